What follows belongs to an exercise in optimizing a design on an open flow for small area, a short achievable clock period and few clock cycles; a production flow would make more cautious choices.
Where RTL was checked, it was by simulation tests only, not by an equivalence proof against the original.
Runs are listed by start time; runs that overlapped did not see each other's results, and the first one shown may already differ from the original design.
The series may have gaps, and a smaller design here may also do less where the tests do not look.
Function not checked in runs 3 to 6: the RTL went through the layout flow alone.
No activity file was given, so power comes from the tool's default toggle rates.

==> flow/design.v <==
module ycbcr(
    input   [ 7: 0] R,
    input   [ 7: 0] G,
    input   [ 7: 0] B,
    output  [ 7: 0] Y,
    output  [ 7: 0] Cb,
    output  [ 7: 0] Cr
);
wire    [10: 0] Y_;
wire    [10: 0] Cb_;
wire    [10: 0] Cr_;
assign Y_   = {2'b0, R, 1'b0} + {1'b0, G, 2'b0} + {3'b0, G};
assign Y    = Y_[10: 3] + {7'b0, Y_[2]};
assign Cb_  = {1'b1, 10'b0} - {3'b0, R} - {2'b0, G, 1'b0} + {1'b0, B, 2'b0};
assign Cb   = Cb_[10: 3] + {7'b0, Cb_[2]};
assign Cr_  = {1'b1, 10'b0} + {1'b0, R, 2'b0} - {2'b0, G, 1'b0} - {3'b0, G} - {3'b0, B};
assign Cr   = Cr_[10: 3] + {7'b0, Cr_[2]};
endmodule
module sort3_8 (
    input  [7:0] a, b, c,
    output [7:0] lo, md, hi
);
wire ab = (a >= b);
wire ac = (a >= c);
wire bc = (b >= c);
assign hi = (ab & ac)   ? a : (bc  ? b : c);
assign lo = (~ab & ~ac) ? a : (~bc ? b : c);
assign md = ab ? (bc ? b : (ac ? c : a)) : (ac ? a : (bc ? c : b));
endmodule
module max3_8 (input [7:0] a, b, c, output [7:0] y);
wire ab = (a >= b);
wire ac = (a >= c);
wire bc = (b >= c);
assign y = (ab & ac) ? a : (bc ? b : c);
endmodule
module min3_8 (input [7:0] a, b, c, output [7:0] y);
wire ab = (a >= b);
wire ac = (a >= c);
wire bc = (b >= c);
assign y = (~ab & ~ac) ? a : (~bc ? b : c);
endmodule
module med3_8 (input [7:0] a, b, c, output [7:0] y);
wire ab = (a >= b);
wire ac = (a >= c);
wire bc = (b >= c);
assign y = ab ? (bc ? b : (ac ? c : a)) : (ac ? a : (bc ? c : b));
endmodule
module median_ch (
    input        clk,
    input  [7:0] top, mid, bot,      
    input        lz, rz,             
    output reg [7:0] med             
);
wire [7:0] l0, m0, h0;
sort3_8 u_sort (.a(top), .b(mid), .c(bot), .lo(l0), .md(m0), .hi(h0));
reg [7:0] l1, m1, h1;    
reg [7:0] l2, m2, h2;    
reg [7:0] l3, m3, h3;    
always @(posedge clk) begin
    {l1, m1, h1} <= {l0, m0, h0};
    {l2, m2, h2} <= {l1, m1, h1};
    {l3, m3, h3} <= {l2, m2, h2};
end
wire [7:0] la = lz ? 8'd0 : l3, ma = lz ? 8'd0 : m3, ha = lz ? 8'd0 : h3;
wire [7:0] lc = rz ? 8'd0 : l1, mc = rz ? 8'd0 : m1, hc = rz ? 8'd0 : h1;
wire [7:0] mx, md, mn;
max3_8 u_mx (.a(la), .b(l2), .c(lc), .y(mx));
med3_8 u_md (.a(ma), .b(m2), .c(mc), .y(md));
min3_8 u_mn (.a(ha), .b(h2), .c(hc), .y(mn));
reg [7:0] s_mx, s_md, s_mn;
always @(posedge clk) {s_mx, s_md, s_mn} <= {mx, md, mn};
wire [7:0] fin;
med3_8 u_fin (.a(s_mx), .b(s_md), .c(s_mn), .y(fin));
always @(posedge clk) med <= fin;
endmodule
module ipdc (                        
	input         i_clk,
	input         i_rst_n,
	input         i_op_valid,
	input  [ 2:0] i_op_mode,
	input         i_in_valid,
	input  [23:0] i_in_data,
	output        o_in_ready,
	output        o_out_valid,
	output [23:0] o_out_data
);
reg  [1535:0] ring;
wire [  23:0] rp [0:63];
genvar gi;
generate
    for (gi = 0; gi < 64; gi = gi + 1) begin : g_rp
        assign rp[gi] = ring[24*gi +: 24];
    end
endgenerate
reg  [23:0] in_q;            
reg         ld_ins;          
reg         ld_first;        
reg         med_ins;         
wire [23:0] med_res;
wire [23:0] ring_in = med_ins ? med_res : (ld_ins ? in_q : rp[0]);
always @(posedge i_clk) begin
    ring <= {ring_in, ring[1535:24]};
    in_q <= i_in_data;
end
reg [5:0] B;
always @(posedge i_clk or negedge i_rst_n) begin
    if (!i_rst_n)               B <= 6'd0;
    else if (ld_ins & ld_first) B <= 6'd63;
    else                        B <= B - 6'd1;
end
wire op_load = i_op_valid & (i_op_mode == 3'd0);
wire op_disp = i_op_valid & (i_op_mode != 3'd0) & ~i_op_mode[2] | i_op_valid & (i_op_mode == 3'd4);
wire op_med  = i_op_valid & (i_op_mode == 3'd5);
wire op_cs   = i_op_valid & (i_op_mode[2:1] == 2'b11);
reg in_ready_r;
always @(posedge i_clk or negedge i_rst_n) begin
    if (!i_rst_n) in_ready_r <= 1'b0;
    else          in_ready_r <= op_load;
end
assign o_in_ready = in_ready_r;
reg [5:0] icnt;
always @(posedge i_clk or negedge i_rst_n) begin
    if (!i_rst_n) begin
        icnt     <= 6'd0;
        ld_ins   <= 1'b0;
        ld_first <= 1'b0;
    end
    else begin
        if (i_in_valid) icnt <= icnt + 6'd1;
        ld_ins   <= i_in_valid;
        ld_first <= i_in_valid & (icnt == 6'd0);
    end
end
wire ld_done = i_in_valid & (icnt == 6'd63);
reg       med_pend;
reg [5:0] ins_cnt;
wire      med_go = (med_pend | op_med) & (B == 6'd1);
always @(posedge i_clk or negedge i_rst_n) begin
    if (!i_rst_n) begin
        med_pend <= 1'b0;
        med_ins  <= 1'b0;
        ins_cnt  <= 6'd0;
    end
    else begin
        if (med_go) begin
            med_ins  <= 1'b1;
            ins_cnt  <= 6'd0;
            med_pend <= 1'b0;
        end
        else begin
            if (op_med) med_pend <= 1'b1;
            if (med_ins) begin
                ins_cnt <= ins_cnt + 6'd1;
                if (ins_cnt == 6'd63) med_ins <= 1'b0;
            end
        end
    end
end
wire med_done = med_ins & (ins_cnt == 6'd61);
wire [5:0] m_next = 6'd9 - B;
wire [5:0] n_now  = 6'd7 - B;
reg mtop, mbot, lz, rz;
reg [7:0] dly_lz;
always @(posedge i_clk) begin
    mtop <= (m_next[5:3] == 3'd0);
    mbot <= (m_next[5:3] == 3'd7);
    lz   <= (n_now[2:0] == 3'd0);
    rz   <= (n_now[2:0] == 3'd7);
end
wire [23:0] tap_t = rp[0]  & {24{~mtop}};
wire [23:0] tap_m = rp[8];
wire [23:0] tap_b = rp[16] & {24{~mbot}};
wire [23:0] med3c;
generate
    for (gi = 0; gi < 3; gi = gi + 1) begin : g_med
        median_ch u_ch (
            .clk (i_clk),
            .top (tap_t[8*gi +: 8]),
            .mid (tap_m[8*gi +: 8]),
            .bot (tap_b[8*gi +: 8]),
            .lz  (lz),
            .rz  (rz),
            .med (med3c[8*gi +: 8])
        );
    end
endgenerate
reg [23:0] md4, md5, md6, md7;
always @(posedge i_clk) begin
    md4 <= med3c;
    md5 <= md4;
    md6 <= md5;
    md7 <= md6;
end
assign med_res = md7;
reg [2:0] ox, oy;
reg       ymode;
wire [2:0] ox1 = (ox < 3'd4) ? ox + 3'd1 : ox;
wire [2:0] oy2 = (oy < 3'd4) ? oy + 3'd1 : oy;
wire [5:0] Bn  = B - 6'd1;
wire [5:0] q1 = Bn + {oy, ox1};
wire [5:0] q2 = Bn + {oy2, ox};
wire [5:0] q3 = Bn;
wire [5:0] q4 = Bn + 6'd18;
function [15:0] onehot16(input [3:0] k);
    begin
        onehot16    = 16'd0;
        onehot16[k] = 1'b1;
    end
endfunction
reg [5:0]  q_is;
always @(*) begin
    case (i_op_mode)
        3'd1:    q_is = q1;
        3'd2:    q_is = q2;
        3'd3:    q_is = q3;
        default: q_is = q4;
    endcase
end
reg        dw;           
reg [5:0]  qw;           
reg        run;          
reg [3:0]  cnt;
reg [15:0] ksel;         
wire [5:0] qn = qw - 6'd1;
always @(posedge i_clk or negedge i_rst_n) begin
    if (!i_rst_n) begin
        ox    <= 3'd0;
        oy    <= 3'd0;
        ymode <= 1'b0;
        dw    <= 1'b0;
        qw    <= 6'd0;
        run   <= 1'b0;
        cnt   <= 4'd0;
        ksel  <= 16'd0;
    end
    else begin
        if (op_cs) ymode <= ~i_op_mode[0];
        if (op_disp) begin
            case (i_op_mode)
                3'd1:    begin ox <= ox1;  end
                3'd2:    begin oy <= oy2;  end
                3'd3:    begin ox <= 3'd0; oy <= 3'd0; end
                default: begin ox <= 3'd2; oy <= 3'd2; end
            endcase
            if (q_is[1:0] == 2'd2) begin
                run  <= 1'b1;
                cnt  <= 4'd0;
                ksel <= onehot16(q_is[5:2]);
            end
            else begin
                dw <= 1'b1;
                qw <= q_is;
            end
        end
        else if (dw) begin
            qw <= qn;
            if (qn[1:0] == 2'd2) begin
                dw   <= 1'b0;
                run  <= 1'b1;
                cnt  <= 4'd0;
                ksel <= onehot16(qn[5:2]);
            end
        end
        if (run) begin
            cnt <= cnt + 4'd1;
            if (cnt[1:0] == 2'd3) ksel <= {ksel[14:0], ksel[15]};
            if (cnt == 4'd15) run <= 1'b0;
        end
    end
end
reg [23:0] pix;
integer k;
always @(*) begin
    pix = 24'd0;
    for (k = 0; k < 16; k = k + 1)
        pix = pix | (rp[4*k + 2'd2] & {24{ksel[k]}});
end
reg [23:0] px_r;
reg        pv;
always @(posedge i_clk) px_r <= pix;
wire [7:0] Y, Cb, Cr;
ycbcr u_ycbcr (px_r[7:0], px_r[15:8], px_r[23:16], Y, Cb, Cr);
reg [23:0] od;
reg        ov;
always @(posedge i_clk) od <= ymode ? {Cr, Cb, Y} : pix;
always @(posedge i_clk or negedge i_rst_n) begin
    if (!i_rst_n) begin
        pv <= 1'b0;
        ov <= 1'b0;
    end
    else begin
        pv <= run;
        ov <= (ymode ? pv : run) | ld_done | med_done | op_cs;
    end
end
assign o_out_valid = ov;
assign o_out_data  = od;
endmodule
==> flow/run.sh <==
#!/bin/bash
# synth_recipe.tcl (not shown) runs the flow's synth.tcl, then flattens the netlist and writes it again
# the make line also repeats each setting of config.mk as NAME=value (left out here)
make -C /OpenROAD-flow-scripts/flow DESIGN_CONFIG=/design/flow/config.mk WORK_HOME=/design/flow/orfs CLKGATE_MAP_FILE= SYNTH_SCRIPT=/design/flow/synth_recipe.tcl finish
==> flow/config.mk <==
export PLATFORM = sky130hd
export DESIGN_NAME = ipdc
export DESIGN_NICKNAME = ipdc
export VERILOG_FILES = /design/flow/design.v
export SDC_FILE = /design/flow/constraint.sdc
export NUM_CORES = 4
export LEC_CHECK = 0
export CAP_MARGIN = 20
export CORE_MARGIN = 2
export CORE_UTILIZATION = 40
export SLEW_MARGIN = 20
==> flow/constraint.sdc <==
create_clock -name core_clock -period 10.0 [get_ports {i_clk}]
set_input_delay 2.0000 -clock core_clock [delete_from_list [all_inputs] [get_ports {i_clk}]]
set_output_delay 2.0000 -clock core_clock [all_outputs]
set_load 0.01 [all_outputs]
==> flow_results.org, run 1 <==
** STA
- After layout, the worst path uses 58.0% of the clock period.
- RSZ-0062 raised after global routing :: no
- The max-slew violation count is 0.
- Derived from the worst setup path, the maximum achievable clock frequency is about 170 MHz.
- Max-Slew Margin vs Limit :: 29.0%
- Clock period minus worst slack :: 5.80 ns
- Post-route setup TNS :: 0 ns
- At the pin with the least slew margin, the transition time is 1.06 ns.
- Final Hold Violating Endpoints :: 0
- Layout Skew :: 0.0575 ns
- Setup violations remaining at the end of the flow were counted as 0.

** CTS
- Clock sinks :: 2080
- The clock passes through at most 3 buffers.
- Root Buffer :: sky130_fd_sc_hd__clkbuf_16
- At the later pin of the worst-skew pair, clock insertion delay measures 0.80 ns.
- In this run the number of H-tree levels came out at 4.
- After clock tree synthesis, the clock-pin slew on the worst setup and hold paths is 0.06 ns.
- In this run, post-CTS repair resized a total of 0 instances.
- TritonCTS built the clock tree.
- Buffers inserted to repair hold after CTS numbered 0.
- The number of setup buffers added after CTS is 0.
- Cts bufs inserted :: 192

** Worst setup path
- The cell family contributing the most delay on the critical path is compound AO/OA/AOI/OAI gates.
- The largest single stage delay on the critical path is 0.67 ns.
- In this run the worst setup path terminates at ksel[12].
- Type of the worst setup path :: in -> reg
- Worst-case register-to-register setup slack :: 5.78 ns
- The endpoint identified for the worst register-to-register timing path is g_med[1].u_ch.s_md[0].
- R2R Path Start :: lz
- CP startpoint kind :: input port
- The number of buffers and inverters on the critical path is 2.
- Highest net fanout along the worst path :: 16
- STA classifies the critical path endpoint as a flip-flop.
- In this run the number of cells on the critical path is 15.
- For the worst setup path, the data required time is 10.70 ns.
- Ordered list of cells on the worst path :: clkdlybuf4s50_1 -> nand2b_1 -> nor2_1 -> nor2_1 -> xor2_1 -> ha_1 -> fa_1 -> maj3_1 -> o31ai_1 -> nor3_1 -> a31oi_1 -> buf_4 -> a221o_1 -> o21ai_0 -> o31ai_1
- Data arrives at the worst endpoint at 6.50 ns.
- Measured in cells, the most critical reg-to-reg path has a length of 12.
- Slowest-stage cell, CP :: sky130_fd_sc_hd__clkdlybuf4s50_1
- The most critical setup path has its startpoint at i_op_mode[2].

** Die
- Floorplan die area :: 157000 um^2
- Die span in x :: 397 um
- Effective utilization at floorplan :: 40.1%
- In this run the vertical extent of the chip is 397 um.
- The floorplan step defined a core boundary enclosing 154000 um^2.
- Number of top-level pins :: 57
- Cell row count :: 144

** Yosys
- Yosys warning count :: 2
- After synthesis the netlist holds a flip-flop and latch count of roughly 2100.
- Most used DFF post-synth :: sky130_fd_sc_hd__dfxtp_1
- Synthesis instantiated 82 different standard cells from the library.
- After synthesis, the cell types taking the most area are sky130_fd_sc_hd__dfxtp_1, sky130_fd_sc_hd__ha_1, sky130_fd_sc_hd__dfrtp_1.
- Gate count after technology mapping :: 4803
- Top cell type by total area after synthesis :: sky130_fd_sc_hd__dfxtp_1
- Synth Area per Inst :: 12.8 um^2
- Post-synth top area share :: 65.5%
- The synthesized netlist occupies a cell area of 61700 um^2.
- Post-synth EDFFs :: 0
- After synthesis, flip-flops and latches occupy 68.0% of the total area.
- In the synthesized netlist the async set-or-reset flop fraction comes to 2.88%.
- Syn nets :: ~5300

** Run
- # Max-Cap Violations :: 0

** GRT
- Wire length of the first global-routing pass :: 202 mm
- Largest net degree at the start of global routing :: 61
- Via count of the first global-routing pass :: 34500
- The initial antenna violation count is 3.
- Across every metal layer, demand over resource in global routing totals 16.5%.
- Congestion Overflow GR :: 0

** Drt
- Final routed DRC violation total :: 0
- First-iteration detailed-routing DRC count :: just over 2000
- The count of nets left with antenna violations once routing finished came out at 0.
- Via count :: 34100
- In the routed layout, each cell is associated on average with a via count of 4.76.
- Routed WL per cell :: 18.1 um
- The pre-antenna-repair detailed-routing pass consisted of 6 iterations.
- Post-detailed-routing wire length :: 130 mm

** Finish
- Final net count :: 5446
- Number of inserted filler cells in the final layout :: between 10000 and 15000
- Post-route cell area :: between 70000 and 80000 um^2
- Growth of design area from synthesis to finish :: 15.5%
- Non-filler cells in the finished layout :: 7165
- Max FFs per register :: approximately 1500
- Fraction of final layout cells with drive strength greater than 1 :: under 10%
- For this run, the share of the core covered by cells in the final layout is between 40% and 50%.
- Largest register by flop count :: ring

** Place
- Routability congestion estimate from global placement :: ~0.84
- # port buffers :: between 50 and 60
- Inst Count DP :: 6812
- Once placement finished, the instance area stood at between 60000 and 70000 um^2.
- Summed over all nets, the half-perimeter wirelength after detailed placement is just under 90 mm.

** Power and ir drop
- The analysis attributes to cell leakage a power of 0.0299 uW.
- Power density over the cells :: ~330 nW/um^2
- IR analysis of the VDD net gives a maximum drop of 0.336 mV.
- Final Power :: 23400 uW

** Worst hold path
- The min-delay analysis places its worst path in the category reg -> reg.

** Outcome
- Outcome :: no timing/DRC/antenna violations
[how the worst min path moves through the flow]
stage                               from    endpoint  slack, ns  depth (start not counted)
floorplan           g_med[0].u_ch.med[0]      md4[0]       0.31                          0
global placement               ring[756]   ring[732]       0.31                          0
detailed placement            ring[1439]  ring[1415]       0.31                          0
CTS                            ring[866]   ring[842]       0.30                          0
global route        g_med[1].u_ch.med[6]     md4[14]       0.31                          0
finish                         ring[866]   ring[842]       0.31                          0
[report_power, final]
part	total (uW)	switching, uW	internal (uW)	leakage, uW
clock network	7480	3160	4320	0.00327
registers	9510	495	9010	0.0174
logic	6430	3860	2570	0.00923
total	23400	7510	15900	0.0299
[cell usage after synthesis (all sizes together) (18+ instances only)]
cell	instances
nor2	193
a21o	73
fa	29
nand2	152
nor3	18
a2111oi	23
o21ai	176
xor2	29
nand3	45
mux2	57
a22oi	18
dfrtp	60
a221oi	143
a22o	93
o21a	23
a211oi	30
mux2i	93
inv	283
a222oi	24
nor2b	90
clkbuf	107
a21oi	165
nand4	31
ha	424
dfxtp	2020
nand2b	191
xnor2	34
[placed cells by master, fill, tap and decap left out, types with 18 or more instances in the layout]
master,instances
sky130_fd_sc_hd__a21oi_1,164
sky130_fd_sc_hd__a22oi_1,18
sky130_fd_sc_hd__mux2_2,57
sky130_fd_sc_hd__a211oi_1,30
sky130_fd_sc_hd__ha_1,424
sky130_fd_sc_hd__nand4_1,31
sky130_fd_sc_hd__nor2_1,193
sky130_fd_sc_hd__clkdlybuf4s50_1,55
sky130_fd_sc_hd__a2111oi_0,22
sky130_fd_sc_hd__clkbuf_8,45
sky130_fd_sc_hd__nor2b_1,90
sky130_fd_sc_hd__o21ai_0,165
sky130_fd_sc_hd__clkbuf_16,193
sky130_fd_sc_hd__a221oi_1,143
sky130_fd_sc_hd__clkbuf_1,28
sky130_fd_sc_hd__a222oi_1,24
sky130_fd_sc_hd__xor2_1,28
sky130_fd_sc_hd__nor3_1,18
sky130_fd_sc_hd__nand2b_1,191
sky130_fd_sc_hd__a22o_1,93
sky130_fd_sc_hd__a21o_1,73
sky130_fd_sc_hd__nand3_1,44
sky130_fd_sc_hd__clkinv_2,32
sky130_fd_sc_hd__dfxtp_1,2018
sky130_fd_sc_hd__xnor2_1,32
sky130_fd_sc_hd__nand2_1,152
sky130_fd_sc_hd__fa_1,29
sky130_fd_sc_hd__mux2i_1,93
sky130_fd_sc_hd__dfrtp_1,58
sky130_fd_sc_hd__inv_1,283
sky130_fd_sc_hd__buf_4,29
sky130_fd_sc_hd__o21a_1,23
[cell families (layout without fill, tap and decap cells)]
family	count (synthesis)	after routing	share of synthesized area (%)
muxes	150	150	2.55
other	0	1	0
buffers and inverters	404	721	2.49
xor gates and xnor gates	63	63	0.931
AOI/OAI and AO/OA	870	870	9.96
and+or+nand+nor	782	782	6.54
adders and majority gates	454	454	9.56
DFF	2080	2080	68.0
[cell type report]
cell class	instances	area (um^2)	share of cell area, %
clock buffers	266	5550	7.79
diodes	1	2.50	0.00351
repair buffers	85	773	1.08
clock inverters	86	1120	1.57
multi-input cells	2319	18300	25.6
flip-flops and latches	2080	41900	58.9
inverters	284	1070	1.50
well taps	2044	2560	3.59
[routing by layer]
metal	part of all wire [%]	vias up	track usage, %
met5	0	-	0
li1	-	16900	-
met4	1.8	0	4.42
met3	3.9	184	2.86
met2	43	616	24.8
met1	52	16300	24.3
[through the flow]
stage | setup slack, ns | hold slack (ns)
6_report | 4.20 | 0.307
5_1_grt | 3.88 | 0.311
4_1_cts | 4.30 | 0.304
3_5_place_dp | 3.45 | 0.312
3_3_place_gp | 3.52 | 0.310
2_1_floorplan | 5.09 | 0.310
Testbench counts, summed over its fixed seeds: cycles 15,536.
==> run 2, diff against run 1 <==
--- a/flow/design.v
+++ b/flow/design.v
@@ -1,18 +1,18 @@
-module ycbcr(
-    input   [ 7: 0] R,
-    input   [ 7: 0] G,
-    input   [ 7: 0] B,
-    output  [ 7: 0] Y,
-    output  [ 7: 0] Cb,
-    output  [ 7: 0] Cr
-);
-wire    [10: 0] Y_;
-wire    [10: 0] Cb_;
-wire    [10: 0] Cr_;
-assign Y_   = {2'b0, R, 1'b0} + {1'b0, G, 2'b0} + {3'b0, G};
-assign Y    = Y_[10: 3] + {7'b0, Y_[2]};
-assign Cb_  = {1'b1, 10'b0} - {3'b0, R} - {2'b0, G, 1'b0} + {1'b0, B, 2'b0};
-assign Cb   = Cb_[10: 3] + {7'b0, Cb_[2]};
-assign Cr_  = {1'b1, 10'b0} + {1'b0, R, 2'b0} - {2'b0, G, 1'b0} - {3'b0, G} - {3'b0, B};
-assign Cr   = Cr_[10: 3] + {7'b0, Cr_[2]};
+module ge8 (input [7:0] a, b, output y);
+wire [7:0] g1 = a & ~b;
+wire [7:0] e1 = a | ~b;
+wire [3:0] g2, e2;
+wire [1:0] g4, e4;
+genvar i;
+generate
+    for (i = 0; i < 4; i = i + 1) begin : l2
+        assign g2[i] = g1[2*i+1] | e1[2*i+1] & g1[2*i];
+        assign e2[i] = g1[2*i+1] | e1[2*i+1] & e1[2*i];
+    end
+    for (i = 0; i < 2; i = i + 1) begin : l4
+        assign g4[i] = g2[2*i+1] | e2[2*i+1] & g2[2*i];
+        assign e4[i] = g2[2*i+1] | e2[2*i+1] & e2[2*i];
+    end
+endgenerate
+assign y = g4[1] | e4[1] & e4[0];
 endmodule
@@ -22,5 +22,6 @@
 );
-wire ab = (a >= b);
-wire ac = (a >= c);
-wire bc = (b >= c);
+wire ab, ac, bc;
+ge8 u_ab (.a(a), .b(b), .y(ab));
+ge8 u_ac (.a(a), .b(c), .y(ac));
+ge8 u_bc (.a(b), .b(c), .y(bc));
 assign hi = (ab & ac)   ? a : (bc  ? b : c);
@@ -30,5 +31,6 @@
 module max3_8 (input [7:0] a, b, c, output [7:0] y);
-wire ab = (a >= b);
-wire ac = (a >= c);
-wire bc = (b >= c);
+wire ab, ac, bc;
+ge8 u_ab (.a(a), .b(b), .y(ab));
+ge8 u_ac (.a(a), .b(c), .y(ac));
+ge8 u_bc (.a(b), .b(c), .y(bc));
 assign y = (ab & ac) ? a : (bc ? b : c);
@@ -36,5 +38,6 @@
 module min3_8 (input [7:0] a, b, c, output [7:0] y);
-wire ab = (a >= b);
-wire ac = (a >= c);
-wire bc = (b >= c);
+wire ab, ac, bc;
+ge8 u_ab (.a(a), .b(b), .y(ab));
+ge8 u_ac (.a(a), .b(c), .y(ac));
+ge8 u_bc (.a(b), .b(c), .y(bc));
 assign y = (~ab & ~ac) ? a : (~bc ? b : c);
@@ -42,5 +45,6 @@
 module med3_8 (input [7:0] a, b, c, output [7:0] y);
-wire ab = (a >= b);
-wire ac = (a >= c);
-wire bc = (b >= c);
+wire ab, ac, bc;
+ge8 u_ab (.a(a), .b(b), .y(ab));
+ge8 u_ac (.a(a), .b(c), .y(ac));
+ge8 u_bc (.a(b), .b(c), .y(bc));
 assign y = ab ? (bc ? b : (ac ? c : a)) : (ac ? a : (bc ? c : b));
@@ -121,2 +125,3 @@
 reg [5:0] icnt;
+reg       icnt0, icnt63;     
 always @(posedge i_clk or negedge i_rst_n) begin
@@ -124,2 +129,4 @@
         icnt     <= 6'd0;
+        icnt0    <= 1'b1;
+        icnt63   <= 1'b0;
         ld_ins   <= 1'b0;
@@ -128,11 +135,20 @@
     else begin
-        if (i_in_valid) icnt <= icnt + 6'd1;
+        if (i_in_valid) begin
+            icnt   <= icnt + 6'd1;
+            icnt0  <= (icnt == 6'd63);
+            icnt63 <= (icnt == 6'd62);
+        end
         ld_ins   <= i_in_valid;
-        ld_first <= i_in_valid & (icnt == 6'd0);
+        ld_first <= i_in_valid & icnt0;
     end
 end
-wire ld_done = i_in_valid & (icnt == 6'd63);
+wire ld_done = i_in_valid & icnt63;
 reg       med_pend;
 reg [5:0] ins_cnt;
-wire      med_go = (med_pend | op_med) & (B == 6'd1);
+reg       b_is1;             
+always @(posedge i_clk or negedge i_rst_n) begin
+    if (!i_rst_n) b_is1 <= 1'b0;
+    else          b_is1 <= (B == 6'd2) & ~(ld_ins & ld_first);
+end
+wire      med_go = (med_pend | op_med) & b_is1;
 always @(posedge i_clk or negedge i_rst_n) begin
@@ -162,3 +178,2 @@
 reg mtop, mbot, lz, rz;
-reg [7:0] dly_lz;
 always @(posedge i_clk) begin
@@ -198,28 +213,34 @@
 wire [2:0] oy2 = (oy < 3'd4) ? oy + 3'd1 : oy;
-wire [5:0] Bn  = B - 6'd1;
-wire [5:0] q1 = Bn + {oy, ox1};
-wire [5:0] q2 = Bn + {oy2, ox};
-wire [5:0] q3 = Bn;
-wire [5:0] q4 = Bn + 6'd18;
-function [15:0] onehot16(input [3:0] k);
-    begin
-        onehot16    = 16'd0;
-        onehot16[k] = 1'b1;
+reg [5:0] cq1, cq2, cq3, cq4;
+always @(posedge i_clk) begin
+    cq1 <= B - 6'd2 + {oy, ox1};
+    cq2 <= B - 6'd2 + {oy2, ox};
+    cq3 <= B - 6'd2;
+    cq4 <= B + 6'd16;
+end
+reg       dreq;
+reg [1:0] dsel;
+always @(posedge i_clk or negedge i_rst_n) begin
+    if (!i_rst_n) begin
+        dreq <= 1'b0;
+        dsel <= 2'd0;
+    end
+    else begin
+        dreq <= op_disp;
+        dsel <= i_op_mode[1:0];
     end
-endfunction
-reg [5:0]  q_is;
+end
+reg [5:0] q_is;
 always @(*) begin
-    case (i_op_mode)
-        3'd1:    q_is = q1;
-        3'd2:    q_is = q2;
-        3'd3:    q_is = q3;
-        default: q_is = q4;
+    case (dsel)
+        2'd1:    q_is = cq1;
+        2'd2:    q_is = cq2;
+        2'd3:    q_is = cq3;
+        default: q_is = cq4;
     endcase
 end
-reg        dw;           
-reg [5:0]  qw;           
-reg        run;          
+reg        dact;
+reg [5:0]  dq;
 reg [3:0]  cnt;
-reg [15:0] ksel;         
-wire [5:0] qn = qw - 6'd1;
+wire       run = dact & (dq[1:0] == 2'd2);
 always @(posedge i_clk or negedge i_rst_n) begin
@@ -229,7 +250,5 @@
         ymode <= 1'b0;
-        dw    <= 1'b0;
-        qw    <= 6'd0;
-        run   <= 1'b0;
+        dact  <= 1'b0;
+        dq    <= 6'd0;
         cnt   <= 4'd0;
-        ksel  <= 16'd0;
     end
@@ -237,33 +256,23 @@
         if (op_cs) ymode <= ~i_op_mode[0];
-        if (op_disp) begin
-            case (i_op_mode)
-                3'd1:    begin ox <= ox1;  end
-                3'd2:    begin oy <= oy2;  end
-                3'd3:    begin ox <= 3'd0; oy <= 3'd0; end
+        if (dreq) begin
+            case (dsel)
+                2'd1:    begin ox <= ox1;  end
+                2'd2:    begin oy <= oy2;  end
+                2'd3:    begin ox <= 3'd0; oy <= 3'd0; end
                 default: begin ox <= 3'd2; oy <= 3'd2; end
             endcase
-            if (q_is[1:0] == 2'd2) begin
-                run  <= 1'b1;
-                cnt  <= 4'd0;
-                ksel <= onehot16(q_is[5:2]);
+            dact <= 1'b1;
+            dq   <= q_is;
+            cnt  <= 4'd0;
+        end
+        else if (dact) begin
+            if (run) begin
+                cnt <= cnt + 4'd1;
+                if (cnt[1:0] == 2'd3) dq[5:2] <= dq[5:2] + 4'd1;
+                if (cnt == 4'd15)     dact <= 1'b0;
             end
             else begin
-                dw <= 1'b1;
-                qw <= q_is;
+                dq <= dq - 6'd1;
             end
         end
-        else if (dw) begin
-            qw <= qn;
-            if (qn[1:0] == 2'd2) begin
-                dw   <= 1'b0;
-                run  <= 1'b1;
-                cnt  <= 4'd0;
-                ksel <= onehot16(qn[5:2]);
-            end
-        end
-        if (run) begin
-            cnt <= cnt + 4'd1;
-            if (cnt[1:0] == 2'd3) ksel <= {ksel[14:0], ksel[15]};
-            if (cnt == 4'd15) run <= 1'b0;
-        end
     end
@@ -275,20 +284,34 @@
     for (k = 0; k < 16; k = k + 1)
-        pix = pix | (rp[4*k + 2'd2] & {24{ksel[k]}});
+        if (dq[5:2] == k) pix = rp[4*k + 2'd2];
 end
 reg [23:0] px_r;
-reg        pv;
 always @(posedge i_clk) px_r <= pix;
-wire [7:0] Y, Cb, Cr;
-ycbcr u_ycbcr (px_r[7:0], px_r[15:8], px_r[23:16], Y, Cb, Cr);
+wire [7:0] pr = px_r[7:0], pg = px_r[15:8], pb = px_r[23:16];
+reg  [10:0] y_a, cb_a, cr_a;
+reg  [ 7:0] y_g, cb_r;
+reg  [ 8:0] cr_s;
+always @(posedge i_clk) begin
+    y_a  <= {2'b0, pr, 1'b0} + {1'b0, pg, 2'b0} + 11'd4;
+    y_g  <= pg;
+    cb_a <= {1'b0, pb, 2'b0} - {2'b0, pg, 1'b0} + 11'd1028;
+    cb_r <= pr;
+    cr_a <= {1'b0, pr, 2'b0} - {2'b0, pg, 1'b0} + 11'd1028;
+    cr_s <= {1'b0, pg} + {1'b0, pb};
+end
+wire [10:0] y_s  = y_a  + {3'b0, y_g};
+wire [10:0] cb_s = cb_a - {3'b0, cb_r};
+wire [10:0] cr_f = cr_a - {2'b0, cr_s};
 reg [23:0] od;
-reg        ov;
-always @(posedge i_clk) od <= ymode ? {Cr, Cb, Y} : pix;
+reg        ov, pv1, pv2;
+always @(posedge i_clk) od <= ymode ? {cr_f[10:3], cb_s[10:3], y_s[10:3]} : pix;
 always @(posedge i_clk or negedge i_rst_n) begin
     if (!i_rst_n) begin
-        pv <= 1'b0;
-        ov <= 1'b0;
+        pv1 <= 1'b0;
+        pv2 <= 1'b0;
+        ov  <= 1'b0;
     end
     else begin
-        pv <= run;
-        ov <= (ymode ? pv : run) | ld_done | med_done | op_cs;
+        pv1 <= run;
+        pv2 <= pv1;
+        ov  <= (ymode ? pv2 : run) | ld_done | med_done | op_cs;
     end
==> run 2 against run 1 <==
Net effect:
- global-route usage grew 0.83 points
- worst hold slack lost 0.016 ns
- register-to-register slack got worse by 0.096 ns
- synthesized cell count rose by 7.2%
- via count is 8.2% higher
- non-clock buffer count rose by 4
- wire length rose by 6.5%
- flip-flop and latch count grew 65
- combinational power grew 1%
- final cell count up 4.3%
- critical path type is now reg -> reg
- largest cell class unchanged
- largest power group unchanged
==> flow_results.org, run 2 <==
** Worst setup path
- Along the worst path, the maximum fanout reaches 59.
- At the worst endpoint, the arrival time is 4.98 ns.
- Type of the worst setup path :: reg -> reg
- STA classifies the critical path startpoint as a flip-flop.
- Count of buffer and inverter cells on the critical path :: 1
- Largest delay contributor family on the critical path :: compound AO/OA/AOI/OAI gates
- Type of destination of the critical path :: flip-flop
- Traced cell by cell, the critical path runs through buf_4 -> nor2b_1 -> or3_1 -> a221oi_1 -> o21ai_0 -> a31o_2 -> a31oi_2 -> nor2b_1 -> a211oi_1 -> o22a_1.
- Counting stages on the worst path, the most repeated cell is sky130_fd_sc_hd__nor2b_1.
- For this design, the slowest cell found on the critical path is sky130_fd_sc_hd__buf_4.
- Crit-path max cell delay :: roughly 0.64 ns
- Critical path required time :: 10.66 ns

** Place
- Inst Count DP :: 7112
- Routability congestion estimate from global placement :: 0.839
- Input and output buffers added on the ports amount to 56.
- Half-perimeter wire length after detailed placement :: 93.9 mm

** Power and ir drop
- Switching Share :: 31.8%
- Cell leakage power :: 0.0287 uW
- Of the total power, combinational logic draws 26.2%.
- The design draws 24900 uW.
- The worst-case IR drop observed on VDD is 0.198 mV.
- Of the total power, registers draw 42.9%.
- Power spread over the standard cell area amounts to roughly 350 nW/um^2.
- Proportion of power drawn by the clock network :: 30.9%
- Internal power contribution :: between 15000 and 20000 uW
- The analysis attributes to net switching a power of 7940 uW.

** Yosys
- In the post-synthesis netlist, the cell with the most instances is sky130_fd_sc_hd__dfxtp_1.
- Number of storage elements in the synthesis netlist :: 2145
- In the post-synthesis netlist, the biggest area contributors are sky130_fd_sc_hd__dfxtp_1, sky130_fd_sc_hd__o21ai_0, sky130_fd_sc_hd__ha_1.
- Synth unique cells :: 94
- By count the netlist is led by sky130_fd_sc_hd__dfxtp_1, sky130_fd_sc_hd__nand2_1, sky130_fd_sc_hd__o21ai_0.
- Post-synth EDFFs :: 0
- Syn nets :: 5285
- For this run, the number of Yosys warnings is 2.
- Post-synth top area share :: between 60% and 70%
- Summed over all instances, the cell type with the most area after synthesis is sky130_fd_sc_hd__dfxtp_1.
- After synthesis, the mean cell area works out to 12.0 um^2.
- For this run, the leading register cell type out of synthesis is sky130_fd_sc_hd__dfxtp_1.
- Counting flops with an async set or reset pin after synthesis yields a share of 2.33%.
- Sequential elements use 69.6% of the synthesized area.
- In the synthesized netlist, the number of instances is between 5000 and 6000.
- Post-synthesis instance area :: 62000 um^2

** Run
- # Max-Cap Violations :: 0

** STA
- Final Hold Violating Endpoints :: 0
- Period utilisation layout :: 43.2%
- At the pin with the least slew margin, the transition time is 1.03 ns.
- Worst hold slack :: 0.290 ns
- The max-slew violation count came to 0.
- Max-Slew Margin vs Limit :: a little under a third
- Clock period minus worst slack :: approximately 4.3 ns
- Layout Skew :: 0.0523 ns
- Setup violations remaining at the end of the flow were counted as 0.
- Post-route setup TNS :: 0 ns
- RSZ-0062 raised after global routing :: no
- Fmax :: 232 MHz

** Die
- Die boundary height :: 398 um
- Cell row count :: 144
- The floorplan step defined a die boundary enclosing 158000 um^2.
- From left edge to right edge, the die measures 398 um.
- CORE AREA :: 154000 um^2
- Number of top-level pins :: 57
- Effective utilization at floorplan :: 40.3%

** Drt
- Dividing the detail-routed via count by the number of cells gives between 4 and 5.
- For this run, the detailed router's first-pass iteration total came to 6.
- Final routed DRC violation total :: 0
- Post-detailed-routing wire length :: 138 mm
- The detailed router placed between 30000 and 40000 vias in this run.
- Routed WL per cell :: 18.5 um
- After the first detailed-routing iteration, the DRC count stood at 2648.
- Antenna-violating nets left :: 0

** Finish
- Number of inserted diodes :: 0
- Most common library cell in the layout ignoring fill and taps :: sky130_fd_sc_hd__dfxtp_1
- Leaving out fill and tap cells, the most frequent cells in the layout are sky130_fd_sc_hd__dfxtp_1, sky130_fd_sc_hd__nand2_1, sky130_fd_sc_hd__o21ai_0.
- After filler insertion, the fill cell instance count of the layout stands at 13700.
- Counting flops per register, the top entry is ring.
- The finished layout holds 7472 standard cells, fillers aside.
- Cells with a size suffix above 1 make up around a tenth of the layout.
- The area growth from synthesis to layout is 15.5%.
- Measured on the finished design, the core utilization comes to 46.5%.
- Max FFs per register :: about 1500
- After the last flow step, the layout net total stands at ~5400.

** GRT
- All-Layer GR Usage :: 17.3%
- The first global-routing pass estimated 213 mm of wire.
- The initial antenna violation count was 5.
- Via count of the first global-routing pass :: 36200
- Congestion Overflow GR :: 0
- Largest net degree at the start of global routing :: 63

** CTS
- Root Buffer :: sky130_fd_sc_hd__clkbuf_16
- Clock-pin slew on the worst setup and hold paths :: 0.06 ns
- The number of setup buffers added after CTS is 0.
- The H-tree was split into 4 levels.
- TritonCTS built the clock tree.
- Counting the buffers created by CTS gives between 150 and 200.
- The clock passes through at most 3 buffers.
- Hold repair after CTS inserted 0 buffers.
- Clock sinks :: 2145
- Worst-skew pair later-pin latency :: roughly 0.81 ns
- Cts repair resizes :: 0

** Worst hold path
- The tightest min-delay check is of the reg -> reg type.

** Outcome
- The run finished with no timing, DRC or antenna violations.
## run 2: final timing paths
path	from	end	slack, ns	cells past startpoint
max	lz	g_med[1].u_ch.s_md[4]	5.68	10
min	ring[368]	ring[344]	0.29	0
max reg2reg	lz	g_med[1].u_ch.s_md[4]	5.68	10
min reg2reg	ring[368]	ring[344]	0.29	0
max in group asynchronous	i_rst_n	ymode	8.23	2
min in group asynchronous	i_rst_n	icnt[0]	1.30	2
## run 2: logic make-up after synthesis
family,share of synthesized area [%]
mux,2.73
flops,69.6
compound gates,12.7
simple gates,7.25
buf+inv,2.74
fa+ha+maj,3.60
xor+xnor,1.30
## run 2: layout make-up
class / instances / area, um^2 / share of cell area, %
inverters: 274 / 1030 / 1.44
clock inverters: 98 / 1260 / 1.76
well taps: 2044 / 2560 / 3.57
multi-input cells: 2561 / 17200 / 24.0
repair buffers: 89 / 801 / 1.12
flip-flops and latches: 2145 / 43200 / 60.3
clock buffers: 261 / 5590 / 7.81
## run 2: power by group through the flow
stage	sequential (uW)	combinational [uW]	clock, uW
floorplan	10500	4850	0
global placement	10900	6340	0
detailed placement	10900	6480	0
CTS	10700	6530	7870
global route	10800	7240	8230
finish	10700	6520	7710
## run 2: per-layer routing
layer,vias up,global-route usage [%],part of all wire (%)
li1,18100,-,-
met1,17800,24.4,49
met2,768,27.4,45
met3,201,2.77,4.0
met4,2,4.92,2.2
met5,-,0,0.0087
## run 2: per-stage QoR
| step | setup slack (ns) | cell area (um^2) |
|---|---|---|
| after global routing | 5.42 | 71600 |
| after CTS | 5.52 | 71600 |
| after detailed placement | 5.56 | 64800 |
| after global placement | 5.69 | 64800 |
| final | 5.68 | 71600 |
| after floorplan | 6.97 | 62000 |
Testbench counts for the RTL of run 2, summed over its fixed seeds: cycles 16,147.
==> run 3, diff against run 2 <==
--- a/flow/design.v
+++ b/flow/design.v
@@ -61,3 +61,5 @@
 reg [7:0] l2, m2, h2;    
-reg [7:0] l3, m3, h3;    
+reg [7:0] m3;            
+reg [7:0] lp, hp;        
+reg       c32;           
 always @(posedge clk) begin
@@ -65,10 +67,23 @@
     {l2, m2, h2} <= {l1, m1, h1};
-    {l3, m3, h3} <= {l2, m2, h2};
+    m3 <= m2;
 end
-wire [7:0] la = lz ? 8'd0 : l3, ma = lz ? 8'd0 : m3, ha = lz ? 8'd0 : h3;
-wire [7:0] lc = rz ? 8'd0 : l1, mc = rz ? 8'd0 : m1, hc = rz ? 8'd0 : h1;
-wire [7:0] mx, md, mn;
-max3_8 u_mx (.a(la), .b(l2), .c(lc), .y(mx));
-med3_8 u_md (.a(ma), .b(m2), .c(mc), .y(md));
-min3_8 u_mn (.a(ha), .b(h2), .c(hc), .y(mn));
+wire g21l, g21m, g21h, g31m;
+ge8 u_g21l (.a(l2), .b(l1), .y(g21l));
+ge8 u_g21m (.a(m2), .b(m1), .y(g21m));
+ge8 u_g21h (.a(h2), .b(h1), .y(g21h));
+ge8 u_g31m (.a(m3), .b(m1), .y(g31m));
+wire [7:0] l21 = g21l ? l2 : l1;         
+wire [7:0] h21 = g21h ? h1 : h2;         
+wire gpl, gph;
+ge8 u_gpl (.a(lp), .b(l1), .y(gpl));
+ge8 u_gph (.a(hp), .b(h1), .y(gph));
+always @(posedge clk) begin
+    lp  <= l21;
+    hp  <= h21;
+    c32 <= g21m;
+end
+wire [7:0] mx = lz ? l21 : rz ? lp : (gpl ? lp : l1);
+wire [7:0] mn = (lz | rz) ? 8'd0 : (gph ? h1 : hp);
+wire [7:0] md3 = c32 ? (g21m ? m2 : (g31m ? m1 : m3)) : (g31m ? m3 : (g21m ? m1 : m2));
+wire [7:0] md = lz ? (g21m ? m1 : m2) : rz ? (c32 ? m2 : m3) : md3;
 reg [7:0] s_mx, s_md, s_mn;
@@ -177,12 +192,2 @@
 wire [5:0] n_now  = 6'd7 - B;
-reg mtop, mbot, lz, rz;
-always @(posedge i_clk) begin
-    mtop <= (m_next[5:3] == 3'd0);
-    mbot <= (m_next[5:3] == 3'd7);
-    lz   <= (n_now[2:0] == 3'd0);
-    rz   <= (n_now[2:0] == 3'd7);
-end
-wire [23:0] tap_t = rp[0]  & {24{~mtop}};
-wire [23:0] tap_m = rp[8];
-wire [23:0] tap_b = rp[16] & {24{~mbot}};
 wire [23:0] med3c;
@@ -190,7 +195,14 @@
     for (gi = 0; gi < 3; gi = gi + 1) begin : g_med
+        reg mtop, mbot, lz, rz;
+        always @(posedge i_clk) begin
+            mtop <= (m_next[5:3] == 3'd0);
+            mbot <= (m_next[5:3] == 3'd7);
+            lz   <= (n_now[2:0] == 3'd0);
+            rz   <= (n_now[2:0] == 3'd7);
+        end
         median_ch u_ch (
             .clk (i_clk),
-            .top (tap_t[8*gi +: 8]),
-            .mid (tap_m[8*gi +: 8]),
-            .bot (tap_b[8*gi +: 8]),
+            .top (rp[0][8*gi +: 8]  & {8{~mtop}}),
+            .mid (rp[8][8*gi +: 8]),
+            .bot (rp[16][8*gi +: 8] & {8{~mbot}}),
             .lz  (lz),
@@ -220,17 +232,5 @@
 end
-reg       dreq;
-reg [1:0] dsel;
-always @(posedge i_clk or negedge i_rst_n) begin
-    if (!i_rst_n) begin
-        dreq <= 1'b0;
-        dsel <= 2'd0;
-    end
-    else begin
-        dreq <= op_disp;
-        dsel <= i_op_mode[1:0];
-    end
-end
 reg [5:0] q_is;
 always @(*) begin
-    case (dsel)
+    case (i_op_mode[1:0])
         2'd1:    q_is = cq1;
@@ -256,4 +256,4 @@
         if (op_cs) ymode <= ~i_op_mode[0];
-        if (dreq) begin
-            case (dsel)
+        if (op_disp) begin
+            case (i_op_mode[1:0])
                 2'd1:    begin ox <= ox1;  end
==> flow/flow/run.sh (new file) <==
#!/bin/bash
# Standard ORFS layout; timing repair aims for a setup slack of 6.5 ns
# against the 10 ns clock, i.e. for a cycle of about 3.5 ns.
bash standard.sh SETUP_SLACK_MARGIN=6.5 finish > standard.log 2>&1
==> flow/standard.sh (new file) <==
#!/bin/bash
# synth_recipe.tcl (not shown) runs the flow's synth.tcl, then flattens the netlist and writes it again
# the make line also repeats each setting of config.mk as NAME=value (left out here)
make -C /OpenROAD-flow-scripts/flow DESIGN_CONFIG=/design/flow/config.mk WORK_HOME=/design/flow/orfs CLKGATE_MAP_FILE= SYNTH_SCRIPT=/design/flow/synth_recipe.tcl "${@:-finish}"
removed: flow/run.sh
==> run 3 against run 2 <==
Net effect:
- still clean
- combinational power decreased by 22%
- worst setup slack improved by 0.90 ns
- flip-flop and latch count unchanged
- largest power group unchanged
==> flow_results.org, run 3 <==
** GRT
- All-Layer GR Usage :: about 17%
- The initial antenna violation count was 5.
- For this run, global-route usage on met2 was measured as 24.9%.
- Largest net degree at the start of global routing :: 75
- For met1 alone, demand over resource in global routing was about a quarter.
- Via count of the first global-routing pass :: ~35000
- Wire length of the first global-routing pass :: 205 mm
- In this run the most used layer during global routing was met2.
- Met3 global-route usage :: 2.78%
- Congestion Overflow GR :: 0

** STA
- RSZ-0062 raised after global routing :: yes
- Fin. max-slew vios :: 0
- In this run the tightest slew margin relative to its limit is 36.2%.
- Dividing the final minimum period by the clock period gives 34.2%.
- Post-route setup TNS :: 0 ns
- Between clock sinks in the finished design, the worst skew comes to 0.0433 ns.
- Setup violations remaining at the end of the flow were counted as 0.
- Transition time of the tightest slew-check pin :: 0.955 ns
- The final count of hold timing violations came to 0.
- Fmax :: between 200 and 300 MHz
- The worst path in the final design needs a cycle of 3.42 ns, including I/O delays and setup.
- Min setup slack post-route :: 6.58 ns

** Die
- Floorplan die area :: roughly 160000 um^2
- Effective utilization at floorplan :: 40.4%
- Number of top-level pins :: 57
- Cell row count :: 143
- CORE AREA :: 152000 um^2
- In this run the horizontal extent of the chip is 396 um.
- In this run the vertical extent of the chip is around 400 um.

** Place
- OpenSTA, run right after detailed placement, puts the worst setup slack at 5.35 ns.
- Summing all placed instances gives a cell area of 64200 um^2.
- Routability congestion estimate from global placement :: around 0.84
- Input and output buffers added on the ports amount to 56.
- Summed over all nets, the half-perimeter wirelength after detailed placement is 87.4 mm.

** Yosys
- In this run the cell area of the synthesized design comes to 61500 um^2.
- Among all cell types in the netlist, the one instantiated most often is sky130_fd_sc_hd__dfxtp_1.
- Sequential-to-total area share from yosys stat :: 70.2%
- Ranked by instance count, the synthesized netlist is headed by sky130_fd_sc_hd__dfxtp_1, sky130_fd_sc_hd__nand2_1, sky130_fd_sc_hd__o21ai_0.
- In the synthesized netlist the async set-or-reset flop fraction comes to ~2.2%.
- Of all cell types, the one taking the most synthesized area is sky130_fd_sc_hd__dfxtp_1.
- Gate count after technology mapping :: 4999
- The Yosys step of the flow raised 2 warnings.
- Most area-consuming cells after synthesis :: sky130_fd_sc_hd__dfxtp_1, sky130_fd_sc_hd__nand2_1, sky130_fd_sc_hd__o21ai_0
- In the synthesized netlist the dominant register cell turns out to be sky130_fd_sc_hd__dfxtp_1.
- Synth unique cells :: 83
- The share of synthesized area in the top cell type comes to a little under 70%.
- Number of storage elements in the synthesis netlist :: roughly 2100
- Syn nets :: 5135
- Post-synth EDFFs :: 0
- In this run the mean area of a mapped cell was between 10 and 15 um^2.

** Finish
- In the final layout, the multi-input gates occupy ~17000 um^2.
- In the final layout, flip-flops and latches occupy around 43000 um^2.
- Fraction of final layout cells with drive strength greater than 1 :: 11.1%
- The finished cells cover 71600 um^2.
- Growth of design area from synthesis to finish :: 16.4%
- Commonest non-fill, non-tap cells in the layout :: sky130_fd_sc_hd__dfxtp_1, sky130_fd_sc_hd__nand2_1, sky130_fd_sc_hd__o21ai_0
- The layout has roughly 13000 filler cells.
- The net count of the finished layout is 5260.
- More flip-flops sit in one register than any other, and that register is ring.
- The register with the most flip-flops in the layout has 1536 of them.
- The library cell used most frequently in the layout, excluding fill and tap cells, is sky130_fd_sc_hd__dfxtp_1.

** Drt
- Final routed DRC violation total :: 0
- For this run, the detailed router's first-pass iteration total came to 5.
- For this block, the via count after detailed routing is between 30000 and 40000.
- In the final routed layout, each cell accounts on average for 18.0 um.
- Post-detailed-routing wire length :: 132 mm
- The count of nets left with antenna violations once routing finished came out at 0.
- In this run, the number of DRC markers left after iteration 0 of detailed routing was 2421.
- Using the TritonRoute via totals, the vias-per-cell ratio works out to between 4 and 5.

** CTS
- CTS max path bufs :: 3
- Level count of the clock H-tree :: 4
- Clock sinks :: approximately 2100
- TritonCTS built the clock tree.
- Root Buffer :: sky130_fd_sc_hd__clkbuf_16
- CTS Hold Buffers Added :: 0
- After clock tree synthesis, the clock-pin slew on the worst setup and hold paths is around 0.060 ns.
- Counting the buffers created by CTS gives ~200.
- Worst-skew pair later-pin latency :: 0.82 ns

** Power and ir drop
- Power spread over the standard cell area amounts to 329 nW/um^2.
- Cell leakage power :: 0.0288 uW
- Across the VDD grid, the largest voltage drop is 0.158 mV.

** Worst setup path
- The signal on the critical path passes through clkdlybuf4s15_2.
- Along the worst path, the maximum fanout reaches 1.
- Largest delay contributor family on the critical path :: flip-flops
- Data arrival time at the worst-slack endpoint :: between 1 and 1.5 ns
- For the worst setup path, the data required time is 8.00 ns.
- Counting both buffers and inverters, the worst setup path holds a total of 1.
- Slowest-stage cell, CP :: sky130_fd_sc_hd__dfxtp_1
- CP startpoint kind :: flip-flop
- The largest single stage delay on the critical path is ~0.36 ns.
- Type of destination of the critical path :: output port
- The worst setup path is of the reg -> out kind.

** Run
- Max-cap violations in this run came to 0.

** Outcome
- Outcome :: no timing/DRC/antenna violations

** Worst hold path
- Class of the tightest hold or removal check :: reg -> reg
run 3: cell count changes in the layout (fill, tap and decap cells not counted), moves of 23 or more:
cell / change
sky130_fd_sc_hd__a21oi_1: -80
sky130_fd_sc_hd__nor2b_1: -48
sky130_fd_sc_hd__nor2_1: -38
sky130_fd_sc_hd__mux2_2: +37
sky130_fd_sc_hd__o22ai_1: -34
sky130_fd_sc_hd__clkdlybuf4s50_1: -26
sky130_fd_sc_hd__nand2_1: +25
sky130_fd_sc_hd__nand2b_1: +23
run 3: logic make-up (layout without fill, tap and decap cells):
kind of cell,after synthesis,after routing,synth area share [%]
flip-flops,2145,2145,70.2
AO/OA/AOI/OAI,1021,1022,11.4
AND/OR/NAND/NOR,916,916,6.89
buffers and inverters,435,727,2.70
adder cells (fa/ha/maj),202,202,3.82
multiplexers,200,200,3.83
XOR/XNOR,80,80,1.15
other,0,3,0
run 3: per-stage QoR:
step           utilization, %  cells  hold slack (ns)  power (uW)
2_1_floorplan               -   4999            0.310       14100
3_3_place_gp             42.2   6949            0.310       15700
3_5_place_dp             42.2   6950            0.312       15800
4_1_cts                  46.9   7320            0.289       23700
5_1_grt                  47.0   7322            0.290       24800
6_report                 47.0   7325            0.299       23600
run 3: layout make-up:
| class | count | area share, % |
|---|---|---|
| sequential | 2145 | 60.4 |
| clock inverter | 95 | 1.91 |
| clock buffer | 273 | 7.96 |
| tap | 2030 | 3.55 |
| inverter | 270 | 1.43 |
| antenna | 3 | 0.0105 |
| multi-input combinational | 2420 | 23.6 |
| timing repair buffer | 89 | 1.18 |
run 3: worst paths after layout:
check	from	end	slack [ns]	depth (start not counted)
max in group asynchronous	i_rst_n	dq[4]	8.32	1
hold / removal	md5[7]	md6[7]	0.30	0
hold reg to reg	md5[7]	md6[7]	0.30	0
setup reg to reg	dq[2]	od[6]	6.62	11
setup / recovery	od[13]	o_out_data[13]	6.58	1
min in group asynchronous	i_rst_n	icnt[3]	1.20	1
run 3: routing by layer:
metal	part of all wire, %	wire, um
met1	51	67800
met2	43	56200
met3	4.3	5710
met4	1.8	2320
met5	0	0
run 3: power breakdown:
part           switching [uW]  internal, uW
logic                    2930          2140
clock network            3270          4630
registers                 805          9790
total                    7000         16600
run 3: what timing repair did:
action / CTS / global route
setup buffers: 2 / 0
resized for setup: 109 / 28
pin swaps: 0 / 2
endpoints found under the setup margin: 121 / 58
gates cloned: 0 / 2
==> run 4, diff against run 3 <==
==> flow/flow/run.sh (replaced) <==
#!/bin/bash
# Standard ORFS layout; timing repair aims for a setup slack of 7.0 ns
# against the 10 ns clock, i.e. for a cycle of about 3.0 ns.
bash standard.sh SETUP_SLACK_MARGIN=7.0 finish > standard.log 2>&1
==> run 4 against run 3 <==
Net effect:
- still clean
- critical path depth is the same
- clock skew decreased by 0.0044 ns
- total power grew 3.2%
- global-route usage up 0.30 points
- sequential power is essentially flat
- design area rose by 2.3%
- first-iteration DRC count rose by 7.9%
- non-clock buffer count rose by 43
- register-to-register slack better by 0.37 ns
- via count up 0.84%
- area after synthesis unchanged
- largest cell class unchanged
- highest routed layer unchanged
==> flow_results.org, run 4 <==
** Finish
- The library cell used most frequently in the layout, excluding fill and tap cells, is sky130_fd_sc_hd__dfxtp_1.
- After the last flow step, the layout net total stands at 5303.
- Summing all multi-input logic gate instances after layout gives 17700 um^2.
- The finished cells cover between 70000 and 80000 um^2.
- Largest register by flop count :: ring
- Growth of design area from synthesis to finish :: 19.1%
- The register with the most flip-flops in the layout has 1536 of them.
- Commonest non-fill, non-tap cells in the layout :: sky130_fd_sc_hd__dfxtp_1, sky130_fd_sc_hd__nand2_1, sky130_fd_sc_hd__inv_1
- The post-route netlist has 14.8% of its cells at a drive strength greater than 1.
- The layout has 13200 filler cells.
- The sequential cells in the finished layout cover a total of 43300 um^2.

** Die
- Number of top-level pins :: 57
- The core region is between 150000 and 200000 um^2.
- The floorplan has 143 rows.
- Effective utilization at floorplan :: 40.4%
- Die span in x :: a little under 400 um
- The floorplan step set the die height to 396 um.
- Floorplan die area :: 157000 um^2

** Yosys
- Averaged over all synthesized cells, the footprint is 12.3 um^2.
- Summing the sequential cell areas from Yosys gives 70.2% of the chip area.
- Top cell type by total area after synthesis :: sky130_fd_sc_hd__dfxtp_1
- Dominant cell by count in the synthesized netlist :: sky130_fd_sc_hd__dfxtp_1
- Yosys attributes the largest share of cell area to sky130_fd_sc_hd__dfxtp_1, sky130_fd_sc_hd__nand2_1, sky130_fd_sc_hd__o21ai_0.
- Most numerous cell types in the synthesized netlist :: sky130_fd_sc_hd__dfxtp_1, sky130_fd_sc_hd__nand2_1, sky130_fd_sc_hd__o21ai_0
- Syn nets :: 5135
- Most used DFF post-synth :: sky130_fd_sc_hd__dfxtp_1
- Post-synthesis instance area :: roughly 61000 um^2
- During synthesis, Yosys emitted a total of 2 warnings.
- In this run the biggest area consumer among cell types represents 68.3% of the synthesized area.
- In this run, synthesis produced a sequential element count of around 2100.
- Counting flops with a built-in enable in the synthesized netlist gives 0.
- In the synthesized netlist the async set-or-reset flop fraction comes to 2.19%.
- Synthesis produced 4999 cells.
- Synth unique cells :: 83

** Outcome
- Outcome :: no timing/DRC/antenna violations

** Drt
- Via count :: 35900
- Using the TritonRoute via totals, the vias-per-cell ratio works out to 4.87.
- In this run, the number of DRC markers left after iteration 0 of detailed routing was ~2600.
- The final layout contains routed wiring with a total length of approximately 130 mm.
- The pre-antenna-repair detailed-routing pass consisted of 6 iterations.
- In the final routed layout, each cell accounts on average for 18.2 um.
- For this run, design rule violations remaining after detail routing come to 0.
- Antenna-violating nets left :: 0

** Power and ir drop
- Internal power contribution :: 17000 uW
- Logic gate share of total power :: a little under a quarter
- For this design the ratio of total power to cell area is roughly 330 nW/um^2.
- Reg power frac :: 43.7%
- IR analysis of the VDD net gives a maximum drop of 0.176 mV.
- In this run, the clock network consumes between 30% and 40% of the power.
- In this run the power spent charging and discharging nets is 7250 uW.
- Cell leakage power :: 0.0294 uW
- Final Power :: ~24000 uW
- Net switching is between 20% and 30% of the power.

** Worst setup path
- For the worst setup path, the data required time is around 8 ns.
- Cell count along the critical path :: 1
- Length in cells of the worst reg-to-reg path :: 9
- Type of the worst setup path :: reg -> out
- Count of buffer and inverter cells on the critical path :: 1
- Highest net fanout along the worst path :: 1
- On the critical path the largest part of the delay comes from flip-flops.
- The worst setup path is launched from a flip-flop.
- Crit-path max cell delay :: roughly 0.35 ns
- The critical path goes through buf_6.
- Slowest-stage cell, CP :: sky130_fd_sc_hd__dfxtp_4
- STA classifies the critical path endpoint as an output port.
- Data arrival time at the worst-slack endpoint :: 1.31 ns

** STA
- At the pin with the least slew margin, the transition time is 1.03 ns.
- Clock period minus worst slack :: between 3 and 4 ns
- Fin. max-slew vios :: 0
- Summed over all failing endpoints, the final setup total negative slack is 0 ns.
- The worst path uses 33.1% of the clock period.
- Setup repair after global routing could not meet its margin everywhere.
- Fmax :: 302 MHz
- Measured against its own limit, the worst slew margin works out to just over 30%.
- Setup violations remaining at the end of the flow were counted as 0.
- Layout Skew :: ~0.039 ns
- Final Hold Violating Endpoints :: 0

** CTS
- Clock tree synthesis found a total of 2145 sinks.
- The cell sitting at the root of the clock tree is a sky130_fd_sc_hd__clkbuf_16.
- TritonCTS clock tree :: built
- After clock tree synthesis, the clock-pin slew on the worst setup and hold paths is ~0.070 ns.
- The later pin in the worst-skew pair is clocked with a latency of 0.82 ns.
- No sink is reached through more buffers than the 3 on the longest clock path.
- In this run the number of H-tree levels came out at 4.
- Buffers inserted during clock tree synthesis total 198.

** Worst hold path
- The worst hold path passes through 0 cells.
- The tightest min-delay check is of the reg -> reg type.

** Place
- Summed over all nets, the half-perimeter wirelength after detailed placement is 87.0 mm.
- Routability congestion estimate from global placement :: 0.847
- # port buffers :: 56
- Summing all placed instances gives a cell area of 64200 um^2.

** Run
- The tool flagged a number of max-cap violations equal to 0.

** GRT
- The number of global-route vias before repair is 35500.
- Global routing consumed, over all layers together, 17.0% of the routing resources.
- The first global-routing pass estimated 208 mm of wire.
- For this run the aggregate overflow at the end of global routing stands at 0.
- Largest net degree at the start of global routing :: between 50 and 60
- Number of antenna violations at the first check in global routing :: 4
==> run 4: final timing paths <==
path | from | end | slack, ns
worst min register to register | ring[1243] | ring[1219] | 0.29
worst max register to register | g_med[1].u_ch.hp[0] | g_med[1].u_ch.s_mn[0] | 6.99
worst min-delay path | ring[1243] | ring[1219] | 0.29
min in group asynchronous | i_rst_n | icnt[0] | 1.19
max in group asynchronous | i_rst_n | dq[4] | 8.34
worst max-delay path | od[1] | o_out_data[1] | 6.69
==> run 4: power groups by stage <==
stage | clock network [uW] | logic (uW) | registers (uW)
2_1_floorplan | 0 | 3720 | 10400
3_3_place_gp | 0 | 4950 | 10800
3_5_place_dp | 0 | 5030 | 10800
4_1_cts | 8200 | 5460 | 10600
5_1_grt | 8560 | 6230 | 10800
6_report | 8030 | 5650 | 10600
==> run 4: final cells by class <==
cell class	count	area share, %
multi-input combinational	2420	24.2
antenna	1	0.00342
clock buffer	277	7.84
clock inverter	98	2.01
inverter	270	1.41
tap	2030	3.47
sequential	2145	59.1
timing repair buffer	132	1.92
==> run 4: cells by family (layout without fill, tap and decap cells) <==
logic type / after synthesis / count (layout) / share of synthesized area [%]
buf+inv: 435 / 777 / 2.70
fa+ha+maj: 202 / 202 / 3.82
simple gates: 916 / 916 / 6.89
flops: 2145 / 2145 / 70.2
other cells: 0 / 1 / 0
xor+xnor: 80 / 80 / 1.15
mux: 200 / 200 / 3.83
compound gates: 1021 / 1022 / 11.4
==> run 4: metal layers <==
layer | vias up | GRT usage [%] | routed length [um]
met5 | - | 0 | 0
met4 | 0 | 5.31 | 3040
met3 | 223 | 2.90 | 5530
met2 | 790 | 25.6 | 57800
met1 | 17200 | 24.7 | 67800
li1 | 17700 | - | -
==> run 4: through the flow <==
stage	worst slack, ns	utilization, %	std cells	hold slack [ns]
2_1_floorplan	7.00	-	4999	0.310
3_3_place_gp	5.39	42.2	6950	0.310
3_5_place_dp	5.33	42.2	6950	0.312
4_1_cts	6.61	47.5	7354	0.292
5_1_grt	6.62	48.1	7372	0.292
6_report	6.69	48.1	7373	0.293
==> run 4: what timing repair did <==
item                       4_1_cts  5_1_grt
cloned                           6        1
hold buffers                     0        0
buffers inserted                23       17
pin swaps                       47       84
setup endpoints to repair      220      178
gates resized for setup        313      181
==> run 5, diff against run 4 <==
==> flow/flow/run.sh (replaced) <==
#!/bin/bash
# Standard ORFS layout; timing repair aims for a setup slack of 6.75 ns
# against the 10 ns clock, i.e. for a cycle of about 3.25 ns.
bash standard.sh SETUP_SLACK_MARGIN=6.75 finish > standard.log 2>&1
==> run 5 against run 4 <==
Net effect:
- still clean on timing, DRC and antenna
- synthesized cell count is the same
- first-iteration DRC count shrank 5.6%
- sequential power is essentially flat
- utilization shrank 0.76 points
- die area is the same
- via count shrank 0.50%
- critical path type unchanged
- largest cell class unchanged
- largest power group unchanged
==> flow_results.org, run 5 <==
** Worst setup path
- Count of buffer and inverter cells on the critical path :: 1
- For this run, the slowest stage of the critical path takes approximately 0.38 ns.
- The worst setup path is captured at an output port.
- The worst register-to-register path has a depth of 10.
- Worst-case register-to-register setup slack :: slightly below 7 ns
- Ordered list of cells on the worst path :: buf_6
- The critical path is of the reg -> out type.
- The worst setup path is launched from a flip-flop.
- For the worst setup path, the data arrival time is 1.32 ns.
- Broken down by cell family, the worst path's largest delay share belongs to flip-flops.
- At the worst endpoint, the required time is 8.00 ns.
- Highest net fanout along the worst path :: 1
- The slowest stage of the critical path is the sky130_fd_sc_hd__dfxtp_4 cell.
- In this run the number of cells on the critical path is 1.

** Drt
- The first routing iteration left 2465 violations.
- TritonRoute pass-1 iters :: 6
- Antenna-violating nets left :: 0
- Routed WL per cell :: between 15 and 20 um
- The final route contains 35700 vias.
- Using the TritonRoute via totals, the vias-per-cell ratio works out to 4.87.
- Post-detailed-routing wire length :: 133 mm
- Final routed DRC violation total :: 0

** STA
- The max-slew violation count is 0.
- Setup-failing EPs final :: 0
- Post-route setup TNS :: 0 ns
- Transition time of the tightest slew-check pin :: roughly 1.0 ns
- Setup repair after global routing could not meet its margin everywhere.
- On the final layout, the worst hold slack is just under 0.3 ns.
- The final count of hold timing violations came to 0.
- Of the available clock period, the critical path in the final layout requires 33.2%.
- Layout Skew :: 0.0432 ns
- Clock period minus worst slack :: 3.32 ns
- Fmax :: 301 MHz
- In this run the tightest slew margin relative to its limit is between 30% and 40%.

** Yosys
- Synth Area per Inst :: 12.3 um^2
- The mapped netlist covers 61500 um^2.
- Synthesis produced a netlist whose cell count is 4999.
- In the post-synthesis netlist, the cell with the most instances is sky130_fd_sc_hd__dfxtp_1.
- Counting flops with an async set or reset pin after synthesis yields a share of 2.19%.
- Synthesis inferred approximately 2100 register bits.
- Syn nets :: 5135
- sky130_fd_sc_hd__dfxtp_1 takes more of the synthesized area than any other cell.
- In the synthesized netlist, the cells that appear most often are sky130_fd_sc_hd__dfxtp_1, sky130_fd_sc_hd__nand2_1, sky130_fd_sc_hd__o21ai_0.
- The number of different library cells used by synthesis comes to 83.
- Most used DFF post-synth :: sky130_fd_sc_hd__dfxtp_1
- Yosys mapped a number of flops with a built-in enable equal to 0.
- Sequential elements use 70.2% of the synthesized area.
- After synthesis, the cell types taking the most area are sky130_fd_sc_hd__dfxtp_1, sky130_fd_sc_hd__nand2_1, sky130_fd_sc_hd__o21ai_0.
- Yosys printed 2 warnings.
- Post-synth top area share :: 68.3%

** Finish
- Non-filler cells in the finished layout :: roughly 7300
- The multi-input combinational cells in the finished layout cover a total of approximately 17000 um^2.
- With fillers left out, the area of the finished cells amounts to 72000 um^2.
- Leaving out fill and tap cells, the most frequent cells in the layout are sky130_fd_sc_hd__dfxtp_1, sky130_fd_sc_hd__nand2_1, sky130_fd_sc_hd__inv_1.
- The register with the most flip-flops in the layout has 1536 of them.
- More flip-flops sit in one register than any other, and that register is ring.
- For this run, the post-layout net count is 5272.
- The library cell used most frequently in the layout, excluding fill and tap cells, is sky130_fd_sc_hd__dfxtp_1.
- Number of inserted filler cells in the final layout :: 13300
- Fraction of final layout cells with drive strength greater than 1 :: 12.5%
- Flip-flop and latch area :: 43300 um^2
- From synthesis to final layout, the design area changed by 17.2%.

** Outcome
- The run finished with no timing, DRC or antenna violations.

** GRT
- All-Layer GR Usage :: roughly 17%
- After global routing the overflow that remains totals 0.
- Wire length of the first global-routing pass :: a little over 200 mm
- The initial antenna violation count is 5.
- Via count of the first global-routing pass :: 35100
- Largest net degree at the start of global routing :: 75

** Place
- The wire-length estimate of the detail-placed layout is approximately 87 mm.
- In this run the tool buffered the top-level ports with 56 buffer cells.
- Inst Count DP :: 6950
- Routability congestion estimate from global placement :: 0.842
- Placed cell area :: about 64000 um^2

** CTS
- Clock tree synthesis inserted a total of 198 buffers.
- Counting every sink on the clock net gives 2145.
- CTS Hold Buffers Added :: 0
- CTS max path bufs :: 3
- After clock tree synthesis, the clock-pin slew on the worst setup and hold paths is 0.06 ns.
- Worst-skew pair later-pin latency :: around 0.83 ns
- Level count of the clock H-tree :: 4
- TritonCTS built the clock tree.
- The tree is rooted in a sky130_fd_sc_hd__clkbuf_16.

** Run
- # Max-Cap Violations :: 0

** Die
- Number of top-level pins :: 57
- Die boundary height :: around 400 um
- After floorplanning, the core was divided into between 100 and 150 placement rows.
- The die covers 157000 um^2.
- Effective utilization at floorplan :: 40.4%
- Die span in x :: 396 um
- CORE AREA :: 152000 um^2

** Worst hold path
- The worst hold path was traced through 0 stages.
- Class of the tightest hold or removal check :: reg -> reg

** Power and ir drop
- Power density over the cells :: 330 nW/um^2
- Cell leakage power :: 0.0290 uW
- VDD sags by at most 0.157 mV.
## run 5: changes by cell type in the layout (fill, tap and decap cells not counted), sizes merged
cell          before  now
buf              100   68
bufinv            27   23
clkbuf           279  274
clkinv            58   52
clkinvlp          12   13
diode              1    6
dlymetal6s2s       1    2
inv              271  277
nor2b             82   83
## run 5: final timing paths
path                          startpoint                   to
setup / recovery                   od[6]        o_out_data[6]
max in group asynchronous        i_rst_n                dq[2]
hold / removal                 ring[662]            ring[638]
hold reg to reg                ring[662]            ring[638]
setup reg to reg           g_med[0].mbot  g_med[1].u_ch.m1[5]
min in group asynchronous        i_rst_n              icnt[3]
## run 5: power breakdown
group / switching [uW] / internal (uW)
clock network: 3280 / 4630
registers: 815 / 9800
logic: 2990 / 2250
total: 7080 / 16700
## run 5: what timing repair did
action,in CTS,in global routing
gates cloned,4,1
buffers inserted,0,11
gates resized for setup,233,64
pin swaps,2,10
setup endpoints to repair,165,143
## run 5: worst register-to-register path, stage by stage (launching register included)
cell and delay (ns):
sky130_fd_sc_hd__dfxtp_1 0.29, sky130_fd_sc_hd__buf_4 0.25, sky130_fd_sc_hd__or3b_2 0.57, sky130_fd_sc_hd__maj3_1 0.37
sky130_fd_sc_hd__maj3_1 0.36, sky130_fd_sc_hd__o21ai_0 0.24, sky130_fd_sc_hd__a21oi_4 0.17, sky130_fd_sc_hd__nor4_4 0.37
sky130_fd_sc_hd__mux2i_1 0.23, sky130_fd_sc_hd__a21oi_1 0.17, sky130_fd_sc_hd__a221oi_1 0.07
## run 5: logic make-up after synthesis
| group | share of synthesized area (%) |
|---|---|
| adders and majority gates | 3.82 |
| AOI/OAI and AO/OA | 11.4 |
| muxes | 3.83 |
| buffers and inverters | 2.70 |
| DFF | 70.2 |
| and+or+nand+nor | 6.89 |
| xor gates and xnor gates | 1.15 |
## run 5: layout make-up
class / count / share of cell area (%)
Tap cell: 2030 / 3.53
Sequential cell: 2145 / 60.0
Multi-Input combinational cell: 2421 / 23.8
Antenna cell: 6 / 0.0208
Clock inverter: 95 / 1.89
Inverter: 270 / 1.43
Clock buffer: 273 / 7.91
Timing Repair Buffer: 100 / 1.43
## run 5: metal layers
layer | GRT usage, % | vias to the layer above | share of wire, %
met3 | 2.78 | 180 | 4.3
li1 | - | 17600 | -
met5 | 0 | - | 0
met1 | 24.9 | 17200 | 51
met4 | 4.43 | 0 | 1.7
met2 | 25.2 | 777 | 43
## run 5: per-stage QoR
stage          total power (uW)  setup slack (ns)  util (%)
4_1_cts                   23900              6.60      47.1
6_report                  23800              6.68      47.3
3_5_place_dp              15800              5.35      42.2
2_1_floorplan             14100              6.76         -
3_3_place_gp              15700              5.42      42.2
5_1_grt                   25000              6.62      47.3
==> run 6, diff against run 5 <==
==> flow/flow/run.sh (replaced) <==
#!/bin/bash
# Standard ORFS layout; timing repair aims for a setup slack of 7 ns
# against the 10 ns clock, i.e. for a cycle of about 3 ns.
bash standard.sh SETUP_SLACK_MARGIN=7 finish > standard.log 2>&1
--- a/flow/config.mk
+++ b/flow/config.mk
@@ -10,2 +10,3 @@
 export CORE_UTILIZATION = 40
+export CTS_BUF_LIST = sky130_fd_sc_hd__clkbuf_8
 export SLEW_MARGIN = 20
==> run 6 against run 5 <==
Net effect:
- still clean
- non-clock buffer count rose by 34
- first-iteration DRC count rose by 0.73%
- wire length rose by 1.9%
- critical path type unchanged
- critical endpoint is now o_out_data[1]
- highest routed layer unchanged
==> flow_results.org, run 6 <==
** Yosys
- Post-synth EDFFs :: 0
- Of the total synthesized cell area, the portion taken by full adders, half adders and majority gates is 3.82%.
- After synthesis, the mean cell area works out to 12.3 um^2.
- In this run, synthesis produced a sequential element count of about 2100.
- The synthesized netlist contains 83 unique library cells.
- Most numerous cell types in the synthesized netlist :: sky130_fd_sc_hd__dfxtp_1, sky130_fd_sc_hd__nand2_1, sky130_fd_sc_hd__o21ai_0
- During synthesis, Yosys emitted a total of 2 warnings.
- The synthesized design spends more area on one cell type than any other, namely sky130_fd_sc_hd__dfxtp_1.
- Combinational family with the most area after synthesis :: compound AO/OA/AOI/OAI gates
- Simple-gate portion of the synthesized area :: 6.89%
- Syn nets :: ~5100
- Post-synthesis instance area :: 61500 um^2
- Multiplexer share of the synthesized area :: 3.83%
- Gate count after technology mapping :: 4999
- For this run, the leading register cell type out of synthesis is sky130_fd_sc_hd__dfxtp_1.
- Dominant cell by count in the synthesized netlist :: sky130_fd_sc_hd__dfxtp_1
- In the synthesized netlist the async set-or-reset flop fraction comes to 2.19%.
- Most area-consuming cells after synthesis :: sky130_fd_sc_hd__dfxtp_1, sky130_fd_sc_hd__nand2_1, sky130_fd_sc_hd__o21ai_0
- Summing the areas of all compound-gate instances in the mapped netlist gives 11.4% of the synthesized area.
- For this run, the register share of the synthesized area comes to 70.2%.
- The share of synthesized area in the top cell type comes to 68.3%.
- The synthesized netlist devotes 1.15% of its cell area to XOR and XNOR gates.

** Die
- CORE AREA :: 152000 um^2
- The floorplan has 143 rows.
- Measured along the y axis, the die boundary spans approximately 400 um.
- Effective utilization at floorplan :: 40.4%
- Die span in x :: 396 um
- In this run the count of I/O pins placed on the die edge is 57.
- Floorplan die area :: between 150000 and 200000 um^2

** Place
- Once detailed placement completed, the half-perimeter wirelength came to between 80 and 90 mm.
- # port buffers :: 56
- Post-Place Setup Slack :: ~5.3 ns
- Routability congestion estimate from global placement :: 0.847

** Worst setup path
- Setup slack on the worst reg-to-reg path comes out at about 7 ns.
- Ordered list of cells on the worst path :: buf_6
- Count of buffer and inverter cells on the critical path :: 1
- CP startpoint kind :: flip-flop
- STA puts the critical path data required time at approximately 8.0 ns.
- For this design, the slowest cell found on the critical path is sky130_fd_sc_hd__dfxtp_4.
- On the critical path the largest part of the delay comes from flip-flops.
- Crit-path max cell delay :: 0.35 ns
- Highest net fanout along the worst path :: 1
- Type of the worst setup path :: reg -> out
- The worst setup path is captured at an output port.
- Data on the critical path arrives at its endpoint at 1.45 ns.

** STA
- Period utilisation layout :: 34.5%
- Min setup slack post-route :: between 6 and 7 ns
- Counting I/O delays and the setup requirement, the final critical path takes 3.45 ns.
- For this run, the top clock speed supported by timing is about 290 MHz.
- Fin. max-slew vios :: 0
- Setup repair after global routing could not meet its margin everywhere.
- Headroom to the max-slew limit came out at a little under two fifths.
- Post-route setup TNS :: 0 ns
- Setup-failing EPs final :: 0
- The final count of hold timing violations came to 0.
- Layout Skew :: around 0.058 ns
- Transition time of the tightest slew-check pin :: 0.943 ns

** GRT
- Congestion Overflow GR :: 0
- The first global-routing pass estimated 210 mm of wire.
- Global routing consumed, over all layers together, about 17% of the routing resources.
- The number of global-route vias before repair is 36600.
- Largest net degree at the start of global routing :: 57
- Number of antenna violations at the first check in global routing :: 4

** Power and ir drop
- The clock network burns 30.7% of the power.
- Switching Share :: between 30% and 40%
- For this design the static power due to leakage is 0.0297 uW.
- For this design the ratio of total power to cell area is 323 nW/um^2.
- Of the total power, registers draw 45.2%.
- IR analysis of the VDD net gives a maximum drop of 0.153 mV.
- Combinational logic is responsible for about a quarter of the overall power.
- Switching Power :: ~7200 uW
- Internal power contribution :: between 15000 and 20000 uW

** Drt
- The detail route stage leaves a number of antenna-violating nets equal to 0.
- After detailed routing, the average wire length per cell comes to about 18 um.
- After detailed routing, the number of vias per cell comes to around 4.8.
- Final routed DRC violation total :: 0
- Wires add up to about 140 mm.
- First-iteration detailed-routing DRC count :: 2483
- The detailed router placed 36600 vias in this run.
- TritonRoute pass-1 iters :: 8

** Finish
- Counting flops per register, the top entry is ring.
- Max FFs per register :: 1536
- Fraction of final layout cells with drive strength greater than 1 :: 16.8%
- Commonest non-fill, non-tap cells in the layout :: sky130_fd_sc_hd__dfxtp_1, sky130_fd_sc_hd__clkbuf_8, sky130_fd_sc_hd__inv_1
- The library cell used most frequently in the layout, excluding fill and tap cells, is sky130_fd_sc_hd__dfxtp_1.
- After the last flow step, the layout net total stands at roughly 5400.
- Growth of design area from synthesis to finish :: 18.3%
- Number of inserted filler cells in the final layout :: 13400

** CTS
- The clock drives 2145 sinks.
- The tree is rooted in a sky130_fd_sc_hd__clkbuf_8.
- Clock-pin slew was measured on the worst setup and hold paths at 0.06 ns.
- Cts bufs inserted :: between 300 and 400
- Worst-skew pair later-pin latency :: 1.00 ns
- In this run the deepest clock path goes through 4 buffers.
- Level count of the clock H-tree :: 5
- TritonCTS built the clock tree.

** Outcome
- Outcome :: no timing/DRC/antenna violations

** Run
- # Max-Cap Violations :: 0

** Worst hold path
- Class of the tightest hold or removal check :: reg -> reg
## run 6: timing repair
item                       in CTS  in global routing
buffers inserted               22                 19
pin swaps                      55                 91
hold buffers                    0                  0
cloned                          6                  2
resized for setup             331                177
setup endpoints to repair     208                196
## run 6: through the flow
step / utilization, % / hold WS [ns] / area (um^2) / power (uW) / cells
2_1_floorplan: - / 0.310 / 61500 / 14100 / 4999
5_1_grt: 47.8 / 0.278 / 72700 / 24800 / 7570
4_1_cts: 47.2 / 0.285 / 71900 / 23500 / 7548
3_3_place_gp: 42.2 / 0.310 / 64200 / 15700 / 6950
3_5_place_dp: 42.2 / 0.312 / 64200 / 15800 / 6950
6_report: 47.8 / 0.286 / 72700 / 23500 / 7570
## run 6: kinds of logic (layout without fill, tap and decap cells)
kind of cell / Yosys count / count (layout)
DFF: 2145 / 2145
AOI/OAI and AO/OA: 1021 / 1022
and+or+nand+nor: 916 / 916
adders and majority gates: 202 / 202
xor gates and xnor gates: 80 / 80
other: 0 / 1
muxes: 200 / 200
buffers and inverters: 435 / 974
## run 6: final timing paths
check,startpoint,to,cells past startpoint
setup / recovery,od[1],o_out_data[1],1
hold / removal,ring[1196],ring[1172],0
setup reg to reg,g_med[1].u_ch.hp[0],g_med[1].u_ch.s_mn[0],9
hold reg to reg,ring[1196],ring[1172],0
max in group asynchronous,i_rst_n,dq[4],1
min in group asynchronous,i_rst_n,icnt[0],1
## run 6: layout make-up
class / instances / area [um^2] / share of cell area, %
clock buffers: 420 / 5780 / 7.95
flip-flops and latches: 2145 / 43300 / 59.5
repair buffers: 134 / 1430 / 1.97
clock inverters: 150 / 906 / 1.25
well taps: 2030 / 2540 / 3.49
diodes: 1 / 2.50 / 0.00344
inverters: 270 / 1030 / 1.42
multi-input cells: 2420 / 17800 / 24.4
## run 6: metal layers
layer	vias up	track usage, %	part of all wire (%)
met3	240	3.72	5.1
met2	938	25.7	43
met5	-	0	0
met4	0	5.44	2.0
li1	18000	-	-
met1	17400	24.5	50
## run 6: power by group through the flow
stage	sequential, uW	combinational [uW]	clock, uW
after floorplan	10400	3720	0
after global placement	10800	4950	0
after detailed placement	10800	5030	0
after CTS	10600	5460	7410
after global routing	10800	6240	7810
final	10600	5660	7210
==> run 7, diff against run 6 <==
--- a/flow/design.v
+++ b/flow/design.v
@@ -113,11 +113,8 @@
 endgenerate
-reg  [23:0] in_q;            
-reg         ld_ins;          
-reg         ld_first;        
+wire        ld_first;        
 reg         med_ins;         
 wire [23:0] med_res;
-wire [23:0] ring_in = med_ins ? med_res : (ld_ins ? in_q : rp[0]);
+wire [23:0] ring_in = med_ins ? med_res : (i_in_valid ? i_in_data : rp[0]);
 always @(posedge i_clk) begin
     ring <= {ring_in, ring[1535:24]};
-    in_q <= i_in_data;
 end
@@ -126,3 +123,3 @@
     if (!i_rst_n)               B <= 6'd0;
-    else if (ld_ins & ld_first) B <= 6'd63;
+    else if (ld_first)          B <= 6'd63;
     else                        B <= B - 6'd1;
@@ -146,4 +143,2 @@
         icnt63   <= 1'b0;
-        ld_ins   <= 1'b0;
-        ld_first <= 1'b0;
     end
@@ -155,6 +150,5 @@
         end
-        ld_ins   <= i_in_valid;
-        ld_first <= i_in_valid & icnt0;
     end
 end
+assign ld_first = i_in_valid & icnt0;
 wire ld_done = i_in_valid & icnt63;
@@ -165,5 +159,5 @@
     if (!i_rst_n) b_is1 <= 1'b0;
-    else          b_is1 <= (B == 6'd2) & ~(ld_ins & ld_first);
+    else          b_is1 <= (B[2:0] == 3'd2) & ~ld_first;
 end
-wire      med_go = (med_pend | op_med) & b_is1;
+wire      med_go = (med_pend | op_med) & b_is1 & ~med_ins;
 always @(posedge i_clk or negedge i_rst_n) begin
@@ -193,2 +187,11 @@
 wire [23:0] med3c;
+reg  [191:0] sv;             
+wire         sv_cap = med_ins & (ins_cnt[5:3] == 3'd0);
+always @(posedge i_clk) sv <= {sv[167:0], sv_cap ? rp[0] : sv[191:168]};
+reg          sv_sel;         
+always @(posedge i_clk or negedge i_rst_n) begin
+    if (!i_rst_n) sv_sel <= 1'b0;
+    else          sv_sel <= med_ins & (ins_cnt >= 6'd47) & (ins_cnt <= 6'd54);
+end
+wire [23:0] bot_raw = sv_sel ? sv[191:168] : rp[16];
 generate
@@ -206,3 +209,3 @@
             .mid (rp[8][8*gi +: 8]),
-            .bot (rp[16][8*gi +: 8] & {8{~mbot}}),
+            .bot (bot_raw[8*gi +: 8] & {8{~mbot}}),
             .lz  (lz),
==> flow/flow/run.sh (replaced) <==
#!/bin/bash
# Standard ORFS layout; timing repair aims for a setup slack of 6.75 ns
# against the 10 ns clock, i.e. for a cycle of about 3.25 ns.
bash standard.sh SETUP_SLACK_MARGIN=6.75 finish > standard.log 2>&1
--- a/flow/config.mk
+++ b/flow/config.mk
@@ -10,3 +10,2 @@
 export CORE_UTILIZATION = 40
-export CTS_BUF_LIST = sky130_fd_sc_hd__clkbuf_8
 export SLEW_MARGIN = 20
==> run 7 against run 6 <==
Net effect:
- still clean on timing, DRC and antenna
- clock power up 13%
- via count up 1.0%
- synthesized cell count up 3.1%
- register-to-register slack worse by 0.49 ns
==> flow_results.org, run 7 <==
** Yosys
- In this run the cell area of the synthesized design comes to around 65000 um^2.
- Yosys mapped a number of flops with a built-in enable equal to 0.
- The most used flip-flop cell after synthesis is sky130_fd_sc_hd__dfxtp_1.
- Dominant cell by count in the synthesized netlist :: sky130_fd_sc_hd__dfxtp_1
- Syn nets :: ~5300
- Number of storage elements in the synthesis netlist :: 2312
- Gate count after technology mapping :: 5154
- Most area-consuming cells after synthesis :: sky130_fd_sc_hd__dfxtp_1, sky130_fd_sc_hd__mux2i_1, sky130_fd_sc_hd__ha_1
- The Yosys step of the flow raised 2 warnings.
- After synthesis, the largest area contributor takes up 70.0% of total cell area.
- Synth unique cells :: 90
- Averaged over all synthesized cells, the footprint is 12.6 um^2.
- Of all flip-flops after synthesis, the portion carrying an async set or reset was slightly below 2%.
- Top cell type by total area after synthesis :: sky130_fd_sc_hd__dfxtp_1
- For this run, the register share of the synthesized area comes to between 70% and 80%.
- By count the netlist is led by sky130_fd_sc_hd__dfxtp_1, sky130_fd_sc_hd__nand2_1, sky130_fd_sc_hd__inv_1.

** Power and ir drop
- The worst-case IR drop observed on VDD is 0.229 mV.
- Overall power consumption after layout is estimated at 26600 uW.
- For this design the ratio of total power to cell area is 344 nW/um^2.
- Per report_power, the clock group accounts for 30.6% of the total.
- Internal power comes to 18800 uW.
- Of the total power, the share spent switching nets is 29.3%.
- Reg power frac :: 48.1%
- Summed over all nets, the switching power comes to 7810 uW.
- Logic gate share of total power :: 21.3%
- Summed over all cells, the static leakage comes to 0.0310 uW.

** CTS
- The longest clock path from root to sink contains 3 buffers.
- The tree is rooted in a sky130_fd_sc_hd__clkbuf_16.
- Clock sinks :: 2312
- In this run, CTS created clock tree buffers numbering 201.
- After clock tree synthesis, the clock-pin slew on the worst setup and hold paths is 0.06 ns.
- Clock latency on the worst-skew pair, taken at its later pin, is 0.81 ns.
- TritonCTS clock tree :: built
- Level count of the clock H-tree :: 4

** Worst hold path
- In this run the worst hold path is classified as reg -> reg.

** Finish
- The library cell used most frequently in the layout, excluding fill and tap cells, is sky130_fd_sc_hd__dfxtp_1.
- Of the cells placed in the final design, the portion with a size suffix greater than 1 is 16.2%.
- Commonest non-fill, non-tap cells in the layout :: sky130_fd_sc_hd__dfxtp_1, sky130_fd_sc_hd__nand2_1, sky130_fd_sc_hd__inv_1
- Largest register by flop count :: ring
- The finished cells cover 77400 um^2.
- The register with the most flip-flops in the layout has 1536 of them.
- Largest registers :: ring (1536), sv (192)
- Compared with the post-synthesis result, the final layout area differs by 19.4%.
- Final net count :: 5516

** Drt
- The final layout contains routed wiring with a total length of 145 mm.
- Routed WL per cell :: around 19 um
- The first routing iteration left 2446 violations.
- The detailed router placed around 37000 vias in this run.
- After detailed routing, the number of remaining DRC violations is 0.
- Vias/cell :: 4.79
- Once detail routing completed, the nets flagged for antenna violations numbered 0.
- The first detailed-routing pass ran for 7 iterations.

** Place
- At the end of routability-driven placement, the weighted congestion stood at 0.853.
- Placed cell area :: 67800 um^2
- Half-perimeter wire length after detailed placement :: 91.8 mm
- OpenSTA, run right after detailed placement, puts the worst setup slack at between 5 and 6 ns.
- In this run the tool buffered the top-level ports with between 50 and 60 buffer cells.

** STA
- Based on the critical path, the design can be clocked at up to 286 MHz.
- Final hold analysis gives a worst-case slack of 0.307 ns.
- For the pin with the worst max-slew slack, the measured transition is 1.07 ns.
- Max-Slew Margin vs Limit :: 28.8%
- After routing, the total negative slack on setup checks comes to 0 ns.
- The max-slew violation count was 0.
- Setup repair after global routing could not meet its margin everywhere.
- Period utilisation layout :: about a third
- The smallest clock period supported by the final layout is computed as 3.50 ns.
- The final count of hold timing violations is 0.
- The worst path meets setup with 6.50 ns of slack.
- Setup violations remaining at the end of the flow were counted as 0.
- Layout Skew :: 0.0254 ns

** Worst setup path
- Data arrival time at the worst-slack endpoint :: 4.13 ns
- Highest net fanout along the worst path :: 7
- Among all stages on the critical path, the largest delay is contributed by sky130_fd_sc_hd__a222oi_1.
- Type of destination of the critical path :: flip-flop
- Ordered list of cells on the worst path :: nor2b_4 -> maj3_2 -> maj3_2 -> maj3_2 -> maj3_2 -> maj3_2 -> maj3_2 -> maj3_2 -> xor2_4 -> a222oi_1
- Most common cell type on the critical path :: sky130_fd_sc_hd__maj3_2
- The critical path is of the reg -> reg type.
- Critical path required time :: between 10 and 15 ns
- The largest single stage delay on the critical path is between 0.5 and 0.6 ns.
- STA classifies the critical path startpoint as a flip-flop.

** GRT
- Wire length of the first global-routing pass :: ~220 mm
- All-Layer GR Usage :: 17.3%
- The number of global-route vias before repair was 36500.
- Entering global routing, the biggest net connects 77 pins.
- The initial antenna violation count is 4.
- Congestion Overflow GR :: 0

** Die
- Effective utilization at floorplan :: 40.3%
- The floorplan step set the die width to 407 um.
- The die covers 165000 um^2.
- Die boundary height :: 407 um
- Cell row count :: 147
- CORE AREA :: 161000 um^2
- In this run the count of I/O pins placed on the die edge is 57.

** Outcome
- Outcome :: no timing/DRC/antenna violations

** Run
- The tool flagged a number of max-cap violations equal to 0.
[run 7: cell count changes after synthesis, moves of 19 or more]
cell / before / now
sky130_fd_sc_hd__a21oi_1: 170 / 214
sky130_fd_sc_hd__a221oi_1: 70 / 36
sky130_fd_sc_hd__dfxtp_1: 2098 / 2266
sky130_fd_sc_hd__maj3_1: 70 / 118
sky130_fd_sc_hd__mux2i_1: 106 / 140
sky130_fd_sc_hd__nand2_1: 360 / 304
sky130_fd_sc_hd__nand3_1: 50 / 73
sky130_fd_sc_hd__nor2b_1: 82 / 61
sky130_fd_sc_hd__nor3_1: 46 / 66
sky130_fd_sc_hd__o21ai_0: 262 / 225
sky130_fd_sc_hd__o21ai_1: 5 / 24
sky130_fd_sc_hd__o221a_2: 2 / 21
sky130_fd_sc_hd__o22ai_1: 37 / 59
sky130_fd_sc_hd__or2_2: 7 / 28
[run 7: final cells by class]
type | count | area [um^2]
Antenna cell | 4 | 10.0
Clock buffer | 271 | 5750
Clock inverter | 104 | 1390
Fill cell | 14000 | 83400
Inverter | 274 | 1030
Multi-Input combinational cell | 2410 | 18000
Sequential cell | 2312 | 46600
Tap cell | 2160 | 2700
Timing Repair Buffer | 180 | 1930
[run 7: metal layers]
layer,routed length [um],track usage [%]
met1,74100,25.9
met2,62100,25.7
met5,0,0
met3,5830,2.64
met4,2600,4.90
[run 7: final timing paths]
check / startpoint / end / slack [ns] / cells past startpoint
min in group asynchronous: i_rst_n / icnt[4] / 1.29 / 2
worst min-delay path: ring[1145] / ring[1121] / 0.31 / 0
worst max-delay path: g_med[0].u_ch.s_mn[0] / g_med[0].u_ch.med[3] / 6.50 / 10
worst max register to register: g_med[0].u_ch.s_mn[0] / g_med[0].u_ch.med[3] / 6.50 / 10
max in group asynchronous: i_rst_n / sv_sel / 8.26 / 2
worst min register to register: ring[1145] / ring[1121] / 0.31 / 0
[run 7: critical path: cells and delay by family (launching register included)]
kind / cells / cell delay [ns]
xor+xnor: 1 / 0.20
simple gates: 1 / 0.11
compound gates: 1 / 0.56
flops: 1 / 0.32
fa+ha+maj: 7 / 2.12
[run 7: repair_timing]
action / in CTS / in global routing
resized for setup: 302 / 194
pin swaps: 43 / 80
setup buffers: 41 / 43
hold buffers: 0 / 0
endpoints found under the setup margin: 239 / 226
cloned: 10 / 3
[run 7: power groups by stage]
stage	clock, uW	sequential [uW]	combinational [uW]
floorplan	0	12400	3440
global placement	0	12900	4800
finish	8150	12800	5670
detailed placement	0	12900	4850
CTS	8300	12800	5380
global route	8690	13000	6200
[run 7: metrics by stage]
step,std cells,utilization [%]
after floorplan,5154,-
after global placement,7239,42.2
after detailed placement,7239,42.2
after CTS,7665,47.4
after global routing,7711,48.1
final,7715,48.1
[run 7: cells by family (layout without fill, tap and decap cells)]
logic type	after synthesis	count (layout)	synth area share (%)
compound gates	943	944	9.59
xor+xnor	84	84	1.16
fa+ha+maj	244	247	4.26
buf+inv	436	829	2.56
flops	2312	2312	71.7
mux	230	230	4.16
other cells	0	4	0
simple gates	905	905	6.53
Testbench counts for the RTL of run 7, summed over its fixed seeds: cycles 13,492.
==> run 8, diff against run 7 <==
==> flow/flow/run.sh (replaced) <==
#!/bin/bash
# Standard ORFS layout; timing repair aims for a setup slack of 6.75 ns
# against the 10 ns clock, i.e. for a cycle of about 3.25 ns. The clock tree
# is built without dummy loads.
bash standard.sh SETUP_SLACK_MARGIN=6.75 \
  'CTS_ARGS=-sink_clustering_enable -repair_clock_nets -dont_use_dummy_load' \
  finish > standard.log 2>&1
==> run 8 against run 7 <==
Net effect:
- maximum frequency grew 1.0%
- count of clock-buffer cells in the layout shrank 70
- design area shrank 2.6%
- wire length shrank 0.76%
- global-route usage shrank 0.13 points
- final cell count is 2.2% lower
- clock power is about 20% lower
- utilization is 1.3 points lower
- critical endpoint unchanged
==> flow_results.org, run 8 <==
** STA
- RSZ-0062 raised after global routing :: yes
- Setup violations remaining at the end of the flow were counted as 0.
- The max-slew violation count was 0.
- Measured against its own limit, the worst slew margin works out to slightly below 30%.
- For the finished layout, the period the worst path requires is around 3.5 ns.
- Transition time of the tightest slew-check pin :: 1.06 ns
- In the final timing run, aggregate negative setup slack is 0 ns.
- Final Hold Violating Endpoints :: 0
- Fmax :: between 200 and 300 MHz
- Layout Skew :: roughly 0.064 ns
- Of the available clock period, the critical path in the final layout requires 34.6%.
- Min setup slack post-route :: 6.54 ns

** Worst setup path
- In this run the critical register-to-register path is captured at g_med[0].u_ch.med[3].
- Count of buffer and inverter cells on the critical path :: 0
- Most common cell type on the critical path :: sky130_fd_sc_hd__maj3_2
- Grouping stages by cell kind, the critical path spends the most delay in adder cells.
- Ordered list of cells on the worst path :: nor2b_4 -> maj3_2 -> maj3_2 -> maj3_2 -> maj3_2 -> maj3_2 -> maj3_2 -> maj3_2 -> xor2_4 -> a222oi_1
- Worst-case register-to-register setup slack :: approximately 6.5 ns
- The worst setup path is launched from a flip-flop.
- In this run the critical register-to-register path is launched from g_med[0].u_ch.s_mn[0].
- Type of destination of the critical path :: flip-flop
- The critical path is of the reg -> reg type.
- Crit-path max cell delay :: 0.55 ns
- Highest net fanout along the worst path :: 7
- Slowest-stage cell, CP :: sky130_fd_sc_hd__a222oi_1
- Data arrival time at the worst-slack endpoint :: 4.07 ns
- STA puts the critical path data required time at roughly 11 ns.
- Length in cells of the worst reg-to-reg path :: 10

** Finish
- Relative to the synthesized area, the layout overhead comes to 16.2%.
- Counting the fill cells in the layout gives 14200.
- Most common library cell in the layout ignoring fill and taps :: sky130_fd_sc_hd__dfxtp_1
- At the end of the flow, the number of nets in the layout was 5524.
- The finished cells cover between 70000 and 80000 um^2.
- Ranked by flip-flop count, first place goes to ring.
- Cells with a size suffix above 1 make up around 14% of the layout.
- Max FFs per register :: 1536
- Commonest non-fill, non-tap cells in the layout :: sky130_fd_sc_hd__dfxtp_1, sky130_fd_sc_hd__nand2_1, sky130_fd_sc_hd__inv_1
- Largest registers :: ring (1536), sv (192)

** Worst hold path
- For hold timing, the worst endpoint is ring[1141].
- The startpoint identified for the worst hold timing path is ring[1165].
- Cell depth of the worst hold path :: 0
- The min-delay analysis places its worst path in the category reg -> reg.

** CTS
- Level count of the clock H-tree :: 4
- CTS max path bufs :: 3
- TritonCTS clock tree :: built
- Clock sinks :: 2312
- Hold repair after CTS inserted 0 buffers.
- Clock-pin slew on the worst setup and hold paths :: approximately 0.06 ns
- Root Buffer :: sky130_fd_sc_hd__clkbuf_16
- The number of clock buffers added by TritonCTS is 201.
- Worst-skew pair later-pin latency :: 0.80 ns

** Power and ir drop
- For this design the static power due to leakage is about 0.030 uW.
- The share of total power dissipated in the clock network is 26.0%.
- Internal power contribution :: approximately 18000 uW
- Maximum vdd drop :: about 0.23 mV
- Overall power consumption after layout is estimated at 24900 uW.
- Logic gate share of total power :: between 20% and 30%
- Reg power frac :: a little over 50%
- For this design the ratio of total power to cell area is 331 nW/um^2.
- Switching Power :: 7350 uW
- Switching Share :: 29.5%

** Yosys
- Synth unique cells :: 90
- After synthesis, the largest family of logic cells by area is compound AO/OA/AOI/OAI gates.
- Measured against the total synthesized area, the mux share comes to between 4 and 5%.
- In this run the biggest area consumer among cell types represents 70.0% of the synthesized area.
- After synthesis, flip-flops and latches occupy 71.7% of the total area.
- Post-synthesis share of cell area spent on xor and xnor gates :: ~1.2%
- Post-synth EDFFs :: 0
- The cell area that synthesis handed to floorplanning was 64800 um^2.
- Async set-reset flop share out of synthesis :: 1.99%
- The number of nets handed over by synthesis was 5291.
- Yosys warning count :: 2
- The most used flip-flop cell after synthesis is sky130_fd_sc_hd__dfxtp_1.
- Number of storage elements in the synthesis netlist :: 2312
- The synthesized netlist devotes ~6.5% of its cell area to simple gates.
- By area the synthesized netlist is led by sky130_fd_sc_hd__dfxtp_1, sky130_fd_sc_hd__mux2i_1, sky130_fd_sc_hd__ha_1.
- Most numerous cell types in the synthesized netlist :: sky130_fd_sc_hd__dfxtp_1, sky130_fd_sc_hd__nand2_1, sky130_fd_sc_hd__inv_1
- Summing the areas of all fa, ha and maj instances in the mapped netlist gives 4.26% of the synthesized area.
- Synth Area per Inst :: roughly 13 um^2
- Dominant cell by count in the synthesized netlist :: sky130_fd_sc_hd__dfxtp_1
- Compound-gate portion of the synthesized area :: 9.59%
- The cell count after synthesis came out at a little over 5000.
- Top cell type by total area after synthesis :: sky130_fd_sc_hd__dfxtp_1

** GRT
- Global routing usage on met1 :: 25.8%
- The first global-routing pass estimated 218 mm of wire.
- In the global route stage, met2 resource usage came out at about a quarter.
- Largest net degree at the start of global routing :: 77
- All-Layer GR Usage :: 17.1%
- Via count of the first global-routing pass :: 36400
- Congestion Overflow GR :: 0
- In the global route stage, met3 resource usage came out at between 2 and 3%.
- Busiest grt layer :: met1
- The initial antenna violation count came to 5.

** Die
- Cell row count :: around 150
- Number of top-level pins :: 57
- Effective utilization at floorplan :: between 40% and 50%
- Die span in x :: 407 um
- Floorplan die area :: 165000 um^2
- Die boundary height :: 407 um
- The floorplan step defined a core boundary enclosing 161000 um^2.

** Drt
- Once detail routing completed, the nets flagged for antenna violations numbered 0.
- Routed WL per cell :: 19.0 um
- Final routed DRC violation total :: 0
- First-iteration detailed-routing DRC count :: roughly 2700
- Detailed routing inserted a total of 36800 vias.
- After detailed routing, the number of vias per cell comes to a little under 5.
- The pre-antenna-repair detailed-routing pass consisted of 8 iterations.
- Post-detailed-routing wire length :: 144 mm

** Run
- The tool flagged a number of max-cap violations equal to 0.

** Outcome
- Outcome :: no timing/DRC/antenna violations

** Place
- Buffers placed on the I/O ports in this run total 56.
- Post-Place Setup Slack :: approximately 5.6 ns
- Detailed placement ended at an HPWL of just over 90 mm.
- Placed cell area :: ~68000 um^2
- Routability congestion estimate from global placement :: 0.853
==> run 8: layout make-up <==
| class | count | area, um^2 | share of cell area [%] |
|---|---|---|---|
| sequential | 2312 | 46600 | 61.8 |
| multi-input combinational | 2411 | 18000 | 23.9 |
| clock buffer | 201 | 5030 | 6.68 |
| tap | 2160 | 2700 | 3.59 |
| timing repair buffer | 187 | 2010 | 2.67 |
| inverter | 274 | 1030 | 1.37 |
| antenna | 3 | 7.51 | 0.00996 |
==> run 8: repair_timing <==
| action | in CTS | in global routing |
|---|---|---|
| gates cloned | 12 | 2 |
| setup buffers | 53 | 38 |
| gates resized for setup | 345 | 166 |
| endpoints found under the hold margin | 0 | 0 |
| pin swaps | 48 | 72 |
| endpoints found under the setup margin | 240 | 233 |
==> run 8: worst max-delay path by stage <==
stage | startpoint | end | slack, ns | cells past startpoint
floorplan | g_med[1].u_ch.h1[0] | g_med[1].u_ch.s_mn[4] | 6.79 | 11
detailed placement | i_op_mode[1] | ins_cnt[2] | 5.60 | 6
finish | g_med[0].u_ch.s_mn[0] | g_med[0].u_ch.med[3] | 6.54 | 10
global route | g_med[0].u_ch.s_mn[0] | g_med[0].u_ch.med[3] | 6.44 | 10
global placement | i_op_mode[1] | ins_cnt[2] | 5.62 | 6
CTS | g_med[0].u_ch.s_mx[0] | g_med[0].u_ch.med[1] | 6.51 | 10
==> run 8: cell families after synthesis <==
group / after synthesis
DFF: 2312
AOI/OAI and AO/OA: 943
and+or+nand+nor: 905
buffers and inverters: 436
adders and majority gates: 244
muxes: 230
xor gates and xnor gates: 84
==> run 8: power by group through the flow <==
| stage | combinational, uW | sequential [uW] | clock [uW] |
|---|---|---|---|
| 6_report | 5650 | 12800 | 6480 |
| 2_1_floorplan | 3440 | 12400 | 0 |
| 3_3_place_gp | 4800 | 12900 | 0 |
| 4_1_cts | 5330 | 12800 | 6640 |
| 3_5_place_dp | 4850 | 12900 | 0 |
| 5_1_grt | 6170 | 13000 | 7010 |
==> run 8: routing by layer <==
metal / wire length, um / vias up
met5: 0 / -
met4: 2540 / 0
met3: 5960 / 213
met2: 61300 / 783
met1: 73800 / 17900
li1: - / 18000
==> run 8: worst reg2reg max path, delay by kind of cell, from the launching register on <==
family | cells | cell delay, ns
and+or+nand+nor | 1 | 0.11
AOI/OAI and AO/OA | 1 | 0.55
DFF | 1 | 0.32
adders and majority gates | 7 | 2.14
xor gates and xnor gates | 1 | 0.20
==> run 8: metrics by stage <==
stage	util (%)	std cells	hold slack, ns
after floorplan	-	5154	0.310
after global placement	42.2	7239	0.310
after detailed placement	42.2	7239	0.312
after CTS	46.3	7505	0.279
after global routing	46.9	7545	0.282
final	46.9	7548	0.281
==> run 9, diff against run 8 <==
==> flow/flow/run.sh (replaced) <==
#!/bin/bash
# Standard ORFS layout; timing repair aims for a setup slack of 6.75 ns
# against the 10 ns clock, i.e. for a cycle of about 3.25 ns.
bash standard.sh SETUP_SLACK_MARGIN=6.75 finish > standard.log 2>&1
--- a/flow/config.mk
+++ b/flow/config.mk
@@ -10,2 +10,4 @@
 export CORE_UTILIZATION = 40
+export CTS_CLUSTER_DIAMETER = 80
+export CTS_CLUSTER_SIZE = 30
 export SLEW_MARGIN = 20
==> run 9 against run 8 <==
Net effect:
- clock skew decreased by 0.032 ns
- synthesized cell count unchanged
- non-clock buffer count decreased by 8
- clock power decreased by 29%
- via count decreased by 1.8%
- flip-flop and latch count unchanged
- maximum frequency decreased by 2.9%
- combinational power decreased by 2%
- final cell count decreased by 1.2%
==> flow_results.org, run 9 <==
** Yosys
- The cell area that synthesis handed to floorplanning was 64800 um^2.
- The number of different library cells used by synthesis comes to 90.
- By count the netlist is led by sky130_fd_sc_hd__dfxtp_1, sky130_fd_sc_hd__nand2_1, sky130_fd_sc_hd__inv_1.
- Number of storage elements in the synthesis netlist :: 2312
- In this run the biggest area consumer among cell types represents 70.0% of the synthesized area.
- Post-synth EDFFs :: 0
- In the post-synthesis netlist, the biggest area contributors are sky130_fd_sc_hd__dfxtp_1, sky130_fd_sc_hd__mux2i_1, sky130_fd_sc_hd__ha_1.
- In the synthesized netlist, the number of instances is 5154.
- Synth Area per Inst :: 12.6 um^2
- In the post-synthesis netlist, the cell with the most instances is sky130_fd_sc_hd__dfxtp_1.
- Most used DFF post-synth :: sky130_fd_sc_hd__dfxtp_1
- During synthesis, Yosys emitted a total of 2 warnings.
- Async set-reset flop share out of synthesis :: 1.99%
- Summed over all instances, the cell type with the most area after synthesis is sky130_fd_sc_hd__dfxtp_1.
- Sequential-to-total area share from yosys stat :: between 70% and 80%
- The number of nets in the synthesized netlist is 5291.

** STA
- Worst hold slack :: ~0.32 ns
- Layout Skew :: 0.0320 ns
- Fmax :: 280 MHz
- Measured against its own limit, the worst slew margin works out to ~29%.
- The final count of hold timing violations came to 0.
- Setup-failing EPs final :: 0
- Clock period minus worst slack :: 3.57 ns
- RSZ-0062 raised after global routing :: yes
- Fin. max-slew vios :: 0
- After layout, the worst path uses 35.7% of the clock period.
- Transition time of the tightest slew-check pin :: 1.06 ns
- After routing, the total negative slack on setup checks comes to 0 ns.

** CTS
- After clock tree synthesis, the clock-pin slew on the worst setup and hold paths is 0.11 ns.
- Buffers inserted during clock tree synthesis total just over 90.
- TritonCTS clock tree :: built
- The later pin in the worst-skew pair is clocked with a latency of 0.75 ns.
- Counting every sink on the clock net gives 2312.
- In this run the deepest clock path goes through 3 buffers.
- Level count of the clock H-tree :: 3
- Root Buffer :: sky130_fd_sc_hd__clkbuf_16

** Worst setup path
- Type of the worst setup path :: reg -> reg
- R2R Path Start :: sv_sel
- R2r endpoint :: g_med[1].u_ch.m1[0]
- In this run the worst setup path begins at sv_sel.
- Critical path required time :: approximately 11 ns
- Worst-case register-to-register setup slack :: 6.43 ns
- Data arrival time at the worst-slack endpoint :: 4.20 ns
- The number of cells on the worst reg-to-reg path is 14.
- Type of destination of the critical path :: flip-flop
- CP startpoint kind :: flip-flop
- In this run the worst setup path terminates at g_med[1].u_ch.m1[0].
- In this run the worst path has a maximum fanout of 6.

** Finish
- From synthesis to final layout, the design area changed by 12.3%.
- Counting flops per register, the top entry is ring.
- The register with the most flip-flops in the layout has 1536 of them.
- Post-route cell area :: about 73000 um^2
- Fraction of final layout cells with drive strength greater than 1 :: 12.5%
- The largest registers in the layout are ring (1536), sv (192).
- The library cell used most frequently in the layout, excluding fill and tap cells, is sky130_fd_sc_hd__dfxtp_1.
- Cells fill a little under half of the core in the end.
- Commonest non-fill, non-tap cells in the layout :: sky130_fd_sc_hd__dfxtp_1, sky130_fd_sc_hd__nand2_1, sky130_fd_sc_hd__inv_1
- Final net count :: 5406

** Drt
- Summed over all nets, wire length on met3 after detailed routing comes to 5.14 mm.
- The routed design has 141 mm of wire.
- Vias/cell :: 4.85
- Routed WL per cell :: approximately 19 um
- Via count :: 36200
- After detailed routing, the number of remaining DRC violations is 0.
- For this run, the detailed router's first-pass iteration total came to 7.
- In this run, the number of DRC markers left after iteration 0 of detailed routing was 2421.
- The detailed router put a total of 72.9 mm of wire on met1.
- The highest metal layer carrying signal wires in the routed design is met4.
- Metal2 WL :: 60.1 mm
- Antenna-violating nets left :: 0

** Power and ir drop
- In this run the power density over the cells is 314 nW/um^2.
- Across the VDD grid, the largest voltage drop is 0.167 mV.
- After layout, the design draws a total of 22900 uW.
- In this run the static leakage power is 0.0287 uW.

** Die
- The floorplan step set the die height to 407 um.
- Number of top-level pins :: 57
- Cell row count :: 147
- Effective utilization at floorplan :: 40.3%
- CORE AREA :: 161000 um^2
- Measured along the x axis, the die boundary spans between 400 and 500 um.
- The die covers 165000 um^2.

** GRT
- Number of antenna violations at the first check in global routing :: 4
- The number of global-route vias before repair is about 35000.
- The first global-routing pass estimated 213 mm of wire.
- Congestion Overflow GR :: 0
- Largest net degree at the start of global routing :: between 70 and 80
- In the global route stage, overall resource usage came out at 16.7%.

** Place
- The HPWL after detailed placement is around 92 mm.
- Routability congestion estimate from global placement :: 0.853
- Placed cell area :: 67800 um^2
- # port buffers :: 56

** Outcome
- Outcome :: no timing/DRC/antenna violations

** Worst hold path
- Class of the tightest hold or removal check :: reg -> reg

** Run
- Max-cap violations in this run came to 0.
## run 9: cell counts after synthesis
No cell type changed its count.
## run 9: cell families after synthesis
kind of cell	count (synthesis)	share of synthesized area, %
AOI/OAI and AO/OA	943	9.59
xor gates and xnor gates	84	1.16
adders and majority gates	244	4.26
buffers and inverters	436	2.56
DFF	2312	71.7
muxes	230	4.16
and+or+nand+nor	905	6.53
## run 9: worst min-delay path by stage
stage	cells after the start	start	endpoint
final	0	md5[14]	md6[14]
after global routing	0	ring[1269]	ring[1245]
after CTS	0	md5[14]	md6[14]
after detailed placement	0	ring[1064]	ring[1040]
after global placement	0	ring[1427]	ring[1403]
after floorplan	0	g_med[0].u_ch.med[0]	md4[0]
## run 9: metrics by stage
| step | std cells | setup slack (ns) |
|---|---|---|
| 6_report | 7458 | 6.43 |
| 3_3_place_gp | 7239 | 5.62 |
| 5_1_grt | 7455 | 6.38 |
| 4_1_cts | 7417 | 6.47 |
| 2_1_floorplan | 5154 | 6.79 |
| 3_5_place_dp | 7239 | 5.60 |
## run 9: timing repair
item | in CTS | in global routing
endpoints found under the setup margin | 240 | 210
resized for setup | 321 | 163
hold buffers | 0 | 0
pin swaps | 44 | 68
cloned | 9 | 1
setup buffers | 49 | 37
## run 9: report_power, final
group | internal (uW) | leakage, uW | total [uW] | switching, uW
clock | 1810 | 0.00133 | 4580 | 2770
combinational | 2390 | 0.00812 | 5550 | 3160
sequential | 11600 | 0.0193 | 12800 | 1150
total | 15800 | 0.0287 | 22900 | 7080
## run 9: worst max-delay path, cell delays in order, from the launching register on
cell                       delay [ns]
sky130_fd_sc_hd__dfrtp_2         0.44
sky130_fd_sc_hd__buf_12          0.15
sky130_fd_sc_hd__buf_12          0.13
sky130_fd_sc_hd__buf_12          0.13
sky130_fd_sc_hd__mux2i_4         0.20
sky130_fd_sc_hd__o21ai_1         0.11
sky130_fd_sc_hd__a221o_1         0.32
sky130_fd_sc_hd__o211ai_1        0.10
sky130_fd_sc_hd__o211ai_1        0.21
sky130_fd_sc_hd__a21o_1          0.20
sky130_fd_sc_hd__maj3_2          0.32
sky130_fd_sc_hd__a221oi_4        0.33
sky130_fd_sc_hd__buf_12          0.17
sky130_fd_sc_hd__mux2_2          0.32
sky130_fd_sc_hd__a221o_1         0.31
## run 9: layout make-up
type,instances,area [um^2]
Antenna cell,3,7.51
Clock buffer,100,2390
Clock inverter,20,334
Fill cell,14500,87900
Inverter,274,1030
Multi-Input combinational cell,2410,17900
Sequential cell,2312,46600
Tap cell,2160,2700
Timing Repair Buffer,179,1910
## run 9: metal layers
layer  vias up  track usage, %
li1      17700               -
met1     17600            25.5
met2       645            25.1
met3       155            2.14
met4         0            3.45
met5         -               0
==> run 10, diff against run 9 <==
--- a/flow/config.mk
+++ b/flow/config.mk
@@ -9,5 +9,4 @@
 export CORE_MARGIN = 2
-export CORE_UTILIZATION = 40
-export CTS_CLUSTER_DIAMETER = 80
-export CTS_CLUSTER_SIZE = 30
+export CORE_UTILIZATION = 60
+export PLACE_DENSITY = 0.72
 export SLEW_MARGIN = 20
==> run 10 against run 9 <==
Net effect:
- critical endpoint is now g_med[0].u_ch.med[4]
- area after synthesis unchanged
- synthesized cell count unchanged
- global-route usage up 8.7 points
- clock power up 76%
- still clean on timing, DRC and antenna
- count of clock-buffer cells in the layout up 188
- first-iteration DRC count up 13%
- final cell count down 6.9%
- largest power group unchanged
==> flow_results.org, run 10 <==
** Outcome
- The flow ran to the end and the layout has no timing, DRC or antenna violations.

** Drt
- Via count :: 37800
- Routed WL per cell :: 20.8 um
- First-iteration detailed-routing DRC count :: 2735
- Antenna-violating nets left :: 0
- Wires add up to 144 mm.
- Dividing the detail-routed via count by the number of cells gives 5.45.
- For this run, design rule violations remaining after detail routing come to 0.
- The first detailed-routing pass took 6 iterations.

** Worst setup path
- On the critical path, the stage with the largest delay is an instance of sky130_fd_sc_hd__a222oi_1.
- Highest net fanout along the worst path :: 4
- At the worst endpoint, the required time is 10.61 ns.
- Most common cell type on the critical path :: sky130_fd_sc_hd__maj3_2
- CP startpoint kind :: flip-flop
- The critical path is of the reg -> reg type.
- On the worst path, the slowest cell contributes a delay of 0.48 ns.
- Data arrival time at the worst-slack endpoint :: slightly above 4 ns
- STA classifies the critical path endpoint as a flip-flop.
- Ordered list of cells on the worst path :: nor2b_4 -> maj3_2 -> maj3_2 -> maj3_2 -> maj3_2 -> maj3_2 -> maj3_2 -> maj3_2 -> xor2_4 -> buf_6 -> a222oi_1

** Yosys
- The cell count after synthesis came out at 5154.
- The synthesized netlist occupies a cell area of 64800 um^2.
- Sequential-to-total area share from yosys stat :: 71.7%
- Synth Area per Inst :: ~13 um^2
- Dominant cell by count in the synthesized netlist :: sky130_fd_sc_hd__dfxtp_1
- In the synthesized netlist the async set-or-reset flop fraction comes to between 1.5 and 2%.
- Yosys warning count :: 2
- The netlist uses 90 different library cells.
- Most numerous cell types in the synthesized netlist :: sky130_fd_sc_hd__dfxtp_1, sky130_fd_sc_hd__nand2_1, sky130_fd_sc_hd__inv_1
- Post-synth top area share :: 70.0%
- Post-synth EDFFs :: 0
- Syn nets :: 5291
- Most used DFF post-synth :: sky130_fd_sc_hd__dfxtp_1
- Most area-consuming cells after synthesis :: sky130_fd_sc_hd__dfxtp_1, sky130_fd_sc_hd__mux2i_1, sky130_fd_sc_hd__ha_1
- Synthesis inferred 2312 register bits.
- Summed over all instances, the cell type with the most area after synthesis is sky130_fd_sc_hd__dfxtp_1.

** CTS
- In this run the clock root is driven by a sky130_fd_sc_hd__clkbuf_16.
- Clock-pin slew on the worst setup and hold paths :: 0.06 ns
- CTS max path bufs :: 3
- Counting the buffers created by CTS gives 198.
- TritonCTS clock tree :: built
- Level count of the clock H-tree :: 4
- Clock tree synthesis found a total of between 2000 and 2500 sinks.
- Worst-skew pair later-pin latency :: 0.79 ns

** GRT
- Via count of the first global-routing pass :: ~37000
- All-Layer GR Usage :: 25.4%
- Congestion Overflow GR :: 0
- Wire length of the first global-routing pass :: around 220 mm
- Number of antenna violations at the first check in global routing :: 5
- Largest net degree at the start of global routing :: 65

** Power and ir drop
- Cell leakage power :: 0.0309 uW
- Power spread over the standard cell area amounts to roughly 350 nW/um^2.
- The completed layout was analyzed and its total power is 26500 uW.
- Maximum vdd drop :: 0.191 mV

** Die
- In this run the core area contains 120 standard-cell rows.
- CORE AREA :: 107000 um^2
- Die boundary height :: 333 um
- The floorplan step set the die width to 333 um.
- Effective utilization at floorplan :: 60.5%
- Floorplan die area :: 111000 um^2
- 57 I/O pins were placed.

** Finish
- After filler insertion, the fill cell instance count of the layout stands at 7028.
- The largest registers in the layout are ring (1536), sv (192).
- Counting flops per register, the top entry is ring.
- The multi-input combinational cells in the finished layout cover a total of 18100 um^2.
- In the final layout, the share of cells above drive strength 1 is 16.1%.
- The area growth from synthesis to layout is 17.8%.
- Across the whole layout, storage elements account for 46600 um^2.
- Leaving out filler cells and counting taps, the final layout contains 6941.
- The net count of the finished layout is between 5000 and 6000.
- Leaving out fill and tap cells, the most frequent cell in the layout is sky130_fd_sc_hd__dfxtp_1.
- The top cell types in the final layout, fill and taps aside, are sky130_fd_sc_hd__dfxtp_1, sky130_fd_sc_hd__nand2_1, sky130_fd_sc_hd__inv_1.
- Max FFs per register :: 1536

** STA
- Post-route setup TNS :: 0 ns
- Layout Skew :: 0.0276 ns
- Worst hold slack :: 0.307 ns
- Max-Slew Margin vs Limit :: 29.0%
- Dividing the final minimum period by the clock period gives 35.4%.
- Counting I/O delays and the setup requirement, the final critical path takes 3.54 ns.
- RSZ-0062 raised after global routing :: yes
- At the pin with the least slew margin, the transition time is ~1.1 ns.
- Final Hold Violating Endpoints :: 0
- Setup violations remaining at the end of the flow were counted as 0.
- Fmax :: ~280 MHz
- Fin. max-slew vios :: 0

** Worst hold path
- The tightest min-delay check is of the reg -> reg type.

** Run
- # Max-Cap Violations :: 0

** Place
- Half-perimeter wire length after detailed placement :: 89.8 mm
- During placement, the flow inserted port buffers numbering 56.
- Inst Count DP :: roughly 6500
- Routability congestion estimate from global placement :: 0.871
## run 10: cells by family (layout without fill, tap and decap cells)
family / Yosys count / count (layout) / share of synthesized area (%)
compound gates: 943 / 944 / 9.59
xor+xnor: 84 / 84 / 1.16
fa+ha+maj: 244 / 247 / 4.26
buf+inv: 436 / 812 / 2.56
flops: 2312 / 2312 / 71.7
mux: 230 / 230 / 4.16
other cells: 0 / 4 / 0
simple gates: 905 / 905 / 6.53
## run 10: final timing paths
path,from,to,slack (ns),cells after the start
worst max-delay path,g_med[0].u_ch.s_mn[0],g_med[0].u_ch.med[4],6.46,11
worst min-delay path,ring[1065],ring[1041],0.31,0
worst max register to register,g_med[0].u_ch.s_mn[0],g_med[0].u_ch.med[4],6.46,11
worst min register to register,ring[1065],ring[1041],0.31,0
max in group asynchronous,i_rst_n,dq[2],8.31,1
min in group asynchronous,i_rst_n,cnt[2],1.24,1
## run 10: layer usage
metal / part of all wire, % / up-vias / GRT usage, %
met5: 0 / - / 0
met3: 5.3 / 278 / 4.19
met2: 46 / 1051 / 40.6
met1: 46 / 18400 / 35.4
met4: 2.7 / 0 / 7.99
li1: - / 18100 / -
## run 10: power by group
group	internal, uW	switching (uW)	total [uW]
combinational	2390	3200	5590
clock	4680	3350	8040
sequential	11600	1200	12800
## run 10: what timing repair did
item,CTS,global route
pin swaps,46,99
gates cloned,5,3
setup endpoints to repair,239,215
resized for setup,332,208
buffers inserted,49,32
hold buffers,0,0
## run 10: area by class of cell
| class | count | share of cell area (%) |
|---|---|---|
| flip-flops and latches | 2312 | 61.0 |
| multi-input cells | 2410 | 23.7 |
| clock buffers | 288 | 7.75 |
| repair buffers | 175 | 2.44 |
| well taps | 1403 | 2.30 |
| clock inverters | 75 | 1.45 |
| inverters | 274 | 1.35 |
| diodes | 4 | 0.0131 |
## run 10: metrics by stage
| step | instance area, um^2 | setup slack, ns | util (%) |
|---|---|---|---|
| 6_report | 76400 | 6.46 | 71.3 |
| 5_1_grt | 76400 | 6.41 | 71.2 |
| 4_1_cts | 75200 | 6.50 | 70.1 |
| 3_5_place_dp | 66800 | 5.78 | 62.4 |
| 3_3_place_gp | 66800 | 5.78 | 62.4 |
| 2_1_floorplan | 64800 | 6.79 | - |
## run 10: worst max-delay path, delay by kind of cell, from the launching register on
kind / cells / cell delay (ns)
buf+inv: 1 / 0.13
fa+ha+maj: 7 / 2.15
simple gates: 1 / 0.12
xor+xnor: 1 / 0.18
flops: 1 / 0.32
compound gates: 1 / 0.48
==> run 11, diff against run 10 <==
--- a/flow/design.v
+++ b/flow/design.v
@@ -235,2 +235,14 @@
 end
+reg       dreq;
+reg [1:0] dsel;
+always @(posedge i_clk or negedge i_rst_n) begin
+    if (!i_rst_n) begin
+        dreq <= 1'b0;
+        dsel <= 2'd0;
+    end
+    else begin
+        dreq <= op_disp;
+        dsel <= i_op_mode[1:0];
+    end
+end
 reg [5:0] q_is;
@@ -259,4 +271,4 @@
         if (op_cs) ymode <= ~i_op_mode[0];
-        if (op_disp) begin
-            case (i_op_mode[1:0])
+        if (dreq) begin
+            case (dsel)
                 2'd1:    begin ox <= ox1;  end
@@ -266,2 +278,4 @@
             endcase
+        end
+        if (op_disp) begin
             dact <= 1'b1;
@@ -287,23 +301,24 @@
     for (k = 0; k < 16; k = k + 1)
-        if (dq[5:2] == k) pix = rp[4*k + 2'd2];
+        pix = pix | (rp[4*k + 2'd2] & {24{dq[5:2] == k}});
 end
-reg [23:0] px_r;
-always @(posedge i_clk) px_r <= pix;
-wire [7:0] pr = px_r[7:0], pg = px_r[15:8], pb = px_r[23:16];
-reg  [10:0] y_a, cb_a, cr_a;
-reg  [ 7:0] y_g, cb_r;
-reg  [ 8:0] cr_s;
+function [21:0] csa11(input [10:0] a, input [10:0] b, input [10:0] c);
+    csa11 = {(a & b | a & c | b & c) << 1, a ^ b ^ c};
+endfunction
+wire [7:0]  pr = pix[7:0], pg = pix[15:8], pb = pix[23:16];
+wire [21:0] y_cs  = csa11({2'b0, pr, 1'b0}, {1'b0, pg, 2'b0}, {3'b0, pg});
+wire [21:0] cb_cs = csa11({1'b0, pb, 2'b0}, ~{2'b0, pg, 1'b0}, ~{3'b0, pr});
+wire [21:0] cr_cs = csa11({1'b0, pr, 2'b0}, ~{2'b0, pg, 1'b0}, ~{3'b0, pg});
+reg  [21:0] y_r, cb_r, cr_r;
+reg  [ 7:0] b_r;
 always @(posedge i_clk) begin
-    y_a  <= {2'b0, pr, 1'b0} + {1'b0, pg, 2'b0} + 11'd4;
-    y_g  <= pg;
-    cb_a <= {1'b0, pb, 2'b0} - {2'b0, pg, 1'b0} + 11'd1028;
-    cb_r <= pr;
-    cr_a <= {1'b0, pr, 2'b0} - {2'b0, pg, 1'b0} + 11'd1028;
-    cr_s <= {1'b0, pg} + {1'b0, pb};
-end
-wire [10:0] y_s  = y_a  + {3'b0, y_g};
-wire [10:0] cb_s = cb_a - {3'b0, cb_r};
-wire [10:0] cr_f = cr_a - {2'b0, cr_s};
+    y_r  <= y_cs;
+    cb_r <= cb_cs;
+    cr_r <= cr_cs;
+    b_r  <= pb;
+end
+wire [10:0] y_s  = y_r[10:0]  + y_r[21:11]  + 11'd4;
+wire [10:0] cb_s = cb_r[10:0] + cb_r[21:11] + 11'd1030;
+wire [10:0] cr_f = cr_r[10:0] + cr_r[21:11] + ~{3'b0, b_r} + 11'd1031;
 reg [23:0] od;
-reg        ov, pv1, pv2;
+reg        ov, pv1;
 always @(posedge i_clk) od <= ymode ? {cr_f[10:3], cb_s[10:3], y_s[10:3]} : pix;
@@ -312,3 +327,2 @@
         pv1 <= 1'b0;
-        pv2 <= 1'b0;
         ov  <= 1'b0;
@@ -317,4 +331,3 @@
         pv1 <= run;
-        pv2 <= pv1;
-        ov  <= (ymode ? pv2 : run) | ld_done | med_done | op_cs;
+        ov  <= (ymode ? pv1 : run) | ld_done | med_done | op_cs;
     end
--- a/flow/config.mk
+++ b/flow/config.mk
@@ -9,4 +9,5 @@
 export CORE_MARGIN = 2
-export CORE_UTILIZATION = 60
-export PLACE_DENSITY = 0.72
+export CORE_UTILIZATION = 40
+export CTS_CLUSTER_DIAMETER = 80
+export CTS_CLUSTER_SIZE = 30
 export SLEW_MARGIN = 20
==> run 11 against run 10 <==
Net effect:
- largest power group unchanged
- clock skew rose by 0.0057 ns
- design area fell by 8.8%
- combinational power is 31% lower
- wire length is 8.7% lower
- maximum frequency is 7.3% higher
- utilization is 27 points lower
- final cell count increased by 2.0%
- still clean on timing, DRC and antenna
==> flow_results.org, run 11 <==
** Worst setup path
- Data arrival time at the worst-slack endpoint :: 1.30 ns
- For the worst flop-to-flop path, the logic depth is 10.
- Ordered list of cells on the worst path :: buf_2
- The largest individual stage delay along the critical path comes from the cell sky130_fd_sc_hd__dfrtp_1.
- The cell family contributing the most delay on the critical path is flip-flops.
- Crit-path max cell delay :: 0.42 ns
- Type of the worst setup path :: reg -> out
- In this run the worst path has a maximum fanout of 1.
- R2r endpoint :: cb_r[2]
- Critical path required time :: ~8 ns
- Counting both buffers and inverters, the worst setup path holds a total of 1.
- The startpoint identified for the worst register-to-register timing path is dq[2].
- Type of destination of the critical path :: output port
- The setup check on the worst reg-to-reg path leaves a slack of 6.85 ns.
- CP startpoint kind :: flip-flop

** Yosys
- Gate count after technology mapping :: just under 5000
- Most numerous cell types in the synthesized netlist :: sky130_fd_sc_hd__dfxtp_1, sky130_fd_sc_hd__inv_1, sky130_fd_sc_hd__nand2_1
- Synth Area per Inst :: 13.0 um^2
- Synthesis produced a netlist with a net count of 5036.
- Post-synth top area share :: 70.9%
- Yosys warning count :: 2
- Dominant cell by count in the synthesized netlist :: sky130_fd_sc_hd__dfxtp_1
- Number of storage elements in the synthesis netlist :: 2298
- Post-synthesis instance area :: 63500 um^2
- Most area-consuming cells after synthesis :: sky130_fd_sc_hd__dfxtp_1, sky130_fd_sc_hd__ha_1, sky130_fd_sc_hd__dfrtp_1
- Synth unique cells :: 99
- Sequential-to-total area share from yosys stat :: 72.8%
- Counting flops with an async set or reset pin after synthesis yields a share of between 2 and 2.5%.
- Post-synth EDFFs :: 0
- Top cell type by total area after synthesis :: sky130_fd_sc_hd__dfxtp_1
- Most used DFF post-synth :: sky130_fd_sc_hd__dfxtp_1

** CTS
- Clock-pin slew on the worst setup and hold paths :: roughly 0.11 ns
- Clock tree synthesis selected as its root buffer the cell sky130_fd_sc_hd__clkbuf_16.
- TritonCTS created 95 clock buffers.
- In this run the deepest clock path goes through 3 buffers.
- For the worst-skew pair, the clock arrives at the later sink with an insertion delay of 0.75 ns.
- TritonCTS built the clock tree.
- Clock sinks :: 2298
- The H-tree was split into 3 levels.
- Buffers inserted to repair hold after CTS numbered 0.

** STA
- Fin. max-slew vios :: 0
- Post-route setup TNS :: 0 ns
- The final count of hold timing violations is 0.
- Layout Skew :: 0.0333 ns
- Derived from the worst setup path, the maximum achievable clock frequency is 303 MHz.
- Setup repair after global routing could not meet its margin everywhere.
- The worst path uses 33.0% of the clock period.
- Clock period minus worst slack :: between 3 and 4 ns
- Transition time of the tightest slew-check pin :: 1.11 ns
- Setup violations remaining at the end of the flow were counted as 0.
- Max-Slew Margin vs Limit :: about a quarter

** Die
- Row generation in the floorplan step produced 146 rows.
- In this run the standard cell core region covers 158000 um^2.
- Number of top-level pins :: 57
- For this configuration, the core starts out at a cell density of 40.2%.
- The die covers 162000 um^2.
- Die boundary height :: 402 um
- Die span in x :: between 400 and 500 um

** Finish
- Growth of design area from synthesis to finish :: 9.77%
- Most common library cell in the layout ignoring fill and taps :: sky130_fd_sc_hd__dfxtp_1
- Fraction of final layout cells with drive strength greater than 1 :: 9.15%
- Largest register by flop count :: ring
- Largest registers :: ring (1536), sv (192)
- The top cell types in the final layout, fill and taps aside, are sky130_fd_sc_hd__dfxtp_1, sky130_fd_sc_hd__inv_1, sky130_fd_sc_hd__nand2_1.
- After the last flow step, the layout net total stands at roughly 5100.
- The register with the most flip-flops in the layout has 1536 of them.

** Power and ir drop
- Proportion of power drawn by the clock network :: a little under a quarter
- Reg power frac :: 58.4%
- Of the total power, the share spent switching nets is 28.8%.
- VDD sags by at most 0.177 mV.
- The share of total power dissipated in combinational logic is 18.9%.
- Cell leakage power :: 0.0277 uW
- Power density over the cells :: roughly 290 nW/um^2
- Summed over all nets, the switching power comes to 5910 uW.
- Internal power comes to roughly 15000 uW.
- Final Power :: 20500 uW

** GRT
- The total overflow left after global routing is 0.
- All-Layer GR Usage :: between 15 and 20%
- The number of global-route vias before repair is 33100.
- The initial antenna violation count was 0.
- The first global-routing pass estimated 198 mm of wire.
- Entering global routing, the biggest net connects 64 pins.

** Worst hold path
- The worst hold path was traced through 0 stages.
- Worst hold endpoint :: sv[31]
- The worst hold path belongs to the class reg -> reg.
- Startpoint of the lowest-slack hold path :: sv[7]

** Place
- At the end of routability-driven placement, the weighted congestion stood at ~0.84.
- Half-perimeter wire length after detailed placement :: 89.2 mm
- # port buffers :: 56

** Drt
- In the routed design, unresolved DRC markers number 0.
- Via count :: 34300
- Post-detailed-routing wire length :: 132 mm
- First-iteration detailed-routing DRC count :: approximately 2700
- Routed WL per cell :: 18.6 um
- Vias/cell :: 4.85
- The first TritonRoute pass finished after 9 iterations.
- The detail route stage leaves a number of antenna-violating nets equal to 0.

** Outcome
- Outcome :: no timing/DRC/antenna violations

** Run
- # Max-Cap Violations :: 0
## run 11: worst max-delay path by stage
| stage | startpoint | to | cells past startpoint |
|---|---|---|---|
| after CTS | ov | o_out_valid | 1 |
| after global routing | ov | o_out_valid | 1 |
| after detailed placement | i_op_mode[0] | ins_cnt[2] | 6 |
| after floorplan | i_op_mode[1] | dq[1] | 8 |
| final | ov | o_out_valid | 1 |
| after global placement | i_op_mode[0] | ins_cnt[2] | 6 |
## run 11: cells by family after synthesis
| kind of cell | Yosys count | synth area share [%] |
|---|---|---|
| AO/OA/AOI/OAI | 862 | 9.67 |
| AND/OR/NAND/NOR | 818 | 6.27 |
| adder cells (fa/ha/maj) | 215 | 4.01 |
| flip-flops | 2298 | 72.8 |
| buffers and inverters | 425 | 2.62 |
| multiplexers | 198 | 3.45 |
| XOR/XNOR | 82 | 1.13 |
## run 11: power groups by stage
stage	Combinational, uW	Clock [uW]	Sequential (uW)
floorplan	2650	0	11800
global placement	3690	0	12200
detailed placement	3760	0	12200
CTS	3820	4800	12000
global route	4310	5120	12200
finish	3880	4650	12000
## run 11: layout make-up
type	instances	area, um^2
Antenna cell	1	2.50
Clock buffer	101	2420
Clock inverter	30	448
Fill cell	14200	88300
Inverter	282	1060
Multi-Input combinational cell	2178	16000
Sequential cell	2298	46300
Tap cell	2072	2590
Timing Repair Buffer	118	945
## run 11: stage by stage
step | std cells | utilization (%) | cell area (um^2) | hold WS, ns | worst slack, ns
2_1_floorplan | 4898 | - | 63500 | 0.310 | 6.80
3_3_place_gp | 6913 | 41.9 | 66300 | 0.310 | 5.97
3_5_place_dp | 6914 | 41.9 | 66300 | 0.312 | 6.03
4_1_cts | 7054 | 43.9 | 69300 | 0.300 | 6.66
5_1_grt | 7079 | 44.1 | 69700 | 0.307 | 6.67
6_report | 7080 | 44.1 | 69700 | 0.301 | 6.70
## run 11: per-layer routing
metal  up-vias  routed length (um)  global-route usage (%)
met5         -                   0                       0
met1     16700               61400                    21.5
met3       176                4440                    1.76
met2       659               61000                    26.1
li1      16800                   -                       -
met4         0                4950                    6.47
## run 11: repair_timing
action,4_1_cts,5_1_grt
endpoints found under the setup margin,116,129
setup buffers,8,23
pin swaps,5,15
gates cloned,1,2
gates resized for setup,157,51
Testbench counts for the RTL of run 11, summed over its fixed seeds: cycles 13,449.
==> run 12, diff against run 11 <==
--- a/flow/config.mk
+++ b/flow/config.mk
@@ -11,3 +11,3 @@
 export CTS_CLUSTER_DIAMETER = 80
-export CTS_CLUSTER_SIZE = 30
+export CTS_CLUSTER_SIZE = 24
 export SLEW_MARGIN = 20
==> run 12 against run 11 <==
Net effect:
- still clean on timing, DRC and antenna
- utilization rose by 0.27 points
- worst setup slack got worse by 0.017 ns
- area after synthesis did not move
==> flow_results.org, run 12 <==
** Yosys
- Post-synth top area share :: 70.9%
- The number of nets handed over by synthesis was a little over 5000.
- Async set-reset flop share out of synthesis :: under 10%
- Most area-consuming cells after synthesis :: sky130_fd_sc_hd__dfxtp_1, sky130_fd_sc_hd__ha_1, sky130_fd_sc_hd__dfrtp_1
- Sequential-to-total area share from yosys stat :: between 70% and 80%
- Number of storage elements in the synthesis netlist :: 2298
- The biggest area contributor in the post-synthesis netlist is sky130_fd_sc_hd__dfxtp_1.
- In the synthesized netlist the dominant register cell turns out to be sky130_fd_sc_hd__dfxtp_1.
- The synthesized netlist contains 99 unique library cells.
- After synthesis, the mean cell area works out to approximately 13 um^2.
- By instance count, the leading cell after synthesis is sky130_fd_sc_hd__dfxtp_1.
- Post-synth EDFFs :: 0
- Most numerous cell types in the synthesized netlist :: sky130_fd_sc_hd__dfxtp_1, sky130_fd_sc_hd__inv_1, sky130_fd_sc_hd__nand2_1
- Post-synthesis instance area :: approximately 63000 um^2
- During synthesis, Yosys emitted a total of 2 warnings.
- Gate count after technology mapping :: 4898

** Drt
- In this run, the number of DRC markers left after iteration 0 of detailed routing was 2694.
- Final routed DRC violation total :: 0
- The final layout contains routed wiring with a total length of between 100 and 150 mm.
- Routed WL per cell :: 18.6 um
- TritonRoute pass-1 iters :: 6
- Antenna-violating nets left :: 0
- Using the TritonRoute via totals, the vias-per-cell ratio works out to 4.85.
- Summing over every cut layer, the via total after detailed routing is 34400.

** GRT
- Via count of the first global-routing pass :: 33300
- The first global-routing pass estimated 199 mm of wire.
- Congestion Overflow GR :: 0
- The initial antenna violation count was 0.
- All-Layer GR Usage :: 15.9%
- Largest net degree at the start of global routing :: 64

** CTS
- CTS built an H-tree with a depth of 3.
- Clock-pin slew on the worst setup and hold paths :: 0.09 ns
- After clock tree synthesis, the flow added hold-fix buffers numbering 0.
- CTS max path bufs :: 3
- Clock sinks :: 2298
- Worst-skew pair later-pin latency :: 0.75 ns
- The cell sitting at the root of the clock tree is a sky130_fd_sc_hd__clkbuf_16.
- Cts bufs inserted :: 112
- TritonCTS clock tree :: built

** Worst setup path
- Largest delay contributor family on the critical path :: flip-flops
- Across all register-to-register paths, the minimum setup slack is approximately 6.8 ns.
- Data on the critical path is required at its endpoint by 8.00 ns.
- The largest single stage delay on the critical path is a little over 0.4 ns.
- Count of buffer and inverter cells on the critical path :: 1
- Type of the worst setup path :: reg -> out
- Ordered list of cells on the worst path :: buf_2
- The largest individual stage delay along the critical path comes from the cell sky130_fd_sc_hd__dfrtp_1.
- Data arrives at the worst endpoint at 1.31 ns.
- The worst setup path is captured at an output port.
- Highest net fanout along the worst path :: 1
- CP startpoint kind :: flip-flop

** Power and ir drop
- Maximum vdd drop :: 0.198 mV
- Power comes to 20800 uW.
- For this design the ratio of total power to cell area is just under 300 nW/um^2.
- Summed over all cells, the static leakage comes to 0.0279 uW.

** STA
- Adding up every negative setup slack in the final design gives 0 ns.
- After layout, the minimum clock period comes to 3.31 ns.
- The final count of hold timing violations is 0.
- Max-Slew Margin vs Limit :: between 20 and 30%
- The max-slew violation count came to 0.
- The worst path uses 33.1% of the clock period.
- Between clock sinks in the finished design, the worst skew comes to 0.0550 ns.
- For this run, the top clock speed supported by timing is 302 MHz.
- Setup repair after global routing could not meet its margin everywhere.
- Setup-failing EPs final :: 0
- At the pin with the least slew margin, the transition time is 1.12 ns.

** Worst hold path
- The path class of the tightest hold or removal check is reg -> reg.

** Finish
- Commonest non-fill, non-tap cells in the layout :: sky130_fd_sc_hd__dfxtp_1, sky130_fd_sc_hd__inv_1, sky130_fd_sc_hd__nand2_1
- Most common library cell in the layout ignoring fill and taps :: sky130_fd_sc_hd__dfxtp_1
- The register with the most flip-flops in the layout has 1536 of them.
- The final layout contains 5129 nets.
- After the flow finishes, the layout carries non-filler instances totaling 7093.
- For this run, the share of the core covered by cells in the final layout is between 40% and 50%.
- Cells with a size suffix above 1 make up under 10% of the layout.
- From synthesis to final layout, the design area changed by 10.4%.
- The filler cells instantiated in the layout total between 10000 and 15000.
- The register with the most flip-flops in the final layout is ring.
- Post-route cell area :: 70100 um^2
- Largest registers :: ring (1536), sv (192)

** Place
- Including well taps, the total number of placed cells is 6914.
- Half-perimeter wire length after detailed placement :: between 80 and 90 mm
- The placed instances occupy a cell area of 66300 um^2.
- Buffers placed on the I/O ports in this run total 56.
- The congestion estimate from routability-driven global placement came to 0.838.

** Run
- # Max-Cap Violations :: 0

** Die
- Effective utilization at floorplan :: 40.2%
- The die covers about 160000 um^2.
- The floorplan has 146 rows.
- Number of top-level pins :: 57
- The floorplan step set the die width to 402 um.
- The floorplan step set the die height to 402 um.
- CORE AREA :: 158000 um^2

** Outcome
- The flow ran to the end and the layout has no timing, DRC or antenna violations.
[run 12: cell types whose count changed in the layout (fill, tap and decap cells not counted), sizes merged]
cell	change
clkbuf	+22
clkinv	-7
inv	-2
bufinv	-1
clkinvlp	+1
[run 12: what timing repair did]
item                       in CTS  in global routing
resized for setup             159                 63
setup endpoints to repair     118                130
pin swaps                       5                 13
cloned                          1                  3
setup buffers                  10                 21
[run 12: final timing paths]
check | start | endpoint | depth (start not counted)
min reg2reg | sv[31] | sv[55] | 0
min | sv[31] | sv[55] | 0
max | ov | o_out_valid | 1
min in group asynchronous | i_rst_n | icnt63 | 2
max reg2reg | sv_sel | g_med[2].u_ch.m1[4] | 10
max in group asynchronous | i_rst_n | sv_sel | 2
[run 12: layout make-up]
type | instances | area (um^2) | share of cell area [%]
sequential | 2298 | 46300 | 66.0
antenna | 1 | 2.50 | 0.00357
clock inverter | 21 | 315 | 0.450
multi-input combinational | 2178 | 16000 | 22.8
tap | 2072 | 2590 | 3.70
clock buffer | 122 | 2900 | 4.14
inverter | 282 | 1060 | 1.51
timing repair buffer | 119 | 1010 | 1.45
[run 12: logic make-up (layout without fill, tap and decap cells)]
group / Yosys count / after routing / share of synthesized area, %
flip-flops: 2298 / 2298 / 72.8
buffers and inverters: 425 / 544 / 2.62
AO/OA/AOI/OAI: 862 / 864 / 9.67
XOR/XNOR: 82 / 82 / 1.13
adder cells (fa/ha/maj): 215 / 216 / 4.01
AND/OR/NAND/NOR: 818 / 818 / 6.27
multiplexers: 198 / 198 / 3.45
other: 0 / 1 / 0
[run 12: power breakdown]
group	total, uW	leakage (uW)	switching [uW]	internal [uW]
Clock	4920	0.00156	2800	2120
Sequential	12000	0.0191	824	11100
Combinational	3900	0.00727	2290	1610
Total	20800	0.0279	5910	14900
[run 12: stage by stage]
stage / hold slack (ns) / worst slack, ns
detailed placement: 0.312 / 6.03
global placement: 0.310 / 5.97
CTS: 0.293 / 6.63
floorplan: 0.310 / 6.80
finish: 0.297 / 6.69
global route: 0.306 / 6.63
[run 12: layer usage]
metal / up-vias / global-route usage [%] / routed length (um)
met2: 664 / 26.3 / 61500
li1: 16900 / - / -
met5: - / 0 / 0
met3: 194 / 1.99 / 4870
met4: 0 / 6.10 / 4540
met1: 16600 / 21.4 / 61300
==> run 13, diff against run 12 <==
--- a/flow/config.mk
+++ b/flow/config.mk
@@ -7,2 +7,3 @@
 export LEC_CHECK = 0
+export ABC_AREA = 1
 export CAP_MARGIN = 20
@@ -11,3 +12,3 @@
 export CTS_CLUSTER_DIAMETER = 80
-export CTS_CLUSTER_SIZE = 24
+export CTS_CLUSTER_SIZE = 30
 export SLEW_MARGIN = 20
==> run 13 against run 12 <==
Net effect:
- still clean on timing, DRC and antenna
- design area increased by 4.1%
- utilization shrank 0.56 points
- global-route usage increased by 1.4 points
- flip-flop and latch count unchanged
- final cell count up 26%
- critical path depth unchanged
- die area rose by 5.4%
- first-iteration DRC count grew 25%
- synthesized cell count grew 36%
- register-to-register slack improved by 0.10 ns
- count of clock-buffer cells in the layout decreased by 17
- critical path type unchanged
- largest power group unchanged
- highest routed layer unchanged
==> flow_results.org, run 13 <==
** Drt
- Detailed routing inserted a total of 42600 vias.
- First-iteration detailed-routing DRC count :: 3355
- The routed design uses 6.08 mm of met3 wire.
- The first detailed-routing pass ran for 8 iterations.
- In the final routing, the length of wire on met1 measures 75.1 mm.
- Final routed DRC violation total :: 0
- Vias/cell :: between 4 and 5
- Antenna-violating nets left :: 0
- In the final routed layout, each cell accounts on average for between 15 and 20 um.
- After detailed routing, the met2 layer carries 66.3 mm of wire.
- Post-detailed-routing wire length :: 151 mm
- Uppermost layer routed :: met4

** Finish
- The register with the most flip-flops in the layout has between 1500 and 2000 of them.
- Most common library cell in the layout ignoring fill and taps :: sky130_fd_sc_hd__dfxtp_1
- Non-filler cells in the finished layout :: roughly 9000
- Counting flops per register, the top entry is ring.
- In the final layout, the registers with the most flip-flops are ring (1536), sv (192).
- Growth of design area from synthesis to finish :: 9.03%
- With fillers left out, the area of the finished cells amounts to 73000 um^2.
- Number of inserted filler cells in the final layout :: 15800
- At the end of the flow, the number of nets in the layout was 6853.
- Commonest non-fill, non-tap cells in the layout :: sky130_fd_sc_hd__dfxtp_1, sky130_fd_sc_hd__nand2_1, sky130_fd_sc_hd__inv_1
- At the end of the flow the core is filled with cells to 43.8%.
- Of the cells placed in the final design, the portion with a size suffix greater than 1 is 5.26%.

** GRT
- Via count of the first global-routing pass :: 40000
- Global routing used between 10% and 20% of the available tracks.
- Wire length of the first global-routing pass :: 230 mm
- Largest net degree at the start of global routing :: 83
- Congestion Overflow GR :: 0
- The initial antenna violation count was 5.

** Worst hold path
- Startpoint of the lowest-slack hold path :: g_med[2].u_ch.med[5]
- The worst hold path terminates at md4[21].
- Class of the tightest hold or removal check :: reg -> reg
- Along the worst hold path, the cell count comes to 0.

** Place
- Half-perimeter wire length after detailed placement :: 104 mm
- In this run the tool buffered the top-level ports with 56 buffer cells.
- Routability congestion estimate from global placement :: 0.845
- Once placement finished, the instance area stood at ~70000 um^2.
- Including well taps, the total number of placed cells is 8806.

** Worst setup path
- Ordered list of cells on the worst path :: buf_2
- Largest delay contributor family on the critical path :: flip-flops
- Length in cells of the worst reg-to-reg path :: 13
- In this run the critical register-to-register path is captured at cb_r[7].
- The worst setup path is launched from a flip-flop.
- In this run the register-to-register setup slack is 6.90 ns.
- R2R Path Start :: dq[2]
- The number of buffers and inverters on the critical path is 1.
- Type of the worst setup path :: reg -> out
- Highest net fanout along the worst path :: 1
- Data on the critical path is required at its endpoint by 8.00 ns.
- The largest single stage delay on the critical path is slightly above 0.4 ns.
- On the critical path, the stage with the largest delay is an instance of sky130_fd_sc_hd__dfrtp_1.
- Type of destination of the critical path :: output port
- Data arrives at the worst endpoint at 1.30 ns.

** STA
- Static timing analysis puts the maximum clock frequency at between 300 and 400 MHz.
- RSZ-0062 raised after global routing :: yes
- Fin. max-slew vios :: 0
- In the finished design, the share of the clock period the worst path needs comes to 33.0%.
- Counting I/O delays and the setup requirement, the final critical path takes 3.30 ns.
- In this run the tightest slew margin relative to its limit is 27.8%.
- For the pin with the worst max-slew slack, the measured transition is 1.08 ns.
- Summed over all failing endpoints, the final setup total negative slack is 0 ns.
- Setup violations remaining at the end of the flow were counted as 0.
- Layout Skew :: 0.0511 ns
- The final count of hold timing violations came to 0.

** Die
- CORE AREA :: 167000 um^2
- The die covers 171000 um^2.
- Once the floorplan was initialized, standard cells occupied 40.2% of the core.
- During I/O placement, the number of pins put on the boundary was 57.
- The die is 413 um wide.
- Cell row count :: 150
- From bottom edge to top edge, the die measures 413 um.

** CTS
- In this run, post-CTS hold repair placed 0 buffers.
- CTS max path bufs :: 3
- Worst-skew pair later-pin latency :: 0.77 ns
- Level count of the clock H-tree :: 3
- Clock sinks :: 2298
- Cts bufs inserted :: 97
- Root Buffer :: sky130_fd_sc_hd__clkbuf_16
- TritonCTS clock tree :: built
- Clock-pin slew on the worst setup and hold paths :: 0.11 ns

** Yosys
- Ranked by total cell area, the synthesized netlist is headed by sky130_fd_sc_hd__dfxtp_1, sky130_fd_sc_hd__nand2_1, sky130_fd_sc_hd__nand3_1.
- The synthesized design contains 0 enable-type register cells.
- Async set-reset flop share out of synthesis :: 2.09%
- The share of the Yosys chip area taken by registers is between 60% and 70%.
- Counting instances in the post-synthesis netlist gives the leading cell types as sky130_fd_sc_hd__dfxtp_1, sky130_fd_sc_hd__nand2_1, sky130_fd_sc_hd__inv_1.
- Synth unique cells :: 65
- For this run, the leading register cell type out of synthesis is sky130_fd_sc_hd__dfxtp_1.
- The number of nets in the synthesized netlist is 6797.
- Post-synth top area share :: 67.3%
- The synthesized netlist occupies a cell area of 67000 um^2.
- Number of storage elements in the synthesis netlist :: 2298
- Top cell type by total area after synthesis :: sky130_fd_sc_hd__dfxtp_1
- Dominant cell by count in the synthesized netlist :: sky130_fd_sc_hd__dfxtp_1
- Dividing the synthesized area by the synthesized cell count gives 10.1 um^2.
- Synthesis produced a netlist whose cell count is 6659.
- Yosys warning count :: 2

** Run
- Across the run, the number of max-cap violations was 0.

** Outcome
- The flow ran to the end and the layout has no timing, DRC or antenna violations.

** Power and ir drop
- Cell leakage power :: 0.0317 uW
- Final Power :: approximately 22000 uW
- Dividing total power by cell area gives a power density of between 300 and 400 nW/um^2.
- Across the VDD grid, the largest voltage drop is 0.201 mV.
run 13: worst max-delay path by stage:
stage	to	startpoint	cells after the start
after CTS	o_out_data[7]	od[7]	1
after floorplan	dq[4]	i_op_mode[1]	10
after global routing	o_out_valid	ov	1
after global placement	icnt[5]	i_in_valid	7
final	o_out_valid	ov	1
after detailed placement	dq[4]	i_op_mode[0]	11
run 13: logic make-up after synthesis:
family	after synthesis	synth area share [%]
compound gates	846	7.27
xor+xnor	50	0.654
fa+ha+maj	107	2.13
buf+inv	729	4.46
flops	2298	69.0
mux	10	0.166
simple gates	2619	16.3
run 13: layer usage:
metal | vias to the layer above | GRT usage, %
li1 | 21400 | -
met3 | 179 | 2.19
met2 | 900 | 27.3
met5 | - | 0
met1 | 20200 | 25.2
met4 | 0 | 3.99
run 13: where the power goes:
| part | switching (uW) | internal [uW] |
|---|---|---|
| logic | 3740 | 1770 |
| registers | 870 | 11000 |
| clock network | 2880 | 1930 |
run 13: final cells by class:
class | count | area (um^2) | area share [%]
antenna | 3 | 7.51 | 0.0103
tap | 2204 | 2760 | 3.78
inverter | 589 | 2250 | 3.08
multi-input combinational | 3632 | 17900 | 24.5
clock buffer | 105 | 2500 | 3.42
clock inverter | 32 | 536 | 0.733
sequential | 2298 | 46300 | 63.4
timing repair buffer | 97 | 841 | 1.15
run 13: through the flow:
stage / setup slack, ns / hold WS, ns
after floorplan: 6.81 / 0.310
after detailed placement: 5.65 / 0.312
after global placement: 5.68 / 0.310
after global routing: 6.64 / 0.300
after CTS: 6.53 / 0.289
final: 6.70 / 0.295
run 13: timing repair:
action                                  in CTS  in global routing
pin swaps                                    6                  4
setup buffers                               12                  2
endpoints found under the setup margin      85                 85
resized for setup                          131                 39
==> run 14, diff against run 13 <==
--- a/flow/design.v
+++ b/flow/design.v
@@ -115,2 +115,3 @@
 reg         med_ins;         
+reg  [ 5:0] ins_cnt;         
 wire [23:0] med_res;
@@ -130,6 +131,14 @@
 wire op_cs   = i_op_valid & (i_op_mode[2:1] == 2'b11);
-reg in_ready_r;
+reg  in_ready_r, ld_pend;
+wire ld_want = op_load | ld_pend;
+wire ld_free = ~med_ins | (ins_cnt == 6'd63);    
 always @(posedge i_clk or negedge i_rst_n) begin
-    if (!i_rst_n) in_ready_r <= 1'b0;
-    else          in_ready_r <= op_load;
+    if (!i_rst_n) begin
+        in_ready_r <= 1'b0;
+        ld_pend    <= 1'b0;
+    end
+    else begin
+        in_ready_r <= ld_want & ld_free;
+        ld_pend    <= ld_want & ~ld_free;
+    end
 end
@@ -155,3 +164,2 @@
 reg       med_pend;
-reg [5:0] ins_cnt;
 reg       b_is1;             
@@ -183,3 +191,3 @@
 end
-wire med_done = med_ins & (ins_cnt == 6'd61);
+wire med_done = med_ins & (ins_cnt == 6'd59);
 wire [5:0] m_next = 6'd9 - B;
--- a/flow/config.mk
+++ b/flow/config.mk
@@ -7,3 +7,2 @@
 export LEC_CHECK = 0
-export ABC_AREA = 1
 export CAP_MARGIN = 20
==> run 14 against run 13 <==
Net effect:
- via count fell by 22%
- register-to-register slack lost 0.49 ns
- critical path type is now reg -> reg
- design area is 2.7% lower
- critical path depth increased by 9
- combinational power fell by 29%
- maximum frequency fell by 8.0%
- area after synthesis is 6.1% lower
==> flow_results.org, run 14 <==
** Power and ir drop
- Cell leakage power :: roughly 0.028 uW
- Logic gate share of total power :: 18.7%
- For this design the ratio of total power to cell area is 294 nW/um^2.
- Per report_power, the clock group accounts for roughly a quarter of the total.
- Switching Power :: about 6000 uW
- Maximum vdd drop :: 0.252 mV
- Reg power frac :: 58.1%
- Of the total power, the share spent switching nets is about 29%.
- Internal power contribution :: 14900 uW

** Drt
- The final route contains 33100 vias.
- In this run, the number of DRC markers left after iteration 0 of detailed routing was approximately 2000.
- In the final routed layout, each cell accounts on average for 18.6 um.
- For this run, design rule violations remaining after detail routing come to 0.
- The detail route stage leaves a number of antenna-violating nets equal to 0.
- Wires add up to between 100 and 150 mm.
- The pre-antenna-repair detailed-routing pass consisted of 9 iterations.
- Dividing the detail-routed via count by the number of cells gives 4.75.

** Outcome
- The flow ran to the end and the layout has no timing, DRC or antenna violations.

** STA
- Timing would allow up to 279 MHz.
- In the finished design, the share of the clock period the worst path needs comes to 35.9%.
- RSZ-0062 raised after global routing :: yes
- Fin. max-slew vios :: 0
- Transition time of the tightest slew-check pin :: roughly 1.1 ns
- Layout Skew :: roughly 0.039 ns
- The final count of hold timing violations was 0.
- Clock period minus worst slack :: 3.59 ns
- Measured against its own limit, the worst slew margin works out to around 25%.
- Post-route setup TNS :: 0 ns
- Setup violations remaining at the end of the flow were counted as 0.

** Yosys
- Most numerous cell types in the synthesized netlist :: sky130_fd_sc_hd__dfxtp_1, sky130_fd_sc_hd__inv_1, sky130_fd_sc_hd__mux2i_1
- Multiplexer share of the synthesized area :: 4.79%
- Dominant cell by count in the synthesized netlist :: sky130_fd_sc_hd__dfxtp_1
- The top cell type by area accounts for between 70 and 80% of the synthesized area.
- Combinational family with the most area after synthesis :: compound AO/OA/AOI/OAI gates
- In this run, synthesis produced a sequential element count of around 2300.
- After Yosys synthesis, XOR and XNOR cells account for under 10% of the synthesized area.
- Counting flops with an async set or reset pin after synthesis yields a share of 2.13%.
- Syn nets :: 4836
- Compound-gate portion of the synthesized area :: 8.35%
- The number of different library cells used by synthesis comes to 79.
- In the synthesized netlist the dominant register cell turns out to be sky130_fd_sc_hd__dfxtp_1.
- The average instance in the mapped netlist occupies approximately 13 um^2.
- Yosys attributes the largest share of cell area to sky130_fd_sc_hd__dfxtp_1, sky130_fd_sc_hd__mux2i_1, sky130_fd_sc_hd__dfrtp_1.
- The synthesized design contains 0 enable-type register cells.
- Post-synthesis adder-cell area fraction :: 4.84%
- Summing the areas of all and, or, nand and nor instances in the mapped netlist gives 4.61% of the synthesized area.
- Post-synthesis instance area :: 62900 um^2
- Of all cell types, the one taking the most synthesized area is sky130_fd_sc_hd__dfxtp_1.
- Yosys printed 2 warnings.
- The share of the Yosys chip area taken by registers is about three quarters.
- Synthesis handed over a netlist of 4699 instances.

** Finish
- Growth of design area from synthesis to finish :: 13.0%
- Summing all multi-input logic gate instances after layout gives 16200 um^2.
- Flip-flop and latch area :: 46300 um^2
- The post-route netlist has ~14% of its cells at a drive strength greater than 1.
- The repair_antennas step left the layout with diodes totalling 0.
- Final net count :: 4995
- The largest registers in the layout are ring (1536), sv (192).
- Non-filler cells in the finished layout :: 6959
- Max FFs per register :: 1536
- Most common library cell in the layout ignoring fill and taps :: sky130_fd_sc_hd__dfxtp_1
- Largest register by flop count :: ring
- In the layout the commonest cells are sky130_fd_sc_hd__dfxtp_1, sky130_fd_sc_hd__inv_1, sky130_fd_sc_hd__mux2i_1.
- Counting the fill cells in the layout gives 13900.

** Place
- The number of placed instances, taps included, is around 6700.
- Routability-driven placement finished with a final weighted congestion of 0.817.
- Half-perimeter wire length after detailed placement :: 83.9 mm
- # port buffers :: 56

** CTS
- Root Buffer :: sky130_fd_sc_hd__clkbuf_16
- CTS Hold Buffers Added :: 0
- TritonCTS built the clock tree.
- Clock-pin slew was measured on the worst setup and hold paths at about 0.11 ns.
- CTS max path bufs :: 3
- Level count of the clock H-tree :: 3
- The later pin in the worst-skew pair is clocked with a latency of about 0.75 ns.
- The number of clock buffers added by TritonCTS is a little under 100.
- Clock sinks :: 2299

** Worst setup path
- Following the worst setup path forward leads to its endpoint at g_med[0].u_ch.med[5].
- Type of destination of the critical path :: flip-flop
- The endpoint identified for the worst register-to-register timing path is g_med[0].u_ch.med[5].
- Crit path from :: g_med[0].u_ch.s_mn[0]
- CP startpoint kind :: flip-flop
- The worst register-to-register path has a setup slack of 6.41 ns.
- Length in cells of the worst reg-to-reg path :: 10
- Critical path required time :: 10.56 ns
- Data arrival time at the worst-slack endpoint :: 4.15 ns
- Type of the worst setup path :: reg -> reg
- Of all nets on the critical path, the largest fanout is 7.
- R2R Path Start :: g_med[0].u_ch.s_mn[0]

** Die
- Effective utilization at floorplan :: between 40% and 50%
- The floorplan step set the die width to 400 um.
- CORE AREA :: 156000 um^2
- Floorplan die area :: 160000 um^2
- 57 I/O pins were placed.
- Cell row count :: about 150
- From bottom edge to top edge, the die measures 400 um.

** GRT
- Largest net degree at the start of global routing :: a little under 60
- Number of antenna violations at the first check in global routing :: 1
- Via count of the first global-routing pass :: 32900
- Congestion Overflow GR :: 0
- Wire length of the first global-routing pass :: slightly below 200 mm
- All-Layer GR Usage :: 15.7%

** Worst hold path
- Class of the tightest hold or removal check :: reg -> reg

** Run
- Max-cap violations in this run came to 0.
run 14: cell types whose count changed after synthesis, moves of 50 or more:
cell and delta:
sky130_fd_sc_hd__nand2_1 -1495, sky130_fd_sc_hd__nand3_1 -434, sky130_fd_sc_hd__inv_1 -282, sky130_fd_sc_hd__mux2i_1 +190, sky130_fd_sc_hd__o21ai_0 -185, sky130_fd_sc_hd__a21oi_1 -152
sky130_fd_sc_hd__nor2_1 -145, sky130_fd_sc_hd__maj3_1 +106, sky130_fd_sc_hd__a22oi_1 +90, sky130_fd_sc_hd__mux2_2 +76, sky130_fd_sc_hd__a221oi_1 +63, sky130_fd_sc_hd__maj3_2 +50
run 14: worst min-delay path by stage:
stage                    startpoint         end  slack (ns)  cells after the start
4_1_cts                   ring[269]   ring[245]        0.31                      0
3_5_place_dp              ring[509]   ring[485]        0.31                      0
6_report                 ring[1293]  ring[1269]        0.31                      0
2_1_floorplan  g_med[0].u_ch.med[0]      md4[0]        0.31                      0
5_1_grt                  ring[1293]  ring[1269]        0.31                      0
3_3_place_gp             ring[1483]  ring[1459]        0.31                      0
run 14: cells by family after synthesis:
family / after synthesis
buffers and inverters: 421
XOR/XNOR: 87
AND/OR/NAND/NOR: 609
AO/OA/AOI/OAI: 738
adder cells (fa/ha/maj): 262
flip-flops: 2299
multiplexers: 283
run 14: layer usage:
layer  routed length (um)  track usage, %  part of all wire (%)
met5                    0               0                     0
met4                 2970            4.55                   2.3
met3                 3990            1.73                   3.1
met2                60000            25.8                    46
met1                62400            22.0                    48
run 14: layout make-up:
| class | instances | share of cell area, % |
|---|---|---|
| multi-input cells | 1982 | 22.8 |
| well taps | 2058 | 3.63 |
| clock buffers | 107 | 3.57 |
| clock inverters | 36 | 0.863 |
| repair inverters | 1 | 0.0106 |
| inverters | 292 | 1.55 |
| flip-flops and latches | 2299 | 65.3 |
| repair buffers | 184 | 2.35 |
run 14: through the flow:
stage | cell area, um^2 | setup slack (ns) | power [uW] | hold slack (ns) | util, %
after detailed placement | 65800 | 5.73 | 16000 | 0.312 | 42.1
final | 71000 | 6.41 | 20900 | 0.311 | 45.5
after global placement | 65800 | 5.80 | 15900 | 0.310 | 42.1
after CTS | 69900 | 6.44 | 21000 | 0.312 | 44.7
after global routing | 71000 | 6.36 | 22100 | 0.314 | 45.5
after floorplan | 62900 | 6.76 | 14500 | 0.310 | -
run 14: power by group through the flow:
stage	registers, uW	logic (uW)	clock network [uW]
global route	12400	4370	5330
detailed placement	12300	3680	0
CTS	12200	3800	4990
floorplan	12000	2540	0
global placement	12300	3640	0
finish	12100	3900	4860
run 14: timing repair:
item | 4_1_cts | 5_1_grt
gates cloned | 5 | 2
resized for setup | 277 | 159
setup buffers | 33 | 59
setup endpoints to repair | 229 | 208
pin swaps | 93 | 90
run 14: critical path, cell delays in order (launching register included):
cell	delay, ns
sky130_fd_sc_hd__dfxtp_4	0.37
sky130_fd_sc_hd__nor2b_4	0.12
sky130_fd_sc_hd__maj3_2	0.29
sky130_fd_sc_hd__maj3_2	0.29
sky130_fd_sc_hd__maj3_2	0.31
sky130_fd_sc_hd__maj3_2	0.30
sky130_fd_sc_hd__maj3_2	0.31
sky130_fd_sc_hd__maj3_2	0.32
sky130_fd_sc_hd__maj3_2	0.40
sky130_fd_sc_hd__xor2_4	0.21
sky130_fd_sc_hd__a222oi_1	0.51
Testbench counts for the RTL of run 14, summed over its fixed seeds: cycles 13,349.
==> run 15, diff against run 14 <==
==> flow/flow/run.sh (replaced) <==
#!/bin/bash
# Standard ORFS layout with two changes:
#  - timing repair aims for a setup slack of 6.85 ns against the 10 ns clock
#    (a cycle of about 3.15 ns), and ports are buffered with buf_6;
#  - after the floorplan, the registers that drive output ports are given
#    their strongest drive (same cell type, larger size), see size_io.tcl.
set -euo pipefail
M=SETUP_SLACK_MARGIN=6.85
B='BUFFER_PORTS_ARGS=-buffer_cell sky130_fd_sc_hd__buf_6'
bash standard.sh "$M" "$B" floorplan > standard_floorplan.log 2>&1
openroad -no_init -exit flow/size_io.tcl > size_io.log 2>&1
bash standard.sh "$M" "$B" finish > standard_finish.log 2>&1
==> flow/flow/size_io.tcl (new file) <==
# Upsize the flip-flops that drive output ports in the floorplanned design.
set odb orfs/results/sky130hd/ipdc/base/2_floorplan.odb
read_liberty $::env(FLOW_HOME)/platforms/sky130hd/lib/sky130_fd_sc_hd__tt_025C_1v80.lib
read_db $odb
foreach inst [get_cells *] {
    set name [get_name $inst]
    if {![regexp {^(ov|in_ready_r|od\[[0-9]+\])\$} $name]} { continue }
    set cell [get_property [get_lib_cells -of_objects $inst] name]
    if {$cell eq "sky130_fd_sc_hd__dfrtp_1"} {
        replace_cell $inst sky130_fd_sc_hd__dfrtp_4
        puts "upsized $name to dfrtp_4"
    } elseif {$cell eq "sky130_fd_sc_hd__dfxtp_1"} {
        replace_cell $inst sky130_fd_sc_hd__dfxtp_4
        puts "upsized $name to dfxtp_4"
    }
}
write_db $odb
==> run 15 against run 14 <==
Net effect:
- still clean
- area after synthesis unchanged
- register-to-register slack improved by 0.07 ns
- critical path depth unchanged
- clock power decreased by 3%
- die area unchanged
- synthesized cell count unchanged
- critical endpoint is now g_med[1].u_ch.med[5]
- largest power group unchanged
- highest routed layer unchanged
==> flow_results.org, run 15 <==
** Yosys
- Most area-consuming cells after synthesis :: sky130_fd_sc_hd__dfxtp_1, sky130_fd_sc_hd__mux2i_1, sky130_fd_sc_hd__dfrtp_1
- Post-synthesis instance area :: 62900 um^2
- In this run, synthesis produced a sequential element count of 2299.
- Syn nets :: 4836
- Post-synth top area share :: 71.6%
- Async set-reset flop share out of synthesis :: 2.13%
- Sequential-to-total area share from yosys stat :: 73.6%
- By count the netlist is led by sky130_fd_sc_hd__dfxtp_1, sky130_fd_sc_hd__inv_1, sky130_fd_sc_hd__mux2i_1.
- The average instance in the mapped netlist occupies ~13 um^2.
- Top cell type by total area after synthesis :: sky130_fd_sc_hd__dfxtp_1
- The netlist uses 79 different library cells.
- Post-synth EDFFs :: 0
- For this run, the leading register cell type out of synthesis is sky130_fd_sc_hd__dfxtp_1.
- For this run, the number of Yosys warnings is 2.
- The most common cell in the synthesized netlist is sky130_fd_sc_hd__dfxtp_1.
- Gate count after technology mapping :: 4699

** GRT
- The initial antenna violation count was 2.
- Congestion Overflow GR :: 0
- Entering global routing, the biggest net connects 59 pins.
- Wire length of the first global-routing pass :: 196 mm
- For this run, the total global-route usage over all layers was measured as 15.8%.
- Via count of the first global-routing pass :: 32500

** Worst setup path
- The critical path in this run is classified as reg -> reg.
- Data on the critical path arrives at its endpoint at 4.12 ns.
- Worst-case register-to-register setup slack :: 6.48 ns
- R2r endpoint :: g_med[1].u_ch.med[5]
- The number of cells on the worst reg-to-reg path is 10.
- Critical path required time :: 10.60 ns
- The cell that appears most often on the critical path is sky130_fd_sc_hd__maj3_2.
- The worst setup path is captured at a flip-flop.
- Crit-path max cell delay :: around 0.48 ns
- The worst setup path is launched from a flip-flop.
- Ordered list of cells on the worst path :: nor2b_4 -> maj3_2 -> maj3_2 -> maj3_2 -> maj3_2 -> maj3_2 -> maj3_2 -> maj3_4 -> xnor2_4 -> a222oi_1
- The slowest stage of the critical path is the sky130_fd_sc_hd__a222oi_1 cell.
- Highest net fanout along the worst path :: 7
- R2R Path Start :: g_med[1].u_ch.s_md[0]

** Power and ir drop
- Cell leakage power :: 0.0285 uW
- The completed layout was analyzed and its total power is ~21000 uW.
- Maximum vdd drop :: 0.169 mV
- For this design the ratio of total power to cell area is 293 nW/um^2.

** Finish
- Leaving out fill and tap cells, the most frequent cell in the layout is sky130_fd_sc_hd__dfxtp_1.
- In the final layout, flip-flops and latches occupy 46400 um^2.
- From synthesis to final layout, the design area changed by 13.5%.
- Largest registers :: ring (1536), sv (192)
- Counting flops per register, the top entry is ring.
- Fraction of final layout cells with drive strength greater than 1 :: 16.1%
- Number of inserted diodes :: 0
- The multi-input combinational cells in the finished layout cover a total of 16500 um^2.
- Max FFs per register :: 1536
- Non-filler cells in the finished layout :: 6946
- Final net count :: 4991
- The top cell types in the final layout, fill and taps aside, are sky130_fd_sc_hd__dfxtp_1, sky130_fd_sc_hd__inv_1, sky130_fd_sc_hd__nand2_1.
- Counting the fill cells in the layout gives 13800.

** Place
- Routability congestion estimate from global placement :: 0.830
- Half-perimeter wire length after detailed placement :: 84.2 mm
- Post-Place Setup Slack :: 5.79 ns
- Counting tap cells, the placed design contains a total of about 6700 instances.
- Buffers placed on the I/O ports in this run total 56.

** CTS
- The H-tree was split into 3 levels.
- CTS Hold Buffers Added :: 0
- The tree is rooted in a sky130_fd_sc_hd__clkbuf_16.
- The clock passes through at most 3 buffers.
- TritonCTS built the clock tree.
- Clock-pin slew on the worst setup and hold paths :: between 0.1 and 0.15 ns
- In this run, CTS created clock tree buffers numbering 95.
- Clock sinks :: 2299
- Worst-skew pair later-pin latency :: 0.73 ns

** Drt
- Antenna-violating nets left :: 0
- Via count :: 33100
- Post-detailed-routing wire length :: about 130 mm
- For this run, design rule violations remaining after detail routing come to 0.
- Routed WL per cell :: 19.0 um
- TritonRoute pass-1 iters :: 7
- For this block, the initial DRC count from the detailed router was about 2200.
- Using the TritonRoute via totals, the vias-per-cell ratio works out to 4.76.

** Outcome
- Outcome :: no timing/DRC/antenna violations

** STA
- Clock period minus worst slack :: roughly 3.5 ns
- Dividing the final minimum period by the clock period gives 35.2%.
- Layout Skew :: 0.0304 ns
- Measured against its own limit, the worst slew margin works out to 21.9%.
- Post-route setup TNS :: 0 ns
- Timing would allow up to 284 MHz.
- Setup violations remaining at the end of the flow were counted as 0.
- RSZ-0062 raised after global routing :: yes
- The max-slew violation count was 0.
- Final Hold Violating Endpoints :: 0
- For the pin with the worst max-slew slack, the measured transition is 1.17 ns.
- On the final layout, the worst hold slack is 0.315 ns.
- Min setup slack post-route :: 6.48 ns

** Worst hold path
- Counting instances, the worst hold path has a depth of 0.
- The worst hold path terminates at sv[125].
- Startpoint of the lowest-slack hold path :: sv[101]
- The worst hold path belongs to the class reg -> reg.

** Die
- Once the floorplan was initialized, standard cells occupied 40.2% of the core.
- The floorplan step set the die width to 400 um.
- The floorplan step defined a die boundary enclosing 160000 um^2.
- CORE AREA :: approximately 160000 um^2
- Number of top-level pins :: 57
- Die boundary height :: 400 um
- Cell row count :: 145

** Run
- # Max-Cap Violations :: 0
-- run 15: cells by family (layout without fill, tap and decap cells) --
family / Yosys count / in the layout / synth area share (%)
and+or+nand+nor: 609 / 610 / 4.61
adders and majority gates: 262 / 268 / 4.84
buffers and inverters: 421 / 602 / 2.54
muxes: 283 / 283 / 4.79
xor gates and xnor gates: 87 / 87 / 1.27
AOI/OAI and AO/OA: 738 / 739 / 8.35
DFF: 2299 / 2299 / 73.6
-- run 15: what timing repair did --
item,4_1_cts,5_1_grt
resized for setup,174,191
gates cloned,5,6
setup buffers,33,57
pin swaps,67,109
endpoints found under the setup margin,245,220
-- run 15: report_power, final --
part	switching, uW	leakage [uW]	internal [uW]
combinational	2290	0.00794	1720
clock	2790	0.00142	1910
sequential	831	0.0192	11300
-- run 15: layout make-up --
class                   instances  area share, %
clock buffers                 105           3.52
clock inverters                26          0.552
inverters                     292           1.55
multi-input cells            1987           23.1
flip-flops and latches       2299           65.1
well taps                    2058           3.61
repair buffers                179           2.57
-- run 15: critical path: cells and delay by family (launching register included) --
family / cells / cell delay [ns]
DFF: 1 / 0.38
and+or+nand+nor: 1 / 0.12
adders and majority gates: 7 / 2.18
xor gates and xnor gates: 1 / 0.21
AOI/OAI and AO/OA: 1 / 0.48
-- run 15: worst max path at each step --
stage | end | from
after floorplan | g_med[0].u_ch.s_mx[2] | g_med[0].u_ch.l2[0]
after global placement | g_med[1].u_ch.m1[0] | sv_sel
after detailed placement | g_med[1].u_ch.m1[3] | sv_sel
after CTS | g_med[1].u_ch.med[5] | g_med[1].u_ch.s_md[0]
after global routing | g_med[1].u_ch.med[0] | g_med[1].u_ch.s_md[0]
final | g_med[1].u_ch.med[5] | g_med[1].u_ch.s_md[0]
-- run 15: layer usage --
layer	GRT usage, %	vias up	part of all wire [%]	wire [um]
met3	2.36	162	3.5	4570
met2	25.8	537	46	60800
li1	-	16200	-	-
met1	21.9	16100	48	63500
met5	0	-	0	0
met4	4.15	0	2.3	3090
-- run 15: metrics by stage --
stage | cell area (um^2) | utilization [%]
6_report | 71300 | 45.7
5_1_grt | 71300 | 45.7
4_1_cts | 70000 | 44.8
3_5_place_dp | 66000 | 42.3
3_3_place_gp | 66000 | 42.3
2_1_floorplan | 63000 | -
==> run 16, diff against run 15 <==
--- a/flow/design.v
+++ b/flow/design.v
@@ -18,78 +18,2 @@
 endmodule
-module sort3_8 (
-    input  [7:0] a, b, c,
-    output [7:0] lo, md, hi
-);
-wire ab, ac, bc;
-ge8 u_ab (.a(a), .b(b), .y(ab));
-ge8 u_ac (.a(a), .b(c), .y(ac));
-ge8 u_bc (.a(b), .b(c), .y(bc));
-assign hi = (ab & ac)   ? a : (bc  ? b : c);
-assign lo = (~ab & ~ac) ? a : (~bc ? b : c);
-assign md = ab ? (bc ? b : (ac ? c : a)) : (ac ? a : (bc ? c : b));
-endmodule
-module max3_8 (input [7:0] a, b, c, output [7:0] y);
-wire ab, ac, bc;
-ge8 u_ab (.a(a), .b(b), .y(ab));
-ge8 u_ac (.a(a), .b(c), .y(ac));
-ge8 u_bc (.a(b), .b(c), .y(bc));
-assign y = (ab & ac) ? a : (bc ? b : c);
-endmodule
-module min3_8 (input [7:0] a, b, c, output [7:0] y);
-wire ab, ac, bc;
-ge8 u_ab (.a(a), .b(b), .y(ab));
-ge8 u_ac (.a(a), .b(c), .y(ac));
-ge8 u_bc (.a(b), .b(c), .y(bc));
-assign y = (~ab & ~ac) ? a : (~bc ? b : c);
-endmodule
-module med3_8 (input [7:0] a, b, c, output [7:0] y);
-wire ab, ac, bc;
-ge8 u_ab (.a(a), .b(b), .y(ab));
-ge8 u_ac (.a(a), .b(c), .y(ac));
-ge8 u_bc (.a(b), .b(c), .y(bc));
-assign y = ab ? (bc ? b : (ac ? c : a)) : (ac ? a : (bc ? c : b));
-endmodule
-module median_ch (
-    input        clk,
-    input  [7:0] top, mid, bot,      
-    input        lz, rz,             
-    output reg [7:0] med             
-);
-wire [7:0] l0, m0, h0;
-sort3_8 u_sort (.a(top), .b(mid), .c(bot), .lo(l0), .md(m0), .hi(h0));
-reg [7:0] l1, m1, h1;    
-reg [7:0] l2, m2, h2;    
-reg [7:0] m3;            
-reg [7:0] lp, hp;        
-reg       c32;           
-always @(posedge clk) begin
-    {l1, m1, h1} <= {l0, m0, h0};
-    {l2, m2, h2} <= {l1, m1, h1};
-    m3 <= m2;
-end
-wire g21l, g21m, g21h, g31m;
-ge8 u_g21l (.a(l2), .b(l1), .y(g21l));
-ge8 u_g21m (.a(m2), .b(m1), .y(g21m));
-ge8 u_g21h (.a(h2), .b(h1), .y(g21h));
-ge8 u_g31m (.a(m3), .b(m1), .y(g31m));
-wire [7:0] l21 = g21l ? l2 : l1;         
-wire [7:0] h21 = g21h ? h1 : h2;         
-wire gpl, gph;
-ge8 u_gpl (.a(lp), .b(l1), .y(gpl));
-ge8 u_gph (.a(hp), .b(h1), .y(gph));
-always @(posedge clk) begin
-    lp  <= l21;
-    hp  <= h21;
-    c32 <= g21m;
-end
-wire [7:0] mx = lz ? l21 : rz ? lp : (gpl ? lp : l1);
-wire [7:0] mn = (lz | rz) ? 8'd0 : (gph ? h1 : hp);
-wire [7:0] md3 = c32 ? (g21m ? m2 : (g31m ? m1 : m3)) : (g31m ? m3 : (g21m ? m1 : m2));
-wire [7:0] md = lz ? (g21m ? m1 : m2) : rz ? (c32 ? m2 : m3) : md3;
-reg [7:0] s_mx, s_md, s_mn;
-always @(posedge clk) {s_mx, s_md, s_mn} <= {mx, md, mn};
-wire [7:0] fin;
-med3_8 u_fin (.a(s_mx), .b(s_md), .c(s_mn), .y(fin));
-always @(posedge clk) med <= fin;
-endmodule
 module ipdc (                        
@@ -204,2 +128,10 @@
 wire [23:0] bot_raw = sv_sel ? sv[191:168] : rp[16];
+function ge8f(input [7:0] a, input [7:0] b);
+    integer j;
+    begin
+        ge8f = 1'b1;
+        for (j = 0; j < 8; j = j + 1)
+            ge8f = (a[j] & ~b[j]) | ((a[j] | ~b[j]) & ge8f);
+    end
+endfunction
 generate
@@ -213,11 +145,45 @@
         end
-        median_ch u_ch (
-            .clk (i_clk),
-            .top (rp[0][8*gi +: 8]  & {8{~mtop}}),
-            .mid (rp[8][8*gi +: 8]),
-            .bot (bot_raw[8*gi +: 8] & {8{~mbot}}),
-            .lz  (lz),
-            .rz  (rz),
-            .med (med3c[8*gi +: 8])
-        );
+        wire [7:0] top = rp[0][8*gi +: 8]   & {8{~mtop}};
+        wire [7:0] mid = rp[8][8*gi +: 8];
+        wire [7:0] bot = bot_raw[8*gi +: 8] & {8{~mbot}};
+        wire ab, ac, bc;
+        ge8 u_ab (.a(top), .b(mid), .y(ab));
+        ge8 u_ac (.a(top), .b(bot), .y(ac));
+        ge8 u_bc (.a(mid), .b(bot), .y(bc));
+        wire [7:0] h0 = (ab & ac)   ? top : (bc  ? mid : bot);
+        wire [7:0] l0 = (~ab & ~ac) ? top : (~bc ? mid : bot);
+        wire [7:0] m0 = ab ? (bc ? mid : (ac ? bot : top)) : (ac ? top : (bc ? bot : mid));
+        reg [7:0] l1, m1, h1;    
+        reg [7:0] l2, m2, h2;    
+        reg [7:0] m3;            
+        reg [7:0] lp, hp;        
+        reg       c32;           
+        always @(posedge i_clk) begin
+            {l1, m1, h1} <= {l0, m0, h0};
+            {l2, m2, h2} <= {l1, m1, h1};
+            m3 <= m2;
+        end
+        wire g21l = ge8f(l2, l1), g21m = ge8f(m2, m1), g21h = ge8f(h2, h1);
+        wire g31m = ge8f(m3, m1), gpl  = ge8f(lp, l1), gph  = ge8f(hp, h1);
+        wire [7:0] l21 = g21l ? l2 : l1;         
+        wire [7:0] h21 = g21h ? h1 : h2;         
+        always @(posedge i_clk) begin
+            lp  <= l21;
+            hp  <= h21;
+            c32 <= g21m;
+        end
+        wire [7:0] mx = lz ? l21 : rz ? lp : (gpl ? lp : l1);
+        wire [7:0] mn = (lz | rz) ? 8'd0 : (gph ? h1 : hp);
+        wire [7:0] md3 = c32 ? (g21m ? m2 : (g31m ? m1 : m3)) : (g31m ? m3 : (g21m ? m1 : m2));
+        wire [7:0] md  = lz ? (g21m ? m1 : m2) : rz ? (c32 ? m2 : m3) : md3;
+        reg [7:0] s_mx, s_md, s_mn;
+        always @(posedge i_clk) {s_mx, s_md, s_mn} <= {mx, md, mn};
+        wire fab, fac, fbc;
+        ge8 u_fab (.a(s_mx), .b(s_md), .y(fab));
+        ge8 u_fac (.a(s_mx), .b(s_mn), .y(fac));
+        ge8 u_fbc (.a(s_md), .b(s_mn), .y(fbc));
+        reg [7:0] med;
+        always @(posedge i_clk)
+            med <= fab ? (fbc ? s_md : (fac ? s_mn : s_mx)) : (fac ? s_mx : (fbc ? s_mn : s_md));
+        assign med3c[8*gi +: 8] = med;
     end
--- a/flow/config.mk
+++ b/flow/config.mk
@@ -13 +13,3 @@
 export SLEW_MARGIN = 20
+export SYNTH_HIERARCHICAL = 1
+export SYNTH_MINIMUM_KEEP_SIZE = 0
==> run 16 against run 15 <==
Net effect:
- largest power group unchanged
- clock power down 1%
- worst setup slack better by 0.17 ns
- highest routed layer unchanged
- maximum frequency up 5.1%
==> flow_results.org, run 16 <==
** CTS
- The clock tree synthesis step divided the H-tree into 3 levels.
- Clock sinks :: 2299
- TritonCTS built the clock tree.
- Root Buffer :: sky130_fd_sc_hd__clkbuf_16
- Clock-pin slew on the worst setup and hold paths :: 0.11 ns
- Counting along the longest clock path gives a buffer depth of 3.
- Clock latency on the worst-skew pair, taken at its later pin, is 0.73 ns.
- Cts bufs inserted :: 94
- CTS Hold Buffers Added :: 0

** STA
- Setup repair after global routing could not meet its margin everywhere.
- Derived from the worst setup path, the maximum achievable clock frequency is 299 MHz.
- The max-slew violation count came to 0.
- Subtracting the final worst setup slack from the clock period gives roughly 3.3 ns.
- Setup-failing EPs final :: 0
- Final Hold Violating Endpoints :: 0
- For the pin with the worst max-slew slack, the measured transition is 0.925 ns.
- After layout, the worst setup slack is between 6 and 7 ns.
- Period utilisation layout :: 33.5%
- Between clock sinks in the finished design, the worst skew comes to 0.0364 ns.
- Max-Slew Margin vs Limit :: 38.2%
- After routing, the total negative slack on setup checks comes to 0 ns.
- Worst hold slack :: 0.311 ns

** Worst setup path
- On the critical path, the stage with the largest delay is an instance of sky130_fd_sc_hd__dfrtp_4.
- Counting both buffers and inverters, the worst setup path holds a total of 1.
- Largest delay contributor family on the critical path :: flip-flops
- Data arrival time at the worst-slack endpoint :: 1.35 ns
- Type of destination of the critical path :: output port
- Ordered list of cells on the worst path :: buf_6
- The worst setup path is launched from a flip-flop.
- For this run, the slowest stage of the critical path takes ~0.49 ns.
- The setup path with the least slack is of type reg -> out.
- Along the worst path, the maximum fanout reaches 1.
- At the worst endpoint, the required time is 8.00 ns.

** GRT
- The first global-routing pass estimated slightly above 200 mm of wire.
- Largest net degree at the start of global routing :: 53
- All-Layer GR Usage :: 16.2%
- The number of global-route vias before repair was roughly 35000.
- After global routing the overflow that remains totals 0.
- Number of antenna violations at the first check in global routing :: 1

** Power and ir drop
- Cell leakage power :: 0.0284 uW
- Maximum vdd drop :: 0.153 mV
- Power density over the cells :: around 300 nW/um^2

** Yosys
- The netlist uses 82 different library cells.
- Post-synth top area share :: between 60% and 70%
- Dominant cell by count in the synthesized netlist :: sky130_fd_sc_hd__dfxtp_1
- After synthesis the cells add up to 64800 um^2.
- Of all flip-flops after synthesis, the portion carrying an async set or reset was 2.13%.
- The share of the Yosys chip area taken by registers is approximately 70%.
- Most numerous cell types in the synthesized netlist :: sky130_fd_sc_hd__dfxtp_1, sky130_fd_sc_hd__inv_1, sky130_fd_sc_hd__a21oi_1
- In the post-synthesis netlist, the biggest area contributors are sky130_fd_sc_hd__dfxtp_1, sky130_fd_sc_hd__mux2i_1, sky130_fd_sc_hd__a21oi_1.
- Top cell type by total area after synthesis :: sky130_fd_sc_hd__dfxtp_1
- In this run, synthesis produced a sequential element count of 2299.
- Syn nets :: 5278
- Synthesis produced a netlist whose cell count is approximately 5000.
- Synth Area per Inst :: 12.6 um^2
- For this run, the leading register cell type out of synthesis is sky130_fd_sc_hd__dfxtp_1.
- Yosys warning count :: 7
- Post-synth EDFFs :: 0

** Finish
- Non-filler cells in the finished layout :: 7406
- From synthesis to final layout, the design area changed by 10.9%.
- After the last flow step, the layout net total stands at 5343.
- Largest register by flop count :: ring
- Final design utilization :: 44.7%
- The top cell types in the final layout, fill and taps aside, are sky130_fd_sc_hd__dfxtp_1, sky130_fd_sc_hd__inv_1, sky130_fd_sc_hd__a21oi_1.
- Of the cells placed in the final design, the portion with a size suffix greater than 1 is 11.4%.
- Max FFs per register :: ~1500
- Flip-flop and latch area :: 46400 um^2
- The library cell used most frequently in the layout, excluding fill and tap cells, is sky130_fd_sc_hd__dfxtp_1.
- In the final layout, the multi-input gates occupy 17300 um^2.
- The largest registers in the layout are ring (1536), sv (192).
- Number of inserted filler cells in the final layout :: 14700

** Run
- # Max-Cap Violations :: 0

** Drt
- Via count :: 35800
- Antenna-violating nets left :: 0
- Dividing the detail-routed via count by the number of cells gives approximately 4.8.
- First-iteration detailed-routing DRC count :: roughly 2500
- For this block, the routed nets add up to 137 mm of wire.
- Final routed DRC violation total :: 0
- After detailed routing, the average wire length per cell comes to 18.5 um.
- The first TritonRoute pass finished after 7 iterations.

** Die
- The total area inside the core boundary comes to 161000 um^2.
- The floorplan step defined a die boundary enclosing 165000 um^2.
- For this configuration, the core starts out at a cell density of 40.3%.
- In this run the vertical extent of the chip is between 400 and 500 um.
- Number of top-level pins :: 57
- Cell row count :: 147
- The die is a little over 400 um wide.

** Place
- # port buffers :: 56
- The HPWL after detailed placement is between 80 and 90 mm.
- The congestion estimate from routability-driven global placement came to between 0.8 and 0.9.
- Inst Count DP :: 7214
- Post-Place Setup Slack :: between 5 and 6 ns

** Outcome
- The run finished with no timing, DRC or antenna violations.

** Worst hold path
- The tightest min-delay check is of the reg -> reg type.
==> run 16: worst paths after layout <==
kind                                 from        endpoint  slack (ns)  cells after the start
setup / recovery               in_ready_r      o_in_ready        6.65                      1
hold / removal                 ring[1065]      ring[1041]        0.31                      0
setup reg to reg           g_med[2].h1[1]  g_med[2].hp[1]        6.85                      9
hold reg to reg                ring[1065]      ring[1041]        0.31                      0
max in group asynchronous         i_rst_n           dq[3]        8.43                      1
min in group asynchronous         i_rst_n         icnt[2]        1.19                      1
==> run 16: timing repair <==
item | 4_1_cts | 5_1_grt
cloned | 1 | 4
endpoints found under the setup margin | 175 | 194
pin swaps | 18 | 41
hold endpoints to repair | 0 | 0
buffers inserted | 18 | 33
resized for setup | 95 | 92
==> run 16: cells by family (layout without fill, tap and decap cells) <==
logic type	Yosys count	in the layout	share of synthesized area [%]
AOI/OAI and AO/OA	964	964	10.1
xor gates and xnor gates	75	75	1.01
adders and majority gates	182	182	3.41
buffers and inverters	504	604	2.92
DFF	2299	2299	71.4
muxes	257	257	4.22
other	0	1	0
and+or+nand+nor	860	864	6.87
==> run 16: per-module statistics from Yosys (local to each module, per instance) <==
module  times used  flops+latches  cell area [um^2]  cells
ge8             18              0               148     24
ipdc             1           2299             62100   4709
==> run 16: per-layer routing <==
metal | part of all wire (%) | vias up | global-route usage [%]
li1 | - | 17700 | -
met1 | 49 | 17400 | 23.0
met2 | 45 | 586 | 25.9
met3 | 3.8 | 188 | 2.46
met4 | 2.4 | 0 | 4.06
met5 | 0 | - | 0
==> run 16: per-stage QoR <==
step	power [uW]	cell area [um^2]
floorplan	15300	64800
global placement	16900	67800
detailed placement	17000	67800
CTS	21700	71200
global route	22800	71800
finish	21600	71800
==> run 16: cell type report <==
cell class                      instances  share of cell area [%]
Inverter                              328                    1.71
Clock buffer                          109                    3.40
Tap cell                             2160                    3.76
Multi-Input combinational cell       2342                    24.0
Sequential cell                      2299                    64.6
Antenna cell                            1                 0.00348
Timing Repair Buffer                  141                    1.95
Clock inverter                         26                   0.561
==> run 16: power by group <==
| group | leakage, uW | total, uW | internal, uW | switching [uW] |
|---|---|---|---|---|
| clock network | 0.00137 | 4640 | 1830 | 2810 |
| logic | 0.00791 | 4470 | 1910 | 2560 |
| registers | 0.0192 | 12500 | 11600 | 949 |
Testbench counts for the RTL of run 16, summed over its fixed seeds: cycles 13,349.
==> run 17, diff against run 16 <==
==> flow/flow/run.sh (replaced) <==
#!/bin/bash
# Standard ORFS layout; timing repair aims for a setup slack of 6.75 ns
# against the 10 ns clock, i.e. for a cycle of about 3.25 ns.
bash standard.sh SETUP_SLACK_MARGIN=6.75 finish > standard.log 2>&1
removed: flow/flow/size_io.tcl
==> run 17 against run 16 <==
Net effect:
- clock skew down 0.0025 ns
- flip-flop and latch count unchanged
- combinational power is 4% lower
- still clean
- highest routed layer unchanged
- critical path depth stayed put
- total power decreased by 0.43%
- worst setup slack gained 0.044 ns
- non-clock buffer count is 20 lower
- register-to-register slack worse by 0.03 ns
- area after synthesis did not move
- sequential power barely moved
- global-route usage decreased by 0.14 points
==> flow_results.org, run 17 <==
** Worst setup path
- Type of destination of the critical path :: output port
- Grouping stages by cell kind, the critical path spends the most delay in flip-flops.
- Highest net fanout along the worst path :: 1
- The critical path is of the reg -> out type.
- CP startpoint kind :: flip-flop
- Counting both buffers and inverters, the worst setup path holds a total of 1.
- Critical path required time :: 8.00 ns
- Crit-path max cell delay :: 0.41 ns
- Slowest-stage cell, CP :: sky130_fd_sc_hd__dfrtp_1
- Data on the critical path arrives at its endpoint at 1.30 ns.
- The critical path goes through buf_2.

** Finish
- Fraction of final layout cells with drive strength greater than 1 :: 9.62%
- The top cell types in the final layout, fill and taps aside, are sky130_fd_sc_hd__dfxtp_1, sky130_fd_sc_hd__inv_1, sky130_fd_sc_hd__a21oi_1.
- Total area of multi-input combinational cells :: 17100 um^2
- From synthesis to final layout, the design area changed by 10.0%.
- Max FFs per register :: roughly 1500
- The largest registers in the layout are ring (1536), sv (192).
- Largest register by flop count :: ring
- In the final layout, flip-flops and latches occupy 46300 um^2.
- For this run, the post-layout net count is 5321.
- Number of inserted filler cells in the final layout :: 14600
- Most common library cell in the layout ignoring fill and taps :: sky130_fd_sc_hd__dfxtp_1

** Die
- Number of top-level pins :: 57
- In this run the horizontal extent of the chip is 406 um.
- The core region is approximately 160000 um^2.
- Measured along the y axis, the die boundary spans 406 um.
- Row generation in the floorplan step produced 147 rows.
- Floorplan die area :: 165000 um^2
- Effective utilization at floorplan :: about two fifths

** GRT
- Largest net degree at the start of global routing :: slightly below 60
- Wire length of the first global-routing pass :: 206 mm
- Global routing used 16.1% of the available tracks across all layers.
- Summed over all layers, the global routing overflow is 0.
- Via count of the first global-routing pass :: 34600
- The initial antenna violation count was 0.

** Drt
- Antenna-violating nets left :: 0
- Wires add up to approximately 130 mm.
- Via count :: 35700
- For this run, design rule violations remaining after detail routing come to 0.
- Routed WL per cell :: between 15 and 20 um
- In this run, the number of DRC markers left after iteration 0 of detailed routing was 2837.
- Dividing the detail-routed via count by the number of cells gives 4.83.
- For this run, the detailed router's first-pass iteration total came to 6.

** Yosys
- Synthesis produced a netlist whose cell count is 5141.
- Most used DFF post-synth :: sky130_fd_sc_hd__dfxtp_1
- Post-synthesis instance area :: 64800 um^2
- Most numerous cell types in the synthesized netlist :: sky130_fd_sc_hd__dfxtp_1, sky130_fd_sc_hd__inv_1, sky130_fd_sc_hd__a21oi_1
- For this run, the register share of the synthesized area comes to 71.4%.
- Number of storage elements in the synthesis netlist :: 2299
- The most common cell in the synthesized netlist is sky130_fd_sc_hd__dfxtp_1.
- Syn nets :: 5278
- In this run, synthesis inferred 0 flip-flops with an integrated enable.
- The largest total area in the synthesized netlist belongs to sky130_fd_sc_hd__dfxtp_1.
- After synthesis, the cell types taking the most area are sky130_fd_sc_hd__dfxtp_1, sky130_fd_sc_hd__mux2i_1, sky130_fd_sc_hd__a21oi_1.
- Synth unique cells :: 82
- Synth Area per Inst :: 12.6 um^2
- After synthesis, the largest area contributor takes up 69.6% of total cell area.
- Counting flops with an async set or reset pin after synthesis yields a share of under 10%.
- During synthesis, Yosys emitted a total of 7 warnings.

** Place
- Post-Place Setup Slack :: 6.04 ns
- Half-perimeter wire length after detailed placement :: 89.4 mm
- Routability-driven placement finished with a final weighted congestion of 0.817.
- The count of buffers added on input and output ports is between 50 and 60.

** Outcome
- Outcome :: no timing/DRC/antenna violations

** STA
- Setup-failing EPs final :: 0
- RSZ-0062 raised after global routing :: yes
- Layout Skew :: between 0.03 and 0.04 ns
- Derived from the worst setup path, the maximum achievable clock frequency is a little over 300 MHz.
- Setup slack closes at 6.70 ns.
- The final count of hold timing violations was 0.
- Post-route setup TNS :: 0 ns
- Headroom to the max-slew limit came out at 29.3%.
- The max-slew violation count came to 0.
- Final hold analysis gives a worst-case slack of 0.314 ns.
- Period utilisation layout :: 33.0%
- Transition time of the tightest slew-check pin :: 1.06 ns
- Counting I/O delays and the setup requirement, the final critical path takes 3.30 ns.

** CTS
- Clock sinks :: 2299
- In this run the number of H-tree levels came out at 3.
- Root Buffer :: sky130_fd_sc_hd__clkbuf_16
- Clock-pin slew on the worst setup and hold paths :: 0.11 ns
- Worst-skew pair later-pin latency :: 0.75 ns
- No sink is reached through more buffers than the 3 on the longest clock path.
- TritonCTS clock tree :: built
- Cts bufs inserted :: 95
- Hold repair after CTS inserted 0 buffers.

** Power and ir drop
- Maximum vdd drop :: 0.166 mV
- Cell leakage power :: 0.0282 uW
- Power density over the cells :: 302 nW/um^2

** Worst hold path
- The path class of the tightest hold or removal check is reg -> reg.

** Run
- Across the run, the number of max-cap violations was 0.
==> run 17: kinds of logic (layout without fill, tap and decap cells) <==
logic type	count (synthesis)	after routing	share of synthesized area [%]
other cells	0	2	0
compound gates	964	964	10.1
flops	2299	2299	71.4
mux	257	257	4.22
fa+ha+maj	182	182	3.41
buf+inv	504	580	2.92
xor+xnor	75	75	1.01
simple gates	860	861	6.87
==> run 17: power by group <==
part / internal (uW) / switching [uW] / leakage (uW)
Clock: 1880 / 2810 / 0.00140
Sequential: 11500 / 982 / 0.0192
Combinational: 1810 / 2510 / 0.00767
Total: 15200 / 6300 / 0.0282
==> run 17: what timing repair did <==
item                       in CTS  in global routing
resized for setup             177                 88
setup endpoints to repair     147                158
pin swaps                       6                 14
buffers inserted                9                 23
hold endpoints to repair        0                  0
cloned                          0                  1
==> run 17: layout make-up <==
type / count / area share, %
antenna: 2 / 0.00702
clock buffer: 102 / 3.39
clock inverter: 29 / 0.655
inverter: 328 / 1.73
multi-input combinational: 2339 / 24.0
sequential: 2299 / 65.0
tap: 2160 / 3.79
timing repair buffer: 121 / 1.49
==> run 17: modules after synthesis (local to each module, per instance) <==
module | area (um^2) | cells inside
ge8 | 148 | 24
ipdc | 62100 | 4709
==> run 17: path summary, 6_finish.rpt <==
| kind | startpoint | endpoint | slack (ns) | cells after the start |
|---|---|---|---|---|
| worst max-delay path | ov | o_out_valid | 6.70 | 1 |
| worst min-delay path | sv[128] | sv[152] | 0.31 | 0 |
| worst max register to register | dq[2] | cb_r[6] | 6.82 | 11 |
| worst min register to register | sv[128] | sv[152] | 0.31 | 0 |
| max in group asynchronous | i_rst_n | dq[3] | 8.16 | 2 |
| min in group asynchronous | i_rst_n | icnt[4] | 1.35 | 2 |
==> run 17: layer usage <==
metal | vias up | track usage [%] | wire (um)
li1 | 17600 | - | -
met1 | 17300 | 22.9 | 66100
met2 | 590 | 25.7 | 60700
met3 | 164 | 2.20 | 4830
met4 | 0 | 3.98 | 2900
met5 | - | 0 | 0
==> run 17: stage by stage <==
step | area [um^2] | power (uW) | cells | util [%]
finish | 71300 | 21500 | 7380 | 44.3
global route | 71300 | 22700 | 7378 | 44.3
CTS | 70700 | 21700 | 7354 | 44.0
detailed placement | 67600 | 16900 | 7214 | 42.1
global placement | 67600 | 16900 | 7214 | 42.1
floorplan | 64800 | 15300 | 5141 | -
==> run 18, diff against run 17 <==
--- a/flow/design.v
+++ b/flow/design.v
@@ -18,2 +18,78 @@
 endmodule
+module sort3_8 (
+    input  [7:0] a, b, c,
+    output [7:0] lo, md, hi
+);
+wire ab, ac, bc;
+ge8 u_ab (.a(a), .b(b), .y(ab));
+ge8 u_ac (.a(a), .b(c), .y(ac));
+ge8 u_bc (.a(b), .b(c), .y(bc));
+assign hi = (ab & ac)   ? a : (bc  ? b : c);
+assign lo = (~ab & ~ac) ? a : (~bc ? b : c);
+assign md = ab ? (bc ? b : (ac ? c : a)) : (ac ? a : (bc ? c : b));
+endmodule
+module max3_8 (input [7:0] a, b, c, output [7:0] y);
+wire ab, ac, bc;
+ge8 u_ab (.a(a), .b(b), .y(ab));
+ge8 u_ac (.a(a), .b(c), .y(ac));
+ge8 u_bc (.a(b), .b(c), .y(bc));
+assign y = (ab & ac) ? a : (bc ? b : c);
+endmodule
+module min3_8 (input [7:0] a, b, c, output [7:0] y);
+wire ab, ac, bc;
+ge8 u_ab (.a(a), .b(b), .y(ab));
+ge8 u_ac (.a(a), .b(c), .y(ac));
+ge8 u_bc (.a(b), .b(c), .y(bc));
+assign y = (~ab & ~ac) ? a : (~bc ? b : c);
+endmodule
+module med3_8 (input [7:0] a, b, c, output [7:0] y);
+wire ab, ac, bc;
+ge8 u_ab (.a(a), .b(b), .y(ab));
+ge8 u_ac (.a(a), .b(c), .y(ac));
+ge8 u_bc (.a(b), .b(c), .y(bc));
+assign y = ab ? (bc ? b : (ac ? c : a)) : (ac ? a : (bc ? c : b));
+endmodule
+module median_ch (
+    input        clk,
+    input  [7:0] top, mid, bot,      
+    input        lz, rz,             
+    output reg [7:0] med             
+);
+wire [7:0] l0, m0, h0;
+sort3_8 u_sort (.a(top), .b(mid), .c(bot), .lo(l0), .md(m0), .hi(h0));
+reg [7:0] l1, m1, h1;    
+reg [7:0] l2, m2, h2;    
+reg [7:0] m3;            
+reg [7:0] lp, hp;        
+reg       c32;           
+always @(posedge clk) begin
+    {l1, m1, h1} <= {l0, m0, h0};
+    {l2, m2, h2} <= {l1, m1, h1};
+    m3 <= m2;
+end
+wire g21l, g21m, g21h, g31m;
+ge8 u_g21l (.a(l2), .b(l1), .y(g21l));
+ge8 u_g21m (.a(m2), .b(m1), .y(g21m));
+ge8 u_g21h (.a(h2), .b(h1), .y(g21h));
+ge8 u_g31m (.a(m3), .b(m1), .y(g31m));
+wire [7:0] l21 = g21l ? l2 : l1;         
+wire [7:0] h21 = g21h ? h1 : h2;         
+wire gpl, gph;
+ge8 u_gpl (.a(lp), .b(l1), .y(gpl));
+ge8 u_gph (.a(hp), .b(h1), .y(gph));
+always @(posedge clk) begin
+    lp  <= l21;
+    hp  <= h21;
+    c32 <= g21m;
+end
+wire [7:0] mx = lz ? l21 : rz ? lp : (gpl ? lp : l1);
+wire [7:0] mn = (lz | rz) ? 8'd0 : (gph ? h1 : hp);
+wire [7:0] md3 = c32 ? (g21m ? m2 : (g31m ? m1 : m3)) : (g31m ? m3 : (g21m ? m1 : m2));
+wire [7:0] md = lz ? (g21m ? m1 : m2) : rz ? (c32 ? m2 : m3) : md3;
+reg [7:0] s_mx, s_md, s_mn;
+always @(posedge clk) {s_mx, s_md, s_mn} <= {mx, md, mn};
+wire [7:0] fin;
+med3_8 u_fin (.a(s_mx), .b(s_md), .c(s_mn), .y(fin));
+always @(posedge clk) med <= fin;
+endmodule
 module ipdc (                        
@@ -58,11 +134,6 @@
 wire ld_free = ~med_ins | (ins_cnt == 6'd63);    
+always @(posedge i_clk) in_ready_r <= ld_want & ld_free;
 always @(posedge i_clk or negedge i_rst_n) begin
-    if (!i_rst_n) begin
-        in_ready_r <= 1'b0;
-        ld_pend    <= 1'b0;
-    end
-    else begin
-        in_ready_r <= ld_want & ld_free;
-        ld_pend    <= ld_want & ~ld_free;
-    end
+    if (!i_rst_n) ld_pend <= 1'b0;
+    else          ld_pend <= ld_want & ~ld_free;
 end
@@ -128,10 +199,2 @@
 wire [23:0] bot_raw = sv_sel ? sv[191:168] : rp[16];
-function ge8f(input [7:0] a, input [7:0] b);
-    integer j;
-    begin
-        ge8f = 1'b1;
-        for (j = 0; j < 8; j = j + 1)
-            ge8f = (a[j] & ~b[j]) | ((a[j] | ~b[j]) & ge8f);
-    end
-endfunction
 generate
@@ -145,45 +208,11 @@
         end
-        wire [7:0] top = rp[0][8*gi +: 8]   & {8{~mtop}};
-        wire [7:0] mid = rp[8][8*gi +: 8];
-        wire [7:0] bot = bot_raw[8*gi +: 8] & {8{~mbot}};
-        wire ab, ac, bc;
-        ge8 u_ab (.a(top), .b(mid), .y(ab));
-        ge8 u_ac (.a(top), .b(bot), .y(ac));
-        ge8 u_bc (.a(mid), .b(bot), .y(bc));
-        wire [7:0] h0 = (ab & ac)   ? top : (bc  ? mid : bot);
-        wire [7:0] l0 = (~ab & ~ac) ? top : (~bc ? mid : bot);
-        wire [7:0] m0 = ab ? (bc ? mid : (ac ? bot : top)) : (ac ? top : (bc ? bot : mid));
-        reg [7:0] l1, m1, h1;    
-        reg [7:0] l2, m2, h2;    
-        reg [7:0] m3;            
-        reg [7:0] lp, hp;        
-        reg       c32;           
-        always @(posedge i_clk) begin
-            {l1, m1, h1} <= {l0, m0, h0};
-            {l2, m2, h2} <= {l1, m1, h1};
-            m3 <= m2;
-        end
-        wire g21l = ge8f(l2, l1), g21m = ge8f(m2, m1), g21h = ge8f(h2, h1);
-        wire g31m = ge8f(m3, m1), gpl  = ge8f(lp, l1), gph  = ge8f(hp, h1);
-        wire [7:0] l21 = g21l ? l2 : l1;         
-        wire [7:0] h21 = g21h ? h1 : h2;         
-        always @(posedge i_clk) begin
-            lp  <= l21;
-            hp  <= h21;
-            c32 <= g21m;
-        end
-        wire [7:0] mx = lz ? l21 : rz ? lp : (gpl ? lp : l1);
-        wire [7:0] mn = (lz | rz) ? 8'd0 : (gph ? h1 : hp);
-        wire [7:0] md3 = c32 ? (g21m ? m2 : (g31m ? m1 : m3)) : (g31m ? m3 : (g21m ? m1 : m2));
-        wire [7:0] md  = lz ? (g21m ? m1 : m2) : rz ? (c32 ? m2 : m3) : md3;
-        reg [7:0] s_mx, s_md, s_mn;
-        always @(posedge i_clk) {s_mx, s_md, s_mn} <= {mx, md, mn};
-        wire fab, fac, fbc;
-        ge8 u_fab (.a(s_mx), .b(s_md), .y(fab));
-        ge8 u_fac (.a(s_mx), .b(s_mn), .y(fac));
-        ge8 u_fbc (.a(s_md), .b(s_mn), .y(fbc));
-        reg [7:0] med;
-        always @(posedge i_clk)
-            med <= fab ? (fbc ? s_md : (fac ? s_mn : s_mx)) : (fac ? s_mx : (fbc ? s_mn : s_md));
-        assign med3c[8*gi +: 8] = med;
+        median_ch u_ch (
+            .clk (i_clk),
+            .top (rp[0][8*gi +: 8]  & {8{~mtop}}),
+            .mid (rp[8][8*gi +: 8]),
+            .bot (bot_raw[8*gi +: 8] & {8{~mbot}}),
+            .lz  (lz),
+            .rz  (rz),
+            .med (med3c[8*gi +: 8])
+        );
     end
--- a/flow/config.mk
+++ b/flow/config.mk
@@ -13,3 +13 @@
 export SLEW_MARGIN = 20
-export SYNTH_HIERARCHICAL = 1
-export SYNTH_MINIMUM_KEEP_SIZE = 0
==> run 18 against run 17 <==
Net effect:
- register-to-register slack got worse by 0.20 ns
- flip-flop and latch count unchanged
- synthesized cell count fell by 4.3%
- maximum frequency down 2.3%
- utilization up 0.55 points
- critical endpoint is now g_med[0].u_ch.s_mx[1]
==> flow_results.org, run 18 <==
** Finish
- After routing the design area is 70900 um^2.
- The layout has 14200 filler cells.
- Largest register by flop count :: ring
- Commonest non-fill, non-tap cells in the layout :: sky130_fd_sc_hd__dfxtp_1, sky130_fd_sc_hd__inv_1, sky130_fd_sc_hd__nand2_1
- The library cell used most frequently in the layout, excluding fill and tap cells, is sky130_fd_sc_hd__dfxtp_1.
- Non-filler cells in the finished layout :: 7125
- Max FFs per register :: 1536
- Number of inserted diodes :: 0
- The post-route netlist has 12.0% of its cells at a drive strength greater than 1.
- Final design utilization :: 44.9%
- Growth of design area from synthesis to finish :: 11.7%
- The net count of the finished layout is 5159.
- The largest registers in the layout are ring (1536), sv (192).

** Worst setup path
- The worst setup path is captured at a flip-flop.
- Crit-path max cell delay :: approximately 0.4 ns
- Most common cell type on the critical path :: sky130_fd_sc_hd__maj3_2
- Data on the critical path arrives at its endpoint at 4.03 ns.
- Of all nets on the critical path, the largest fanout is 6.
- CP startpoint kind :: flip-flop
- In this design, the largest share of critical-path delay is due to adder cells.
- Count of buffer and inverter cells on the critical path :: 0
- The critical path in this run is classified as reg -> reg.
- Slowest-stage cell, CP :: sky130_fd_sc_hd__maj3_4
- Traced cell by cell, the critical path runs through nand2b_4 -> maj3_2 -> maj3_2 -> maj3_2 -> maj3_2 -> maj3_2 -> maj3_2 -> maj3_4 -> mux2_4 -> mux2_2.
- Critical path required time :: 10.64 ns

** GRT
- The first global-routing pass estimated 199 mm of wire.
- For this run, global-route usage on met2 was measured as roughly 25%.
- For met1 alone, demand over resource in global routing was 22.9%.
- Busiest grt layer :: met2
- Largest net degree at the start of global routing :: 65
- Met3 global-route usage :: 2.20%
- After global routing the overflow that remains totals 0.
- Via count of the first global-routing pass :: 33400
- Global routing consumed, over all layers together, between 10% and 20% of the routing resources.
- Number of antenna violations at the first check in global routing :: 0

** STA
- The max-slew violation count came to 0.
- The final count of hold timing violations was 0.
- Transition time of the tightest slew-check pin :: 0.929 ns
- After layout, the worst path uses between 30% and 40% of the clock period.
- Layout Skew :: between 0.04 and 0.05 ns
- Fmax :: between 200 and 300 MHz
- Setup-failing EPs final :: 0
- On the final layout, the worst hold slack is 0.308 ns.
- The clock period could shrink to around 3.4 ns.
- Setup repair after global routing could not meet its margin everywhere.
- Max-Slew Margin vs Limit :: 38.0%
- Post-route setup TNS :: 0 ns

** CTS
- TritonCTS clock tree :: built
- The H-tree was split into 3 levels.
- Counting every sink on the clock net gives 2299.
- Worst-skew pair later-pin latency :: between 0.7 and 0.8 ns
- Clock-pin slew on the worst setup and hold paths :: between 0.1 and 0.15 ns
- Cts bufs inserted :: 95
- Root Buffer :: sky130_fd_sc_hd__clkbuf_16
- In this run the deepest clock path goes through 3 buffers.

** Power and ir drop
- In this run the static leakage power is 0.0283 uW.
- Per report_power, the clock group accounts for 20.9% of the total.
- IR analysis of the VDD net gives a maximum drop of between 0.2 and 0.25 mV.
- For this design the total switching power over the nets is 6840 uW.
- Reg power frac :: 56.1%
- Internal power contribution :: 15500 uW
- Switching Share :: roughly 30%
- Logic gate share of total power :: approximately 23%
- Power density over the cells :: 316 nW/um^2

** Die
- 57 I/O pins were placed.
- Floorplan die area :: 162000 um^2
- From left edge to right edge, the die measures 402 um.
- Effective utilization at floorplan :: between 40 and 50%
- The floorplan has 146 rows.
- CORE AREA :: 158000 um^2
- The floorplan step set the die height to 402 um.

** Drt
- Post-detailed-routing wire length :: 132 mm
- Final routed DRC violation total :: 0
- Before antenna repair, the detailed router went through 5 iterations.
- Dividing the detail-routed via count by the number of cells gives 4.83.
- The detail route stage leaves a number of antenna-violating nets equal to 0.
- Via count :: around 34000
- Routed WL per cell :: 18.5 um
- First-iteration detailed-routing DRC count :: 2064

** Yosys
- Synthesis produced a netlist with a net count of 5059.
- Synth unique cells :: 91
- Ranked by total cell area, the synthesized netlist is headed by sky130_fd_sc_hd__dfxtp_1, sky130_fd_sc_hd__mux2i_1, sky130_fd_sc_hd__dfrtp_1.
- In the synthesized netlist, the cells that appear most often are sky130_fd_sc_hd__dfxtp_1, sky130_fd_sc_hd__inv_1, sky130_fd_sc_hd__nand2_1.
- Dominant cell by count in the synthesized netlist :: sky130_fd_sc_hd__dfxtp_1
- Top cell type by total area after synthesis :: sky130_fd_sc_hd__dfxtp_1
- Synthesis produced 4922 cells.
- Counting flops with a built-in enable in the synthesized netlist gives 0.
- Most used DFF post-synth :: sky130_fd_sc_hd__dfxtp_1
- Yosys warning count :: 2
- Post-synthesis instance area :: 63500 um^2
- In this run the biggest area consumer among cell types represents between 70% and 80% of the synthesized area.
- In the synthesized netlist the async set-or-reset flop fraction comes to 2.09%.
- Synth Area per Inst :: 12.9 um^2
- Sequential cells were found to cover approximately 73% of the synthesized design area.
- After synthesis the netlist holds a flip-flop and latch count of 2299.

** Place
- After detailed placement, the total cell area comes to 66300 um^2.
- Half-perimeter wire length after detailed placement :: 86.3 mm
- In this run the tool buffered the top-level ports with 56 buffer cells.
- Counting tap cells, the placed design contains a total of 6926 instances.
- Routability congestion estimate from global placement :: 0.822

** Outcome
- Outcome :: no timing/DRC/antenna violations

** Run
- The tool flagged a number of max-cap violations equal to 0.

** Worst hold path
- The min-delay analysis places its worst path in the category reg -> reg.
[run 18: cell count changes after synthesis, moves of 40 or more]
cell	delta
sky130_fd_sc_hd__o21ai_0	+119
sky130_fd_sc_hd__nand2_1	+47
sky130_fd_sc_hd__nor2_1	-40
sky130_fd_sc_hd__a21oi_1	-122
sky130_fd_sc_hd__mux2i_1	-57
sky130_fd_sc_hd__o22ai_1	-71
[run 18: final timing paths]
check                                     from                     to  slack [ns]  depth (start not counted)
max reg2reg                g_med[0].u_ch.l2[0]  g_med[0].u_ch.s_mx[1]        6.62                         10
max in group asynchronous              i_rst_n                  dq[3]        8.16                          2
max                        g_med[0].u_ch.l2[0]  g_med[0].u_ch.s_mx[1]        6.62                         10
min reg2reg                          ring[421]              ring[397]        0.31                          0
min in group asynchronous              i_rst_n                icnt[4]        1.35                          2
min                                  ring[421]              ring[397]        0.31                          0
[run 18: area by class of cell]
type	count	area [um^2]	area share (%)
clock buffer	98	2390	3.37
clock inverter	30	517	0.729
sequential	2299	46300	65.3
timing repair buffer	158	1470	2.07
multi-input combinational	2213	16700	23.5
tap	2072	2590	3.66
inverter	255	960	1.35
[run 18: worst reg2reg max path, delay by kind of cell, from the launching register on]
kind	cells	cell delay [ns]
multiplexers	2	0.60
adder cells (fa/ha/maj)	7	2.22
flip-flops	1	0.33
AND/OR/NAND/NOR	1	0.13
[run 18: per-stage QoR]
step           total power, uW  setup WS, ns
3_3_place_gp             17400          5.83
6_report                 22400          6.62
4_1_cts                  22400          6.63
3_5_place_dp             17500          5.71
2_1_floorplan            15700          6.75
5_1_grt                  23700          6.53
[run 18: metal layers]
layer | routed length [um] | vias up
met4 | 2770 | 0
met3 | 4500 | 161
met1 | 65300 | 16800
li1 | - | 17000
met2 | 59300 | 510
met5 | 0 | -
[run 18: cell families (layout without fill, tap and decap cells)]
group	after synthesis	count (layout)	synth area share [%]
buffers and inverters	414	541	2.49
and+or+nand+nor	802	802	6.08
muxes	207	207	3.57
adders and majority gates	221	224	4.09
AOI/OAI and AO/OA	893	894	9.75
xor gates and xnor gates	86	86	1.19
DFF	2299	2299	72.8
[run 18: timing repair]
item / in CTS / in global routing
hold buffers: 0 / 0
endpoints found under the hold margin: 0 / 0
cloned: 6 / 0
endpoints found under the setup margin: 191 / 195
pin swaps: 39 / 57
buffers inserted: 35 / 30
resized for setup: 235 / 156
[run 18: power by group through the flow]
| stage | clock, uW | combinational, uW | sequential [uW] |
|---|---|---|---|
| after floorplan | 0 | 3430 | 12300 |
| after global placement | 0 | 4700 | 12700 |
| after detailed placement | 0 | 4780 | 12800 |
| after CTS | 4810 | 5020 | 12600 |
| after global routing | 5130 | 5740 | 12800 |
| final | 4680 | 5150 | 12600 |
Testbench counts for the RTL of run 18, summed over its fixed seeds: cycles 13,349.
==> run 19, diff against run 18 <==
==> flow/flow/run.sh (replaced) <==
#!/bin/bash
# Standard ORFS layout with two settings changed:
#  - timing repair aims for a setup slack of 6.75 ns against the 10 ns clock
#    (a cycle of about 3.25 ns);
#  - the majority cells (maj3) are added to the platform's don't-use list, so
#    that synthesis does not build the 8-bit comparators as slow maj3 chains.
set -euo pipefail
DONT_USE="sky130_fd_sc_hd__lpflow_bleeder_1 sky130_fd_sc_hd__lpflow_clkbufkapwr_1 sky130_fd_sc_hd__lpflow_clkbufkapwr_16 sky130_fd_sc_hd__lpflow_clkbufkapwr_2 sky130_fd_sc_hd__lpflow_clkbufkapwr_4 sky130_fd_sc_hd__lpflow_clkbufkapwr_8 sky130_fd_sc_hd__lpflow_clkinvkapwr_1 sky130_fd_sc_hd__lpflow_clkinvkapwr_16 sky130_fd_sc_hd__lpflow_clkinvkapwr_2 sky130_fd_sc_hd__lpflow_clkinvkapwr_4 sky130_fd_sc_hd__lpflow_clkinvkapwr_8 sky130_fd_sc_hd__lpflow_decapkapwr_12 sky130_fd_sc_hd__lpflow_decapkapwr_3 sky130_fd_sc_hd__lpflow_decapkapwr_4 sky130_fd_sc_hd__lpflow_decapkapwr_6 sky130_fd_sc_hd__lpflow_decapkapwr_8 sky130_fd_sc_hd__lpflow_inputiso0n_1 sky130_fd_sc_hd__lpflow_inputiso0p_1 sky130_fd_sc_hd__lpflow_inputiso1n_1 sky130_fd_sc_hd__lpflow_inputiso1p_1 sky130_fd_sc_hd__lpflow_inputisolatch_1 sky130_fd_sc_hd__lpflow_isobufsrc_1 sky130_fd_sc_hd__lpflow_isobufsrc_16 sky130_fd_sc_hd__lpflow_isobufsrc_2 sky130_fd_sc_hd__lpflow_isobufsrc_4 sky130_fd_sc_hd__lpflow_isobufsrc_8 sky130_fd_sc_hd__lpflow_isobufsrckapwr_16 sky130_fd_sc_hd__lpflow_lsbuf_lh_hl_isowell_tap_1 sky130_fd_sc_hd__lpflow_lsbuf_lh_hl_isowell_tap_2 sky130_fd_sc_hd__lpflow_lsbuf_lh_hl_isowell_tap_4 sky130_fd_sc_hd__lpflow_lsbuf_lh_isowell_4 sky130_fd_sc_hd__lpflow_lsbuf_lh_isowell_tap_1 sky130_fd_sc_hd__lpflow_lsbuf_lh_isowell_tap_2 sky130_fd_sc_hd__lpflow_lsbuf_lh_isowell_tap_4 sky130_fd_sc_hd__probe_p_8 sky130_fd_sc_hd__probec_p_8  sky130_fd_sc_hd__maj3_1 sky130_fd_sc_hd__maj3_2 sky130_fd_sc_hd__maj3_4"
bash standard.sh "DONT_USE_CELLS=$DONT_USE" SETUP_SLACK_MARGIN=6.75 finish > standard.log 2>&1
==> run 19 against run 18 <==
Net effect:
- still clean on timing, DRC and antenna
- combinational power down 19%
- synthesized cell count up 3.0%
- global-route usage up 0.41 points
- total power down 4.8%
- non-clock buffer count down 21
- area after synthesis up 0.72%
- sequential power about the same
- utilization down 0.24 points
- final cell count up 1.7%
- worst setup slack better by 0.12 ns
- via count up 3.9%
- critical endpoint is now o_out_valid
==> flow_results.org, run 19 <==
** CTS
- The tree is rooted in a sky130_fd_sc_hd__clkbuf_16.
- TritonCTS built the clock tree.
- Level count of the clock H-tree :: 3
- Clock sinks :: 2299
- Worst-skew pair later-pin latency :: 0.74 ns
- Clock-pin slew on the worst setup and hold paths :: 0.11 ns
- CTS max path bufs :: 3
- Cts bufs inserted :: 97

** GRT
- All-Layer GR Usage :: between 15 and 20%
- Wire length of the first global-routing pass :: 205 mm
- The total overflow left after global routing is 0.
- Number of antenna violations at the first check in global routing :: 2
- Via count of the first global-routing pass :: 34400
- Entering global routing, the biggest net connects 60 pins.

** Die
- In this run the count of I/O pins placed on the die edge is 57.
- Cell row count :: 146
- Floorplan die area :: between 150000 and 200000 um^2
- Die span in x :: 404 um
- CORE AREA :: 159000 um^2
- The die is 404 um tall.
- Effective utilization at floorplan :: 40.3%

** Yosys
- Syn nets :: 5205
- The Yosys step of the flow raised 2 warnings.
- Number of storage elements in the synthesis netlist :: 2299
- Post-synth EDFFs :: 0
- The share of synthesized area in the top cell type comes to 70.4%.
- Gate count after technology mapping :: 5068
- In this run, distinct cell masters in the synthesized netlist total between 90 and 100.
- Sequential-to-total area share from yosys stat :: 72.3%
- Synth Area per Inst :: 12.6 um^2
- Dominant cell by count in the synthesized netlist :: sky130_fd_sc_hd__dfxtp_1
- Most numerous cell types in the synthesized netlist :: sky130_fd_sc_hd__dfxtp_1, sky130_fd_sc_hd__nand2_1, sky130_fd_sc_hd__inv_1
- Async set-reset flop share out of synthesis :: 2.09%
- By area the synthesized netlist is led by sky130_fd_sc_hd__dfxtp_1, sky130_fd_sc_hd__mux2i_1, sky130_fd_sc_hd__dfrtp_1.
- Most used DFF post-synth :: sky130_fd_sc_hd__dfxtp_1
- Summing every instance area after synthesis gives ~64000 um^2.
- Top cell type by total area after synthesis :: sky130_fd_sc_hd__dfxtp_1

** Worst setup path
- Cell count along the critical path :: 1
- The slowest stage of the critical path is the sky130_fd_sc_hd__dfrtp_1 cell.
- Data on the critical path arrives at its endpoint at 1.27 ns.
- Ordered list of cells on the worst path :: buf_2
- Length in cells of the worst reg-to-reg path :: 14
- The largest single stage delay on the critical path is approximately 0.4 ns.
- R2r endpoint :: g_med[0].u_ch.l1[1]
- Critical path required time :: 8.00 ns
- Along the worst path, the maximum fanout reaches 1.
- The most critical setup path has its endpoint at o_out_valid.
- Together, buffers and inverters on the worst path number 1.
- The startpoint identified for the worst register-to-register timing path is sv_sel.
- Type of the worst setup path :: reg -> out
- Largest delay contributor family on the critical path :: flip-flops
- Worst-case register-to-register setup slack :: 6.78 ns
- The worst setup path is captured at an output port.
- Crit path from :: ov
- CP startpoint kind :: flip-flop

** Place
- At the end of routability-driven placement, the weighted congestion stood at 0.831.
- Buffers placed on the I/O ports in this run total 56.
- Inst Count DP :: 7069
- Half-perimeter wire length after detailed placement :: 89.6 mm
- Post-Place Setup Slack :: 5.98 ns

** Drt
- TritonRoute pass-1 iters :: 6
- Post-detailed-routing wire length :: 136 mm
- Final routed DRC violation total :: 0
- The count of nets left with antenna violations once routing finished came out at 0.
- For this block, the initial DRC count from the detailed router was 2373.
- After detailed routing, the average wire length per cell comes to approximately 19 um.
- Vias/cell :: 4.93
- Via count :: 35800

** Finish
- Final design utilization :: 44.6%
- Final net count :: 5272
- The register with the most flip-flops in the layout has 1536 of them.
- Counting flops per register, the top entry is ring.
- Fraction of final layout cells with drive strength greater than 1 :: a little under a tenth
- The area growth from synthesis to layout is 10.6%.
- Most common library cell in the layout ignoring fill and taps :: sky130_fd_sc_hd__dfxtp_1
- The repair_antennas step left the layout with diodes totalling 0.
- The library cells used most frequently in the layout, excluding fill and tap cells, are sky130_fd_sc_hd__dfxtp_1, sky130_fd_sc_hd__nand2_1, sky130_fd_sc_hd__inv_1.
- For this run, the number of standard cells in the final layout without fillers is 7245.
- In the final layout, the registers with the most flip-flops are ring (1536), sv (192).

** STA
- Worst hold slack :: 0.301 ns
- Based on the critical path, the design can be clocked at up to a little over 300 MHz.
- Final Hold Violating Endpoints :: 0
- Max-Slew Margin vs Limit :: just under 40%
- After layout, the minimum clock period comes to about 3.3 ns.
- Period utilisation layout :: 32.7%
- Setup total negative slack on the finished layout was measured at 0 ns.
- Setup violations remaining at the end of the flow were counted as 0.
- Once routing completed, OpenROAD measured the worst setup slack at 6.73 ns.
- RSZ-0062 raised after global routing :: yes
- Transition time of the tightest slew-check pin :: 0.910 ns
- Fin. max-slew vios :: 0
- For the final database, setup skew stands at 0.0366 ns.

** Power and ir drop
- VDD sags by at most 0.217 mV.
- Power density over the cells :: around 300 nW/um^2
- In this run the static leakage power is around 0.028 uW.

** Outcome
- Outcome :: no timing/DRC/antenna violations

** Run
- # Max-Cap Violations :: 0

** Worst hold path
- Class of the tightest hold or removal check :: reg -> reg
[run 19: area by class of cell]
class                      instances  area, um^2
sequential                      2299       46300
multi-input combinational       2330       16500
timing repair buffer             137        1350
clock buffer                     108        2560
inverter                         270        1020
clock inverter                    29         498
fill                           14300       87800
tap                             2072        2590
[run 19: repair_timing]
action	in CTS	in global routing
pin swaps	3	17
hold buffers	0	0
buffers inserted	8	25
cloned	1	5
resized for setup	149	105
setup endpoints to repair	124	135
[run 19: how the worst min path moves through the flow]
stage               cells past startpoint  slack [ns]   endpoint                  from
floorplan                               0        0.31     md4[0]  g_med[0].u_ch.med[0]
global placement                        0        0.31  ring[309]             ring[333]
detailed placement                      0        0.31    md7[23]               md6[23]
CTS                                     0        0.31     md5[1]                md4[1]
global route                            0        0.30     md4[5]  g_med[0].u_ch.med[5]
finish                                  0        0.30     md4[5]  g_med[0].u_ch.med[5]
[run 19: kinds of logic after synthesis]
kind of cell | share of synthesized area [%]
flops | 72.3
xor+xnor | 1.23
compound gates | 11.4
simple gates | 6.55
mux | 3.56
buf+inv | 2.70
fa+ha+maj | 2.21
[run 19: power by group]
part | total (uW) | leakage (uW) | internal [uW] | switching, uW
registers | 12300 | 0.0191 | 11400 | 938
logic | 4160 | 0.00757 | 1700 | 2450
clock network | 4810 | 0.00148 | 1960 | 2850
total | 21300 | 0.0282 | 15100 | 6240
[run 19: stage by stage]
stage                     power [uW]  cell area (um^2)
final                          21300             70800
after global routing           22500             70800
after CTS                      21400             70000
after detailed placement       16600             66800
after global placement         16500             66800
after floorplan                14900             64000
[run 19: layer usage]
metal / GRT usage [%] / up-vias / wire length, um / part of all wire [%]
met5: 0 / - / 0 / 0
met4: 4.20 / 0 / 3210 / 2.3
met3: 2.18 / 167 / 5400 / 4.0
met2: 26.3 / 659 / 61800 / 45
met1: 22.9 / 17400 / 66000 / 48
li1: - / 17500 / - / -
==> run 20, diff against run 19 <==
--- a/flow/design.v
+++ b/flow/design.v
@@ -115,3 +115,2 @@
 reg         med_ins;         
-reg  [ 5:0] ins_cnt;         
 wire [23:0] med_res;
@@ -131,9 +130,6 @@
 wire op_cs   = i_op_valid & (i_op_mode[2:1] == 2'b11);
-reg  in_ready_r, ld_pend;
-wire ld_want = op_load | ld_pend;
-wire ld_free = ~med_ins | (ins_cnt == 6'd63);    
-always @(posedge i_clk) in_ready_r <= ld_want & ld_free;
+reg in_ready_r;
 always @(posedge i_clk or negedge i_rst_n) begin
-    if (!i_rst_n) ld_pend <= 1'b0;
-    else          ld_pend <= ld_want & ~ld_free;
+    if (!i_rst_n) in_ready_r <= 1'b0;
+    else          in_ready_r <= op_load;
 end
@@ -159,2 +155,3 @@
 reg       med_pend;
+reg [5:0] ins_cnt;
 reg       b_is1;             
@@ -186,3 +183,3 @@
 end
-wire med_done = med_ins & (ins_cnt == 6'd59);
+wire med_done = med_ins & (ins_cnt == 6'd61);
 wire [5:0] m_next = 6'd9 - B;
==> run 20 against run 19 <==
Net effect:
- still clean on timing, DRC and antenna
- area after synthesis is 0.12% lower
- design area is 0.69% lower
- clock skew is 0.0061 ns lower
- non-clock buffer count is 27 lower
- final cell count is 0.41% lower
- sequential share of layout area is 0.40 points higher
- synthesized cell count is 0.34% lower
- critical path type unchanged
==> flow_results.org, run 20 <==
** Drt
- After detailed routing, the average wire length per cell comes to 18.6 um.
- Final routed DRC violation total :: 0
- The detail route stage leaves a number of antenna-violating nets equal to 0.
- TritonRoute pass-1 iters :: 6
- Detailed routing inserted a total of 35800 vias.
- Vias/cell :: approximately 5.0
- The detailed router finished its first iteration with 2607 violations.
- The routed design has 135 mm of wire.

** Finish
- Of the cells placed in the final design, the portion with a size suffix greater than 1 is 7.70%.
- Final design utilization :: 44.3%
- Commonest non-fill, non-tap cells in the layout :: sky130_fd_sc_hd__dfxtp_1, sky130_fd_sc_hd__inv_1, sky130_fd_sc_hd__nand2_1
- Largest registers :: ring (1536), sv (192)
- 0 antenna diodes ended up in the layout.
- The final layout contains between 5000 and 6000 nets.
- Largest register by flop count :: ring
- The area growth from synthesis to layout is 9.99%.
- Post-route cell area :: 70300 um^2
- The library cell used most frequently in the layout, excluding fill and tap cells, is sky130_fd_sc_hd__dfxtp_1.
- The register with the most flip-flops in the layout has 1536 of them.

** GRT
- Via count of the first global-routing pass :: between 30000 and 40000
- After global routing the overflow that remains totals 0.
- The initial antenna violation count is 2.
- Global routing consumed, over all layers together, between 10% and 20% of the routing resources.
- The first global-routing pass estimated roughly 200 mm of wire.
- Entering global routing, the biggest net connects 76 pins.

** Worst setup path
- Ordered list of cells on the worst path :: buf_2
- Crit-path max cell delay :: 0.37 ns
- Type of the worst setup path :: reg -> out
- Highest net fanout along the worst path :: 1
- Among all stages on the critical path, the largest delay is contributed by sky130_fd_sc_hd__dfrtp_1.
- Largest delay contributor family on the critical path :: flip-flops
- Data on the critical path arrives at its endpoint at 1.24 ns.
- Cell count along the critical path :: 1
- In this run the critical register-to-register path is launched from sv_sel.
- STA puts the critical path data required time at 8.00 ns.
- STA classifies the critical path endpoint as an output port.
- Length in cells of the worst reg-to-reg path :: 10
- R2r endpoint :: g_med[1].u_ch.m1[3]
- STA classifies the critical path startpoint as a flip-flop.
- Worst-case register-to-register setup slack :: 6.82 ns
- Together, buffers and inverters on the worst path number 1.

** Place
- Routability congestion estimate from global placement :: ~0.85
- Placed cell area :: 66700 um^2
- # port buffers :: 56
- Half-perimeter wire length after detailed placement :: 89.9 mm

** STA
- Setup repair after global routing could not meet its margin everywhere.
- Clock period minus worst slack :: 3.24 ns
- Setup-failing EPs final :: 0
- Fin. max-slew vios :: 0
- Headroom to the max-slew limit came out at 37.9%.
- Layout Skew :: 0.0304 ns
- The final count of hold timing violations was 0.
- At the pin with the least slew margin, the transition time is 0.928 ns.
- Post-route setup TNS :: 0 ns
- Fmax :: 308 MHz
- Period utilisation layout :: 32.4%

** Power and ir drop
- VDD sags by at most 0.182 mV.
- Power density over the cells :: 304 nW/um^2
- Cell leakage power :: 0.0282 uW

** Die
- In this run the horizontal extent of the chip is 404 um.
- The die is 404 um tall.
- Number of top-level pins :: 57
- The core region is 159000 um^2.
- The initial utilization of the core area, before any placement, comes to 40.3%.
- Floorplan die area :: approximately 160000 um^2
- The initialized floorplan defines roughly 150 standard-cell rows.

** CTS
- The clock passes through at most 3 buffers.
- Cts bufs inserted :: 99
- Level count of the clock H-tree :: 3
- TritonCTS clock tree :: built
- Clock-pin slew on the worst setup and hold paths :: 0.11 ns
- Clock sinks :: approximately 2300
- Clock tree synthesis selected as its root buffer the cell sky130_fd_sc_hd__clkbuf_16.
- The later pin in the worst-skew pair is clocked with a latency of 0.75 ns.
- CTS Hold Buffers Added :: 0

** Yosys
- Most numerous cell types in the synthesized netlist :: sky130_fd_sc_hd__dfxtp_1, sky130_fd_sc_hd__inv_1, sky130_fd_sc_hd__nand2_1
- Top cell type by total area after synthesis :: sky130_fd_sc_hd__dfxtp_1
- Post-synth top area share :: 70.5%
- Counting flops with a built-in enable in the synthesized netlist gives 0.
- Gate count after technology mapping :: 5051
- Post-synthesis instance area :: 63900 um^2
- The most used flip-flop cell after synthesis is sky130_fd_sc_hd__dfxtp_1.
- Synth Area per Inst :: 12.7 um^2
- Number of storage elements in the synthesis netlist :: 2298
- Most area-consuming cells after synthesis :: sky130_fd_sc_hd__dfxtp_1, sky130_fd_sc_hd__mux2i_1, sky130_fd_sc_hd__ha_1
- Yosys warning count :: 2
- For this run, asynchronously set or reset flops after synthesis account for under 10%.
- The number of nets in the synthesized netlist is 5189.
- Sequential cells were found to cover slightly above 70% of the synthesized design area.
- The synthesized netlist contains 92 unique library cells.
- By instance count, the leading cell after synthesis is sky130_fd_sc_hd__dfxtp_1.

** Outcome
- The run finished with no timing, DRC or antenna violations.

** Worst hold path
- Cell depth of the worst hold path :: 0
- In this run the most critical hold path is launched from sv[60].
- Worst hold endpoint :: sv[84]
- In this run the worst hold path is classified as reg -> reg.

** Run
- Max-cap violations in this run came to 0.
## run 20: cell types whose count changed after synthesis, sizes merged, moves of 13 or more
cell,change
a21oi,+39
nand3,+19
or2,-14
o211ai,+13
nand2,-38
o21ai,-38
## run 20: area by class of cell
cell class | instances | area, um^2
Timing Repair Buffer | 110 | 942
Fill cell | 14300 | 88300
Sequential cell | 2298 | 46300
Clock inverter | 33 | 613
Clock buffer | 110 | 2580
Inverter | 278 | 1040
Multi-Input combinational cell | 2314 | 16300
Tap cell | 2072 | 2590
## run 20: routing by layer
layer / global-route usage [%] / part of all wire, %
met1: 22.5 / 47
met2: 26.1 / 46
met3: 2.26 / 4.2
met4: 5.35 / 2.6
met5: 0 / 0.0097
## run 20: worst max-delay path by stage
stage	startpoint	to	slack [ns]
2_1_floorplan	i_op_mode[1]	dq[1]	6.80
3_3_place_gp	i_op_mode[0]	ins_cnt[2]	5.99
3_5_place_dp	i_op_mode[0]	ins_cnt[2]	5.98
4_1_cts	in_ready_r	o_in_ready	6.69
5_1_grt	in_ready_r	o_in_ready	6.71
6_report	in_ready_r	o_in_ready	6.76
## run 20: cells by family (layout without fill, tap and decap cells)
family,after synthesis,after routing,share of synthesized area [%]
XOR/XNOR,81,81,1.12
buffers and inverters,440,531,2.66
AO/OA/AOI/OAI,1067,1068,11.7
adder cells (fa/ha/maj),107,107,2.24
AND/OR/NAND/NOR,849,849,6.37
multiplexers,209,209,3.51
flip-flops,2298,2298,72.4
## run 20: stage by stage
step	setup slack, ns	power, uW	hold slack (ns)	instances
finish	6.76	21300	0.305	7215
global route	6.71	22500	0.310	7215
CTS	6.69	21500	0.306	7199
detailed placement	5.98	16600	0.312	7052
global placement	5.99	16500	0.310	7052
floorplan	6.80	14900	0.310	5051
## run 20: what timing repair did
action	in CTS	in global routing
setup endpoints to repair	132	90
cloned	1	0
endpoints found under the hold margin	0	0
resized for setup	147	50
pin swaps	2	10
buffers inserted	3	16
## run 20: power by group
part,total (uW),switching [uW],internal (uW),leakage [uW]
logic,4200,2520,1680,0.00757
registers,12200,932,11300,0.0191
clock network,4890,2890,2000,0.00154
Testbench counts for the RTL of run 20, summed over its fixed seeds: cycles 13,449.
==> run 21, diff against run 20 <==
==> flow/flow/run.sh (replaced) <==
#!/bin/bash
# Standard ORFS layout; timing repair aims for a setup slack of 6.75 ns
# against the 10 ns clock, i.e. for a cycle of about 3.25 ns.
bash standard.sh SETUP_SLACK_MARGIN=6.75 finish > standard.log 2>&1
--- a/flow/config.mk
+++ b/flow/config.mk
@@ -10,4 +10,4 @@
 export CORE_UTILIZATION = 40
-export CTS_CLUSTER_DIAMETER = 80
-export CTS_CLUSTER_SIZE = 30
+export CTS_CLUSTER_DIAMETER = 60
+export CTS_CLUSTER_SIZE = 28
 export SLEW_MARGIN = 20
==> run 21 against run 20 <==
Net effect:
- worst hold slack worse by 0.0068 ns
- non-clock buffer count is 9 higher
- via count is 3.6% lower
- register-to-register slack better by 0.02 ns
- sequential share of layout area is 1.1 points lower
- critical path depth stayed put
- count of clock-buffer cells in the layout is 37 higher
- maximum frequency is 2.6% lower
- critical endpoint is now o_out_valid
==> flow_results.org, run 21 <==
** Yosys
- Among all flip-flop cells after synthesis, the most frequent one is sky130_fd_sc_hd__dfxtp_1.
- The number of nets handed over by synthesis was between 5000 and 6000.
- Synth unique cells :: slightly below 100
- In this run, synthesis produced a sequential element count of 2298.
- Post-synthesis instance area :: 63500 um^2
- In the synthesized netlist, the number of instances is 4898.
- Of the synthesized area, sequential elements account for 72.8%.
- Most area-consuming cells after synthesis :: sky130_fd_sc_hd__dfxtp_1, sky130_fd_sc_hd__ha_1, sky130_fd_sc_hd__dfrtp_1
- Post-synth EDFFs :: 0
- After synthesis, the share of flip-flops with an asynchronous set or reset is around 2.1%.
- Synth Area per Inst :: around 13 um^2
- In the post-synthesis netlist, the cell with the most instances is sky130_fd_sc_hd__dfxtp_1.
- Post-synth top area share :: 70.9%
- Yosys warning count :: 2
- sky130_fd_sc_hd__dfxtp_1 takes more of the synthesized area than any other cell.
- Most numerous cell types in the synthesized netlist :: sky130_fd_sc_hd__dfxtp_1, sky130_fd_sc_hd__inv_1, sky130_fd_sc_hd__nand2_1

** Worst setup path
- Ordered list of cells on the worst path :: buf_2
- Largest delay contributor family on the critical path :: flip-flops
- Highest net fanout along the worst path :: 1
- Type of the worst setup path :: reg -> out
- Crit-path max cell delay :: 0.41 ns
- The slowest stage of the critical path belongs to the cell sky130_fd_sc_hd__dfrtp_1.
- At the worst endpoint, the required time is 8.00 ns.
- Type of destination of the critical path :: output port
- Data arrival time at the worst-slack endpoint :: 1.33 ns
- Count of buffer and inverter cells on the critical path :: 1
- CP startpoint kind :: flip-flop

** Die
- The die covers 162000 um^2.
- In this run the count of I/O pins placed on the die edge is between 50 and 60.
- From bottom edge to top edge, the die measures 402 um.
- In this run the core area contains 146 standard-cell rows.
- The core region is 158000 um^2.
- The die is 402 um wide.
- Effective utilization at floorplan :: 40.2%

** Finish
- Flip-flop and latch area :: between 40000 and 50000 um^2
- The multi-input combinational cells in the finished layout cover a total of 16000 um^2.
- The largest registers in the layout are ring (1536), sv (192).
- Final net count :: 5148
- Largest register by flop count :: ring
- Max FFs per register :: 1536
- Compared with the post-synthesis result, the final layout area differs by 12.6%.
- In the layout the commonest cells are sky130_fd_sc_hd__dfxtp_1, sky130_fd_sc_hd__inv_1, sky130_fd_sc_hd__nand2_1.
- The library cell used most frequently in the layout, excluding fill and tap cells, is sky130_fd_sc_hd__dfxtp_1.
- Number of inserted filler cells in the final layout :: ~14000
- Fraction of final layout cells with drive strength greater than 1 :: 10.9%
- Number of inserted diodes :: 0

** CTS
- TritonCTS clock tree :: built
- CTS max path bufs :: 3
- The H-tree generated during clock tree synthesis spans 4 levels.
- Clock latency on the worst-skew pair, taken at its later pin, is between 0.7 and 0.8 ns.
- Clock sinks :: 2298
- Clock-pin slew on the worst setup and hold paths :: 0.10 ns
- Cts bufs inserted :: 131
- The tree is rooted in a sky130_fd_sc_hd__clkbuf_16.

** Drt
- Vias/cell :: about 4.8
- TritonRoute pass-1 iters :: 7
- Once detail routing completed, the nets flagged for antenna violations numbered 0.
- Final routed DRC violation total :: 0
- Dividing the detail-routed wire length by the instance count gives 18.6 um.
- Via count :: between 30000 and 40000
- The routed design has 133 mm of wire.
- First-iteration detailed-routing DRC count :: 2564

** STA
- At the pin with the least slew margin, the transition time is 1.13 ns.
- Period utilisation layout :: 33.3%
- Clock period minus worst slack :: 3.33 ns
- Across the routed clock network, the largest skew measured is 0.0421 ns.
- Max-Slew Margin vs Limit :: 24.4%
- Setup-failing EPs final :: 0
- In the final timing run, aggregate negative setup slack is 0 ns.
- Fmax :: 300 MHz
- Final Hold Violating Endpoints :: 0
- The max-slew violation count came to 0.
- Setup repair after global routing could not meet its margin everywhere.

** GRT
- Number of antenna violations at the first check in global routing :: 0
- Entering global routing, the biggest net connects 64 pins.
- The number of global-route vias before repair is 33600.
- All-Layer GR Usage :: 16.1%
- Congestion Overflow GR :: 0
- Wire length of the first global-routing pass :: 200 mm

** Place
- # port buffers :: between 50 and 60
- Half-perimeter wire length after detailed placement :: 89.2 mm
- Routability congestion estimate from global placement :: 0.838

** Worst hold path
- Class of the tightest hold or removal check :: reg -> reg

** Outcome
- The flow ran to the end and the layout has no timing, DRC or antenna violations.

** Power and ir drop
- Final Power :: 21900 uW
- Maximum vdd drop :: roughly 0.20 mV
- Cell leakage power :: ~0.029 uW
- Power density over the cells :: 307 nW/um^2

** Run
- # Max-Cap Violations :: 0
run 21: power by group:
part	internal [uW]	switching, uW	leakage (uW)
Combinational	1610	2300	0.00729
Clock	2810	3220	0.00222
Sequential	11100	826	0.0191
run 21: repair_timing:
item / in CTS / in global routing
resized for setup: 159 / 71
hold buffers: 0 / 0
setup endpoints to repair: 119 / 148
buffers inserted: 6 / 25
pin swaps: 5 / 17
cloned: 1 / 3
run 21: final timing paths:
kind / start / end / slack, ns / cells after the start
setup / recovery: ov / o_out_valid / 6.67 / 1
hold / removal: ring[1159] / ring[1135] / 0.30 / 0
setup reg to reg: sv_sel / g_med[0].u_ch.h1[4] / 6.84 / 12
hold reg to reg: ring[1159] / ring[1135] / 0.30 / 0
max in group asynchronous: i_rst_n / sv_sel / 8.23 / 2
min in group asynchronous: i_rst_n / icnt[1] / 1.31 / 2
run 21: cell type report:
type / count / area share [%]
Timing Repair Buffer: 119 / 1.43
Multi-Input combinational cell: 2178 / 22.4
Inverter: 282 / 1.48
Tap cell: 2072 / 3.63
Clock buffer: 147 / 4.94
Sequential cell: 2298 / 64.7
Clock inverter: 71 / 1.43
run 21: cells by family (layout without fill, tap and decap cells):
logic type,count (synthesis),after routing,share of synthesized area [%]
flops,2298,2298,72.8
buf+inv,425,619,2.62
fa+ha+maj,215,216,4.01
simple gates,818,818,6.27
mux,198,198,3.45
compound gates,862,864,9.67
xor+xnor,82,82,1.13
run 21: routing by layer:
layer	track usage [%]	share of wire [%]	vias to the layer above	routed length, um
li1	-	-	17000	-
met1	21.5	46	16600	61300
met2	26.4	47	719	62000
met3	2.40	4.0	215	5260
met4	6.29	3.4	0	4500
met5	0	0	-	0
run 21: stage by stage:
stage / utilization [%] / cells / setup WS, ns / hold WS, ns / instance area, um^2
2_1_floorplan: - / 4898 / 6.80 / 0.310 / 63500
3_3_place_gp: 41.9 / 6913 / 5.97 / 0.310 / 66300
3_5_place_dp: 41.9 / 6914 / 6.03 / 0.312 / 66300
4_1_cts: 44.9 / 7139 / 6.61 / 0.293 / 71000
5_1_grt: 45.2 / 7167 / 6.61 / 0.292 / 71500
6_report: 45.2 / 7167 / 6.67 / 0.298 / 71500
==> run 22, diff against run 21 <==
--- a/flow/config.mk
+++ b/flow/config.mk
@@ -10,4 +10,4 @@
 export CORE_UTILIZATION = 40
-export CTS_CLUSTER_DIAMETER = 60
-export CTS_CLUSTER_SIZE = 28
+export CTS_CLUSTER_DIAMETER = 120
+export CTS_CLUSTER_SIZE = 30
 export SLEW_MARGIN = 20
==> run 22 against run 21 <==
Net effect:
- still clean
- area after synthesis unchanged
- clock power fell by 29%
- via count fell by 1.2%
- sequential power about the same
- flip-flop and latch count unchanged
- combinational power is essentially flat
- largest cell class unchanged
- largest power group unchanged
- highest routed layer unchanged
==> flow_results.org, run 22 <==
** Outcome
- Outcome :: no timing/DRC/antenna violations

** Yosys
- The synthesized design spends more area on one cell type than any other, namely sky130_fd_sc_hd__dfxtp_1.
- Synth Area per Inst :: 13.0 um^2
- By count the netlist is led by sky130_fd_sc_hd__dfxtp_1, sky130_fd_sc_hd__inv_1, sky130_fd_sc_hd__nand2_1.
- Post-synthesis instance area :: between 60000 and 70000 um^2
- Gate count after technology mapping :: about 5000
- Yosys printed 2 warnings.
- Most used DFF post-synth :: sky130_fd_sc_hd__dfxtp_1
- Sequential-to-total area share from yosys stat :: 72.8%
- Sorting the synthesized cells by area gives the leading types as sky130_fd_sc_hd__dfxtp_1, sky130_fd_sc_hd__ha_1, sky130_fd_sc_hd__dfrtp_1.
- Yosys mapped a number of flops with a built-in enable equal to 0.
- Post-synth top area share :: between 70% and 80%
- By instance count, the leading cell after synthesis is sky130_fd_sc_hd__dfxtp_1.
- Syn nets :: 5036
- After synthesis, the netlist uses slightly below 100 different library cells.
- Async set-reset flop share out of synthesis :: 2.09%
- Number of storage elements in the synthesis netlist :: 2298

** Die
- The die covers 162000 um^2.
- In this run the horizontal extent of the chip is around 400 um.
- CORE AREA :: ~160000 um^2
- Number of top-level pins :: 57
- Effective utilization at floorplan :: 40.2%
- Cell row count :: 146
- Measured along the y axis, the die boundary spans 402 um.

** GRT
- Congestion Overflow GR :: 0
- Entering global routing, the biggest net connects 64 pins.
- The first global-routing pass estimated just under 200 mm of wire.
- All-Layer GR Usage :: 15.8%
- Via count of the first global-routing pass :: 33000
- The initial antenna violation count came to 0.

** Worst setup path
- In this run the worst path has a maximum fanout of 1.
- Type of destination of the critical path :: output port
- Counting both buffers and inverters, the worst setup path holds a total of 1.
- Largest delay contributor family on the critical path :: flip-flops
- Worst-case register-to-register setup slack :: 6.82 ns
- The slowest stage of the critical path belongs to the cell sky130_fd_sc_hd__dfrtp_1.
- CP startpoint kind :: flip-flop
- Ordered list of cells on the worst path :: buf_2
- Critical path required time :: 8.00 ns
- Type of the worst setup path :: reg -> out
- Data arrival time at the worst-slack endpoint :: 1.27 ns
- The largest single stage delay on the critical path is about 0.42 ns.

** Finish
- After the last flow step, the layout net total stands at 5100.
- Total area of multi-input combinational cells :: 16000 um^2
- Number of inserted diodes :: 0
- Number of inserted filler cells in the final layout :: 14300
- In the layout the commonest cells are sky130_fd_sc_hd__dfxtp_1, sky130_fd_sc_hd__inv_1, sky130_fd_sc_hd__nand2_1.
- Leaving out fill and tap cells, the most frequent cell in the layout is sky130_fd_sc_hd__dfxtp_1.
- The largest registers in the layout are ring (1536), sv (192).
- ring holds more flip-flops than any other register.
- Fraction of final layout cells with drive strength greater than 1 :: 8.58%
- The register with the most flip-flops in the layout has 1536 of them.
- Growth of design area from synthesis to finish :: 9.03%
- Across the whole layout, storage elements account for 46300 um^2.

** STA
- RSZ-0062 raised after global routing :: yes
- Clock period minus worst slack :: 3.27 ns
- Post-route setup TNS :: 0 ns
- At the pin with the least slew margin, the transition time is roughly 1.1 ns.
- Setup-failing EPs final :: 0
- For this run, the top clock speed supported by timing is approximately 310 MHz.
- The final critical path takes up between 30% and 40% of the cycle.
- The clock arrives with 0.0306 ns of skew.
- The max-slew violation count is 0.
- The final count of hold timing violations was 0.
- Max-Slew Margin vs Limit :: 26.4%

** Place
- Once detailed placement completed, the half-perimeter wirelength came to 89.2 mm.
- Routability-driven placement finished with a final weighted congestion of 0.838.
- # port buffers :: 56

** CTS
- Buffers inserted to repair hold after CTS numbered 0.
- Root Buffer :: sky130_fd_sc_hd__clkbuf_16
- Level count of the clock H-tree :: 3
- Cts bufs inserted :: 87
- TritonCTS built the clock tree.
- Clock-pin slew on the worst setup and hold paths :: 0.11 ns
- For the worst-skew pair, the clock arrives at the later sink with an insertion delay of 0.72 ns.
- Clock sinks :: ~2300
- CTS max path bufs :: 3

** Power and ir drop
- Final Power :: 20100 uW
- For this design the static power due to leakage is 0.0275 uW.
- Power density over the cells :: 291 nW/um^2
- Maximum vdd drop :: roughly 0.17 mV

** Drt
- For this block, the routed nets add up to around 130 mm of wire.
- In the routed layout, each cell is associated on average with a via count of 4.84.
- In the routed design, unresolved DRC markers number 0.
- Routed WL per cell :: around 19 um
- The routed layout has 34100 vias.
- First-iteration detailed-routing DRC count :: 2668
- For this run, the detailed router's first-pass iteration total came to 7.
- Antenna-violating nets left :: 0

** Run
- # Max-Cap Violations :: 0

** Worst hold path
- Class of the tightest hold or removal check :: reg -> reg
run 22: cell count changes in the layout (fill, tap and decap cells not counted), sizes merged:
cell,before,now
clkbuf,148,94
inv,324,280
clkinv,24,12
buf,90,87
bufinv,3,0
a21o,17,16
clkinvlp,2,1
run 22: final timing paths:
| kind | cells after the start | startpoint | endpoint |
|---|---|---|---|
| min reg2reg | 0 | ring[1479] | ring[1455] |
| min | 0 | ring[1479] | ring[1455] |
| max | 1 | ov | o_out_valid |
| min in group asynchronous | 2 | i_rst_n | icnt[5] |
| max in group asynchronous | 2 | i_rst_n | dq[3] |
| max reg2reg | 12 | sv_sel | g_med[0].u_ch.h1[6] |
run 22: per-stage QoR:
step	instance area (um^2)	setup slack, ns	hold WS (ns)	utilization [%]	cells
final	69200	6.73	0.313	43.8	7049
after CTS	68800	6.68	0.313	43.5	7026
after detailed placement	66300	6.03	0.312	41.9	6914
after global routing	69200	6.67	0.318	43.8	7049
after global placement	66300	5.97	0.310	41.9	6913
after floorplan	63500	6.80	0.310	-	4898
run 22: power breakdown:
group          internal [uW]  switching, uW
registers              11100            821
logic                   1590           2290
clock network           1640           2640
run 22: cells by family after synthesis:
family                     synth area share, %
AOI/OAI and AO/OA                         9.67
xor gates and xnor gates                  1.13
adders and majority gates                 4.01
buffers and inverters                     2.62
DFF                                       72.8
muxes                                     3.45
and+or+nand+nor                           6.27
run 22: timing repair:
item,4_1_cts,5_1_grt
buffers inserted,7,21
setup endpoints to repair,116,132
resized for setup,151,55
pin swaps,5,13
gates cloned,1,2
run 22: final cells by class:
| type | instances | area share (%) |
|---|---|---|
| Multi-Input combinational cell | 2177 | 23.1 |
| Clock inverter | 11 | 0.275 |
| Timing Repair Buffer | 116 | 1.35 |
| Inverter | 282 | 1.53 |
| Sequential cell | 2298 | 66.8 |
| Clock buffer | 93 | 3.21 |
| Tap cell | 2072 | 3.75 |
run 22: worst register-to-register path: stages, from the launching register on:
cell	delay, ns
sky130_fd_sc_hd__dfrtp_2	0.46
sky130_fd_sc_hd__buf_12	0.14
sky130_fd_sc_hd__clkbuf_16	0.19
sky130_fd_sc_hd__mux2i_1	0.17
sky130_fd_sc_hd__nor4_1	0.27
sky130_fd_sc_hd__a2111o_1	0.16
sky130_fd_sc_hd__a31oi_1	0.10
sky130_fd_sc_hd__maj3_1	0.43
sky130_fd_sc_hd__maj3_4	0.41
sky130_fd_sc_hd__buf_4	0.16
sky130_fd_sc_hd__nor2_1	0.07
sky130_fd_sc_hd__a21oi_1	0.04
sky130_fd_sc_hd__o21ai_0	0.39
run 22: metal layers:
layer	routed length [um]	part of all wire, %	up-vias	global-route usage [%]
met2	61000	46	649	26.2
li1	-	-	16800	-
met4	4410	3.3	0	5.65
met1	61200	47	16500	21.5
met3	4940	3.8	174	1.88
met5	0	0	-	0
==> run 23, diff against run 22 <==
--- a/flow/config.mk
+++ b/flow/config.mk
@@ -10,4 +10,4 @@
 export CORE_UTILIZATION = 40
-export CTS_CLUSTER_DIAMETER = 120
-export CTS_CLUSTER_SIZE = 30
+export CTS_CLUSTER_DIAMETER = 150
+export CTS_CLUSTER_SIZE = 32
 export SLEW_MARGIN = 20
==> run 23 against run 22 <==
Net effect:
- utilization down 0.11 points
- worst hold slack better by 0.0082 ns
- synthesized cell count unchanged
- highest routed layer unchanged
- clock power down 4%
- critical path type unchanged
==> flow_results.org, run 23 <==
** GRT
- Number of antenna violations at the first check in global routing :: 0
- The number of global-route vias before repair came to around 33000.
- Largest net degree at the start of global routing :: 64
- Across every metal layer, demand over resource in global routing totals 15.8%.
- Congestion Overflow GR :: 0
- The first global-routing pass estimated 197 mm of wire.

** Yosys
- Summed over its instances, the top area cell type makes up 70.9% of the synthesized netlist area.
- Most numerous cell types in the synthesized netlist :: sky130_fd_sc_hd__dfxtp_1, sky130_fd_sc_hd__inv_1, sky130_fd_sc_hd__nand2_1
- Gate count after technology mapping :: 4898
- Ranked by total cell area, the synthesized netlist is headed by sky130_fd_sc_hd__dfxtp_1, sky130_fd_sc_hd__ha_1, sky130_fd_sc_hd__dfrtp_1.
- Synth unique cells :: 99
- In this run, synthesis inferred 0 flip-flops with an integrated enable.
- After synthesis, the share of flip-flops with an asynchronous set or reset is 2.09%.
- Syn nets :: 5036
- In the post-synthesis netlist, the cell with the most instances is sky130_fd_sc_hd__dfxtp_1.
- Synth Area per Inst :: 13.0 um^2
- Summing every instance area after synthesis gives 63500 um^2.
- Most used DFF post-synth :: sky130_fd_sc_hd__dfxtp_1
- The synthesized design contains 2298 register bits.
- The Yosys step of the flow raised 2 warnings.
- Sequential-to-total area share from yosys stat :: 72.8%
- Top cell type by total area after synthesis :: sky130_fd_sc_hd__dfxtp_1

** STA
- The final count of hold timing violations was 0.
- Setup violations remaining at the end of the flow were counted as 0.
- Clock period minus worst slack :: approximately 3.3 ns
- Transition time of the tightest slew-check pin :: 1.11 ns
- Dividing the final minimum period by the clock period gives 32.8%.
- Fmax :: 305 MHz
- Headroom to the max-slew limit came out at 26.1%.
- Summed over all failing endpoints, the final setup total negative slack is 0 ns.
- Fin. max-slew vios :: 0
- RSZ-0062 raised after global routing :: yes
- Layout Skew :: 0.0235 ns

** Worst setup path
- The worst register-to-register path has a setup slack of 6.85 ns.
- Slowest-stage cell, CP :: sky130_fd_sc_hd__dfrtp_1
- Traced cell by cell, the critical path runs through buf_2.
- Counting cells, the worst reg-to-reg path comes to 11.
- Type of destination of the critical path :: output port
- R2r endpoint :: g_med[0].u_ch.h1[6]
- Critical path required time :: 8.00 ns
- R2R Path Start :: sv_sel
- Crit-path max cell delay :: 0.42 ns
- Type of the worst setup path :: reg -> out
- Largest delay contributor family on the critical path :: flip-flops
- CP startpoint kind :: flip-flop
- Along the worst path, the maximum fanout reaches 1.
- Together, buffers and inverters on the worst path number 1.
- Data arrival time at the worst-slack endpoint :: 1.28 ns

** Finish
- Growth of design area from synthesis to finish :: 8.76%
- Largest registers :: ring (1536), sv (192)
- With fillers left out, the area of the finished cells amounts to 69000 um^2.
- Commonest non-fill, non-tap cells in the layout :: sky130_fd_sc_hd__dfxtp_1, sky130_fd_sc_hd__inv_1, sky130_fd_sc_hd__nand2_1
- Fill cells in the final layout number 14300.
- Final net count :: 5095
- Leaving out fill and tap cells, the most frequent cell in the layout is sky130_fd_sc_hd__dfxtp_1.
- The count of cells in the finished layout, fillers not included, comes to 7042.
- ring holds more flip-flops than any other register.
- The register with the most flip-flops in the layout has ~1500 of them.
- Fraction of final layout cells with drive strength greater than 1 :: 8.51%

** Die
- Die boundary height :: 402 um
- Number of top-level pins :: 57
- Cell row count :: 146
- Die span in x :: 402 um
- In this run the standard cell core region covers 158000 um^2.
- The die covers 162000 um^2.
- Effective utilization at floorplan :: around 40%

** Place
- Placed cell area :: 66300 um^2
- During placement, the flow inserted port buffers numbering 56.
- The congestion estimate from routability-driven global placement came to 0.838.
- The number of placed instances, taps included, is approximately 7000.
- Half-perimeter wire length after detailed placement :: 89.2 mm

** Drt
- After the first detailed-routing iteration, the DRC count stood at 2689.
- Vias/cell :: 4.86
- Before antenna repair, the detailed router went through 6 iterations.
- Post-detailed-routing wire length :: 131 mm
- Dividing the detail-routed wire length by the instance count gives 18.7 um.
- Antenna-violating nets left :: 0
- Via count :: approximately 34000
- Final routed DRC violation total :: 0

** CTS
- Cts bufs inserted :: 81
- Root Buffer :: sky130_fd_sc_hd__clkbuf_16
- TritonCTS built the clock tree.
- Worst-skew pair later-pin latency :: roughly 0.72 ns
- In this run the deepest clock path goes through 3 buffers.
- CTS saw 2298 sinks.
- Level count of the clock H-tree :: 3
- Clock-pin slew on the worst setup and hold paths :: between 0.1 and 0.15 ns

** Worst hold path
- Along the worst hold path, the cell count comes to 0.
- Worst hold endpoint :: sv[171]
- Class of the tightest hold or removal check :: reg -> reg
- The worst hold path begins at sv[147].

** Run
- The tool flagged a number of max-cap violations equal to 0.

** Power and ir drop
- Final Power :: 19900 uW
- Cell leakage power :: roughly 0.027 uW
- Power density over the cells :: 289 nW/um^2
- Maximum vdd drop :: roughly 0.16 mV

** Outcome
- Outcome :: no timing/DRC/antenna violations
[run 23: cell counts after synthesis]
No cell type changed its count.
[run 23: worst max path at each step]
| stage | start | to | slack [ns] | cells past startpoint |
|---|---|---|---|---|
| floorplan | i_op_mode[1] | dq[1] | 6.80 | 8 |
| global placement | i_op_mode[0] | ins_cnt[2] | 5.97 | 6 |
| detailed placement | i_op_mode[0] | ins_cnt[2] | 6.03 | 6 |
| CTS | ov | o_out_valid | 6.68 | 1 |
| global route | sv_sel | g_med[2].u_ch.m1[4] | 6.64 | 11 |
| finish | ov | o_out_valid | 6.72 | 1 |
[run 23: per-layer routing]
layer	global-route usage (%)	share of wire [%]	up-vias
met2	26.1	47	621
met5	0	0	-
met3	1.71	3.5	171
li1	-	-	16800
met1	21.5	47	16600
met4	5.58	3.2	0
[run 23: cell families (layout without fill, tap and decap cells)]
group,Yosys count,after routing,synth area share (%)
simple gates,818,818,6.27
other cells,0,1,0
flops,2298,2298,72.8
fa+ha+maj,215,216,4.01
buf+inv,425,494,2.62
xor+xnor,82,82,1.13
compound gates,862,863,9.67
mux,198,198,3.45
[run 23: cell type report]
type                       instances  area, um^2  share of cell area [%]
sequential                      2298       46300                    67.0
multi-input combinational       2177       16000                    23.2
tap                             2072        2590                    3.75
clock buffer                      87        2050                    2.97
inverter                         282        1060                    1.53
timing repair buffer             117         951                    1.38
clock inverter                     8         138                   0.199
antenna                            1        2.50                 0.00362
[run 23: power breakdown]
group	internal, uW	switching, uW	total, uW
clock network	1510	2590	4090
logic	1580	2290	3870
registers	11100	821	12000
[run 23: worst register-to-register path, stage by stage, from the launching register on]
cell and delay (ns):
sky130_fd_sc_hd__dfrtp_2 0.40, sky130_fd_sc_hd__buf_4 0.17, sky130_fd_sc_hd__clkbuf_16 0.22, sky130_fd_sc_hd__mux2i_2 0.30, sky130_fd_sc_hd__nor2_1 0.11, sky130_fd_sc_hd__a2111o_1 0.46, sky130_fd_sc_hd__a31oi_1 0.22, sky130_fd_sc_hd__maj3_1 0.28
sky130_fd_sc_hd__maj3_4 0.28, sky130_fd_sc_hd__buf_4 0.14, sky130_fd_sc_hd__a21oi_1 0.05, sky130_fd_sc_hd__o21ai_0 0.37
[run 23: repair_timing]
item,in CTS,in global routing
pin swaps,4,14
hold buffers,0,0
setup endpoints to repair,114,138
cloned,1,2
resized for setup,151,59
setup buffers,4,25
[run 23: metrics by stage]
step | util (%) | worst slack, ns | hold WS [ns]
after global routing | 43.7 | 6.64 | 0.324
after global placement | 41.9 | 5.97 | 0.310
after CTS | 43.4 | 6.68 | 0.319
after floorplan | - | 6.80 | 0.310
final | 43.7 | 6.72 | 0.322
after detailed placement | 41.9 | 6.03 | 0.312
==> run 24, diff against run 23 <==
--- a/flow/config.mk
+++ b/flow/config.mk
@@ -10,4 +10,5 @@
 export CORE_UTILIZATION = 40
-export CTS_CLUSTER_DIAMETER = 150
-export CTS_CLUSTER_SIZE = 32
+export CTS_CLUSTER_DIAMETER = 120
+export CTS_CLUSTER_SIZE = 30
+export PLACE_DENSITY = 0.72
 export SLEW_MARGIN = 20
==> run 24 against run 23 <==
Net effect:
- still clean
- sequential power is essentially flat
- clock skew increased by 0.014 ns
- wire length shrank 2.8%
- worst setup slack better by 0.044 ns
- clock power up 4%
- utilization about the same
- design area barely moved
- register-to-register slack worse by 0.05 ns
- count of clock-buffer cells in the layout up 7
- maximum frequency up 1.4%
- combinational power about the same
- die area unchanged
- largest cell class unchanged
==> flow_results.org, run 24 <==
** CTS
- CTS Hold Buffers Added :: 0
- Counting along the longest clock path gives a buffer depth of 3.
- Level count of the clock H-tree :: 3
- Cts bufs inserted :: 87
- Worst-skew pair later-pin latency :: 0.72 ns
- The clock drives 2298 sinks.
- After clock tree synthesis, the clock-pin slew on the worst setup and hold paths is 0.11 ns.
- TritonCTS clock tree :: built
- Root Buffer :: sky130_fd_sc_hd__clkbuf_16

** Worst setup path
- STA classifies the critical path startpoint as a flip-flop.
- Slowest-stage cell, CP :: sky130_fd_sc_hd__dfrtp_1
- The number of cells on the worst reg-to-reg path is 10.
- Type of destination of the critical path :: output port
- The kind of cell with the highest combined delay along the critical path is flip-flops.
- The worst register-to-register path begins at sv_sel.
- Critical path required time :: 8.00 ns
- Type of the worst setup path :: reg -> out
- Crit-path max cell delay :: between 0.3 and 0.4 ns
- Traced cell by cell, the critical path runs through buf_2.
- In this run the number of cells on the critical path is 1.
- Of all nets on the critical path, the largest fanout is 1.
- Crit path from :: in_ready_r
- Counting both buffers and inverters, the worst setup path holds a total of 1.
- Data on the critical path arrives at its endpoint at 1.24 ns.

** Drt
- Summed over all layers, the routed wires come to 128 mm.
- The pre-antenna-repair detailed-routing pass consisted of 6 iterations.
- Vias/cell :: 4.90
- The routed layout has 34500 vias.
- First-iteration detailed-routing DRC count :: 2703
- Routed WL per cell :: 18.1 um
- For this run, design rule violations remaining after detail routing come to 0.
- Antenna-violating nets left :: 0

** STA
- Max-Slew Margin vs Limit :: 26.2%
- The max-slew violation count is 0.
- Period utilisation layout :: 32.4%
- Final Hold Violating Endpoints :: 0
- Layout Skew :: 0.0375 ns
- Setup repair after global routing could not meet its margin everywhere.
- Fmax :: between 300 and 400 MHz
- Post-route setup TNS :: 0 ns
- At the pin with the least slew margin, the transition time is 1.11 ns.
- The routed design could run at a clock period as short as 3.24 ns.
- Worst hold slack :: 0.307 ns
- Setup violations remaining at the end of the flow were counted as 0.

** Die
- Die span in x :: 402 um
- CORE AREA :: 158000 um^2
- Cell row count :: about 150
- The floorplan step set the die height to 402 um.
- The floorplan step defined a die boundary enclosing 162000 um^2.
- Effective utilization at floorplan :: 40.2%
- Number of top-level pins :: 57

** GRT
- Entering global routing, the biggest net connects 64 pins.
- Congestion Overflow GR :: 0
- The initial antenna violation count came to 5.
- All-Layer GR Usage :: between 10% and 20%
- The number of global-route vias before repair is 33900.
- The first global-routing pass estimated 196 mm of wire.

** Power and ir drop
- The analysis attributes to cell leakage a power of 0.0274 uW.
- Maximum vdd drop :: about 0.20 mV
- For this design the ratio of total power to cell area is 291 nW/um^2.

** Yosys
- During synthesis, Yosys emitted a total of 2 warnings.
- Most numerous cell types in the synthesized netlist :: sky130_fd_sc_hd__dfxtp_1, sky130_fd_sc_hd__inv_1, sky130_fd_sc_hd__nand2_1
- In the synthesized netlist the async set-or-reset flop fraction comes to 2.09%.
- Post-synth EDFFs :: 0
- After synthesis the cells add up to 63500 um^2.
- Gate count after technology mapping :: 4898
- Synth unique cells :: 99
- Dominant cell by count in the synthesized netlist :: sky130_fd_sc_hd__dfxtp_1
- In the synthesized netlist the dominant register cell turns out to be sky130_fd_sc_hd__dfxtp_1.
- Top cell type by total area after synthesis :: sky130_fd_sc_hd__dfxtp_1
- Number of storage elements in the synthesis netlist :: 2298
- The number of nets in the synthesized netlist is ~5000.
- Post-synth top area share :: 70.9%
- Of the synthesized area, sequential elements account for 72.8%.
- Most area-consuming cells after synthesis :: sky130_fd_sc_hd__dfxtp_1, sky130_fd_sc_hd__ha_1, sky130_fd_sc_hd__dfrtp_1
- A synthesized cell averages 13.0 um^2.

** Worst hold path
- Cell depth of the worst hold path :: 0
- Startpoint of the lowest-slack hold path :: g_med[0].u_ch.med[0]
- Class of the tightest hold or removal check :: reg -> reg

** Finish
- The register with the most flip-flops in the final layout is ring.
- The register with the most flip-flops in the layout has 1536 of them.
- The area growth from synthesis to layout is 8.76%.
- The library cell used most frequently in the layout, excluding fill and tap cells, is sky130_fd_sc_hd__dfxtp_1.
- In the final design database the tool counted slightly above 5000 nets.
- Fraction of final layout cells with drive strength greater than 1 :: 8.24%
- Number of inserted diodes :: 0
- The library cells used most frequently in the layout, excluding fill and tap cells, are sky130_fd_sc_hd__dfxtp_1, sky130_fd_sc_hd__inv_1, sky130_fd_sc_hd__nand2_1.
- Largest registers :: ring (1536), sv (192)

** Outcome
- The flow ran to the end and the layout has no timing, DRC or antenna violations.

** Run
- # Max-Cap Violations :: 0

** Place
- In this run the tool buffered the top-level ports with 56 buffer cells.
- Once detailed placement completed, the half-perimeter wirelength came to 85.8 mm.
- At the end of routability-driven placement, the weighted congestion stood at 0.853.
## run 24: layer usage
layer,global-route usage [%],wire [um],part of all wire (%)
met5,0,0,0
met1,20.7,58600,46
met2,25.9,60200,47
met4,4.82,3670,2.9
met3,1.83,5200,4.1
## run 24: kinds of logic (layout without fill, tap and decap cells)
kind of cell	after synthesis	after routing	share of synthesized area, %
adders and majority gates	215	216	4.01
buffers and inverters	425	489	2.62
xor gates and xnor gates	82	82	1.13
AOI/OAI and AO/OA	862	863	9.67
and+or+nand+nor	818	818	6.27
muxes	198	198	3.45
DFF	2298	2298	72.8
## run 24: timing repair
item	CTS	global route
buffers inserted	6	7
hold endpoints to repair	0	0
cloned	1	2
pin swaps	5	8
setup endpoints to repair	101	105
gates resized for setup	145	50
## run 24: final timing paths
kind,end,slack (ns)
setup / recovery,o_in_ready,6.76
hold / removal,md4[0],0.31
setup reg to reg,g_med[1].u_ch.m1[5],6.80
hold reg to reg,md4[0],0.31
max in group asynchronous,med_ins,8.18
min in group asynchronous,icnt[3],1.36
## run 24: where the power goes
part	leakage, uW	switching, uW	internal [uW]	total [uW]
registers	0.0191	837	11100	12000
logic	0.00715	2280	1560	3840
clock network	0.00117	2610	1650	4250
total	0.0274	5730	14300	20100
## run 24: layout make-up
class	count	area, um^2
fillers	14000	89000
flip-flops and latches	2298	46300
multi-input cells	2177	15900
well taps	2072	2590
clock buffers	94	2200
inverters	282	1060
repair buffers	101	802
clock inverters	12	210
## run 24: per-stage QoR
step | area, um^2 | instances | setup WS [ns] | util, % | total power [uW]
after CTS | 68800 | 7027 | 6.72 | 43.5 | 20100
after detailed placement | 66300 | 6914 | 6.01 | 41.9 | 15900
after global routing | 69000 | 7036 | 6.66 | 43.7 | 21100
after floorplan | 63500 | 4898 | 6.80 | - | 14400
after global placement | 66300 | 6914 | 6.05 | 41.9 | 15800
final | 69000 | 7036 | 6.76 | 43.7 | 20100
==> run 25, diff against run 24 <==
--- a/flow/config.mk
+++ b/flow/config.mk
@@ -7,3 +7,3 @@
 export LEC_CHECK = 0
-export CAP_MARGIN = 20
+export CAP_MARGIN = 5
 export CORE_MARGIN = 2
@@ -12,3 +12,2 @@
 export CTS_CLUSTER_SIZE = 30
-export PLACE_DENSITY = 0.72
-export SLEW_MARGIN = 20
+export SLEW_MARGIN = 5
==> run 25 against run 24 <==
Net effect:
- largest cell class unchanged
- critical path type unchanged
- register-to-register slack better by 0.05 ns
- sequential share of layout area hardly changed
- combinational power hardly changed
- highest routed layer unchanged
- wire length is 3.0% higher
- area after synthesis stayed put
- utilization hardly changed
- design area hardly changed
- critical path depth stayed put
==> flow_results.org, run 25 <==
** STA
- The smallest clock period supported by the final layout is computed as 3.26 ns.
- Fin. max-slew vios :: 0
- After routing, the total negative slack on setup checks comes to 0 ns.
- Worst hold slack :: approximately 0.31 ns
- Headroom to the max-slew limit came out at 25.9%.
- Fmax :: 307 MHz
- Period utilisation layout :: between 30% and 40%
- Setup slack closes at 6.74 ns.
- Setup repair after global routing could not meet its margin everywhere.
- Layout Skew :: ~0.033 ns
- At the pin with the least slew margin, the transition time is between 1 and 1.5 ns.
- Setup violations remaining at the end of the flow were counted as 0.
- Final Hold Violating Endpoints :: 0

** Die
- The core region is 158000 um^2.
- The die is slightly above 400 um wide.
- Effective utilization at floorplan :: 40.2%
- The die covers roughly 160000 um^2.
- For this design the top-level I/O count stands at 57.
- In this run the vertical extent of the chip is ~400 um.
- The initialized floorplan defines roughly 150 standard-cell rows.

** CTS
- CTS max path bufs :: 3
- Root Buffer :: sky130_fd_sc_hd__clkbuf_16
- TritonCTS clock tree :: built
- Clock-pin slew on the worst setup and hold paths :: 0.11 ns
- Clock sinks :: 2298
- Cts bufs inserted :: 86
- Level count of the clock H-tree :: 3
- Worst-skew pair later-pin latency :: ~0.72 ns

** Yosys
- After synthesis, the share of flip-flops with an asynchronous set or reset is 2.09%.
- Synth unique cells :: slightly below 100
- Post-synth EDFFs :: 0
- In the synthesized netlist the dominant register cell turns out to be sky130_fd_sc_hd__dfxtp_1.
- Gate count after technology mapping :: approximately 4900
- Synth Area per Inst :: 13.0 um^2
- Yosys warning count :: 2
- In this run the cell area of the synthesized design comes to 63500 um^2.
- Sequential-to-total area share from yosys stat :: 72.8%
- Most area-consuming cells after synthesis :: sky130_fd_sc_hd__dfxtp_1, sky130_fd_sc_hd__ha_1, sky130_fd_sc_hd__dfrtp_1
- The synthesized design spends more area on one cell type than any other, namely sky130_fd_sc_hd__dfxtp_1.
- Counting every net in the synthesized netlist gives 5036.
- By instance count, the leading cell after synthesis is sky130_fd_sc_hd__dfxtp_1.
- Number of storage elements in the synthesis netlist :: roughly 2300
- Post-synth top area share :: a little under three quarters
- Most numerous cell types in the synthesized netlist :: sky130_fd_sc_hd__dfxtp_1, sky130_fd_sc_hd__inv_1, sky130_fd_sc_hd__nand2_1

** Worst setup path
- The signal on the critical path passes through buf_6.
- Highest net fanout along the worst path :: 1
- For the worst flop-to-flop path, the logic depth is 10.
- Type of the worst setup path :: reg -> out
- Slowest-stage cell, CP :: sky130_fd_sc_hd__dfrtp_1
- Critical path required time :: 8.00 ns
- Count of buffer and inverter cells on the critical path :: 1
- On the worst path, the slowest cell contributes a delay of 0.42 ns.
- The kind of cell with the highest combined delay along the critical path is flip-flops.
- R2r endpoint :: g_med[1].u_ch.m1[0]
- The worst setup path is launched from a flip-flop.
- At the worst endpoint, the arrival time is 1.26 ns.
- In this run the critical register-to-register path is launched from sv_sel.
- Type of destination of the critical path :: output port
- Worst-case register-to-register setup slack :: 6.85 ns

** GRT
- Via count of the first global-routing pass :: between 30000 and 40000
- Congestion Overflow GR :: 0
- Global routing consumed, over all layers together, between 10% and 20% of the routing resources.
- Largest net degree at the start of global routing :: 64
- The initial antenna violation count came to 1.
- The first global-routing pass estimated 198 mm of wire.

** Place
- Timing analysis after detailed placement gives a worst setup slack of 6.02 ns.
- The placed instances occupy a cell area of 66300 um^2.
- In this run the tool buffered the top-level ports with 56 buffer cells.
- Routability congestion estimate from global placement :: 0.838
- Half-perimeter wire length after detailed placement :: 89.3 mm

** Drt
- Antenna-violating nets left :: 0
- Final routed DRC violation total :: 0
- Post-detailed-routing wire length :: 131 mm
- For this block, the via count after detailed routing is approximately 34000.
- In the routed layout, each cell is associated on average with a via count of 4.83.
- Routed WL per cell :: 18.7 um
- TritonRoute pass-1 iters :: 7
- First-iteration detailed-routing DRC count :: roughly 2400

** Finish
- Largest register by flop count :: ring
- After the last flow step, the layout net total stands at 5089.
- Largest registers :: ring (1536), sv (192)
- The finished cells cover between 60000 and 70000 um^2.
- Of the cells placed in the final design, the portion with a size suffix greater than 1 is 8.36%.
- Most common library cell in the layout ignoring fill and taps :: sky130_fd_sc_hd__dfxtp_1
- The register with the most flip-flops in the layout has about 1500 of them.
- In the layout the commonest cells are sky130_fd_sc_hd__dfxtp_1, sky130_fd_sc_hd__inv_1, sky130_fd_sc_hd__nand2_1.
- Growth of design area from synthesis to finish :: 8.74%

** Power and ir drop
- Switching Power :: 5730 uW
- Cell internal power was estimated by the tool at 14300 uW.
- Combinational logic is responsible for 19.3% of the overall power.
- In this run, the clock network consumes approximately a fifth of the power.
- Power density over the cells :: 291 nW/um^2
- In this run switching power makes up 28.5% of total power.
- Summed over all cells, the static leakage comes to 0.0274 uW.
- Of the total power, registers draw about three fifths.
- Across the VDD grid, the largest voltage drop is 0.165 mV.

** Worst hold path
- For hold timing, the worst endpoint is sv[37].
- Along the worst hold path, the cell count comes to 0.
- The min-delay analysis places its worst path in the category reg -> reg.
- In this run the most critical hold path is launched from sv[13].

** Outcome
- The run finished with no timing, DRC or antenna violations.

** Run
- Across the run, the number of max-cap violations was 0.
run 25: final cells by class:
class,instances,area [um^2]
repair buffers,106,836
flip-flops and latches,2298,46300
diodes,1,2.50
well taps,2072,2590
clock inverters,7,98.8
multi-input cells,2177,16000
fillers,14300,89000
clock buffers,94,2220
inverters,282,1060
run 25: what timing repair did:
| action | 4_1_cts | 5_1_grt |
|---|---|---|
| resized for setup | 155 | 54 |
| gates cloned | 1 | 1 |
| buffers inserted | 8 | 12 |
| endpoints found under the setup margin | 120 | 108 |
| hold buffers | 0 | 0 |
| pin swaps | 5 | 10 |
run 25: cell families (layout without fill, tap and decap cells):
kind of cell	Yosys count	count (layout)	share of synthesized area, %
flip-flops	2298	2298	72.8
AO/OA/AOI/OAI	862	863	9.67
AND/OR/NAND/NOR	818	818	6.27
XOR/XNOR	82	82	1.13
multiplexers	198	198	3.45
buffers and inverters	425	489	2.62
adder cells (fa/ha/maj)	215	216	4.01
other	0	1	0
run 25: how the worst max path moves through the flow:
| stage | startpoint | endpoint | slack (ns) | cells after the start |
|---|---|---|---|---|
| CTS | ov | o_out_valid | 6.69 | 1 |
| detailed placement | i_op_mode[0] | ins_cnt[2] | 6.02 | 6 |
| global route | sv_sel | g_med[0].u_ch.m1[3] | 6.67 | 10 |
| global placement | i_op_mode[0] | ins_cnt[2] | 5.97 | 6 |
| floorplan | i_op_mode[1] | dq[1] | 6.80 | 8 |
| finish | ov | o_out_valid | 6.74 | 1 |
run 25: metrics by stage:
stage          total power, uW  cells  util (%)
2_1_floorplan            14400   4898         -
3_3_place_gp             15800   6913      41.9
3_5_place_dp             15900   6913      41.9
4_1_cts                  20200   7023      43.5
5_1_grt                  21100   7036      43.7
6_report                 20100   7037      43.7
run 25: metal layers:
layer	vias to the layer above	routed length (um)	global-route usage [%]	part of all wire (%)
met5	-	0	0	0
met4	0	4230	5.70	3.2
met3	168	4690	1.78	3.6
met2	627	61100	26.2	46
met1	16400	61400	21.5	47
li1	16800	-	-	-
run 25: power by group through the flow:
stage	Combinational [uW]	Sequential (uW)	Clock (uW)
2_1_floorplan	2650	11800	0
3_3_place_gp	3690	12200	0
3_5_place_dp	3760	12200	0
4_1_cts	3810	12000	4360
5_1_grt	4300	12200	4660
6_report	3860	12000	4230
==> run 26, diff against run 25 <==
--- a/flow/config.mk
+++ b/flow/config.mk
@@ -7,3 +7,3 @@
 export LEC_CHECK = 0
-export CAP_MARGIN = 5
+export CAP_MARGIN = 10
 export CORE_MARGIN = 2
@@ -12,2 +12,3 @@
 export CTS_CLUSTER_SIZE = 30
-export SLEW_MARGIN = 5
+export PLACE_DENSITY = 0.72
+export SLEW_MARGIN = 10
==> run 26 against run 25 <==
Net effect:
- worst setup slack better by 0.016 ns
- flip-flop and latch count unchanged
- clock skew up 0.0047 ns
==> flow_results.org, run 26 <==
** STA
- Post-route setup TNS :: 0 ns
- Setup-failing EPs final :: 0
- Max-Slew Margin vs Limit :: about a quarter
- Period utilisation layout :: 32.4%
- Final Hold Violating Endpoints :: 0
- On the final layout, the worst clock skew is 0.0375 ns.
- Clock period minus worst slack :: 3.24 ns
- Transition time of the tightest slew-check pin :: ~1.1 ns
- Min setup slack post-route :: 6.76 ns
- Fmax :: 309 MHz
- Fin. max-slew vios :: 0
- Setup repair after global routing could not meet its margin everywhere.

** Place
- Inst Count DP :: 6914
- Timing analysis after detailed placement gives a worst setup slack of between 6 and 7 ns.
- Input and output buffers added on the ports amount to 56.
- Half-perimeter wire length after detailed placement :: roughly 86 mm
- The congestion estimate from routability-driven global placement came to 0.853.
- After detailed placement, the total cell area comes to about 66000 um^2.

** GRT
- Via count of the first global-routing pass :: 33900
- Global routing used between 15 and 20% of the available tracks.
- Largest net degree at the start of global routing :: between 60 and 70
- The total overflow left after global routing is 0.
- The initial antenna violation count came to 5.
- Wire length of the first global-routing pass :: ~200 mm

** Worst setup path
- Worst-case register-to-register setup slack :: 6.80 ns
- Crit-path max cell delay :: 0.38 ns
- Length in cells of the worst reg-to-reg path :: 10
- Slowest-stage cell, CP :: sky130_fd_sc_hd__dfrtp_1
- Type of destination of the critical path :: output port
- R2R Path Start :: sv_sel
- The critical path starts at in_ready_r.
- The critical path is of the reg -> out type.
- Critical path required time :: about 8 ns
- Largest delay contributor family on the critical path :: flip-flops
- In this run the worst path has a maximum fanout of 1.
- Count of buffer and inverter cells on the critical path :: 1
- In this run the critical register-to-register path is captured at g_med[1].u_ch.m1[5].
- CP startpoint kind :: flip-flop
- Walking the worst path, the cells encountered are buf_2.
- Data arrival time at the worst-slack endpoint :: between 1 and 1.5 ns

** Finish
- Fraction of final layout cells with drive strength greater than 1 :: 8.24%
- 0 antenna diodes ended up in the layout.
- The register with the most flip-flops in the layout has 1536 of them.
- Growth of design area from synthesis to finish :: 8.76%
- In the layout the commonest cells are sky130_fd_sc_hd__dfxtp_1, sky130_fd_sc_hd__inv_1, sky130_fd_sc_hd__nand2_1.
- Non-filler cells in the finished layout :: 7036
- Largest registers :: ring (1536), sv (192)
- Most common library cell in the layout ignoring fill and taps :: sky130_fd_sc_hd__dfxtp_1
- For this run, the post-layout net count is 5085.
- Summing all non-filler instances in the final layout gives an area of just under 70000 um^2.
- Ranked by flip-flop count, first place goes to ring.
- At the end of the flow the core is filled with cells to a little over two fifths.

** Yosys
- Most numerous cell types in the synthesized netlist :: sky130_fd_sc_hd__dfxtp_1, sky130_fd_sc_hd__inv_1, sky130_fd_sc_hd__nand2_1
- Counting flops and latches in the post-synthesis netlist gives 2298.
- Of the synthesized area, sequential elements account for between 70% and 80%.
- Yosys printed 2 warnings.
- Async set-reset flop share out of synthesis :: 2.09%
- In the synthesized netlist, the number of instances is 4898.
- Among all flip-flop cells after synthesis, the most frequent one is sky130_fd_sc_hd__dfxtp_1.
- Post-synthesis instance area :: 63500 um^2
- The synthesized design contains 0 enable-type register cells.
- Each instance of the synthesized netlist takes up on average 13.0 um^2.
- Dominant cell by count in the synthesized netlist :: sky130_fd_sc_hd__dfxtp_1
- Most area-consuming cells after synthesis :: sky130_fd_sc_hd__dfxtp_1, sky130_fd_sc_hd__ha_1, sky130_fd_sc_hd__dfrtp_1
- Top cell type by total area after synthesis :: sky130_fd_sc_hd__dfxtp_1
- Synth unique cells :: 99
- Syn nets :: 5036
- In this run the biggest area consumer among cell types represents 70.9% of the synthesized area.

** CTS
- TritonCTS built the clock tree.
- After clock tree synthesis, the clock-pin slew on the worst setup and hold paths is 0.11 ns.
- In this run, post-CTS hold repair placed 0 buffers.
- The clock tree synthesis step divided the H-tree into 3 levels.
- Root Buffer :: sky130_fd_sc_hd__clkbuf_16
- Worst-skew pair later-pin latency :: 0.72 ns
- The clock passes through at most 3 buffers.
- Counting the buffers created by CTS gives 87.
- The tree built by TritonCTS fans out to roughly 2300 sinks.

** Die
- Cell row count :: roughly 150
- Die span in x :: 402 um
- During I/O placement, the number of pins put on the boundary was 57.
- The floorplan step defined a die boundary enclosing 162000 um^2.
- Effective utilization at floorplan :: 40.2%
- The total area inside the core boundary comes to 158000 um^2.
- The die is 402 um tall.

** Worst hold path
- Class of the tightest hold or removal check :: reg -> reg
- Worst hold endpoint :: md4[0]
- Startpoint of the lowest-slack hold path :: g_med[0].u_ch.med[0]
- The worst hold path was traced through 0 stages.

** Drt
- TritonRoute pass-1 iters :: 6
- First-iteration detailed-routing DRC count :: 2703
- Routed WL per cell :: 18.1 um
- The detailed router placed around 34000 vias in this run.
- Antenna-violating nets left :: 0
- The routed design has roughly 130 mm of wire.
- Vias/cell :: 4.90
- Final routed DRC violation total :: 0

** Power and ir drop
- VDD sags by at most 0.200 mV.
- Power density over the cells :: 291 nW/um^2
- Cell leakage power :: 0.0274 uW

** Run
- # Max-Cap Violations :: 0

** Outcome
- Outcome :: no timing/DRC/antenna violations
==> run 26: cell counts after synthesis <==
Identical to the previous run, type by type.
==> run 26: per-stage QoR <==
step                      power [uW]  hold slack [ns]
after global placement         15800            0.310
after detailed placement       15900            0.312
after floorplan                14400            0.310
after global routing           21100            0.316
final                          20100            0.307
after CTS                      20100            0.312
==> run 26: repair_timing <==
item / CTS / global route
buffers inserted: 6 / 7
pin swaps: 5 / 8
setup endpoints to repair: 101 / 105
gates cloned: 1 / 2
resized for setup: 145 / 50
==> run 26: worst max-delay path by stage <==
stage                                     end  slack [ns]  cells after the start
after global placement             ins_cnt[2]        6.05                      6
final                              o_in_ready        6.76                      1
after floorplan                         dq[1]        6.80                      8
after detailed placement           ins_cnt[2]        6.01                      6
after CTS                          o_in_ready        6.72                      1
after global routing      g_med[1].u_ch.m1[5]        6.66                     10
==> run 26: layer usage <==
metal  share of wire [%]  up-vias  GRT usage, %
li1                    -    16700             -
met1                  46    16700          20.7
met2                  47      817          25.9
met3                 4.1      193          1.83
met4                 2.9        0          4.82
met5                   0        -             0
==> run 26: area by class of cell <==
type / count / area (um^2)
timing repair buffer: 101 / 802
fill: 14000 / 89000
inverter: 282 / 1060
multi-input combinational: 2177 / 15900
clock inverter: 12 / 210
tap: 2072 / 2590
sequential: 2298 / 46300
clock buffer: 94 / 2200
==> run 26: where the power goes <==
group / internal, uW / leakage, uW / switching (uW) / total, uW
logic: 1560 / 0.00715 / 2280 / 3840
registers: 11100 / 0.0191 / 837 / 12000
clock network: 1650 / 0.00117 / 2610 / 4250
==> run 26: kinds of logic (layout without fill, tap and decap cells) <==
kind of cell	count (synthesis)	count (layout)	share of synthesized area, %
AOI/OAI and AO/OA	862	863	9.67
xor gates and xnor gates	82	82	1.13
adders and majority gates	215	216	4.01
buffers and inverters	425	489	2.62
DFF	2298	2298	72.8
muxes	198	198	3.45
and+or+nand+nor	818	818	6.27
==> run 27, diff against run 26 <==
--- a/flow/config.mk
+++ b/flow/config.mk
@@ -12,3 +12,2 @@
 export CTS_CLUSTER_SIZE = 30
-export PLACE_DENSITY = 0.72
 export SLEW_MARGIN = 10
==> run 27 against run 26 <==
Net effect:
- design area about the same
- worst setup slack worse by 0.016 ns
- flip-flop and latch count unchanged
- global-route usage is 0.44 points higher
- clock skew decreased by 0.0047 ns
- via count fell by 1.4%
- non-clock buffer count increased by 5
- synthesized cell count unchanged
==> flow_results.org, run 27 <==
** STA
- Layout Skew :: 0.0328 ns
- In the finished design, the share of the clock period the worst path needs comes to 32.6%.
- Setup-failing EPs final :: 0
- Post-route setup TNS :: 0 ns
- Final Hold Violating Endpoints :: 0
- Transition time of the tightest slew-check pin :: 1.11 ns
- The max-slew violation count is 0.
- Worst hold slack :: approximately 0.3 ns
- Clock period minus worst slack :: 3.26 ns
- Max-Slew Margin vs Limit :: 25.9%
- Static timing analysis puts the maximum clock frequency at 307 MHz.
- RSZ-0062 raised after global routing :: yes

** CTS
- Clock-pin slew on the worst setup and hold paths :: around 0.11 ns
- Clock sinks :: 2298
- Cts bufs inserted :: 86
- Root Buffer :: sky130_fd_sc_hd__clkbuf_16
- TritonCTS built the clock tree.
- Clock latency on the worst-skew pair, taken at its later pin, is 0.72 ns.
- The clock passes through at most 3 buffers.
- CTS Hold Buffers Added :: 0
- Level count of the clock H-tree :: 3

** Place
- Port buffering added 56 buffers.
- The placed instances occupy a cell area of 66300 um^2.
- Detailed placement ended at an HPWL of 89.3 mm.
- Routability congestion estimate from global placement :: approximately 0.84

** Worst setup path
- Worst-case register-to-register setup slack :: between 6 and 7 ns
- STA classifies the critical path startpoint as a flip-flop.
- Highest net fanout along the worst path :: 1
- Count of buffer and inverter cells on the critical path :: 1
- The critical path goes through buf_6.
- The kind of cell with the highest combined delay along the critical path is flip-flops.
- Crit-path max cell delay :: about 0.42 ns
- Data arrives at the worst endpoint at 1.26 ns.
- STA classifies the critical path endpoint as an output port.
- Type of the worst setup path :: reg -> out
- On the critical path, the stage with the largest delay is an instance of sky130_fd_sc_hd__dfrtp_1.
- For the worst setup path, the data required time is 8.00 ns.

** Drt
- Final routed DRC violation total :: 0
- Using the TritonRoute via totals, the vias-per-cell ratio works out to 4.83.
- Via count :: 34000
- Wires add up to ~130 mm.
- TritonRoute pass-1 iters :: 7
- Routed WL per cell :: 18.7 um
- Antenna-violating nets left :: 0
- After the first detailed-routing iteration, the DRC count stood at 2408.

** GRT
- Wire length of the first global-routing pass :: between 150 and 200 mm
- The initial antenna violation count is 1.
- The number of global-route vias before repair is 33000.
- Entering global routing, the biggest net connects 64 pins.
- Global routing finished with a remaining overflow of 0.
- Global routing used 15.8% of the available tracks.

** Finish
- The register with the most flip-flops in the layout has approximately 1500 of them.
- Most common library cell in the layout ignoring fill and taps :: sky130_fd_sc_hd__dfxtp_1
- Counting flops per register, the top entry is ring.
- Post-route cell area :: 69000 um^2
- Commonest non-fill, non-tap cells in the layout :: sky130_fd_sc_hd__dfxtp_1, sky130_fd_sc_hd__inv_1, sky130_fd_sc_hd__nand2_1
- Compared with the post-synthesis result, the final layout area differs by 8.74%.
- Final net count :: 5089
- In the final layout, the registers with the most flip-flops are ring (1536), sv (192).
- Fraction of final layout cells with drive strength greater than 1 :: about 8.4%

** Yosys
- Top cell type by total area after synthesis :: sky130_fd_sc_hd__dfxtp_1
- Most area-consuming cells after synthesis :: sky130_fd_sc_hd__dfxtp_1, sky130_fd_sc_hd__ha_1, sky130_fd_sc_hd__dfrtp_1
- The most used flip-flop cell after synthesis is sky130_fd_sc_hd__dfxtp_1.
- Counting flops and latches in the post-synthesis netlist gives around 2300.
- During synthesis, Yosys emitted a total of 2 warnings.
- Combinational family with the most area after synthesis :: compound AO/OA/AOI/OAI gates
- In the synthesized netlist, mux cells make up 3.45% of the area.
- Gate count after technology mapping :: 4898
- The synthesized netlist devotes 9.67% of its cell area to compound gates.
- For this run, asynchronously set or reset flops after synthesis account for 2.09%.
- Of the synthesized area, sequential elements account for between 70% and 80%.
- Post-synthesis share of cell area spent on xor and xnor gates :: 1.13%
- Simple-gate portion of the synthesized area :: 6.27%
- Post-synth top area share :: 70.9%
- The synthesized netlist occupies a cell area of 63500 um^2.
- After Yosys synthesis, full adders, half adders and majority gates account for 4.01% of the synthesized area.
- The netlist uses 99 different library cells.
- Most numerous cell types in the synthesized netlist :: sky130_fd_sc_hd__dfxtp_1, sky130_fd_sc_hd__inv_1, sky130_fd_sc_hd__nand2_1
- Dominant cell by count in the synthesized netlist :: sky130_fd_sc_hd__dfxtp_1
- In this run the mean area of a mapped cell was 13.0 um^2.
- The number of nets handed over by synthesis was 5036.
- Post-synth EDFFs :: 0

** Power and ir drop
- Internal power contribution :: 14300 uW
- Reg power frac :: 59.6%
- In this run the power spent charging and discharging nets is between 5000 and 6000 uW.
- Logic gate share of total power :: 19.3%
- Switching Share :: 28.5%
- IR analysis of the VDD net gives a maximum drop of 0.165 mV.
- In this run the power density over the cells is around 290 nW/um^2.
- The clock network accounts for 21.1% of the total power.
- For this design the static power due to leakage is around 0.027 uW.

** Die
- The die covers 162000 um^2.
- Die boundary height :: 402 um
- Number of top-level pins :: between 50 and 60
- Effective utilization at floorplan :: between 40 and 50%
- CORE AREA :: between 150000 and 200000 um^2
- The die is 402 um wide.
- In this run the core area contains ~150 standard-cell rows.

** Outcome
- Outcome :: no timing/DRC/antenna violations

** Worst hold path
- Class of the tightest hold or removal check :: reg -> reg

** Run
- Max-cap violations in this run came to 0.
==> run 27: cell counts after synthesis <==
No cell type changed its count.
==> run 27: cell type report <==
| type | instances | area, um^2 |
|---|---|---|
| fill | 14300 | 89000 |
| sequential | 2298 | 46300 |
| inverter | 282 | 1060 |
| multi-input combinational | 2177 | 16000 |
| timing repair buffer | 106 | 836 |
| antenna | 1 | 2.50 |
| clock inverter | 7 | 98.8 |
| tap | 2072 | 2590 |
| clock buffer | 94 | 2220 |
==> run 27: metal layers <==
metal / up-vias / track usage (%) / part of all wire (%)
met1: 16400 / 21.5 / 47
met5: - / 0 / 0
li1: 16800 / - / -
met2: 627 / 26.2 / 46
met3: 168 / 1.78 / 3.6
met4: 0 / 5.70 / 3.2
==> run 27: repair_timing <==
action | in CTS | in global routing
gates resized for setup | 155 | 54
cloned | 1 | 1
setup buffers | 8 | 12
endpoints found under the setup margin | 120 | 108
pin swaps | 5 | 10
==> run 27: power groups by stage <==
stage / Clock, uW / Combinational (uW) / Sequential [uW]
2_1_floorplan: 0 / 2650 / 11800
3_3_place_gp: 0 / 3690 / 12200
3_5_place_dp: 0 / 3760 / 12200
4_1_cts: 4360 / 3810 / 12000
5_1_grt: 4660 / 4300 / 12200
6_report: 4230 / 3860 / 12000
==> run 27: cells by family (layout without fill, tap and decap cells) <==
family                     after synthesis  in the layout
buffers and inverters                  425            489
AOI/OAI and AO/OA                      862            863
adders and majority gates              215            216
other                                    0              1
DFF                                   2298           2298
xor gates and xnor gates                82             82
muxes                                  198            198
and+or+nand+nor                        818            818
==> run 27: final timing paths <==
path	startpoint	endpoint	cells past startpoint
max in group asynchronous	i_rst_n	med_ins	2
hold reg to reg	sv[13]	sv[37]	0
hold / removal	sv[13]	sv[37]	0
min in group asynchronous	i_rst_n	icnt[1]	2
setup reg to reg	sv_sel	g_med[1].u_ch.m1[0]	10
setup / recovery	ov	o_out_valid	1
==> run 27: stage by stage <==
stage | worst slack [ns] | utilization (%) | std cells | power [uW]
final | 6.74 | 43.7 | 7037 | 20100
after global routing | 6.67 | 43.7 | 7036 | 21100
after CTS | 6.69 | 43.5 | 7023 | 20200
after detailed placement | 6.02 | 41.9 | 6913 | 15900
after global placement | 5.97 | 41.9 | 6913 | 15800
after floorplan | 6.80 | - | 4898 | 14400
==> run 27: worst reg2reg max path: cells and delay by family, from the launching register on <==
kind            cells  cell delay (ns)
simple gates        2             0.52
compound gates      5             1.31
buf+inv             1             0.18
flops               1             0.42
mux                 1             0.29
fa+ha+maj           1             0.32
==> run 28, diff against run 27 <==
--- a/flow/config.mk
+++ b/flow/config.mk
@@ -9,3 +9,3 @@
 export CORE_MARGIN = 2
-export CORE_UTILIZATION = 40
+export CORE_UTILIZATION = 50
 export CTS_CLUSTER_DIAMETER = 120
==> run 28 against run 27 <==
Net effect:
- worst hold slack improved by 0.0065 ns
- combinational power hardly changed
- still clean
- critical path depth stayed put
- global-route usage is 3.8 points higher
- area after synthesis did not move
- clock skew up 0.0033 ns
- flip-flop and latch count unchanged
- clock power decreased by 1%
- critical endpoint unchanged
- first-iteration DRC count rose by 14%
- final cell count is 5.9% lower
==> flow_results.org, run 28 <==
** Outcome
- The flow ran to the end and the layout has no timing, DRC or antenna violations.

** GRT
- The first global-routing pass estimated ~200 mm of wire.
- Global routing used between 10% and 20% of the available tracks across all layers.
- Number of antenna violations at the first check in global routing :: 0
- Entering global routing, the biggest net connects 64 pins.
- The number of global-route vias before repair was 32700.
- Global routing finished with a remaining overflow of 0.

** Worst setup path
- Crit-path max cell delay :: 0.39 ns
- Broken down by cell family, the worst path's largest delay share belongs to flip-flops.
- Type of destination of the critical path :: output port
- CP startpoint kind :: flip-flop
- Of all nets on the critical path, the largest fanout is 1.
- The signal on the critical path passes through buf_2.
- Together, buffers and inverters on the worst path number 1.
- The critical path in this run is classified as reg -> out.
- In this run the number of cells on the critical path is 1.
- For the worst flop-to-flop path, the logic depth is 11.
- At the worst endpoint, the arrival time is 1.25 ns.
- For the worst setup path, the data required time is 8.00 ns.
- The slowest stage of the critical path belongs to the cell sky130_fd_sc_hd__dfrtp_1.

** Power and ir drop
- Cell leakage power :: 0.0274 uW
- Maximum vdd drop :: ~0.16 mV
- In this run the power density over the cells is 292 nW/um^2.

** Yosys
- Summed over its instances, the top area cell type makes up 70.9% of the synthesized netlist area.
- The most used flip-flop cell after synthesis is sky130_fd_sc_hd__dfxtp_1.
- sky130_fd_sc_hd__dfxtp_1 takes more of the synthesized area than any other cell.
- In this run the cell area of the synthesized design comes to 63500 um^2.
- Gate count after technology mapping :: around 5000
- Sequential-to-total area share from yosys stat :: 72.8%
- For this run, asynchronously set or reset flops after synthesis account for 2.09%.
- The netlist uses 99 different library cells.
- Dominant cell by count in the synthesized netlist :: sky130_fd_sc_hd__dfxtp_1
- Most numerous cell types in the synthesized netlist :: sky130_fd_sc_hd__dfxtp_1, sky130_fd_sc_hd__inv_1, sky130_fd_sc_hd__nand2_1
- Most area-consuming cells after synthesis :: sky130_fd_sc_hd__dfxtp_1, sky130_fd_sc_hd__ha_1, sky130_fd_sc_hd__dfrtp_1
- Yosys mapped a number of flops with a built-in enable equal to 0.
- Counting every net in the synthesized netlist gives roughly 5000.
- Synth Area per Inst :: roughly 13 um^2
- For this run, the number of Yosys warnings is 2.
- After synthesis the netlist holds a flip-flop and latch count of 2298.

** STA
- Period utilisation layout :: 32.5%
- Adding up every negative setup slack in the final design gives 0 ns.
- The final count of hold timing violations came to 0.
- RSZ-0062 raised after global routing :: yes
- Clock period minus worst slack :: around 3.3 ns
- Fmax :: ~310 MHz
- The max-slew violation count was 0.
- Layout Skew :: 0.0361 ns
- Min setup slack post-route :: 6.75 ns
- Measured against its own limit, the worst slew margin works out to between 30 and 40%.
- For the pin with the worst max-slew slack, the measured transition is roughly 1.0 ns.
- Setup violations remaining at the end of the flow were counted as 0.

** Finish
- Largest registers :: ring (1536), sv (192)
- Commonest non-fill, non-tap cells in the layout :: sky130_fd_sc_hd__dfxtp_1, sky130_fd_sc_hd__inv_1, sky130_fd_sc_hd__nand2_1
- In the final design database the tool counted slightly above 5000 nets.
- Leaving out fill and tap cells, the most frequent cell in the layout is sky130_fd_sc_hd__dfxtp_1.
- The count of cells in the finished layout, fillers not included, comes to 6624.
- Number of inserted diodes :: 0
- At the end of the flow the core is filled with cells to 54.6%.
- After routing the design area is 68600 um^2.
- Growth of design area from synthesis to finish :: 8.10%
- Cells with a size suffix above 1 make up 8.42% of the layout.
- The filler cells instantiated in the layout total 10600.
- Largest register by flop count :: ring
- Max FFs per register :: approximately 1500

** CTS
- Clock tree synthesis inserted a total of 86 buffers.
- CTS max path bufs :: 3
- At the later pin of the worst-skew pair, clock insertion delay measures 0.72 ns.
- After clock tree synthesis, the clock-pin slew on the worst setup and hold paths is 0.11 ns.
- Level count of the clock H-tree :: 3
- Clock sinks :: 2298
- Root Buffer :: sky130_fd_sc_hd__clkbuf_16
- TritonCTS clock tree :: built

** Drt
- After detailed routing, the total wire length is 130 mm.
- After detailed routing, the average wire length per cell comes to 19.7 um.
- First-iteration detailed-routing DRC count :: 2747
- Once detail routing completed, the nets flagged for antenna violations numbered 0.
- Via count :: 34100
- Final routed DRC violation total :: 0
- TritonRoute pass-1 iters :: 7
- After detailed routing, the number of vias per cell comes to 5.15.

** Die
- The die is between 300 and 400 um tall.
- The initial utilization of the core area, before any placement, comes to 50.5%.
- The die is around 360 um wide.
- The initialized floorplan defines 130 standard-cell rows.
- CORE AREA :: 126000 um^2
- Number of top-level pins :: 57
- The die covers 130000 um^2.

** Place
- Post-Place Setup Slack :: approximately 6.0 ns
- Input and output buffers added on the ports amount to 56.
- At the end of routability-driven placement, the weighted congestion stood at 0.870.
- Counting tap cells, the placed design contains a total of 6492 instances.
- Half-perimeter wire length after detailed placement :: 88.6 mm
- Once placement finished, the instance area stood at 65700 um^2.

** Worst hold path
- Cell depth of the worst hold path :: 0
- The path class of the tightest hold or removal check is reg -> reg.

** Run
- # Max-Cap Violations :: 0
==> run 28: cell counts after synthesis <==
No cell type changed its count.
==> run 28: power by group <==
part	internal, uW	switching [uW]
clock network	1590	2590
registers	11100	836
logic	1580	2280
==> run 28: kinds of logic after synthesis <==
family	synth area share, %
AOI/OAI and AO/OA	9.67
xor gates and xnor gates	1.13
adders and majority gates	4.01
buffers and inverters	2.62
DFF	72.8
muxes	3.45
and+or+nand+nor	6.27
==> run 28: final cells by class <==
class,count,area [um^2],share of cell area (%)
multi-input combinational,2177,16000,23.3
clock buffer,94,2180,3.18
tap,1650,2060,3.01
clock inverter,7,116,0.170
timing repair buffer,116,970,1.41
sequential,2298,46300,67.4
inverter,282,1060,1.54
==> run 28: per-stage QoR <==
stage | power (uW) | hold slack, ns
floorplan | 14400 | 0.310
global placement | 15800 | 0.310
detailed placement | 15900 | 0.312
CTS | 20100 | 0.314
global route | 21100 | 0.319
finish | 20000 | 0.315
==> run 28: final timing paths <==
path                                       end  slack [ns]     startpoint
max reg2reg                g_med[2].u_ch.h1[3]        6.82  g_med[0].mtop
max                                o_out_valid        6.75             ov
min in group asynchronous              icnt[2]        1.37        i_rst_n
min reg2reg                          ring[677]        0.31      ring[701]
max in group asynchronous                dq[3]        8.13        i_rst_n
min                                  ring[677]        0.31      ring[701]
==> run 28: timing repair <==
item / 4_1_cts / 5_1_grt
resized for setup: 151 / 56
hold buffers: 0 / 0
cloned: 1 / 2
pin swaps: 3 / 16
setup buffers: 2 / 26
setup endpoints to repair: 126 / 105
==> run 28: routing by layer <==
layer	share of wire [%]	global-route usage (%)	vias up
li1	-	-	16800
met1	48	27.8	16500
met2	46	31.8	676
met3	3.6	2.38	166
met4	2.8	5.56	0
met5	0	0	-
==> run 29, diff against run 28 <==
==> flow/flow/run.sh (replaced) <==
#!/bin/bash
# Standard ORFS layout; timing repair aims for a setup slack of 6.85 ns
# against the 10 ns clock, i.e. for a cycle of about 3.15 ns.
bash standard.sh SETUP_SLACK_MARGIN=6.85 finish > standard.log 2>&1
--- a/flow/config.mk
+++ b/flow/config.mk
@@ -9,3 +9,3 @@
 export CORE_MARGIN = 2
-export CORE_UTILIZATION = 50
+export CORE_UTILIZATION = 40
 export CTS_CLUSTER_DIAMETER = 120
==> run 29 against run 28 <==
Net effect:
- total power grew 1.2%
- flip-flop and latch count is the same
- maximum frequency is 0.23% higher
- via count is essentially flat
- sequential power is essentially flat
- synthesized cell count did not move
- non-clock buffer count grew 17
- largest power group unchanged
==> flow_results.org, run 29 <==
** Finish
- Commonest non-fill, non-tap cells in the layout :: sky130_fd_sc_hd__dfxtp_1, sky130_fd_sc_hd__inv_1, sky130_fd_sc_hd__nand2_1
- Number of inserted filler cells in the final layout :: 14200
- From synthesis to final layout, the design area changed by 9.63%.
- Largest register by flop count :: ring
- Final net count :: roughly 5100
- Total area of multi-input combinational cells :: approximately 16000 um^2
- In the final layout, the registers with the most flip-flops are ring (1536), sv (192).
- Final design utilization :: 44.0%
- Summing all flip-flop and latch instances after layout gives 46300 um^2.
- Of the cells placed in the final design, the portion with a size suffix greater than 1 is about a tenth.
- Max FFs per register :: 1536
- Most common library cell in the layout ignoring fill and taps :: sky130_fd_sc_hd__dfxtp_1

** Die
- For this configuration, the core starts out at a cell density of 40.2%.
- The die is 402 um tall.
- Number of top-level pins :: 57
- After floorplanning, the core was divided into 146 placement rows.
- Die span in x :: 402 um
- Floorplan die area :: about 160000 um^2
- CORE AREA :: 158000 um^2

** Drt
- Once detail routing completed, the nets flagged for antenna violations numbered 0.
- Post-detailed-routing wire length :: 132 mm
- Via count :: 34200
- For this block, the initial DRC count from the detailed router was about 2600.
- TritonRoute pass-1 iters :: 8
- In the final routed layout, each cell accounts on average for 18.7 um.
- After detailed routing, the number of remaining DRC violations is 0.
- Vias/cell :: a little under 5

** Yosys
- Gate count after technology mapping :: 4898
- Syn nets :: 5036
- Most used DFF post-synth :: sky130_fd_sc_hd__dfxtp_1
- Synth unique cells :: 99
- In this run, synthesis inferred 0 flip-flops with an integrated enable.
- Top cell type by total area after synthesis :: sky130_fd_sc_hd__dfxtp_1
- Counting flops and latches in the post-synthesis netlist gives about 2300.
- Most numerous cell types in the synthesized netlist :: sky130_fd_sc_hd__dfxtp_1, sky130_fd_sc_hd__inv_1, sky130_fd_sc_hd__nand2_1
- During synthesis, Yosys emitted a total of 2 warnings.
- Dominant cell by count in the synthesized netlist :: sky130_fd_sc_hd__dfxtp_1
- After synthesis, the largest area contributor takes up ~71% of total cell area.
- Summing the sequential cell areas from Yosys gives 72.8% of the chip area.
- Async set-reset flop share out of synthesis :: 2.09%
- Post-synthesis instance area :: around 63000 um^2
- Most area-consuming cells after synthesis :: sky130_fd_sc_hd__dfxtp_1, sky130_fd_sc_hd__ha_1, sky130_fd_sc_hd__dfrtp_1
- Synth Area per Inst :: ~13 um^2

** Power and ir drop
- Power density over the cells :: roughly 290 nW/um^2
- Maximum vdd drop :: 0.242 mV
- Cell leakage power :: between 0.02 and 0.03 uW

** Place
- At the end of routability-driven placement, the weighted congestion stood at 0.821.
- # port buffers :: 56
- Summed over all nets, the half-perimeter wirelength after detailed placement is 88.8 mm.

** CTS
- Level count of the clock H-tree :: 3
- TritonCTS clock tree :: built
- Counting the buffers created by CTS gives 87.
- The clock passes through at most 3 buffers.
- In this run the clock root is driven by a sky130_fd_sc_hd__clkbuf_16.
- The tree built by TritonCTS fans out to 2298 sinks.
- Clock-pin slew on the worst setup and hold paths :: 0.12 ns
- Worst-skew pair later-pin latency :: between 0.7 and 0.8 ns

** Worst setup path
- Data arrival time at the worst-slack endpoint :: 1.24 ns
- For this run, the slowest stage of the critical path takes 0.39 ns.
- On the critical path, the stage with the largest delay is an instance of sky130_fd_sc_hd__dfrtp_1.
- Length in cells of the worst reg-to-reg path :: 9
- Type of the worst setup path :: reg -> out
- The critical path goes through buf_2.
- The kind of cell with the highest combined delay along the critical path is flip-flops.
- CP startpoint kind :: flip-flop
- The worst register-to-register path begins at g_med[0].u_ch.s_mn[0].
- Data on the critical path is required at its endpoint by 8.00 ns.
- Of all nets on the critical path, the largest fanout is 1.
- Counting both buffers and inverters, the worst setup path holds a total of 1.
- Across all register-to-register paths, the minimum setup slack is 6.85 ns.
- Type of destination of the critical path :: output port
- R2r endpoint :: g_med[0].u_ch.med[1]

** STA
- RSZ-0062 raised after global routing :: yes
- In the final timing run, aggregate negative setup slack is 0 ns.
- The clock arrives with 0.0265 ns of skew.
- The routed design could run at a clock period as short as 3.24 ns.
- The max-slew violation count came to 0.
- Period utilisation layout :: 32.4%
- Static timing analysis puts the maximum clock frequency at between 300 and 400 MHz.
- At the pin with the least slew margin, the transition time is 1.12 ns.
- Setup-failing EPs final :: 0
- The final count of hold timing violations is 0.
- Measured against its own limit, the worst slew margin works out to between 20% and 30%.

** GRT
- Global routing used between 10% and 20% of the available tracks across all layers.
- Via count of the first global-routing pass :: 33100
- The total overflow left after global routing is 0.
- The initial antenna violation count was 1.
- Wire length of the first global-routing pass :: 199 mm
- Largest net degree at the start of global routing :: 64

** Worst hold path
- The path class of the tightest hold or removal check is reg -> reg.
- Worst hold endpoint :: sv[184]
- Startpoint of the lowest-slack hold path :: sv[160]
- Cell depth of the worst hold path :: 0

** Run
- # Max-Cap Violations :: 0

** Outcome
- The run finished with no timing, DRC or antenna violations.
## run 29: cell counts after synthesis
Identical to the previous run, type by type.
## run 29: power by group
group	switching (uW)	internal (uW)
clock	2630	1690
sequential	829	11100
combinational	2330	1640
## run 29: logic make-up after synthesis
group | Yosys count | share of synthesized area [%]
adders and majority gates | 215 | 4.01
and+or+nand+nor | 818 | 6.27
muxes | 198 | 3.45
buffers and inverters | 425 | 2.62
DFF | 2298 | 72.8
AOI/OAI and AO/OA | 862 | 9.67
xor gates and xnor gates | 82 | 1.13
## run 29: routing by layer
layer	routed length, um	GRT usage (%)
met5	13	0
met4	2990	4.59
met3	4700	1.77
met2	62600	26.7
met1	62200	21.8
## run 29: stage by stage
stage                     std cells  hold slack, ns  area [um^2]  total power, uW  setup WS [ns]
after detailed placement       6915           0.312        66300            15900           6.01
after global placement         6915           0.310        66300            15900           6.03
final                          7069           0.321        69600            20300           6.76
after floorplan                4898           0.310        63500            14400           6.89
after CTS                      7035           0.324        69000            20400           6.69
after global routing           7067           0.331        69600            21400           6.70
## run 29: worst max-delay path by stage
stage            startpoint          to  slack (ns)  cells after the start
6_report         in_ready_r  o_in_ready        6.76                      1
4_1_cts          in_ready_r  o_in_ready        6.69                      1
3_3_place_gp   i_op_mode[0]  ins_cnt[2]        6.03                      6
2_1_floorplan    i_in_valid  ring[1530]        6.89                      4
3_5_place_dp   i_op_mode[0]  ins_cnt[2]        6.01                      6
5_1_grt          in_ready_r  o_in_ready        6.70                      1
## run 29: repair_timing
| action | in CTS | in global routing |
|---|---|---|
| hold buffers | 0 | 0 |
| hold endpoints to repair | 0 | 0 |
| gates resized for setup | 179 | 76 |
| buffers inserted | 16 | 28 |
| pin swaps | 14 | 23 |
| cloned | 1 | 4 |
| setup endpoints to repair | 161 | 164 |
## run 29: area by class of cell
cell class	count	area share [%]
tap	2072	3.72
antenna	2	0.00719
sequential	2298	66.5
clock buffer	96	3.27
inverter	282	1.52
multi-input combinational	2179	23.1
clock inverter	7	0.228
timing repair buffer	133	1.63
==> run 30, diff against run 29 <==
==> flow/flow/run.sh (replaced) <==
#!/bin/bash
# Standard ORFS layout; timing repair aims for a setup slack of 6.75 ns
# against the 10 ns clock, i.e. for a cycle of about 3.25 ns. After the
# floorplan, the register that drives o_out_valid is given the next drive
# strength of its cell type (size_io.tcl).
set -euo pipefail
bash standard.sh SETUP_SLACK_MARGIN=6.75 floorplan > standard_floorplan.log 2>&1
openroad -no_init -exit flow/size_io.tcl > size_io.log 2>&1
bash standard.sh SETUP_SLACK_MARGIN=6.75 finish > standard_finish.log 2>&1
==> flow/flow/size_io.tcl (new file) <==
# Give the o_out_valid register (dfrtp_1 from synthesis) the _2 drive strength.
set odb orfs/results/sky130hd/ipdc/base/2_floorplan.odb
read_liberty $::env(FLOW_HOME)/platforms/sky130hd/lib/sky130_fd_sc_hd__tt_025C_1v80.lib
read_db $odb
foreach inst [get_cells *] {
    set name [get_name $inst]
    if {![regexp {^ov\$} $name]} { continue }
    set cell [get_property [get_lib_cells -of_objects $inst] name]
    if {$cell eq "sky130_fd_sc_hd__dfrtp_1"} {
        replace_cell $inst sky130_fd_sc_hd__dfrtp_2
        puts "upsized $name to dfrtp_2"
    }
}
write_db $odb
==> run 30 against run 29 <==
Net effect:
- final cell count is 0.42% lower
- critical endpoint unchanged
- total power is 1.0% lower
- non-clock buffer count is 26 lower
- critical path depth stayed put
- design area is 0.83% lower
==> flow_results.org, run 30 <==
** CTS
- After clock tree synthesis, the flow added hold-fix buffers numbering 0.
- The later pin in the worst-skew pair is clocked with a latency of 0.74 ns.
- CTS max path bufs :: 3
- After clock tree synthesis, the clock-pin slew on the worst setup and hold paths is around 0.11 ns.
- The H-tree was split into 3 levels.
- TritonCTS clock tree :: built
- Buffers inserted during clock tree synthesis total 86.
- The tree built by TritonCTS fans out to 2298 sinks.
- The tree is rooted in a sky130_fd_sc_hd__clkbuf_16.

** Drt
- Routed WL per cell :: 18.5 um
- Wires add up to 130 mm.
- For this block, the via count after detailed routing is 33800.
- Vias/cell :: 4.80
- Final routed DRC violation total :: 0
- First-iteration detailed-routing DRC count :: 2462
- Antenna-violating nets left :: 0
- TritonRoute pass-1 iters :: 9

** Worst setup path
- Slowest-stage cell, CP :: sky130_fd_sc_hd__dfrtp_1
- Count of buffer and inverter cells on the critical path :: 1
- Type of destination of the critical path :: output port
- Type of the worst setup path :: reg -> out
- For the worst setup path, the data required time is approximately 8.0 ns.
- On the worst path, the slowest cell contributes a delay of between 0.3 and 0.4 ns.
- CP startpoint kind :: flip-flop
- Data arrival time at the worst-slack endpoint :: 1.26 ns
- The signal on the critical path passes through buf_2.
- On the critical path the largest part of the delay comes from flip-flops.
- Highest net fanout along the worst path :: 1

** Yosys
- The commonest cells after synthesis are sky130_fd_sc_hd__dfxtp_1, sky130_fd_sc_hd__inv_1, sky130_fd_sc_hd__nand2_1.
- Post-synth top area share :: 70.9%
- The cell area that synthesis handed to floorplanning was 63500 um^2.
- Yosys warning count :: 2
- After synthesis, the share of cell area in mux cells is 3.45%.
- Gate count after technology mapping :: 4898
- Most used DFF post-synth :: sky130_fd_sc_hd__dfxtp_1
- Most area-consuming cells after synthesis :: sky130_fd_sc_hd__dfxtp_1, sky130_fd_sc_hd__ha_1, sky130_fd_sc_hd__dfrtp_1
- Top cell type by total area after synthesis :: sky130_fd_sc_hd__dfxtp_1
- Synth Area per Inst :: 13.0 um^2
- Async set-reset flop share out of synthesis :: 2.09%
- Number of storage elements in the synthesis netlist :: between 2000 and 2500
- Summing the areas of all and, or, nand and nor instances in the mapped netlist gives 6.27% of the synthesized area.
- Compound-gate portion of the synthesized area :: under 10%
- After Yosys synthesis, XOR and XNOR cells account for about 1.1% of the synthesized area.
- In this run, distinct cell masters in the synthesized netlist total 99.
- Post-synth EDFFs :: 0
- Synthesis produced a netlist with a net count of about 5000.
- Sequential-to-total area share from yosys stat :: 72.8%
- Combinational family with the most area after synthesis :: compound AO/OA/AOI/OAI gates
- Of the total synthesized cell area, the portion taken by full adders, half adders and majority gates is 4.01%.
- Dominant cell by count in the synthesized netlist :: sky130_fd_sc_hd__dfxtp_1

** Die
- Cell row count :: 146
- The die covers 162000 um^2.
- Number of top-level pins :: between 50 and 60
- Die boundary height :: 402 um
- In this run the horizontal extent of the chip is 402 um.
- CORE AREA :: 158000 um^2
- The initial utilization of the core area, before any placement, comes to roughly two fifths.

** STA
- After routing, the total negative slack on setup checks comes to 0 ns.
- RSZ-0062 raised after global routing :: yes
- The final count of hold timing violations came to 0.
- Based on the critical path, the design can be clocked at up to between 300 and 400 MHz.
- The worst path in the final design needs a cycle of 3.26 ns, including I/O delays and setup.
- Setup violations remaining at the end of the flow were counted as 0.
- The max-slew violation count was 0.
- Setup slack closes at between 6 and 7 ns.
- For the pin with the worst max-slew slack, the measured transition is between 1 and 1.5 ns.
- Layout Skew :: around 0.037 ns
- Max-Slew Margin vs Limit :: 24.3%
- Period utilisation layout :: 32.6%

** Outcome
- Outcome :: no timing/DRC/antenna violations

** GRT
- All-Layer GR Usage :: 15.7%
- Busiest grt layer :: met2
- Largest net degree at the start of global routing :: 64
- The first global-routing pass estimated 197 mm of wire.
- Global routing used 26.4% of the available met2 tracks.
- For met1 alone, demand over resource in global routing was 21.2%.
- After global routing the overflow that remains totals 0.
- The initial antenna violation count is 1.
- Global routing used 1.85% of the available met3 tracks.
- The number of global-route vias before repair is 33200.

** Power and ir drop
- Per report_power, the sequential group accounts for between 50% and 60% of the total.
- In this run the power density over the cells is 290 nW/um^2.
- Switching Share :: between 20% and 30%
- Internal power contribution :: 14300 uW
- The analysis attributes to cell leakage a power of 0.0274 uW.
- In this run the power spent charging and discharging nets is 5710 uW.
- Maximum vdd drop :: 0.202 mV
- Power comes to about 20000 uW.
- Logic gate share of total power :: 19.2%
- The clock network burns a little over a fifth of the power.

** Finish
- Non-filler cells in the finished layout :: about 7000
- The number of antenna diodes in the final layout is 0.
- In the final layout, the share of cells above drive strength 1 is under 10%.
- Number of inserted filler cells in the final layout :: 14300
- Largest register by flop count :: ring
- At the end of the flow, the number of nets in the layout was 5090.
- Total area of multi-input combinational cells :: between 15000 and 20000 um^2
- In the final layout, the registers with the most flip-flops are ring (1536), sv (192).
- Max FFs per register :: 1536
- Growth of design area from synthesis to finish :: 8.72%
- Commonest non-fill, non-tap cells in the layout :: sky130_fd_sc_hd__dfxtp_1, sky130_fd_sc_hd__inv_1, sky130_fd_sc_hd__nand2_1
- Flip-flop and latch area :: roughly 46000 um^2
- Most common library cell in the layout ignoring fill and taps :: sky130_fd_sc_hd__dfxtp_1
- After routing the design area is slightly below 70000 um^2.

** Run
- Max-cap violations in this run came to 0.

** Place
- Inst Count DP :: 6915
- Placed cell area :: 66300 um^2
- Routability-driven placement finished with a final weighted congestion of roughly 0.84.
- In this run the tool buffered the top-level ports with 56 buffer cells.
- Half-perimeter wire length after detailed placement :: approximately 87 mm
- Post-Place Setup Slack :: 5.93 ns

** Worst hold path
- The min-delay analysis places its worst path in the category reg -> reg.
==> run 30: cell counts after synthesis <==
No cell type changed its count.
==> run 30: per-layer routing <==
layer | up-vias | wire length, um
li1 | 16700 | -
met1 | 16300 | 61700
met2 | 615 | 61500
met3 | 161 | 4280
met4 | 2 | 2870
met5 | - | 12
==> run 30: repair_timing <==
action	CTS	global route
pin swaps	3	5
resized for setup	132	51
setup buffers	5	14
setup endpoints to repair	102	93
hold endpoints to repair	0	0
gates cloned	1	1
==> run 30: area by class of cell <==
| cell class | count | area share (%) |
|---|---|---|
| clock buffers | 97 | 3.27 |
| clock inverters | 6 | 0.147 |
| inverters | 282 | 1.54 |
| multi-input cells | 2177 | 23.0 |
| flip-flops and latches | 2298 | 67.0 |
| well taps | 2072 | 3.76 |
| repair buffers | 107 | 1.25 |
==> run 30: logic make-up after synthesis <==
family	after synthesis
adder cells (fa/ha/maj)	215
XOR/XNOR	82
AND/OR/NAND/NOR	818
multiplexers	198
flip-flops	2298
buffers and inverters	425
AO/OA/AOI/OAI	862
==> run 30: final timing paths <==
path	depth (start not counted)	to	slack [ns]	from
max	1	o_in_ready	6.74	in_ready_r
min	0	ring[550]	0.31	ring[574]
max reg2reg	9	cr_r[14]	6.88	dq[3]
min reg2reg	0	ring[550]	0.31	ring[574]
max in group asynchronous	1	med_ins	7.78	i_rst_n
min in group asynchronous	1	icnt[2]	1.47	i_rst_n
==> run 30: through the flow <==
stage	utilization, %	hold WS [ns]
after floorplan	-	0.310
after global placement	41.9	0.310
after detailed placement	41.9	0.312
after CTS	43.5	0.315
after global routing	43.7	0.321
final	43.7	0.314
==> run 30: power by group through the flow <==
stage                     sequential, uW  combinational [uW]  clock (uW)
after floorplan                    11800                2650           0
after global placement             12100                3720           0
after detailed placement           12200                3790           0
after CTS                          12000                3820        4370
after global routing               12100                4290        4670
final                              11900                3850        4250

[static timing again, ports no longer ideal]
The results above use ideal ports. As a check the final layouts listed here were re-extracted and re-timed, cells and wires unchanged. Step 1: set_driving_cell puts a clkbuf_16 on i_clk and a buf_2 on each other input, an assumption about the parent block. Step 2 moves the port delays by t, midway between the first and last clock arrival at a register: inputs arrive t later, outputs are due t later. That takes back most of the time a late clock gives input paths. a / b / c = ideal ports / drivers / drivers and shift; a / b = the first two.
| run | t, ns | slack for setup (ns) | latest minus earliest clock arrival (ns) | slew at the worst register clock pin (ns) |
|---|---|---|---|---|
| run 1 | 0.855 | 4.201 / 4.261 / 3.405 | 0.060 / 0.061 | 0.07 / 0.07 |
| run 2 | 0.861 | 5.684 / 5.684 / 5.684 | 0.058 / 0.058 | 0.07 / 0.07 |
| run 3 | 0.872 | 6.583 / 6.514 / 5.950 | 0.046 / 0.046 | 0.07 / 0.07 |
| run 4 | 0.876 | 6.692 / 6.621 / 6.233 | 0.045 / 0.044 | 0.07 / 0.07 |
| run 5 | 0.874 | 6.679 / 6.610 / 6.254 | 0.047 / 0.046 | 0.07 / 0.07 |
| run 6 | 1.034 | 6.550 / 6.478 / 6.233 | 0.071 / 0.072 | 0.07 / 0.07 |
| run 7 | 0.877 | 6.504 / 6.504 / 6.133 | 0.031 / 0.031 | 0.07 / 0.07 |
| run 8 | 0.851 | 6.538 / 6.538 / 6.161 | 0.065 / 0.065 | 0.07 / 0.07 |
| run 9 | 0.808 | 6.434 / 6.434 / 6.161 | 0.039 / 0.039 | 0.11 / 0.11 |
| run 10 | 0.851 | 6.463 / 6.463 / 6.200 | 0.032 / 0.032 | 0.07 / 0.07 |
| run 11 | 0.807 | 6.703 / 6.624 / 6.217 | 0.045 / 0.045 | 0.11 / 0.11 |
| run 12 | 0.794 | 6.687 / 6.612 / 6.246 | 0.064 / 0.064 | 0.09 / 0.09 |
| run 13 | 0.824 | 6.700 / 6.623 / 6.092 | 0.055 / 0.055 | 0.12 / 0.12 |
| run 14 | 0.809 | 6.413 / 6.413 / 6.345 | 0.042 / 0.042 | 0.12 / 0.12 |
| run 15 | 0.791 | 6.480 / 6.480 / 6.480 | 0.038 / 0.038 | 0.11 / 0.11 |
| run 16 | 0.802 | 6.652 / 6.568 / 6.779 | 0.047 / 0.047 | 0.12 / 0.12 |
| run 17 | 0.817 | 6.696 / 6.611 / 6.210 | 0.044 / 0.045 | 0.12 / 0.12 |
| run 18 | 0.823 | 6.617 / 6.609 / 6.368 | 0.046 / 0.046 | 0.11 / 0.11 |
| run 19 | 0.801 | 6.732 / 6.653 / 6.108 | 0.045 / 0.045 | 0.11 / 0.11 |
| run 20 | 0.816 | 6.756 / 6.681 / 6.188 | 0.035 / 0.035 | 0.11 / 0.11 |
| run 21 | 0.834 | 6.670 / 6.594 / 6.215 | 0.052 / 0.052 | 0.10 / 0.10 |
| run 22 | 0.784 | 6.725 / 6.647 / 6.216 | 0.039 / 0.039 | 0.12 / 0.12 |
| run 23 | 0.784 | 6.717 / 6.639 / 6.230 | 0.027 / 0.027 | 0.12 / 0.12 |
| run 24 | 0.772 | 6.761 / 6.686 / 6.199 | 0.048 / 0.048 | 0.12 / 0.12 |
| run 25 | 0.789 | 6.745 / 6.664 / 6.205 | 0.036 / 0.036 | 0.12 / 0.12 |
| run 26 | 0.772 | 6.761 / 6.686 / 6.199 | 0.048 / 0.048 | 0.12 / 0.12 |
| run 27 | 0.789 | 6.745 / 6.664 / 6.205 | 0.036 / 0.036 | 0.12 / 0.12 |
| run 28 | 0.772 | 6.748 / 6.677 / 6.304 | 0.044 / 0.044 | 0.12 / 0.12 |
| run 29 | 0.788 | 6.755 / 6.679 / 6.338 | 0.029 / 0.029 | 0.12 / 0.12 |
| run 30 | 0.794 | 6.745 / 6.669 / 6.283 | 0.042 / 0.043 | 0.12 / 0.12 |
After both steps every run listed still meets setup and hold. The setup slack of run 1, which loses most, moves by +0.060 ns with the drivers and by -0.796 ns with both steps.
